Source: an optimization exercise on an open RTL-to-GDS flow (aim: small area, a short achievable clock period and few clock cycles). Production flows keep margins and buffers that such runs may drop. Where RTL was checked, it was by simulation tests only, not by an equivalence proof against the original. Runs are listed by start time; runs that overlapped did not see each other's results, and the first one shown may already differ from the original design. Some runs may be left out. An edit can pass the tests and still lose a function that they never use. Only the layout flow was run in runs 4, 5, 7, 9, 10, 12, 13, 17, 18, 22, 24, 25, 28, 37 and 41; the RTL was not checked for function there. Power and IR drop assume default switching activity.

==> flow/design.v <==
module ULA (
	input  [15:0] A,
	input  [15:0] B,
	input  [7:0]  OP,
	output reg [15:0] RESU,
	output reg O,
	output reg C,
	output reg S,
	output reg Z
);
	reg [16:0] AUX;
	reg signed [17:0] EXATO;  
	always @(*) begin
		RESU = 16'd0;
		C = 1'b0;
		O = 1'b0;
		AUX = 17'd0;
		EXATO = 18'sd0;
		if (OP[7:6] == 2'b01) begin             
			RESU = B;
		end else if (OP[7:6] == 2'b11) begin    
			if (OP[5])
				RESU = B | (A & 16'h00FF);
			else
				RESU = B | (A & 16'hFF00);
		end else if (OP[4:3] == 2'b00) begin    
			case (OP[4:0])
				5'b00000: begin
					AUX = {1'b0, A} + {1'b0, B};
					C = AUX[16];
					EXATO = $signed({{2{A[15]}}, A}) + $signed({{2{B[15]}}, B});
				end
				5'b00001: begin
					AUX = {1'b0, A} + {1'b0, B} + 17'd1;
					C = AUX[16];
					EXATO = $signed({{2{A[15]}}, A}) + $signed({{2{B[15]}}, B}) + 18'sd1;
				end
				5'b00011: begin
					AUX = {1'b0, A} + 17'd1;
					C = AUX[16];
					EXATO = $signed({{2{A[15]}}, A}) + 18'sd1;
				end
				5'b00100: begin
					AUX = {1'b0, A} - {1'b0, B} - 17'd1;
					C = ({1'b0, A} < ({1'b0, B} + 17'd1));
					EXATO = $signed({{2{A[15]}}, A}) - $signed({{2{B[15]}}, B}) - 18'sd1;
				end
				5'b00101: begin
					AUX = {1'b0, A} - {1'b0, B};
					C = (A < B);
					EXATO = $signed({{2{A[15]}}, A}) - $signed({{2{B[15]}}, B});
				end
				5'b00110: begin
					AUX = {1'b0, A} + 17'h0FFFF;
					C = AUX[16];
					EXATO = $signed({{2{A[15]}}, A}) - 18'sd1;
				end
				default: AUX = 17'd0;
			endcase
			RESU = AUX[15:0];
			O = (EXATO > 18'sd32767) || (EXATO < -18'sd32768);
		end else begin                           
			case (OP[4:0])
				5'b01000: begin C = A[15]; RESU = {A[14:0], 1'b0}; end
				5'b01001: begin C = A[0];  RESU = {A[15], A[15:1]}; end
				5'b10011: RESU = B;
				5'b11111: RESU = 16'd1;
				5'b10000: RESU = 16'd0;
				5'b10001: RESU = A & B;
				5'b10010: RESU = (~A) & B;
				5'b10100: RESU = A & (~B);
				5'b10101: RESU = A;
				5'b10110: RESU = A ^ B;
				5'b10111: RESU = A | B;
				5'b11000: RESU = (~A) & (~B);
				5'b11001: RESU = ~(A ^ B);
				5'b11010: RESU = ~A;
				5'b11011: RESU = (~A) | B;
				5'b11100: RESU = ~B;
				5'b11101: RESU = A | (~B);
				5'b11110: RESU = (~A) | (~B);
				default:  RESU = 16'd0;
			endcase
		end
		S = RESU[15];
		Z = (RESU == 16'd0);
	end
endmodule
module Registrador_Flags(
	input clock,
	input reset,
	input habilita,
	input [4:0] controleOperacao,
	input Z, C, S, O,
	output reg [3:0] ZCSO       
);
	always @(posedge clock) begin
		if (reset)
			ZCSO <= 4'b0000;
		else if (habilita) begin
			case (controleOperacao)
				5'b10000: ZCSO[0] <= Z;
				5'b01000, 5'b01001: begin
					ZCSO[0] <= Z; ZCSO[1] <= C; ZCSO[2] <= S;
				end
				5'b00000, 5'b00001, 5'b00011,
				5'b00100, 5'b00101, 5'b00110: begin
					ZCSO <= {O, S, C, Z};
				end
				5'b10001, 5'b10010,
				5'b10100, 5'b10101, 5'b10110, 5'b10111,
				5'b11000, 5'b11001, 5'b11010, 5'b11011,
				5'b11100, 5'b11101, 5'b11110: begin
					ZCSO[0] <= Z; ZCSO[2] <= S;
				end
				default: ;
			endcase
		end
	end
endmodule
module TesteFlagsTemporario(
	input [3:0] RFlag_ZCSO,
	input [3:0] condicao,
	input Ver_Fal,
	output reg saida
);
	always @(*) begin
		case (condicao)
			4'b0100: saida = ~(Ver_Fal ^ RFlag_ZCSO[2]);
			4'b0101: saida = ~(Ver_Fal ^ RFlag_ZCSO[0]);
			4'b0110: saida = ~(Ver_Fal ^ RFlag_ZCSO[1]);
			4'b0111: saida = (~(Ver_Fal ^ RFlag_ZCSO[2])) | (~(Ver_Fal ^ RFlag_ZCSO[0]));
			4'b0000: saida = Ver_Fal;
			4'b0011: saida = ~(Ver_Fal ^ RFlag_ZCSO[3]);
			default: saida = 1'b0;
		endcase
	end
endmodule
module Extensor(
	input [15:0] instrucao,
	output reg [15:0] constanteExtendida
);
	always @(*) begin
		case (instrucao[15:14])
			2'b01: constanteExtendida = {{5{instrucao[10]}}, instrucao[10:0]};      
			2'b11: constanteExtendida = instrucao[10] ? {instrucao[7:0], 8'h00}     
			                                          : {8'h00, instrucao[7:0]};    
			2'b00: constanteExtendida = (instrucao[13:12] == 2'b10)
			                          ? {{4{instrucao[11]}}, instrucao[11:0]}        
			                          : {{8{instrucao[7]}}, instrucao[7:0]};        
			default: constanteExtendida = 16'd0;
		endcase
	end
endmodule
module Banco_Registro (
	input clock,
	input Hab_Escrita,
	input [2:0] Sel_E,
	input [15:0] E,
	input [2:0] Sel_A,
	input [2:0] Sel_B,
	output [15:0] A,
	output [15:0] B
);
	reg [15:0] registro [0:7];
	always @(posedge clock)
		if (Hab_Escrita)
			registro[Sel_E] <= E;
	assign A = registro[Sel_A];
	assign B = registro[Sel_B];
endmodule
module Controle(
	input clock,
	input reset,
	input [15:0] instrucao,        
	input salto,                   
	output reg [1:0] estado,
	output reg halted,
	output controlePC,             
	output carregaIR,              
	output habJump,                
	output [2:0] Sel_A,
	output [7:0] ULA_OP,
	output Controle_Mux_PC,        
	output Controle_Mux1,          
	output [1:0] Controle_Mux2,    
	output BR_Hab_Escrita,
	output MD_Hab_Escrita,
	output atualizaFlag,
	output controlePCcopia,
	output acessoMem               
);
	localparam BUSCA = 2'b00, DECODIFICA = 2'b01, EXECUTA = 2'b10, ESCREVE = 2'b11;
	wire [1:0] formato = instrucao[15:14];
	wire [4:0] op = instrucao[10:6];
	wire eh_store = (formato == 2'b10) && (op == 5'b01011);
	wire eh_load  = (formato == 2'b10) && (op == 5'b01010);
	wire eh_jreg  = (formato == 2'b00) && (instrucao[13:12] == 2'b11);
	wire eh_jal   = eh_jreg && !instrucao[11];
	wire eh_jcond = (formato == 2'b00) && !instrucao[13];
	wire eh_halt  = (instrucao == 16'h2FFF);
	always @(posedge clock) begin
		if (reset) begin
			estado <= BUSCA;
			halted <= 1'b0;
		end else if (!halted) begin
			estado <= estado + 2'b01;
			if (estado == EXECUTA && eh_halt)
				halted <= 1'b1;
		end
	end
	wire ativo = !halted;
	assign controlePC      = ativo && (estado == BUSCA);
	assign carregaIR       = ativo && (estado == BUSCA);
	assign controlePCcopia = ativo && (estado == DECODIFICA);
	assign habJump         = ativo && (estado == EXECUTA) && (formato == 2'b00)
	                         && (eh_jcond ? salto : 1'b1);
	assign MD_Hab_Escrita  = ativo && (estado == EXECUTA) && eh_store;
	assign acessoMem       = ativo && (estado == EXECUTA) && (eh_store || eh_load);
	assign atualizaFlag    = ativo && (estado == EXECUTA) && (formato == 2'b10);
	assign BR_Hab_Escrita  = ativo && (estado == ESCREVE)
	                         && ((formato == 2'b01) || (formato == 2'b11)
	                             || ((formato == 2'b10) && !eh_store) || eh_jal);
	assign Sel_A = (formato == 2'b11) ? instrucao[13:11] : instrucao[5:3];
	assign Controle_Mux_PC = (formato == 2'b00) && !eh_jreg;
	assign Controle_Mux1 = !((formato == 2'b10) || eh_jreg);
	assign Controle_Mux2 = eh_load ? 2'b01 : (eh_jal ? 2'b10 : 2'b00);
	assign ULA_OP = (formato == 2'b00) ? {2'b00, instrucao[10], (eh_jreg ? 5'b10011 : 5'b00000)}
	                                   : {formato, instrucao[10], op};
endmodule
module IntegracaoModulos(
	input clock,
	input reset,
	output [15:0] imem_addr,
	input  [15:0] imem_data,
	output [15:0] dmem_addr,
	output [15:0] dmem_wdata,
	output dmem_we,
	input  [15:0] dmem_rdata,
	output halted
);
	reg [15:0] PC, IR, RA, RB, Saida_ULA_r, MDR, CopiaPC;
	wire [1:0] estado;
	wire controlePC, carregaIR, habJump, Controle_Mux_PC, Controle_Mux1;
	wire BR_Hab_Escrita, MD_Hab_Escrita, atualizaFlag, controlePCcopia, salto, acessoMem;
	wire [1:0] Controle_Mux2;
	wire [2:0] Sel_A;
	wire [7:0] ULA_OP;
	wire [15:0] A, B, constanteExtendida, Saida_ULA, entrada_A, entrada_B;
	reg  [15:0] saida_Mux;
	wire Z, C, S, O;
	wire [3:0] ZCSO;
	Controle Controle(
		.clock(clock), .reset(reset), .instrucao(IR), .salto(salto),
		.estado(estado), .halted(halted), .controlePC(controlePC),
		.carregaIR(carregaIR), .habJump(habJump), .Sel_A(Sel_A), .ULA_OP(ULA_OP),
		.Controle_Mux_PC(Controle_Mux_PC), .Controle_Mux1(Controle_Mux1),
		.Controle_Mux2(Controle_Mux2), .BR_Hab_Escrita(BR_Hab_Escrita),
		.MD_Hab_Escrita(MD_Hab_Escrita), .atualizaFlag(atualizaFlag),
		.controlePCcopia(controlePCcopia), .acessoMem(acessoMem)
	);
	always @(posedge clock) begin
		if (reset)
			PC <= 16'd0;
		else if (controlePC)
			PC <= PC + 16'd1;
		else if (habJump)
			PC <= Saida_ULA;
		if (carregaIR)
			IR <= imem_data;
	end
	assign imem_addr = PC;
	Banco_Registro Banco_Registro(
		.clock(clock), .Hab_Escrita(BR_Hab_Escrita), .Sel_E(IR[13:11]), .E(saida_Mux),
		.Sel_A(Sel_A), .Sel_B(IR[2:0]), .A(A), .B(B)
	);
	Extensor Extensor(.instrucao(IR), .constanteExtendida(constanteExtendida));
	always @(posedge clock) begin
		if (estado == 2'b01) begin
			RA <= A;
			RB <= B;
		end
		if (controlePCcopia)
			CopiaPC <= PC;
	end
	assign entrada_A = Controle_Mux_PC ? PC : RA;
	assign entrada_B = Controle_Mux1 ? constanteExtendida : RB;
	ULA ULA(.A(entrada_A), .B(entrada_B), .OP(ULA_OP), .RESU(Saida_ULA),
	        .O(O), .C(C), .S(S), .Z(Z));
	Registrador_Flags Registrador_Flags(
		.clock(clock), .reset(reset), .habilita(atualizaFlag), .controleOperacao(IR[10:6]),
		.Z(Z), .C(C), .S(S), .O(O), .ZCSO(ZCSO)
	);
	TesteFlagsTemporario TesteFlagsTemporario(
		.RFlag_ZCSO(ZCSO), .condicao(IR[11:8]), .Ver_Fal(IR[12]), .saida(salto)
	);
	always @(posedge clock)
		if (estado == 2'b10) begin
			Saida_ULA_r <= Saida_ULA;
			MDR <= dmem_rdata;
		end
	assign dmem_addr  = acessoMem ? RA : 16'd0;
	assign dmem_wdata = RB;
	assign dmem_we    = MD_Hab_Escrita;
	always @(*) begin
		case (Controle_Mux2)
			2'b01:   saida_Mux = MDR;
			2'b10:   saida_Mux = CopiaPC;
			default: saida_Mux = Saida_ULA_r;
		endcase
	end
endmodule
==> flow/run.sh <==
#!/bin/bash
# synth_recipe.tcl (not shown) runs the flow's synth.tcl, then flattens the netlist and writes it again
# the make line also repeats each setting of config.mk as NAME=value (left out here)
make -C /OpenROAD-flow-scripts/flow DESIGN_CONFIG=/design/flow/config.mk WORK_HOME=/design/flow/orfs CLKGATE_MAP_FILE= SYNTH_SCRIPT=/design/flow/synth_recipe.tcl finish
==> flow/config.mk <==
export PLATFORM = sky130hd
export DESIGN_NAME = IntegracaoModulos
export DESIGN_NICKNAME = IntegracaoModulos
export VERILOG_FILES = /design/flow/design.v
export SDC_FILE = /design/flow/constraint.sdc
export NUM_CORES = 4
export LEC_CHECK = 0
export CAP_MARGIN = 20
export CORE_MARGIN = 2
export CORE_UTILIZATION = 40
export SLEW_MARGIN = 20
==> flow/constraint.sdc <==
create_clock -name core_clock -period 9.0 [get_ports {clock}]
set_input_delay 1.8000 -clock core_clock [delete_from_list [all_inputs] [get_ports {clock}]]
set_output_delay 1.8000 -clock core_clock [all_outputs]
set_load 0.01 [all_outputs]
==> metrics.md, run 1 <==
| Metric | Value |
|---|---|
| Status | `no timing/DRC/antenna violations` |
| Worst Hold Path Cells | `2` |
| Kind of critical path | `reg -> reg` |
| Setup TNS | `0 ns` |
| Final setup violating endpoints | `0` |
| Final Skew | `0.0221 ns` |
| Port bufs | `83` |
| Layout cells sized above 1 | `12.7%` |
| Vias per cell | `6.62` |
| Sink Count | `247` |
| Share of the synthesized area in the top cell type | `36.7%` |
| Buffer depth of the longest clock path | `3` |
| Maximum net fanout on the critical path | `30` |
| Fill cell count | `4,348` |
| Hold buffer count at cts | `0` |
| Worst setup margin | `1.86 ns` |
| Top post-synthesis cells by area | `edfxtp_1 (37%), mux4_2 (7.9%), ha_1 (5.1%)` |
| First-pass GRT wire length | `113,000 um` |
| Reg2reg start | `IR[14]` |
| Vias in the first global route | `15,800` |
| Post-CTS Setup Inserts | `0` |
| WL/cell | `30.9 um` |
| DRT Wirelength | `78,200 um` |
| Die X | `218 um` |
| Biggest area consumer among synthesized cells | `edfxtp_1` |
| Slew margin rel. | `25.4%` |
| Via count | `16,800` |
| Post-DP HPWL | `58,100 um` |
| Most frequent cells after synthesis | `edfxtp_1 (224), nor2_1 (179), nand2_1 (162), a21oi_1 (91), o21ai_0 (81)` |
| Yosys cell types | `95` |
| Hold Path End | `Registrador_Flags.ZCSO[0]` |
| Inserted Diodes | `0` |
| Final period util | `79.3%` |
| Net Sw Power | `1650 uW` |
| Post-synth EDFFs | `224` |
| Avg Inst Size Synth | `9.83 sq um` |
| RR Endpoint | `Registrador_Flags.ZCSO[0]` |
| Crit. End Element | `flop` |
| Worst Min Path Start | `Registrador_Flags.ZCSO[0]` |
| Final instance area | `20,800 sq um` |
| Placer congestion estimate | `1.02` |
| R2r setup slk | `1.86 ns` |
| Worst Tran Pin Value | `1.11 ns` |
| Req. time, crit path | `9.46 ns` |
| Mapped Cells | `1,862` |
| Multi-input gate area | `10,500 sq um` |
| Synthesized flop and latch total | `247` |
| Worst Path Arrival | `7.59 ns` |
| Largest net degree at the start of global routing | `36` |
| Core box area | `45,300 sq um` |
| Final Hold Fails | `0` |
| Syn nets | `1,972` |
| Residual DRC | `0` |
| Clock root buffer | `clkbuf_16` |
| Count leader, synth | `edfxtp_1` |
| Cell Area, Placed | `19,900 sq um` |
| Nets | `2,025` |
| TritonCTS Buffers | `25` |
| Reg2Reg Depth | `16` |
| Cell internal pwr | `2470 uW` |
| PostCTS Resize Cnt | `0` |
| Total grt overflow | `0` |
| VDD IR max | `0.176 mV` |
| Startpoint types | `flop` |
| Leakage | `0.00709 uW` |
| Slew Viols, Final | `0` |
| Worst hold margin | `0.523 ns` |
| Yosys warning total | `7` |
| FFs w/ async S/R, synth | `0%` |
| Worst-skew pair later-pin latency | `0.56 ns` |
| Die Y-Extent | `218 um` |
| Iteration-0 DRC Markers | `2,213` |
| Die Area | `47,500 sq um` |
| Post-synth top flop | `edfxtp_1` |
| Sequential cell area | `7190 sq um` |
| Net Sw Frac | `40.0%` |
| Power Dens Cells | `199 nW/um^2` |
| Seq pwr share | `33.8%` |
| Max cap viols | `0` |
| Rows | `78` |
| Antenna violations before repair | `1` |
| CTS H-tree depth | `1` |
| TritonCTS clock tree | `built` |
| FMAX | `0.140 GHz` |
| Sequential area share after synthesis | `39.3%` |
| RSZ-0062 raised after global routing | `false` |
| Comb pwr share | `41.1%` |
| Tightest Hold Check Type | `reg -> reg` |
| Ports | `84` |
| Minimum clock period | `7.14 ns` |
| Post-route antenna net violation count | `0` |
| TritonRoute pass-1 iters | `6` |
| Tot GR Track Use | `32.6%` |
| Pre-CTS setup slack | `2.16 ns` |
| Syn-to-layout area delta | `13.4%` |
| Clk pwr share | `25.1%` |
| Post-synthesis cell area | `18,300 sq um` |
| Clock slew at reported path FFs | `0.06 ns` |
| Initial Utilization | `40.4%` |
[worst max-delay path by stage]
| stage | depth (start not counted) | endpoint | slack (ns) | from |
|---|---|---|---|---|
| finish | 16 | Registrador_Flags.ZCSO[0] | 1.86 | IR[14] |
| global route | 15 | Registrador_Flags.ZCSO[0] | 1.61 | IR[14] |
| CTS | 16 | Registrador_Flags.ZCSO[0] | 2.10 | IR[2] |
| detailed placement | 16 | Registrador_Flags.ZCSO[0] | 2.16 | IR[2] |
| global placement | 16 | Registrador_Flags.ZCSO[0] | 2.34 | IR[14] |
| floorplan | 20 | Registrador_Flags.ZCSO[0] | 4.12 | IR[14] |
[state kept, by name, indices dropped and copies added, names as in the netlist, 16 cells and up]
signal                   cells
Banco_Registro.registro    128
CopiaPC                     16
IR                          16
MDR                         16
PC                          16
RA                          16
RB                          16
Saida_ULA_r                 16
[layer usage]
metal	routed length, um	global-route usage, %	vias up
li1	-	-	7277
met1	33000	45.6	8343
met2	34600	50.1	972
met3	6990	5.45	194
met4	3570	13.4	0
met5	0	0	-
[cells in the final DEF (no fill, tap or decap), types with 32 or more instances in the layout]
cell / synthesis / final
ha_1: 74 / 74
and2_1: 36 / 36
xnor2_1: 59 / 59
mux4_2: 64 / 64
clkdlybuf4s50_1: 0 / 83
nand2_1: 162 / 162
nor3_1: 59 / 53
o21ai_0: 81 / 81
edfxtp_1: 224 / 224
nand3_1: 62 / 62
inv_1: 62 / 62
a211oi_1: 32 / 32
a21oi_1: 91 / 91
o22ai_1: 39 / 39
nor2_1: 179 / 178
buf_4: 3 / 57
[cells by family (layout without fill, tap and decap cells)]
family                   after synthesis  after routing  synth area share (%)
multiplexers                         119            119                  11.4
AND/OR/NAND/NOR                      683            683                  18.4
flip-flops                           247            247                  39.3
buffers and inverters                185            257                  4.07
XOR/XNOR                              70             70                  3.35
AO/OA/AOI/OAI                        482            482                  18.2
adder cells (fa/ha/maj)               76             76                  5.28
[critical path: stages, from the launching register on]
cell and delay [ns]:
edfxtp_1 1.05, nand3b_1 0.36, or2_2 0.18, and3_1 0.61, inv_1 0.23, ha_1 0.62
o21bai_1 0.19, a2111o_1 0.39, a32oi_1 0.42, o2111ai_1 0.43, o31ai_1 0.37, a21oi_1 0.13
a2111oi_1 0.79, o21ai_1 0.29, nand4bb_1 0.25, or4_1 0.49, o32ai_1 0.22
[per-stage QoR]
step | std cells | total power [uW] | utilization [%]
floorplan | 1862 | 2490 | -
global placement | 2488 | 3050 | 44.0
detailed placement | 2488 | 3050 | 44.0
CTS | 2534 | 4080 | 45.8
global route | 2534 | 4290 | 45.8
finish | 2534 | 4120 | 45.8
[final cells by class]
class	instances	area share, %
multi-input combinational	1430	50.5
sequential	247	34.6
timing repair buffer	140	6.06
tap	600	3.62
inverter	71	1.28
clock inverter	16	0.687
clock buffer	30	3.26
[power groups by stage]
stage,Combinational (uW),Sequential [uW],Clock (uW)
after floorplan,1120,1380,0
after global placement,1630,1410,0
after detailed placement,1630,1420,0
after CTS,1640,1390,1050
after global routing,1800,1400,1090
final,1690,1390,1040
Testbench counts, summed over its fixed seeds: cycles 105,356.
==> inputs of run 2 (changes only) <==
==> flow/design.v (replaced) <==
module ULA (
	input  [15:0] A,
	input  [15:0] B,
	input  [4:0]  OP,
	output reg [15:0] RESU,
	output O,
	output C,
	output S,
	output Z
);
	wire [15:0] Y = OP[1] ? {16{OP[2]}} : (B ^ {16{OP[2]}});
	wire [16:0] SOMA = {1'b0, A} + {1'b0, Y} + {16'd0, OP[0]};
	wire arit_ok = (OP[2:0] != 3'b010) && (OP[2:0] != 3'b111);
	wire C_arit = SOMA[16] ^ (OP[2] & ~OP[1]);
	assign O = (A[15] == Y[15]) && (SOMA[15] != A[15]);
	wire um = (OP[3:0] == 4'b1111);
	wire [15:0] LOGICA;
	genvar i;
	generate
		for (i = 0; i < 16; i = i + 1) begin : g_logica
			assign LOGICA[i] = OP[{~B[i], ~A[i]}] && (i == 0 || !um);
		end
	endgenerate
	always @(*) begin
		if (OP[4])
			RESU = LOGICA;
		else if (!OP[3])
			RESU = arit_ok ? SOMA[15:0] : 16'd0;
		else if (OP[2:0] == 3'b000)
			RESU = {A[14:0], 1'b0};
		else if (OP[2:0] == 3'b001)
			RESU = {A[15], A[15:1]};
		else
			RESU = 16'd0;
	end
	assign C = OP[3] ? (OP[0] ? A[0] : A[15]) : C_arit;
	assign S = RESU[15];
	assign Z = (RESU == 16'd0);
endmodule
module Registrador_Flags(
	input clock,
	input reset,
	input habilita,
	input [4:0] controleOperacao,
	input Z, C, S, O,
	output reg [3:0] ZCSO       
);
	always @(posedge clock) begin
		if (reset)
			ZCSO <= 4'b0000;
		else if (habilita) begin
			case (controleOperacao)
				5'b10000: ZCSO[0] <= Z;
				5'b01000, 5'b01001: begin
					ZCSO[0] <= Z; ZCSO[1] <= C; ZCSO[2] <= S;
				end
				5'b00000, 5'b00001, 5'b00011,
				5'b00100, 5'b00101, 5'b00110: begin
					ZCSO <= {O, S, C, Z};
				end
				5'b10001, 5'b10010,
				5'b10100, 5'b10101, 5'b10110, 5'b10111,
				5'b11000, 5'b11001, 5'b11010, 5'b11011,
				5'b11100, 5'b11101, 5'b11110: begin
					ZCSO[0] <= Z; ZCSO[2] <= S;
				end
				default: ;
			endcase
		end
	end
endmodule
module TesteFlagsTemporario(
	input [3:0] RFlag_ZCSO,
	input [3:0] condicao,
	input Ver_Fal,
	output reg saida
);
	always @(*) begin
		case (condicao)
			4'b0100: saida = ~(Ver_Fal ^ RFlag_ZCSO[2]);
			4'b0101: saida = ~(Ver_Fal ^ RFlag_ZCSO[0]);
			4'b0110: saida = ~(Ver_Fal ^ RFlag_ZCSO[1]);
			4'b0111: saida = (~(Ver_Fal ^ RFlag_ZCSO[2])) | (~(Ver_Fal ^ RFlag_ZCSO[0]));
			4'b0000: saida = Ver_Fal;
			4'b0011: saida = ~(Ver_Fal ^ RFlag_ZCSO[3]);
			default: saida = 1'b0;
		endcase
	end
endmodule
module Extensor(
	input [15:0] instrucao,
	input [15:0] PC,
	input [15:0] B,
	output [15:0] alvo
);
	wire [15:0] desloc = instrucao[13] ? {{4{instrucao[11]}}, instrucao[11:0]}    
	                                   : {{8{instrucao[7]}}, instrucao[7:0]};     
	assign alvo = (instrucao[13:12] == 2'b11) ? B : PC + desloc;
endmodule
module Banco_Registro (
	input clock,
	input Hab_Lo,
	input Hab_Hi,
	input [2:0] Sel_E,
	input [15:0] E,
	input [2:0] Sel_A,
	input [2:0] Sel_B,
	output [15:0] A,
	output [15:0] B
);
	reg [15:0] registro [0:7];
	always @(posedge clock) begin
		if (Hab_Lo)
			registro[Sel_E][7:0] <= E[7:0];
		if (Hab_Hi)
			registro[Sel_E][15:8] <= E[15:8];
	end
	assign A = registro[Sel_A];
	assign B = registro[Sel_B];
endmodule
module IntegracaoModulos(
	input clock,
	input reset,
	output [15:0] imem_addr,
	input  [15:0] imem_data,
	output [15:0] dmem_addr,
	output [15:0] dmem_wdata,
	output dmem_we,
	input  [15:0] dmem_rdata,
	output halted
);
	reg [15:0] PC;         
	reg [15:0] IR;         
	reg        valido;     
	reg        halted_r;
	wire [1:0] formato = IR[15:14];
	wire [4:0] op = IR[10:6];
	wire [15:0] A, B, RESU, alvo;
	wire Z, C, S, O, salto;
	wire [3:0] ZCSO;
	wire eh_alu   = (formato == 2'b10);
	wire eh_store = eh_alu && (op == 5'b01011);
	wire eh_load  = eh_alu && (op == 5'b01010);
	wire eh_jreg  = (formato == 2'b00) && (IR[13:12] == 2'b11);
	wire eh_jal   = eh_jreg && !IR[11];
	wire eh_halt  = (IR == 16'h2FFF);
	wire desvia   = valido && (formato == 2'b00) && (IR[13] ? 1'b1 : salto);
	always @(posedge clock) begin
		if (reset) begin
			PC <= 16'd0;
			valido <= 1'b0;
			halted_r <= 1'b0;
		end else begin
			PC <= desvia ? alvo : PC + 16'd1;
			valido <= !desvia;
			if (valido && eh_halt)
				halted_r <= 1'b1;
		end
		IR <= imem_data;
	end
	assign imem_addr = PC;
	assign halted = halted_r || (valido && eh_halt);
	Extensor Extensor(.instrucao(IR), .PC(PC), .B(B), .alvo(alvo));
	wire [2:0] Sel_E = eh_jal ? 3'd6 : IR[13:11];
	reg  [15:0] E;
	always @(*) begin
		case (formato)
			2'b01:   E = {{5{IR[10]}}, IR[10:0]};
			2'b11:   E = {IR[7:0], IR[7:0]};
			2'b10:   E = eh_load ? dmem_rdata : RESU;
			default: E = PC;
		endcase
	end
	wire escreve = valido && ((formato == 2'b01) || (eh_alu && !eh_store) || eh_jal);
	wire hab_lo = escreve || (valido && formato == 2'b11 && !IR[10]);
	wire hab_hi = escreve || (valido && formato == 2'b11 && IR[10]);
	Banco_Registro Banco_Registro(
		.clock(clock), .Hab_Lo(hab_lo), .Hab_Hi(hab_hi), .Sel_E(Sel_E), .E(E),
		.Sel_A(IR[5:3]), .Sel_B(IR[2:0]), .A(A), .B(B)
	);
	ULA ULA(.A(A), .B(B), .OP(op), .RESU(RESU), .O(O), .C(C), .S(S), .Z(Z));
	Registrador_Flags Registrador_Flags(
		.clock(clock), .reset(reset), .habilita(valido && eh_alu), .controleOperacao(op),
		.Z(Z), .C(C), .S(S), .O(O), .ZCSO(ZCSO)
	);
	TesteFlagsTemporario TesteFlagsTemporario(
		.RFlag_ZCSO(ZCSO), .condicao(IR[11:8]), .Ver_Fal(IR[12]), .saida(salto)
	);
	assign dmem_addr  = A;
	assign dmem_wdata = B;
	assign dmem_we    = valido && eh_store;
endmodule
==> run 2 against run 1 <==
Critical path depth is 1 lower. Combinational power down 69%. Sequential share of layout area up 1.6 points. Worst hold slack lost 0.0059 ns. Die area fell by 39%. Design area decreased by 39%. Utilization is 1.2 points higher. Clock skew down 0.0058 ns. Clock-buffer cell count down 11. Clock power shrank about 30%. Register-to-register slack improved by 1.7 ns. Cell count shrank 45%. Critical path type unchanged. Critical endpoint is now Banco_Registro.registro[2][15].
==> metrics.md, run 2 <==
| Metric | Value |
|---|---|
| Top post-synthesis cells by area | `edfxtp_1 (35%), mux4_2 (12%), dfxtp_1 (6.9%)` |
| First-pass GRT wire length | `52,300 um (-54%)` |
| Leakage | `0.00458 uW (-35%)` |
| Most frequent cells in the layout | `edfxtp_1 (128), nor2_1 (99), clkdlybuf4s50_1 (83)` |
| Most frequent cells after synthesis | `edfxtp_1 (128), nor2_1 (99), nand2_1 (61), mux4_2 (60), a21oi_1 (55)` |
| Post-synth EDFFs | `128 (-43%)` |
| Largest net degree at the start of global routing | `45 (+25%)` |
| Worst Path Arrival | `5.54 ns (-2.05 ns)` |
| Die Area | `28,900 sq um (-39%)` |
| Tot GR Track Use | `24.6% (-8.0 points)` |
| RSZ-0062 raised after global routing | `false` |
| VDD IR max | `0.128 mV (-27%)` |
| R2r setup slk | `3.59 ns (+1.72 ns)` |
| Hold buffer count at cts | `0 (unchanged)` |
| Via count | `8,598 (-49%)` |
| Die X | `170 um (-22%)` |
| Nets | `1,096 (-46%)` |
| Critical Path Sink | `Banco_Registro.registro[2][15]` |
| Clock slew at reported path FFs | `0.07 ns (about the same)` |
| Layout cells sized above 1 | `14.7% (+2.0 points)` |
| Avg Inst Size Synth | `11.4 sq um (+16%)` |
| Reg2reg start | `IR[0]` |
| Minimum clock period | `5.41 ns (-1.72 ns)` |
| FFs w/ async S/R, synth | `0% (unchanged)` |
| TritonCTS Buffers | `17 (-32%)` |
| Commonest non-fill, non-tap cell in the layout | `edfxtp_1` |
| Biggest regs | `Banco_Registro.registro: 128 flops, IR: 16 flops, PC: 16 flops` |
| Biggest area consumer among synthesized cells | `edfxtp_1` |
| Share of the synthesized area in the top cell type | `34.9% (-1.9 points)` |
| Worst-skew pair later-pin latency | `0.44 ns (-0.12 ns)` |
| Final Hold Fails | `0 (unchanged)` |
| Setup TNS | `0 ns (unchanged)` |
| Maximum net fanout on the critical path | `24 (-20%)` |
| Mapped Cells | `964 (-48%)` |
| Final setup violating endpoints | `0 (unchanged)` |
| Critical path origin | `IR[0]` |
| Status | `no timing/DRC/antenna violations` |
| Kind of critical path | `reg -> reg` |
| Inserted Diodes | `0 (unchanged)` |
| Slew margin rel. | `27.7% (+2.3 points)` |
| Req. time, crit path | `9.13 ns (-0.33 ns)` |
| Vias in the first global route | `8,326 (-47%)` |
| TritonCTS clock tree | `built` |
| DRT Wirelength | `35,100 um (-55%)` |
| Power Dens Cells | `167 nW/um^2 (-16%)` |
| Reg2Reg Depth | `15 (-1)` |
| Residual DRC | `0 (unchanged)` |
| Pre-CTS setup slack | `3.50 ns (+1.34 ns)` |
| Synthesized flop and latch total | `166 (-33%)` |
| Final period util | `60.1% (-19 points)` |
| Worst setup margin | `3.59 ns (+1.72 ns)` |
| Post-route antenna net violation count | `0 (unchanged)` |
| Rows | `60 (-23%)` |
| Core box area | `27,000 sq um (-40%)` |
| Crit. End Element | `flop` |
| Port bufs | `83 (unchanged)` |
| Worst Min Path Start | `Registrador_Flags.ZCSO[3]` |
| Placer congestion estimate | `0.932 (-9.1%)` |
| TritonRoute pass-1 iters | `6 (unchanged)` |
| Count leader, synth | `edfxtp_1` |
| Vias per cell | `6.22 (-6.1%)` |
| FMAX | `0.185 GHz (+32%)` |
| Post-synthesis cell area | `11,000 sq um (-40%)` |
| Die Y-Extent | `170 um (-22%)` |
| Slew Viols, Final | `0 (unchanged)` |
| Yosys warning total | `5 (-2)` |
| Yosys cell types | `74 (-22%)` |
| Number of flip-flops in the largest register | `128 (unchanged)` |
| Startpoint types | `flop` |
| Post-CTS Setup Inserts | `0 (unchanged)` |
| Worst Tran Pin Value | `1.08 ns (-0.0325 ns)` |
| Syn nets | `1,032 (-48%)` |
| Antenna violations before repair | `0 (-1)` |
| Ports | `84 (unchanged)` |
| Iteration-0 DRC Markers | `916 (-59%)` |
| Post-DP HPWL | `25,000 um (-57%)` |
| PostCTS Resize Cnt | `0 (unchanged)` |
| Syn-to-layout area delta | `15.3%` |
| Buffer depth of the longest clock path | `2 (-1)` |
| Post-synth top flop | `edfxtp_1` |
| Tightest Hold Check Type | `reg -> reg` |
| Sink Count | `166 (-33%)` |
| Initial Utilization | `40.8% (+0.37 points)` |
| Total grt overflow | `0 (unchanged)` |
| Biggest register | `Banco_Registro.registro` |
| Clock root buffer | `clkbuf_16` |
| Sequential area share after synthesis | `41.8% (+2.5 points)` |
| Final Skew | `0.0163 ns (-0.00577 ns)` |
| Max cap viols | `0 (unchanged)` |
| RR Endpoint | `Banco_Registro.registro[2][15]` |
| WL/cell | `25.4 um (-18%)` |
| CTS H-tree depth | `4 (+3)` |
## run 2: cell types whose count changed after synthesis, moves of 36 or more
cell      delta
clkbuf_1    -45
ha_1        -43
nor3_1      -43
o21ai_0     -46
nand2_1    -101
nor2_1      -80
a21oi_1     -36
edfxtp_1    -96
nand3_1     -38
## run 2: cells by family (layout without fill, tap and decap cells)
group	count (synthesis)	count (layout)	synth area share (%)
fa+ha+maj	34	34	4.06
compound gates	217	217	13.0
flops	166	166	41.8
mux	127	127	21.5
xor+xnor	51	51	4.05
simple gates	259	259	10.9
buf+inv	110	187	4.76
## run 2: area by class of cell
type                    count  area, sq um
well taps                 341          427
flip-flops and latches    166         4610
clock inverters            13          134
inverters                  48          180
repair buffers            107         1010
clock buffers              19          433
multi-input cells         688         5920
fillers                  2429        14300
## run 2: per-layer routing
| metal | part of all wire, % | wire length (um) | GRT usage [%] |
|---|---|---|---|
| met3 | 9.4 | 3310 | 6.35 |
| met4 | 3.7 | 1300 | 10.2 |
| met1 | 42 | 14600 | 33.1 |
| met5 | 0 | 0 | 0 |
| met2 | 45 | 15900 | 37.8 |
## run 2: worst max-delay path, cell delays in order, from the launching register on
cell and delay (ns):
dfxtp_2 0.56, buf_4 0.49, mux4_2 0.58, mux2i_2 0.46
nor2_1 0.14, xnor2_1 0.16, ha_1 0.42, nand4_1 0.17
a211oi_1 0.25, a21oi_1 0.09, a21oi_1 0.24, o21ai_0 0.22
a2111oi_0 0.41, nand3b_1 0.25, a211oi_1 0.08, o22ai_1 0.58
## run 2: worst min path at each step
stage	slack, ns	cells past startpoint	to
final	0.52	2	Registrador_Flags.ZCSO[3]
after global routing	0.55	2	Registrador_Flags.ZCSO[3]
after CTS	0.52	2	Registrador_Flags.ZCSO[3]
after detailed placement	0.51	2	Registrador_Flags.ZCSO[3]
after global placement	0.50	2	Registrador_Flags.ZCSO[3]
after floorplan	0.47	2	Registrador_Flags.ZCSO[3]
## run 2: where the power goes
group | internal [uW] | total [uW] | switching (uW)
Sequential | 858 | 879 | 20.7
Combinational | 220 | 523 | 304
Clock | 390 | 724 | 333
Total | 1470 | 2130 | 658
## run 2: stage by stage
step | hold slack, ns | cells | instance area [sq um] | total power (uW) | util [%]
after floorplan | 0.472 | 964 | 11000 | 1240 | -
after detailed placement | 0.509 | 1350 | 12100 | 1410 | 44.9
after CTS | 0.519 | 1382 | 12700 | 2130 | 47.0
after global routing | 0.551 | 1382 | 12700 | 2210 | 47.0
after global placement | 0.503 | 1350 | 12100 | 1400 | 44.9
final | 0.517 | 1382 | 12700 | 2130 | 47.0
Testbench counts for the RTL of run 2, summed over its fixed seeds: cycles 28,186.
==> inputs of run 3 (changes only) <==
--- a/flow/config.mk
+++ b/flow/config.mk
@@ -8,4 +8,5 @@
 export CAP_MARGIN = 20
 export CORE_MARGIN = 2
 export CORE_UTILIZATION = 40
+export SETUP_SLACK_MARGIN = 5
 export SLEW_MARGIN = 20
==> run 3 against run 2 <==
Clock power barely moved. Sequential share of layout area fell by 5.1 points. Clock-buffer cell count did not move. Setup slack improved by 1.1 ns. Sequential power rose by 0.5%. Cell count rose by 10%. Global-route usage rose by 2.7 points. Synthesized area did not move. Via count rose by 11%. First-iteration DRC count rose by 60%. Largest power group unchanged.
==> metrics.md, run 3 <==
| Metric | Value |
|---|---|
| Biggest register | `Banco_Registro.registro` |
| Vias per cell | `6.28 (+0.89%)` |
| Syn-to-layout area delta | `34.6%` |
| Biggest regs | `Banco_Registro.registro: 128 flops, IR: 16 flops, PC: 16 flops` |
| Clock root buffer | `clkbuf_16` |
| Largest net degree at the start of global routing | `45 (unchanged)` |
| Post-route antenna net violation count | `0 (unchanged)` |
| Worst-skew pair later-pin latency | `0.44 ns (about the same)` |
| Final instance area | `14,800 sq um (+17%)` |
| Sink Count | `166 (unchanged)` |
| Max cap viols | `0 (unchanged)` |
| Top post-synthesis cells by area | `edfxtp_1 (35%), mux4_2 (12%), dfxtp_1 (6.9%)` |
| Worst Hold Path Cells | `2 (unchanged)` |
| Antenna violations before repair | `0 (unchanged)` |
| Final setup violating endpoints | `0 (unchanged)` |
| Maximum net fanout on the critical path | `8 (-67%)` |
| Yosys warning total | `5 (unchanged)` |
| Ports | `84 (unchanged)` |
| Initial Utilization | `40.8% (unchanged)` |
| Worst Min Path Start | `Registrador_Flags.ZCSO[3]` |
| Reg2reg start | `IR[0]` |
| FFs w/ async S/R, synth | `0% (unchanged)` |
| Core box area | `27,000 sq um (unchanged)` |
| Power Dens Cells | `158 nW/um^2 (-5.7%)` |
| Post-synth top flop | `edfxtp_1` |
| Vias in the first global route | `8,941 (+7.4%)` |
| Die Area | `28,900 sq um (unchanged)` |
| Share of the synthesized area in the top cell type | `34.9% (unchanged)` |
| Startpoint types | `flop` |
| Hold Path End | `Registrador_Flags.ZCSO[3]` |
| Tightest Hold Check Type | `reg -> reg` |
| Sequential area share after synthesis | `41.8% (unchanged)` |
| TritonRoute pass-1 iters | `6 (unchanged)` |
| Reg2Reg Depth | `16 (+1)` |
| Yosys cell types | `74 (unchanged)` |
| Crit. End Element | `flop` |
| Slew margin rel. | `24.4% (-3.3 points)` |
| Worst Tran Pin Value | `1.13 ns (+0.0460 ns)` |
| Avg Inst Size Synth | `11.4 sq um (unchanged)` |
| Layout cells sized above 1 | `37.0% (+22 points)` |
| Nets | `1,240 (+13%)` |
| Most frequent cells after synthesis | `edfxtp_1 (128), nor2_1 (99), nand2_1 (61), mux4_2 (60), a21oi_1 (55)` |
| Rows | `60 (unchanged)` |
| RR Endpoint | `Banco_Registro.registro[4][14]` |
| Clock slew at reported path FFs | `0.07 ns (about the same)` |
| Minimum clock period | `4.35 ns (-1.06 ns)` |
| Syn nets | `1,032 (unchanged)` |
| Slew Viols, Final | `0 (unchanged)` |
| DRT Wirelength | `39,700 um (+13%)` |
| Status | `no timing/DRC/antenna violations` |
| Iteration-0 DRC Markers | `1,470 (+60%)` |
| Total grt overflow | `0 (unchanged)` |
| Biggest area consumer among synthesized cells | `edfxtp_1` |
| RSZ-0062 raised after global routing | `true` |
| Residual DRC | `0 (unchanged)` |
| Die Y-Extent | `170 um (unchanged)` |
| Commonest non-fill, non-tap cell in the layout | `edfxtp_1` |
| Number of flip-flops in the largest register | `128 (unchanged)` |
| Post-DP HPWL | `25,000 um (+0.26%)` |
| Req. time, crit path | `9.15 ns (+0.02 ns)` |
| Post-synth EDFFs | `128 (unchanged)` |
| Worst Path Arrival | `4.50 ns (-1.04 ns)` |
| Final period util | `48.3% (-12 points)` |
| Final core occ | `54.9% (+7.9 points)` |
| R2r setup slk | `4.65 ns (+1.06 ns)` |
| TritonCTS Buffers | `17 (unchanged)` |
| Port bufs | `83 (unchanged)` |
| Mapped Cells | `964 (unchanged)` |
| VDD IR max | `0.137 mV (+7.0%)` |
| First-pass GRT wire length | `57,400 um (+9.9%)` |
| Leakage | `0.00552 uW (+20%)` |
| Setup TNS | `0 ns (unchanged)` |
| Final Skew | `0.0164 ns (+0.0000445 ns)` |
| Inserted Diodes | `0 (unchanged)` |
| Die X | `170 um (unchanged)` |
| Synthesized flop and latch total | `166 (unchanged)` |
| Tot GR Track Use | `27.2% (+2.7 points)` |
| Cell Area, Placed | `12,200 sq um (+0.15%)` |
| Placer congestion estimate | `0.942 (+1.1%)` |
| CTS H-tree depth | `4 (unchanged)` |
| Kind of critical path | `reg -> reg` |
| Post-synthesis cell area | `11,000 sq um (unchanged)` |
| FMAX | `0.230 GHz (+24%)` |
| TritonCTS clock tree | `built` |
| Final Hold Fails | `0 (unchanged)` |
| Via count | `9,578 (+11%)` |
| Count leader, synth | `edfxtp_1` |
| Buffer depth of the longest clock path | `2 (unchanged)` |
| Hold buffer count at cts | `0 (unchanged)` |
| Most frequent cells in the layout | `edfxtp_1 (128), buf_4 (102), nor2_1 (90)` |
| WL/cell | `26.0 um (+2.4%)` |
| Total power | `2340 uW (+10%)` |
## run 3: cell counts after synthesis
Identical to the previous run, type by type.
## run 3: per-layer routing
metal	part of all wire (%)	wire length (um)	vias up	GRT usage [%]
met5	0	0	-	0
met4	3.7	1470	0	10.4
met3	11	4400	85	6.19
met2	46	18400	653	43.3
met1	39	15400	4707	36.5
li1	-	-	4133	-
## run 3: worst max-delay path by stage
stage / from / to / slack [ns] / cells past startpoint
2_1_floorplan: IR[0] / Banco_Registro.registro[0][14] / 4.57 / 18
3_3_place_gp: IR[0] / Banco_Registro.registro[3][14] / 3.68 / 15
3_5_place_dp: IR[0] / Banco_Registro.registro[1][13] / 3.61 / 14
4_1_cts: IR[0] / Banco_Registro.registro[4][14] / 4.67 / 16
5_1_grt: IR[0] / Banco_Registro.registro[0][14] / 4.55 / 17
6_report: IR[0] / Banco_Registro.registro[4][14] / 4.65 / 16
## run 3: cell type report
class	instances	area [sq um]
clock inverters	13	134
fillers	2218	12200
well taps	341	427
flip-flops and latches	166	4630
inverters	48	191
clock buffers	19	443
repair buffers	251	2490
multi-input cells	688	6520
## run 3: kinds of logic (layout without fill, tap and decap cells)
| group | count (synthesis) | after routing | share of synthesized area (%) |
|---|---|---|---|
| xor gates and xnor gates | 51 | 51 | 4.05 |
| muxes | 127 | 127 | 21.5 |
| adders and majority gates | 34 | 34 | 4.06 |
| DFF | 166 | 166 | 41.8 |
| AOI/OAI and AO/OA | 217 | 217 | 13.0 |
| buffers and inverters | 110 | 331 | 4.76 |
| and+or+nand+nor | 259 | 259 | 10.9 |
## run 3: metrics by stage
step / hold WS (ns) / cells / worst slack [ns]
after floorplan: 0.472 / 964 / 4.57
after global placement: 0.492 / 1346 / 3.68
after detailed placement: 0.498 / 1346 / 3.61
after CTS: 0.509 / 1479 / 4.67
after global routing: 0.555 / 1526 / 4.55
final: 0.508 / 1526 / 4.65
## run 3: report_power, final
| part | leakage (uW) | internal, uW | switching [uW] |
|---|---|---|---|
| Combinational | 0.00376 | 353 | 378 |
| Sequential | 0.00148 | 857 | 25.6 |
| Clock | 0.000277 | 376 | 350 |
## run 3: repair_timing
action	in CTS	in global routing
resized for setup	227	118
setup endpoints to repair	168	156
endpoints found under the hold margin	0	0
gates cloned	4	1
buffers inserted	97	46
pin swaps	27	27
## run 3: worst max-delay path: stages, from the launching register on
cell and delay, ns:
dfxtp_4 0.44, buf_12 0.13, mux4_2 0.52, mux2i_4 0.19, nor2_2 0.07, xnor2_2 0.16, fa_2 0.41, fa_2 0.36
nand2b_4 0.16, a21oi_4 0.15, o22a_4 0.19, a21oi_4 0.07, o21ai_4 0.17, xnor2_2 0.14, o221ai_2 0.15, a21o_1 0.20
mux4_2 0.55
==> inputs of run 4 (changes only) <==
--- a/flow/design.v
+++ b/flow/design.v
@@ -131,6 +131,7 @@
 );
 	reg [15:0] PC;         
 	reg [15:0] IR;         
+	reg [15:0] RA, RB;     
 	reg        valido;     
 	reg        halted_r;
 	wire [1:0] formato = IR[15:14];
@@ -145,6 +146,26 @@
 	wire eh_jal   = eh_jreg && !IR[11];
 	wire eh_halt  = (IR == 16'h2FFF);
 	wire desvia   = valido && (formato == 2'b00) && (IR[13] ? 1'b1 : salto);
+	wire [2:0] Sel_E = eh_jal ? 3'd6 : IR[13:11];
+	reg  [15:0] E;
+	always @(*) begin
+		case (formato)
+			2'b01:   E = {{5{IR[10]}}, IR[10:0]};
+			2'b11:   E = {IR[7:0], IR[7:0]};
+			2'b10:   E = eh_load ? dmem_rdata : RESU;
+			default: E = PC;
+		endcase
+	end
+	wire escreve = valido && ((formato == 2'b01) || (eh_alu && !eh_store) || eh_jal);
+	wire hab_lo = escreve || (valido && formato == 2'b11 && !IR[10]);
+	wire hab_hi = escreve || (valido && formato == 2'b11 && IR[10]);
+	wire [2:0] Sel_A = imem_data[5:3];
+	wire [2:0] Sel_B = imem_data[2:0];
+	Banco_Registro Banco_Registro(
+		.clock(clock), .Hab_Lo(hab_lo), .Hab_Hi(hab_hi), .Sel_E(Sel_E), .E(E),
+		.Sel_A(Sel_A), .Sel_B(Sel_B), .A(A), .B(B)
+	);
+	wire fA = (Sel_A == Sel_E), fB = (Sel_B == Sel_E);
 	always @(posedge clock) begin
 		if (reset) begin
 			PC <= 16'd0;
@@ -157,28 +178,15 @@
 				halted_r <= 1'b1;
 		end
 		IR <= imem_data;
+		RA[7:0]  <= (fA && hab_lo) ? E[7:0]  : A[7:0];
+		RA[15:8] <= (fA && hab_hi) ? E[15:8] : A[15:8];
+		RB[7:0]  <= (fB && hab_lo) ? E[7:0]  : B[7:0];
+		RB[15:8] <= (fB && hab_hi) ? E[15:8] : B[15:8];
 	end
 	assign imem_addr = PC;
 	assign halted = halted_r || (valido && eh_halt);
-	Extensor Extensor(.instrucao(IR), .PC(PC), .B(B), .alvo(alvo));
-	wire [2:0] Sel_E = eh_jal ? 3'd6 : IR[13:11];
-	reg  [15:0] E;
-	always @(*) begin
-		case (formato)
-			2'b01:   E = {{5{IR[10]}}, IR[10:0]};
-			2'b11:   E = {IR[7:0], IR[7:0]};
-			2'b10:   E = eh_load ? dmem_rdata : RESU;
-			default: E = PC;
-		endcase
-	end
-	wire escreve = valido && ((formato == 2'b01) || (eh_alu && !eh_store) || eh_jal);
-	wire hab_lo = escreve || (valido && formato == 2'b11 && !IR[10]);
-	wire hab_hi = escreve || (valido && formato == 2'b11 && IR[10]);
-	Banco_Registro Banco_Registro(
-		.clock(clock), .Hab_Lo(hab_lo), .Hab_Hi(hab_hi), .Sel_E(Sel_E), .E(E),
-		.Sel_A(IR[5:3]), .Sel_B(IR[2:0]), .A(A), .B(B)
-	);
-	ULA ULA(.A(A), .B(B), .OP(op), .RESU(RESU), .O(O), .C(C), .S(S), .Z(Z));
+	Extensor Extensor(.instrucao(IR), .PC(PC), .B(RB), .alvo(alvo));
+	ULA ULA(.A(RA), .B(RB), .OP(op), .RESU(RESU), .O(O), .C(C), .S(S), .Z(Z));
 	Registrador_Flags Registrador_Flags(
 		.clock(clock), .reset(reset), .habilita(valido && eh_alu), .controleOperacao(op),
 		.Z(Z), .C(C), .S(S), .O(O), .ZCSO(ZCSO)
@@ -186,7 +194,7 @@
 	TesteFlagsTemporario TesteFlagsTemporario(
 		.RFlag_ZCSO(ZCSO), .condicao(IR[11:8]), .Ver_Fal(IR[12]), .saida(salto)
 	);
-	assign dmem_addr  = A;
-	assign dmem_wdata = B;
+	assign dmem_addr  = RA;
+	assign dmem_wdata = RB;
 	assign dmem_we    = valido && eh_store;
 endmodule
==> run 4 against run 3 <==
Routed wire length down 6.6%. Global-route usage fell by 1.2 points. Fmax decreased by 3.9%. First-iteration DRC count fell by 27%. Total power increased by 1.6%. Design area shrank 2.8%. Clock-buffer cell count shrank 1. Sequential cell count did not move. Worst hold slack gained 0.012 ns. Critical path type unchanged.
==> metrics.md, run 4 <==
| Metric | Value |
|---|---|
| Post-DP HPWL | `23,200 um (-7.2%)` |
| Core box area | `26,200 sq um (-3.0%)` |
| Total grt overflow | `0 (unchanged)` |
| Avg Inst Size Synth | `11.6 sq um (+1.2%)` |
| Worst setup margin | `4.47 ns (-0.176 ns)` |
| Antenna violations before repair | `0 (unchanged)` |
| Post-synth top flop | `edfxtp_1` |
| FFs w/ async S/R, synth | `0% (unchanged)` |
| Minimum clock period | `4.53 ns (+0.176 ns)` |
| Synthesized flop and latch total | `166 (unchanged)` |
| Buffer depth of the longest clock path | `2 (unchanged)` |
| Die Y-Extent | `168 um (-1.4%)` |
| Count leader, synth | `edfxtp_1` |
| Yosys warning total | `5 (unchanged)` |
| Inserted Diodes | `0 (unchanged)` |
| Power Dens Cells | `165 nW/um^2 (+4.5%)` |
| Initial Utilization | `40.9% (+0.11 points)` |
| TritonCTS Buffers | `17 (unchanged)` |
| Clock root buffer | `clkbuf_16` |
| Mapped Cells | `926 (-3.9%)` |
| WL/cell | `25.1 um (-3.5%)` |
| Top post-synthesis cells by area | `edfxtp_1 (36%), mux4_2 (16%), dfxtp_1 (7.1%)` |
| Vias per cell | `6.20 (-1.3%)` |
| Sequential area share after synthesis | `43.0% (+1.2 points)` |
| Rows | `59 (-1.7%)` |
| Nets | `1,196 (-3.5%)` |
| Final instance area | `14,400 sq um (-2.8%)` |
| Final Hold Fails | `0 (unchanged)` |
| Status | `no timing/DRC/antenna violations` |
| Tot GR Track Use | `26.0% (-1.2 points)` |
| Final Skew | `0.0121 ns (-0.00429 ns)` |
| Die X | `168 um (-1.4%)` |
| Commonest non-fill, non-tap cell in the layout | `edfxtp_1` |
| Total power | `2380 uW (+1.6%)` |
| RSZ-0062 raised after global routing | `true` |
| Tightest Hold Check Type | `reg -> reg` |
| Startpoint types | `flop` |
| Cell Area, Placed | `12,000 sq um (-1.5%)` |
| Worst-skew pair later-pin latency | `0.44 ns (about the same)` |
| Pre-CTS setup slack | `3.40 ns (-0.202 ns)` |
| VDD IR max | `0.132 mV (-3.5%)` |
| Slew margin rel. | `21.8% (-2.6 points)` |
| Hold buffer count at cts | `0 (unchanged)` |
| CTS H-tree depth | `4 (unchanged)` |
| Biggest regs | `Banco_Registro.registro: 128 flops, IR: 16 flops, PC: 16 flops` |
| Maximum net fanout on the critical path | `8 (unchanged)` |
| Worst Path Arrival | `4.67 ns (+0.17 ns)` |
| FMAX | `0.221 GHz (-3.9%)` |
| Final period util | `50.3% (+2.0 points)` |
| Die Area | `28,100 sq um (-2.7%)` |
| Ports | `84 (unchanged)` |
| Post-synth EDFFs | `128 (unchanged)` |
| Layout cells sized above 1 | `34.2% (-2.9 points)` |
| Kind of critical path | `reg -> reg` |
| Via count | `9,144 (-4.5%)` |
| Biggest register | `Banco_Registro.registro` |
| Leakage | `0.00544 uW (-1.5%)` |
| Sink Count | `166 (unchanged)` |
| Setup TNS | `0 ns (unchanged)` |
| TritonRoute pass-1 iters | `6 (unchanged)` |
| Number of flip-flops in the largest register | `128 (unchanged)` |
| Slew Viols, Final | `0 (unchanged)` |
| First-pass GRT wire length | `54,300 um (-5.5%)` |
| Largest net degree at the start of global routing | `53 (+18%)` |
| Syn nets | `994 (-3.7%)` |
| Port bufs | `83 (unchanged)` |
| Worst Tran Pin Value | `1.17 ns (+0.0428 ns)` |
| Residual DRC | `0 (unchanged)` |
| DRT Wirelength | `37,100 um (-6.6%)` |
| Iteration-0 DRC Markers | `1,073 (-27%)` |
| Biggest area consumer among synthesized cells | `edfxtp_1` |
| Post-route antenna net violation count | `0 (unchanged)` |
| Post-synthesis cell area | `10,700 sq um (-2.8%)` |
| Reg2Reg Depth | `15 (-1)` |
| Max cap viols | `0 (unchanged)` |
| Final setup violating endpoints | `0 (unchanged)` |
| Crit. End Element | `flop` |
| Most frequent cells after synthesis | `edfxtp_1 (128), nor2_1 (83), mux4_2 (77), nand2_1 (60), a21oi_1 (50)` |
| TritonCTS clock tree | `built` |
| Yosys cell types | `65 (-12%)` |
| Vias in the first global route | `8,689 (-2.8%)` |
| Share of the synthesized area in the top cell type | `35.9% (+0.99 points)` |
| Req. time, crit path | `9.14 ns (about the same)` |
| Worst Hold Path Cells | `2 (unchanged)` |
| Clock slew at reported path FFs | `0.07 ns (about the same)` |
| Placer congestion estimate | `0.935 (-0.75%)` |
| Syn-to-layout area delta | `34.6% (about the same)` |
| Most frequent cells in the layout | `edfxtp_1 (128), buf_4 (108), nor2_1 (80)` |
run 4: changes by cell type in the layout (fill, tap and decap cells not counted), sizes merged, moves of 6 or more:
cell / previous run / this run
xor2: 14 / 30
mux2i: 34 / 50
clkdlybuf4s50: 51 / 57
nor2: 101 / 83
xnor2: 37 / 24
a22oi: 2 / 8
inv: 55 / 48
clkbuf: 30 / 22
a211oi: 30 / 24
and3: 10 / 4
o21ai: 41 / 32
run 4: cell families after synthesis:
family / count (synthesis) / share of synthesized area [%]
fa+ha+maj: 34 / 4.18
flops: 166 / 43.0
xor+xnor: 54 / 4.41
mux: 142 / 22.5
simple gates: 237 / 10.2
compound gates: 190 / 11.9
buf+inv: 103 / 3.89
run 4: final cells by class:
class	count	area (sq um)
well taps	335	419
clock inverters	14	210
inverters	43	168
flip-flops and latches	166	4620
fillers	2152	11800
clock buffers	18	429
multi-input cells	657	6220
repair buffers	243	2360
run 4: per-stage QoR:
| stage | hold WS (ns) | instances | utilization, % |
|---|---|---|---|
| after detailed placement | 0.497 | 1303 | 45.7 |
| after global placement | 0.490 | 1303 | 45.7 |
| after global routing | 0.554 | 1476 | 55.0 |
| after CTS | 0.507 | 1447 | 53.6 |
| final | 0.520 | 1476 | 55.0 |
| after floorplan | 0.463 | 926 | - |
run 4: worst paths after layout:
path	end	start	slack (ns)
worst max-delay path	Banco_Registro.registro[1][15]	IR[0]	4.47
worst min-delay path	Registrador_Flags.ZCSO[3]	Registrador_Flags.ZCSO[3]	0.52
worst max register to register	Banco_Registro.registro[1][15]	IR[0]	4.47
worst min register to register	Registrador_Flags.ZCSO[3]	Registrador_Flags.ZCSO[3]	0.52
run 4: worst max-delay path, cell delays in order (launching register included):
cell     delay (ns)
dfxtp_4        0.41
buf_6          0.13
buf_16         0.12
mux4_2         0.53
mux2i_4        0.23
nor2_1         0.11
xor2_1         0.17
ha_2           0.20
or3_1          0.39
o221a_4        0.27
o31a_1         0.26
o41a_1         0.35
mux2i_1        0.20
o21ai_2        0.10
a21o_1         0.18
mux4_2         0.58
run 4: report_power, final:
part	total [uW]	internal [uW]	switching, uW
Sequential	881	857	24.3
Combinational	689	337	352
Clock	808	474	334
run 4: per-layer routing:
layer / vias up / part of all wire [%] / global-route usage [%]
met5: - / 0 / 0
li1: 3974 / - / -
met3: 97 / 7.7 / 4.16
met4: 0 / 3.7 / 9.68
met2: 469 / 48 / 42.0
met1: 4604 / 41 / 35.5
run 4: timing repair:
action | 4_1_cts | 5_1_grt
pin swaps | 22 | 15
gates resized for setup | 204 | 48
buffers inserted | 106 | 29
cloned | 6 | 0
setup endpoints to repair | 166 | 137
==> inputs of run 5 (changes only) <==
--- a/flow/design.v
+++ b/flow/design.v
@@ -89,13 +89,10 @@
 endmodule
 module Extensor(
 	input [15:0] instrucao,
-	input [15:0] PC,
-	input [15:0] B,
-	output [15:0] alvo
-);
-	wire [15:0] desloc = instrucao[13] ? {{4{instrucao[11]}}, instrucao[11:0]}    
-	                                   : {{8{instrucao[7]}}, instrucao[7:0]};     
-	assign alvo = (instrucao[13:12] == 2'b11) ? B : PC + desloc;
+	output [15:0] desloc
+);
+	assign desloc = instrucao[13] ? {{4{instrucao[11]}}, instrucao[11:0]}    
+	                              : {{8{instrucao[7]}}, instrucao[7:0]};     
 endmodule
 module Banco_Registro (
 	input clock,
@@ -108,15 +105,17 @@
 	output [15:0] A,
 	output [15:0] B
 );
-	reg [15:0] registro [0:7];
-	always @(posedge clock) begin
-		if (Hab_Lo)
-			registro[Sel_E][7:0] <= E[7:0];
-		if (Hab_Hi)
-			registro[Sel_E][15:8] <= E[15:8];
-	end
-	assign A = registro[Sel_A];
-	assign B = registro[Sel_B];
+	reg [127:0] registro;    
+	integer i;
+	always @(posedge clock)
+		for (i = 0; i < 8; i = i + 1) begin
+			if (Hab_Lo && Sel_E == i)
+				registro[16*i +: 8] <= E[7:0];
+			if (Hab_Hi && Sel_E == i)
+				registro[16*i+8 +: 8] <= E[15:8];
+		end
+	assign A = registro[16*Sel_A +: 16];
+	assign B = registro[16*Sel_B +: 16];
 endmodule
 module IntegracaoModulos(
 	input clock,
@@ -130,71 +129,83 @@
 	output halted
 );
 	reg [15:0] PC;         
-	reg [15:0] IR;         
+	reg [15:0] IR_D, IR_E;
+	reg        vD, vE;     
 	reg [15:0] RA, RB;     
-	reg        valido;     
+	reg [15:0] ALT;        
 	reg        halted_r;
-	wire [1:0] formato = IR[15:14];
-	wire [4:0] op = IR[10:6];
-	wire [15:0] A, B, RESU, alvo;
+	wire [1:0] fmt = IR_E[15:14];
+	wire [4:0] op  = IR_E[10:6];
+	wire [15:0] RESU;
 	wire Z, C, S, O, salto;
 	wire [3:0] ZCSO;
-	wire eh_alu   = (formato == 2'b10);
-	wire eh_store = eh_alu && (op == 5'b01011);
-	wire eh_load  = eh_alu && (op == 5'b01010);
-	wire eh_jreg  = (formato == 2'b00) && (IR[13:12] == 2'b11);
-	wire eh_jal   = eh_jreg && !IR[11];
-	wire eh_halt  = (IR == 16'h2FFF);
-	wire desvia   = valido && (formato == 2'b00) && (IR[13] ? 1'b1 : salto);
-	wire [2:0] Sel_E = eh_jal ? 3'd6 : IR[13:11];
+	wire e_alu   = (fmt == 2'b10);
+	wire e_store = e_alu && (op == 5'b01011);
+	wire e_load  = e_alu && (op == 5'b01010);
+	wire e_cond  = (IR_E[15:13] == 3'b000);
+	wire e_jreg  = (IR_E[15:12] == 4'b0011);
+	wire e_jal   = e_jreg && !IR_E[11];
+	wire e_halt  = (IR_E == 16'h2FFF);
+	wire redirE  = vE && ((e_cond && (salto != IR_E[7])) || e_jreg);
+	wire [15:0] tgtE = e_jreg ? RB : ALT;
+	wire [2:0] Sel_E = e_jal ? 3'd6 : IR_E[13:11];
 	reg  [15:0] E;
 	always @(*) begin
-		case (formato)
-			2'b01:   E = {{5{IR[10]}}, IR[10:0]};
-			2'b11:   E = {IR[7:0], IR[7:0]};
-			2'b10:   E = eh_load ? dmem_rdata : RESU;
-			default: E = PC;
+		case (fmt)
+			2'b01:   E = {{5{IR_E[10]}}, IR_E[10:0]};
+			2'b11:   E = {IR_E[7:0], IR_E[7:0]};
+			2'b10:   E = e_load ? dmem_rdata : RESU;
+			default: E = ALT;
 		endcase
 	end
-	wire escreve = valido && ((formato == 2'b01) || (eh_alu && !eh_store) || eh_jal);
-	wire hab_lo = escreve || (valido && formato == 2'b11 && !IR[10]);
-	wire hab_hi = escreve || (valido && formato == 2'b11 && IR[10]);
-	wire [2:0] Sel_A = imem_data[5:3];
-	wire [2:0] Sel_B = imem_data[2:0];
+	wire escreve = vE && ((fmt == 2'b01) || (e_alu && !e_store) || e_jal);
+	wire hab_lo = escreve || (vE && fmt == 2'b11 && !IR_E[10]);
+	wire hab_hi = escreve || (vE && fmt == 2'b11 && IR_E[10]);
+	ULA ULA(.A(RA), .B(RB), .OP(op), .RESU(RESU), .O(O), .C(C), .S(S), .Z(Z));
+	Registrador_Flags Registrador_Flags(
+		.clock(clock), .reset(reset), .habilita(vE && e_alu), .controleOperacao(op),
+		.Z(Z), .C(C), .S(S), .O(O), .ZCSO(ZCSO)
+	);
+	TesteFlagsTemporario TesteFlagsTemporario(
+		.RFlag_ZCSO(ZCSO), .condicao(IR_E[11:8]), .Ver_Fal(IR_E[12]), .saida(salto)
+	);
+	assign dmem_addr  = RA;
+	assign dmem_wdata = RB;
+	assign dmem_we    = vE && e_store;
+	assign halted     = halted_r || (vE && e_halt);
+	wire [2:0] Sel_A = IR_D[5:3];
+	wire [2:0] Sel_B = IR_D[2:0];
+	wire [15:0] A, B, desloc;
 	Banco_Registro Banco_Registro(
 		.clock(clock), .Hab_Lo(hab_lo), .Hab_Hi(hab_hi), .Sel_E(Sel_E), .E(E),
 		.Sel_A(Sel_A), .Sel_B(Sel_B), .A(A), .B(B)
 	);
 	wire fA = (Sel_A == Sel_E), fB = (Sel_B == Sel_E);
+	Extensor Extensor(.instrucao(IR_D), .desloc(desloc));
+	wire [15:0] tgtD = PC + desloc;
+	wire d_jump  = (IR_D[15:12] == 4'b0010);
+	wire d_cond  = (IR_D[15:13] == 3'b000);
+	wire redirD  = vD && (d_jump || (d_cond && IR_D[7]));
 	always @(posedge clock) begin
 		if (reset) begin
 			PC <= 16'd0;
-			valido <= 1'b0;
+			vD <= 1'b0;
+			vE <= 1'b0;
 			halted_r <= 1'b0;
 		end else begin
-			PC <= desvia ? alvo : PC + 16'd1;
-			valido <= !desvia;
-			if (valido && eh_halt)
+			PC <= redirE ? tgtE : (redirD ? tgtD : PC + 16'd1);
+			vD <= !(redirE || redirD);
+			vE <= vD && !redirE;
+			if (vE && e_halt)
 				halted_r <= 1'b1;
 		end
-		IR <= imem_data;
+		IR_D <= imem_data;
+		IR_E <= IR_D;
+		ALT  <= (d_cond && !IR_D[7]) ? tgtD : PC;
 		RA[7:0]  <= (fA && hab_lo) ? E[7:0]  : A[7:0];
 		RA[15:8] <= (fA && hab_hi) ? E[15:8] : A[15:8];
 		RB[7:0]  <= (fB && hab_lo) ? E[7:0]  : B[7:0];
 		RB[15:8] <= (fB && hab_hi) ? E[15:8] : B[15:8];
 	end
 	assign imem_addr = PC;
-	assign halted = halted_r || (valido && eh_halt);
-	Extensor Extensor(.instrucao(IR), .PC(PC), .B(RB), .alvo(alvo));
-	ULA ULA(.A(RA), .B(RB), .OP(op), .RESU(RESU), .O(O), .C(C), .S(S), .Z(Z));
-	Registrador_Flags Registrador_Flags(
-		.clock(clock), .reset(reset), .habilita(valido && eh_alu), .controleOperacao(op),
-		.Z(Z), .C(C), .S(S), .O(O), .ZCSO(ZCSO)
-	);
-	TesteFlagsTemporario TesteFlagsTemporario(
-		.RFlag_ZCSO(ZCSO), .condicao(IR[11:8]), .Ver_Fal(IR[12]), .saida(salto)
-	);
-	assign dmem_addr  = RA;
-	assign dmem_wdata = RB;
-	assign dmem_we    = valido && eh_store;
-endmodule
+endmodule
==> run 5 against run 4 <==
Still clean. Critical path depth fell by 10. First-iteration DRC count shrank 14%. Total power increased by 17%. Global-route usage is 3.6 points lower. Die area increased by 22%. Worst hold slack worse by 0.17 ns. Clock skew increased by 0.0074 ns. Sequential share of layout area rose by 6.5 points. Synthesized cell count up 25%. Routed wire length increased by 3.4%. Combinational power down 23%. Critical endpoint is now halted. Largest cell class unchanged. Highest routed layer unchanged.
==> metrics.md, run 5 <==
| Metric | Value |
|---|---|
| VDD IR max | `0.144 mV (+9.2%)` |
| Sequential area share after synthesis | `45.0% (+2.0 points)` |
| Yosys cell types | `75 (+15%)` |
| Worst setup margin | `4.88 ns (+0.406 ns)` |
| Clock slew at reported path FFs | `0.06 ns (about the same)` |
| Nets | `1,291 (+7.9%)` |
| Count leader, synth | `edfxtp_1` |
| Critical path origin | `IR_E[8]` |
| Most frequent cells after synthesis | `edfxtp_1 (128), dfxtp_1 (103), nor2_1 (85), mux4_2 (82), a21oi_1 (81)` |
| Placer congestion estimate | `0.880 (-5.9%)` |
| TritonRoute pass-1 iters | `6 (unchanged)` |
| Most frequent cells in the layout | `edfxtp_1 (128), dfxtp_1 (95), nor2_1 (83)` |
| Commonest non-fill, non-tap cell in the layout | `edfxtp_1` |
| Layout cells sized above 1 | `16.9% (-17 points)` |
| DRT Wirelength | `38,300 um (+3.4%)` |
| Share of the synthesized area in the top cell type | `29.3% (-6.6 points)` |
| Buffer depth of the longest clock path | `3 (+1)` |
| Antenna violations before repair | `0 (unchanged)` |
| Ports | `84 (unchanged)` |
| Iteration-0 DRC Markers | `925 (-14%)` |
| FFs w/ async S/R, synth | `0% (unchanged)` |
| TritonCTS clock tree | `built` |
| Fill cell count | `2,925 (+36%)` |
| Synthesized flop and latch total | `231 (+39%)` |
| Pre-CTS setup slack | `4.71 ns (+1.31 ns)` |
| Crit. End Element | `output pin` |
| Vias per cell | `5.82 (-6.1%)` |
| Final period util | `45.8% (-4.5 points)` |
| Top delay family on crit path | `buffers and inverters` |
| Die Area | `34,300 sq um (+22%)` |
| Post-synthesis simple-gate area fraction | `12.2% (+2.0 points)` |
| Rows | `66 (+12%)` |
| Worst Tran Pin Value | `1.15 ns (-0.0224 ns)` |
| Number of flip-flops in the largest register | `128 (unchanged)` |
| Startpoint types | `flop` |
| Sink Count | `231 (+39%)` |
| Slew margin rel. | `22.6% (+0.81 points)` |
| Multiplexer share of the synthesized area | `18.2% (-4.3 points)` |
| CP Depth | `5 (-10)` |
| Top post-synthesis cells by area | `edfxtp_1 (29%), dfxtp_1 (16%), mux4_2 (14%)` |
| Clock root buffer | `clkbuf_16` |
| Maximum net fanout on the critical path | `36 (+28)` |
| Status | `no timing/DRC/antenna violations` |
| Post-synthesis compound-gate area fraction | `14.5% (+2.6 points)` |
| Worst Hold Path Cells | `0 (-2)` |
| FMAX | `0.243 GHz (+9.9%)` |
| Final setup violating endpoints | `0 (unchanged)` |
| Total grt overflow | `0 (unchanged)` |
| Post-Synth Adder-Cell Area | `3.41% (-0.77 points)` |
| Critical Path Sink | `halted` |
| Post-synthesis xor/xnor area fraction | `3.47% (-0.94 points)` |
| Vias in the first global route | `9,530 (+9.7%)` |
| Die X | `185 um (+10%)` |
| Post-synth top flop | `edfxtp_1` |
| RSZ-0062 raised after global routing | `true` |
| Cell Area, Placed | `14,400 sq um (+20%)` |
| Die Y-Extent | `185 um (+10%)` |
| Worst Path Buf+Inv | `2 (unchanged)` |
| WL/cell | `22.7 um (-9.5%)` |
| Post-route antenna net violation count | `0 (unchanged)` |
| Yosys warning total | `5 (unchanged)` |
| Biggest area consumer among synthesized cells | `edfxtp_1` |
| Residual DRC | `0 (unchanged)` |
| TritonCTS Buffers | `26 (+9)` |
| Final core occ | `47.3% (-7.7 points)` |
| Max cap viols | `0 (unchanged)` |
| Tightest Hold Check Type | `reg -> reg` |
| Post-DP HPWL | `26,800 um (+15%)` |
| Largest net degree at the start of global routing | `52 (-1.9%)` |
| Setup TNS | `0 ns (unchanged)` |
| Post-synthesis cell area | `13,100 sq um (+23%)` |
| Final Hold Fails | `0 (unchanged)` |
| R2r setup slk | `5.22 ns (+0.75 ns)` |
| Power Dens Cells | `182 nW/um^2 (+10%)` |
| Reg2Reg Depth | `12 (-3)` |
| Critical-path top delay cell | `clkdlybuf4s50_1` |
| Worst hold margin | `0.351 ns (-0.169 ns)` |
| Via count | `9,812 (+7.3%)` |
| Syn-to-layout area delta | `17.0%` |
| Syn nets | `1,227 (+23%)` |
| Worst-skew pair later-pin latency | `0.54 ns (+0.10 ns)` |
| RR Endpoint | `Banco_Registro.registro[25]` |
| Port bufs | `83 (unchanged)` |
| Largest family of logic cells by synthesized area | `multiplexers` |
| Initial Utilization | `40.5% (-0.44 points)` |
| Hold buffer count at cts | `0 (unchanged)` |
| Core box area | `32,500 sq um (+24%)` |
| Leakage | `0.00537 uW (-1.2%)` |
| Minimum clock period | `4.12 ns (-0.406 ns)` |
| Biggest register | `Banco_Registro.registro` |
| First-pass GRT wire length | `57,900 um (+6.6%)` |
| Critical path, cell by cell | `buf_6 > nand4_1 > nor3_1 > a21o_1 > clkdlybuf4s50_1` |
| CP peak stage delay | `0.55 ns (-0.03 ns)` |
| Tot GR Track Use | `22.4% (-3.6 points)` |
| CTS H-tree depth | `1 (-3)` |
| Final instance area | `15,400 sq um (+6.5%)` |
| Worst Path Arrival | `2.32 ns (-2.35 ns)` |
| Post-synth EDFFs | `128 (unchanged)` |
| Kind of critical path | `reg -> out` |
| Mapped Cells | `1,159 (+25%)` |
| Reg2reg start | `IR_E[8]` |
| Avg Inst Size Synth | `11.3 sq um (-2.1%)` |
| Final Skew | `0.0195 ns (+0.00742 ns)` |
| Req. time, crit path | `7.20 ns (-1.94 ns)` |
| Slew Viols, Final | `0 (unchanged)` |
-- run 5: layout make-up --
cell class	count	area, sq um	area share [%]
clock buffers	36	761	4.95
clock inverters	12	68.8	0.448
well taps	442	553	3.60
multi-input cells	818	6850	44.6
inverters	37	141	0.920
diodes	1	2.50	0.0163
flip-flops and latches	231	5920	38.5
repair buffers	109	1070	6.94
-- run 5: per-stage QoR --
stage | power [uW] | std cells
2_1_floorplan | 1590 | 1159
3_3_place_gp | 1770 | 1633
3_5_place_dp | 1770 | 1633
4_1_cts | 2790 | 1683
5_1_grt | 2890 | 1685
6_report | 2790 | 1686
-- run 5: cell families (layout without fill, tap and decap cells) --
family                     Yosys count  count (layout)
AOI/OAI and AO/OA                  278             278
xor gates and xnor gates            52              52
adders and majority gates           34              34
buffers and inverters              110             194
DFF                                231             231
muxes                              134             134
other                                0               1
and+or+nand+nor                    320             320
-- run 5: repair_timing --
item / 4_1_cts / 5_1_grt
endpoints found under the hold margin: 0 / 0
pin swaps: 1 / 1
endpoints found under the setup margin: 91 / 52
resized for setup: 14 / 13
buffers inserted: 2 / 2
-- run 5: power by group --
group	internal (uW)	total, uW	switching, uW
Sequential	1170	1230	68.2
Combinational	243	530	287
Clock	591	1020	433
Total	2000	2790	788
-- run 5: worst min path at each step --
stage,startpoint,slack (ns),end
2_1_floorplan,IR_D[11],0.33,IR_E[11]
3_3_place_gp,IR_D[9],0.35,IR_E[9]
3_5_place_dp,IR_D[14],0.34,IR_E[14]
4_1_cts,IR_D[11],0.35,IR_E[11]
5_1_grt,IR_D[11],0.36,IR_E[11]
6_report,IR_D[11],0.35,IR_E[11]
-- run 5: metal layers --
metal / wire length (um) / global-route usage (%) / up-vias
li1: - / - / 4550
met1: 15800 / 28.9 / 4818
met2: 18300 / 37.2 / 354
met3: 2590 / 4.46 / 90
met4: 1590 / 8.76 / 0
met5: 0 / 0 / -
==> inputs of run 6 (changes only) <==
--- a/flow/design.v
+++ b/flow/design.v
@@ -89,10 +89,13 @@
 endmodule
 module Extensor(
 	input [15:0] instrucao,
-	output [15:0] desloc
-);
-	assign desloc = instrucao[13] ? {{4{instrucao[11]}}, instrucao[11:0]}    
-	                              : {{8{instrucao[7]}}, instrucao[7:0]};     
+	input [15:0] PC,
+	input [15:0] B,
+	output [15:0] alvo
+);
+	wire [15:0] desloc = instrucao[13] ? {{4{instrucao[11]}}, instrucao[11:0]}    
+	                                   : {{8{instrucao[7]}}, instrucao[7:0]};     
+	assign alvo = (instrucao[13:12] == 2'b11) ? B : PC + desloc;
 endmodule
 module Banco_Registro (
 	input clock,
@@ -129,83 +132,71 @@
 	output halted
 );
 	reg [15:0] PC;         
-	reg [15:0] IR_D, IR_E;
-	reg        vD, vE;     
+	reg [15:0] IR;         
 	reg [15:0] RA, RB;     
-	reg [15:0] ALT;        
+	reg        valido;     
 	reg        halted_r;
-	wire [1:0] fmt = IR_E[15:14];
-	wire [4:0] op  = IR_E[10:6];
-	wire [15:0] RESU;
+	wire [1:0] formato = IR[15:14];
+	wire [4:0] op = IR[10:6];
+	wire [15:0] A, B, RESU, alvo;
 	wire Z, C, S, O, salto;
 	wire [3:0] ZCSO;
-	wire e_alu   = (fmt == 2'b10);
-	wire e_store = e_alu && (op == 5'b01011);
-	wire e_load  = e_alu && (op == 5'b01010);
-	wire e_cond  = (IR_E[15:13] == 3'b000);
-	wire e_jreg  = (IR_E[15:12] == 4'b0011);
-	wire e_jal   = e_jreg && !IR_E[11];
-	wire e_halt  = (IR_E == 16'h2FFF);
-	wire redirE  = vE && ((e_cond && (salto != IR_E[7])) || e_jreg);
-	wire [15:0] tgtE = e_jreg ? RB : ALT;
-	wire [2:0] Sel_E = e_jal ? 3'd6 : IR_E[13:11];
+	wire eh_alu   = (formato == 2'b10);
+	wire eh_store = eh_alu && (op == 5'b01011);
+	wire eh_load  = eh_alu && (op == 5'b01010);
+	wire eh_jreg  = (formato == 2'b00) && (IR[13:12] == 2'b11);
+	wire eh_jal   = eh_jreg && !IR[11];
+	wire eh_halt  = (IR == 16'h2FFF);
+	wire desvia   = valido && (formato == 2'b00) && (IR[13] ? 1'b1 : salto);
+	wire [2:0] Sel_E = eh_jal ? 3'd6 : IR[13:11];
 	reg  [15:0] E;
 	always @(*) begin
-		case (fmt)
-			2'b01:   E = {{5{IR_E[10]}}, IR_E[10:0]};
-			2'b11:   E = {IR_E[7:0], IR_E[7:0]};
-			2'b10:   E = e_load ? dmem_rdata : RESU;
-			default: E = ALT;
+		case (formato)
+			2'b01:   E = {{5{IR[10]}}, IR[10:0]};
+			2'b11:   E = {IR[7:0], IR[7:0]};
+			2'b10:   E = eh_load ? dmem_rdata : RESU;
+			default: E = PC;
 		endcase
 	end
-	wire escreve = vE && ((fmt == 2'b01) || (e_alu && !e_store) || e_jal);
-	wire hab_lo = escreve || (vE && fmt == 2'b11 && !IR_E[10]);
-	wire hab_hi = escreve || (vE && fmt == 2'b11 && IR_E[10]);
-	ULA ULA(.A(RA), .B(RB), .OP(op), .RESU(RESU), .O(O), .C(C), .S(S), .Z(Z));
-	Registrador_Flags Registrador_Flags(
-		.clock(clock), .reset(reset), .habilita(vE && e_alu), .controleOperacao(op),
-		.Z(Z), .C(C), .S(S), .O(O), .ZCSO(ZCSO)
-	);
-	TesteFlagsTemporario TesteFlagsTemporario(
-		.RFlag_ZCSO(ZCSO), .condicao(IR_E[11:8]), .Ver_Fal(IR_E[12]), .saida(salto)
-	);
-	assign dmem_addr  = RA;
-	assign dmem_wdata = RB;
-	assign dmem_we    = vE && e_store;
-	assign halted     = halted_r || (vE && e_halt);
-	wire [2:0] Sel_A = IR_D[5:3];
-	wire [2:0] Sel_B = IR_D[2:0];
-	wire [15:0] A, B, desloc;
+	wire escreve = valido && ((formato == 2'b01) || (eh_alu && !eh_store) || eh_jal);
+	wire hab_lo = escreve || (valido && formato == 2'b11 && !IR[10]);
+	wire hab_hi = escreve || (valido && formato == 2'b11 && IR[10]);
+	wire [2:0] Sel_A = imem_data[5:3];
+	wire [2:0] Sel_B = imem_data[2:0];
 	Banco_Registro Banco_Registro(
 		.clock(clock), .Hab_Lo(hab_lo), .Hab_Hi(hab_hi), .Sel_E(Sel_E), .E(E),
 		.Sel_A(Sel_A), .Sel_B(Sel_B), .A(A), .B(B)
 	);
 	wire fA = (Sel_A == Sel_E), fB = (Sel_B == Sel_E);
-	Extensor Extensor(.instrucao(IR_D), .desloc(desloc));
-	wire [15:0] tgtD = PC + desloc;
-	wire d_jump  = (IR_D[15:12] == 4'b0010);
-	wire d_cond  = (IR_D[15:13] == 3'b000);
-	wire redirD  = vD && (d_jump || (d_cond && IR_D[7]));
 	always @(posedge clock) begin
 		if (reset) begin
 			PC <= 16'd0;
-			vD <= 1'b0;
-			vE <= 1'b0;
+			valido <= 1'b0;
 			halted_r <= 1'b0;
 		end else begin
-			PC <= redirE ? tgtE : (redirD ? tgtD : PC + 16'd1);
-			vD <= !(redirE || redirD);
-			vE <= vD && !redirE;
-			if (vE && e_halt)
+			PC <= desvia ? alvo : PC + 16'd1;
+			valido <= !desvia;
+			if (valido && eh_halt)
 				halted_r <= 1'b1;
 		end
-		IR_D <= imem_data;
-		IR_E <= IR_D;
-		ALT  <= (d_cond && !IR_D[7]) ? tgtD : PC;
+		IR <= imem_data;
 		RA[7:0]  <= (fA && hab_lo) ? E[7:0]  : A[7:0];
 		RA[15:8] <= (fA && hab_hi) ? E[15:8] : A[15:8];
 		RB[7:0]  <= (fB && hab_lo) ? E[7:0]  : B[7:0];
 		RB[15:8] <= (fB && hab_hi) ? E[15:8] : B[15:8];
 	end
 	assign imem_addr = PC;
-endmodule
+	assign halted = halted_r || (valido && eh_halt);
+	Extensor Extensor(.instrucao(IR), .PC(PC), .B(RB), .alvo(alvo));
+	ULA ULA(.A(RA), .B(RB), .OP(op), .RESU(RESU), .O(O), .C(C), .S(S), .Z(Z));
+	Registrador_Flags Registrador_Flags(
+		.clock(clock), .reset(reset), .habilita(valido && eh_alu), .controleOperacao(op),
+		.Z(Z), .C(C), .S(S), .O(O), .ZCSO(ZCSO)
+	);
+	TesteFlagsTemporario TesteFlagsTemporario(
+		.RFlag_ZCSO(ZCSO), .condicao(IR[11:8]), .Ver_Fal(IR[12]), .saida(salto)
+	);
+	assign dmem_addr  = RA;
+	assign dmem_wdata = RB;
+	assign dmem_we    = valido && eh_store;
+endmodule
==> run 6 against run 5 <==
Sequential power shrank 11%. Die area fell by 8.8%. Via count decreased by 7.6%. Sequential cell count fell by 33. Clock-buffer cell count is 19 lower. Routed wire length fell by 5.4%. Still clean on timing, DRC and antenna. Highest routed layer unchanged. Combinational power is 3% higher. Clock power shrank 18%. Sequential share of layout area is 1.3 points lower. Setup slack gained 0.24 ns.
==> metrics.md, run 6 <==
| Metric | Value |
|---|---|
| Commonest non-fill, non-tap cell in the layout | `edfxtp_1` |
| Clock root buffer | `clkbuf_16` |
| Req. time, crit path | `7.20 ns (about the same)` |
| First-pass GRT wire length | `54,400 um (-5.9%)` |
| Post-synthesis simple-gate area fraction | `11.8% (-0.39 points)` |
| Port bufs | `83 (unchanged)` |
| Initial Utilization | `40.4% (-0.052 points)` |
| Buffer depth of the longest clock path | `2 (-1)` |
| Final period util | `43.1% (-2.6 points)` |
| Fill cell count | `2,639 (-9.8%)` |
| Final instance area | `14,100 sq um (-8.0%)` |
| TritonCTS Buffers | `17 (-35%)` |
| Crit. End Element | `output pin` |
| Power Dens Cells | `175 nW/um^2 (-3.7%)` |
| Clock slew at reported path FFs | `0.09 ns (+0.03 ns)` |
| Final Hold Fails | `0 (unchanged)` |
| Maximum net fanout on the critical path | `18 (-50%)` |
| Tightest Hold Check Type | `reg -> reg` |
| Ports | `84 (unchanged)` |
| DRT Wirelength | `36,200 um (-5.4%)` |
| Startpoint types | `flop` |
| CTS H-tree depth | `4 (+3)` |
| Post-DP HPWL | `23,900 um (-11%)` |
| TritonCTS clock tree | `built` |
| Placer congestion estimate | `0.887 (+0.80%)` |
| FFs w/ async S/R, synth | `0% (unchanged)` |
| Layout cells sized above 1 | `17.1% (+0.21 points)` |
| Vias in the first global route | `8,831 (-7.3%)` |
| Iteration-0 DRC Markers | `860 (-7.0%)` |
| RSZ-0062 raised after global routing | `false` |
| Residual DRC | `0 (unchanged)` |
| TritonRoute pass-1 iters | `6 (unchanged)` |
| Setup TNS | `0 ns (unchanged)` |
| Rows | `63 (-4.5%)` |
| Die Y-Extent | `177 um (-4.5%)` |
| Final Skew | `0.0153 ns (-0.00421 ns)` |
| Via count | `9,062 (-7.6%)` |
| Core box area | `29,600 sq um (-8.9%)` |
| Sequential area share after synthesis | `43.9% (-1.1 points)` |
| Largest family of logic cells by synthesized area | `multiplexers` |
| Die X | `177 um (-4.5%)` |
| Nets | `1,167 (-9.6%)` |
| Post-synth top flop | `edfxtp_1` |
| Final setup violating endpoints | `0 (unchanged)` |
| Syn nets | `1,106 (-9.9%)` |
| Post-Synth Adder-Cell Area | `3.86% (+0.44 points)` |
| Syn-to-layout area delta | `18.3%` |
| Tot GR Track Use | `23.6% (+1.2 points)` |
| Avg Inst Size Synth | `11.5 sq um (+1.7%)` |
| Worst Path Arrival | `2.08 ns (-0.24 ns)` |
| Post-route antenna net violation count | `0 (unchanged)` |
| Number of flip-flops in the largest register | `128 (unchanged)` |
| Max cap viols | `0 (unchanged)` |
| Synthesized flop and latch total | `198 (-14%)` |
| Most frequent cells after synthesis | `edfxtp_1 (128), mux4_2 (79), a21oi_1 (76), dfxtp_1 (70), nand2_1 (60)` |
| Cell Area, Placed | `13,100 sq um (-9.0%)` |
| Sink Count | `198 (-14%)` |
| Worst Path Buf+Inv | `2 (unchanged)` |
| Kind of critical path | `reg -> out` |
| Vias per cell | `6.04 (+3.7%)` |
| Slew Viols, Final | `0 (unchanged)` |
| Yosys cell types | `76 (+1.3%)` |
| Count leader, synth | `edfxtp_1` |
| Status | `no timing/DRC/antenna violations` |
| Worst Tran Pin Value | `1.07 ns (-0.0798 ns)` |
| Antenna violations before repair | `0 (unchanged)` |
| Minimum clock period | `3.88 ns (-0.237 ns)` |
| Mapped Cells | `1,037 (-11%)` |
| Worst-skew pair later-pin latency | `0.45 ns (-0.09 ns)` |
| WL/cell | `24.1 um (+6.2%)` |
| Die Area | `31,300 sq um (-8.8%)` |
| Biggest register | `Banco_Registro.registro` |
| Leakage | `0.00496 uW (-7.6%)` |
| Critical path, cell by cell | `buf_12 > nand2b_1 > nor4_1 > clkdlybuf4s50_1` |
| Post-synth EDFFs | `128 (unchanged)` |
| Multiplexer share of the synthesized area | `17.6% (-0.59 points)` |
| Share of the synthesized area in the top cell type | `32.2% (+2.9 points)` |
| Slew margin rel. | `28.6% (+6.0 points)` |
| Total grt overflow | `0 (unchanged)` |
| Most frequent cells in the layout | `edfxtp_1 (128), clkdlybuf4s50_1 (80), mux4_2 (79)` |
| Post-synthesis cell area | `11,900 sq um (-9.0%)` |
| Biggest area consumer among synthesized cells | `edfxtp_1` |
| Top post-synthesis cells by area | `edfxtp_1 (32%), mux4_2 (15%), dfxtp_1 (12%)` |
| CP peak stage delay | `0.59 ns (+0.04 ns)` |
| Yosys warning total | `5 (unchanged)` |
| Inserted Diodes | `0 (-1)` |
| Critical-path top delay cell | `clkdlybuf4s50_1` |
| FMAX | `0.258 GHz (+6.1%)` |
| VDD IR max | `0.144 mV (-0.13%)` |
| Top delay family on crit path | `buffers and inverters` |
| Post-synthesis xor/xnor area fraction | `4.03% (+0.56 points)` |
| Post-synthesis compound-gate area fraction | `15.0% (+0.51 points)` |
| Largest net degree at the start of global routing | `39 (-25%)` |
## run 6: cell types whose count changed after synthesis, moves of 6 or more
cell      delta
a21o_1       +8
clkbuf_1     -7
dfxtp_1     -33
mux2_2       -9
mux2i_1     -17
nand2_1     -20
nand3_1      +9
nor2_1      -26
o21a_1       -7
o21ai_0      -9
o21bai_1     +6
## run 6: power by group
group          total (uW)  switching (uW)  internal [uW]
clock                 836             441            395
combinational         547             289            258
sequential           1090            73.2           1010
## run 6: area by class of cell
type / count / area (sq um) / area share (%)
Clock inverter: 15 / 220 / 1.56
Sequential cell: 198 / 5260 / 37.2
Inverter: 35 / 131 / 0.930
Timing Repair Buffer: 114 / 1280 / 9.06
Multi-Input combinational cell: 732 / 6330 / 44.8
Clock buffer: 17 / 425 / 3.01
Tap cell: 390 / 488 / 3.45
## run 6: worst register-to-register path: cells and delay by family (launching register included)
family,cells,cell delay [ns]
xor gates and xnor gates,1,0.15
adders and majority gates,2,0.68
AOI/OAI and AO/OA,6,1.59
DFF,1,0.50
and+or+nand+nor,2,0.48
buffers and inverters,2,0.20
## run 6: per-stage QoR
step / setup WS, ns / hold slack (ns) / instances / power, uW / utilization, %
after global routing: 5.00 / 0.530 / 1501 / 2570 / 47.8
after CTS: 4.95 / 0.501 / 1500 / 2470 / 47.6
final: 5.12 / 0.500 / 1501 / 2470 / 47.8
after global placement: 4.75 / 0.482 / 1460 / 1620 / 44.4
after floorplan: 5.03 / 0.467 / 1037 / 1440 / -
after detailed placement: 4.68 / 0.486 / 1460 / 1630 / 44.4
## run 6: logic make-up after synthesis
family / Yosys count
flops: 198
simple gates: 272
fa+ha+maj: 35
buf+inv: 107
mux: 107
xor+xnor: 55
compound gates: 263
## run 6: timing repair
item / CTS / global route
resized for setup: 24 / 13
pin swaps: 2 / 1
buffers inserted: 2 / 0
endpoints found under the setup margin: 37 / 44
hold buffers: 0 / 0
cloned: 6 / 0
## run 6: final timing paths
| kind | end | slack [ns] | startpoint | cells after the start |
|---|---|---|---|---|
| max reg2reg | Banco_Registro.registro[76] | 5.14 | RB[0] | 13 |
| max | dmem_we | 5.12 | IR[8] | 4 |
| min | Registrador_Flags.ZCSO[3] | 0.50 | Registrador_Flags.ZCSO[3] | 2 |
| min reg2reg | Registrador_Flags.ZCSO[3] | 0.50 | Registrador_Flags.ZCSO[3] | 2 |
## run 6: per-layer routing
metal	share of wire [%]	global-route usage, %
met3	7.8	5.11
met2	48	39.2
met1	39	29.6
met5	0	0
met4	4.3	10.6
Testbench counts for the RTL of run 6, summed over its fixed seeds: cycles 28,186.
==> inputs of run 7 (changes only) <==
==> flow/design.v: back to that of run 5 <==
==> flow/flow/run.sh (new file) <==
#!/bin/bash
set -euo pipefail
bash standard.sh SETUP_SLACK_MARGIN=${MARGIN:-6} finish > standard.log 2>&1
==> flow/standard.sh (new file) <==
#!/bin/bash
# synth_recipe.tcl (not shown) runs the flow's synth.tcl, then flattens the netlist and writes it again
# the make line also repeats each setting of config.mk as NAME=value (left out here)
make -C /OpenROAD-flow-scripts/flow DESIGN_CONFIG=/design/flow/config.mk WORK_HOME=/design/flow/orfs CLKGATE_MAP_FILE= SYNTH_SCRIPT=/design/flow/synth_recipe.tcl "${@:-finish}"
--- a/flow/config.mk
+++ b/flow/config.mk
@@ -8,5 +8,4 @@
 export CAP_MARGIN = 20
 export CORE_MARGIN = 2
 export CORE_UTILIZATION = 40
-export SETUP_SLACK_MARGIN = 5
 export SLEW_MARGIN = 20
removed: flow/run.sh
==> run 7 against run 6 <==
Non-clock buffer count is 85 higher. Die area is 9.7% higher. Largest cell class unchanged. Utilization is 5.3 points higher. Critical endpoint is now halted. Still clean on timing, DRC and antenna.
==> metrics.md, run 7 <==
| Metric | Value |
|---|---|
| Sequential area share after synthesis | `45.0% (+1.1 points)` |
| Minimum clock period | `3.47 ns (-0.415 ns)` |
| Post-synthesis cell area | `13,100 sq um (+9.9%)` |
| Buffer depth of the longest clock path | `3 (+1)` |
| Final core occ | `53.1% (+5.3 points)` |
| Number of flip-flops in the largest register | `128 (unchanged)` |
| Via count | `10,600 (+17%)` |
| Iteration-0 DRC Markers | `981 (+14%)` |
| Critical-path top delay cell | `dfxtp_4` |
| Residual DRC | `0 (unchanged)` |
| Clock slew at reported path FFs | `0.06 ns (-0.03 ns)` |
| Max cap viols | `0 (unchanged)` |
| VDD IR max | `0.118 mV (-18%)` |
| Ports | `84 (unchanged)` |
| Reg2reg start | `IR_E[7]` |
| Tot GR Track Use | `24.1% (+0.49 points)` |
| Vias in the first global route | `10,100 (+14%)` |
| Worst Hold Path Cells | `0 (-2)` |
| Req. time, crit path | `7.20 ns (about the same)` |
| Post-synth top flop | `edfxtp_1` |
| Rows | `66 (+4.8%)` |
| Reg2Reg Depth | `15 (+2)` |
| Top delay family on crit path | `simple AND/OR/NAND/NOR gates` |
| CTS H-tree depth | `1 (-3)` |
| Core box area | `32,500 sq um (+9.8%)` |
| Yosys warning total | `5 (unchanged)` |
| Setup TNS | `0 ns (unchanged)` |
| Critical path, cell by cell | `buf_12 > nand4_1 > nor3_2 > a21o_1 > buf_6` |
| FFs w/ async S/R, synth | `0% (unchanged)` |
| CP peak stage delay | `0.36 ns (-0.23 ns)` |
| Synthesized flop and latch total | `231 (+17%)` |
| Tightest Hold Check Type | `reg -> reg` |
| First-pass GRT wire length | `61,800 um (+13%)` |
| Commonest non-fill, non-tap cell in the layout | `edfxtp_1` |
| Maximum net fanout on the critical path | `8 (-10)` |
| Post-route antenna net violation count | `0 (unchanged)` |
| TritonCTS Buffers | `26 (+9)` |
| FMAX | `0.288 GHz (+12%)` |
| Syn nets | `1,227 (+11%)` |
| Worst-skew pair later-pin latency | `0.55 ns (+0.10 ns)` |
| Antenna violations before repair | `0 (unchanged)` |
| Syn-to-layout area delta | `31.2%` |
| Hold Path End | `IR_E[14]` |
| Count leader, synth | `edfxtp_1` |
| Slew Viols, Final | `0 (unchanged)` |
| Most frequent cells after synthesis | `edfxtp_1 (128), dfxtp_1 (103), nor2_1 (85), mux4_2 (82), a21oi_1 (81)` |
| Top post-synthesis cells by area | `edfxtp_1 (29%), dfxtp_1 (16%), mux4_2 (14%)` |
| Initial Utilization | `40.5% (+0.052 points)` |
| RR Endpoint | `Banco_Registro.registro[47]` |
| Largest net degree at the start of global routing | `37 (-5.1%)` |
| Sink Count | `231 (+17%)` |
| Port bufs | `83 (unchanged)` |
| DRT Wirelength | `42,000 um (+16%)` |
| Worst hold margin | `0.365 ns (-0.135 ns)` |
| TritonCTS clock tree | `built` |
| Worst Tran Pin Value | `1.02 ns (-0.0497 ns)` |
| Clock root buffer | `clkbuf_16` |
| TritonRoute pass-1 iters | `5 (-1)` |
| Crit. End Element | `output pin` |
| Share of the synthesized area in the top cell type | `29.3% (-2.9 points)` |
| Power Dens Cells | `174 nW/um^2 (-0.52%)` |
| Placer congestion estimate | `0.899 (+1.4%)` |
| Die Area | `34,300 sq um (+9.7%)` |
| Inserted Diodes | `0 (unchanged)` |
| Status | `no timing/DRC/antenna violations` |
| Final period util | `38.5% (-4.6 points)` |
| Final setup violating endpoints | `0 (unchanged)` |
| Worst setup margin | `5.53 ns (+0.415 ns)` |
| Die X | `185 um (+4.7%)` |
| Post-DP HPWL | `26,700 um (+12%)` |
| Die Y-Extent | `185 um (+4.7%)` |
| Yosys cell types | `75 (-1.3%)` |
| R2r setup slk | `5.62 ns (+0.48 ns)` |
| Post-synth EDFFs | `128 (unchanged)` |
| Slew margin rel. | `32.0% (+3.3 points)` |
| Worst Path Buf+Inv | `2 (unchanged)` |
| Worst Path Arrival | `1.67 ns (-0.41 ns)` |
| RSZ-0062 raised after global routing | `true` |
| Kind of critical path | `reg -> out` |
| Nets | `1,382 (+18%)` |
| Mapped Cells | `1,159 (+12%)` |
| Vias per cell | `5.95 (-1.4%)` |
| Worst Min Path Start | `IR_D[14]` |
| Pre-CTS setup slack | `4.90 ns (+0.213 ns)` |
| Final Hold Fails | `0 (unchanged)` |
| Hold buffer count at cts | `0 (unchanged)` |
| WL/cell | `23.7 um (-2.0%)` |
| Biggest area consumer among synthesized cells | `edfxtp_1` |
| Layout cells sized above 1 | `37.8% (+21 points)` |
| Avg Inst Size Synth | `11.3 sq um (-1.6%)` |
| Biggest register | `Banco_Registro.registro` |
| Startpoint types | `flop` |
| Total grt overflow | `0 (unchanged)` |
| Final Skew | `0.0156 ns (+0.000344 ns)` |
| Most frequent cells in the layout | `edfxtp_1 (128), buf_4 (85), mux4_2 (82)` |
| Leakage | `0.00620 uW (+25%)` |
-- run 7: final cells by class --
| class | instances | area, sq um |
|---|---|---|
| timing repair buffer | 199 | 1990 |
| clock buffer | 32 | 724 |
| tap | 442 | 553 |
| sequential | 231 | 6110 |
| clock inverter | 16 | 126 |
| inverter | 37 | 169 |
| fill | 2689 | 15200 |
| multi-input combinational | 819 | 7550 |
-- run 7: report_power, final --
group / internal [uW] / switching [uW] / leakage (uW)
sequential: 1170 / 59.3 / 0.00205
combinational: 341 / 371 / 0.00374
clock: 604 / 453 / 0.000415
total: 2110 / 884 / 0.00620
-- run 7: worst register-to-register path: cells and delay by family (launching register included) --
kind	cells	cell delay, ns
and+or+nand+nor	3	0.62
DFF	1	0.35
buffers and inverters	4	0.54
adders and majority gates	1	0.35
muxes	1	0.38
AOI/OAI and AO/OA	5	0.94
xor gates and xnor gates	1	0.08
-- run 7: cells by family after synthesis --
group	synth area share, %
fa+ha+maj	3.41
flops	45.0
compound gates	14.5
simple gates	12.2
buf+inv	3.30
mux	18.2
xor+xnor	3.47
-- run 7: per-stage QoR --
stage          total power [uW]  std cells  area (sq um)
3_5_place_dp               1780       1632         14500
3_3_place_gp               1780       1632         14500
6_report                   2990       1776         17200
5_1_grt                    3100       1776         17200
2_1_floorplan              1600       1159         13200
4_1_cts                    2940       1752         16700
-- run 7: how the worst max path moves through the flow --
stage          startpoint                           end  slack, ns  depth (start not counted)
2_1_floorplan     IR_E[7]  Banco_Registro.registro[104]       5.72                         15
3_3_place_gp      IR_E[8]   Banco_Registro.registro[41]       4.94                         12
3_5_place_dp      IR_E[8]   Banco_Registro.registro[41]       4.90                         12
4_1_cts          IR_E[15]                       dmem_we       5.52                          6
5_1_grt           IR_E[9]                        halted       5.48                          5
6_report          IR_E[9]                        halted       5.53                          5
-- run 7: per-layer routing --
metal	global-route usage (%)	wire, um	part of all wire, %	vias up
li1	-	-	-	4730
met1	31.9	16900	40	5271
met2	39.2	19800	47	451
met3	3.56	2910	6.9	123
met4	11.0	2440	5.8	0
met5	0	0	0	-
-- run 7: timing repair --
item                                    4_1_cts  5_1_grt
resized for setup                           350      102
buffers inserted                             65       22
gates cloned                                  7        2
pin swaps                                    36       25
endpoints found under the setup margin      333      256
==> inputs of run 8 (changes only) <==
==> flow/design.v: back to that of run 6 <==
==> run 8 against run 7 <==
Still clean. Sequential share of layout area is 1.5 points lower. Global-route usage up 0.99 points. Die area fell by 8.8%. Worst hold slack gained 0.15 ns. Critical endpoint unchanged. Highest routed layer unchanged.
==> metrics.md, run 8 <==
| Metric | Value |
|---|---|
| R2r setup slk | `5.55 ns (-0.07 ns)` |
| RR Endpoint | `Banco_Registro.registro[104]` |
| Synthesized flop and latch total | `198 (-14%)` |
| Net Sw Frac | `32.5% (+3.0 points)` |
| Tightest Hold Check Type | `reg -> reg` |
| Die Area | `31,300 sq um (-8.8%)` |
| Nets | `1,245 (-9.9%)` |
| Post-synth EDFFs | `128 (unchanged)` |
| Reg2Reg Depth | `15 (unchanged)` |
| Worst Tran Pin Value | `0.991 ns (-0.0257 ns)` |
| TritonCTS Buffers | `17 (-35%)` |
| Post-synthesis cell area | `11,900 sq um (-9.0%)` |
| Count leader, synth | `edfxtp_1` |
| Kind of critical path | `reg -> out` |
| Antenna violations before repair | `0 (unchanged)` |
| Syn-to-layout area delta | `33.8%` |
| Yosys cell types | `76 (+1.3%)` |
| Req. time, crit path | `7.20 ns (about the same)` |
| Net Sw Power | `844 uW (-4.5%)` |
| Buffer depth of the longest clock path | `2 (-1)` |
| Clock slew at reported path FFs | `0.09 ns (+0.03 ns)` |
| Inserted Diodes | `0 (unchanged)` |
| Initial Utilization | `40.4% (-0.052 points)` |
| Slew Viols, Final | `0 (unchanged)` |
| Number of flip-flops in the largest register | `128 (unchanged)` |
| Biggest register | `Banco_Registro.registro` |
| CTS H-tree depth | `4 (+3)` |
| Seq pwr share | `41.9% (+1.0 points)` |
| RSZ-0062 raised after global routing | `true` |
| Critical Path Sink | `halted` |
| Clock root buffer | `clkbuf_16` |
| Multi-input gate area | `7150 sq um (-5.4%)` |
| Reg2reg start | `IR[7]` |
| Post-route antenna net violation count | `0 (unchanged)` |
| Worst-skew pair later-pin latency | `0.44 ns (-0.11 ns)` |
| Leakage | `0.00578 uW (-6.8%)` |
| Final core occ | `54.1% (+1.0 points)` |
| Comb pwr share | `28.4% (+4.6 points)` |
| Commonest non-fill, non-tap cell in the layout | `edfxtp_1` |
| Crit. End Element | `output pin` |
| Final Skew | `0.0186 ns (+0.00296 ns)` |
| Die X | `177 um (-4.5%)` |
| Residual DRC | `0 (unchanged)` |
| Total power | `2600 uW (-13%)` |
| TritonRoute pass-1 iters | `5 (unchanged)` |
| Most frequent cells in the layout | `edfxtp_1 (128), mux4_2 (79), buf_4 (60)` |
| Layout cells sized above 1 | `36.8% (-1.0 points)` |
| Max cap viols | `0 (unchanged)` |
| Rows | `63 (-4.5%)` |
| Iteration-0 DRC Markers | `798 (-19%)` |
| FFs w/ async S/R, synth | `0% (unchanged)` |
| Final Hold Fails | `0 (unchanged)` |
| Via count | `9,578 (-9.4%)` |
| TritonCTS clock tree | `built` |
| Sequential area share after synthesis | `43.9% (-1.1 points)` |
| Post-synth top flop | `edfxtp_1` |
| Clk pwr share | `29.7% (-5.6 points)` |
| Tot GR Track Use | `25.1% (+0.99 points)` |
| Die Y-Extent | `177 um (-4.5%)` |
| Final setup violating endpoints | `0 (unchanged)` |
| Maximum net fanout on the critical path | `2 (-6)` |
| Mapped Cells | `1,037 (-11%)` |
| WL/cell | `25.3 um (+6.7%)` |
| Ports | `84 (unchanged)` |
| Hold buffer count at cts | `0 (unchanged)` |
| Share of the synthesized area in the top cell type | `32.2% (+2.9 points)` |
| Critical path origin | `IR[10]` |
| Biggest area consumer among synthesized cells | `edfxtp_1` |
| Setup TNS | `0 ns (unchanged)` |
| Minimum clock period | `3.50 ns (+0.0270 ns)` |
| First-pass GRT wire length | `58,300 um (-5.6%)` |
| Cell internal pwr | `1750 uW (-17%)` |
| Status | `no timing/DRC/antenna violations` |
| Most frequent cells after synthesis | `edfxtp_1 (128), mux4_2 (79), a21oi_1 (76), dfxtp_1 (70), nand2_1 (60)` |
| VDD IR max | `0.131 mV (+11%)` |
| Post-DP HPWL | `24,300 um (-9.3%)` |
| Vias in the first global route | `9,487 (-6.2%)` |
| Slew margin rel. | `33.7% (+1.7 points)` |
| FMAX | `0.286 GHz (-0.77%)` |
| Core box area | `29,600 sq um (-8.9%)` |
| Final period util | `38.8% (+0.30 points)` |
| Fill cell count | `2,464 (-8.4%)` |
| Sequential cell area | `5440 sq um (-11%)` |
| Avg Inst Size Synth | `11.5 sq um (+1.7%)` |
| Startpoint types | `flop` |
| Sink Count | `198 (-14%)` |
| Vias per cell | `6.07 (+1.9%)` |
| Worst Path Arrival | `1.70 ns (+0.03 ns)` |
| Power Dens Cells | `163 nW/um^2 (-6.5%)` |
| Yosys warning total | `5 (unchanged)` |
| Syn nets | `1,106 (-9.9%)` |
| Top post-synthesis cells by area | `edfxtp_1 (32%), mux4_2 (15%), dfxtp_1 (12%)` |
| DRT Wirelength | `39,900 um (-5.1%)` |
| Total grt overflow | `0 (unchanged)` |
| Largest net degree at the start of global routing | `39 (+5.4%)` |
| Port bufs | `83 (unchanged)` |
| Placer congestion estimate | `0.931 (+3.5%)` |
==> run 8: worst min-delay path by stage <==
stage / from / to / cells past startpoint
floorplan: Registrador_Flags.ZCSO[3] / Registrador_Flags.ZCSO[3] / 2
global placement: Registrador_Flags.ZCSO[3] / Registrador_Flags.ZCSO[3] / 2
detailed placement: Registrador_Flags.ZCSO[3] / Registrador_Flags.ZCSO[3] / 2
CTS: Registrador_Flags.ZCSO[3] / Registrador_Flags.ZCSO[3] / 2
global route: PC[0] / PC[0] / 1
finish: PC[0] / PC[0] / 1
==> run 8: routing by layer <==
metal	vias up	track usage, %	part of all wire (%)
li1	4304	-	-
met4	0	10.5	4.7
met5	-	0	0
met2	411	43.1	50
met3	114	4.77	7.5
met1	4749	31.0	38
==> run 8: layout make-up <==
cell class | count | share of cell area, %
multi-input combinational | 733 | 44.7
sequential | 198 | 34.0
timing repair buffer | 191 | 13.5
tap | 390 | 3.05
clock buffer | 18 | 2.69
clock inverter | 14 | 1.04
inverter | 35 | 0.979
==> run 8: what timing repair did <==
item / CTS / global route
pin swaps: 51 / 31
cloned: 9 / 5
buffers inserted: 53 / 23
endpoints found under the hold margin: 0 / 0
gates resized for setup: 310 / 76
endpoints found under the setup margin: 335 / 238
==> run 8: worst max-delay path, stage by stage, from the launching register on <==
cell and delay, ns:
dfxtp_4 0.37, buf_12 0.11, nand4_1 0.13, nor4_4 0.33
a21o_1 0.18, buf_2 0.14
==> run 8: logic make-up after synthesis <==
kind of cell	after synthesis	synth area share, %
adder cells (fa/ha/maj)	35	3.86
AO/OA/AOI/OAI	263	15.0
flip-flops	198	43.9
multiplexers	107	17.6
XOR/XNOR	55	4.03
AND/OR/NAND/NOR	272	11.8
buffers and inverters	107	3.82
==> run 8: power groups by stage <==
stage / Clock (uW) / Combinational, uW / Sequential [uW]
global placement: 0 / 527 / 1110
detailed placement: 0 / 532 / 1110
finish: 773 / 737 / 1090
floorplan: 0 / 383 / 1070
global route: 822 / 786 / 1090
CTS: 780 / 667 / 1080
==> run 8: per-stage QoR <==
step | setup slack (ns) | area [sq um] | cells | hold slack, ns
after global routing | 5.45 | 16000 | 1579 | 0.537
final | 5.50 | 16000 | 1579 | 0.517
after floorplan | 5.65 | 12200 | 1037 | 0.467
after detailed placement | 4.86 | 13200 | 1456 | 0.492
after CTS | 5.53 | 15300 | 1550 | 0.503
after global placement | 4.87 | 13200 | 1456 | 0.489
Testbench counts for the RTL of run 8, summed over its fixed seeds: cycles 28,186.
==> inputs of run 9 (changes only) <==
--- a/flow/design.v
+++ b/flow/design.v
@@ -135,7 +135,8 @@
 	reg [15:0] IR;         
 	reg [15:0] RA, RB;     
 	reg        valido;     
-	reg        halted_r;
+	reg        halted_r;   
+	reg        escrita;    
 	wire [1:0] formato = IR[15:14];
 	wire [4:0] op = IR[10:6];
 	wire [15:0] A, B, RESU, alvo;
@@ -146,7 +147,6 @@
 	wire eh_load  = eh_alu && (op == 5'b01010);
 	wire eh_jreg  = (formato == 2'b00) && (IR[13:12] == 2'b11);
 	wire eh_jal   = eh_jreg && !IR[11];
-	wire eh_halt  = (IR == 16'h2FFF);
 	wire desvia   = valido && (formato == 2'b00) && (IR[13] ? 1'b1 : salto);
 	wire [2:0] Sel_E = eh_jal ? 3'd6 : IR[13:11];
 	reg  [15:0] E;
@@ -173,11 +173,13 @@
 			PC <= 16'd0;
 			valido <= 1'b0;
 			halted_r <= 1'b0;
+			escrita <= 1'b0;
 		end else begin
 			PC <= desvia ? alvo : PC + 16'd1;
 			valido <= !desvia;
-			if (valido && eh_halt)
+			if (!desvia && imem_data == 16'h2FFF)
 				halted_r <= 1'b1;
+			escrita <= !desvia && (imem_data[15:14] == 2'b10) && (imem_data[10:6] == 5'b01011);
 		end
 		IR <= imem_data;
 		RA[7:0]  <= (fA && hab_lo) ? E[7:0]  : A[7:0];
@@ -186,7 +188,7 @@
 		RB[15:8] <= (fB && hab_hi) ? E[15:8] : B[15:8];
 	end
 	assign imem_addr = PC;
-	assign halted = halted_r || (valido && eh_halt);
+	assign halted = halted_r;
 	Extensor Extensor(.instrucao(IR), .PC(PC), .B(RB), .alvo(alvo));
 	ULA ULA(.A(RA), .B(RB), .OP(op), .RESU(RESU), .O(O), .C(C), .S(S), .Z(Z));
 	Registrador_Flags Registrador_Flags(
@@ -198,5 +200,5 @@
 	);
 	assign dmem_addr  = RA;
 	assign dmem_wdata = RB;
-	assign dmem_we    = valido && eh_store;
-endmodule
+	assign dmem_we    = escrita;
+endmodule
==> flow/run.sh (new file) <==
#!/bin/bash
# synth_recipe.tcl (not shown) runs the flow's synth.tcl, then flattens the netlist and writes it again
# the make line also repeats each setting of config.mk as NAME=value (left out here)
make -C /OpenROAD-flow-scripts/flow DESIGN_CONFIG=/design/flow/config.mk WORK_HOME=/design/flow/orfs CLKGATE_MAP_FILE= SYNTH_SCRIPT=/design/flow/synth_recipe.tcl finish
--- a/flow/config.mk
+++ b/flow/config.mk
@@ -7,5 +7,6 @@
 export LEC_CHECK = 0
 export CAP_MARGIN = 20
 export CORE_MARGIN = 2
-export CORE_UTILIZATION = 40
+export CORE_UTILIZATION = 65
+export SETUP_SLACK_MARGIN = 5
 export SLEW_MARGIN = 20
removed: flow/flow/run.sh
removed: flow/standard.sh
==> run 9 against run 8 <==
Clock skew decreased by 0.0089 ns. Sequential cell count up 1. Routed wire length down 16%. Setup slack worse by 0.39 ns. Non-clock buffer count down 83. Synthesized cell count is 1.5% higher. Clock power fell by 2%. Fmax fell by 10%. Total power fell by 7.9%. Sequential share of layout area grew 4.6 points. Combinational power is 27% lower. Critical endpoint is now Banco_Registro.registro[46].
==> metrics.md, run 9 <==
| Metric | Value |
|---|---|
| Clock slew at reported path FFs | `0.07 ns (-0.02 ns)` |
| Worst-skew pair later-pin latency | `0.44 ns (about the same)` |
| Post-synth top flop | `edfxtp_1` |
| Post-route antenna net violation count | `0 (unchanged)` |
| Power Dens Cells | `175 nW/um^2 (+7.9%)` |
| Clock root buffer | `clkbuf_16` |
| Ports | `84 (unchanged)` |
| Most frequent cells after synthesis | `edfxtp_1 (128), a21oi_1 (86), mux4_2 (80), nor2_1 (78), dfxtp_1 (71)` |
| Max cap viols | `0 (unchanged)` |
| Avg Inst Size Synth | `11.3 sq um (-1.7%)` |
| Vias per cell | `6.95 (+15%)` |
| Final period util | `43.2% (+4.4 points)` |
| Core box area | `18,000 sq um (-39%)` |
| Commonest non-fill, non-tap cell in the layout | `edfxtp_1` |
| Startpoint types | `flop` |
| Share of the synthesized area in the top cell type | `32.2% (+0.051 points)` |
| Rows | `49 (-22%)` |
| Syn nets | `1,122 (+1.4%)` |
| Initial Utilization | `66.4% (+26 points)` |
| DRT Wirelength | `33,300 um (-16%)` |
| Worst Path Arrival | `4.15 ns (+2.45 ns)` |
| Hold buffer count at cts | `0 (unchanged)` |
| Post-synth EDFFs | `128 (unchanged)` |
| Worst Tran Pin Value | `0.938 ns (-0.0529 ns)` |
| Biggest area consumer among synthesized cells | `edfxtp_1` |
| RSZ-0062 raised after global routing | `true` |
| Sink Count | `199 (+0.51%)` |
| Worst setup margin | `5.11 ns (-0.395 ns)` |
| FMAX | `0.257 GHz (-10%)` |
| Most frequent cells in the layout | `edfxtp_1 (128), a21oi_1 (84), clkdlybuf4s50_1 (81)` |
| Iteration-0 DRC Markers | `1,158 (+45%)` |
| Placer congestion estimate | `0.977 (+4.9%)` |
| Finished Layout Cells | `1,349 (-15%)` |
| Mapped Cells | `1,053 (+1.5%)` |
| Sequential area share after synthesis | `44.2% (+0.24 points)` |
| CTS H-tree depth | `4 (unchanged)` |
| Status | `no timing/DRC/antenna violations` |
| Minimum clock period | `3.89 ns (+0.395 ns)` |
| Antenna violations before repair | `0 (unchanged)` |
| Count leader, synth | `edfxtp_1` |
| Biggest register | `Banco_Registro.registro` |
| Die Y-Extent | `139 um (-21%)` |
| Yosys warning total | `5 (unchanged)` |
| Final setup violating endpoints | `0 (unchanged)` |
| Worst hold margin | `0.496 ns (-0.0204 ns)` |
| Slew Viols, Final | `0 (unchanged)` |
| Final Skew | `0.00966 ns (-0.00893 ns)` |
| TritonCTS Buffers | `17 (unchanged)` |
| Number of flip-flops in the largest register | `128 (unchanged)` |
| Leakage | `0.00478 uW (-17%)` |
| WL/cell | `24.7 um (-2.2%)` |
| Via count | `9,381 (-2.1%)` |
| First-pass GRT wire length | `51,200 um (-12%)` |
| Post-synthesis cell area | `11,900 sq um (-0.16%)` |
| Tightest Hold Check Type | `reg -> reg` |
| Crit. End Element | `flop` |
| Die X | `139 um (-21%)` |
| Placed insts | `1,312 (-9.9%)` |
| Final Hold Fails | `0 (unchanged)` |
| TritonRoute pass-1 iters | `5 (unchanged)` |
| Largest net degree at the start of global routing | `53 (+36%)` |
| Kind of critical path | `reg -> reg` |
| Slew margin rel. | `37.1% (+3.4 points)` |
| FFs w/ async S/R, synth | `0% (unchanged)` |
| Syn-to-layout area delta | `14.4%` |
| Yosys cell types | `70 (-7.9%)` |
| Inserted Diodes | `0 (unchanged)` |
| Top post-synthesis cells by area | `edfxtp_1 (32%), mux4_2 (15%), dfxtp_1 (12%)` |
| Die Area | `19,400 sq um (-38%)` |
| Layout cells sized above 1 | `15.8% (-21 points)` |
| TritonCTS clock tree | `built` |
| VDD IR max | `0.159 mV (+21%)` |
| Synthesized flop and latch total | `199 (+0.51%)` |
| Pre-CTS setup slack | `4.44 ns (-0.420 ns)` |
| Tot GR Track Use | `34.7% (+9.6 points)` |
| Vias in the first global route | `8,839 (-6.8%)` |
| Residual DRC | `0 (unchanged)` |
| Post-DP HPWL | `23,000 um (-5.4%)` |
| Port bufs | `83 (unchanged)` |
| Total grt overflow | `0 (unchanged)` |
| Buffer depth of the longest clock path | `2 (unchanged)` |
| Setup TNS | `0 ns (unchanged)` |
| Req. time, crit path | `9.26 ns (+2.06 ns)` |
| Maximum net fanout on the critical path | `42 (+40)` |
| Nets | `1,177 (-5.5%)` |
run 9: through the flow:
step	util (%)	power, uW	instance area, sq um
4_1_cts	75.4	2370	13500
2_1_floorplan	-	1440	11900
6_report	76.0	2390	13600
5_1_grt	76.0	2480	13600
3_3_place_gp	71.8	1620	12900
3_5_place_dp	71.8	1620	12900
run 9: final cells by class:
class / count / area, sq um
Tap cell: 229 / 287
Inverter: 33 / 128
Timing Repair Buffer: 108 / 1050
Sequential cell: 199 / 5270
Multi-Input combinational cell: 748 / 6320
Clock inverter: 14 / 163
Fill cell: 1208 / 4320
Timing Repair inverter: 1 / 5.00
Clock buffer: 17 / 425
run 9: cell families after synthesis:
group                      count (synthesis)  synth area share [%]
buffers and inverters                    106                  3.74
and+or+nand+nor                          299                  12.5
DFF                                      199                  44.2
adders and majority gates                 35                  3.86
muxes                                    103                  17.1
xor gates and xnor gates                  60                  4.41
AOI/OAI and AO/OA                        251                  14.2
run 9: worst max-delay path, cell delays in order, from the launching register on:
cell	delay [ns]
dfxtp_1	0.32
clkbuf_8	0.32
inv_1	0.18
fa_1	0.45
inv_1	0.10
fa_1	0.26
a211oi_2	0.12
o211ai_1	0.35
nand4_1	0.27
a211oi_2	0.30
nor3_1	0.10
o311ai_1	0.45
a31oi_2	0.23
inv_1	0.23
run 9: worst paths after layout:
kind / start / endpoint / slack [ns] / cells after the start
worst max-delay path: IR[6] / Banco_Registro.registro[46] / 5.11 / 13
worst min-delay path: Registrador_Flags.ZCSO[1] / Registrador_Flags.ZCSO[1] / 0.50 / 2
worst max register to register: IR[6] / Banco_Registro.registro[46] / 5.11 / 13
worst min register to register: Registrador_Flags.ZCSO[1] / Registrador_Flags.ZCSO[1] / 0.50 / 2
run 9: power breakdown:
part | switching [uW] | internal, uW
combinational | 295 | 246
clock | 367 | 393
sequential | 72.4 | 1020
total | 734 | 1660
run 9: what timing repair did:
action,in CTS,in global routing
setup endpoints to repair,169,118
buffers inserted,2,1
resized for setup,10,18
pin swaps,0,1
hold endpoints to repair,0,0
gates cloned,1,1
run 9: per-layer routing:
metal | GRT usage [%] | part of all wire (%) | vias to the layer above
met4 | 14.0 | 3.9 | 0
met2 | 55.1 | 48 | 558
met3 | 6.88 | 11 | 98
met5 | 0 | 0 | -
li1 | - | - | 4172
met1 | 47.6 | 38 | 4553
==> inputs of run 10 (changes only) <==
--- a/flow/config.mk
+++ b/flow/config.mk
@@ -7,6 +7,6 @@
 export LEC_CHECK = 0
 export CAP_MARGIN = 20
 export CORE_MARGIN = 2
-export CORE_UTILIZATION = 65
+export CORE_UTILIZATION = 40
 export SETUP_SLACK_MARGIN = 5
 export SLEW_MARGIN = 20
==> run 10 against run 9 <==
Fmax is 1.9% higher. Clock power down 1%. Synthesized area unchanged. Largest cell class unchanged.
==> metrics.md, run 10 <==
| Metric | Value |
|---|---|
| Slew margin rel. | `26.2% (-11 points)` |
| Fill cell count | `2,680 (+120%)` |
| Worst Tran Pin Value | `1.10 ns (+0.165 ns)` |
| Top post-synthesis cells by area | `edfxtp_1 (32%), mux4_2 (15%), dfxtp_1 (12%)` |
| Cell Area, Placed | `13,100 sq um (+1.9%)` |
| Post-synthesis cell area | `11,900 sq um (unchanged)` |
| Die Area | `31,200 sq um (+60%)` |
| Vias per cell | `6.09 (-12%)` |
| DRT Wirelength | `35,400 um (+6.2%)` |
| Top delay family on crit path | `compound AO/OA/AOI/OAI gates` |
| Multiplexer share of the synthesized area | `17.1% (unchanged)` |
| Clock slew at reported path FFs | `0.08 ns (about the same)` |
| Sink Count | `199 (unchanged)` |
| Count leader, synth | `edfxtp_1` |
| Req. time, crit path | `9.38 ns (+0.12 ns)` |
| VDD IR max | `0.129 mV (-18%)` |
| Post-synthesis xor/xnor area fraction | `4.41% (unchanged)` |
| Post-synth EDFFs | `128 (unchanged)` |
| Yosys warning total | `5 (unchanged)` |
| Clk pwr share | `31.4% (-0.4 points)` |
| Post-synth top flop | `edfxtp_1` |
| Setup TNS | `0 ns (unchanged)` |
| TritonCTS clock tree | `built` |
| TritonCTS Buffers | `17 (unchanged)` |
| Final instance area | `13,900 sq um (+1.6%)` |
| Cell internal pwr | `1640 uW (-0.90%)` |
| Share of the synthesized area in the top cell type | `32.2% (unchanged)` |
| Rows | `63 (+29%)` |
| Largest family of logic cells by synthesized area | `multiplexers` |
| Final period util | `42.4% (-0.81 points)` |
| Slew Viols, Final | `0 (unchanged)` |
| Post-synthesis compound-gate area fraction | `14.2% (unchanged)` |
| Most frequent cells after synthesis | `edfxtp_1 (128), a21oi_1 (86), mux4_2 (80), nor2_1 (78), dfxtp_1 (71)` |
| Comb pwr share | `23.2% (+0.6 points)` |
| CP peak stage delay | `0.61 ns (+0.16 ns)` |
| Buffer depth of the longest clock path | `2 (unchanged)` |
| Tot GR Track Use | `22.9% (-12 points)` |
| Hold buffer count at cts | `0 (unchanged)` |
| Syn-to-layout area delta | `16.2%` |
| Yosys cell types | `70 (unchanged)` |
| Final Hold Fails | `0 (unchanged)` |
| Total grt overflow | `0 (unchanged)` |
| CTS H-tree depth | `4 (unchanged)` |
| Antenna violations before repair | `0 (unchanged)` |
| RSZ-0062 raised after global routing | `true` |
| Critical-path top delay cell | `or4_1` |
| Layout cells sized above 1 | `16.0% (+0.21 points)` |
| Biggest area consumer among synthesized cells | `edfxtp_1` |
| Iteration-0 DRC Markers | `823 (-29%)` |
| Final setup violating endpoints | `0 (unchanged)` |
| Seq pwr share | `45.5% (about the same)` |
| Most used cell, CP | `fa_1` |
| Startpoint types | `flop` |
| Crit. End Element | `flop` |
| Residual DRC | `0 (unchanged)` |
| Critical path, cell by cell | `buf_12 > nor2b_1 > xnor2_1 > fa_1 > inv_1 > fa_1 > a211oi_2 > o211ai_1 > a41oi_2 > xor2_1 > o221ai_1 > or4_1 > nor4_4 > a32o_1` |
| Max cap viols | `0 (unchanged)` |
| Tightest Hold Check Type | `reg -> reg` |
| Synthesized flop and latch total | `199 (unchanged)` |
| Mapped Cells | `1,053 (unchanged)` |
| Kind of critical path | `reg -> reg` |
| Die X | `177 um (+27%)` |
| Post-route antenna net violation count | `0 (unchanged)` |
| Maximum net fanout on the critical path | `52 (+24%)` |
| Inserted Diodes | `0 (unchanged)` |
| Port bufs | `83 (unchanged)` |
| Worst Path Buf+Inv | `2 (-2)` |
| Net Sw Power | `747 uW (+1.8%)` |
| FFs w/ async S/R, synth | `0% (unchanged)` |
| Vias in the first global route | `8,925 (+0.97%)` |
| Commonest non-fill, non-tap cell in the layout | `edfxtp_1` |
| First-pass GRT wire length | `53,800 um (+5.1%)` |
| Die Y-Extent | `177 um (+27%)` |
| Core box area | `29,500 sq um (+64%)` |
| Largest net degree at the start of global routing | `53 (unchanged)` |
| Worst Path Arrival | `4.20 ns (+0.05 ns)` |
| Post-Synth Adder-Cell Area | `3.86% (unchanged)` |
| Sequential area share after synthesis | `44.2% (unchanged)` |
| FMAX | `0.262 GHz (+1.9%)` |
| Leakage | `0.00479 uW (+0.23%)` |
| Status | `no timing/DRC/antenna violations` |
| Minimum clock period | `3.82 ns (-0.0728 ns)` |
| Final Skew | `0.0132 ns (+0.00358 ns)` |
| Placer congestion estimate | `0.914 (-6.4%)` |
| Clock root buffer | `clkbuf_16` |
| Power Dens Cells | `173 nW/um^2 (-1.6%)` |
| Final core occ | `47.0% (-29 points)` |
| Via count | `9,220 (-1.7%)` |
| Post-DP HPWL | `24,400 um (+6.4%)` |
| Avg Inst Size Synth | `11.3 sq um (unchanged)` |
| Nets | `1,180 (+0.25%)` |
| Biggest register | `Banco_Registro.registro` |
| Post-synthesis simple-gate area fraction | `12.5% (unchanged)` |
| Most frequent cells in the layout | `edfxtp_1 (128), a21oi_1 (83), mux4_2 (80)` |
| Net Sw Frac | `31.3% (+0.58 points)` |
| Worst-skew pair later-pin latency | `0.44 ns (about the same)` |
| Number of flip-flops in the largest register | `128 (unchanged)` |
| Syn nets | `1,122 (unchanged)` |
| Initial Utilization | `40.5% (-26 points)` |
| WL/cell | `23.4 um (-5.4%)` |
| TritonRoute pass-1 iters | `5 (unchanged)` |
| Ports | `84 (unchanged)` |
==> run 10: tightest hold or removal path, cell delays in order, from the launching register on <==
cell	delay (ns)
dfxtp_1	0.35
a21oi_1	0.05
nor2_1	0.08
==> run 10: final cells by class <==
class	instances	area [sq um]	share of cell area, %
Tap cell	390	488	3.52
Sequential cell	199	5270	38.0
Clock inverter	13	139	1.00
Clock buffer	19	443	3.20
Inverter	33	128	0.921
Timing Repair Buffer	112	1050	7.59
Multi-Input combinational cell	748	6340	45.8
==> run 10: per-layer routing <==
layer / GRT usage [%] / wire (um)
met1: 30.6 / 15200
met2: 37.3 / 16800
met3: 3.50 / 1900
met4: 9.95 / 1430
met5: 0 / 0
==> run 10: path summary, 6_finish.rpt <==
kind         startpoint                   endpoint  slack (ns)  depth (start not counted)
max               IR[7]  Registrador_Flags.ZCSO[0]        5.18                         14
min            halted_r                   halted_r        0.50                          2
max reg2reg       IR[7]  Registrador_Flags.ZCSO[0]        5.18                         14
min reg2reg    halted_r                   halted_r        0.50                          2
==> run 10: stage by stage <==
step	total power [uW]	std cells	hold slack (ns)	setup WS, ns
floorplan	1440	1053	0.449	5.01
global placement	1630	1478	0.472	4.79
detailed placement	1640	1478	0.472	4.70
CTS	2380	1513	0.496	5.00
global route	2480	1514	0.531	4.98
finish	2390	1514	0.501	5.18
==> run 10: cell families after synthesis <==
group / after synthesis
and+or+nand+nor: 299
AOI/OAI and AO/OA: 251
DFF: 199
buffers and inverters: 106
muxes: 103
xor gates and xnor gates: 60
adders and majority gates: 35
==> run 10: power by group through the flow <==
stage | logic, uW | registers [uW] | clock network (uW)
after global placement | 527 | 1110 | 0
final | 554 | 1090 | 750
after detailed placement | 531 | 1110 | 0
after CTS | 539 | 1090 | 758
after floorplan | 362 | 1080 | 0
after global routing | 602 | 1090 | 793
==> run 10: what timing repair did <==
action / CTS / global route
setup endpoints to repair: 57 / 71
resized for setup: 6 / 21
pin swaps: 1 / 4
buffers inserted: 3 / 0
==> inputs of run 11 (changes only) <==
--- a/flow/design.v
+++ b/flow/design.v
@@ -89,13 +89,15 @@
 endmodule
 module Extensor(
 	input [15:0] instrucao,
+	input desvia,              
 	input [15:0] PC,
 	input [15:0] B,
-	output [15:0] alvo
-);
-	wire [15:0] desloc = instrucao[13] ? {{4{instrucao[11]}}, instrucao[11:0]}    
+	output [15:0] proximo
+);
+	wire [15:0] desloc = !desvia ? 16'd1
+	                   : instrucao[13] ? {{4{instrucao[11]}}, instrucao[11:0]}    
 	                                   : {{8{instrucao[7]}}, instrucao[7:0]};     
-	assign alvo = (instrucao[13:12] == 2'b11) ? B : PC + desloc;
+	assign proximo = (desvia && instrucao[13:12] == 2'b11) ? B : PC + desloc;
 endmodule
 module Banco_Registro (
 	input clock,
@@ -139,7 +141,7 @@
 	reg        escrita;    
 	wire [1:0] formato = IR[15:14];
 	wire [4:0] op = IR[10:6];
-	wire [15:0] A, B, RESU, alvo;
+	wire [15:0] A, B, RESU, proximo;
 	wire Z, C, S, O, salto;
 	wire [3:0] ZCSO;
 	wire eh_alu   = (formato == 2'b10);
@@ -175,7 +177,7 @@
 			halted_r <= 1'b0;
 			escrita <= 1'b0;
 		end else begin
-			PC <= desvia ? alvo : PC + 16'd1;
+			PC <= proximo;
 			valido <= !desvia;
 			if (!desvia && imem_data == 16'h2FFF)
 				halted_r <= 1'b1;
@@ -189,7 +191,7 @@
 	end
 	assign imem_addr = PC;
 	assign halted = halted_r;
-	Extensor Extensor(.instrucao(IR), .PC(PC), .B(RB), .alvo(alvo));
+	Extensor Extensor(.instrucao(IR), .desvia(desvia), .PC(PC), .B(RB), .proximo(proximo));
 	ULA ULA(.A(RA), .B(RB), .OP(op), .RESU(RESU), .O(O), .C(C), .S(S), .Z(Z));
 	Registrador_Flags Registrador_Flags(
 		.clock(clock), .reset(reset), .habilita(valido && eh_alu), .controleOperacao(op),
==> run 11 against run 10 <==
Combinational power fell by 6.1%. Fmax hardly changed. Sequential power about the same. Worst hold slack gained 0.0026 ns. Synthesized cell count fell by 3.5%. Critical path type unchanged. Highest routed layer unchanged.
==> metrics.md, run 11 <==
| Metric | Value |
|---|---|
| Iteration-0 DRC Markers | `913 (+11%)` |
| Net Sw Frac | `31.3% (+0.084 points)` |
| Synthesized flop and latch total | `199 (unchanged)` |
| Core box area | `28,700 sq um (-2.6%)` |
| Final core occ | `47.3% (+0.26 points)` |
| VDD IR max | `0.141 mV (+8.8%)` |
| Vias in the first global route | `8,619 (-3.4%)` |
| Worst-skew pair later-pin latency | `0.46 ns (+0.02 ns)` |
| Top delay family on crit path | `compound AO/OA/AOI/OAI gates` |
| Rows | `62 (-1.6%)` |
| Sink Count | `199 (unchanged)` |
| Crit. End Element | `flop` |
| Inserted Diodes | `0 (unchanged)` |
| Reg2reg start | `IR[8]` |
| Clock slew at reported path FFs | `0.08 ns (about the same)` |
| Fill cell count | `2,597 (-3.1%)` |
| Post-DP HPWL | `23,700 um (-2.9%)` |
| Final instance area | `13,600 sq um (-2.1%)` |
| Final period util | `42.4% (about the same)` |
| Count leader, synth | `edfxtp_1` |
| Setup TNS | `0 ns (unchanged)` |
| Final Skew | `0.0218 ns (+0.00855 ns)` |
| TritonCTS clock tree | `built` |
| Biggest area consumer among synthesized cells | `edfxtp_1` |
| Buffer depth of the longest clock path | `2 (unchanged)` |
| Die Area | `30,500 sq um (-2.3%)` |
| Critical-path top delay cell | `a221o_1` |
| Status | `no timing/DRC/antenna violations` |
| Biggest register | `Banco_Registro.registro` |
| Share of the synthesized area in the top cell type | `33.0% (+0.77 points)` |
| Worst hold margin | `0.504 ns (+0.00256 ns)` |
| Syn-to-layout area delta | `16.5%` |
| Largest net degree at the start of global routing | `44 (-17%)` |
| Die X | `175 um (-1.2%)` |
| Seq pwr share | `45.3% (-0.2 points)` |
| Top post-synthesis cells by area | `edfxtp_1 (33%), mux4_2 (15%), dfxtp_1 (12%)` |
| Comb pwr share | `21.7% (-1.5 points)` |
| Max cap viols | `0 (unchanged)` |
| FFs w/ async S/R, synth | `0% (unchanged)` |
| Antenna violations before repair | `0 (unchanged)` |
| TritonCTS Buffers | `17 (unchanged)` |
| Yosys warning total | `5 (unchanged)` |
| Layout cells sized above 1 | `16.8% (+0.76 points)` |
| Tot GR Track Use | `22.6% (-0.38 points)` |
| Slew Viols, Final | `0 (unchanged)` |
| Critical path, cell by cell | `buf_12 > clkinvlp_4 > buf_4 > xnor2_1 > ha_1 > and2_4 > a221o_1 > o21a_1 > or3_1 > a31o_1 > a211oi_2 > nor3_1 > a21oi_2 > inv_1` |
| Critical path origin | `IR[8]` |
| Post-synth top flop | `edfxtp_1` |
| Placer congestion estimate | `0.919 (+0.58%)` |
| Post-synth EDFFs | `128 (unchanged)` |
| Residual DRC | `0 (unchanged)` |
| Worst Tran Pin Value | `1.11 ns (+0.00351 ns)` |
| First-pass GRT wire length | `51,800 um (-3.8%)` |
| Cell Area, Placed | `12,800 sq um (-2.5%)` |
| Initial Utilization | `40.6% (+0.12 points)` |
| Worst Min Path Start | `Registrador_Flags.ZCSO[0]` |
| RSZ-0062 raised after global routing | `true` |
| Nets | `1,145 (-3.0%)` |
| Hold buffer count at cts | `0 (unchanged)` |
| Total grt overflow | `0 (unchanged)` |
| Commonest non-fill, non-tap cell in the layout | `edfxtp_1` |
| Post-route antenna net violation count | `0 (unchanged)` |
| Syn nets | `1,083 (-3.5%)` |
| Die Y-Extent | `175 um (-1.2%)` |
| CP peak stage delay | `0.38 ns (-0.23 ns)` |
| Maximum net fanout on the critical path | `35 (-33%)` |
| FMAX | `0.262 GHz (about the same)` |
| Minimum clock period | `3.82 ns (+0.00247 ns)` |
| Port bufs | `83 (unchanged)` |
| Cell internal pwr | `1650 uW (+0.19%)` |
| Req. time, crit path | `9.16 ns (-0.22 ns)` |
| Kind of critical path | `reg -> reg` |
| TritonRoute pass-1 iters | `6 (+1)` |
| CTS H-tree depth | `4 (unchanged)` |
| Clock root buffer | `clkbuf_16` |
| Avg Inst Size Synth | `11.5 sq um (+1.2%)` |
| Vias per cell | `5.95 (-2.3%)` |
| Number of flip-flops in the largest register | `128 (unchanged)` |
| Ports | `84 (unchanged)` |
| Power Dens Cells | `177 nW/um^2 (+2.5%)` |
| Tightest Hold Check Type | `reg -> reg` |
| Mapped Cells | `1,016 (-3.5%)` |
| Slew margin rel. | `25.7% (-0.52 points)` |
| Most frequent cells in the layout | `edfxtp_1 (128), mux4_2 (80), clkdlybuf4s50_1 (79)` |
| Leakage | `0.00472 uW (-1.4%)` |
| Clk pwr share | `33.0% (+1.6 points)` |
| Worst Path Arrival | `3.98 ns (-0.22 ns)` |
| DRT Wirelength | `33,500 um (-5.4%)` |
| Worst Path Buf+Inv | `4 (+2)` |
| Post-synthesis cell area | `11,600 sq um (-2.3%)` |
| Yosys cell types | `74 (+5.7%)` |
| Final Hold Fails | `0 (unchanged)` |
| Via count | `8,777 (-4.8%)` |
| Sequential area share after synthesis | `45.2% (+1.1 points)` |
| Most frequent cells after synthesis | `edfxtp_1 (128), mux4_2 (80), a21oi_1 (77), nand2_1 (77), dfxtp_1 (71)` |
| Startpoint types | `flop` |
| Final setup violating endpoints | `0 (unchanged)` |
| WL/cell | `22.7 um (-2.9%)` |
| Net Sw Power | `752 uW (+0.58%)` |
## run 11: cell count changes in the layout (fill, tap and decap cells not counted), moves of 7 or more
cell | before | now
xor2_1 | 24 | 4
o21ai_0 | 19 | 38
nor2_1 | 78 | 61
a211oi_1 | 47 | 35
nand2_1 | 65 | 77
a31oi_1 | 4 | 14
nand3_1 | 20 | 11
o21ai_1 | 0 | 9
nor3_1 | 13 | 21
a21oi_1 | 83 | 76
## run 11: cell families after synthesis
logic type	share of synthesized area [%]
AOI/OAI and AO/OA	14.4
xor gates and xnor gates	3.16
adders and majority gates	3.74
buffers and inverters	3.86
DFF	45.2
muxes	17.6
and+or+nand+nor	12.1
## run 11: metrics by stage
stage,total power [uW],worst slack [ns],instances
6_report,2400,5.18,1475
5_1_grt,2500,4.89,1475
4_1_cts,2400,4.99,1472
3_5_place_dp,1610,4.44,1436
3_3_place_gp,1610,4.59,1436
2_1_floorplan,1430,5.29,1016
## run 11: worst min-delay path: cells and delay by family (launching register included)
kind	cells	cell delay, ns
AO/OA/AOI/OAI	1	0.05
flip-flops	1	0.34
AND/OR/NAND/NOR	1	0.07
## run 11: area by class of cell
| type | count | area, sq um | area share (%) |
|---|---|---|---|
| multi-input combinational | 712 | 5990 | 44.1 |
| sequential | 199 | 5270 | 38.8 |
| clock buffer | 17 | 425 | 3.14 |
| clock inverter | 15 | 191 | 1.41 |
| inverter | 37 | 144 | 1.06 |
| timing repair buffer | 110 | 1060 | 7.84 |
| tap | 384 | 480 | 3.54 |
| timing repair inverter | 1 | 5.00 | 0.0369 |
## run 11: routing by layer
layer	wire [um]	track usage, %	vias to the layer above
li1	-	-	4012
met1	15000	31.7	4384
met2	15700	36.1	335
met3	2070	3.68	46
met4	698	6.94	0
met5	0	0	-
## run 11: power by group through the flow
stage,registers [uW],clock network [uW],logic [uW]
final,1090,791,520
after global routing,1090,843,567
after CTS,1090,800,510
after detailed placement,1110,0,503
after global placement,1110,0,499
after floorplan,1080,0,345
## run 11: repair_timing
item                                    4_1_cts  5_1_grt
gates resized for setup                       8       22
pin swaps                                     1        3
cloned                                        1        0
endpoints found under the setup margin       92       57
buffers inserted                              3        2
## run 11: worst paths after layout
check / to / slack (ns) / depth (start not counted)
max: Banco_Registro.registro[57] / 5.18 / 14
min: Registrador_Flags.ZCSO[0] / 0.50 / 2
max reg2reg: Banco_Registro.registro[57] / 5.18 / 14
min reg2reg: Registrador_Flags.ZCSO[0] / 0.50 / 2
Testbench counts for the RTL of run 11, summed over its fixed seeds: cycles 28,186.
==> inputs of run 12 (changes only) <==
--- a/flow/design.v
+++ b/flow/design.v
@@ -9,33 +9,69 @@
 	output Z
 );
 	wire [15:0] Y = OP[1] ? {16{OP[2]}} : (B ^ {16{OP[2]}});
-	wire [16:0] SOMA = {1'b0, A} + {1'b0, Y} + {16'd0, OP[0]};
+	wire cin = OP[0];
+	wire [15:0] P = A ^ Y;
+	wire [15:0] G = A & Y;
+	wire [15:0] gg0, pp0, gg1, pp1, gg2, pp2, gg3, pp3, gg4;
+	assign gg0 = {G[15:1], G[0] | (P[0] & cin)};
+	assign pp0 = P;
+	genvar i;
+	generate
+		for (i = 0; i < 16; i = i + 1) begin : g_pref
+			if (i >= 1) begin : l1
+				assign gg1[i] = gg0[i] | (pp0[i] & gg0[i-1]);
+				assign pp1[i] = pp0[i] & pp0[i-1];
+			end else begin : l1b
+				assign gg1[i] = gg0[i];
+				assign pp1[i] = pp0[i];
+			end
+			if (i >= 2) begin : l2
+				assign gg2[i] = gg1[i] | (pp1[i] & gg1[i-2]);
+				assign pp2[i] = pp1[i] & pp1[i-2];
+			end else begin : l2b
+				assign gg2[i] = gg1[i];
+				assign pp2[i] = pp1[i];
+			end
+			if (i >= 4) begin : l3
+				assign gg3[i] = gg2[i] | (pp2[i] & gg2[i-4]);
+				assign pp3[i] = pp2[i] & pp2[i-4];
+			end else begin : l3b
+				assign gg3[i] = gg2[i];
+				assign pp3[i] = pp2[i];
+			end
+			if (i >= 8) begin : l4
+				assign gg4[i] = gg3[i] | (pp3[i] & gg3[i-8]);
+			end else begin : l4b
+				assign gg4[i] = gg3[i];
+			end
+		end
+	endgenerate
+	wire [16:0] carry = {gg4, cin};           
+	wire [15:0] SOMA = P ^ carry[15:0];
 	wire arit_ok = (OP[2:0] != 3'b010) && (OP[2:0] != 3'b111);
-	wire C_arit = SOMA[16] ^ (OP[2] & ~OP[1]);
-	assign O = (A[15] == Y[15]) && (SOMA[15] != A[15]);
+	wire C_arit = carry[16] ^ (OP[2] & ~OP[1]);
+	assign O = carry[16] ^ carry[15];
+	wire Z_arit = &(P ^ ~{A[14:0] | Y[14:0], cin});
 	wire um = (OP[3:0] == 4'b1111);
 	wire [15:0] LOGICA;
-	genvar i;
 	generate
 		for (i = 0; i < 16; i = i + 1) begin : g_logica
 			assign LOGICA[i] = OP[{~B[i], ~A[i]}] && (i == 0 || !um);
 		end
 	endgenerate
+	wire [15:0] DESLOC = (OP[2:0] == 3'b000) ? {A[14:0], 1'b0}
+	                   : (OP[2:0] == 3'b001) ? {A[15], A[15:1]} : 16'd0;
 	always @(*) begin
 		if (OP[4])
 			RESU = LOGICA;
 		else if (!OP[3])
-			RESU = arit_ok ? SOMA[15:0] : 16'd0;
-		else if (OP[2:0] == 3'b000)
-			RESU = {A[14:0], 1'b0};
-		else if (OP[2:0] == 3'b001)
-			RESU = {A[15], A[15:1]};
+			RESU = arit_ok ? SOMA : 16'd0;
 		else
-			RESU = 16'd0;
+			RESU = DESLOC;
 	end
 	assign C = OP[3] ? (OP[0] ? A[0] : A[15]) : C_arit;
 	assign S = RESU[15];
-	assign Z = (RESU == 16'd0);
+	assign Z = OP[4] ? (LOGICA == 16'd0) : !OP[3] ? (!arit_ok || Z_arit) : (DESLOC == 16'd0);
 endmodule
 module Registrador_Flags(
 	input clock,
==> run 12 against run 11 <==
Synthesized area increased by 5.7%. Sequential power about the same. Global-route usage increased by 1.7 points. Clock skew decreased by 0.0048 ns. Still clean. Total power increased by 4.3%. Design area increased by 5.2%. Setup slack got worse by 0.10 ns. Cell count increased by 6.3%. Combinational power increased by 15%. Worst hold slack got worse by 0.023 ns.
==> metrics.md, run 12 <==
| Metric | Value |
|---|---|
| Status | `no timing/DRC/antenna violations` |
| Seq pwr share | `43.9% (-1.4 points)` |
| Yosys cell types | `78 (+5.4%)` |
| VDD IR max | `0.142 mV (+0.86%)` |
| Tightest Hold Check Type | `reg -> reg` |
| Syn nets | `1,185 (+9.4%)` |
| DRT Wirelength | `39,600 um (+18%)` |
| CTS H-tree depth | `4 (unchanged)` |
| RSZ-0062 raised after global routing | `true` |
| Setup TNS | `0 ns (unchanged)` |
| Post-synthesis cell area | `12,300 sq um (+5.7%)` |
| Post-DP HPWL | `28,300 um (+19%)` |
| Minimum clock period | `3.92 ns (+0.100 ns)` |
| Max cap viols | `0 (unchanged)` |
| Worst-skew pair later-pin latency | `0.45 ns (about the same)` |
| Crit. End Element | `flop` |
| Vias in the first global route | `9,455 (+9.7%)` |
| TritonRoute pass-1 iters | `7 (+1)` |
| Die Y-Extent | `179 um (+2.8%)` |
| Multiplexer share of the synthesized area | `18.8% (+1.2 points)` |
| Fill cell count | `2,765 (+6.5%)` |
| Req. time, crit path | `9.35 ns (+0.19 ns)` |
| Syn-to-layout area delta | `16.0%` |
| Residual DRC | `0 (unchanged)` |
| Final instance area | `14,300 sq um (+5.2%)` |
| Iteration-0 DRC Markers | `892 (-2.3%)` |
| Clock slew at reported path FFs | `0.08 ns (about the same)` |
| Total grt overflow | `0 (unchanged)` |
| Post-synth top flop | `edfxtp_1` |
| Post-synthesis simple-gate area fraction | `11.2% (-0.84 points)` |
| Critical Path Sink | `PC[14]` |
| Top post-synthesis cells by area | `edfxtp_1 (31%), mux4_2 (15%), dfxtp_1 (12%)` |
| Rows | `64 (+3.2%)` |
| Power Dens Cells | `175 nW/um^2 (-0.86%)` |
| Vias per cell | `6.13 (+3.1%)` |
| Antenna violations before repair | `0 (unchanged)` |
| Tot GR Track Use | `24.3% (+1.7 points)` |
| Ports | `84 (unchanged)` |
| Post-Synth Adder-Cell Area | `5.06% (+1.3 points)` |
| Comb pwr share | `23.9% (+2.2 points)` |
| Largest family of logic cells by synthesized area | `multiplexers` |
| Pre-CTS setup slack | `4.51 ns (+0.0634 ns)` |
| Sequential cell area | `5270 sq um (about the same)` |
| Clk pwr share | `32.2% (-0.8 points)` |
| Count leader, synth | `edfxtp_1` |
| Synthesized flop and latch total | `199 (unchanged)` |
| Initial Utilization | `40.5% (-0.11 points)` |
| Sink Count | `199 (unchanged)` |
| Mapped Cells | `1,103 (+8.6%)` |
| Placer congestion estimate | `0.987 (+7.4%)` |
| Core box area | `30,400 sq um (+6.0%)` |
| Final period util | `43.6% (+1.1 points)` |
| Critical path origin | `IR[10]` |
| Worst Hold Path Cells | `2 (unchanged)` |
| Hold buffer count at cts | `0 (unchanged)` |
| Most frequent cells in the layout | `edfxtp_1 (128), nand2_1 (106), mux4_2 (80), clkdlybuf4s50_1 (80), dfxtp_1 (69)` |
| Post-synth EDFFs | `128 (unchanged)` |
| Cell internal pwr | `1730 uW (+5.3%)` |
| Final setup violating endpoints | `0 (unchanged)` |
| Biggest area consumer among synthesized cells | `edfxtp_1` |
| Most frequent cells after synthesis | `edfxtp_1 (128), nand2_1 (106), mux4_2 (80), dfxtp_1 (71), a21oi_1 (63)` |
| Clock root buffer | `clkbuf_16` |
| Yosys warning total | `5 (unchanged)` |
| Biggest register | `Banco_Registro.registro` |
| Startpoint types | `flop` |
| Slew margin rel. | `29.1% (+3.4 points)` |
| R2r setup slk | `5.08 ns (-0.10 ns)` |
| WL/cell | `25.2 um (+11%)` |
| FMAX | `0.255 GHz (-2.6%)` |
| Maximum net fanout on the critical path | `43 (+23%)` |
| Via count | `9,616 (+9.6%)` |
| Avg Inst Size Synth | `11.2 sq um (-2.6%)` |
| Die X | `179 um (+2.8%)` |
| Net Sw Power | `768 uW (+2.1%)` |
| Slew Viols, Final | `0 (unchanged)` |
| Port bufs | `83 (unchanged)` |
| Reg2Reg Depth | `16 (+2)` |
| FFs w/ async S/R, synth | `0% (unchanged)` |
| Commonest non-fill, non-tap cell in the layout | `edfxtp_1` |
| Buffer depth of the longest clock path | `2 (unchanged)` |
| Reg2reg start | `IR[10]` |
| Final Hold Fails | `0 (unchanged)` |
| Worst Path Arrival | `4.27 ns (+0.29 ns)` |
| TritonCTS Buffers | `17 (unchanged)` |
| TritonCTS clock tree | `built` |
| Multi-input gate area | `6620 sq um (+11%)` |
| Final Skew | `0.0170 ns (-0.00481 ns)` |
| Nets | `1,241 (+8.4%)` |
| Worst setup margin | `5.08 ns (-0.100 ns)` |
| Cell Area, Placed | `13,500 sq um (+5.3%)` |
| Post-route antenna net violation count | `0 (unchanged)` |
| Share of the synthesized area in the top cell type | `31.2% (-1.8 points)` |
| Leakage | `0.00530 uW (+12%)` |
| First-pass GRT wire length | `59,000 um (+14%)` |
| Post-synthesis xor/xnor area fraction | `4.05% (+0.90 points)` |
| Net Sw Frac | `30.7% (-0.66 points)` |
| Inserted Diodes | `0 (unchanged)` |
| Worst Tran Pin Value | `1.06 ns (-0.0461 ns)` |
| Largest net degree at the start of global routing | `45 (+2.3%)` |
| Kind of critical path | `reg -> reg` |
| Die Area | `32,200 sq um (+5.6%)` |
| Layout cells sized above 1 | `16.6% (-0.14 points)` |
| RR Endpoint | `PC[14]` |
| Post-synthesis compound-gate area fraction | `13.9% (-0.50 points)` |
| Sequential area share after synthesis | `42.8% (-2.4 points)` |
| Number of flip-flops in the largest register | `128 (unchanged)` |
run 12: layout make-up:
type	instances	share of cell area, %
multi-input combinational	773	46.4
tap	396	3.47
inverter	56	1.56
sequential	199	36.9
clock buffer	20	3.13
timing repair buffer	112	7.46
clock inverter	12	1.14
run 12: repair_timing:
action / 4_1_cts / 5_1_grt
pin swaps: 1 / 1
endpoints found under the setup margin: 67 / 83
setup buffers: 5 / 4
gates cloned: 0 / 0
resized for setup: 7 / 17
run 12: layer usage:
layer	routed length (um)	part of all wire (%)	GRT usage, %
met5	0	0	0
met4	1630	4.1	10.9
met3	2920	7.4	4.11
met2	18600	47	38.9
met1	16500	42	32.3
run 12: per-stage QoR:
| step | total power [uW] | cells | utilization, % | hold slack (ns) |
|---|---|---|---|---|
| detailed placement | 1690 | 1527 | 44.4 | 0.464 |
| global placement | 1690 | 1527 | 44.3 | 0.454 |
| floorplan | 1470 | 1103 | - | 0.473 |
| global route | 2590 | 1568 | 46.9 | 0.534 |
| finish | 2500 | 1568 | 46.9 | 0.481 |
| CTS | 2500 | 1564 | 46.6 | 0.481 |
run 12: how the worst min path moves through the flow:
stage,slack (ns),from,endpoint
CTS,0.48,halted_r,halted_r
global placement,0.45,halted_r,halted_r
detailed placement,0.46,halted_r,halted_r
global route,0.53,halted_r,halted_r
floorplan,0.47,Registrador_Flags.ZCSO[2],Registrador_Flags.ZCSO[2]
finish,0.48,halted_r,halted_r
run 12: power groups by stage:
stage               logic, uW  clock network (uW)  registers [uW]
finish                    598                 805            1100
CTS                       585                 816            1100
global route              645                 847            1100
detailed placement        578                   0            1120
floorplan                 387                   0            1080
global placement          575                   0            1120
run 12: critical path, cell delays in order, from the launching register on:
cell and delay (ns):
dfxtp_1 0.32, buf_6 0.32, clkinvlp_4 0.34, a31oi_1 0.29, o21ai_2 0.16, a21oi_4 0.36, nand2b_1 0.11, ha_1 0.22
inv_1 0.08, fa_1 0.22, nor2b_1 0.08, o2111ai_1 0.30, a31oi_2 0.18, a221o_1 0.37, a31oi_1 0.23, xnor2_1 0.10
a21o_1 0.15
run 12: kinds of logic after synthesis:
| logic type | Yosys count |
|---|---|
| DFF | 199 |
| AOI/OAI and AO/OA | 257 |
| adders and majority gates | 48 |
| muxes | 129 |
| xor gates and xnor gates | 57 |
| buffers and inverters | 131 |
| and+or+nand+nor | 282 |
==> inputs of run 13 (changes only) <==
--- a/flow/design.v
+++ b/flow/design.v
@@ -9,51 +9,14 @@
 	output Z
 );
 	wire [15:0] Y = OP[1] ? {16{OP[2]}} : (B ^ {16{OP[2]}});
-	wire cin = OP[0];
-	wire [15:0] P = A ^ Y;
-	wire [15:0] G = A & Y;
-	wire [15:0] gg0, pp0, gg1, pp1, gg2, pp2, gg3, pp3, gg4;
-	assign gg0 = {G[15:1], G[0] | (P[0] & cin)};
-	assign pp0 = P;
-	genvar i;
-	generate
-		for (i = 0; i < 16; i = i + 1) begin : g_pref
-			if (i >= 1) begin : l1
-				assign gg1[i] = gg0[i] | (pp0[i] & gg0[i-1]);
-				assign pp1[i] = pp0[i] & pp0[i-1];
-			end else begin : l1b
-				assign gg1[i] = gg0[i];
-				assign pp1[i] = pp0[i];
-			end
-			if (i >= 2) begin : l2
-				assign gg2[i] = gg1[i] | (pp1[i] & gg1[i-2]);
-				assign pp2[i] = pp1[i] & pp1[i-2];
-			end else begin : l2b
-				assign gg2[i] = gg1[i];
-				assign pp2[i] = pp1[i];
-			end
-			if (i >= 4) begin : l3
-				assign gg3[i] = gg2[i] | (pp2[i] & gg2[i-4]);
-				assign pp3[i] = pp2[i] & pp2[i-4];
-			end else begin : l3b
-				assign gg3[i] = gg2[i];
-				assign pp3[i] = pp2[i];
-			end
-			if (i >= 8) begin : l4
-				assign gg4[i] = gg3[i] | (pp3[i] & gg3[i-8]);
-			end else begin : l4b
-				assign gg4[i] = gg3[i];
-			end
-		end
-	endgenerate
-	wire [16:0] carry = {gg4, cin};           
-	wire [15:0] SOMA = P ^ carry[15:0];
+	wire [16:0] SOMA = {1'b0, A} + {1'b0, Y} + {16'd0, OP[0]};
 	wire arit_ok = (OP[2:0] != 3'b010) && (OP[2:0] != 3'b111);
-	wire C_arit = carry[16] ^ (OP[2] & ~OP[1]);
-	assign O = carry[16] ^ carry[15];
-	wire Z_arit = &(P ^ ~{A[14:0] | Y[14:0], cin});
+	wire C_arit = SOMA[16] ^ (OP[2] & ~OP[1]);
+	assign O = (A[15] == Y[15]) && (SOMA[15] != A[15]);
+	wire Z_arit = &((A ^ Y) ^ ~{A[14:0] | Y[14:0], OP[0]});
 	wire um = (OP[3:0] == 4'b1111);
 	wire [15:0] LOGICA;
+	genvar i;
 	generate
 		for (i = 0; i < 16; i = i + 1) begin : g_logica
 			assign LOGICA[i] = OP[{~B[i], ~A[i]}] && (i == 0 || !um);
@@ -65,7 +28,7 @@
 		if (OP[4])
 			RESU = LOGICA;
 		else if (!OP[3])
-			RESU = arit_ok ? SOMA : 16'd0;
+			RESU = arit_ok ? SOMA[15:0] : 16'd0;
 		else
 			RESU = DESLOC;
 	end
==> run 13 against run 12 <==
Critical path type unchanged. Setup slack gained 0.0074 ns. Die area rose by 1.1%. Largest power group unchanged. Non-clock buffer count rose by 3. Cell count grew 0.96%. First-iteration DRC count up 34%. Sequential share of layout area fell by 0.23 points. Via count is 0.31% higher. Sequential cell count unchanged.
==> metrics.md, run 13 <==
| Metric | Value |
|---|---|
| Die Area | `32,600 sq um (+1.1%)` |
| WL/cell | `24.8 um (-1.9%)` |
| Post-synth EDFFs | `128 (unchanged)` |
| Final period util | `43.5% (-0.082 points)` |
| Residual DRC | `0 (unchanged)` |
| TritonCTS clock tree | `built` |
| RR Endpoint | `Banco_Registro.registro[68]` |
| Setup TNS | `0 ns (unchanged)` |
| Ports | `84 (unchanged)` |
| Comb pwr share | `24.3% (+0.4 points)` |
| Largest net degree at the start of global routing | `50 (+11%)` |
| Pre-CTS setup slack | `4.52 ns (+0.0111 ns)` |
| Die Y-Extent | `180 um (+0.55%)` |
| Leakage | `0.00527 uW (-0.47%)` |
| Worst Tran Pin Value | `1.06 ns (-0.00131 ns)` |
| Biggest register | `Banco_Registro.registro` |
| Startpoint types | `flop` |
| Reg2Reg Depth | `12 (-4)` |
| Die X | `180 um (+0.55%)` |
| Biggest area consumer among synthesized cells | `edfxtp_1` |
| Top post-synthesis cells by area | `edfxtp_1 (31%), mux4_2 (14%), dfxtp_1 (11%)` |
| TritonCTS Buffers | `17 (unchanged)` |
| Vias in the first global route | `9,387 (-0.72%)` |
| Tightest Hold Check Type | `reg -> reg` |
| Yosys warning total | `5 (unchanged)` |
| Final Hold Fails | `0 (unchanged)` |
| Final setup violating endpoints | `0 (unchanged)` |
| VDD IR max | `0.121 mV (-15%)` |
| Cell Area, Placed | `13,500 sq um (-0.10%)` |
| Slew margin rel. | `29.1% (+0.088 points)` |
| Worst Path Arrival | `4.03 ns (-0.24 ns)` |
| RSZ-0062 raised after global routing | `false` |
| Req. time, crit path | `9.12 ns (-0.23 ns)` |
| Via count | `9,646 (+0.31%)` |
| Clock root buffer | `clkbuf_16` |
| Port bufs | `83 (unchanged)` |
| Inserted Diodes | `0 (unchanged)` |
| Slew Viols, Final | `0 (unchanged)` |
| CTS H-tree depth | `4 (unchanged)` |
| Kind of critical path | `reg -> reg` |
| Most frequent cells after synthesis | `edfxtp_1 (128), a21oi_1 (95), nand2_1 (81), mux4_2 (78), nor2_1 (72)` |
| Tot GR Track Use | `23.8% (-0.47 points)` |
| Cell internal pwr | `1680 uW (-3.1%)` |
| Total grt overflow | `0 (unchanged)` |
| Final Skew | `0.0303 ns (+0.0133 ns)` |
| Worst Hold Path Cells | `2 (unchanged)` |
| Status | `no timing/DRC/antenna violations` |
| Net Sw Frac | `33.2% (+2.5 points)` |
| Placer congestion estimate | `0.961 (-2.7%)` |
| Commonest non-fill, non-tap cell in the layout | `edfxtp_1` |
| Sequential area share after synthesis | `42.3% (-0.48 points)` |
| Max cap viols | `0 (unchanged)` |
| Power Dens Cells | `175 nW/um^2 (-0.15%)` |
| TritonRoute pass-1 iters | `6 (-1)` |
| Clock slew at reported path FFs | `0.08 ns (about the same)` |
| Critical path origin | `IR[7]` |
| Worst-skew pair later-pin latency | `0.46 ns (about the same)` |
| Post-synthesis cell area | `12,500 sq um (+1.1%)` |
| Maximum net fanout on the critical path | `39 (-9.3%)` |
| Final instance area | `14,400 sq um (+0.76%)` |
| Seq pwr share | `43.6% (-0.3 points)` |
| Crit. End Element | `flop` |
| Nets | `1,257 (+1.3%)` |
| Post-synth top flop | `edfxtp_1` |
| FFs w/ async S/R, synth | `0% (unchanged)` |
| Post-DP HPWL | `27,500 um (-2.7%)` |
| Yosys cell types | `85 (+9.0%)` |
| Share of the synthesized area in the top cell type | `30.9% (-0.35 points)` |
| Vias per cell | `6.09 (-0.64%)` |
| Count leader, synth | `edfxtp_1` |
| Net Sw Power | `836 uW (+8.9%)` |
| Initial Utilization | `40.7% (+0.24 points)` |
| Critical Path Sink | `Banco_Registro.registro[68]` |
| Minimum clock period | `3.91 ns (-0.00741 ns)` |
| Reg2reg start | `IR[7]` |
| First-pass GRT wire length | `58,700 um (-0.55%)` |
| Syn-to-layout area delta | `15.6%` |
| Mapped Cells | `1,112 (+0.82%)` |
| Core box area | `30,600 sq um (+0.53%)` |
| Worst setup margin | `5.09 ns (+0.00741 ns)` |
| Layout cells sized above 1 | `17.2% (+0.55 points)` |
| DRT Wirelength | `39,200 um (-0.99%)` |
| Syn nets | `1,195 (+0.84%)` |
| Sink Count | `199 (unchanged)` |
| Buffer depth of the longest clock path | `2 (unchanged)` |
| Hold buffer count at cts | `0 (unchanged)` |
| Post-route antenna net violation count | `0 (unchanged)` |
| Iteration-0 DRC Markers | `1,194 (+34%)` |
| Most frequent cells in the layout | `edfxtp_1 (128), a21oi_1 (92), nand2_1 (81)` |
| R2r setup slk | `5.09 ns (about the same)` |
| Antenna violations before repair | `0 (unchanged)` |
| Avg Inst Size Synth | `11.2 sq um (+0.31%)` |
| Clk pwr share | `32.1% (about the same)` |
| Synthesized flop and latch total | `199 (unchanged)` |
| Number of flip-flops in the largest register | `128 (unchanged)` |
| Rows | `64 (unchanged)` |
| FMAX | `0.256 GHz (+0.19%)` |
run 13: worst min-delay path by stage:
stage	from	endpoint	slack [ns]
floorplan	Registrador_Flags.ZCSO[3]	Registrador_Flags.ZCSO[3]	0.45
global placement	Registrador_Flags.ZCSO[3]	Registrador_Flags.ZCSO[3]	0.48
detailed placement	Registrador_Flags.ZCSO[3]	Registrador_Flags.ZCSO[3]	0.49
CTS	Registrador_Flags.ZCSO[3]	Registrador_Flags.ZCSO[3]	0.50
global route	Registrador_Flags.ZCSO[3]	Registrador_Flags.ZCSO[3]	0.52
finish	Registrador_Flags.ZCSO[3]	Registrador_Flags.ZCSO[3]	0.51
run 13: cell type report:
class | instances | area, sq um
multi-input cells | 784 | 6630
clock buffers | 17 | 425
clock inverters | 15 | 208
well taps | 396 | 495
flip-flops and latches | 199 | 5280
inverters | 57 | 229
repair buffers | 115 | 1130
fillers | 2812 | 16200
run 13: repair_timing:
item / 4_1_cts / 5_1_grt
gates resized for setup: 8 / 27
setup buffers: 7 / 6
endpoints found under the setup margin: 50 / 76
pin swaps: 0 / 6
gates cloned: 0 / 2
run 13: cells by family after synthesis:
family	count (synthesis)	synth area share [%]
simple gates	302	12.1
flops	199	42.3
mux	103	16.4
xor+xnor	65	4.57
fa+ha+maj	49	5.11
compound gates	265	14.2
buf+inv	129	5.39
run 13: power groups by stage:
stage | logic (uW) | registers (uW) | clock network [uW]
floorplan | 413 | 1090 | 0
global placement | 582 | 1110 | 0
detailed placement | 586 | 1110 | 0
CTS | 594 | 1090 | 817
global route | 659 | 1100 | 852
finish | 613 | 1100 | 807
run 13: layer usage:
metal | track usage, % | vias to the layer above | wire length (um)
li1 | - | 4301 | -
met1 | 32.8 | 4744 | 16600
met2 | 36.6 | 525 | 17600
met3 | 5.17 | 76 | 3450
met4 | 9.35 | 0 | 1480
met5 | 0 | - | 0
run 13: metrics by stage:
step                utilization (%)  instances  hold slack, ns  power (uW)
finish                         47.0       1583           0.509        2520
global route                   47.0       1583           0.517        2610
CTS                            46.4       1575           0.503        2510
detailed placement             44.1       1536           0.493        1700
global placement               44.1       1536           0.478        1700
floorplan                         -       1112           0.448        1500
run 13: worst max-delay path, stage by stage (launching register included):
cell,delay [ns]
dfxtp_1,0.34
buf_8,0.24
nor2b_1,0.11
xnor2_1,0.25
fa_1,0.26
inv_1,0.07
fa_1,0.46
a21o_2,0.22
a21oi_1,0.17
xor2_1,0.22
o221ai_1,0.21
a222oi_1,0.70
inv_1,0.33
==> inputs of run 14 (changes only) <==
--- a/flow/design.v
+++ b/flow/design.v
@@ -13,7 +13,6 @@
 	wire arit_ok = (OP[2:0] != 3'b010) && (OP[2:0] != 3'b111);
 	wire C_arit = SOMA[16] ^ (OP[2] & ~OP[1]);
 	assign O = (A[15] == Y[15]) && (SOMA[15] != A[15]);
-	wire Z_arit = &((A ^ Y) ^ ~{A[14:0] | Y[14:0], OP[0]});
 	wire um = (OP[3:0] == 4'b1111);
 	wire [15:0] LOGICA;
 	genvar i;
@@ -22,19 +21,21 @@
 			assign LOGICA[i] = OP[{~B[i], ~A[i]}] && (i == 0 || !um);
 		end
 	endgenerate
-	wire [15:0] DESLOC = (OP[2:0] == 3'b000) ? {A[14:0], 1'b0}
-	                   : (OP[2:0] == 3'b001) ? {A[15], A[15:1]} : 16'd0;
 	always @(*) begin
 		if (OP[4])
 			RESU = LOGICA;
 		else if (!OP[3])
 			RESU = arit_ok ? SOMA[15:0] : 16'd0;
+		else if (OP[2:0] == 3'b000)
+			RESU = {A[14:0], 1'b0};
+		else if (OP[2:0] == 3'b001)
+			RESU = {A[15], A[15:1]};
 		else
-			RESU = DESLOC;
+			RESU = 16'd0;
 	end
 	assign C = OP[3] ? (OP[0] ? A[0] : A[15]) : C_arit;
 	assign S = RESU[15];
-	assign Z = OP[4] ? (LOGICA == 16'd0) : !OP[3] ? (!arit_ok || Z_arit) : (DESLOC == 16'd0);
+	assign Z = (RESU == 16'd0);
 endmodule
 module Registrador_Flags(
 	input clock,
==> flow/flow/run.sh (new file) <==
#!/bin/bash
# The standard layout, with two changes to how it is made:
#  - ports are buffered with buf_2 cells (by default buffer_ports picks a
#    delay buffer, clkdlybuf4s50_1, which is larger and slower);
#  - clock tree synthesis adds no dummy loads.
set -euo pipefail
bash standard.sh \
	"BUFFER_PORTS_ARGS=-buffer_cell sky130_fd_sc_hd__buf_2" \
	"CTS_ARGS=-sink_clustering_enable -repair_clock_nets -dont_use_dummy_load" \
	finish > standard.log 2>&1
==> flow/standard.sh (new file) <==
#!/bin/bash
# synth_recipe.tcl (not shown) runs the flow's synth.tcl, then flattens the netlist and writes it again
# the make line also repeats each setting of config.mk as NAME=value (left out here)
make -C /OpenROAD-flow-scripts/flow DESIGN_CONFIG=/design/flow/config.mk WORK_HOME=/design/flow/orfs CLKGATE_MAP_FILE= SYNTH_SCRIPT=/design/flow/synth_recipe.tcl "${@:-finish}"
removed: flow/run.sh
==> run 14 against run 13 <==
Utilization decreased by 1.6 points. Global-route usage decreased by 1.5 points. Design area decreased by 9.3%. Combinational power decreased by 19%. Synthesized area decreased by 6.5%. Clock-buffer cell count unchanged. Sequential cell count unchanged. Sequential power about the same. Critical path depth increased by 1. Worst hold slack got worse by 0.011 ns. First-iteration DRC count decreased by 21%. Largest cell class unchanged.
==> metrics.md, run 14 <==
| Metric | Value |
|---|---|
| Status | `no timing/DRC/antenna violations` |
| Mapped Cells | `1,016 (-8.6%)` |
| Worst setup margin | `5.19 ns (+0.102 ns)` |
| Buffer depth of the longest clock path | `2 (unchanged)` |
| Finished Layout Cells | `1,466 (-7.4%)` |
| Final core occ | `45.5% (-1.6 points)` |
| Largest net degree at the start of global routing | `44 (-12%)` |
| Final setup violating endpoints | `0 (unchanged)` |
| Post-synthesis cell area | `11,600 sq um (-6.5%)` |
| Vias per cell | `6.05 (-0.64%)` |
| Die Area | `30,500 sq um (-6.3%)` |
| Final period util | `42.3% (-1.1 points)` |
| Die Y-Extent | `175 um (-3.2%)` |
| Startpoint types | `flop` |
| Via count | `8,876 (-8.0%)` |
| Yosys warning total | `5 (unchanged)` |
| Slew Viols, Final | `0 (unchanged)` |
| Req. time, crit path | `9.15 ns (+0.03 ns)` |
| Crit. End Element | `flop` |
| VDD IR max | `0.132 mV (+9.1%)` |
| Setup TNS | `0 ns (unchanged)` |
| Minimum clock period | `3.81 ns (-0.102 ns)` |
| First-pass GRT wire length | `51,100 um (-13%)` |
| TritonCTS clock tree | `built` |
| Max cap viols | `0 (unchanged)` |
| Avg Inst Size Synth | `11.5 sq um (+2.4%)` |
| FMAX | `0.262 GHz (+2.7%)` |
| Pre-CTS setup slack | `4.05 ns (-0.465 ns)` |
| Synthesized flop and latch total | `199 (unchanged)` |
| Residual DRC | `0 (unchanged)` |
| DRT Wirelength | `33,900 um (-13%)` |
| Kind of critical path | `reg -> reg` |
| Post-synth EDFFs | `128 (unchanged)` |
| Fill cell count | `2,645 (-5.9%)` |
| Layout cells sized above 1 | `23.6% (+6.4 points)` |
| Post-synth top flop | `edfxtp_1` |
| Syn-to-layout area delta | `12.0%` |
| Port bufs | `83 (unchanged)` |
| CTS H-tree depth | `4 (unchanged)` |
| Biggest area consumer among synthesized cells | `edfxtp_1` |
| Final Skew | `0.0302 ns (-0.0000717 ns)` |
| Clock slew at reported path FFs | `0.06 ns (-0.02 ns)` |
| Inserted Diodes | `0 (unchanged)` |
| RSZ-0062 raised after global routing | `true` |
| Vias in the first global route | `8,443 (-10%)` |
| Total grt overflow | `0 (unchanged)` |
| Placed insts | `1,436 (-6.5%)` |
| Count leader, synth | `edfxtp_1` |
| Tot GR Track Use | `22.3% (-1.5 points)` |
| Most frequent cells after synthesis | `edfxtp_1 (128), mux4_2 (80), a21oi_1 (77), nand2_1 (77), dfxtp_1 (71)` |
| Worst Tran Pin Value | `1.06 ns (+0.00219 ns)` |
| Syn nets | `1,083 (-9.4%)` |
| Number of flip-flops in the largest register | `128 (unchanged)` |
| TritonRoute pass-1 iters | `5 (-1)` |
| Slew margin rel. | `28.7% (-0.42 points)` |
| Yosys cell types | `74 (-13%)` |
| Nets | `1,151 (-8.4%)` |
| Iteration-0 DRC Markers | `944 (-21%)` |
| Maximum net fanout on the critical path | `43 (+10%)` |
| Worst hold margin | `0.499 ns (-0.0106 ns)` |
| WL/cell | `23.1 um (-6.5%)` |
| Clock root buffer | `clkbuf_16` |
| Power Dens Cells | `169 nW/um^2 (-3.3%)` |
| Rows | `62 (-3.1%)` |
| Initial Utilization | `40.6% (-0.13 points)` |
| Placer congestion estimate | `0.902 (-6.1%)` |
| Biggest register | `Banco_Registro.registro` |
| Final Hold Fails | `0 (unchanged)` |
| TritonCTS Buffers | `17 (unchanged)` |
| Sequential area share after synthesis | `45.2% (+2.9 points)` |
| Post-DP HPWL | `23,900 um (-13%)` |
| Ports | `84 (unchanged)` |
| Sink Count | `199 (unchanged)` |
| Share of the synthesized area in the top cell type | `33.0% (+2.1 points)` |
| Die X | `175 um (-3.2%)` |
| Antenna violations before repair | `0 (unchanged)` |
| Commonest non-fill, non-tap cell in the layout | `edfxtp_1` |
| Tightest Hold Check Type | `reg -> reg` |
| Worst Path Arrival | `3.96 ns (-0.07 ns)` |
| Top post-synthesis cells by area | `edfxtp_1 (33%), mux4_2 (15%), dfxtp_1 (12%)` |
| FFs w/ async S/R, synth | `0% (unchanged)` |
| Core box area | `28,700 sq um (-6.2%)` |
| Worst-skew pair later-pin latency | `0.45 ns (about the same)` |
| Post-route antenna net violation count | `0 (unchanged)` |
| Leakage | `0.00470 uW (-11%)` |
| Most frequent cells in the layout | `edfxtp_1 (128), buf_2 (83), mux4_2 (80)` |
-- run 14: changes by cell type after synthesis, moves of 15 or more --
cell     change
xor2_1      -22
a21oi_1     -18
inv_1       -21
ha_1        -16
nor2b_1     +15
-- run 14: worst paths after layout --
| check | start | endpoint | slack, ns | depth (start not counted) |
|---|---|---|---|---|
| setup / recovery | IR[6] | Banco_Registro.registro[72] | 5.19 | 13 |
| hold / removal | Registrador_Flags.ZCSO[0] | Registrador_Flags.ZCSO[0] | 0.50 | 2 |
| setup reg to reg | IR[6] | Banco_Registro.registro[72] | 5.19 | 13 |
| hold reg to reg | Registrador_Flags.ZCSO[0] | Registrador_Flags.ZCSO[0] | 0.50 | 2 |
-- run 14: power breakdown --
group	leakage, uW	internal (uW)	total [uW]	switching, uW
clock	0.000209	329	624	295
combinational	0.00273	217	497	280
sequential	0.00176	1020	1090	64.4
total	0.00470	1570	2210	639
-- run 14: repair_timing --
action,CTS,global route
pin swaps,0,6
gates cloned,1,2
hold buffers,0,0
resized for setup,10,20
setup buffers,2,8
setup endpoints to repair,88,56
-- run 14: final cells by class --
class	count	area, sq um	area share, %
Clock buffer	17	425	3.26
Inverter	37	144	1.10
Multi-Input combinational cell	713	6010	46.1
Sequential cell	199	5270	40.4
Tap cell	384	480	3.68
Timing Repair Buffer	115	709	5.44
Timing Repair inverter	1	5.00	0.0384
-- run 14: per-stage QoR --
stage / area, sq um / power (uW)
global route: 13000 / 2300
finish: 13000 / 2210
detailed placement: 12400 / 1580
CTS: 12900 / 2210
floorplan: 11600 / 1430
global placement: 12400 / 1580
-- run 14: layer usage --
| metal | vias up | routed length (um) | share of wire [%] | track usage [%] |
|---|---|---|---|---|
| li1 | 4017 | - | - | - |
| met4 | 0 | 1140 | 3.4 | 7.92 |
| met5 | - | 0 | 0 | 0 |
| met2 | 383 | 15700 | 46 | 35.4 |
| met1 | 4405 | 14500 | 43 | 30.7 |
| met3 | 71 | 2520 | 7.4 | 4.05 |
-- run 14: logic make-up after synthesis --
| group | synth area share (%) |
|---|---|
| multiplexers | 17.6 |
| XOR/XNOR | 3.16 |
| buffers and inverters | 3.86 |
| adder cells (fa/ha/maj) | 3.74 |
| AO/OA/AOI/OAI | 14.4 |
| flip-flops | 45.2 |
| AND/OR/NAND/NOR | 12.1 |
-- run 14: critical path: stages (launching register included) --
cell      delay [ns]
dfxtp_2         0.33
buf_8           0.29
inv_1           0.22
fa_1            0.49
fa_1            0.48
nor2b_4         0.14
o31a_1          0.21
o21ai_0         0.15
xnor2_1         0.19
a222oi_1        0.26
buf_4           0.18
o31ai_1         0.07
a21oi_2         0.31
inv_1           0.18
Testbench counts for the RTL of run 14, summed over its fixed seeds: cycles 28,186.
==> inputs of run 15 (changes only) <==
==> flow/run.sh (new file) <==
#!/bin/bash
# synth_recipe.tcl (not shown) runs the flow's synth.tcl, then flattens the netlist and writes it again
# the make line also repeats each setting of config.mk as NAME=value (left out here)
make -C /OpenROAD-flow-scripts/flow DESIGN_CONFIG=/design/flow/config.mk WORK_HOME=/design/flow/orfs CLKGATE_MAP_FILE= SYNTH_SCRIPT=/design/flow/synth_recipe.tcl finish
--- a/flow/config.mk
+++ b/flow/config.mk
@@ -8,5 +8,5 @@
 export CAP_MARGIN = 20
 export CORE_MARGIN = 2
 export CORE_UTILIZATION = 40
-export SETUP_SLACK_MARGIN = 5
+export SETUP_SLACK_MARGIN = 4.5
 export SLEW_MARGIN = 20
removed: flow/flow/run.sh
removed: flow/standard.sh
==> run 15 against run 14 <==
Sequential share of layout area is 1.3 points lower. Combinational power is 3% higher. Synthesized cell count stayed put. Fmax is 10% lower. Clock-buffer cell count stayed put. Die area stayed put. Worst hold slack better by 0.0044 ns. Total power is 8.2% higher. Clock power is 26% higher. Utilization is 1.5 points higher.
==> metrics.md, run 15 <==
| Metric | Value |
|---|---|
| RSZ-0062 raised after global routing | `false` |
| CP peak stage delay | `0.54 ns (+0.05 ns)` |
| Top post-synthesis cells by area | `edfxtp_1 (33%), mux4_2 (15%), dfxtp_1 (12%)` |
| Crit. End Element | `flop` |
| Inserted Diodes | `0 (unchanged)` |
| Commonest non-fill, non-tap cell in the layout | `edfxtp_1` |
| Worst Tran Pin Value | `1.09 ns (+0.0332 ns)` |
| Biggest area consumer among synthesized cells | `edfxtp_1` |
| TritonCTS clock tree | `built` |
| Fill cell count | `2,609 (-1.4%)` |
| FFs w/ async S/R, synth | `0% (unchanged)` |
| Post-synth EDFFs | `128 (unchanged)` |
| Clock slew at reported path FFs | `0.08 ns (+0.02 ns)` |
| Mapped Cells | `1,016 (unchanged)` |
| Number of flip-flops in the largest register | `128 (unchanged)` |
| Ports | `84 (unchanged)` |
| FMAX | `0.235 GHz (-10%)` |
| Maximum net fanout on the critical path | `43 (unchanged)` |
| Vias per cell | `5.96 (-1.5%)` |
| Hold buffer count at cts | `0 (unchanged)` |
| Tot GR Track Use | `22.5% (+0.26 points)` |
| Final setup violating endpoints | `0 (unchanged)` |
| Max cap viols | `0 (unchanged)` |
| Post-route antenna net violation count | `0 (unchanged)` |
| Critical path origin | `IR[7]` |
| Critical-path top delay cell | `a222oi_1` |
| Total grt overflow | `0 (unchanged)` |
| Sequential cell area | `5270 sq um (about the same)` |
| Status | `no timing/DRC/antenna violations` |
| TritonCTS Buffers | `17 (unchanged)` |
| Worst setup margin | `4.75 ns (-0.439 ns)` |
| Die Y-Extent | `175 um (unchanged)` |
| Biggest register | `Banco_Registro.registro` |
| Sequential area share after synthesis | `45.2% (unchanged)` |
| Iteration-0 DRC Markers | `937 (-0.74%)` |
| Req. time, crit path | `9.14 ns (about the same)` |
| VDD IR max | `0.140 mV (+5.8%)` |
| Avg Inst Size Synth | `11.5 sq um (unchanged)` |
| Via count | `8,770 (-1.2%)` |
| Startpoint types | `flop` |
| Final period util | `47.2% (+4.9 points)` |
| Initial Utilization | `40.6% (unchanged)` |
| Die X | `175 um (unchanged)` |
| Post-DP HPWL | `23,700 um (-0.67%)` |
| Tightest Hold Check Type | `reg -> reg` |
| Die Area | `30,500 sq um (unchanged)` |
| Final core occ | `46.9% (+1.5 points)` |
| Most frequent cells after synthesis | `edfxtp_1 (128), mux4_2 (80), a21oi_1 (77), nand2_1 (77), dfxtp_1 (71)` |
| Yosys warning total | `5 (unchanged)` |
| First-pass GRT wire length | `51,700 um (+1.2%)` |
| Top delay family on crit path | `compound AO/OA/AOI/OAI gates` |
| Count leader, synth | `edfxtp_1` |
| Vias in the first global route | `8,628 (+2.2%)` |
| Share of the synthesized area in the top cell type | `33.0% (unchanged)` |
| Slew margin rel. | `26.5% (-2.2 points)` |
| WL/cell | `22.8 um (-1.5%)` |
| Total power | `2390 uW (+8.2%)` |
| Sink Count | `199 (unchanged)` |
| Worst Path Arrival | `4.39 ns (+0.43 ns)` |
| Reg2reg start | `IR[7]` |
| Largest net degree at the start of global routing | `44 (unchanged)` |
| Layout cells sized above 1 | `15.5% (-8.0 points)` |
| Critical path, cell by cell | `buf_4 > nor2b_1 > xnor2_1 > fa_1 > fa_1 > nor2b_4 > o31a_1 > o21ai_0 > xnor2_1 > a222oi_1 > o31ai_1 > a21oi_1 > inv_1` |
| Worst Min Path Start | `Registrador_Flags.ZCSO[0]` |
| Worst-skew pair later-pin latency | `0.46 ns (about the same)` |
| CTS H-tree depth | `4 (unchanged)` |
| Synthesized flop and latch total | `199 (unchanged)` |
| Syn nets | `1,083 (unchanged)` |
| Syn-to-layout area delta | `15.6%` |
| Setup TNS | `0 ns (unchanged)` |
| Minimum clock period | `4.25 ns (+0.439 ns)` |
| Port bufs | `83 (unchanged)` |
| Leakage | `0.00468 uW (-0.48%)` |
| Yosys cell types | `74 (unchanged)` |
| Antenna violations before repair | `0 (unchanged)` |
| TritonRoute pass-1 iters | `5 (unchanged)` |
| Slew Viols, Final | `0 (unchanged)` |
| Post-synth top flop | `edfxtp_1` |
| Pre-CTS setup slack | `4.44 ns (+0.391 ns)` |
| Placer congestion estimate | `0.919 (+1.9%)` |
| Worst Path Buf+Inv | `2 (-2)` |
| Final Skew | `0.0219 ns (-0.00830 ns)` |
| Nets | `1,141 (-0.87%)` |
| Buffer depth of the longest clock path | `2 (unchanged)` |
| Most frequent cells in the layout | `edfxtp_1 (128), mux4_2 (80), clkdlybuf4s50_1 (79)` |
| Multi-input gate area | `5960 sq um (-0.85%)` |
| Rows | `62 (unchanged)` |
| Core box area | `28,700 sq um (unchanged)` |
| Post-synthesis cell area | `11,600 sq um (unchanged)` |
| Power Dens Cells | `177 nW/um^2 (+4.8%)` |
| DRT Wirelength | `33,500 um (-1.2%)` |
| Final Hold Fails | `0 (unchanged)` |
| Residual DRC | `0 (unchanged)` |
| Clock root buffer | `clkbuf_16` |
| Kind of critical path | `reg -> reg` |
==> run 15: area by class of cell <==
cell class | instances | area share [%]
Timing Repair inverter | 1 | 0.0372
Sequential cell | 199 | 39.1
Inverter | 37 | 1.09
Multi-Input combinational cell | 712 | 44.3
Clock inverter | 15 | 1.42
Clock buffer | 17 | 3.16
Tap cell | 384 | 3.57
Timing Repair Buffer | 106 | 7.36
==> run 15: repair_timing <==
| item | CTS | global route |
|---|---|---|
| setup buffers | 0 | 1 |
| setup endpoints to repair | 2 | 14 |
| gates cloned | 1 | 0 |
| gates resized for setup | 1 | 3 |
==> run 15: logic make-up after synthesis <==
| group | synth area share (%) |
|---|---|
| XOR/XNOR | 3.16 |
| buffers and inverters | 3.86 |
| multiplexers | 17.6 |
| adder cells (fa/ha/maj) | 3.74 |
| AND/OR/NAND/NOR | 12.1 |
| AO/OA/AOI/OAI | 14.4 |
| flip-flops | 45.2 |
==> run 15: layer usage <==
metal  routed length (um)  track usage, %  up-vias
met1                14800            31.6     4375
met4                  723            7.43        0
met2                15700            35.8      349
li1                     -               -     3999
met3                 2290            3.68       47
met5                    0               0        -
==> run 15: stage by stage <==
step / hold slack (ns) / instances / cell area, sq um
floorplan: 0.455 / 1016 / 11600
global placement: 0.477 / 1436 / 12800
detailed placement: 0.486 / 1436 / 12800
CTS: 0.504 / 1469 / 13400
global route: 0.527 / 1471 / 13500
finish: 0.503 / 1471 / 13500
==> run 15: worst min-delay path, delay by kind of cell, from the launching register on <==
| kind | cells | cell delay [ns] |
|---|---|---|
| AND/OR/NAND/NOR | 1 | 0.07 |
| flip-flops | 1 | 0.34 |
| AO/OA/AOI/OAI | 1 | 0.05 |
==> run 15: worst paths after layout <==
check | end | cells past startpoint | slack, ns
worst min register to register | Registrador_Flags.ZCSO[0] | 2 | 0.50
worst max register to register | Banco_Registro.registro[72] | 13 | 4.75
worst max-delay path | Banco_Registro.registro[72] | 13 | 4.75
worst min-delay path | Registrador_Flags.ZCSO[0] | 2 | 0.50
==> run 15: power by group <==
group	leakage, uW	switching (uW)	total, uW	internal [uW]
sequential	0.00176	66.9	1090	1020
clock	0.000299	407	789	382
combinational	0.00262	275	511	237
total	0.00468	749	2390	1640
==> inputs of run 16 (changes only) <==
==> flow/flow/run.sh (new file) <==
#!/bin/bash
# The standard layout, with two changes to how it is made:
#  - ports are buffered with buf_2 cells (by default buffer_ports picks a
#    delay buffer, clkdlybuf4s50_1, which is larger and slower);
#  - clock tree synthesis adds no dummy loads.
set -euo pipefail
bash standard.sh \
	"BUFFER_PORTS_ARGS=-buffer_cell sky130_fd_sc_hd__buf_2" \
	"CTS_ARGS=-sink_clustering_enable -repair_clock_nets -dont_use_dummy_load -buf_list {sky130_fd_sc_hd__clkbuf_4 sky130_fd_sc_hd__clkbuf_8}" \
	finish > standard.log 2>&1
==> flow/standard.sh (new file) <==
#!/bin/bash
# synth_recipe.tcl (not shown) runs the flow's synth.tcl, then flattens the netlist and writes it again
# the make line also repeats each setting of config.mk as NAME=value (left out here)
make -C /OpenROAD-flow-scripts/flow DESIGN_CONFIG=/design/flow/config.mk WORK_HOME=/design/flow/orfs CLKGATE_MAP_FILE= SYNTH_SCRIPT=/design/flow/synth_recipe.tcl "${@:-finish}"
--- a/flow/config.mk
+++ b/flow/config.mk
@@ -8,5 +8,5 @@
 export CAP_MARGIN = 20
 export CORE_MARGIN = 2
 export CORE_UTILIZATION = 40
-export SETUP_SLACK_MARGIN = 4.5
+export SETUP_SLACK_MARGIN = 5
 export SLEW_MARGIN = 20
removed: flow/run.sh
==> run 16 against run 15 <==
Largest power group unchanged. Design area fell by 4.8%. Highest routed layer unchanged. Largest cell class unchanged. Clock power fell by 45%. Global-route usage is 0.27 points lower. Via count is 0.24% higher. Utilization shrank 2.3 points. Register-to-register slack gained 0.42 ns. Non-clock buffer count is 7 higher.
==> metrics.md, run 16 <==
| Metric | Value |
|---|---|
| Status | `no timing/DRC/antenna violations` |
| Via count | `8,791 (+0.24%)` |
| First-pass GRT wire length | `51,100 um (-1.2%)` |
| Multi-input gate area | `6000 sq um (+0.65%)` |
| TritonCTS Buffers | `17 (unchanged)` |
| Mapped Cells | `1,016 (unchanged)` |
| Post-synthesis cell area | `11,600 sq um (unchanged)` |
| Sink Count | `199 (unchanged)` |
| Final Hold Fails | `0 (unchanged)` |
| Leakage | `0.00460 uW (-1.8%)` |
| Iteration-0 DRC Markers | `794 (-15%)` |
| Residual DRC | `0 (unchanged)` |
| CTS H-tree depth | `4 (unchanged)` |
| FMAX | `0.261 GHz (+11%)` |
| Die Y-Extent | `175 um (unchanged)` |
| Power Dens Cells | `157 nW/um^2 (-11%)` |
| Yosys cell types | `74 (unchanged)` |
| Cell Area, Placed | `12,400 sq um (-3.1%)` |
| Biggest register | `Banco_Registro.registro` |
| Port bufs | `83 (unchanged)` |
| Nets | `1,148 (+0.61%)` |
| Critical path, cell by cell | `clkbuf_8 > nor2b_1 > xnor2_1 > fa_1 > fa_1 > nor2b_4 > o31a_1 > o21ai_0 > xnor2_1 > a222oi_1 > buf_4 > o31ai_1 > a21oi_2 > inv_1` |
| Top delay family on crit path | `compound AO/OA/AOI/OAI gates` |
| Clock root buffer | `clkbuf_8` |
| Biggest area consumer among synthesized cells | `edfxtp_1` |
| Count leader, synth | `edfxtp_1` |
| CP peak stage delay | `0.48 ns (-0.06 ns)` |
| Die X | `175 um (unchanged)` |
| RSZ-0062 raised after global routing | `true` |
| Worst Path Buf+Inv | `3 (+1)` |
| Tightest Hold Check Type | `reg -> reg` |
| Final Skew | `0.0460 ns (+0.0241 ns)` |
| Post-synth EDFFs | `128 (unchanged)` |
| Tot GR Track Use | `22.2% (-0.27 points)` |
| Final instance area | `12,800 sq um (-4.8%)` |
| Avg Inst Size Synth | `11.5 sq um (unchanged)` |
| WL/cell | `22.9 um (+0.57%)` |
| Post-synth top flop | `edfxtp_1` |
| Pre-CTS setup slack | `4.05 ns (-0.391 ns)` |
| Worst setup margin | `5.17 ns (+0.425 ns)` |
| Post-route antenna net violation count | `0 (unchanged)` |
| VDD IR max | `0.0890 mV (-36%)` |
| Post-DP HPWL | `23,900 um (+0.68%)` |
| Inserted Diodes | `0 (unchanged)` |
| Fill cell count | `2,671 (+2.4%)` |
| Total power | `2020 uW (-16%)` |
| Antenna violations before repair | `0 (unchanged)` |
| Crit. End Element | `flop` |
| Placer congestion estimate | `0.902 (-1.8%)` |
| DRT Wirelength | `33,500 um (about the same)` |
| Slew Viols, Final | `0 (unchanged)` |
| Worst Tran Pin Value | `1.06 ns (-0.0380 ns)` |
| Kind of critical path | `reg -> reg` |
| Req. time, crit path | `9.18 ns (+0.04 ns)` |
| Ports | `84 (unchanged)` |
| TritonCTS clock tree | `built` |
| Slew margin rel. | `29.0% (+2.6 points)` |
| Largest net degree at the start of global routing | `44 (unchanged)` |
| TritonRoute pass-1 iters | `5 (unchanged)` |
| Startpoint types | `flop` |
| Worst-skew pair later-pin latency | `0.49 ns (+0.03 ns)` |
| Synthesized flop and latch total | `199 (unchanged)` |
| Final setup violating endpoints | `0 (unchanged)` |
| Minimum clock period | `3.83 ns (-0.425 ns)` |
| Rows | `62 (unchanged)` |
| Yosys warning total | `5 (unchanged)` |
| Vias in the first global route | `8,411 (-2.5%)` |
| Sequential area share after synthesis | `45.2% (unchanged)` |
| Critical-path top delay cell | `fa_1` |
| Total grt overflow | `0 (unchanged)` |
| Share of the synthesized area in the top cell type | `33.0% (unchanged)` |
| Final period util | `42.5% (-4.7 points)` |
| Max cap viols | `0 (unchanged)` |
| Syn nets | `1,083 (unchanged)` |
| Buffer depth of the longest clock path | `2 (unchanged)` |
| Setup TNS | `0 ns (unchanged)` |
| Most frequent cells after synthesis | `edfxtp_1 (128), mux4_2 (80), a21oi_1 (77), nand2_1 (77), dfxtp_1 (71)` |
| Vias per cell | `6.01 (+0.79%)` |
| Layout cells sized above 1 | `23.2% (+7.6 points)` |
| Most frequent cells in the layout | `edfxtp_1 (128), buf_2 (83), mux4_2 (80)` |
| Sequential cell area | `5270 sq um (about the same)` |
| Maximum net fanout on the critical path | `43 (unchanged)` |
| Clock slew at reported path FFs | `0.09 ns (about the same)` |
| Syn-to-layout area delta | `10.1%` |
| Die Area | `30,500 sq um (unchanged)` |
| Commonest non-fill, non-tap cell in the layout | `edfxtp_1` |
| Worst Path Arrival | `4.00 ns (-0.39 ns)` |
| Number of flip-flops in the largest register | `128 (unchanged)` |
| Top post-synthesis cells by area | `edfxtp_1 (33%), mux4_2 (15%), dfxtp_1 (12%)` |
| Initial Utilization | `40.6% (unchanged)` |
| Core box area | `28,700 sq um (unchanged)` |
| FFs w/ async S/R, synth | `0% (unchanged)` |
run 16: cell types whose count changed in the layout (fill, tap and decap cells not counted), moves of 3 or more:
cell,change
clkbuf_8,+18
clkdlybuf4s50_1,-79
inv_8,-3
o21ai_1,+4
buf_2,+79
buf_4,+5
clkinv_8,-6
clkbuf_16,-17
o21ai_0,-4
inv_6,-5
buf_12,+3
run 16: layer usage:
layer	track usage, %	vias to the layer above	share of wire (%)
li1	-	4018	-
met1	30.9	4369	43
met2	35.2	341	47
met3	4.22	63	6.9
met4	7.50	0	2.9
met5	0	-	0
run 16: report_power, final:
group | switching, uW | internal (uW) | total (uW)
Combinational | 278 | 216 | 494
Sequential | 64.2 | 1020 | 1090
Clock | 269 | 167 | 437
run 16: kinds of logic (layout without fill, tap and decap cells):
group / count (synthesis) / count (layout) / share of synthesized area, %
AO/OA/AOI/OAI: 253 / 253 / 14.4
XOR/XNOR: 42 / 42 / 3.16
adder cells (fa/ha/maj): 33 / 33 / 3.74
buffers and inverters: 105 / 168 / 3.86
flip-flops: 199 / 199 / 45.2
multiplexers: 104 / 104 / 17.6
AND/OR/NAND/NOR: 280 / 280 / 12.1
run 16: cell type report:
type	count	share of cell area [%]
flip-flops and latches	199	41.1
well taps	384	3.75
multi-input cells	712	46.8
inverters	37	1.12
repair buffers	113	5.34
clock buffers	17	1.83
repair inverters	1	0.0586
run 16: stage by stage:
step / std cells / hold slack (ns) / utilization, %
after CTS: 1457 / 0.500 / 44.3
after floorplan: 1016 / 0.455 / -
after global routing: 1463 / 0.535 / 44.7
after detailed placement: 1436 / 0.483 / 43.2
final: 1463 / 0.501 / 44.7
after global placement: 1436 / 0.479 / 43.2
run 16: path summary, 6_finish.rpt:
path | start | end | slack, ns | depth (start not counted)
worst max-delay path | IR[7] | Banco_Registro.registro[72] | 5.17 | 14
worst min-delay path | Registrador_Flags.ZCSO[0] | Registrador_Flags.ZCSO[0] | 0.50 | 2
worst max register to register | IR[7] | Banco_Registro.registro[72] | 5.17 | 14
worst min register to register | Registrador_Flags.ZCSO[0] | Registrador_Flags.ZCSO[0] | 0.50 | 2
run 16: what timing repair did:
action                     in CTS  in global routing
resized for setup               9                 22
setup buffers                   3                  6
pin swaps                       0                  5
hold buffers                    0                  0
setup endpoints to repair      89                 56
cloned                          1                  0
run 16: worst register-to-register path: stages (launching register included):
cell and delay (ns):
dfxtp_1 0.33, clkbuf_8 0.31, nor2b_1 0.11, xnor2_1 0.15, fa_1 0.43, fa_1 0.48
nor2b_4 0.14, o31a_1 0.21, o21ai_0 0.15, xnor2_1 0.18, a222oi_1 0.28, buf_4 0.19
o31ai_1 0.08, a21oi_2 0.31, inv_1 0.19
==> inputs of run 17 (changes only) <==
--- a/flow/design.v
+++ b/flow/design.v
@@ -2,7 +2,11 @@
 	input  [15:0] A,
 	input  [15:0] B,
 	input  [4:0]  OP,
-	output reg [15:0] RESU,
+	input  [6:0]  SEL,         
+	input  [15:0] LIDO,        
+	input  [15:0] LITERAL,
+	input  [15:0] LINK,
+	output [15:0] RESU,        
 	output O,
 	output C,
 	output S,
@@ -10,7 +14,6 @@
 );
 	wire [15:0] Y = OP[1] ? {16{OP[2]}} : (B ^ {16{OP[2]}});
 	wire [16:0] SOMA = {1'b0, A} + {1'b0, Y} + {16'd0, OP[0]};
-	wire arit_ok = (OP[2:0] != 3'b010) && (OP[2:0] != 3'b111);
 	wire C_arit = SOMA[16] ^ (OP[2] & ~OP[1]);
 	assign O = (A[15] == Y[15]) && (SOMA[15] != A[15]);
 	wire um = (OP[3:0] == 4'b1111);
@@ -21,21 +24,14 @@
 			assign LOGICA[i] = OP[{~B[i], ~A[i]}] && (i == 0 || !um);
 		end
 	endgenerate
-	always @(*) begin
-		if (OP[4])
-			RESU = LOGICA;
-		else if (!OP[3])
-			RESU = arit_ok ? SOMA[15:0] : 16'd0;
-		else if (OP[2:0] == 3'b000)
-			RESU = {A[14:0], 1'b0};
-		else if (OP[2:0] == 3'b001)
-			RESU = {A[15], A[15:1]};
-		else
-			RESU = 16'd0;
-	end
+	wire [15:0] LS = ({16{SEL[1]}} & LOGICA)
+	               | ({16{SEL[2]}} & {A[14:0], 1'b0})
+	               | ({16{SEL[3]}} & {A[15], A[15:1]});
+	assign RESU = ({16{SEL[0]}} & SOMA[15:0]) | LS
+	            | ({16{SEL[4]}} & LIDO) | ({16{SEL[5]}} & LITERAL) | ({16{SEL[6]}} & LINK);
 	assign C = OP[3] ? (OP[0] ? A[0] : A[15]) : C_arit;
-	assign S = RESU[15];
-	assign Z = (RESU == 16'd0);
+	assign S = SEL[0] ? SOMA[15] : LS[15];
+	assign Z = SEL[0] ? (SOMA[15:0] == 16'd0) : (LS == 16'd0);
 endmodule
 module Registrador_Flags(
 	input clock,
@@ -139,6 +135,7 @@
 	reg        valido;     
 	reg        halted_r;   
 	reg        escrita;    
+	reg  [6:0] sel;        
 	wire [1:0] formato = IR[15:14];
 	wire [4:0] op = IR[10:6];
 	wire [15:0] A, B, RESU, proximo;
@@ -146,20 +143,12 @@
 	wire [3:0] ZCSO;
 	wire eh_alu   = (formato == 2'b10);
 	wire eh_store = eh_alu && (op == 5'b01011);
-	wire eh_load  = eh_alu && (op == 5'b01010);
 	wire eh_jreg  = (formato == 2'b00) && (IR[13:12] == 2'b11);
 	wire eh_jal   = eh_jreg && !IR[11];
 	wire desvia   = valido && (formato == 2'b00) && (IR[13] ? 1'b1 : salto);
 	wire [2:0] Sel_E = eh_jal ? 3'd6 : IR[13:11];
-	reg  [15:0] E;
-	always @(*) begin
-		case (formato)
-			2'b01:   E = {{5{IR[10]}}, IR[10:0]};
-			2'b11:   E = {IR[7:0], IR[7:0]};
-			2'b10:   E = eh_load ? dmem_rdata : RESU;
-			default: E = PC;
-		endcase
-	end
+	wire [15:0] E = RESU;
+	wire [15:0] literal = IR[15] ? {IR[7:0], IR[7:0]} : {{5{IR[10]}}, IR[10:0]};
 	wire escreve = valido && ((formato == 2'b01) || (eh_alu && !eh_store) || eh_jal);
 	wire hab_lo = escreve || (valido && formato == 2'b11 && !IR[10]);
 	wire hab_hi = escreve || (valido && formato == 2'b11 && IR[10]);
@@ -170,6 +159,18 @@
 		.Sel_A(Sel_A), .Sel_B(Sel_B), .A(A), .B(B)
 	);
 	wire fA = (Sel_A == Sel_E), fB = (Sel_B == Sel_E);
+	wire [1:0] fmt_F = imem_data[15:14];
+	wire [4:0] op_F  = imem_data[10:6];
+	wire [6:0] sel_F = {
+		(fmt_F == 2'b00) && (imem_data[13:11] == 3'b110),                   
+		fmt_F[0],                                                             
+		(fmt_F == 2'b10) && (op_F == 5'b01010),                               
+		(fmt_F == 2'b10) && (op_F == 5'b01001),                               
+		(fmt_F == 2'b10) && (op_F == 5'b01000),                               
+		(fmt_F == 2'b10) && op_F[4],                                          
+		(fmt_F == 2'b10) && (op_F[4:3] == 2'b00) && (op_F[2:0] != 3'b010)
+		                 && (op_F[2:0] != 3'b111)                             
+	};
 	always @(posedge clock) begin
 		if (reset) begin
 			PC <= 16'd0;
@@ -184,6 +185,7 @@
 			escrita <= !desvia && (imem_data[15:14] == 2'b10) && (imem_data[10:6] == 5'b01011);
 		end
 		IR <= imem_data;
+		sel <= sel_F;
 		RA[7:0]  <= (fA && hab_lo) ? E[7:0]  : A[7:0];
 		RA[15:8] <= (fA && hab_hi) ? E[15:8] : A[15:8];
 		RB[7:0]  <= (fB && hab_lo) ? E[7:0]  : B[7:0];
@@ -192,7 +194,8 @@
 	assign imem_addr = PC;
 	assign halted = halted_r;
 	Extensor Extensor(.instrucao(IR), .desvia(desvia), .PC(PC), .B(RB), .proximo(proximo));
-	ULA ULA(.A(RA), .B(RB), .OP(op), .RESU(RESU), .O(O), .C(C), .S(S), .Z(Z));
+	ULA ULA(.A(RA), .B(RB), .OP(op), .SEL(sel), .LIDO(dmem_rdata), .LITERAL(literal),
+	        .LINK(PC), .RESU(RESU), .O(O), .C(C), .S(S), .Z(Z));
 	Registrador_Flags Registrador_Flags(
 		.clock(clock), .reset(reset), .habilita(valido && eh_alu), .controleOperacao(op),
 		.Z(Z), .C(C), .S(S), .O(O), .ZCSO(ZCSO)
--- a/flow/flow/run.sh
+++ b/flow/flow/run.sh
@@ -6,5 +6,5 @@
 set -euo pipefail
 bash standard.sh \
 	"BUFFER_PORTS_ARGS=-buffer_cell sky130_fd_sc_hd__buf_2" \
-	"CTS_ARGS=-sink_clustering_enable -repair_clock_nets -dont_use_dummy_load -buf_list {sky130_fd_sc_hd__clkbuf_4 sky130_fd_sc_hd__clkbuf_8}" \
+	"CTS_ARGS=-sink_clustering_enable -repair_clock_nets -dont_use_dummy_load" \
 	finish > standard.log 2>&1
==> run 17 against run 16 <==
Fmax up 1.7%. Die area up 1.7%. Register-to-register slack better by 0.07 ns. Utilization up 1.1 points. Critical path depth up 3. Critical endpoint is now PC[14]. Largest cell class unchanged.
==> metrics.md, run 17 <==
| Metric | Value |
|---|---|
| Worst Path Arrival | `4.20 ns (+0.20 ns)` |
| Syn-to-layout area delta | `11.7%` |
| Tightest Hold Check Type | `reg -> reg` |
| Total power | `2400 uW (+19%)` |
| Vias per cell | `6.10 (+1.6%)` |
| Worst Hold Path Cells | `2 (unchanged)` |
| Final Skew | `0.0591 ns (+0.0131 ns)` |
| Post-route antenna net violation count | `0 (unchanged)` |
| Crit. End Element | `flop` |
| FFs w/ async S/R, synth | `0% (unchanged)` |
| Kind of critical path | `reg -> reg` |
| Worst setup margin | `5.24 ns (+0.0651 ns)` |
| Syn nets | `1,075 (-0.74%)` |
| Sequential area share after synthesis | `45.5% (+0.26 points)` |
| Die X | `176 um (+0.82%)` |
| Yosys warning total | `4 (-1)` |
| Post-synthesis cell area | `11,800 sq um (+1.7%)` |
| Reg2reg start | `IR[8]` |
| Most frequent cells in the layout | `edfxtp_1 (128), buf_2 (83), dfxtp_1 (74)` |
| Inserted Diodes | `0 (unchanged)` |
| Pre-CTS setup slack | `4.70 ns (+0.643 ns)` |
| DRT Wirelength | `34,100 um (+1.6%)` |
| Largest net degree at the start of global routing | `47 (+6.8%)` |
| Mapped Cells | `1,008 (-0.79%)` |
| FMAX | `0.266 GHz (+1.7%)` |
| Via count | `8,827 (+0.41%)` |
| Ports | `84 (unchanged)` |
| Placed insts | `1,418 (-1.3%)` |
| First-pass GRT wire length | `52,000 um (+1.8%)` |
| Layout cells sized above 1 | `21.8% (-1.4 points)` |
| Sink Count | `205 (+3.0%)` |
| Final setup violating endpoints | `0 (unchanged)` |
| Die Y-Extent | `176 um (+0.82%)` |
| Worst-skew pair later-pin latency | `0.53 ns (+0.04 ns)` |
| Core box area | `28,900 sq um (+0.81%)` |
| Die Area | `31,000 sq um (+1.7%)` |
| Placer congestion estimate | `0.947 (+5.0%)` |
| Slew margin rel. | `28.8% (-0.28 points)` |
| WL/cell | `23.6 um (+2.8%)` |
| Clock root buffer | `clkbuf_16` |
| Count leader, synth | `edfxtp_1` |
| Port bufs | `83 (unchanged)` |
| TritonCTS clock tree | `built` |
| Leakage | `0.00478 uW (+4.0%)` |
| Finished Layout Cells | `1,446 (-1.2%)` |
| Residual DRC | `0 (unchanged)` |
| Commonest non-fill, non-tap cell in the layout | `edfxtp_1` |
| Top post-synthesis cells by area | `edfxtp_1 (32%), mux4_2 (14%), dfxtp_1 (13%)` |
| Final period util | `41.8% (-0.72 points)` |
| Maximum net fanout on the critical path | `32 (-26%)` |
| Power Dens Cells | `182 nW/um^2 (+15%)` |
| CTS H-tree depth | `1 (-3)` |
| Worst Min Path Start | `halted_r` |
| Synthesized flop and latch total | `205 (+3.0%)` |
| Hold Path End | `halted_r` |
| Metal3 WL | `2500 um (+7.3%)` |
| Uppermost layer routed | `met4` |
| WL met2 | `16,400 um (+4.6%)` |
| RSZ-0062 raised after global routing | `true` |
| Setup TNS | `0 ns (unchanged)` |
| Biggest register | `Banco_Registro.registro` |
| TritonCTS Buffers | `23 (+6)` |
| Tot GR Track Use | `21.9% (-0.32 points)` |
| Reg2Reg Depth | `17 (+3)` |
| Initial Utilization | `40.9% (+0.35 points)` |
| Biggest area consumer among synthesized cells | `edfxtp_1` |
| Post-synth EDFFs | `128 (unchanged)` |
| Share of the synthesized area in the top cell type | `32.5% (-0.55 points)` |
| Total grt overflow | `0 (unchanged)` |
| Yosys cell types | `73 (-1.4%)` |
| Post-synth top flop | `edfxtp_1` |
| Max cap viols | `0 (unchanged)` |
| RR Endpoint | `PC[14]` |
| Startpoint types | `flop` |
| Req. time, crit path | `9.44 ns (+0.26 ns)` |
| Status | `no timing/DRC/antenna violations` |
| Worst Tran Pin Value | `1.06 ns (+0.00814 ns)` |
| Buffer depth of the longest clock path | `3 (+1)` |
| Most frequent cells after synthesis | `edfxtp_1 (128), dfxtp_1 (77), nand2_1 (73), mux4_2 (72), a21oi_1 (58)` |
| R2r setup slk | `5.24 ns (+0.07 ns)` |
| Vias in the first global route | `8,886 (+5.6%)` |
| Hold buffer count at cts | `0 (unchanged)` |
| VDD IR max | `0.0964 mV (+8.4%)` |
| Final Hold Fails | `0 (unchanged)` |
| Worst hold margin | `0.470 ns (-0.0309 ns)` |
| Clock slew at reported path FFs | `0.06 ns (-0.03 ns)` |
| Antenna violations before repair | `0 (unchanged)` |
| Iteration-0 DRC Markers | `912 (+15%)` |
| Rows | `62 (unchanged)` |
| Avg Inst Size Synth | `11.7 sq um (+2.5%)` |
| Post-DP HPWL | `23,700 um (-0.59%)` |
| Number of flip-flops in the largest register | `128 (unchanged)` |
| Post-Route M1 WL | `14,400 um (-1.4%)` |
| TritonRoute pass-1 iters | `9 (+4)` |
| Minimum clock period | `3.76 ns (-0.0651 ns)` |
| Slew Viols, Final | `0 (unchanged)` |
| Nets | `1,131 (-1.5%)` |
run 17: cell count changes in the layout (fill, tap and decap cells not counted), moves of 14 or more:
cell	delta
nor2_1	-30
clkbuf_16	+23
a21oi_1	-18
clkbuf_8	-18
mux2i_1	-16
nand3_1	+14
run 17: repair_timing:
item                                    in CTS  in global routing
resized for setup                            2                 16
setup buffers                                3                  1
pin swaps                                    0                  2
endpoints found under the setup margin      39                 52
gates cloned                                 1                  0
run 17: layout make-up:
cell class / count / area, sq um
well taps: 384 / 480
multi-input cells: 697 / 6070
inverters: 35 / 135
clock buffers: 23 / 576
flip-flops and latches: 205 / 5390
repair inverters: 1 / 5.00
fillers: 2627 / 15700
repair buffers: 101 / 571
run 17: per-stage QoR:
step | cell area (sq um) | util [%]
after floorplan | 11800 | -
after global placement | 12500 | 43.3
after detailed placement | 12500 | 43.3
after CTS | 13100 | 45.4
after global routing | 13200 | 45.7
final | 13200 | 45.7
run 17: layer usage:
metal / GRT usage [%] / vias up
li1: - / 4036
met1: 29.5 / 4394
met2: 36.6 / 333
met3: 3.66 / 64
met4: 6.61 / 0
met5: 0 / -
run 17: worst max-delay path by stage:
stage,to,depth (start not counted),from
floorplan,PC[14],15,IR[15]
global placement,PC[14],16,IR[8]
detailed placement,PC[14],16,IR[8]
CTS,PC[14],17,IR[8]
global route,PC[14],17,IR[8]
finish,PC[14],17,IR[8]
run 17: where the power goes:
group | internal (uW) | switching, uW | total, uW | leakage, uW
logic | 210 | 288 | 498 | 0.00268
clock network | 446 | 338 | 784 | 0.000283
registers | 1050 | 69.1 | 1120 | 0.00181
total | 1710 | 695 | 2400 | 0.00478
run 17: cells by family (layout without fill, tap and decap cells):
group                      count (synthesis)  count (layout)  synth area share [%]
and+or+nand+nor                          286             286                  12.8
adders and majority gates                 33              33                  3.68
buffers and inverters                    106             160                  4.03
muxes                                     88              88                  16.2
xor gates and xnor gates                  45              45                  3.33
DFF                                      205             205                  45.5
AOI/OAI and AO/OA                        245             245                  14.5
run 17: worst max-delay path, stage by stage, from the launching register on:
cell and delay (ns):
dfxtp_1 0.35, buf_12 0.19, clkinvlp_4 0.11, buf_4 0.14, nand3_1 0.06, a41oi_1 0.16
or2_4 0.32, nand2b_1 0.10, ha_1 0.18, inv_1 0.07, fa_1 0.40, and2b_1 0.25
o211ai_1 0.11, nand2_1 0.11, a311o_1 0.26, a211oi_2 0.11, or4b_2 0.61, a31oi_1 0.14
==> inputs of run 18 (changes only) <==
--- a/flow/flow/run.sh
+++ b/flow/flow/run.sh
@@ -6,5 +6,5 @@
 set -euo pipefail
 bash standard.sh \
 	"BUFFER_PORTS_ARGS=-buffer_cell sky130_fd_sc_hd__buf_2" \
-	"CTS_ARGS=-sink_clustering_enable -repair_clock_nets -dont_use_dummy_load" \
+	"CTS_ARGS=-sink_clustering_enable -repair_clock_nets -dont_use_dummy_load -buf_list sky130_fd_sc_hd__clkbuf_8" \
 	finish > standard.log 2>&1
==> run 18 against run 17 <==
First-iteration DRC count fell by 11%. Combinational power barely moved. Global-route usage rose by 0.10 points. Register-to-register slack got worse by 0.12 ns. Sequential share of layout area rose by 0.30 points. Synthesized cell count did not move. Critical path type unchanged.
==> metrics.md, run 18 <==
| Metric | Value |
|---|---|
| DRT Wirelength | `34,300 um (+0.64%)` |
| Worst-skew pair later-pin latency | `0.53 ns (about the same)` |
| FFs w/ async S/R, synth | `0% (unchanged)` |
| FMAX | `0.258 GHz (-3.1%)` |
| Total grt overflow | `0 (unchanged)` |
| Largest net degree at the start of global routing | `47 (unchanged)` |
| Inserted Diodes | `0 (unchanged)` |
| Biggest register | `Banco_Registro.registro` |
| Ports | `84 (unchanged)` |
| Worst setup margin | `5.12 ns (-0.121 ns)` |
| Port bufs | `83 (unchanged)` |
| Total power | `2300 uW (-4.0%)` |
| Post-DP HPWL | `23,700 um (unchanged)` |
| Tightest Hold Check Type | `reg -> reg` |
| Fill cell count | `2,656 (+1.1%)` |
| Syn-to-layout area delta | `10.8%` |
| Iteration-0 DRC Markers | `812 (-11%)` |
| Final Skew | `0.0591 ns (+0.0000622 ns)` |
| Syn nets | `1,075 (unchanged)` |
| Share of the synthesized area in the top cell type | `32.5% (unchanged)` |
| Die Y-Extent | `176 um (unchanged)` |
| Rows | `62 (unchanged)` |
| Vias per cell | `6.12 (+0.24%)` |
| Commonest non-fill, non-tap cell in the layout | `edfxtp_1` |
| Core box area | `28,900 sq um (unchanged)` |
| Avg Inst Size Synth | `11.7 sq um (unchanged)` |
| Sequential cell area | `5390 sq um (about the same)` |
| Status | `no timing/DRC/antenna violations` |
| Die X | `176 um (unchanged)` |
| TritonCTS clock tree | `built` |
| Reg2reg start | `sel[5]` |
| Top post-synthesis cells by area | `edfxtp_1 (32%), mux4_2 (14%), dfxtp_1 (13%)` |
| Tot GR Track Use | `22.0% (+0.10 points)` |
| Maximum net fanout on the critical path | `15 (-53%)` |
| Post-synthesis cell area | `11,800 sq um (unchanged)` |
| Initial Utilization | `40.9% (unchanged)` |
| Biggest area consumer among synthesized cells | `edfxtp_1` |
| Slew margin rel. | `28.7% (-0.11 points)` |
| Sequential area share after synthesis | `45.5% (unchanged)` |
| Seq pwr share | `48.6% (+2.0 points)` |
| Final period util | `43.1% (+1.3 points)` |
| Comb pwr share | `21.6% (+0.9 points)` |
| Power Dens Cells | `176 nW/um^2 (-3.3%)` |
| Max cap viols | `0 (unchanged)` |
| Clock root buffer | `clkbuf_8` |
| Worst hold margin | `0.468 ns (-0.00191 ns)` |
| Number of flip-flops in the largest register | `128 (unchanged)` |
| Most frequent cells after synthesis | `edfxtp_1 (128), dfxtp_1 (77), nand2_1 (73), mux4_2 (72), a21oi_1 (58)` |
| RR Endpoint | `PC[14]` |
| First-pass GRT wire length | `52,100 um (about the same)` |
| Multi-input gate area | `6070 sq um (about the same)` |
| VDD IR max | `0.0960 mV (-0.40%)` |
| Final Hold Fails | `0 (unchanged)` |
| Critical Path Sink | `PC[14]` |
| Worst Tran Pin Value | `1.07 ns (+0.00164 ns)` |
| Pre-CTS setup slack | `4.70 ns (unchanged)` |
| Req. time, crit path | `9.44 ns (about the same)` |
| Sink Count | `205 (unchanged)` |
| Residual DRC | `0 (unchanged)` |
| R2r setup slk | `5.12 ns (-0.12 ns)` |
| TritonCTS Buffers | `36 (+57%)` |
| Reg2Reg Depth | `15 (-2)` |
| Startpoint types | `flop` |
| Slew Viols, Final | `0 (unchanged)` |
| Nets | `1,143 (+1.1%)` |
| CTS H-tree depth | `2 (+1)` |
| Synthesized flop and latch total | `205 (unchanged)` |
| Most frequent cells in the layout | `edfxtp_1 (128), buf_2 (83), dfxtp_1 (76)` |
| Yosys cell types | `73 (unchanged)` |
| Via count | `8,922 (+1.1%)` |
| Kind of critical path | `reg -> reg` |
| Cell internal pwr | `1610 uW (-5.4%)` |
| Layout cells sized above 1 | `22.3% (+0.59 points)` |
| Leakage | `0.00475 uW (-0.71%)` |
| Crit. End Element | `flop` |
| Die Area | `31,000 sq um (unchanged)` |
| Vias in the first global route | `8,920 (+0.38%)` |
| Worst Path Arrival | `4.32 ns (+0.12 ns)` |
| Final setup violating endpoints | `0 (unchanged)` |
| RSZ-0062 raised after global routing | `true` |
| Clock slew at reported path FFs | `0.05 ns (about the same)` |
| Post-synth top flop | `edfxtp_1` |
| Setup TNS | `0 ns (unchanged)` |
| Placer congestion estimate | `0.947 (unchanged)` |
| Count leader, synth | `edfxtp_1` |
| Buffer depth of the longest clock path | `3 (unchanged)` |
| Minimum clock period | `3.88 ns (+0.121 ns)` |
| Critical path origin | `sel[5]` |
| Net Sw Power | `691 uW (-0.51%)` |
| Clk pwr share | `29.8% (-2.8 points)` |
| TritonRoute pass-1 iters | `6 (-3)` |
| Mapped Cells | `1,008 (unchanged)` |
| Yosys warning total | `4 (unchanged)` |
| Post-synth EDFFs | `128 (unchanged)` |
| Post-route antenna net violation count | `0 (unchanged)` |
| Antenna violations before repair | `0 (unchanged)` |
| WL/cell | `23.5 um (-0.19%)` |
| Net Sw Frac | `30.0% (+1.1 points)` |
run 18: power by group through the flow:
stage	combinational [uW]	clock (uW)	sequential [uW]
6_report	499	686	1120
4_1_cts	488	706	1120
2_1_floorplan	352	0	1110
3_5_place_dp	484	0	1140
3_3_place_gp	482	0	1140
5_1_grt	544	738	1120
run 18: timing repair:
action | 4_1_cts | 5_1_grt
cloned | 1 | 0
buffers inserted | 3 | 0
endpoints found under the setup margin | 39 | 46
gates resized for setup | 2 | 12
hold buffers | 0 | 0
run 18: through the flow:
step	std cells	utilization [%]	cell area, sq um
after floorplan	1008	-	11800
after global placement	1418	43.3	12500
after detailed placement	1418	43.3	12500
after CTS	1458	45.2	13100
after global routing	1458	45.4	13100
final	1458	45.4	13100
run 18: kinds of logic (layout without fill, tap and decap cells):
group | count (synthesis) | after routing | synth area share [%]
mux | 88 | 88 | 16.2
fa+ha+maj | 33 | 33 | 3.68
flops | 205 | 205 | 45.5
simple gates | 286 | 286 | 12.8
compound gates | 245 | 245 | 14.5
xor+xnor | 45 | 45 | 3.33
buf+inv | 106 | 172 | 4.03
run 18: layout make-up:
cell class | instances | share of cell area, %
clock buffers | 36 | 3.77
inverters | 35 | 1.03
multi-input cells | 697 | 46.2
flip-flops and latches | 205 | 41.1
well taps | 384 | 3.66
repair buffers | 100 | 4.22
repair inverters | 1 | 0.0381
run 18: worst max-delay path: stages (launching register included):
cell	delay, ns
dfxtp_1	0.72
nor3b_2	0.16
nand3_1	0.12
o21ai_0	0.13
or2_4	0.33
nand2b_1	0.10
ha_1	0.18
inv_1	0.07
fa_1	0.40
and2b_1	0.25
o211ai_1	0.12
nand2_1	0.11
a311o_1	0.25
a211oi_1	0.12
or4b_2	0.61
a31oi_1	0.14
run 18: layer usage:
| layer | wire [um] | up-vias | GRT usage (%) |
|---|---|---|---|
| li1 | - | 4055 | - |
| met1 | 14500 | 4434 | 29.5 |
| met2 | 16400 | 369 | 36.2 |
| met3 | 2510 | 64 | 4.03 |
| met4 | 832 | 0 | 7.37 |
| met5 | 0 | - | 0 |
run 18: how the worst min path moves through the flow:
stage / startpoint / end / slack, ns / depth (start not counted)
6_report: halted_r / halted_r / 0.47 / 2
4_1_cts: halted_r / halted_r / 0.47 / 2
5_1_grt: halted_r / halted_r / 0.50 / 2
3_3_place_gp: halted_r / halted_r / 0.45 / 2
2_1_floorplan: Registrador_Flags.ZCSO[3] / Registrador_Flags.ZCSO[3] / 0.46 / 2
3_5_place_dp: halted_r / halted_r / 0.46 / 2
==> inputs of run 19 (changes only) <==
==> flow/design.v: back to that of run 11 <==
==> run 19 against run 18 <==
Still clean on timing, DRC and antenna. Sequential share of layout area is essentially flat. Register-to-register slack better by 0.06 ns. Global-route usage grew 0.22 points. Largest power group unchanged.
==> metrics.md, run 19 <==
| Metric | Value |
|---|---|
| Nets | `1,148 (+0.44%)` |
| CTS H-tree depth | `4 (+2)` |
| TritonCTS Buffers | `17 (-53%)` |
| Share of the synthesized area in the top cell type | `33.0% (+0.55 points)` |
| CP peak stage delay | `0.48 ns (-0.24 ns)` |
| TritonCTS clock tree | `built` |
| Post-synth EDFFs | `128 (unchanged)` |
| Top delay family on crit path | `compound AO/OA/AOI/OAI gates` |
| Number of flip-flops in the largest register | `128 (unchanged)` |
| Worst setup margin | `5.17 ns (+0.0558 ns)` |
| VDD IR max | `0.0890 mV (-7.3%)` |
| Die X | `175 um (-0.82%)` |
| Biggest area consumer among synthesized cells | `edfxtp_1` |
| Kind of critical path | `reg -> reg` |
| Worst Path Arrival | `4.00 ns (-0.32 ns)` |
| Critical path, cell by cell | `clkbuf_8 > nor2b_1 > xnor2_1 > fa_1 > fa_1 > nor2b_4 > o31a_1 > o21ai_0 > xnor2_1 > a222oi_1 > buf_4 > o31ai_1 > a21oi_2 > inv_1` |
| Count leader, synth | `edfxtp_1` |
| Post-DP HPWL | `23,900 um (+0.59%)` |
| Rows | `62 (unchanged)` |
| Setup TNS | `0 ns (unchanged)` |
| Leakage | `0.00460 uW (-3.1%)` |
| Maximum net fanout on the critical path | `43 (+28)` |
| Post-route antenna net violation count | `0 (unchanged)` |
| Status | `no timing/DRC/antenna violations` |
| Layout cells sized above 1 | `23.2% (+0.82 points)` |
| Vias in the first global route | `8,411 (-5.7%)` |
| Post-synthesis cell area | `11,600 sq um (-1.7%)` |
| Pre-CTS setup slack | `4.05 ns (-0.643 ns)` |
| Avg Inst Size Synth | `11.5 sq um (-2.4%)` |
| Ports | `84 (unchanged)` |
| Syn-to-layout area delta | `10.1%` |
| Post-synth top flop | `edfxtp_1` |
| Tightest Hold Check Type | `reg -> reg` |
| Most frequent cells in the layout | `edfxtp_1 (128), buf_2 (83), mux4_2 (80)` |
| Total grt overflow | `0 (unchanged)` |
| Syn nets | `1,083 (+0.74%)` |
| Residual DRC | `0 (unchanged)` |
| Critical-path top delay cell | `fa_1` |
| Finished Layout Cells | `1,463 (+0.34%)` |
| Port bufs | `83 (unchanged)` |
| DRT Wirelength | `33,500 um (-2.2%)` |
| Most frequent cells after synthesis | `edfxtp_1 (128), mux4_2 (80), a21oi_1 (77), nand2_1 (77), dfxtp_1 (71)` |
| First-pass GRT wire length | `51,100 um (-1.8%)` |
| Slew Viols, Final | `0 (unchanged)` |
| Worst Tran Pin Value | `1.06 ns (-0.00978 ns)` |
| Final Skew | `0.0460 ns (-0.0132 ns)` |
| FFs w/ async S/R, synth | `0% (unchanged)` |
| WL/cell | `22.9 um (-2.6%)` |
| Antenna violations before repair | `0 (unchanged)` |
| Vias per cell | `6.01 (-1.8%)` |
| Mapped Cells | `1,016 (+0.79%)` |
| Final setup violating endpoints | `0 (unchanged)` |
| Largest net degree at the start of global routing | `44 (-6.4%)` |
| Iteration-0 DRC Markers | `794 (-2.2%)` |
| Power Dens Cells | `157 nW/um^2 (-10%)` |
| Max cap viols | `0 (unchanged)` |
| Final period util | `42.5% (-0.62 points)` |
| Initial Utilization | `40.6% (-0.35 points)` |
| Worst-skew pair later-pin latency | `0.49 ns (-0.04 ns)` |
| TritonRoute pass-1 iters | `5 (-1)` |
| Placed insts | `1,436 (+1.3%)` |
| Final instance area | `12,800 sq um (-2.3%)` |
| Tot GR Track Use | `22.2% (+0.22 points)` |
| Core box area | `28,700 sq um (-0.80%)` |
| Die Area | `30,500 sq um (-1.6%)` |
| Final Hold Fails | `0 (unchanged)` |
| Slew margin rel. | `29.0% (+0.39 points)` |
| FMAX | `0.261 GHz (+1.5%)` |
| Hold buffer count at cts | `0 (unchanged)` |
| Sequential area share after synthesis | `45.2% (-0.26 points)` |
| Total power | `2020 uW (-12%)` |
| Sink Count | `199 (-2.9%)` |
| Clock slew at reported path FFs | `0.09 ns (+0.04 ns)` |
| Commonest non-fill, non-tap cell in the layout | `edfxtp_1` |
| Startpoint types | `flop` |
| RSZ-0062 raised after global routing | `true` |
| Clock root buffer | `clkbuf_8` |
| Synthesized flop and latch total | `199 (-2.9%)` |
| Inserted Diodes | `0 (unchanged)` |
| Top post-synthesis cells by area | `edfxtp_1 (33%), mux4_2 (15%), dfxtp_1 (12%)` |
| Via count | `8,791 (-1.5%)` |
| Die Y-Extent | `175 um (-0.82%)` |
| Buffer depth of the longest clock path | `2 (-1)` |
| Yosys cell types | `74 (+1.4%)` |
| Req. time, crit path | `9.18 ns (-0.26 ns)` |
| Worst Path Buf+Inv | `3 (+2)` |
| Cell Area, Placed | `12,400 sq um (-1.0%)` |
| Placer congestion estimate | `0.902 (-4.7%)` |
| Minimum clock period | `3.83 ns (-0.0558 ns)` |
| Crit. End Element | `flop` |
| Yosys warning total | `5 (+1)` |
| Biggest register | `Banco_Registro.registro` |
==> run 19: what timing repair did <==
action | CTS | global route
resized for setup | 9 | 22
pin swaps | 0 | 5
buffers inserted | 3 | 6
gates cloned | 1 | 0
endpoints found under the setup margin | 89 | 56
==> run 19: worst paths after layout <==
check | start | end | slack, ns | cells after the start
worst max register to register | IR[7] | Banco_Registro.registro[72] | 5.17 | 14
worst max-delay path | IR[7] | Banco_Registro.registro[72] | 5.17 | 14
worst min register to register | Registrador_Flags.ZCSO[0] | Registrador_Flags.ZCSO[0] | 0.50 | 2
worst min-delay path | Registrador_Flags.ZCSO[0] | Registrador_Flags.ZCSO[0] | 0.50 | 2
==> run 19: cell type report <==
| cell class | instances | area (sq um) |
|---|---|---|
| Timing Repair Buffer | 113 | 684 |
| Inverter | 37 | 144 |
| Sequential cell | 199 | 5270 |
| Timing Repair inverter | 1 | 7.51 |
| Tap cell | 384 | 480 |
| Clock buffer | 17 | 234 |
| Multi-Input combinational cell | 712 | 6000 |
| Fill cell | 2671 | 15900 |
==> run 19: cell families (layout without fill, tap and decap cells) <==
family                     Yosys count  in the layout  synth area share (%)
DFF                                199            199                  45.2
xor gates and xnor gates            42             42                  3.16
AOI/OAI and AO/OA                  253            253                  14.4
and+or+nand+nor                    280            280                  12.1
buffers and inverters              105            168                  3.86
adders and majority gates           33             33                  3.74
muxes                              104            104                  17.6
==> run 19: per-layer routing <==
| metal | share of wire, % | up-vias | track usage [%] |
|---|---|---|---|
| met2 | 47 | 341 | 35.2 |
| met5 | 0 | - | 0 |
| li1 | - | 4018 | - |
| met1 | 43 | 4369 | 30.9 |
| met3 | 6.9 | 63 | 4.22 |
| met4 | 2.9 | 0 | 7.50 |
==> run 19: stage by stage <==
stage | utilization [%] | hold slack, ns
6_report | 44.7 | 0.501
5_1_grt | 44.7 | 0.535
4_1_cts | 44.3 | 0.500
3_5_place_dp | 43.2 | 0.483
3_3_place_gp | 43.2 | 0.479
2_1_floorplan | - | 0.455
==> run 19: worst min-delay path, cell delays in order (launching register included) <==
cell and delay (ns):
dfxtp_1 0.34, nand2b_1 0.07, o21ai_1 0.05
==> run 19: power by group <==
group	total (uW)	switching [uW]	leakage [uW]	internal (uW)
Combinational	494	278	0.00272	216
Sequential	1090	64.2	0.00176	1020
Clock	437	269	0.000122	167
Total	2020	612	0.00460	1410
Testbench counts for the RTL of run 19, summed over its fixed seeds: cycles 28,186.
==> inputs of run 20 (changes only) <==
--- a/flow/config.mk
+++ b/flow/config.mk
@@ -5,6 +5,7 @@
 export SDC_FILE = /design/flow/constraint.sdc
 export NUM_CORES = 4
 export LEC_CHECK = 0
+export ABC_AREA = 1
 export CAP_MARGIN = 20
 export CORE_MARGIN = 2
 export CORE_UTILIZATION = 40
==> run 20 against run 19 <==
Design area up 4.1%. Still clean. Combinational power up 9.1%. Utilization fell by 0.92 points. Sequential cell count is the same. Register-to-register slack better by 0.05 ns. Total power up 2.3%. Fmax up 1.4%. Setup slack better by 0.054 ns. Die area up 6.2%.
==> metrics.md, run 20 <==
| Metric | Value |
|---|---|
| Status | `no timing/DRC/antenna violations` |
| RSZ-0062 raised after global routing | `true` |
| Final period util | `41.9% (-0.60 points)` |
| Top delay family on crit path | `compound AO/OA/AOI/OAI gates` |
| TritonCTS Buffers | `17 (unchanged)` |
| Cell Area, Placed | `13,000 sq um (+4.9%)` |
| CP Depth | `21 (+7)` |
| Reg2Reg Depth | `21 (+7)` |
| Die Y-Extent | `180 um (+3.1%)` |
| Syn-to-layout area delta | `7.70%` |
| Final Skew | `0.0485 ns (+0.00257 ns)` |
| DRT Wirelength | `44,000 um (+31%)` |
| RR Endpoint | `PC[12]` |
| Nets | `1,799 (+57%)` |
| TritonCTS clock tree | `built` |
| Worst Hold Path Cells | `2 (unchanged)` |
| Share of the synthesized area in the top cell type | `31.0% (-2.0 points)` |
| Yosys cell types | `47 (-36%)` |
| Post-synth EDFFs | `128 (unchanged)` |
| Commonest non-fill, non-tap cell in the layout | `nand2_1` |
| Fill cell count | `3,157 (+18%)` |
| Buffer depth of the longest clock path | `2 (unchanged)` |
| Reg2reg start | `IR[8]` |
| Most used cell, CP | `o21ai_1` |
| Top post-synthesis cells by area | `edfxtp_1 (31%), nand2_1 (12%), dfxtp_1 (11%)` |
| Mapped Cells | `1,693 (+67%)` |
| Post-route antenna net violation count | `0 (unchanged)` |
| Largest net degree at the start of global routing | `68 (+55%)` |
| Vias in the first global route | `11,500 (+36%)` |
| CTS H-tree depth | `4 (unchanged)` |
| VDD IR max | `0.0973 mV (+9.3%)` |
| Most frequent cells after synthesis | `nand2_1 (382), o21ai_0 (263), inv_1 (190), a21oi_1 (156), nor2_1 (149)` |
| Die X | `180 um (+3.1%)` |
| Slew Viols, Final | `0 (unchanged)` |
| Final instance area | `13,300 sq um (+4.1%)` |
| Residual DRC | `0 (unchanged)` |
| Total power | `2060 uW (+2.3%)` |
| Sequential area share after synthesis | `42.5% (-2.7 points)` |
| Tightest Hold Check Type | `reg -> reg` |
| Final Hold Fails | `0 (unchanged)` |
| Die Area | `32,400 sq um (+6.2%)` |
| Post-synthesis cell area | `12,400 sq um (+6.4%)` |
| Biggest area consumer among synthesized cells | `edfxtp_1` |
| Core box area | `30,500 sq um (+6.3%)` |
| Iteration-0 DRC Markers | `1,150 (+45%)` |
| FFs w/ async S/R, synth | `0% (unchanged)` |
| Biggest register | `Banco_Registro.registro` |
| Ports | `84 (unchanged)` |
| R2r setup slk | `5.23 ns (+0.05 ns)` |
| Power Dens Cells | `155 nW/um^2 (-1.7%)` |
| Layout cells sized above 1 | `9.42% (-14 points)` |
| Placer congestion estimate | `0.988 (+9.5%)` |
| Tot GR Track Use | `26.9% (+4.7 points)` |
| Crit. End Element | `flop` |
| Yosys warning total | `5 (unchanged)` |
| Total grt overflow | `0 (unchanged)` |
| Count leader, synth | `nand2_1` |
| Final setup violating endpoints | `0 (unchanged)` |
| Post-DP HPWL | `31,800 um (+33%)` |
| Clock root buffer | `clkbuf_8` |
| Port bufs | `83 (unchanged)` |
| Syn nets | `1,760 (+63%)` |
| Most frequent cells in the layout | `nand2_1 (382), o21ai_0 (263), inv_1 (187)` |
| TritonRoute pass-1 iters | `5 (unchanged)` |
| Antenna violations before repair | `0 (unchanged)` |
| Sink Count | `199 (unchanged)` |
| Slew margin rel. | `37.1% (+8.1 points)` |
| Leakage | `0.00607 uW (+32%)` |
| Setup TNS | `0 ns (unchanged)` |
| Synthesized flop and latch total | `199 (unchanged)` |
| Critical path, cell by cell | `buf_4 > inv_6 > nand2_2 > nor2_1 > o21ai_0 > a31oi_1 > nor2_1 > nand2_1 > nand2_2 > or2_2 > ha_1 > inv_1 > fa_1 > o21ai_1 > a21oi_1 > o21ai_1 > a21boi_1 > o21ai_1 > xor2_1 > o21ai_0 > inv_1` |
| Kind of critical path | `reg -> reg` |
| Inserted Diodes | `0 (unchanged)` |
| Worst Path Buf+Inv | `4 (+1)` |
| FMAX | `0.265 GHz (+1.4%)` |
| Worst-skew pair later-pin latency | `0.49 ns (about the same)` |
| Critical-path top delay cell | `or2_2` |
| Maximum net fanout on the critical path | `28 (-35%)` |
| Vias per cell | `5.59 (-7.0%)` |
| Worst Tran Pin Value | `0.940 ns (-0.117 ns)` |
| Via count | `11,900 (+35%)` |
| Minimum clock period | `3.77 ns (-0.0541 ns)` |
| Hold Path End | `Registrador_Flags.ZCSO[0]` |
| Startpoint types | `flop` |
| WL/cell | `20.7 um (-9.8%)` |
| Number of flip-flops in the largest register | `128 (unchanged)` |
| Worst Path Arrival | `4.18 ns (+0.18 ns)` |
| Max cap viols | `0 (unchanged)` |
| Initial Utilization | `40.6% (about the same)` |
| Post-synth top flop | `edfxtp_1` |
| Hold buffer count at cts | `0 (unchanged)` |
| Avg Inst Size Synth | `7.32 sq um (-36%)` |
| Clock slew at reported path FFs | `0.12 ns (+0.03 ns)` |
| CP peak stage delay | `0.33 ns (-0.15 ns)` |
| Worst Min Path Start | `Registrador_Flags.ZCSO[0]` |
| Req. time, crit path | `9.41 ns (+0.23 ns)` |
| First-pass GRT wire length | `67,200 um (+31%)` |
| Rows | `64 (+3.2%)` |
==> run 20: power by group <==
| group | switching, uW | total (uW) | internal (uW) |
|---|---|---|---|
| sequential | 66.0 | 1090 | 1020 |
| clock | 272 | 440 | 167 |
| combinational | 368 | 539 | 170 |
==> run 20: timing repair <==
action / 4_1_cts / 5_1_grt
gates resized for setup: 4 / 14
setup buffers: 2 / 4
setup endpoints to repair: 126 / 96
pin swaps: 0 / 1
==> run 20: logic make-up after synthesis <==
kind of cell | after synthesis | share of synthesized area (%)
AO/OA/AOI/OAI | 506 | 21.8
XOR/XNOR | 19 | 1.34
adder cells (fa/ha/maj) | 33 | 3.51
buffers and inverters | 283 | 9.10
flip-flops | 199 | 42.5
AND/OR/NAND/NOR | 653 | 21.8
==> run 20: stage by stage <==
step / setup slack (ns) / hold slack (ns) / cells / util (%)
after global placement: 4.63 / 0.494 / 2103 / 42.7
after global routing: 4.90 / 0.547 / 2126 / 43.7
after CTS: 5.09 / 0.508 / 2122 / 43.5
after floorplan: 5.61 / 0.464 / 1693 / -
final: 5.23 / 0.509 / 2126 / 43.7
after detailed placement: 4.48 / 0.494 / 2103 / 42.7
==> run 20: worst max path at each step <==
stage          slack (ns)   from                      endpoint
2_1_floorplan        5.61  IR[7]  Banco_Registro.registro[108]
3_3_place_gp         4.63  IR[7]   Banco_Registro.registro[41]
3_5_place_dp         4.48  IR[8]   Banco_Registro.registro[25]
4_1_cts              5.09  IR[8]   Banco_Registro.registro[42]
5_1_grt              4.90  IR[8]                        PC[12]
6_report             5.23  IR[8]                        PC[12]
==> run 20: area by class of cell <==
class | instances | area, sq um | area share [%]
inverters | 202 | 769 | 5.77
well taps | 396 | 495 | 3.71
flip-flops and latches | 199 | 5270 | 39.5
multi-input cells | 1211 | 6020 | 45.1
clock buffers | 17 | 234 | 1.75
repair buffers | 101 | 557 | 4.17
==> run 20: per-layer routing <==
layer / wire length, um / track usage (%) / vias up
met5: 0 / 0 / -
met4: 2120 / 13.5 / 0
met3: 2900 / 3.95 / 111
met2: 20600 / 44.6 / 497
met1: 18300 / 34.4 / 5532
li1: - / - / 5737
==> run 20: worst reg2reg max path, delay by kind of cell, from the launching register on <==
kind	cells	cell delay [ns]
compound gates	8	1.28
xor+xnor	1	0.15
fa+ha+maj	2	0.40
buf+inv	4	0.58
flops	1	0.31
simple gates	6	0.97
==> inputs of run 21 (changes only) <==
==> flow/flow/run.sh (replaced) <==
#!/bin/bash
# The standard layout, with changes to how it is made:
#  - ports are buffered with buf_2 cells (by default buffer_ports picks a
#    delay buffer, clkdlybuf4s50_1, which is larger and slower);
#  - clock tree synthesis adds no dummy loads and uses clkbuf_8 buffers;
set -euo pipefail
bash standard.sh \
	"SETUP_SLACK_MARGIN=6" \
	"BUFFER_PORTS_ARGS=-buffer_cell sky130_fd_sc_hd__buf_2" \
	"CTS_ARGS=-sink_clustering_enable -repair_clock_nets -dont_use_dummy_load -buf_list sky130_fd_sc_hd__clkbuf_8" \
	finish > standard.log 2>&1
--- a/flow/config.mk
+++ b/flow/config.mk
@@ -5,9 +5,7 @@
 export SDC_FILE = /design/flow/constraint.sdc
 export NUM_CORES = 4
 export LEC_CHECK = 0
-export ABC_AREA = 1
 export CAP_MARGIN = 20
 export CORE_MARGIN = 2
 export CORE_UTILIZATION = 40
-export SETUP_SLACK_MARGIN = 5
 export SLEW_MARGIN = 20
==> run 21 against run 20 <==
Non-clock buffer count grew 71. Global-route usage shrank 3.5 points. Critical path depth down 7. First-iteration DRC count is 28% lower. Total power increased by 6.3%. Clock-buffer cell count did not move.
==> metrics.md, run 21 <==
| Metric | Value |
|---|---|
| Tightest Hold Check Type | `reg -> reg` |
| Initial Utilization | `40.6% (about the same)` |
| Vias in the first global route | `9,107 (-21%)` |
| WL/cell | `23.6 um (+14%)` |
| Final setup violating endpoints | `0 (unchanged)` |
| Placer congestion estimate | `0.923 (-6.5%)` |
| Worst hold margin | `0.495 ns (-0.0137 ns)` |
| Residual DRC | `0 (unchanged)` |
| Nets | `1,207 (-33%)` |
| FFs w/ async S/R, synth | `0% (unchanged)` |
| Post-route antenna net violation count | `0 (unchanged)` |
| Biggest area consumer among synthesized cells | `edfxtp_1` |
| TritonCTS clock tree | `built` |
| Cell Area, Placed | `12,500 sq um (-3.7%)` |
| CP peak stage delay | `0.38 ns (+0.05 ns)` |
| Final Hold Fails | `0 (unchanged)` |
| Multi-input gate area | `6910 sq um (+15%)` |
| Post-DP HPWL | `23,800 um (-25%)` |
| Sequential cell area | `5320 sq um (+0.93%)` |
| Hold buffer count at cts | `0 (unchanged)` |
| CTS H-tree depth | `4 (unchanged)` |
| Die X | `175 um (-3.0%)` |
| Biggest register | `Banco_Registro.registro` |
| Critical-path top delay cell | `a221o_1` |
| Share of the synthesized area in the top cell type | `33.0% (+2.0 points)` |
| Slew Viols, Final | `0 (unchanged)` |
| Minimum clock period | `3.39 ns (-0.386 ns)` |
| Startpoint types | `flop` |
| Via count | `9,251 (-22%)` |
| Maximum net fanout on the critical path | `8 (-71%)` |
| Worst Hold Path Cells | `2 (unchanged)` |
| Rows | `62 (-3.1%)` |
| Largest net degree at the start of global routing | `37 (-46%)` |
| Core box area | `28,700 sq um (-5.9%)` |
| Avg Inst Size Synth | `11.5 sq um (+57%)` |
| Kind of critical path | `reg -> reg` |
| Reg2Reg Depth | `14 (-33%)` |
| Slew margin rel. | `44.2% (+7.0 points)` |
| Layout cells sized above 1 | `42.2% (+33 points)` |
| Ports | `84 (unchanged)` |
| Number of flip-flops in the largest register | `128 (unchanged)` |
| Most frequent cells after synthesis | `edfxtp_1 (128), mux4_2 (80), a21oi_1 (77), nand2_1 (77), dfxtp_1 (71)` |
| Sink Count | `199 (unchanged)` |
| VDD IR max | `0.0941 mV (-3.3%)` |
| Final period util | `37.6% (-4.3 points)` |
| Die Y-Extent | `175 um (-3.0%)` |
| FMAX | `0.295 GHz (+11%)` |
| Vias per cell | `6.08 (+8.8%)` |
| Clock slew at reported path FFs | `0.12 ns (about the same)` |
| Count leader, synth | `edfxtp_1` |
| RSZ-0062 raised after global routing | `true` |
| Post-synth EDFFs | `128 (unchanged)` |
| Yosys warning total | `5 (unchanged)` |
| Top post-synthesis cells by area | `edfxtp_1 (33%), mux4_2 (15%), dfxtp_1 (12%)` |
| Final instance area | `14,500 sq um (+8.5%)` |
| Worst Path Buf+Inv | `3 (-1)` |
| Power Dens Cells | `152 nW/um^2 (-2.0%)` |
| Worst-skew pair later-pin latency | `0.49 ns (about the same)` |
| Total grt overflow | `0 (unchanged)` |
| Crit. End Element | `flop` |
| Top delay family on crit path | `compound AO/OA/AOI/OAI gates` |
| Max cap viols | `0 (unchanged)` |
| TritonCTS Buffers | `17 (unchanged)` |
| Setup TNS | `0 ns (unchanged)` |
| Clock root buffer | `clkbuf_8` |
| CP Depth | `14 (-33%)` |
| Antenna violations before repair | `0 (unchanged)` |
| Inserted Diodes | `0 (unchanged)` |
| Req. time, crit path | `9.20 ns (-0.21 ns)` |
| Synthesized flop and latch total | `199 (unchanged)` |
| Fill cell count | `2,505 (-21%)` |
| Die Area | `30,500 sq um (-5.9%)` |
| Leakage | `0.00516 uW (-15%)` |
| Post-synth top flop | `edfxtp_1` |
| Buffer depth of the longest clock path | `2 (unchanged)` |
| Tot GR Track Use | `23.5% (-3.5 points)` |
| Commonest non-fill, non-tap cell in the layout | `edfxtp_1` |
| DRT Wirelength | `35,900 um (-18%)` |
| Final Skew | `0.0497 ns (+0.00118 ns)` |
| Worst Tran Pin Value | `0.837 ns (-0.102 ns)` |
| Sequential area share after synthesis | `45.2% (+2.7 points)` |
| Syn-to-layout area delta | `24.4%` |
| Iteration-0 DRC Markers | `830 (-28%)` |
| First-pass GRT wire length | `53,700 um (-20%)` |
| Critical path, cell by cell | `buf_12 > buf_6 > nor2b_4 > xnor2_2 > ha_1 > and2_4 > a221o_1 > o21a_1 > or3_1 > a31o_1 > a211oi_2 > nor3_2 > a21oi_2 > inv_2` |
| Syn nets | `1,083 (-38%)` |
| Mapped Cells | `1,016 (-40%)` |
| Post-synthesis cell area | `11,600 sq um (-6.0%)` |
| Worst Path Arrival | `3.58 ns (-0.60 ns)` |
| Yosys cell types | `74 (+57%)` |
| Port bufs | `83 (unchanged)` |
| Most frequent cells in the layout | `edfxtp_1 (128), mux4_2 (80), buf_2 (79)` |
| Status | `no timing/DRC/antenna violations` |
| TritonRoute pass-1 iters | `6 (+1)` |
[run 21: changes by cell type after synthesis, sizes merged, moves of 35 or more]
cell,delta
nand2,-313
inv,-165
a211oi,+36
nand3,-53
a21oi,-78
nor2b,+52
mux4,+80
o21ai,-234
nor2,-91
xnor2,+35
[run 21: routing by layer]
layer / share of wire, % / track usage [%] / routed length (um)
met1: 39 / 30.1 / 14100
met2: 47 / 37.7 / 17000
met3: 8.8 / 5.57 / 3150
met4: 4.5 / 11.0 / 1610
met5: 0 / 0 / 0
[run 21: cell type report]
class | instances | area share [%]
clock buffer | 17 | 1.62
multi-input combinational | 713 | 47.7
tap | 384 | 3.32
sequential | 199 | 36.7
timing repair buffer | 172 | 9.57
inverter | 37 | 1.12
[run 21: cells by family (layout without fill, tap and decap cells)]
logic type / after synthesis / count (layout) / share of synthesized area, %
flip-flops: 199 / 199 / 45.2
multiplexers: 104 / 104 / 17.6
AO/OA/AOI/OAI: 253 / 253 / 14.4
adder cells (fa/ha/maj): 33 / 33 / 3.74
buffers and inverters: 105 / 226 / 3.86
AND/OR/NAND/NOR: 280 / 281 / 12.1
XOR/XNOR: 42 / 42 / 3.16
[run 21: repair_timing]
action                     CTS  global route
resized for setup          133           110
buffers inserted            46            22
setup endpoints to repair  261           248
pin swaps                   58            61
cloned                       7             0
[run 21: path summary, 6_finish.rpt]
| check | from | endpoint | slack (ns) |
|---|---|---|---|
| setup / recovery | IR[7] | Banco_Registro.registro[89] | 5.61 |
| hold / removal | RB[3] | PC[3] | 0.50 |
| setup reg to reg | IR[7] | Banco_Registro.registro[89] | 5.61 |
| hold reg to reg | RB[3] | PC[3] | 0.50 |
[run 21: through the flow]
stage               worst slack [ns]  power, uW  instances  util [%]
finish                          5.61       2190       1522      50.5
global route                    5.47       2290       1522      50.5
CTS                             5.64       2100       1500      48.1
detailed placement              4.55       1590       1430      43.7
global placement                4.68       1590       1430      43.7
floorplan                       5.89       1450       1016         -
[run 21: report_power, final]
group	total, uW	internal, uW	switching (uW)
logic	671	316	355
registers	1090	1020	69.0
clock network	431	167	264
[run 21: worst reg2reg max path, cell delays in order (launching register included)]
cell	delay [ns]
dfxtp_4	0.36
buf_12	0.15
buf_6	0.12
nor2b_4	0.12
xnor2_2	0.12
ha_1	0.27
and2_4	0.18
a221o_1	0.39
o21a_1	0.23
or3_1	0.35
a31o_1	0.21
a211oi_2	0.18
nor3_2	0.08
a21oi_2	0.24
inv_2	0.13
==> inputs of run 22 (changes only) <==
--- a/flow/design.v
+++ b/flow/design.v
@@ -9,7 +9,8 @@
 	output Z
 );
 	wire [15:0] Y = OP[1] ? {16{OP[2]}} : (B ^ {16{OP[2]}});
-	wire [16:0] SOMA = {1'b0, A} + {1'b0, Y} + {16'd0, OP[0]};
+	wire [17:0] SOMA_X = {1'b0, A, 1'b1} + {1'b0, Y, OP[0]};
+	wire [16:0] SOMA = SOMA_X[17:1];
 	wire arit_ok = (OP[2:0] != 3'b010) && (OP[2:0] != 3'b111);
 	wire C_arit = SOMA[16] ^ (OP[2] & ~OP[1]);
 	assign O = (A[15] == Y[15]) && (SOMA[15] != A[15]);
--- a/flow/flow/run.sh
+++ b/flow/flow/run.sh
@@ -5,7 +5,7 @@
 #  - clock tree synthesis adds no dummy loads and uses clkbuf_8 buffers;
 set -euo pipefail
 bash standard.sh \
-	"SETUP_SLACK_MARGIN=6" \
+	"SETUP_SLACK_MARGIN=5.5" \
 	"BUFFER_PORTS_ARGS=-buffer_cell sky130_fd_sc_hd__buf_2" \
 	"CTS_ARGS=-sink_clustering_enable -repair_clock_nets -dont_use_dummy_load -buf_list sky130_fd_sc_hd__clkbuf_8" \
 	finish > standard.log 2>&1
==> run 22 against run 21 <==
Still clean. Critical path depth up 4. Utilization down 3.1 points. Clock power up 3%. Cell count down 2.4%. Register-to-register slack worse by 0.23 ns. Sequential power about the same. Via count down 2.6%. Die area up 0.59%. Largest cell class unchanged. Largest power group unchanged.
==> metrics.md, run 22 <==
| Metric | Value |
|---|---|
| Cell internal pwr | `1440 uW (-4.5%)` |
| Most frequent cells after synthesis | `edfxtp_1 (128), a21oi_1 (95), mux4_2 (82), nand2_1 (72), dfxtp_1 (71)` |
| Startpoint types | `flop` |
| Slew margin rel. | `30.9% (-13 points)` |
| Rows | `62 (unchanged)` |
| FMAX | `0.277 GHz (-6.4%)` |
| Post-DP HPWL | `24,300 um (+1.8%)` |
| Via count | `9,014 (-2.6%)` |
| TritonCTS clock tree | `built` |
| Clock slew at reported path FFs | `0.09 ns (-0.03 ns)` |
| Minimum clock period | `3.62 ns (+0.230 ns)` |
| Final instance area | `13,600 sq um (-5.9%)` |
| CTS H-tree depth | `4 (unchanged)` |
| Fill cell count | `2,607 (+4.1%)` |
| Ports | `84 (unchanged)` |
| R2r setup slk | `5.38 ns (-0.23 ns)` |
| Largest net degree at the start of global routing | `51 (+38%)` |
| Crit. End Element | `flop` |
| Most frequent cells in the layout | `edfxtp_1 (128), a21oi_1 (83), mux4_2 (83), buf_2 (83), nand2_1 (69)` |
| Total grt overflow | `0 (unchanged)` |
| Yosys cell types | `87 (+18%)` |
| Avg Inst Size Synth | `11.6 sq um (+1.4%)` |
| Clk pwr share | `21.2% (+1.6 points)` |
| Final Hold Fails | `0 (unchanged)` |
| RSZ-0062 raised after global routing | `true` |
| VDD IR max | `0.0849 mV (-9.7%)` |
| Syn nets | `1,076 (-0.65%)` |
| Net Sw Frac | `31.4% (+0.067 points)` |
| Initial Utilization | `40.7% (+0.13 points)` |
| Die Y-Extent | `175 um (+0.29%)` |
| Tightest Hold Check Type | `reg -> reg` |
| Buffer depth of the longest clock path | `2 (unchanged)` |
| Power Dens Cells | `154 nW/um^2 (+1.5%)` |
| Post-synth top flop | `edfxtp_1` |
| Kind of critical path | `reg -> reg` |
| Tot GR Track Use | `22.6% (-0.83 points)` |
| Sequential area share after synthesis | `44.9% (-0.27 points)` |
| Post-route antenna net violation count | `0 (unchanged)` |
| Top delay family on crit path | `compound AO/OA/AOI/OAI gates` |
| Nets | `1,172 (-2.9%)` |
| Setup TNS | `0 ns (unchanged)` |
| Mapped Cells | `1,008 (-0.79%)` |
| Hold Path End | `Registrador_Flags.ZCSO[3]` |
| Inserted Diodes | `0 (unchanged)` |
| Cell Area, Placed | `12,500 sq um (-0.31%)` |
| Die Area | `30,700 sq um (+0.59%)` |
| Worst Min Path Start | `Registrador_Flags.ZCSO[3]` |
| Leakage | `0.00486 uW (-5.8%)` |
| Worst Path Arrival | `4.02 ns (+0.44 ns)` |
| Top post-synthesis cells by area | `edfxtp_1 (33%), mux4_2 (16%), dfxtp_1 (12%)` |
| Iteration-0 DRC Markers | `777 (-6.4%)` |
| Worst Hold Path Cells | `2 (unchanged)` |
| Die X | `175 um (+0.29%)` |
| First-pass GRT wire length | `52,300 um (-2.6%)` |
| Residual DRC | `0 (unchanged)` |
| Biggest register | `Banco_Registro.registro` |
| Maximum net fanout on the critical path | `8 (unchanged)` |
| Most used cell, CP | `a21oi_2` |
| Final setup violating endpoints | `0 (unchanged)` |
| WL/cell | `23.8 um (+0.97%)` |
| Critical-path top delay cell | `dfxtp_2` |
| TritonRoute pass-1 iters | `5 (-1)` |
| Core box area | `28,800 sq um (+0.27%)` |
| Post-synthesis cell area | `11,700 sq um (+0.60%)` |
| Port bufs | `83 (unchanged)` |
| Count leader, synth | `edfxtp_1` |
| Synthesized flop and latch total | `199 (unchanged)` |
| Status | `no timing/DRC/antenna violations` |
| Req. time, crit path | `9.41 ns (+0.21 ns)` |
| Final Skew | `0.0445 ns (-0.00524 ns)` |
| FFs w/ async S/R, synth | `0% (unchanged)` |
| Commonest non-fill, non-tap cell in the layout | `edfxtp_1` |
| Net Sw Power | `658 uW (-4.2%)` |
| Post-synth EDFFs | `128 (unchanged)` |
| RR Endpoint | `PC[14]` |
| TritonCTS Buffers | `17 (unchanged)` |
| Seq pwr share | `51.6% (+1.8 points)` |
| Vias per cell | `6.07 (-0.20%)` |
| Reg2Reg Depth | `18 (+4)` |
| DRT Wirelength | `35,400 um (-1.4%)` |
| Comb pwr share | `27.2% (-3.4 points)` |
| Max cap viols | `0 (unchanged)` |
| Reg2reg start | `IR[8]` |
| Final period util | `40.2% (+2.6 points)` |
| Antenna violations before repair | `0 (unchanged)` |
| Worst-skew pair later-pin latency | `0.48 ns (about the same)` |
| Multi-input gate area | `6490 sq um (-5.9%)` |
| Sequential cell area | `5280 sq um (-0.75%)` |
| Worst Path Buf+Inv | `2 (-1)` |
| Number of flip-flops in the largest register | `128 (unchanged)` |
| Placer congestion estimate | `0.878 (-5.0%)` |
| Share of the synthesized area in the top cell type | `32.8% (-0.20 points)` |
| Vias in the first global route | `8,705 (-4.4%)` |
| Critical path origin | `IR[8]` |
| Layout cells sized above 1 | `31.6% (-11 points)` |
| CP peak stage delay | `0.33 ns (-0.05 ns)` |
| Sink Count | `199 (unchanged)` |
| Critical path, cell by cell | `buf_12 > nand2b_4 > o221a_1 > a21oi_2 > a31oi_2 > nor2b_4 > nand2_1 > ha_2 > inv_2 > fa_2 > nor2b_2 > o31a_1 > o211ai_1 > a21oi_2 > o31ai_4 > o21ai_2 > nor4b_2 > a211o_1` |
| Worst Tran Pin Value | `1.03 ns (+0.195 ns)` |
| Syn-to-layout area delta | `16.4%` |
| Yosys warning total | `5 (unchanged)` |
| Slew Viols, Final | `0 (unchanged)` |
| Clock root buffer | `clkbuf_8` |
| Biggest area consumer among synthesized cells | `edfxtp_1` |
==> run 22: metal layers <==
| layer | GRT usage, % | wire length (um) | vias to the layer above |
|---|---|---|---|
| li1 | - | - | 4055 |
| met3 | 3.98 | 2590 | 73 |
| met4 | 9.31 | 1290 | 0 |
| met1 | 30.6 | 14900 | 4494 |
| met5 | 0 | 0 | - |
| met2 | 36.0 | 16600 | 392 |
==> run 22: power by group through the flow <==
stage          registers [uW]  clock network, uW  logic (uW)
2_1_floorplan            1080                  0         348
3_3_place_gp             1100                  0         479
3_5_place_dp             1100                  0         483
4_1_cts                  1080                457         520
5_1_grt                  1080                486         615
6_report                 1080                445         569
==> run 22: kinds of logic after synthesis <==
logic type	count (synthesis)	share of synthesized area, %
compound gates	250	14.5
xor+xnor	43	3.21
fa+ha+maj	34	3.76
buf+inv	101	3.67
flops	199	44.9
mux	101	17.4
simple gates	280	12.5
==> run 22: timing repair <==
action | 4_1_cts | 5_1_grt
hold buffers | 0 | 0
pin swaps | 21 | 31
gates resized for setup | 50 | 59
buffers inserted | 15 | 23
setup endpoints to repair | 108 | 100
gates cloned | 2 | 2
==> run 22: worst min-delay path, stage by stage, from the launching register on <==
cell and delay [ns]:
dfxtp_1 0.35, o21ai_0 0.08, a21oi_1 0.06
==> run 22: worst max path at each step <==
stage                                        to  slack [ns]  cells past startpoint
floorplan                                 RA[5]        5.51                      8
global placement    Banco_Registro.registro[26]        4.75                     13
detailed placement  Banco_Registro.registro[42]        4.73                     13
CTS                                       RA[2]        5.50                      7
global route                             PC[14]        5.25                     18
finish                                   PC[14]        5.38                     18
==> run 22: layout make-up <==
class	count	share of cell area, %
multi-input combinational	709	47.6
sequential	199	38.7
timing repair buffer	146	7.51
tap	384	3.52
clock buffer	17	1.72
inverter	31	0.927
==> run 22: stage by stage <==
stage          hold slack, ns  util [%]  total power (uW)  setup WS (ns)  instances
3_5_place_dp            0.513      43.4              1580           4.73       1427
6_report                0.532      47.4              2100           5.38       1486
2_1_floorplan           0.462         -              1420           5.51       1008
4_1_cts                 0.523      45.6              2050           5.50       1461
5_1_grt                 0.561      47.4              2190           5.25       1486
3_3_place_gp            0.514      43.4              1580           4.75       1427
==> inputs of run 23 (changes only) <==
--- a/flow/design.v
+++ b/flow/design.v
@@ -9,8 +9,7 @@
 	output Z
 );
 	wire [15:0] Y = OP[1] ? {16{OP[2]}} : (B ^ {16{OP[2]}});
-	wire [17:0] SOMA_X = {1'b0, A, 1'b1} + {1'b0, Y, OP[0]};
-	wire [16:0] SOMA = SOMA_X[17:1];
+	wire [16:0] SOMA = {1'b0, A} + {1'b0, Y} + {16'd0, OP[0]};
 	wire arit_ok = (OP[2:0] != 3'b010) && (OP[2:0] != 3'b111);
 	wire C_arit = SOMA[16] ^ (OP[2] & ~OP[1]);
 	assign O = (A[15] == Y[15]) && (SOMA[15] != A[15]);
==> run 23 against run 22 <==
Sequential power barely moved. Utilization rose by 0.51 points. Routed wire length rose by 1.0%. Clock skew rose by 0.0063 ns. Via count rose by 0.39%. Sequential share of layout area fell by 0.24 points. Largest cell class unchanged. Total power rose by 1.1%. Sequential cell count did not move. Critical endpoint is now Banco_Registro.registro[73]. Global-route usage rose by 0.53 points.
==> metrics.md, run 23 <==
| Metric | Value |
|---|---|
| FFs w/ async S/R, synth | `0% (unchanged)` |
| Syn nets | `1,083 (+0.65%)` |
| VDD IR max | `0.0883 mV (+4.0%)` |
| TritonRoute pass-1 iters | `5 (unchanged)` |
| Yosys warning total | `5 (unchanged)` |
| Worst setup margin | `5.52 ns (+0.136 ns)` |
| Worst Path Arrival | `3.65 ns (-0.37 ns)` |
| FMAX | `0.287 GHz (+3.9%)` |
| Pre-CTS setup slack | `4.46 ns (-0.263 ns)` |
| Residual DRC | `0 (unchanged)` |
| Final period util | `38.7% (-1.5 points)` |
| Syn-to-layout area delta | `18.0%` |
| Yosys cell types | `74 (-15%)` |
| Sink Count | `199 (unchanged)` |
| Die Y-Extent | `175 um (-0.29%)` |
| Power Dens Cells | `154 nW/um^2 (+0.27%)` |
| Nets | `1,177 (+0.43%)` |
| Crit. End Element | `flop` |
| Clock slew at reported path FFs | `0.09 ns (about the same)` |
| RSZ-0062 raised after global routing | `true` |
| Total grt overflow | `0 (unchanged)` |
| Final core occ | `47.9% (+0.51 points)` |
| Final Skew | `0.0508 ns (+0.00629 ns)` |
| Placer congestion estimate | `0.905 (+3.2%)` |
| Critical-path top delay cell | `a221o_1` |
| Most used cell, CP | `buf_12` |
| Multi-input gate area | `6550 sq um (+0.87%)` |
| Most frequent cells in the layout | `edfxtp_1 (128), buf_2 (82), mux4_2 (80)` |
| Minimum clock period | `3.48 ns (-0.136 ns)` |
| CP peak stage delay | `0.39 ns (+0.06 ns)` |
| Biggest area consumer among synthesized cells | `edfxtp_1` |
| Post-route antenna net violation count | `0 (unchanged)` |
| Post-synth top flop | `edfxtp_1` |
| Req. time, crit path | `9.17 ns (-0.24 ns)` |
| First-pass GRT wire length | `52,900 um (+1.3%)` |
| DRT Wirelength | `35,700 um (+1.0%)` |
| Total power | `2120 uW (+1.1%)` |
| Mapped Cells | `1,016 (+0.79%)` |
| Most frequent cells after synthesis | `edfxtp_1 (128), mux4_2 (80), a21oi_1 (77), nand2_1 (77), dfxtp_1 (71)` |
| Commonest non-fill, non-tap cell in the layout | `edfxtp_1` |
| Antenna violations before repair | `0 (unchanged)` |
| Slew Viols, Final | `0 (unchanged)` |
| Share of the synthesized area in the top cell type | `33.0% (+0.20 points)` |
| Clock root buffer | `clkbuf_8` |
| TritonCTS Buffers | `17 (unchanged)` |
| Die X | `175 um (-0.29%)` |
| Core box area | `28,700 sq um (-0.27%)` |
| Avg Inst Size Synth | `11.5 sq um (-1.4%)` |
| Setup TNS | `0 ns (unchanged)` |
| Largest net degree at the start of global routing | `37 (-27%)` |
| Max cap viols | `0 (unchanged)` |
| Synthesized flop and latch total | `199 (unchanged)` |
| Rows | `62 (unchanged)` |
| Sequential area share after synthesis | `45.2% (+0.27 points)` |
| Number of flip-flops in the largest register | `128 (unchanged)` |
| Final setup violating endpoints | `0 (unchanged)` |
| Post-synthesis cell area | `11,600 sq um (-0.60%)` |
| Post-DP HPWL | `24,000 um (-0.97%)` |
| Final Hold Fails | `0 (unchanged)` |
| Status | `no timing/DRC/antenna violations` |
| Buffer depth of the longest clock path | `2 (unchanged)` |
| Maximum net fanout on the critical path | `8 (unchanged)` |
| Tot GR Track Use | `23.2% (+0.53 points)` |
| Sequential cell area | `5290 sq um (+0.19%)` |
| Ports | `84 (unchanged)` |
| Critical path, cell by cell | `buf_12 > clkinvlp_4 > buf_12 > xnor2_4 > ha_4 > and2_4 > a221o_1 > o21a_1 > or3_1 > a31o_1 > a211oi_2 > nor3_2 > a21oi_2 > inv_2` |
| Iteration-0 DRC Markers | `909 (+17%)` |
| R2r setup slk | `5.52 ns (+0.14 ns)` |
| TritonCTS clock tree | `built` |
| Startpoint types | `flop` |
| Slew margin rel. | `30.3% (-0.62 points)` |
| Fill cell count | `2,606 (-0.038%)` |
| Kind of critical path | `reg -> reg` |
| Inserted Diodes | `0 (unchanged)` |
| Via count | `9,049 (+0.39%)` |
| Tightest Hold Check Type | `reg -> reg` |
| Vias in the first global route | `8,581 (-1.4%)` |
| Initial Utilization | `40.6% (-0.13 points)` |
| Layout cells sized above 1 | `32.4% (+0.82 points)` |
| Top post-synthesis cells by area | `edfxtp_1 (33%), mux4_2 (15%), dfxtp_1 (12%)` |
| Die Area | `30,500 sq um (-0.59%)` |
| Leakage | `0.00491 uW (+1.1%)` |
| WL/cell | `24.0 um (+0.63%)` |
| Biggest register | `Banco_Registro.registro` |
| Port bufs | `83 (unchanged)` |
| Vias per cell | `6.07 (about the same)` |
| Worst-skew pair later-pin latency | `0.49 ns (about the same)` |
| CTS H-tree depth | `4 (unchanged)` |
| Post-synth EDFFs | `128 (unchanged)` |
| Count leader, synth | `edfxtp_1` |
| Worst Tran Pin Value | `1.04 ns (+0.00930 ns)` |
[run 23: cell types whose count changed after synthesis, moves of 4 or more]
cell | before | now
o21ai_1 | 11 | 6
a31oi_1 | 5 | 14
or3_1 | 3 | 9
nor3_1 | 19 | 25
nand2_1 | 72 | 77
mux2i_1 | 16 | 22
o21ai_0 | 19 | 41
xor2_1 | 8 | 4
a21oi_1 | 95 | 77
clkbuf_1 | 44 | 38
buf_1 | 4 | 8
nor2b_1 | 55 | 51
inv_1 | 30 | 35
[run 23: power by group]
group          leakage [uW]  switching, uW  total (uW)  internal [uW]
Combinational       0.00303            317         592            275
Sequential          0.00176           68.3        1090           1020
Clock              0.000122            270         438            168
Total               0.00491            656        2120           1460
[run 23: critical path, delay by kind of cell (launching register included)]
kind	cells	cell delay [ns]
AO/OA/AOI/OAI	5	1.31
adder cells (fa/ha/maj)	1	0.23
buffers and inverters	4	0.57
flip-flops	1	0.36
XOR/XNOR	1	0.18
AND/OR/NAND/NOR	3	0.53
[run 23: per-layer routing]
| layer | share of wire [%] | up-vias | routed length [um] | GRT usage, % |
|---|---|---|---|---|
| li1 | - | 4061 | - | - |
| met2 | 47 | 427 | 16900 | 37.0 |
| met5 | 0 | - | 0 | 0 |
| met1 | 42 | 4497 | 14900 | 32.2 |
| met3 | 8.1 | 64 | 2910 | 4.29 |
| met4 | 2.9 | 0 | 1030 | 7.15 |
[run 23: path summary, 6_finish.rpt]
check / from / endpoint / cells past startpoint
max: IR[8] / Banco_Registro.registro[73] / 14
min reg2reg: Registrador_Flags.ZCSO[0] / Registrador_Flags.ZCSO[0] / 2
min: Registrador_Flags.ZCSO[0] / Registrador_Flags.ZCSO[0] / 2
max reg2reg: IR[8] / Banco_Registro.registro[73] / 14
[run 23: repair_timing]
item | in CTS | in global routing
hold buffers | 0 | 0
pin swaps | 12 | 59
cloned | 3 | 1
endpoints found under the setup margin | 156 | 109
gates resized for setup | 50 | 93
setup buffers | 17 | 24
[run 23: final cells by class]
class                      instances  share of cell area [%]
tap                              384                    3.50
sequential                       199                    38.5
clock buffer                      17                    1.70
multi-input combinational        712                    47.7
timing repair buffer             143                    7.58
inverter                          37                    1.10
[run 23: cell families (layout without fill, tap and decap cells)]
logic type | after synthesis | in the layout | share of synthesized area, %
AND/OR/NAND/NOR | 280 | 280 | 12.1
AO/OA/AOI/OAI | 253 | 253 | 14.4
flip-flops | 199 | 199 | 45.2
buffers and inverters | 105 | 197 | 3.86
multiplexers | 104 | 104 | 17.6
XOR/XNOR | 42 | 42 | 3.16
adder cells (fa/ha/maj) | 33 | 33 | 3.74
[run 23: through the flow]
step,hold WS [ns],std cells,instance area [sq um]
finish,0.497,1492,13700
global placement,0.475,1430,12400
detailed placement,0.473,1430,12400
floorplan,0.455,1016,11700
global route,0.539,1492,13700
CTS,0.496,1467,13000
Testbench counts for the RTL of run 23, summed over its fixed seeds: cycles 28,186.
==> inputs of run 24 (changes only) <==
--- a/flow/design.v
+++ b/flow/design.v
@@ -2,16 +2,23 @@
 	input  [15:0] A,
 	input  [15:0] B,
 	input  [4:0]  OP,
-	output reg [15:0] RESU,
+	input  [6:0]  SEL,
+	input         YK,          
+	input         YI,          
+	input         CI,          
+	input  [15:0] LIDO,        
+	input  [15:0] LITERAL,
+	input  [15:0] LINK,
+	output [15:0] RESU,        
 	output O,
 	output C,
 	output S,
 	output Z
 );
-	wire [15:0] Y = OP[1] ? {16{OP[2]}} : (B ^ {16{OP[2]}});
-	wire [16:0] SOMA = {1'b0, A} + {1'b0, Y} + {16'd0, OP[0]};
-	wire arit_ok = (OP[2:0] != 3'b010) && (OP[2:0] != 3'b111);
-	wire C_arit = SOMA[16] ^ (OP[2] & ~OP[1]);
+	wire [15:0] Y = (B & {16{~YK}}) ^ {16{YI}};
+	wire [17:0] SOMA_X = {1'b0, A, 1'b1} + {1'b0, Y, CI};
+	wire [16:0] SOMA = SOMA_X[17:1];
+	wire C_arit = SOMA[16] ^ (YI & ~YK);
 	assign O = (A[15] == Y[15]) && (SOMA[15] != A[15]);
 	wire um = (OP[3:0] == 4'b1111);
 	wire [15:0] LOGICA;
@@ -21,21 +28,14 @@
 			assign LOGICA[i] = OP[{~B[i], ~A[i]}] && (i == 0 || !um);
 		end
 	endgenerate
-	always @(*) begin
-		if (OP[4])
-			RESU = LOGICA;
-		else if (!OP[3])
-			RESU = arit_ok ? SOMA[15:0] : 16'd0;
-		else if (OP[2:0] == 3'b000)
-			RESU = {A[14:0], 1'b0};
-		else if (OP[2:0] == 3'b001)
-			RESU = {A[15], A[15:1]};
-		else
-			RESU = 16'd0;
-	end
-	assign C = OP[3] ? (OP[0] ? A[0] : A[15]) : C_arit;
-	assign S = RESU[15];
-	assign Z = (RESU == 16'd0);
+	wire [15:0] LS = ({16{SEL[1]}} & LOGICA)
+	               | ({16{SEL[2]}} & {A[14:0], 1'b0})
+	               | ({16{SEL[3]}} & {A[15], A[15:1]});
+	assign RESU = ({16{SEL[0]}} & SOMA[15:0]) | LS
+	            | ({16{SEL[4]}} & LIDO) | ({16{SEL[5]}} & LITERAL) | ({16{SEL[6]}} & LINK);
+	assign C = SEL[0] ? C_arit : (SEL[2] ? A[15] : A[0]);
+	assign S = SEL[0] ? SOMA[15] : LS[15];
+	assign Z = SEL[0] ? (SOMA[15:0] == 16'd0) : (LS == 16'd0);
 endmodule
 module Registrador_Flags(
 	input clock,
@@ -139,6 +139,8 @@
 	reg        valido;     
 	reg        halted_r;   
 	reg        escrita;    
+	reg  [6:0] sel;        
+	reg  [2:0] yctl;       
 	wire [1:0] formato = IR[15:14];
 	wire [4:0] op = IR[10:6];
 	wire [15:0] A, B, RESU, proximo;
@@ -146,20 +148,12 @@
 	wire [3:0] ZCSO;
 	wire eh_alu   = (formato == 2'b10);
 	wire eh_store = eh_alu && (op == 5'b01011);
-	wire eh_load  = eh_alu && (op == 5'b01010);
 	wire eh_jreg  = (formato == 2'b00) && (IR[13:12] == 2'b11);
 	wire eh_jal   = eh_jreg && !IR[11];
 	wire desvia   = valido && (formato == 2'b00) && (IR[13] ? 1'b1 : salto);
 	wire [2:0] Sel_E = eh_jal ? 3'd6 : IR[13:11];
-	reg  [15:0] E;
-	always @(*) begin
-		case (formato)
-			2'b01:   E = {{5{IR[10]}}, IR[10:0]};
-			2'b11:   E = {IR[7:0], IR[7:0]};
-			2'b10:   E = eh_load ? dmem_rdata : RESU;
-			default: E = PC;
-		endcase
-	end
+	wire [15:0] E = RESU;
+	wire [15:0] literal = IR[15] ? {IR[7:0], IR[7:0]} : {{5{IR[10]}}, IR[10:0]};
 	wire escreve = valido && ((formato == 2'b01) || (eh_alu && !eh_store) || eh_jal);
 	wire hab_lo = escreve || (valido && formato == 2'b11 && !IR[10]);
 	wire hab_hi = escreve || (valido && formato == 2'b11 && IR[10]);
@@ -170,6 +164,18 @@
 		.Sel_A(Sel_A), .Sel_B(Sel_B), .A(A), .B(B)
 	);
 	wire fA = (Sel_A == Sel_E), fB = (Sel_B == Sel_E);
+	wire [1:0] fmt_F = imem_data[15:14];
+	wire [4:0] op_F  = imem_data[10:6];
+	wire [6:0] sel_F = {
+		(fmt_F == 2'b00) && (imem_data[13:11] == 3'b110),                   
+		fmt_F[0],                                                             
+		(fmt_F == 2'b10) && (op_F == 5'b01010),                               
+		(fmt_F == 2'b10) && (op_F == 5'b01001),                               
+		(fmt_F == 2'b10) && (op_F == 5'b01000),                               
+		(fmt_F == 2'b10) && op_F[4],                                          
+		(fmt_F == 2'b10) && (op_F[4:3] == 2'b00) && (op_F[2:0] != 3'b010)
+		                 && (op_F[2:0] != 3'b111)                             
+	};
 	always @(posedge clock) begin
 		if (reset) begin
 			PC <= 16'd0;
@@ -184,6 +190,8 @@
 			escrita <= !desvia && (imem_data[15:14] == 2'b10) && (imem_data[10:6] == 5'b01011);
 		end
 		IR <= imem_data;
+		sel <= sel_F;
+		yctl <= (fmt_F == 2'b10 && op_F[4:3] == 2'b00) ? op_F[2:0] : 3'b000;
 		RA[7:0]  <= (fA && hab_lo) ? E[7:0]  : A[7:0];
 		RA[15:8] <= (fA && hab_hi) ? E[15:8] : A[15:8];
 		RB[7:0]  <= (fB && hab_lo) ? E[7:0]  : B[7:0];
@@ -192,7 +200,8 @@
 	assign imem_addr = PC;
 	assign halted = halted_r;
 	Extensor Extensor(.instrucao(IR), .desvia(desvia), .PC(PC), .B(RB), .proximo(proximo));
-	ULA ULA(.A(RA), .B(RB), .OP(op), .RESU(RESU), .O(O), .C(C), .S(S), .Z(Z));
+	ULA ULA(.A(RA), .B(RB), .OP(op), .SEL(sel), .YK(yctl[1]), .YI(yctl[2]), .CI(yctl[0]), .LIDO(dmem_rdata), .LITERAL(literal),
+	        .LINK(PC), .RESU(RESU), .O(O), .C(C), .S(S), .Z(Z));
 	Registrador_Flags Registrador_Flags(
 		.clock(clock), .reset(reset), .habilita(valido && eh_alu), .controleOperacao(op),
 		.Z(Z), .C(C), .S(S), .O(O), .ZCSO(ZCSO)
==> run 24 against run 23 <==
Critical path depth is 3 higher. First-iteration DRC count is 13% higher. Worst hold slack worse by 0.044 ns. Non-clock buffer count is 18 lower. Design area is 1.3% higher. Setup slack better by 0.033 ns. Sequential cell count is 9 higher. Via count is 1.1% lower. Clock skew is 0.029 ns higher. Die area is 2.3% higher. Highest routed layer unchanged.
==> metrics.md, run 24 <==
| Metric | Value |
|---|---|
| Status | `no timing/DRC/antenna violations` |
| Power Dens Cells | `166 nW/um^2 (+7.5%)` |
| Clock slew at reported path FFs | `0.06 ns (-0.03 ns)` |
| Yosys warning total | `4 (-1)` |
| Share of the synthesized area in the top cell type | `32.2% (-0.76 points)` |
| Biggest area consumer among synthesized cells | `edfxtp_1` |
| Kind of critical path | `reg -> reg` |
| Clock root buffer | `clkbuf_8` |
| Nets | `1,145 (-2.7%)` |
| Crit. End Element | `flop` |
| Via count | `8,946 (-1.1%)` |
| Maximum net fanout on the critical path | `6 (-2)` |
| FMAX | `0.290 GHz (+0.96%)` |
| Vias per cell | `6.10 (+0.62%)` |
| Post-synthesis compound-gate area fraction | `11.4% (-3.0 points)` |
| Fill cell count | `2,690 (+3.2%)` |
| Synthesized flop and latch total | `208 (+4.5%)` |
| Multi-input gate area | `6520 sq um (-0.53%)` |
| Yosys cell types | `76 (+2.7%)` |
| CP peak stage delay | `0.41 ns (+0.02 ns)` |
| Post-synthesis xor/xnor area fraction | `3.23% (+0.075 points)` |
| Largest family of logic cells by synthesized area | `multiplexers` |
| First-pass GRT wire length | `53,100 um (+0.31%)` |
| VDD IR max | `0.0910 mV (+3.0%)` |
| Core box area | `29,500 sq um (+2.7%)` |
| TritonRoute pass-1 iters | `9 (+4)` |
| Final Skew | `0.0802 ns (+0.0294 ns)` |
| Post-synth EDFFs | `128 (unchanged)` |
| Leakage | `0.00506 uW (+3.0%)` |
| Setup TNS | `0 ns (unchanged)` |
| Die Area | `31,200 sq um (+2.3%)` |
| Buffer depth of the longest clock path | `3 (+1)` |
| Syn nets | `1,048 (-3.2%)` |
| Final setup violating endpoints | `0 (unchanged)` |
| Tot GR Track Use | `22.7% (-0.43 points)` |
| Post-synth top flop | `edfxtp_1` |
| Post-route antenna net violation count | `0 (unchanged)` |
| Multiplexer share of the synthesized area | `21.2% (+3.7 points)` |
| RSZ-0062 raised after global routing | `true` |
| CTS H-tree depth | `2 (-2)` |
| Antenna violations before repair | `0 (unchanged)` |
| Tightest Hold Check Type | `reg -> reg` |
| Layout cells sized above 1 | `31.4% (-0.99 points)` |
| FFs w/ async S/R, synth | `0% (unchanged)` |
| Top post-synthesis cells by area | `edfxtp_1 (32%), mux4_2 (15%), dfxtp_1 (13%)` |
| Req. time, crit path | `9.41 ns (+0.24 ns)` |
| Initial Utilization | `40.4% (-0.15 points)` |
| Worst Tran Pin Value | `1.03 ns (-0.0155 ns)` |
| Sink Count | `208 (+4.5%)` |
| Minimum clock period | `3.45 ns (-0.0332 ns)` |
| Worst hold margin | `0.453 ns (-0.0435 ns)` |
| Finished Layout Cells | `1,466 (-1.7%)` |
| Critical path, cell by cell | `buf_12 > mux2i_4 > xnor2_2 > a221oi_2 > nor2_2 > o21a_4 > nand2b_1 > ha_2 > inv_2 > fa_2 > nor2b_4 > o31ai_4 > a211o_1 > nand3_2 > a41oi_2 > xor2_1 > o31ai_1` |
| WL/cell | `24.3 um (+1.3%)` |
| Count leader, synth | `edfxtp_1` |
| Syn-to-layout area delta | `16.8%` |
| Mapped Cells | `981 (-3.4%)` |
| Inserted Diodes | `0 (unchanged)` |
| Biggest register | `Banco_Registro.registro` |
| Final Hold Fails | `0 (unchanged)` |
| Placer congestion estimate | `0.908 (+0.25%)` |
| Hold buffer count at cts | `0 (unchanged)` |
| TritonCTS Buffers | `35 (+18)` |
| Ports | `84 (unchanged)` |
| Sequential area share after synthesis | `45.7% (+0.48 points)` |
| Startpoint types | `flop` |
| Critical-path top delay cell | `fa_2` |
| Post-synthesis simple-gate area fraction | `11.5% (-0.62 points)` |
| Post-Synth Adder-Cell Area | `3.59% (-0.15 points)` |
| Worst Path Arrival | `3.86 ns (+0.21 ns)` |
| Max cap viols | `0 (unchanged)` |
| Total grt overflow | `0 (unchanged)` |
| Most frequent cells after synthesis | `edfxtp_1 (128), dfxtp_1 (80), mux4_2 (80), mux2i_1 (66), nand2_1 (56)` |
| Placed insts | `1,399 (-2.2%)` |
| Die X | `177 um (+1.1%)` |
| Port bufs | `83 (unchanged)` |
| Slew Viols, Final | `0 (unchanged)` |
| Sequential cell area | `5470 sq um (+3.4%)` |
| Post-synthesis cell area | `11,900 sq um (+2.3%)` |
| Commonest non-fill, non-tap cell in the layout | `edfxtp_1` |
| Slew margin rel. | `31.3% (+1.0 points)` |
| Residual DRC | `0 (unchanged)` |
| Worst-skew pair later-pin latency | `0.54 ns (+0.05 ns)` |
| Iteration-0 DRC Markers | `1,026 (+13%)` |
| Die Y-Extent | `177 um (+1.1%)` |
| Most frequent cells in the layout | `edfxtp_1 (128), buf_2 (82), mux4_2 (80)` |
| DRT Wirelength | `35,600 um (-0.43%)` |
| Number of flip-flops in the largest register | `128 (unchanged)` |
| Avg Inst Size Synth | `12.1 sq um (+6.0%)` |
| Final period util | `38.3% (-0.37 points)` |
| Rows | `63 (+1.6%)` |
| Post-DP HPWL | `24,300 um (+1.2%)` |
| Largest net degree at the start of global routing | `36 (-2.7%)` |
| TritonCTS clock tree | `built` |
| Vias in the first global route | `8,751 (+2.0%)` |
==> run 24: cell types whose count changed after synthesis, sizes merged, moves of 19 or more <==
| cell | before | now |
|---|---|---|
| mux2i | 22 | 66 |
| a21oi | 80 | 43 |
| nor2b | 52 | 23 |
| nor2 | 64 | 39 |
| o21ai | 48 | 23 |
| a211oi | 39 | 15 |
| nand2 | 77 | 56 |
| a222oi | 2 | 21 |
==> run 24: final cells by class <==
class	instances	share of cell area, %
flip-flops and latches	208	39.3
well taps	390	3.50
multi-input cells	671	46.8
repair buffers	125	5.92
inverters	37	1.06
clock buffers	35	3.46
==> run 24: worst max-delay path: cells and delay by family, from the launching register on <==
| family | cells | cell delay [ns] |
|---|---|---|
| AO/OA/AOI/OAI | 6 | 1.27 |
| multiplexers | 1 | 0.18 |
| adder cells (fa/ha/maj) | 2 | 0.59 |
| buffers and inverters | 2 | 0.17 |
| XOR/XNOR | 2 | 0.32 |
| AND/OR/NAND/NOR | 4 | 0.42 |
| flip-flops | 1 | 0.35 |
==> run 24: logic make-up after synthesis <==
| group | count (synthesis) |
|---|---|
| fa+ha+maj | 33 |
| flops | 208 |
| xor+xnor | 44 |
| compound gates | 189 |
| mux | 152 |
| buf+inv | 103 |
| simple gates | 252 |
==> run 24: stage by stage <==
step                utilization, %  setup WS (ns)  instance area, sq um  total power [uW]
floorplan                        -           5.50                 11900              1450
global placement              43.1           4.81                 12700              1610
detailed placement            43.1           4.67                 12700              1610
CTS                           45.8           5.43                 13500              2300
global route                  47.2           5.38                 13900              2400
finish                        47.2           5.55                 13900              2310
==> run 24: path summary, 6_finish.rpt <==
kind,startpoint,slack (ns),endpoint,cells after the start
worst max-delay path,IR[9],5.55,PC[14],17
worst min-delay path,halted_r,0.45,halted_r,2
worst max register to register,IR[9],5.55,PC[14],17
worst min register to register,halted_r,0.45,halted_r,2
==> run 24: metal layers <==
layer,GRT usage (%),vias up,wire length (um)
li1,-,4009,-
met1,30.4,4457,14700
met2,36.8,393,16700
met3,4.32,87,2870
met4,8.44,0,1320
met5,0,-,0
==> run 24: what timing repair did <==
action                                  CTS  global route
endpoints found under the setup margin  106            66
pin swaps                                 9            36
gates resized for setup                  47            57
setup buffers                            12            17
cloned                                    3             0
==> run 24: where the power goes <==
group | internal, uW | switching [uW] | leakage [uW]
registers | 1060 | 70.1 | 0.00184
logic | 221 | 282 | 0.00297
clock network | 343 | 331 | 0.000252
==> inputs of run 25 (changes only) <==
--- a/flow/flow/run.sh
+++ b/flow/flow/run.sh
@@ -5,7 +5,7 @@
 #  - clock tree synthesis adds no dummy loads and uses clkbuf_8 buffers;
 set -euo pipefail
 bash standard.sh \
-	"SETUP_SLACK_MARGIN=5.5" \
+	"SETUP_SLACK_MARGIN=6" \
 	"BUFFER_PORTS_ARGS=-buffer_cell sky130_fd_sc_hd__buf_2" \
 	"CTS_ARGS=-sink_clustering_enable -repair_clock_nets -dont_use_dummy_load -buf_list sky130_fd_sc_hd__clkbuf_8" \
 	finish > standard.log 2>&1
==> run 25 against run 24 <==
Die area did not move. Sequential power barely moved. Setup slack improved by 0.095 ns. Routed wire length rose by 3.5%. Still clean. Critical path type unchanged. Total power rose by 4.9%.
==> metrics.md, run 25 <==
| Metric | Value |
|---|---|
| Status | `no timing/DRC/antenna violations` |
| Yosys warning total | `4 (unchanged)` |
| Iteration-0 DRC Markers | `845 (-18%)` |
| R2r setup slk | `5.65 ns (+0.09 ns)` |
| Worst Path Arrival | `3.78 ns (-0.08 ns)` |
| Nets | `1,172 (+2.4%)` |
| Ports | `84 (unchanged)` |
| WL/cell | `24.6 um (+1.5%)` |
| Rows | `63 (unchanged)` |
| Post-Synth Adder-Cell Area | `3.59% (unchanged)` |
| Number of flip-flops in the largest register | `128 (unchanged)` |
| CTS H-tree depth | `2 (unchanged)` |
| Die Y-Extent | `177 um (unchanged)` |
| DRT Wirelength | `36,800 um (+3.5%)` |
| Biggest register | `Banco_Registro.registro` |
| Max cap viols | `0 (unchanged)` |
| Req. time, crit path | `9.43 ns (+0.02 ns)` |
| Most frequent cells in the layout | `edfxtp_1 (128), mux4_2 (80), buf_2 (80)` |
| Most frequent cells after synthesis | `edfxtp_1 (128), dfxtp_1 (80), mux4_2 (80), mux2i_1 (66), nand2_1 (56)` |
| Worst setup margin | `5.65 ns (+0.0948 ns)` |
| Fill cell count | `2,633 (-2.1%)` |
| Syn nets | `1,048 (unchanged)` |
| Post-DP HPWL | `24,900 um (+2.4%)` |
| Largest family of logic cells by synthesized area | `multiplexers` |
| CP peak stage delay | `0.39 ns (-0.02 ns)` |
| Placer congestion estimate | `0.925 (+1.9%)` |
| Worst-skew pair later-pin latency | `0.54 ns (about the same)` |
| Net Sw Frac | `30.4% (+0.82 points)` |
| Vias per cell | `6.12 (+0.29%)` |
| Net Sw Power | `736 uW (+7.8%)` |
| Post-synthesis cell area | `11,900 sq um (unchanged)` |
| Sink Count | `208 (unchanged)` |
| Post-synth top flop | `edfxtp_1` |
| Critical-path top delay cell | `or3_4` |
| TritonRoute pass-1 iters | `7 (-2)` |
| First-pass GRT wire length | `54,700 um (+3.1%)` |
| Port bufs | `83 (unchanged)` |
| Antenna violations before repair | `2 (+2)` |
| Total grt overflow | `0 (unchanged)` |
| Clk pwr share | `28.7% (-0.5 points)` |
| Power Dens Cells | `167 nW/um^2 (+0.88%)` |
| Largest net degree at the start of global routing | `36 (unchanged)` |
| Maximum net fanout on the critical path | `5 (-1)` |
| Die X | `177 um (unchanged)` |
| TritonCTS Buffers | `36 (+2.9%)` |
| Worst Tran Pin Value | `1.15 ns (+0.125 ns)` |
| Die Area | `31,200 sq um (unchanged)` |
| Kind of critical path | `reg -> reg` |
| FFs w/ async S/R, synth | `0% (unchanged)` |
| Biggest area consumer among synthesized cells | `edfxtp_1` |
| Critical path, cell by cell | `mux2i_2 > xnor2_1 > a221oi_2 > nor2_2 > o21a_4 > buf_12 > and2_4 > ha_4 > or3_4 > o21ai_4 > a211oi_4 > o21ai_1 > a21boi_1 > or3_1 > a311oi_2` |
| Pre-CTS setup slack | `5.15 ns (+0.476 ns)` |
| Final period util | `37.2% (-1.1 points)` |
| Residual DRC | `0 (unchanged)` |
| Slew Viols, Final | `0 (unchanged)` |
| VDD IR max | `0.0808 mV (-11%)` |
| Synthesized flop and latch total | `208 (unchanged)` |
| Top post-synthesis cells by area | `edfxtp_1 (32%), mux4_2 (15%), dfxtp_1 (13%)` |
| Post-synthesis compound-gate area fraction | `11.4% (unchanged)` |
| Commonest non-fill, non-tap cell in the layout | `edfxtp_1` |
| Core box area | `29,500 sq um (unchanged)` |
| Seq pwr share | `46.8% (-2.2 points)` |
| Multiplexer share of the synthesized area | `21.2% (unchanged)` |
| Post-synthesis simple-gate area fraction | `11.5% (unchanged)` |
| Comb pwr share | `24.5% (+2.7 points)` |
| Post-synthesis xor/xnor area fraction | `3.23% (unchanged)` |
| Crit. End Element | `flop` |
| Final Hold Fails | `0 (unchanged)` |
| Minimum clock period | `3.35 ns (-0.0948 ns)` |
| Vias in the first global route | `9,049 (+3.4%)` |
| Top delay family on crit path | `compound AO/OA/AOI/OAI gates` |
| Startpoint types | `flop` |
| Avg Inst Size Synth | `12.1 sq um (unchanged)` |
| Syn-to-layout area delta | `21.5%` |
| Worst hold margin | `0.464 ns (+0.0109 ns)` |
| Clock slew at reported path FFs | `0.06 ns (about the same)` |
| Worst Path Buf+Inv | `1 (-1)` |
| FMAX | `0.298 GHz (+2.8%)` |
| Final Skew | `0.0766 ns (-0.00362 ns)` |
| RSZ-0062 raised after global routing | `true` |
| Final setup violating endpoints | `0 (unchanged)` |
| Count leader, synth | `edfxtp_1` |
| Sequential area share after synthesis | `45.7% (unchanged)` |
| Via count | `9,149 (+2.3%)` |
| Post-route antenna net violation count | `0 (unchanged)` |
| Cell internal pwr | `1690 uW (+3.7%)` |
| Clock root buffer | `clkbuf_8` |
| Slew margin rel. | `23.2% (-8.2 points)` |
| Tightest Hold Check Type | `reg -> reg` |
| Buffer depth of the longest clock path | `3 (unchanged)` |
| Yosys cell types | `76 (unchanged)` |
| Leakage | `0.00526 uW (+4.0%)` |
| Initial Utilization | `40.4% (unchanged)` |
| Layout cells sized above 1 | `40.3% (+8.8 points)` |
| Mapped Cells | `981 (unchanged)` |
| TritonCTS clock tree | `built` |
| Post-synth EDFFs | `128 (unchanged)` |
| Share of the synthesized area in the top cell type | `32.2% (unchanged)` |
| Tot GR Track Use | `23.4% (+0.70 points)` |
| Setup TNS | `0 ns (unchanged)` |
[run 25: routing by layer]
layer / up-vias / part of all wire [%] / global-route usage [%]
li1: 4063 / - / -
met1: 4551 / 40 / 31.1
met2: 448 / 48 / 38.4
met3: 87 / 8.2 / 4.30
met4: 0 / 3.7 / 8.61
met5: - / 0 / 0
[run 25: repair_timing]
item / in CTS / in global routing
setup buffers: 34 / 22
endpoints found under the setup margin: 253 / 154
hold buffers: 0 / 0
hold endpoints to repair: 0 / 0
cloned: 0 / 2
pin swaps: 15 / 33
resized for setup: 93 / 87
[run 25: power by group through the flow]
stage / combinational, uW / sequential [uW] / clock [uW]
3_5_place_dp: 471 / 1150 / 0
6_report: 593 / 1130 / 696
5_1_grt: 636 / 1140 / 750
3_3_place_gp: 468 / 1150 / 0
4_1_cts: 527 / 1130 / 709
2_1_floorplan: 350 / 1120 / 0
[run 25: worst paths after layout]
| path | depth (start not counted) | start | endpoint |
|---|---|---|---|
| max | 15 | IR[9] | PC[15] |
| min | 2 | halted_r | halted_r |
| max reg2reg | 15 | IR[9] | PC[15] |
| min reg2reg | 2 | halted_r | halted_r |
[run 25: final cells by class]
cell class,instances,area [sq um],area share [%]
well taps,390,488,3.37
inverters,37,161,1.11
multi-input cells,671,6760,46.6
diodes,2,5.00,0.0346
repair buffers,151,1050,7.27
flip-flops and latches,208,5520,38.1
clock buffers,36,495,3.42
[run 25: logic make-up after synthesis]
logic type / after synthesis
compound gates: 189
xor+xnor: 44
fa+ha+maj: 33
buf+inv: 103
flops: 208
mux: 152
simple gates: 252
[run 25: per-stage QoR]
stage	total power (uW)	std cells	area, sq um	util (%)
6_report	2420	1495	14500	49.1
3_3_place_gp	1620	1399	12800	43.5
5_1_grt	2520	1493	14500	49.1
3_5_place_dp	1620	1399	12800	43.5
2_1_floorplan	1470	981	12200	-
4_1_cts	2370	1469	13900	47.1
[run 25: worst register-to-register path, delay by kind of cell, from the launching register on]
| family | cells | cell delay [ns] |
|---|---|---|
| and+or+nand+nor | 4 | 0.98 |
| muxes | 1 | 0.23 |
| DFF | 1 | 0.38 |
| buffers and inverters | 1 | 0.13 |
| adders and majority gates | 1 | 0.17 |
| AOI/OAI and AO/OA | 7 | 1.23 |
| xor gates and xnor gates | 1 | 0.10 |
==> inputs of run 26 (changes only) <==
==> flow/design.v: back to that of run 11 <==
--- a/flow/flow/run.sh
+++ b/flow/flow/run.sh
@@ -5,7 +5,7 @@
 #  - clock tree synthesis adds no dummy loads and uses clkbuf_8 buffers;
 set -euo pipefail
 bash standard.sh \
-	"SETUP_SLACK_MARGIN=6" \
+	"SETUP_SLACK_MARGIN=5.5" "TNS_END_PERCENT=0" \
 	"BUFFER_PORTS_ARGS=-buffer_cell sky130_fd_sc_hd__buf_2" \
 	"CTS_ARGS=-sink_clustering_enable -repair_clock_nets -dont_use_dummy_load -buf_list sky130_fd_sc_hd__clkbuf_8" \
 	finish > standard.log 2>&1
==> run 26 against run 25 <==
Global-route usage fell by 0.35 points. Setup slack got worse by 0.22 ns. Total power fell by 15%. Combinational power fell by 9.4%. Synthesized cell count rose by 3.6%. Sequential cell count fell by 9. Die area fell by 2.2%. Fmax fell by 6.3%. Non-clock buffer count fell by 27. Design area fell by 8.5%. Clock power fell by 38%. Cell count fell by 1.5%. Largest cell class unchanged.
==> metrics.md, run 26 <==
| Metric | Value |
|---|---|
| First-pass GRT wire length | `52,500 um (-4.1%)` |
| Status | `no timing/DRC/antenna violations` |
| Max cap viols | `0 (unchanged)` |
| Rows | `62 (-1.6%)` |
| Synthesized flop and latch total | `199 (-4.3%)` |
| Clock root buffer | `clkbuf_8` |
| Worst Tran Pin Value | `1.25 ns (+0.104 ns)` |
| Total power | `2060 uW (-15%)` |
| Tightest Hold Check Type | `reg -> reg` |
| Clock slew at reported path FFs | `0.09 ns (+0.03 ns)` |
| Worst-skew pair later-pin latency | `0.49 ns (-0.05 ns)` |
| Post-synthesis compound-gate area fraction | `14.4% (+3.0 points)` |
| Minimum clock period | `3.57 ns (+0.224 ns)` |
| Number of flip-flops in the largest register | `128 (unchanged)` |
| Post-synth EDFFs | `128 (unchanged)` |
| Leakage | `0.00474 uW (-9.8%)` |
| Slew margin rel. | `16.4% (-6.8 points)` |
| Reg2reg start | `IR[8]` |
| Inserted Diodes | `0 (-2)` |
| TritonRoute pass-1 iters | `6 (-1)` |
| Buffer depth of the longest clock path | `2 (-1)` |
| Final period util | `39.7% (+2.5 points)` |
| Critical path origin | `IR[8]` |
| Most frequent cells in the layout | `edfxtp_1 (128), buf_2 (82), mux4_2 (80)` |
| Most frequent cells after synthesis | `edfxtp_1 (128), mux4_2 (80), a21oi_1 (77), nand2_1 (77), dfxtp_1 (71)` |
| Post-Synth Adder-Cell Area | `3.74% (+0.15 points)` |
| Post-synth top flop | `edfxtp_1` |
| Final Skew | `0.0455 ns (-0.0311 ns)` |
| Syn-to-layout area delta | `13.8%` |
| Biggest register | `Banco_Registro.registro` |
| Biggest area consumer among synthesized cells | `edfxtp_1` |
| WL/cell | `23.9 um (-3.1%)` |
| Tot GR Track Use | `23.1% (-0.35 points)` |
| Count leader, synth | `edfxtp_1` |
| Finished Layout Cells | `1,473 (-1.5%)` |
| DRT Wirelength | `35,200 um (-4.5%)` |
| Fill cell count | `2,685 (+2.0%)` |
| Residual DRC | `0 (unchanged)` |
| Ports | `84 (unchanged)` |
| Multiplexer share of the synthesized area | `17.6% (-3.7 points)` |
| CTS H-tree depth | `4 (+2)` |
| Post-route antenna net violation count | `0 (unchanged)` |
| Core box area | `28,700 sq um (-2.6%)` |
| Pre-CTS setup slack | `4.51 ns (-0.637 ns)` |
| Slew Viols, Final | `0 (unchanged)` |
| Post-synthesis xor/xnor area fraction | `3.16% (-0.075 points)` |
| Multi-input gate area | `6200 sq um (-8.2%)` |
| Avg Inst Size Synth | `11.5 sq um (-5.7%)` |
| Worst Path Arrival | `3.75 ns (-0.03 ns)` |
| Total grt overflow | `0 (unchanged)` |
| Worst setup margin | `5.43 ns (-0.224 ns)` |
| Post-synthesis simple-gate area fraction | `12.1% (+0.62 points)` |
| FFs w/ async S/R, synth | `0% (unchanged)` |
| Die X | `175 um (-1.1%)` |
| Largest net degree at the start of global routing | `40 (+11%)` |
| Via count | `8,902 (-2.7%)` |
| Post-DP HPWL | `24,000 um (-3.7%)` |
| VDD IR max | `0.0889 mV (+10%)` |
| Req. time, crit path | `9.18 ns (-0.25 ns)` |
| Layout cells sized above 1 | `27.6% (-13 points)` |
| Antenna violations before repair | `0 (-2)` |
| Largest family of logic cells by synthesized area | `multiplexers` |
| Syn nets | `1,083 (+3.3%)` |
| Sequential area share after synthesis | `45.2% (-0.48 points)` |
| Yosys warning total | `5 (+1)` |
| Vias per cell | `6.04 (-1.2%)` |
| Nets | `1,158 (-1.2%)` |
| Placed insts | `1,429 (+2.1%)` |
| Die Area | `30,500 sq um (-2.2%)` |
| Share of the synthesized area in the top cell type | `33.0% (+0.76 points)` |
| TritonCTS Buffers | `17 (-53%)` |
| Hold buffer count at cts | `0 (unchanged)` |
| Top post-synthesis cells by area | `edfxtp_1 (33%), mux4_2 (15%), dfxtp_1 (12%)` |
| Crit. End Element | `flop` |
| Kind of critical path | `reg -> reg` |
| Maximum net fanout on the critical path | `19 (+14)` |
| Final setup violating endpoints | `0 (unchanged)` |
| TritonCTS clock tree | `built` |
| Commonest non-fill, non-tap cell in the layout | `edfxtp_1` |
| Post-synthesis cell area | `11,600 sq um (-2.3%)` |
| Mapped Cells | `1,016 (+3.6%)` |
| Sequential cell area | `5280 sq um (-4.3%)` |
| Iteration-0 DRC Markers | `856 (+1.3%)` |
| Sink Count | `199 (-4.3%)` |
| Port bufs | `83 (unchanged)` |
| Power Dens Cells | `155 nW/um^2 (-7.2%)` |
| Die Y-Extent | `175 um (-1.1%)` |
| Yosys cell types | `74 (-2.6%)` |
| RSZ-0062 raised after global routing | `true` |
| Vias in the first global route | `8,713 (-3.7%)` |
| Worst Min Path Start | `Registrador_Flags.ZCSO[0]` |
| Setup TNS | `0 ns (unchanged)` |
| Initial Utilization | `40.6% (+0.15 points)` |
| Final Hold Fails | `0 (unchanged)` |
| Startpoint types | `flop` |
| Placer congestion estimate | `0.924 (about the same)` |
| FMAX | `0.280 GHz (-6.3%)` |
-- run 26: cell types whose count changed in the layout (fill, tap and decap cells not counted), moves of 11 or more --
cell / previous run / this run
dfxtp_2: 29 / 3
nor2_1: 30 / 61
buf_4: 59 / 29
a22oi_1: 13 / 2
nand2_1: 55 / 76
a211oi_1: 6 / 34
clkbuf_8: 36 / 17
a222oi_1: 21 / 2
a21oi_1: 32 / 75
nor2b_1: 14 / 48
mux2i_1: 65 / 21
dfxtp_1: 40 / 64
o21ai_0: 9 / 34
-- run 26: final timing paths --
kind,slack [ns],cells past startpoint,end
worst max-delay path,5.43,14,Banco_Registro.registro[9]
worst min-delay path,0.49,2,Registrador_Flags.ZCSO[0]
worst max register to register,5.43,14,Banco_Registro.registro[9]
worst min register to register,0.49,2,Registrador_Flags.ZCSO[0]
-- run 26: routing by layer --
metal  share of wire, %  routed length [um]  track usage, %  up-vias
met5                  0                   0               0        -
met4                4.0                1400            9.10        0
met3                7.1                2480            4.77       91
met2                 47               16700            36.8      391
met1                 42               14600            31.1     4393
li1                   -                   -               -     4027
-- run 26: metrics by stage --
step | util [%] | hold slack (ns) | area, sq um
after floorplan | - | 0.455 | 11700
after global placement | 43.2 | 0.473 | 12400
after detailed placement | 43.2 | 0.481 | 12400
after CTS | 44.9 | 0.495 | 12900
after global routing | 46.2 | 0.507 | 13300
final | 46.2 | 0.495 | 13300
-- run 26: what timing repair did --
| action | 4_1_cts | 5_1_grt |
|---|---|---|
| pin swaps | 4 | 20 |
| gates cloned | 3 | 2 |
| gates resized for setup | 39 | 46 |
| endpoints found under the setup margin | 152 | 149 |
| buffers inserted | 6 | 16 |
-- run 26: power breakdown --
| group | switching (uW) | total, uW | internal (uW) |
|---|---|---|---|
| logic | 297 | 537 | 240 |
| clock network | 265 | 432 | 167 |
| registers | 66.7 | 1090 | 1020 |
| total | 629 | 2060 | 1430 |
-- run 26: final cells by class --
type	count	area share, %
inverters	37	1.11
repair buffers	124	6.84
flip-flops and latches	199	39.9
multi-input cells	712	46.8
well taps	384	3.63
clock buffers	17	1.77
-- run 26: kinds of logic (layout without fill, tap and decap cells) --
logic type / after synthesis / count (layout)
flops: 199 / 199
mux: 104 / 104
buf+inv: 105 / 178
compound gates: 253 / 253
xor+xnor: 42 / 42
fa+ha+maj: 33 / 33
simple gates: 280 / 280
-- run 26: worst max-delay path, cell delays in order (launching register included) --
cell and delay [ns]:
dfxtp_4 0.38, buf_12 0.12, clkinvlp_4 0.13, buf_12 0.19
xnor2_2 0.15, ha_1 0.32, and2_4 0.16, a221o_1 0.37
o21a_1 0.21, or3_1 0.35, a31o_1 0.24, a211oi_2 0.19
nor3_1 0.11, a21oi_2 0.22, inv_2 0.11
Testbench counts for the RTL of run 26, summed over its fixed seeds: cycles 28,186.
==> inputs of run 27 (changes only) <==
--- a/flow/flow/run.sh
+++ b/flow/flow/run.sh
@@ -5,7 +5,7 @@
 #  - clock tree synthesis adds no dummy loads and uses clkbuf_8 buffers;
 set -euo pipefail
 bash standard.sh \
-	"SETUP_SLACK_MARGIN=5.5" "TNS_END_PERCENT=0" \
+	"SETUP_SLACK_MARGIN=6" "TNS_END_PERCENT=0" \
 	"BUFFER_PORTS_ARGS=-buffer_cell sky130_fd_sc_hd__buf_2" \
 	"CTS_ARGS=-sink_clustering_enable -repair_clock_nets -dont_use_dummy_load -buf_list sky130_fd_sc_hd__clkbuf_8" \
 	finish > standard.log 2>&1
==> run 27 against run 26 <==
Synthesized area unchanged. Global-route usage decreased by 0.51 points. Routed wire length decreased by 0.44%. Sequential cell count unchanged. Sequential power about the same. Synthesized cell count unchanged. Clock-buffer cell count unchanged. Critical path type unchanged. Critical endpoint is now RB[10].
==> metrics.md, run 27 <==
| Metric | Value |
|---|---|
| Status | `no timing/DRC/antenna violations` |
| Biggest register | `Banco_Registro.registro` |
| First-pass GRT wire length | `51,900 um (-1.1%)` |
| Die Area | `30,500 sq um (unchanged)` |
| Power Dens Cells | `154 nW/um^2 (-0.73%)` |
| Worst Min Path Start | `Registrador_Flags.ZCSO[0]` |
| Synthesized flop and latch total | `199 (unchanged)` |
| WL/cell | `23.6 um (-1.2%)` |
| FFs w/ async S/R, synth | `0% (unchanged)` |
| Final Hold Fails | `0 (unchanged)` |
| Most frequent cells after synthesis | `edfxtp_1 (128), mux4_2 (80), a21oi_1 (77), nand2_1 (77), dfxtp_1 (71)` |
| TritonCTS Buffers | `17 (unchanged)` |
| Final Skew | `0.0421 ns (-0.00338 ns)` |
| Minimum clock period | `3.51 ns (-0.0625 ns)` |
| Kind of critical path | `reg -> reg` |
| Final period util | `39.0% (-0.69 points)` |
| Sink Count | `199 (unchanged)` |
| Layout cells sized above 1 | `28.5% (+0.81 points)` |
| TritonRoute pass-1 iters | `7 (+1)` |
| Share of the synthesized area in the top cell type | `33.0% (unchanged)` |
| Req. time, crit path | `9.31 ns (+0.13 ns)` |
| Post-synth EDFFs | `128 (unchanged)` |
| Post-synthesis cell area | `11,600 sq um (unchanged)` |
| Nets | `1,169 (+0.95%)` |
| Clock slew at reported path FFs | `0.10 ns (about the same)` |
| DRT Wirelength | `35,000 um (-0.44%)` |
| Syn-to-layout area delta | `14.7%` |
| VDD IR max | `0.0964 mV (+8.5%)` |
| Largest net degree at the start of global routing | `44 (+10%)` |
| Top post-synthesis cells by area | `edfxtp_1 (33%), mux4_2 (15%), dfxtp_1 (12%)` |
| Worst-skew pair later-pin latency | `0.47 ns (-0.02 ns)` |
| Placer congestion estimate | `0.927 (+0.37%)` |
| Setup TNS | `0 ns (unchanged)` |
| Vias in the first global route | `8,614 (-1.1%)` |
| Iteration-0 DRC Markers | `823 (-3.9%)` |
| Maximum net fanout on the critical path | `10 (-9)` |
| Worst hold margin | `0.496 ns (+0.000921 ns)` |
| Clock root buffer | `clkbuf_8` |
| Via count | `8,977 (+0.84%)` |
| Final setup violating endpoints | `0 (unchanged)` |
| Worst Tran Pin Value | `1.02 ns (-0.234 ns)` |
| Avg Inst Size Synth | `11.5 sq um (unchanged)` |
| RSZ-0062 raised after global routing | `true` |
| Die Y-Extent | `175 um (unchanged)` |
| Vias per cell | `6.05 (about the same)` |
| Initial Utilization | `40.6% (unchanged)` |
| Startpoint types | `flop` |
| Leakage | `0.00481 uW (+1.5%)` |
| Syn nets | `1,083 (unchanged)` |
| Inserted Diodes | `0 (unchanged)` |
| Core box area | `28,700 sq um (unchanged)` |
| Ports | `84 (unchanged)` |
| Yosys cell types | `74 (unchanged)` |
| Yosys warning total | `5 (unchanged)` |
| Post-DP HPWL | `24,000 um (+0.22%)` |
| Residual DRC | `0 (unchanged)` |
| Number of flip-flops in the largest register | `128 (unchanged)` |
| CTS H-tree depth | `4 (unchanged)` |
| Most frequent cells in the layout | `edfxtp_1 (128), buf_2 (83), mux4_2 (80)` |
| Biggest area consumer among synthesized cells | `edfxtp_1` |
| Tightest Hold Check Type | `reg -> reg` |
| Port bufs | `83 (unchanged)` |
| Slew Viols, Final | `0 (unchanged)` |
| TritonCTS clock tree | `built` |
| Sequential area share after synthesis | `45.2% (unchanged)` |
| Crit. End Element | `flop` |
| Die X | `175 um (unchanged)` |
| Count leader, synth | `edfxtp_1` |
| Mapped Cells | `1,016 (unchanged)` |
| FMAX | `0.285 GHz (+1.8%)` |
| Rows | `62 (unchanged)` |
| Post-synth top flop | `edfxtp_1` |
| Antenna violations before repair | `1 (+1)` |
| Fill cell count | `2,647 (-1.4%)` |
| Post-route antenna net violation count | `0 (unchanged)` |
| Buffer depth of the longest clock path | `2 (unchanged)` |
| Total grt overflow | `0 (unchanged)` |
| Commonest non-fill, non-tap cell in the layout | `edfxtp_1` |
| Max cap viols | `0 (unchanged)` |
| Reg2reg start | `IR[8]` |
| Critical path origin | `IR[8]` |
| Slew margin rel. | `31.7% (+15 points)` |
| Worst Path Arrival | `3.82 ns (+0.07 ns)` |
| Tot GR Track Use | `22.6% (-0.51 points)` |
## run 27: logic make-up after synthesis
logic type | Yosys count | share of synthesized area, %
AOI/OAI and AO/OA | 253 | 14.4
xor gates and xnor gates | 42 | 3.16
adders and majority gates | 33 | 3.74
buffers and inverters | 105 | 3.86
DFF | 199 | 45.2
muxes | 104 | 17.6
and+or+nand+nor | 280 | 12.1
## run 27: cell type report
cell class                      count  area (sq um)  area share, %
Tap cell                          384           480           3.60
Multi-Input combinational cell    713          6230           46.7
Timing Repair Buffer              134           976           7.30
Clock buffer                       17           234           1.75
Inverter                           37           156           1.17
Sequential cell                   199          5280           39.5
## run 27: path summary, 6_finish.rpt
| path | end | slack, ns | depth (start not counted) |
|---|---|---|---|
| setup / recovery | RB[10] | 5.49 | 15 |
| hold / removal | Registrador_Flags.ZCSO[0] | 0.50 | 2 |
| setup reg to reg | RB[10] | 5.49 | 15 |
| hold reg to reg | Registrador_Flags.ZCSO[0] | 0.50 | 2 |
## run 27: stage by stage
step	instance area (sq um)	power, uW	utilization [%]	cells	setup WS (ns)
finish	13400	2060	46.6	1484	5.49
global route	13400	2150	46.6	1484	5.32
CTS	13100	2040	45.5	1472	5.55
detailed placement	12400	1580	43.3	1433	4.66
global placement	12400	1580	43.3	1433	4.75
floorplan	11800	1440	-	1016	5.89
## run 27: critical path, cell delays in order (launching register included)
cell and delay, ns:
dfxtp_2 0.36, buf_12 0.15, buf_4 0.16, xnor2_2 0.15
fa_2 0.26, fa_2 0.24, nor2b_4 0.05, o31a_1 0.34
o21a_1 0.23, buf_4 0.14, or3_1 0.39, a31oi_4 0.24
a21oi_2 0.12, a211o_2 0.38, nand2_1 0.09, o21ai_1 0.06
## run 27: timing repair
item,CTS,global route
pin swaps,12,16
setup endpoints to repair,208,208
buffers inserted,19,8
gates resized for setup,44,31
endpoints found under the hold margin,0,0
hold buffers,0,0
gates cloned,3,4
## run 27: per-layer routing
layer | vias up | routed length, um | global-route usage [%]
li1 | 4051 | - | -
met1 | 4436 | 14600 | 30.8
met2 | 411 | 16700 | 36.8
met3 | 77 | 2630 | 3.33
met4 | 2 | 1030 | 8.02
met5 | - | 7 | 0
## run 27: power breakdown
part           internal, uW  switching, uW
sequential             1020           66.1
clock                   167            264
combinational           240            300
total                  1430            630
==> inputs of run 28 (changes only) <==
==> flow/design.v: back to that of run 24 <==
==> run 28 against run 27 <==
Sequential power rose by 4%. Routed wire length rose by 0.42%. Synthesized area increased by 2.3%. Total power increased by 13%. Register-to-register slack improved by 0.07 ns. Setup slack gained 0.069 ns. Non-clock buffer count decreased by 23. Critical path type unchanged. Cell count decreased by 2.2%. Sequential share of layout area rose by 0.79 points. Largest cell class unchanged. Still clean on timing, DRC and antenna. Global-route usage decreased by 0.15 points.
==> metrics.md, run 28 <==
| Metric | Value |
|---|---|
| Fill cell count | `2,717 (+2.6%)` |
| First-pass GRT wire length | `51,900 um (about the same)` |
| Clk pwr share | `30.0% (+9.1 points)` |
| Most frequent cells in the layout | `edfxtp_1 (128), buf_2 (83), mux4_2 (80)` |
| Layout cells sized above 1 | `27.9% (-0.58 points)` |
| Die Y-Extent | `177 um (+1.1%)` |
| Final instance area | `13,500 sq um (+1.4%)` |
| Inserted Diodes | `0 (unchanged)` |
| Residual DRC | `0 (unchanged)` |
| Slew margin rel. | `30.8% (-0.95 points)` |
| Worst-skew pair later-pin latency | `0.54 ns (+0.07 ns)` |
| Power Dens Cells | `171 nW/um^2 (+11%)` |
| Yosys warning total | `4 (-1)` |
| Max cap viols | `0 (unchanged)` |
| Total grt overflow | `0 (unchanged)` |
| Cell internal pwr | `1630 uW (+14%)` |
| Sequential area share after synthesis | `45.7% (+0.48 points)` |
| Final Skew | `0.0741 ns (+0.0320 ns)` |
| Syn nets | `1,048 (-3.2%)` |
| RSZ-0062 raised after global routing | `true` |
| Worst Tran Pin Value | `1.03 ns (+0.0143 ns)` |
| Clock root buffer | `clkbuf_8` |
| Seq pwr share | `48.7% (-4.1 points)` |
| Core box area | `29,500 sq um (+2.7%)` |
| Yosys cell types | `76 (+2.7%)` |
| Sink Count | `208 (+4.5%)` |
| Avg Inst Size Synth | `12.1 sq um (+6.0%)` |
| Biggest area consumer among synthesized cells | `edfxtp_1` |
| CTS H-tree depth | `2 (-2)` |
| Net Sw Power | `693 uW (+10%)` |
| Sequential cell area | `5460 sq um (+3.4%)` |
| Placer congestion estimate | `0.914 (-1.4%)` |
| Antenna violations before repair | `0 (-1)` |
| Kind of critical path | `reg -> reg` |
| Comb pwr share | `21.2% (-5.0 points)` |
| DRT Wirelength | `35,200 um (+0.42%)` |
| Maximum net fanout on the critical path | `18 (+8)` |
| Crit. End Element | `flop` |
| TritonRoute pass-1 iters | `13 (+6)` |
| Clock slew at reported path FFs | `0.07 ns (-0.03 ns)` |
| Count leader, synth | `edfxtp_1` |
| Most frequent cells after synthesis | `edfxtp_1 (128), dfxtp_1 (80), mux4_2 (80), mux2i_1 (66), nand2_1 (56)` |
| Post-DP HPWL | `24,300 um (+1.0%)` |
| TritonCTS clock tree | `built` |
| Multi-input gate area | `6280 sq um (+0.74%)` |
| WL/cell | `24.2 um (+2.6%)` |
| Slew Viols, Final | `0 (unchanged)` |
| Port bufs | `83 (unchanged)` |
| Mapped Cells | `981 (-3.4%)` |
| FMAX | `0.290 GHz (+2.0%)` |
| Final setup violating endpoints | `0 (unchanged)` |
| Nets | `1,131 (-3.3%)` |
| Die Area | `31,200 sq um (+2.3%)` |
| Largest net degree at the start of global routing | `36 (-18%)` |
| Net Sw Frac | `29.9% (-0.72 points)` |
| Post-synthesis cell area | `11,900 sq um (+2.3%)` |
| VDD IR max | `0.0723 mV (-25%)` |
| Final Hold Fails | `0 (unchanged)` |
| Biggest register | `Banco_Registro.registro` |
| Startpoint types | `flop` |
| Status | `no timing/DRC/antenna violations` |
| Ports | `84 (unchanged)` |
| Iteration-0 DRC Markers | `930 (+13%)` |
| Number of flip-flops in the largest register | `128 (unchanged)` |
| Post-route antenna net violation count | `0 (unchanged)` |
| Top post-synthesis cells by area | `edfxtp_1 (32%), mux4_2 (15%), dfxtp_1 (13%)` |
| Vias in the first global route | `8,487 (-1.5%)` |
| Minimum clock period | `3.44 ns (-0.0689 ns)` |
| Tightest Hold Check Type | `reg -> reg` |
| TritonCTS Buffers | `36 (+19)` |
| Synthesized flop and latch total | `208 (+4.5%)` |
| Post-synth top flop | `edfxtp_1` |
| Final period util | `38.3% (-0.77 points)` |
| Post-synth EDFFs | `128 (unchanged)` |
| Tot GR Track Use | `22.4% (-0.15 points)` |
| Rows | `63 (+1.6%)` |
| Buffer depth of the longest clock path | `3 (+1)` |
| Vias per cell | `6.04 (about the same)` |
| Cell Area, Placed | `12,700 sq um (+2.2%)` |
| Syn-to-layout area delta | `13.7%` |
| Via count | `8,777 (-2.2%)` |
| Initial Utilization | `40.4% (-0.15 points)` |
| Worst Path Arrival | `3.70 ns (-0.12 ns)` |
| Commonest non-fill, non-tap cell in the layout | `edfxtp_1` |
| Die X | `177 um (+1.1%)` |
| Setup TNS | `0 ns (unchanged)` |
| FFs w/ async S/R, synth | `0% (unchanged)` |
| Leakage | `0.00496 uW (+3.0%)` |
| Hold buffer count at cts | `0 (unchanged)` |
| Req. time, crit path | `9.26 ns (-0.05 ns)` |
| Share of the synthesized area in the top cell type | `32.2% (-0.76 points)` |
[run 28: cell types whose count changed after synthesis, sizes merged, moves of 9 or more]
cell,change
mux2i,+44
a21oi,-37
nor2b,-29
nor2,-25
o21ai,-25
a211oi,-24
nand2,-21
a222oi,+19
a22oi,+10
nand3,+10
buf,-9
dfxtp,+9
[run 28: worst max-delay path: stages, from the launching register on]
cell     delay, ns
dfxtp_4       0.49
nor2b_1       0.09
xnor2_1       0.13
ha_1          0.43
a21oi_1       0.20
o21ai_0       0.17
a211o_1       0.36
o211a_1       0.26
or4_4         0.54
a31oi_4       0.29
inv_1         0.18
[run 28: metrics by stage]
step           hold WS (ns)  utilization, %  cells  setup slack [ns]  power [uW]
2_1_floorplan         0.459               -    981              5.75        1460
3_3_place_gp          0.435            43.1   1398              4.79        1610
3_5_place_dp          0.438            43.1   1398              4.65        1620
4_1_cts               0.451            45.8   1451              5.50        2320
5_1_grt               0.464            46.0   1452              5.43        2410
6_report              0.450            46.0   1452              5.56        2320
[run 28: cells by family after synthesis]
| logic type | share of synthesized area (%) |
|---|---|
| simple gates | 11.5 |
| compound gates | 11.4 |
| fa+ha+maj | 3.59 |
| xor+xnor | 3.23 |
| flops | 45.7 |
| mux | 21.2 |
| buf+inv | 3.45 |
[run 28: layout make-up]
| class | count | share of cell area [%] |
|---|---|---|
| multi-input combinational | 670 | 46.4 |
| sequential | 208 | 40.3 |
| timing repair buffer | 111 | 4.99 |
| clock buffer | 36 | 3.66 |
| tap | 390 | 3.60 |
| inverter | 37 | 1.09 |
[run 28: per-layer routing]
metal,routed length [um],track usage (%)
met2,16700,36.5
met1,14600,29.4
met3,2800,5.22
met5,0,0
met4,1100,7.89
[run 28: power groups by stage]
| stage | Clock (uW) | Combinational [uW] | Sequential, uW |
|---|---|---|---|
| after CTS | 708 | 484 | 1130 |
| final | 697 | 492 | 1130 |
| after global routing | 748 | 530 | 1130 |
| after detailed placement | 0 | 467 | 1150 |
| after global placement | 0 | 464 | 1150 |
| after floorplan | 0 | 337 | 1120 |
[run 28: final timing paths]
check	start	slack, ns	to	depth (start not counted)
worst max-delay path	yctl[1]	5.56	Banco_Registro.registro[111]	10
worst min-delay path	halted_r	0.45	halted_r	2
worst max register to register	yctl[1]	5.56	Banco_Registro.registro[111]	10
worst min register to register	halted_r	0.45	halted_r	2
[run 28: timing repair]
item / in CTS / in global routing
pin swaps: 13 / 8
resized for setup: 39 / 12
endpoints found under the setup margin: 286 / 272
buffers inserted: 16 / 1
cloned: 1 / 0
==> inputs of run 29 (changes only) <==
==> flow/design.v: back to that of run 11 <==
--- a/flow/flow/run.sh
+++ b/flow/flow/run.sh
@@ -5,7 +5,7 @@
 #  - clock tree synthesis adds no dummy loads and uses clkbuf_8 buffers;
 set -euo pipefail
 bash standard.sh \
-	"SETUP_SLACK_MARGIN=6" "TNS_END_PERCENT=0" \
+	"SETUP_SLACK_MARGIN=7" "TNS_END_PERCENT=0" \
 	"BUFFER_PORTS_ARGS=-buffer_cell sky130_fd_sc_hd__buf_2" \
 	"CTS_ARGS=-sink_clustering_enable -repair_clock_nets -dont_use_dummy_load -buf_list sky130_fd_sc_hd__clkbuf_8" \
 	finish > standard.log 2>&1
==> run 29 against run 28 <==
Still clean. Synthesized cell count rose by 3.6%. Non-clock buffer count rose by 23. Sequential cell count fell by 9. Sequential power fell by 4%. Critical endpoint is now RB[10]. Largest cell class unchanged. Largest power group unchanged. Highest routed layer is now met5.
==> metrics.md, run 29 <==
| Metric | Value |
|---|---|
| Status | `no timing/DRC/antenna violations` |
| FMAX | `0.285 GHz (-2.0%)` |
| Antenna violations before repair | `1 (+1)` |
| Syn nets | `1,083 (+3.3%)` |
| Post-route antenna net violation count | `0 (unchanged)` |
| Mapped Cells | `1,016 (+3.6%)` |
| Slew margin rel. | `31.7% (+0.95 points)` |
| Minimum clock period | `3.51 ns (+0.0689 ns)` |
| Post-synth top flop | `edfxtp_1` |
| Avg Inst Size Synth | `11.5 sq um (-5.7%)` |
| Post-Synth Adder-Cell Area | `3.74% (+0.15 points)` |
| Clock slew at reported path FFs | `0.10 ns (+0.03 ns)` |
| Share of the synthesized area in the top cell type | `33.0% (+0.76 points)` |
| Inserted Diodes | `0 (unchanged)` |
| Iteration-0 DRC Markers | `823 (-12%)` |
| Post-synthesis compound-gate area fraction | `14.4% (+3.0 points)` |
| Port bufs | `83 (unchanged)` |
| Vias in the first global route | `8,614 (+1.5%)` |
| Largest net degree at the start of global routing | `44 (+22%)` |
| Setup TNS | `0 ns (unchanged)` |
| Count leader, synth | `edfxtp_1` |
| TritonCTS Buffers | `17 (-53%)` |
| Crit. End Element | `flop` |
| Worst Path Arrival | `3.82 ns (+0.12 ns)` |
| Nets | `1,169 (+3.4%)` |
| TritonRoute pass-1 iters | `7 (-6)` |
| Via count | `8,977 (+2.3%)` |
| Biggest register | `Banco_Registro.registro` |
| Ports | `84 (unchanged)` |
| Max cap viols | `0 (unchanged)` |
| Top post-synthesis cells by area | `edfxtp_1 (33%), mux4_2 (15%), dfxtp_1 (12%)` |
| Final setup violating endpoints | `0 (unchanged)` |
| Final period util | `39.0% (+0.77 points)` |
| Vias per cell | `6.05 (about the same)` |
| First-pass GRT wire length | `51,900 um (about the same)` |
| Initial Utilization | `40.6% (+0.15 points)` |
| Sink Count | `199 (-4.3%)` |
| Post-synthesis xor/xnor area fraction | `3.16% (-0.075 points)` |
| Die Area | `30,500 sq um (-2.2%)` |
| Finished Layout Cells | `1,484 (+2.2%)` |
| Post-DP HPWL | `24,000 um (-0.99%)` |
| Biggest area consumer among synthesized cells | `edfxtp_1` |
| Comb pwr share | `26.2% (+5.0 points)` |
| Maximum net fanout on the critical path | `10 (-8)` |
| Kind of critical path | `reg -> reg` |
| Yosys cell types | `74 (-2.6%)` |
| Syn-to-layout area delta | `14.7%` |
| TritonCTS clock tree | `built` |
| Commonest non-fill, non-tap cell in the layout | `edfxtp_1` |
| Hold buffer count at cts | `0 (unchanged)` |
| Layout cells sized above 1 | `28.5% (+0.58 points)` |
| Sequential cell area | `5280 sq um (-3.3%)` |
| Clock root buffer | `clkbuf_8` |
| Die X | `175 um (-1.1%)` |
| Multi-input gate area | `6230 sq um (-0.74%)` |
| FFs w/ async S/R, synth | `0% (unchanged)` |
| Tightest Hold Check Type | `reg -> reg` |
| Sequential area share after synthesis | `45.2% (-0.48 points)` |
| Largest family of logic cells by synthesized area | `multiplexers` |
| Startpoint types | `flop` |
| Post-synthesis simple-gate area fraction | `12.1% (+0.62 points)` |
| Rows | `62 (-1.6%)` |
| Residual DRC | `0 (unchanged)` |
| Total grt overflow | `0 (unchanged)` |
| Cell Area, Placed | `12,400 sq um (-2.2%)` |
| Synthesized flop and latch total | `199 (-4.3%)` |
| Total power | `2060 uW (-11%)` |
| Multiplexer share of the synthesized area | `17.6% (-3.7 points)` |
| Power Dens Cells | `154 nW/um^2 (-10%)` |
| Req. time, crit path | `9.31 ns (+0.05 ns)` |
| Post-synthesis cell area | `11,600 sq um (-2.3%)` |
| Worst-skew pair later-pin latency | `0.47 ns (-0.07 ns)` |
| Most frequent cells in the layout | `edfxtp_1 (128), buf_2 (83), mux4_2 (80)` |
| Final Hold Fails | `0 (unchanged)` |
| Cell internal pwr | `1430 uW (-12%)` |
| Leakage | `0.00481 uW (-2.9%)` |
| Placer congestion estimate | `0.927 (+1.4%)` |
| Clk pwr share | `20.9% (-9.1 points)` |
| Core box area | `28,700 sq um (-2.6%)` |
| VDD IR max | `0.0964 mV (+33%)` |
| Die Y-Extent | `175 um (-1.1%)` |
| Worst Tran Pin Value | `1.02 ns (-0.0143 ns)` |
| Net Sw Power | `630 uW (-9.1%)` |
| Most frequent cells after synthesis | `edfxtp_1 (128), mux4_2 (80), a21oi_1 (77), nand2_1 (77), dfxtp_1 (71)` |
| Placed insts | `1,433 (+2.5%)` |
| WL/cell | `23.6 um (-2.6%)` |
| Final instance area | `13,400 sq um (-1.4%)` |
| Number of flip-flops in the largest register | `128 (unchanged)` |
| Net Sw Frac | `30.6% (+0.72 points)` |
| Post-synth EDFFs | `128 (unchanged)` |
| Tot GR Track Use | `22.6% (+0.15 points)` |
| Seq pwr share | `52.8% (+4.1 points)` |
| DRT Wirelength | `35,000 um (-0.42%)` |
| Buffer depth of the longest clock path | `2 (-1)` |
| Slew Viols, Final | `0 (unchanged)` |
| Yosys warning total | `5 (+1)` |
| RSZ-0062 raised after global routing | `true` |
| Final Skew | `0.0421 ns (-0.0320 ns)` |
| Fill cell count | `2,647 (-2.6%)` |
| CTS H-tree depth | `4 (+2)` |
-- run 29: area by class of cell --
| cell class | count | area share, % |
|---|---|---|
| Inverter | 37 | 1.17 |
| Multi-Input combinational cell | 713 | 46.7 |
| Clock buffer | 17 | 1.75 |
| Sequential cell | 199 | 39.5 |
| Tap cell | 384 | 3.60 |
| Timing Repair Buffer | 134 | 7.30 |
-- run 29: worst paths after layout --
kind                            cells after the start                       from  slack [ns]                   endpoint
worst max register to register                     15                      IR[8]        5.49                     RB[10]
worst min-delay path                                2  Registrador_Flags.ZCSO[0]        0.50  Registrador_Flags.ZCSO[0]
worst min register to register                      2  Registrador_Flags.ZCSO[0]        0.50  Registrador_Flags.ZCSO[0]
worst max-delay path                               15                      IR[8]        5.49                     RB[10]
-- run 29: critical path, stage by stage (launching register included) --
cell and delay, ns:
dfxtp_2 0.36, buf_12 0.15, buf_4 0.16, xnor2_2 0.15, fa_2 0.26, fa_2 0.24, nor2b_4 0.05, o31a_1 0.34
o21a_1 0.23, buf_4 0.14, or3_1 0.39, a31oi_4 0.24, a21oi_2 0.12, a211o_2 0.38, nand2_1 0.09, o21ai_1 0.06
-- run 29: power by group through the flow --
stage / sequential (uW) / combinational [uW] / clock, uW
2_1_floorplan: 1080 / 355 / 0
3_3_place_gp: 1110 / 475 / 0
3_5_place_dp: 1100 / 480 / 0
4_1_cts: 1090 / 509 / 448
5_1_grt: 1090 / 585 / 474
6_report: 1090 / 540 / 431
-- run 29: kinds of logic after synthesis --
family | Yosys count
AOI/OAI and AO/OA | 253
xor gates and xnor gates | 42
adders and majority gates | 33
buffers and inverters | 105
DFF | 199
muxes | 104
and+or+nand+nor | 280
-- run 29: layer usage --
layer / global-route usage (%) / wire length [um] / vias up
met1: 30.8 / 14600 / 4436
met3: 3.33 / 2630 / 77
met4: 8.02 / 1030 / 2
li1: - / - / 4051
met5: 0 / 7 / -
met2: 36.8 / 16700 / 411
-- run 29: metrics by stage --
stage          setup WS [ns]  utilization, %  hold slack [ns]
2_1_floorplan           5.89               -            0.455
3_3_place_gp            4.75            43.3            0.477
3_5_place_dp            4.66            43.3            0.476
4_1_cts                 5.55            45.5            0.490
5_1_grt                 5.32            46.6            0.547
6_report                5.49            46.6            0.496
-- run 29: timing repair --
item / 4_1_cts / 5_1_grt
setup endpoints to repair: 367 / 367
gates resized for setup: 44 / 31
pin swaps: 12 / 16
gates cloned: 3 / 4
setup buffers: 19 / 8
Testbench counts for the RTL of run 29, summed over its fixed seeds: cycles 28,186.
==> inputs of run 30 (changes only) <==
--- a/flow/design.v
+++ b/flow/design.v
@@ -2,16 +2,23 @@
 	input  [15:0] A,
 	input  [15:0] B,
 	input  [4:0]  OP,
-	output reg [15:0] RESU,
+	input  [6:0]  SEL,
+	input         YK,          
+	input         YI,          
+	input         CI,          
+	input  [15:0] LIDO,        
+	input  [15:0] LITERAL,
+	input  [15:0] LINK,
+	output [15:0] RESU,        
 	output O,
 	output C,
 	output S,
 	output Z
 );
-	wire [15:0] Y = OP[1] ? {16{OP[2]}} : (B ^ {16{OP[2]}});
-	wire [16:0] SOMA = {1'b0, A} + {1'b0, Y} + {16'd0, OP[0]};
-	wire arit_ok = (OP[2:0] != 3'b010) && (OP[2:0] != 3'b111);
-	wire C_arit = SOMA[16] ^ (OP[2] & ~OP[1]);
+	wire [15:0] Y = (B & {16{~YK}}) ^ {16{YI}};
+	wire [17:0] SOMA_X = {1'b0, A, 1'b1} + {1'b0, Y, CI};
+	wire [16:0] SOMA = SOMA_X[17:1];
+	wire C_arit = SOMA[16] ^ (YI & ~YK);
 	assign O = (A[15] == Y[15]) && (SOMA[15] != A[15]);
 	wire um = (OP[3:0] == 4'b1111);
 	wire [15:0] LOGICA;
@@ -21,21 +28,14 @@
 			assign LOGICA[i] = OP[{~B[i], ~A[i]}] && (i == 0 || !um);
 		end
 	endgenerate
-	always @(*) begin
-		if (OP[4])
-			RESU = LOGICA;
-		else if (!OP[3])
-			RESU = arit_ok ? SOMA[15:0] : 16'd0;
-		else if (OP[2:0] == 3'b000)
-			RESU = {A[14:0], 1'b0};
-		else if (OP[2:0] == 3'b001)
-			RESU = {A[15], A[15:1]};
-		else
-			RESU = 16'd0;
-	end
-	assign C = OP[3] ? (OP[0] ? A[0] : A[15]) : C_arit;
-	assign S = RESU[15];
-	assign Z = (RESU == 16'd0);
+	wire [15:0] LS = ({16{SEL[1]}} & LOGICA)
+	               | ({16{SEL[2]}} & {A[14:0], 1'b0})
+	               | ({16{SEL[3]}} & {A[15], A[15:1]});
+	assign RESU = ({16{SEL[0]}} & SOMA[15:0]) | LS
+	            | ({16{SEL[4]}} & LIDO) | ({16{SEL[5]}} & LITERAL) | ({16{SEL[6]}} & LINK);
+	assign C = SEL[0] ? C_arit : (SEL[2] ? A[15] : A[0]);
+	assign S = SEL[0] ? SOMA[15] : LS[15];
+	assign Z = SEL[0] ? (SOMA[15:0] == 16'd0) : (LS == 16'd0);
 endmodule
 module Registrador_Flags(
 	input clock,
@@ -94,10 +94,10 @@
 	input [15:0] B,
 	output [15:0] proximo
 );
-	wire [15:0] desloc = !desvia ? 16'd1
-	                   : instrucao[13] ? {{4{instrucao[11]}}, instrucao[11:0]}    
+	wire [15:0] desloc = instrucao[13] ? {{4{instrucao[11]}}, instrucao[11:0]}    
 	                                   : {{8{instrucao[7]}}, instrucao[7:0]};     
-	assign proximo = (desvia && instrucao[13:12] == 2'b11) ? B : PC + desloc;
+	wire [15:0] alvo = (instrucao[13:12] == 2'b11) ? B : PC + desloc;
+	assign proximo = desvia ? alvo : PC + 16'd1;
 endmodule
 module Banco_Registro (
 	input clock,
@@ -139,6 +139,8 @@
 	reg        valido;     
 	reg        halted_r;   
 	reg        escrita;    
+	reg  [6:0] sel;        
+	reg  [2:0] yctl;       
 	wire [1:0] formato = IR[15:14];
 	wire [4:0] op = IR[10:6];
 	wire [15:0] A, B, RESU, proximo;
@@ -146,20 +148,12 @@
 	wire [3:0] ZCSO;
 	wire eh_alu   = (formato == 2'b10);
 	wire eh_store = eh_alu && (op == 5'b01011);
-	wire eh_load  = eh_alu && (op == 5'b01010);
 	wire eh_jreg  = (formato == 2'b00) && (IR[13:12] == 2'b11);
 	wire eh_jal   = eh_jreg && !IR[11];
 	wire desvia   = valido && (formato == 2'b00) && (IR[13] ? 1'b1 : salto);
 	wire [2:0] Sel_E = eh_jal ? 3'd6 : IR[13:11];
-	reg  [15:0] E;
-	always @(*) begin
-		case (formato)
-			2'b01:   E = {{5{IR[10]}}, IR[10:0]};
-			2'b11:   E = {IR[7:0], IR[7:0]};
-			2'b10:   E = eh_load ? dmem_rdata : RESU;
-			default: E = PC;
-		endcase
-	end
+	wire [15:0] E = RESU;
+	wire [15:0] literal = IR[15] ? {IR[7:0], IR[7:0]} : {{5{IR[10]}}, IR[10:0]};
 	wire escreve = valido && ((formato == 2'b01) || (eh_alu && !eh_store) || eh_jal);
 	wire hab_lo = escreve || (valido && formato == 2'b11 && !IR[10]);
 	wire hab_hi = escreve || (valido && formato == 2'b11 && IR[10]);
@@ -170,6 +164,18 @@
 		.Sel_A(Sel_A), .Sel_B(Sel_B), .A(A), .B(B)
 	);
 	wire fA = (Sel_A == Sel_E), fB = (Sel_B == Sel_E);
+	wire [1:0] fmt_F = imem_data[15:14];
+	wire [4:0] op_F  = imem_data[10:6];
+	wire [6:0] sel_F = {
+		(fmt_F == 2'b00) && (imem_data[13:11] == 3'b110),                   
+		fmt_F[0],                                                             
+		(fmt_F == 2'b10) && (op_F == 5'b01010),                               
+		(fmt_F == 2'b10) && (op_F == 5'b01001),                               
+		(fmt_F == 2'b10) && (op_F == 5'b01000),                               
+		(fmt_F == 2'b10) && op_F[4],                                          
+		(fmt_F == 2'b10) && (op_F[4:3] == 2'b00) && (op_F[2:0] != 3'b010)
+		                 && (op_F[2:0] != 3'b111)                             
+	};
 	always @(posedge clock) begin
 		if (reset) begin
 			PC <= 16'd0;
@@ -184,6 +190,8 @@
 			escrita <= !desvia && (imem_data[15:14] == 2'b10) && (imem_data[10:6] == 5'b01011);
 		end
 		IR <= imem_data;
+		sel <= sel_F;
+		yctl <= (fmt_F == 2'b10 && op_F[4:3] == 2'b00) ? op_F[2:0] : 3'b000;
 		RA[7:0]  <= (fA && hab_lo) ? E[7:0]  : A[7:0];
 		RA[15:8] <= (fA && hab_hi) ? E[15:8] : A[15:8];
 		RB[7:0]  <= (fB && hab_lo) ? E[7:0]  : B[7:0];
@@ -192,7 +200,8 @@
 	assign imem_addr = PC;
 	assign halted = halted_r;
 	Extensor Extensor(.instrucao(IR), .desvia(desvia), .PC(PC), .B(RB), .proximo(proximo));
-	ULA ULA(.A(RA), .B(RB), .OP(op), .RESU(RESU), .O(O), .C(C), .S(S), .Z(Z));
+	ULA ULA(.A(RA), .B(RB), .OP(op), .SEL(sel), .YK(yctl[1]), .YI(yctl[2]), .CI(yctl[0]), .LIDO(dmem_rdata), .LITERAL(literal),
+	        .LINK(PC), .RESU(RESU), .O(O), .C(C), .S(S), .Z(Z));
 	Registrador_Flags Registrador_Flags(
 		.clock(clock), .reset(reset), .habilita(valido && eh_alu), .controleOperacao(op),
 		.Z(Z), .C(C), .S(S), .O(O), .ZCSO(ZCSO)
--- a/flow/flow/run.sh
+++ b/flow/flow/run.sh
@@ -5,7 +5,7 @@
 #  - clock tree synthesis adds no dummy loads and uses clkbuf_8 buffers;
 set -euo pipefail
 bash standard.sh \
-	"SETUP_SLACK_MARGIN=7" "TNS_END_PERCENT=0" \
+	"SETUP_SLACK_MARGIN=6" "TNS_END_PERCENT=0" \
 	"BUFFER_PORTS_ARGS=-buffer_cell sky130_fd_sc_hd__buf_2" \
 	"CTS_ARGS=-sink_clustering_enable -repair_clock_nets -dont_use_dummy_load -buf_list sky130_fd_sc_hd__clkbuf_8" \
 	finish > standard.log 2>&1
==> run 30 against run 29 <==
Critical endpoint is now imem_addr[1]. Clock skew is 0.021 ns higher. Sequential share of layout area is 0.76 points higher. Largest cell class unchanged. Design area is 1.5% higher. Cell count is 1.8% higher.
==> metrics.md, run 30 <==
| Metric | Value |
|---|---|
| Biggest register | `Banco_Registro.registro` |
| Post-DP HPWL | `24,500 um (+2.2%)` |
| Commonest non-fill, non-tap cell in the layout | `edfxtp_1` |
| CTS H-tree depth | `2 (-2)` |
| WL/cell | `23.1 um (-2.3%)` |
| Post-Synth Adder-Cell Area | `3.64% (-0.099 points)` |
| Count leader, synth | `edfxtp_1` |
| Crit. End Element | `output pin` |
| Top post-synthesis cells by area | `edfxtp_1 (32%), mux4_2 (15%), dfxtp_1 (13%)` |
| Total grt overflow | `0 (unchanged)` |
| Critical-path top delay cell | `dfxtp_1` |
| Sequential area share after synthesis | `45.0% (-0.21 points)` |
| Startpoint types | `flop` |
| Residual DRC | `0 (unchanged)` |
| Core box area | `29,700 sq um (+3.5%)` |
| Setup TNS | `0 ns (unchanged)` |
| Worst setup margin | `5.89 ns (+0.406 ns)` |
| Most frequent cells after synthesis | `edfxtp_1 (128), dfxtp_1 (80), mux4_2 (80), a21oi_1 (79), nand2_1 (67)` |
| Post-synthesis xor/xnor area fraction | `4.56% (+1.4 points)` |
| Tot GR Track Use | `21.9% (-0.65 points)` |
| Number of flip-flops in the largest register | `128 (unchanged)` |
| FMAX | `0.322 GHz (+13%)` |
| Post-synthesis simple-gate area fraction | `12.6% (+0.51 points)` |
| Max cap viols | `0 (unchanged)` |
| VDD IR max | `0.0978 mV (+1.4%)` |
| Tightest Hold Check Type | `reg -> reg` |
| Post-synthesis cell area | `12,100 sq um (+3.9%)` |
| Syn nets | `1,123 (+3.7%)` |
| Power Dens Cells | `173 nW/um^2 (+12%)` |
| Post-synth top flop | `edfxtp_1` |
| Final period util | `34.5% (-4.5 points)` |
| Post-synthesis compound-gate area fraction | `15.0% (+0.61 points)` |
| Die Y-Extent | `178 um (+1.9%)` |
| Buffer depth of the longest clock path | `3 (+1)` |
| CP peak stage delay | `0.58 ns (+0.19 ns)` |
| Worst hold margin | `0.478 ns (-0.0175 ns)` |
| Antenna violations before repair | `0 (-1)` |
| Via count | `9,235 (+2.9%)` |
| Yosys warning total | `4 (-1)` |
| TritonRoute pass-1 iters | `5 (-2)` |
| Vias in the first global route | `8,993 (+4.4%)` |
| Rows | `63 (+1.6%)` |
| DRT Wirelength | `34,800 um (-0.56%)` |
| Die X | `178 um (+1.9%)` |
| Sink Count | `208 (+4.5%)` |
| Port bufs | `83 (unchanged)` |
| Largest net degree at the start of global routing | `36 (-18%)` |
| First-pass GRT wire length | `52,600 um (+1.4%)` |
| FFs w/ async S/R, synth | `0% (unchanged)` |
| Worst-skew pair later-pin latency | `0.53 ns (+0.06 ns)` |
| TritonCTS clock tree | `built` |
| Kind of critical path | `reg -> out` |
| Final setup violating endpoints | `0 (unchanged)` |
| Largest family of logic cells by synthesized area | `multiplexers` |
| Worst Tran Pin Value | `1.09 ns (+0.0744 ns)` |
| Minimum clock period | `3.11 ns (-0.406 ns)` |
| RSZ-0062 raised after global routing | `true` |
| Clock slew at reported path FFs | `0.06 ns (-0.04 ns)` |
| Synthesized flop and latch total | `208 (+4.5%)` |
| Critical path, cell by cell | `buf_2` |
| Top delay family on crit path | `flip-flops` |
| Slew margin rel. | `27.0% (-4.7 points)` |
| Nets | `1,190 (+1.8%)` |
| Most frequent cells in the layout | `edfxtp_1 (128), buf_2 (83), mux4_2 (80)` |
| Ports | `84 (unchanged)` |
| Die Area | `31,700 sq um (+3.8%)` |
| Worst Path Arrival | `1.31 ns (-2.51 ns)` |
| TritonCTS Buffers | `36 (+19)` |
| Yosys cell types | `73 (-1.4%)` |
| Leakage | `0.00493 uW (+2.5%)` |
| Iteration-0 DRC Markers | `731 (-11%)` |
| Placer congestion estimate | `0.937 (+1.1%)` |
| Final Skew | `0.0627 ns (+0.0206 ns)` |
| Avg Inst Size Synth | `11.5 sq um (about the same)` |
| Pre-CTS setup slack | `5.08 ns (+0.423 ns)` |
| Biggest area consumer among synthesized cells | `edfxtp_1` |
| Share of the synthesized area in the top cell type | `31.8% (-1.2 points)` |
| Vias per cell | `6.12 (+1.1%)` |
| Mapped Cells | `1,055 (+3.8%)` |
| Layout cells sized above 1 | `24.9% (-3.5 points)` |
| Status | `no timing/DRC/antenna violations` |
| Inserted Diodes | `0 (unchanged)` |
| Final Hold Fails | `0 (unchanged)` |
| Req. time, crit path | `7.20 ns (-2.11 ns)` |
| Multiplexer share of the synthesized area | `15.6% (-2.0 points)` |
| Post-route antenna net violation count | `0 (unchanged)` |
| Clock root buffer | `clkbuf_8` |
| Slew Viols, Final | `0 (unchanged)` |
| Post-synth EDFFs | `128 (unchanged)` |
| Maximum net fanout on the critical path | `10 (unchanged)` |
| Syn-to-layout area delta | `12.1%` |
| Initial Utilization | `40.7% (+0.14 points)` |
| Worst Path Buf+Inv | `1 (-2)` |
-- run 30: cell count changes in the layout (fill, tap and decap cells not counted), moves of 11 or more --
cell | before | now
a211oi_1 | 34 | 49
a22o_1 | 2 | 15
buf_4 | 41 | 17
clkbuf_8 | 17 | 36
mux2i_1 | 21 | 4
nand3_1 | 11 | 22
nor2_1 | 59 | 38
o21ai_0 | 34 | 17
xor2_1 | 4 | 17
-- run 30: final timing paths --
path,startpoint,depth (start not counted),slack (ns),to
hold / removal,halted_r,2,0.48,halted_r
setup / recovery,PC[1],1,5.89,imem_addr[1]
hold reg to reg,halted_r,2,0.48,halted_r
setup reg to reg,IR[13],7,5.98,Banco_Registro.registro[56]
-- run 30: repair_timing --
action / CTS / global route
buffers inserted: 0 / 5
cloned: 0 / 0
hold endpoints to repair: 0 / 0
hold buffers: 0 / 0
resized for setup: 9 / 41
endpoints found under the setup margin: 238 / 253
pin swaps: 0 / 5
-- run 30: metrics by stage --
step                      instances  area, sq um  utilization, %  power, uW
after floorplan                1055        12300               -       1500
after global placement         1469        12900            43.3       1650
after detailed placement       1469        12900            43.3       1650
after CTS                      1505        13400            45.1       2350
after global routing           1510        13600            45.6       2450
final                          1510        13600            45.6       2340
-- run 30: worst register-to-register path: cells and delay by family (launching register included) --
family,cells,cell delay (ns)
AOI/OAI and AO/OA,3,0.75
buffers and inverters,1,0.11
DFF,1,0.67
and+or+nand+nor,3,1.13
-- run 30: area by class of cell --
type	count	area [sq um]
fillers	2692	16200
repair buffers	103	581
flip-flops and latches	208	5460
clock buffers	36	495
well taps	390	488
inverters	37	144
multi-input cells	736	6390
-- run 30: kinds of logic (layout without fill, tap and decap cells) --
group,Yosys count,count (layout)
simple gates,287,287
compound gates,264,264
flops,208,208
buf+inv,111,176
mux,88,88
xor+xnor,63,63
fa+ha+maj,34,34
-- run 30: routing by layer --
layer | wire length (um) | global-route usage [%] | up-vias
met5 | 0 | 0 | -
met4 | 1340 | 8.44 | 0
met3 | 2750 | 3.47 | 96
met2 | 16800 | 37.4 | 393
met1 | 13900 | 28.0 | 4544
li1 | - | - | 4202
-- run 30: report_power, final --
group / leakage, uW / switching, uW / internal, uW / total [uW]
registers: 0.00184 / 68.4 / 1060 / 1130
clock network: 0.000259 / 335 / 352 / 688
logic: 0.00284 / 300 / 221 / 522
total: 0.00493 / 704 / 1640 / 2340
Testbench counts for the RTL of run 30, summed over its fixed seeds: cycles 28,186.
==> inputs of run 31 (changes only) <==
--- a/flow/flow/run.sh
+++ b/flow/flow/run.sh
@@ -5,7 +5,7 @@
 #  - clock tree synthesis adds no dummy loads and uses clkbuf_8 buffers;
 set -euo pipefail
 bash standard.sh \
-	"SETUP_SLACK_MARGIN=6" "TNS_END_PERCENT=0" \
+	"SETUP_SLACK_MARGIN=7" "TNS_END_PERCENT=0" \
 	"BUFFER_PORTS_ARGS=-buffer_cell sky130_fd_sc_hd__buf_2" \
 	"CTS_ARGS=-sink_clustering_enable -repair_clock_nets -dont_use_dummy_load -buf_list sky130_fd_sc_hd__clkbuf_8" \
 	finish > standard.log 2>&1
==> run 31 against run 30 <==
Total power up 3.2%. Die area unchanged. Synthesized area unchanged. Synthesized cell count unchanged. Critical path depth up 5. Register-to-register slack about the same. Cell count up 1.3%. Clock skew down 0.0066 ns. Largest cell class unchanged. Highest routed layer unchanged.
==> metrics.md, run 31 <==
| Metric | Value |
|---|---|
| Total grt overflow | `0 (unchanged)` |
| Die Y-Extent | `178 um (unchanged)` |
| Setup TNS | `0 ns (unchanged)` |
| Commonest non-fill, non-tap cell in the layout | `edfxtp_1` |
| Yosys warning total | `4 (unchanged)` |
| Buffer depth of the longest clock path | `3 (unchanged)` |
| FFs w/ async S/R, synth | `0% (unchanged)` |
| Most frequent cells in the layout | `edfxtp_1 (128), buf_2 (81), mux4_2 (80)` |
| Power Dens Cells | `173 nW/um^2 (+0.13%)` |
| R2r setup slk | `5.98 ns (about the same)` |
| Most frequent cells after synthesis | `edfxtp_1 (128), dfxtp_1 (80), mux4_2 (80), a21oi_1 (79), nand2_1 (67)` |
| Placer congestion estimate | `0.942 (+0.57%)` |
| Minimum clock period | `3.04 ns (-0.0667 ns)` |
| Pre-CTS setup slack | `5.06 ns (-0.0214 ns)` |
| Status | `no timing/DRC/antenna violations` |
| Die Area | `31,700 sq um (unchanged)` |
| Max cap viols | `0 (unchanged)` |
| Syn-to-layout area delta | `15.5%` |
| WL met2 | `17,000 um (+1.0%)` |
| Avg Inst Size Synth | `11.5 sq um (unchanged)` |
| Post-Route M1 WL | `14,400 um (+3.3%)` |
| Clock slew at reported path FFs | `0.05 ns (about the same)` |
| Layout cells sized above 1 | `30.5% (+5.6 points)` |
| FMAX | `0.329 GHz (+2.2%)` |
| Syn nets | `1,123 (unchanged)` |
| TritonCTS Buffers | `36 (unchanged)` |
| Yosys cell types | `73 (unchanged)` |
| Uppermost layer routed | `met4` |
| Leakage | `0.00510 uW (+3.4%)` |
| Maximum net fanout on the critical path | `35 (+25)` |
| Antenna violations before repair | `0 (unchanged)` |
| RSZ-0062 raised after global routing | `true` |
| Ports | `84 (unchanged)` |
| Clock root buffer | `clkbuf_8` |
| Number of flip-flops in the largest register | `128 (unchanged)` |
| Post-synth EDFFs | `128 (unchanged)` |
| Final period util | `33.8% (-0.74 points)` |
| Mapped Cells | `1,055 (unchanged)` |
| Worst Tran Pin Value | `1.10 ns (+0.00725 ns)` |
| Sequential area share after synthesis | `45.0% (unchanged)` |
| Post-route antenna net violation count | `0 (unchanged)` |
| Port bufs | `83 (unchanged)` |
| Via count | `9,344 (+1.2%)` |
| Req. time, crit path | `9.36 ns (+2.16 ns)` |
| Core box area | `29,700 sq um (unchanged)` |
| Inserted Diodes | `0 (unchanged)` |
| Worst setup margin | `5.96 ns (+0.0667 ns)` |
| Kind of critical path | `in -> reg` |
| Hold buffer count at cts | `0 (unchanged)` |
| DRT Wirelength | `35,500 um (+1.9%)` |
| Worst-skew pair later-pin latency | `0.52 ns (about the same)` |
| Tot GR Track Use | `22.4% (+0.53 points)` |
| Crit. End Element | `flop` |
| Vias in the first global route | `9,242 (+2.8%)` |
| Slew Viols, Final | `0 (unchanged)` |
| WL/cell | `23.2 um (+0.53%)` |
| VDD IR max | `0.0696 mV (-29%)` |
| Share of the synthesized area in the top cell type | `31.8% (unchanged)` |
| Slew margin rel. | `26.5% (-0.48 points)` |
| TritonCTS clock tree | `built` |
| TritonRoute pass-1 iters | `6 (+1)` |
| First-pass GRT wire length | `53,500 um (+1.5%)` |
| Post-synthesis cell area | `12,100 sq um (unchanged)` |
| Final Hold Fails | `0 (unchanged)` |
| Final core occ | `47.0% (+1.4 points)` |
| Die X | `178 um (unchanged)` |
| Vias per cell | `6.11 (-0.14%)` |
| Sink Count | `208 (unchanged)` |
| Rows | `63 (unchanged)` |
| Initial Utilization | `40.7% (unchanged)` |
| Residual DRC | `0 (unchanged)` |
| Final Skew | `0.0561 ns (-0.00661 ns)` |
| Count leader, synth | `edfxtp_1` |
| Worst Path Arrival | `3.40 ns (+2.09 ns)` |
| Tightest Hold Check Type | `reg -> reg` |
| Iteration-0 DRC Markers | `744 (+1.8%)` |
| Post-synth top flop | `edfxtp_1` |
| Biggest register | `Banco_Registro.registro` |
| Nets | `1,210 (+1.7%)` |
| Startpoint types | `primary input` |
| Post-DP HPWL | `24,200 um (-1.3%)` |
| Largest net degree at the start of global routing | `36 (unchanged)` |
| Biggest area consumer among synthesized cells | `edfxtp_1` |
| CTS H-tree depth | `2 (unchanged)` |
| Synthesized flop and latch total | `208 (unchanged)` |
| Final setup violating endpoints | `0 (unchanged)` |
| Top post-synthesis cells by area | `edfxtp_1 (32%), mux4_2 (15%), dfxtp_1 (13%)` |
| Metal3 WL | `2710 um (-1.2%)` |
==> run 31: cell counts after synthesis <==
Identical to the previous run, type by type.
==> run 31: per-layer routing <==
layer / GRT usage, % / vias to the layer above
li1: - / 4244
met1: 28.7 / 4596
met2: 37.3 / 406
met3: 3.92 / 98
met4: 9.84 / 0
met5: 0 / -
==> run 31: what timing repair did <==
action / 4_1_cts / 5_1_grt
resized for setup: 95 / 22
cloned: 0 / 0
setup endpoints to repair: 372 / 371
pin swaps: 22 / 25
buffers inserted: 18 / 9
==> run 31: report_power, final <==
part	internal (uW)	total (uW)	switching, uW
Combinational	263	591	328
Sequential	1070	1130	66.9
Clock	353	691	339
Total	1680	2420	734
==> run 31: stage by stage <==
stage	instances	total power, uW	hold WS, ns	instance area (sq um)
after floorplan	1055	1500	0.470	12300
after global placement	1467	1650	0.462	12900
after detailed placement	1467	1650	0.471	12900
after CTS	1521	2400	0.486	13800
after global routing	1530	2530	0.511	14000
final	1530	2420	0.471	14000
==> run 31: area by class of cell <==
class                   instances  area (sq um)
flip-flops and latches        208          5490
inverters                      37           146
repair buffers                123           747
well taps                     390           488
clock buffers                  36           495
multi-input cells             736          6610
fillers                      2656         15700
==> run 31: path summary, 6_finish.rpt <==
| check | from | end | cells past startpoint |
|---|---|---|---|
| worst max-delay path | imem_data[0] | RB[3] | 6 |
| worst min-delay path | halted_r | halted_r | 2 |
| worst max register to register | RB[0] | Registrador_Flags.ZCSO[0] | 13 |
| worst min register to register | halted_r | halted_r | 2 |
==> run 31: critical path, cell delays in order <==
cell      delay, ns
buf_2          0.09
buf_8          0.35
mux4_2         0.54
nor2b_1        0.15
a211oi_1       0.36
a21oi_1        0.08
==> run 31: cells by family after synthesis <==
family / share of synthesized area (%)
xor gates and xnor gates: 4.56
and+or+nand+nor: 12.6
buffers and inverters: 3.61
AOI/OAI and AO/OA: 15.0
adders and majority gates: 3.64
muxes: 15.6
DFF: 45.0
==> inputs of run 32 (changes only) <==
==> flow/flow/run.sh (replaced) <==
#!/bin/bash
# The standard layout, with changes to how it is made:
#  - ports are buffered with buf_2 cells (by default buffer_ports picks a
#    delay buffer, clkdlybuf4s50_1, which is larger and slower);
#  - clock tree synthesis adds no dummy loads and uses clkbuf_8 buffers;
set -euo pipefail
bash standard.sh \
	"SETUP_SLACK_MARGIN=6" "TNS_END_PERCENT=0" \
	"BUFFER_PORTS_ARGS=-buffer_cell sky130_fd_sc_hd__buf_2" \
	"CTS_ARGS=-sink_clustering_enable -repair_clock_nets -dont_use_dummy_load -buf_list sky130_fd_sc_hd__clkbuf_16" \
	finish > standard.log 2>&1
==> run 32 against run 31 <==
Still clean on timing, DRC and antenna. Global-route usage is 0.60 points lower. Die area unchanged. First-iteration DRC count up 18%. Critical endpoint is now dmem_addr[0].
==> metrics.md, run 32 <==
| Metric | Value |
|---|---|
| Inserted Diodes | `0 (unchanged)` |
| Critical path origin | `RA[0]` |
| Ports | `84 (unchanged)` |
| Final setup violating endpoints | `0 (unchanged)` |
| Placer congestion estimate | `0.937 (-0.56%)` |
| Number of flip-flops in the largest register | `128 (unchanged)` |
| Critical-path top delay cell | `dfxtp_1` |
| Share of the synthesized area in the top cell type | `31.8% (unchanged)` |
| TritonCTS Buffers | `23 (-36%)` |
| Total grt overflow | `0 (unchanged)` |
| Core box area | `29,700 sq um (unchanged)` |
| Sequential area share after synthesis | `45.0% (unchanged)` |
| Yosys cell types | `73 (unchanged)` |
| Mapped Cells | `1,055 (unchanged)` |
| Pre-CTS setup slack | `5.08 ns (+0.0214 ns)` |
| Syn-to-layout area delta | `12.9%` |
| Post-synth EDFFs | `128 (unchanged)` |
| Commonest non-fill, non-tap cell in the layout | `edfxtp_1` |
| Final instance area | `13,700 sq um (-2.3%)` |
| Cell internal pwr | `1730 uW (+3.0%)` |
| Rows | `63 (unchanged)` |
| Final period util | `34.4% (+0.66 points)` |
| Net Sw Power | `705 uW (-3.9%)` |
| Fill cell count | `2,685 (+1.1%)` |
| Slew margin rel. | `29.1% (+2.6 points)` |
| FMAX | `0.323 GHz (-1.9%)` |
| Leakage | `0.00497 uW (-2.6%)` |
| Post-synthesis cell area | `12,100 sq um (unchanged)` |
| Yosys warning total | `4 (unchanged)` |
| Initial Utilization | `40.7% (unchanged)` |
| Syn nets | `1,123 (unchanged)` |
| Tot GR Track Use | `21.8% (-0.60 points)` |
| Worst Path Arrival | `1.30 ns (-2.10 ns)` |
| Req. time, crit path | `7.20 ns (-2.16 ns)` |
| Worst Tran Pin Value | `1.06 ns (-0.0390 ns)` |
| Clock root buffer | `clkbuf_16` |
| Die Y-Extent | `178 um (unchanged)` |
| Tightest Hold Check Type | `reg -> reg` |
| Reg2reg start | `yctl[2]` |
| TritonCTS clock tree | `built` |
| Post-synth top flop | `edfxtp_1` |
| Post-DP HPWL | `24,500 um (+1.3%)` |
| GR Util met2 | `37.3% (+0.048 points)` |
| RR Endpoint | `Registrador_Flags.ZCSO[0]` |
| Busiest grt layer | `met2` |
| Slew Viols, Final | `0 (unchanged)` |
| Setup TNS | `0 ns (unchanged)` |
| Count leader, synth | `edfxtp_1` |
| FFs w/ async S/R, synth | `0% (unchanged)` |
| Post-route antenna net violation count | `0 (unchanged)` |
| Vias in the first global route | `8,948 (-3.2%)` |
| Met1 Use GR | `28.2% (-0.55 points)` |
| Sequential cell area | `5460 sq um (-0.55%)` |
| Die X | `178 um (unchanged)` |
| Buffer depth of the longest clock path | `3 (unchanged)` |
| Cell Area, Placed | `12,900 sq um (about the same)` |
| Port bufs | `83 (unchanged)` |
| Critical Path Sink | `dmem_addr[0]` |
| Top post-synthesis cells by area | `edfxtp_1 (32%), mux4_2 (15%), dfxtp_1 (13%)` |
| Die Area | `31,700 sq um (unchanged)` |
| CP Depth | `1 (-5)` |
| Total power | `2440 uW (+0.89%)` |
| Worst-skew pair later-pin latency | `0.51 ns (about the same)` |
| Via count | `9,099 (-2.6%)` |
| Kind of critical path | `reg -> out` |
| DRT Wirelength | `34,700 um (-2.0%)` |
| Vias per cell | `6.07 (-0.54%)` |
| Final Skew | `0.0170 ns (-0.0391 ns)` |
| Nets | `1,178 (-2.6%)` |
| Worst Path Buf+Inv | `1 (-1)` |
| Crit. End Element | `output pin` |
| R2r setup slk | `5.99 ns (about the same)` |
| Layout cells sized above 1 | `23.8% (-6.7 points)` |
| Most frequent cells in the layout | `edfxtp_1 (128), buf_2 (83), mux4_2 (80)` |
| Biggest register | `Banco_Registro.registro` |
| Critical path, cell by cell | `buf_2` |
| Maximum net fanout on the critical path | `6 (-83%)` |
| CTS H-tree depth | `1 (-1)` |
| Largest net degree at the start of global routing | `36 (unchanged)` |
| Startpoint types | `flop` |
| Max cap viols | `0 (unchanged)` |
| Iteration-0 DRC Markers | `877 (+18%)` |
| VDD IR max | `0.122 mV (+76%)` |
| Most frequent cells after synthesis | `edfxtp_1 (128), dfxtp_1 (80), mux4_2 (80), a21oi_1 (79), nand2_1 (67)` |
| Residual DRC | `0 (unchanged)` |
| RSZ-0062 raised after global routing | `true` |
| Minimum clock period | `3.10 ns (+0.0590 ns)` |
| Seq pwr share | `46.5% (-0.4 points)` |
| Top delay family on crit path | `flip-flops` |
| Final Hold Fails | `0 (unchanged)` |
| Hold buffer count at cts | `0 (unchanged)` |
| Biggest area consumer among synthesized cells | `edfxtp_1` |
| Reg2Reg Depth | `10 (-3)` |
| Clk pwr share | `32.1% (+3.5 points)` |
| Antenna violations before repair | `0 (unchanged)` |
| Power Dens Cells | `179 nW/um^2 (+3.2%)` |
| Comb pwr share | `21.4% (-3.1 points)` |
| Avg Inst Size Synth | `11.5 sq um (unchanged)` |
| CP peak stage delay | `0.58 ns (+0.04 ns)` |
| Multi-input gate area | `6390 sq um (-3.3%)` |
| WL/cell | `23.2 um (about the same)` |
| Sink Count | `208 (unchanged)` |
| Synthesized flop and latch total | `208 (unchanged)` |
| Met3 GRT Util | `3.19% (-0.73 points)` |
| Worst setup margin | `5.90 ns (-0.0590 ns)` |
| Worst Hold Path Cells | `2 (unchanged)` |
| Clock slew at reported path FFs | `0.06 ns (about the same)` |
| First-pass GRT wire length | `52,700 um (-1.3%)` |
| Net Sw Frac | `28.9% (-1.4 points)` |
| Status | `no timing/DRC/antenna violations` |
| Final core occ | `46.0% (-1.1 points)` |
| TritonRoute pass-1 iters | `6 (unchanged)` |
## run 32: through the flow
stage,hold WS (ns),cells
2_1_floorplan,0.470,1055
3_3_place_gp,0.468,1469
3_5_place_dp,0.468,1469
5_1_grt,0.535,1498
4_1_cts,0.485,1492
6_report,0.480,1498
## run 32: how the worst min path moves through the flow
| stage | from | to |
|---|---|---|
| final | halted_r | halted_r |
| after global routing | Registrador_Flags.ZCSO[2] | Registrador_Flags.ZCSO[2] |
| after CTS | halted_r | halted_r |
| after detailed placement | halted_r | halted_r |
| after global placement | halted_r | halted_r |
| after floorplan | Registrador_Flags.ZCSO[2] | Registrador_Flags.ZCSO[2] |
## run 32: power by group through the flow
| stage | logic (uW) | clock network [uW] | registers [uW] |
|---|---|---|---|
| floorplan | 374 | 0 | 1120 |
| global placement | 497 | 0 | 1150 |
| detailed placement | 501 | 0 | 1150 |
| CTS | 507 | 802 | 1130 |
| global route | 573 | 835 | 1140 |
| finish | 523 | 783 | 1130 |
## run 32: area by class of cell
type / instances / share of cell area [%]
multi-input combinational: 736 / 46.8
sequential: 208 / 40.0
timing repair buffer: 104 / 4.40
clock buffer: 23 / 4.21
tap: 390 / 3.57
inverter: 37 / 1.04
## run 32: per-layer routing
| metal | vias up | wire length [um] |
|---|---|---|
| li1 | 4186 | - |
| met1 | 4479 | 14100 |
| met2 | 370 | 17100 |
| met3 | 64 | 2590 |
| met4 | 0 | 1000 |
| met5 | - | 0 |
## run 32: cell families after synthesis
kind of cell	count (synthesis)	synth area share, %
muxes	88	15.6
adders and majority gates	34	3.64
and+or+nand+nor	287	12.6
xor gates and xnor gates	63	4.56
buffers and inverters	111	3.61
DFF	208	45.0
AOI/OAI and AO/OA	264	15.0
## run 32: worst reg2reg max path, stage by stage (launching register included)
cell and delay (ns):
dfxtp_1 0.32, inv_4 0.22, xnor2_1 0.15, fa_1 0.45, a211oi_2 0.32, o21bai_1 0.12
a21oi_1 0.18, xnor2_1 0.10, or4b_1 0.47, or4_1 0.43, o31ai_2 0.17
## run 32: timing repair
item / CTS / global route
hold endpoints to repair: 0 / 0
pin swaps: 0 / 8
setup endpoints to repair: 235 / 275
buffers inserted: 0 / 6
resized for setup: 20 / 25
==> inputs of run 33 (changes only) <==
--- a/flow/flow/run.sh
+++ b/flow/flow/run.sh
@@ -7,5 +7,5 @@
 bash standard.sh \
 	"SETUP_SLACK_MARGIN=6" "TNS_END_PERCENT=0" \
 	"BUFFER_PORTS_ARGS=-buffer_cell sky130_fd_sc_hd__buf_2" \
-	"CTS_ARGS=-sink_clustering_enable -repair_clock_nets -dont_use_dummy_load -buf_list sky130_fd_sc_hd__clkbuf_16" \
+	"CTS_ARGS=-sink_clustering_enable -repair_clock_nets -dont_use_dummy_load -buf_list sky130_fd_sc_hd__clkbuf_16 -sink_clustering_size 25" \
 	finish > standard.log 2>&1
==> run 33 against run 32 <==
Still clean. Utilization unchanged. Worst hold slack did not move. Sequential share of layout area unchanged. Sequential power hardly changed. Cell count unchanged. Fmax did not move. Design area stayed put. Highest routed layer unchanged.
==> metrics.md, run 33 <==
| Metric | Value |
|---|---|
| Slew Viols, Final | `0 (unchanged)` |
| Layout cells sized above 1 | `23.8% (unchanged)` |
| Ports | `84 (unchanged)` |
| Post-Route M1 WL | `14,100 um (unchanged)` |
| Kind of critical path | `reg -> out` |
| Final period util | `34.4% (unchanged)` |
| Setup TNS | `0 ns (unchanged)` |
| Worst Hold Path Cells | `2 (unchanged)` |
| Post-synth EDFFs | `128 (unchanged)` |
| RSZ-0062 raised after global routing | `true` |
| Vias in the first global route | `8,948 (unchanged)` |
| Post-synthesis cell area | `12,100 sq um (unchanged)` |
| Worst Path Buf+Inv | `1 (unchanged)` |
| Mapped Cells | `1,055 (unchanged)` |
| FMAX | `0.323 GHz (unchanged)` |
| Worst Path Arrival | `1.30 ns (about the same)` |
| Initial Utilization | `40.7% (unchanged)` |
| Post-synth top flop | `edfxtp_1` |
| Biggest area consumer among synthesized cells | `edfxtp_1` |
| Critical path, cell by cell | `buf_2` |
| Fill cell count | `2,685 (unchanged)` |
| Iteration-0 DRC Markers | `877 (unchanged)` |
| FFs w/ async S/R, synth | `0% (unchanged)` |
| Tot GR Track Use | `21.8% (unchanged)` |
| Worst Tran Pin Value | `1.06 ns (unchanged)` |
| Total grt overflow | `0 (unchanged)` |
| Yosys warning total | `4 (unchanged)` |
| Post-route antenna net violation count | `0 (unchanged)` |
| Syn-to-layout area delta | `12.9% (unchanged)` |
| Core box area | `29,700 sq um (unchanged)` |
| Via count | `9,099 (unchanged)` |
| Residual DRC | `0 (unchanged)` |
| Vias per cell | `6.07 (unchanged)` |
| Metal3 WL | `2590 um (unchanged)` |
| Maximum net fanout on the critical path | `6 (unchanged)` |
| Req. time, crit path | `7.20 ns (about the same)` |
| Rows | `63 (unchanged)` |
| Final setup violating endpoints | `0 (unchanged)` |
| Hold Path End | `halted_r` |
| Die Area | `31,700 sq um (unchanged)` |
| Top delay family on crit path | `flip-flops` |
| Final Hold Fails | `0 (unchanged)` |
| Die Y-Extent | `178 um (unchanged)` |
| Tightest Hold Check Type | `reg -> reg` |
| Biggest register | `Banco_Registro.registro` |
| Sink Count | `208 (unchanged)` |
| Commonest non-fill, non-tap cell in the layout | `edfxtp_1` |
| RR Endpoint | `Registrador_Flags.ZCSO[0]` |
| WL met2 | `17,100 um (unchanged)` |
| Status | `no timing/DRC/antenna violations` |
| Crit. End Element | `output pin` |
| Final Skew | `0.0170 ns (unchanged)` |
| Syn nets | `1,123 (unchanged)` |
| Minimum clock period | `3.10 ns (unchanged)` |
| First-pass GRT wire length | `52,700 um (unchanged)` |
| Critical-path top delay cell | `dfxtp_1` |
| R2r setup slk | `5.99 ns (about the same)` |
| Antenna violations before repair | `0 (unchanged)` |
| Placer congestion estimate | `0.937 (unchanged)` |
| Power Dens Cells | `179 nW/um^2 (unchanged)` |
| Inserted Diodes | `0 (unchanged)` |
| Uppermost layer routed | `met4` |
| Yosys cell types | `73 (unchanged)` |
| Count leader, synth | `edfxtp_1` |
| Hold buffer count at cts | `0 (unchanged)` |
| Largest net degree at the start of global routing | `36 (unchanged)` |
| Most frequent cells after synthesis | `edfxtp_1 (128), dfxtp_1 (80), mux4_2 (80), a21oi_1 (79), nand2_1 (67)` |
| WL/cell | `23.2 um (unchanged)` |
| Worst Min Path Start | `halted_r` |
| Most frequent cells in the layout | `edfxtp_1 (128), buf_2 (83), mux4_2 (80)` |
| Number of flip-flops in the largest register | `128 (unchanged)` |
| Avg Inst Size Synth | `11.5 sq um (unchanged)` |
| Sequential area share after synthesis | `45.0% (unchanged)` |
| Worst hold margin | `0.480 ns (unchanged)` |
| Reg2reg start | `yctl[2]` |
| VDD IR max | `0.122 mV (unchanged)` |
| TritonRoute pass-1 iters | `6 (unchanged)` |
| Die X | `178 um (unchanged)` |
| Reg2Reg Depth | `10 (unchanged)` |
| DRT Wirelength | `34,700 um (unchanged)` |
| Top post-synthesis cells by area | `edfxtp_1 (32%), mux4_2 (15%), dfxtp_1 (13%)` |
| Startpoint types | `flop` |
| Worst-skew pair later-pin latency | `0.51 ns (about the same)` |
| Slew margin rel. | `29.1% (unchanged)` |
| Post-DP HPWL | `24,500 um (unchanged)` |
| Max cap viols | `0 (unchanged)` |
| TritonCTS clock tree | `built` |
| TritonCTS Buffers | `23 (unchanged)` |
| Buffer depth of the longest clock path | `3 (unchanged)` |
| Leakage | `0.00497 uW (unchanged)` |
| Port bufs | `83 (unchanged)` |
| Share of the synthesized area in the top cell type | `31.8% (unchanged)` |
| Synthesized flop and latch total | `208 (unchanged)` |
| Nets | `1,178 (unchanged)` |
| Clock root buffer | `clkbuf_16` |
| Clock slew at reported path FFs | `0.06 ns (about the same)` |
| CTS H-tree depth | `1 (unchanged)` |
| CP peak stage delay | `0.58 ns (about the same)` |
==> run 33: cell counts after synthesis <==
Identical to the previous run, type by type.
==> run 33: area by class of cell <==
cell class                      instances  area (sq um)  share of cell area, %
Inverter                               37           141                   1.04
Tap cell                              390           488                   3.57
Sequential cell                       208          5460                   40.0
Clock buffer                           23           576                   4.21
Multi-Input combinational cell        736          6390                   46.8
Timing Repair Buffer                  104           601                   4.40
==> run 33: worst max-delay path by stage <==
stage	start	end	slack, ns	cells past startpoint
3_3_place_gp	imem_data[0]	RB[2]	5.10	7
6_report	RA[0]	dmem_addr[0]	5.90	1
2_1_floorplan	reset	Registrador_Flags.ZCSO[0]	5.96	6
5_1_grt	yctl[1]	Registrador_Flags.ZCSO[0]	5.84	11
4_1_cts	IR[12]	Banco_Registro.registro[65]	5.82	5
3_5_place_dp	imem_data[0]	RB[2]	5.08	7
==> run 33: per-stage QoR <==
step	cells	setup WS [ns]	total power [uW]	util (%)	instance area [sq um]
2_1_floorplan	1055	5.96	1500	-	12300
3_3_place_gp	1469	5.10	1650	43.3	12900
3_5_place_dp	1469	5.08	1650	43.3	12900
4_1_cts	1492	5.82	2440	45.5	13500
5_1_grt	1498	5.84	2540	46.0	13700
6_report	1498	5.90	2440	46.0	13700
==> run 33: logic make-up after synthesis <==
kind of cell             count (synthesis)  synth area share (%)
AND/OR/NAND/NOR                        287                  12.6
buffers and inverters                  111                  3.61
adder cells (fa/ha/maj)                 34                  3.64
AO/OA/AOI/OAI                          264                  15.0
flip-flops                             208                  45.0
multiplexers                            88                  15.6
XOR/XNOR                                63                  4.56
==> run 33: power by group <==
part / total, uW / internal, uW / switching, uW / leakage [uW]
Sequential: 1130 / 1060 / 68.4 / 0.00184
Clock: 783 / 446 / 337 / 0.000283
Combinational: 523 / 223 / 300 / 0.00285
Total: 2440 / 1730 / 705 / 0.00497
==> run 33: layer usage <==
layer	up-vias	global-route usage (%)
met2	370	37.3
met5	-	0
li1	4186	-
met4	0	7.82
met3	64	3.19
met1	4479	28.2
==> run 33: what timing repair did <==
| item | 4_1_cts | 5_1_grt |
|---|---|---|
| buffers inserted | 0 | 6 |
| endpoints found under the setup margin | 235 | 275 |
| pin swaps | 0 | 8 |
| hold endpoints to repair | 0 | 0 |
| resized for setup | 20 | 25 |
==> inputs of run 34 (changes only) <==
--- a/flow/flow/run.sh
+++ b/flow/flow/run.sh
@@ -7,5 +7,5 @@
 bash standard.sh \
 	"SETUP_SLACK_MARGIN=6" "TNS_END_PERCENT=0" \
 	"BUFFER_PORTS_ARGS=-buffer_cell sky130_fd_sc_hd__buf_2" \
-	"CTS_ARGS=-sink_clustering_enable -repair_clock_nets -dont_use_dummy_load -buf_list sky130_fd_sc_hd__clkbuf_16 -sink_clustering_size 25" \
+	"CTS_ARGS=-sink_clustering_enable -repair_clock_nets -dont_use_dummy_load -buf_list sky130_fd_sc_hd__clkbuf_8" \
 	finish > standard.log 2>&1
--- a/flow/config.mk
+++ b/flow/config.mk
@@ -7,5 +7,5 @@
 export LEC_CHECK = 0
 export CAP_MARGIN = 20
 export CORE_MARGIN = 2
-export CORE_UTILIZATION = 40
+export CORE_UTILIZATION = 55
 export SLEW_MARGIN = 20
==> run 34 against run 33 <==
Still clean. Worst hold slack gained 0.00067 ns. Cell count shrank 7.0%. Sequential cell count unchanged. Combinational power is essentially flat. Critical path depth is the same. Design area down 2.4%. Total power fell by 3.5%. Synthesized area stayed put. Non-clock buffer count fell by 8. Sequential share of layout area grew 1.0 points. Routed wire length decreased by 0.14%. Largest cell class unchanged.
==> metrics.md, run 34 <==
| Metric | Value |
|---|---|
| Nets | `1,183 (+0.42%)` |
| Tot GR Track Use | `29.8% (+7.9 points)` |
| Slew Viols, Final | `0 (unchanged)` |
| Most frequent cells in the layout | `edfxtp_1 (128), buf_2 (81), mux4_2 (80)` |
| Mapped Cells | `1,055 (unchanged)` |
| Startpoint types | `flop` |
| Leakage | `0.00489 uW (-1.7%)` |
| Biggest area consumer among synthesized cells | `edfxtp_1` |
| Die Area | `23,200 sq um (-27%)` |
| Number of flip-flops in the largest register | `128 (unchanged)` |
| Die X | `152 um (-14%)` |
| Sequential cell area | `5470 sq um (about the same)` |
| Total grt overflow | `0 (unchanged)` |
| Power Dens Cells | `177 nW/um^2 (-1.1%)` |
| Die Y-Extent | `152 um (-14%)` |
| Vias in the first global route | `8,851 (-1.1%)` |
| Placer congestion estimate | `0.918 (-2.0%)` |
| Post-synth top flop | `edfxtp_1` |
| Final setup violating endpoints | `0 (unchanged)` |
| Ports | `84 (unchanged)` |
| Final Hold Fails | `0 (unchanged)` |
| Syn-to-layout area delta | `10.1%` |
| Worst-skew pair later-pin latency | `0.53 ns (+0.02 ns)` |
| FFs w/ async S/R, synth | `0% (unchanged)` |
| Synthesized flop and latch total | `208 (unchanged)` |
| Post-synthesis cell area | `12,100 sq um (unchanged)` |
| Antenna violations before repair | `0 (unchanged)` |
| Initial Utilization | `55.8% (+15 points)` |
| WL/cell | `24.9 um (+7.4%)` |
| Sequential area share after synthesis | `45.0% (unchanged)` |
| Final Skew | `0.0744 ns (+0.0574 ns)` |
| Count leader, synth | `edfxtp_1` |
| Vias per cell | `6.57 (+8.1%)` |
| Status | `no timing/DRC/antenna violations` |
| Via count | `9,150 (+0.56%)` |
| Setup TNS | `0 ns (unchanged)` |
| TritonCTS Buffers | `36 (+57%)` |
| First-pass GRT wire length | `53,000 um (+0.45%)` |
| Biggest register | `Banco_Registro.registro` |
| Inserted Diodes | `0 (unchanged)` |
| Worst setup margin | `5.87 ns (-0.0364 ns)` |
| Kind of critical path | `reg -> out` |
| Core box area | `21,700 sq um (-27%)` |
| RSZ-0062 raised after global routing | `true` |
| Minimum clock period | `3.13 ns (+0.0364 ns)` |
| Tightest Hold Check Type | `reg -> reg` |
| Crit. End Element | `output pin` |
| Multi-input gate area | `6340 sq um (-0.76%)` |
| Post-route antenna net violation count | `0 (unchanged)` |
| Yosys warning total | `4 (unchanged)` |
| Post-synth EDFFs | `128 (unchanged)` |
| Worst Path Arrival | `1.33 ns (+0.03 ns)` |
| DRT Wirelength | `34,700 um (-0.14%)` |
| FMAX | `0.319 GHz (-1.2%)` |
| Buffer depth of the longest clock path | `3 (unchanged)` |
| Residual DRC | `0 (unchanged)` |
| Post-DP HPWL | `24,900 um (+1.5%)` |
| Rows | `54 (-14%)` |
| Sink Count | `208 (unchanged)` |
| Critical path, cell by cell | `buf_2` |
| Avg Inst Size Synth | `11.5 sq um (unchanged)` |
| Iteration-0 DRC Markers | `939 (+7.1%)` |
| Final core occ | `61.4% (+15 points)` |
| CTS H-tree depth | `2 (+1)` |
| Hold buffer count at cts | `0 (unchanged)` |
| Clock root buffer | `clkbuf_8` |
| Largest net degree at the start of global routing | `36 (unchanged)` |
| Worst hold margin | `0.481 ns (+0.000674 ns)` |
| Clock slew at reported path FFs | `0.06 ns (about the same)` |
| Req. time, crit path | `7.20 ns (about the same)` |
| Syn nets | `1,123 (unchanged)` |
| Top post-synthesis cells by area | `edfxtp_1 (32%), mux4_2 (15%), dfxtp_1 (13%)` |
| Final period util | `34.8% (+0.40 points)` |
| Placed insts | `1,354 (-7.8%)` |
| Layout cells sized above 1 | `23.6% (-0.20 points)` |
| Worst Tran Pin Value | `1.06 ns (-0.00730 ns)` |
| Yosys cell types | `73 (unchanged)` |
| Commonest non-fill, non-tap cell in the layout | `edfxtp_1` |
| Most frequent cells after synthesis | `edfxtp_1 (128), dfxtp_1 (80), mux4_2 (80), a21oi_1 (79), nand2_1 (67)` |
| Pre-CTS setup slack | `5.14 ns (+0.0576 ns)` |
| Port bufs | `83 (unchanged)` |
| Share of the synthesized area in the top cell type | `31.8% (unchanged)` |
| CP peak stage delay | `0.60 ns (+0.02 ns)` |
| Worst Path Buf+Inv | `1 (unchanged)` |
| Top delay family on crit path | `flip-flops` |
| Finished Layout Cells | `1,393 (-7.0%)` |
| Slew margin rel. | `29.0% (-0.099 points)` |
| TritonCTS clock tree | `built` |
| Critical-path top delay cell | `dfxtp_1` |
| TritonRoute pass-1 iters | `6 (unchanged)` |
| VDD IR max | `0.121 mV (-1.5%)` |
| Fill cell count | `1,762 (-34%)` |
| Max cap viols | `0 (unchanged)` |
| Maximum net fanout on the critical path | `4 (-2)` |
run 34: stage by stage:
step                total power (uW)  area, sq um
finish                          2350        13300
global route                    2450        13300
CTS                             2350        13300
detailed placement              1660        12700
global placement                1660        12700
floorplan                       1500        12300
run 34: report_power, final:
part / internal [uW] / switching (uW)
logic: 218 / 304
registers: 1070 / 77.7
clock network: 352 / 334
total: 1640 / 716
run 34: area by class of cell:
cell class | count | area share, %
flip-flops and latches | 208 | 41.0
clock buffers | 36 | 3.72
well taps | 280 | 2.63
repair buffers | 96 | 3.94
multi-input cells | 736 | 47.6
inverters | 37 | 1.08
run 34: cell families after synthesis:
| kind of cell | after synthesis | synth area share [%] |
|---|---|---|
| multiplexers | 88 | 15.6 |
| AND/OR/NAND/NOR | 287 | 12.6 |
| adder cells (fa/ha/maj) | 34 | 3.64 |
| XOR/XNOR | 63 | 4.56 |
| AO/OA/AOI/OAI | 264 | 15.0 |
| flip-flops | 208 | 45.0 |
| buffers and inverters | 111 | 3.61 |
run 34: worst paths after layout:
kind	from	end	slack [ns]	cells past startpoint
max	RB[10]	dmem_wdata[10]	5.87	1
min	halted_r	halted_r	0.48	2
max reg2reg	yctl[1]	Registrador_Flags.ZCSO[0]	5.89	11
min reg2reg	halted_r	halted_r	0.48	2
run 34: timing repair:
action                                  4_1_cts  5_1_grt
gates resized for setup                      21       18
endpoints found under the setup margin      187      211
pin swaps                                     1        1
setup buffers                                 0        3
gates cloned                                  0        0
run 34: metal layers:
| metal | routed length, um | vias to the layer above | track usage [%] |
|---|---|---|---|
| li1 | - | 4197 | - |
| met1 | 14400 | 4496 | 41.9 |
| met2 | 16200 | 370 | 47.4 |
| met3 | 2740 | 87 | 4.29 |
| met4 | 1410 | 0 | 11.5 |
| met5 | 0 | - | 0 |
==> inputs of run 35 (changes only) <==
--- a/flow/flow/run.sh
+++ b/flow/flow/run.sh
@@ -6,6 +6,6 @@
 set -euo pipefail
 bash standard.sh \
 	"SETUP_SLACK_MARGIN=6" "TNS_END_PERCENT=0" \
-	"BUFFER_PORTS_ARGS=-buffer_cell sky130_fd_sc_hd__buf_2" \
+	"BUFFER_PORTS_ARGS=-buffer_cell sky130_fd_sc_hd__buf_1" \
 	"CTS_ARGS=-sink_clustering_enable -repair_clock_nets -dont_use_dummy_load -buf_list sky130_fd_sc_hd__clkbuf_8" \
 	finish > standard.log 2>&1
--- a/flow/config.mk
+++ b/flow/config.mk
@@ -7,5 +7,5 @@
 export LEC_CHECK = 0
 export CAP_MARGIN = 20
 export CORE_MARGIN = 2
-export CORE_UTILIZATION = 55
+export CORE_UTILIZATION = 40
 export SLEW_MARGIN = 20
==> run 35 against run 34 <==
Still clean. Critical path depth did not move. Die area rose by 36%. Setup slack better by 0.039 ns. Fmax rose by 1.2%. Global-route usage is 7.8 points lower. Sequential share of layout area fell by 0.64 points. Total power fell by 0.10%. Clock power rose by 1%. Cell count is 8.7% higher. Critical path type unchanged. Critical endpoint is now dmem_addr[15]. Largest power group unchanged.
==> metrics.md, run 35 <==
| Metric | Value |
|---|---|
| Hold Path End | `Registrador_Flags.ZCSO[2]` |
| Post-synthesis cell area | `12,100 sq um (unchanged)` |
| Post-synth EDFFs | `128 (unchanged)` |
| Most frequent cells after synthesis | `edfxtp_1 (128), dfxtp_1 (80), mux4_2 (80), a21oi_1 (79), nand2_1 (67)` |
| Biggest register | `Banco_Registro.registro` |
| Synthesized flop and latch total | `208 (unchanged)` |
| Startpoint types | `flop` |
| Die Y-Extent | `178 um (+17%)` |
| Inserted Diodes | `0 (unchanged)` |
| CP peak stage delay | `0.53 ns (-0.07 ns)` |
| Worst Tran Pin Value | `1.08 ns (+0.0278 ns)` |
| Final Skew | `0.0505 ns (-0.0240 ns)` |
| RR Endpoint | `PC[2]` |
| Syn-to-layout area delta | `11.6%` |
| Mapped Cells | `1,055 (unchanged)` |
| Top post-synthesis cells by area | `edfxtp_1 (32%), mux4_2 (15%), dfxtp_1 (13%)` |
| TritonCTS Buffers | `36 (unchanged)` |
| Status | `no timing/DRC/antenna violations` |
| Kind of critical path | `reg -> out` |
| Biggest area consumer among synthesized cells | `edfxtp_1` |
| Critical-path top delay cell | `dfxtp_1` |
| First-pass GRT wire length | `53,100 um (+0.16%)` |
| Die Area | `31,700 sq um (+36%)` |
| Post-synth top flop | `edfxtp_1` |
| DRT Wirelength | `34,700 um (about the same)` |
| Sequential area share after synthesis | `45.0% (unchanged)` |
| Fill cell count | `2,736 (+55%)` |
| Placer congestion estimate | `0.956 (+4.2%)` |
| FFs w/ async S/R, synth | `0% (unchanged)` |
| Crit. End Element | `output pin` |
| FMAX | `0.323 GHz (+1.2%)` |
| Final setup violating endpoints | `0 (unchanged)` |
| Initial Utilization | `40.7% (-15 points)` |
| Nets | `1,194 (+0.93%)` |
| Core box area | `29,700 sq um (+37%)` |
| Power Dens Cells | `174 nW/um^2 (-1.5%)` |
| Slew Viols, Final | `0 (unchanged)` |
| Worst-skew pair later-pin latency | `0.53 ns (about the same)` |
| Port bufs | `83 (unchanged)` |
| Number of flip-flops in the largest register | `128 (unchanged)` |
| R2r setup slk | `6.01 ns (+0.12 ns)` |
| Layout cells sized above 1 | `17.6% (-6.0 points)` |
| Maximum net fanout on the critical path | `7 (+3)` |
| Reg2reg start | `IR[8]` |
| Post-route antenna net violation count | `0 (unchanged)` |
| Antenna violations before repair | `0 (unchanged)` |
| VDD IR max | `0.0747 mV (-38%)` |
| Leakage | `0.00472 uW (-3.4%)` |
| Largest net degree at the start of global routing | `36 (unchanged)` |
| TritonCTS clock tree | `built` |
| Residual DRC | `0 (unchanged)` |
| Tightest Hold Check Type | `reg -> reg` |
| Via count | `9,156 (+0.066%)` |
| Count leader, synth | `edfxtp_1` |
| Die X | `178 um (+17%)` |
| Worst setup margin | `5.90 ns (+0.0387 ns)` |
| Most frequent cells in the layout | `edfxtp_1 (128), mux4_2 (80), buf_1 (77)` |
| Critical path, cell by cell | `buf_1` |
| Iteration-0 DRC Markers | `668 (-29%)` |
| Hold buffer count at cts | `0 (unchanged)` |
| TritonRoute pass-1 iters | `5 (-1)` |
| Vias per cell | `6.05 (-7.9%)` |
| Ports | `84 (unchanged)` |
| Req. time, crit path | `7.20 ns (about the same)` |
| Commonest non-fill, non-tap cell in the layout | `edfxtp_1` |
| Worst Path Arrival | `1.30 ns (-0.03 ns)` |
| Avg Inst Size Synth | `11.5 sq um (unchanged)` |
| Total grt overflow | `0 (unchanged)` |
| Buffer depth of the longest clock path | `3 (unchanged)` |
| Worst Min Path Start | `Registrador_Flags.ZCSO[2]` |
| WL/cell | `22.9 um (-7.9%)` |
| Yosys cell types | `73 (unchanged)` |
| Sink Count | `208 (unchanged)` |
| Top delay family on crit path | `flip-flops` |
| Slew margin rel. | `27.8% (-1.3 points)` |
| Final period util | `34.4% (-0.43 points)` |
| RSZ-0062 raised after global routing | `true` |
| Yosys warning total | `4 (unchanged)` |
| Pre-CTS setup slack | `5.17 ns (+0.0301 ns)` |
| Worst Hold Path Cells | `2 (unchanged)` |
| Post-DP HPWL | `24,700 um (-0.79%)` |
| Tot GR Track Use | `22.0% (-7.8 points)` |
| Syn nets | `1,123 (unchanged)` |
| Setup TNS | `0 ns (unchanged)` |
| Share of the synthesized area in the top cell type | `31.8% (unchanged)` |
| Vias in the first global route | `9,121 (+3.1%)` |
| Final Hold Fails | `0 (unchanged)` |
| Rows | `63 (+17%)` |
| Reg2Reg Depth | `8 (-3)` |
| CTS H-tree depth | `2 (unchanged)` |
| Clock slew at reported path FFs | `0.06 ns (about the same)` |
| Minimum clock period | `3.10 ns (-0.0387 ns)` |
| Worst Path Buf+Inv | `1 (unchanged)` |
| Max cap viols | `0 (unchanged)` |
| Clock root buffer | `clkbuf_8` |
run 35: cell counts after synthesis:
Identical to the previous run, type by type.
run 35: kinds of logic (layout without fill, tap and decap cells):
kind of cell,after synthesis,in the layout,share of synthesized area (%)
fa+ha+maj,34,34,3.64
xor+xnor,63,63,4.56
mux,88,88,15.6
compound gates,264,264,15.0
buf+inv,111,180,3.61
flops,208,208,45.0
simple gates,287,287,12.6
run 35: worst max path at each step:
| stage | depth (start not counted) | slack, ns | start | endpoint |
|---|---|---|---|---|
| floorplan | 6 | 5.96 | reset | Registrador_Flags.ZCSO[0] |
| global placement | 10 | 5.25 | yctl[1] | Banco_Registro.registro[45] |
| detailed placement | 10 | 5.17 | yctl[1] | Banco_Registro.registro[45] |
| CTS | 5 | 5.74 | IR[12] | Banco_Registro.registro[14] |
| global route | 10 | 5.83 | RB[12] | Registrador_Flags.ZCSO[0] |
| finish | 1 | 5.90 | RA[15] | dmem_addr[15] |
run 35: metal layers:
metal / wire, um / GRT usage [%]
met1: 14500 / 28.3
met2: 16600 / 36.4
met3: 2370 / 4.03
met4: 1280 / 9.12
met5: 0 / 0
run 35: per-stage QoR:
| step | total power [uW] | hold WS, ns | instances | area, sq um | utilization (%) |
|---|---|---|---|---|---|
| 6_report | 2350 | 0.507 | 1514 | 13500 | 45.4 |
| 3_3_place_gp | 1640 | 0.498 | 1474 | 12800 | 43.0 |
| 3_5_place_dp | 1640 | 0.497 | 1474 | 12800 | 43.0 |
| 4_1_cts | 2350 | 0.507 | 1510 | 13300 | 44.8 |
| 2_1_floorplan | 1500 | 0.470 | 1055 | 12300 | - |
| 5_1_grt | 2460 | 0.542 | 1514 | 13500 | 45.4 |
run 35: layout make-up:
type	count	area, sq um	share of cell area, %
inverters	37	144	1.07
repair buffers	107	510	3.78
flip-flops and latches	208	5460	40.4
well taps	390	488	3.61
clock buffers	36	495	3.67
multi-input cells	736	6410	47.5
run 35: power by group:
group | switching (uW) | internal [uW] | total (uW)
Combinational | 307 | 219 | 527
Sequential | 62.9 | 1060 | 1130
Clock | 343 | 353 | 696
Total | 713 | 1640 | 2350
run 35: what timing repair did:
item / 4_1_cts / 5_1_grt
setup buffers: 0 / 4
pin swaps: 0 / 4
resized for setup: 8 / 40
hold endpoints to repair: 0 / 0
setup endpoints to repair: 224 / 249
==> inputs of run 36 (changes only) <==
--- a/flow/config.mk
+++ b/flow/config.mk
@@ -5,6 +5,7 @@
 export SDC_FILE = /design/flow/constraint.sdc
 export NUM_CORES = 4
 export LEC_CHECK = 0
+export ABC_AREA = 1
 export CAP_MARGIN = 20
 export CORE_MARGIN = 2
 export CORE_UTILIZATION = 40
==> run 36 against run 35 <==
Register-to-register slack got worse by 0.04 ns. Utilization fell by 0.57 points. Critical endpoint is now dmem_addr[11]. Die area rose by 5.8%. Sequential share of layout area fell by 1.9 points. Sequential power barely moved. Largest cell class unchanged. Sequential cell count did not move.
==> metrics.md, run 36 <==
| Metric | Value |
|---|---|
| Post-Synth Adder-Cell Area | `3.44% (-0.20 points)` |
| Most frequent cells after synthesis | `nand2_1 (368), o21ai_0 (282), inv_1 (201), nor2_1 (156), a21oi_1 (135)` |
| Core box area | `31,600 sq um (+6.2%)` |
| Worst-skew pair later-pin latency | `0.53 ns (about the same)` |
| Vias per cell | `5.69 (-5.9%)` |
| Largest net degree at the start of global routing | `105 (+190%)` |
| TritonCTS clock tree | `built` |
| Worst Path Arrival | `1.34 ns (+0.04 ns)` |
| Sink Count | `208 (unchanged)` |
| FFs w/ async S/R, synth | `0% (unchanged)` |
| Largest family of logic cells by synthesized area | `simple AND/OR/NAND/NOR gates` |
| Status | `no timing/DRC/antenna violations` |
| Antenna violations before repair | `0 (unchanged)` |
| Yosys warning total | `4 (unchanged)` |
| Clk pwr share | `30.2% (+0.6 points)` |
| Final setup violating endpoints | `0 (unchanged)` |
| Ports | `84 (unchanged)` |
| Via count | `12,500 (+37%)` |
| Sequential area share after synthesis | `42.5% (-2.5 points)` |
| Clock slew at reported path FFs | `0.05 ns (about the same)` |
| Biggest register | `Banco_Registro.registro` |
| Multiplexer share of the synthesized area | `0% (-16 points)` |
| Residual DRC | `0 (unchanged)` |
| Post-synth top flop | `edfxtp_1` |
| Buffer depth of the longest clock path | `3 (unchanged)` |
| Worst Tran Pin Value | `0.801 ns (-0.283 ns)` |
| Top post-synthesis cells by area | `edfxtp_1 (30%), dfxtp_1 (13%), o21ai_0 (11%)` |
| Share of the synthesized area in the top cell type | `30.0% (-1.8 points)` |
| CTS H-tree depth | `2 (unchanged)` |
| Worst hold margin | `0.523 ns (+0.0153 ns)` |
| Tightest Hold Check Type | `reg -> reg` |
| Startpoint types | `flop` |
| Synthesized flop and latch total | `208 (unchanged)` |
| Net Sw Frac | `33.6% (+3.2 points)` |
| WL/cell | `20.4 um (-11%)` |
| RSZ-0062 raised after global routing | `true` |
| Maximum net fanout on the critical path | `8 (+1)` |
| Mapped Cells | `1,740 (+65%)` |
| Uppermost layer routed | `met4` |
| Most frequent cells in the layout | `nand2_1 (367), o21ai_0 (277), inv_1 (199)` |
| Initial Utilization | `40.6% (-0.12 points)` |
| Count leader, synth | `nand2_1` |
| Layout cells sized above 1 | `7.32% (-10 points)` |
| Number of flip-flops in the largest register | `128 (unchanged)` |
| Kind of critical path | `reg -> out` |
| First-pass GRT wire length | `66,800 um (+26%)` |
| Comb pwr share | `22.8% (+0.4 points)` |
| Inserted Diodes | `0 (unchanged)` |
| Nets | `1,873 (+57%)` |
| Top delay family on crit path | `flip-flops` |
| Critical-path top delay cell | `dfxtp_1` |
| Vias in the first global route | `11,500 (+26%)` |
| Leakage | `0.00585 uW (+24%)` |
| Req. time, crit path | `7.20 ns (about the same)` |
| Hold buffer count at cts | `0 (unchanged)` |
| Clock root buffer | `clkbuf_8` |
| Post-synthesis xor/xnor area fraction | `1.71% (-2.9 points)` |
| Rows | `65 (+3.2%)` |
| Max cap viols | `0 (unchanged)` |
| Port bufs | `83 (unchanged)` |
| Post-DP HPWL | `31,900 um (+29%)` |
| Syn nets | `1,808 (+61%)` |
| Cell internal pwr | `1600 uW (-2.0%)` |
| Yosys cell types | `46 (-37%)` |
| VDD IR max | `0.0826 mV (+11%)` |
| Biggest area consumer among synthesized cells | `edfxtp_1` |
| Iteration-0 DRC Markers | `1,159 (+74%)` |
| CP peak stage delay | `0.61 ns (+0.08 ns)` |
| Critical path, cell by cell | `buf_1` |
| Placer congestion estimate | `0.972 (+1.7%)` |
| Die Y-Extent | `183 um (+2.8%)` |
| Worst Path Buf+Inv | `1 (unchanged)` |
| Final Hold Fails | `0 (unchanged)` |
| Avg Inst Size Synth | `7.36 sq um (-36%)` |
| Power Dens Cells | `170 nW/um^2 (-2.0%)` |
| Crit. End Element | `output pin` |
| WL met2 | `20,200 um (+22%)` |
| Die Area | `33,500 sq um (+5.8%)` |
| Post-synth EDFFs | `128 (unchanged)` |
| Final Skew | `0.0390 ns (-0.0114 ns)` |
| Setup TNS | `0 ns (unchanged)` |
| TritonRoute pass-1 iters | `6 (+1)` |
| TritonCTS Buffers | `38 (+5.6%)` |
| Die X | `183 um (+2.8%)` |
| Post-route antenna net violation count | `0 (unchanged)` |
| Slew margin rel. | `46.6% (+19 points)` |
| Post-synthesis compound-gate area fraction | `20.9% (+5.9 points)` |
| DRT Wirelength | `45,000 um (+30%)` |
| Syn-to-layout area delta | `10.5%` |
| Post-synthesis cell area | `12,800 sq um (+5.9%)` |
| Tot GR Track Use | `26.1% (+4.1 points)` |
| Slew Viols, Final | `0 (unchanged)` |
| FMAX | `0.318 GHz (-1.5%)` |
| Net Sw Power | `811 uW (+14%)` |
| Seq pwr share | `47.0% (-1.0 points)` |
| Minimum clock period | `3.14 ns (+0.0470 ns)` |
| Commonest non-fill, non-tap cell in the layout | `nand2_1` |
| Metal3 WL | `3400 um (+43%)` |
| Final period util | `34.9% (+0.52 points)` |
| Post-synthesis simple-gate area fraction | `22.7% (+10 points)` |
| Post-Route M1 WL | `19,400 um (+34%)` |
| Total grt overflow | `0 (unchanged)` |
[run 36: repair_timing]
action,in CTS,in global routing
setup buffers,3,4
endpoints found under the setup margin,235,285
pin swaps,3,3
resized for setup,17,41
cloned,0,1
[run 36: final cells by class]
type                    instances  area, sq um
clock buffers                  38          523
fillers                      3196        17400
inverters                     206          782
multi-input cells            1250         6420
flip-flops and latches        208         5450
well taps                     402          503
repair buffers                101          484
[run 36: power groups by stage]
stage	registers [uW]	clock network [uW]	logic, uW
4_1_cts	1130	743	525
2_1_floorplan	1120	0	354
6_report	1130	730	550
5_1_grt	1140	777	615
3_3_place_gp	1150	0	509
3_5_place_dp	1150	0	516
[run 36: metal layers]
layer / global-route usage, % / vias to the layer above
met3: 3.67 / 98
li1: - / 5992
met2: 41.5 / 544
met4: 12.0 / 0
met1: 35.2 / 5913
met5: 0 / -
[run 36: cells by family after synthesis]
| logic type | Yosys count |
|---|---|
| adder cells (fa/ha/maj) | 34 |
| XOR/XNOR | 25 |
| AND/OR/NAND/NOR | 690 |
| buffers and inverters | 283 |
| flip-flops | 208 |
| AO/OA/AOI/OAI | 500 |
[run 36: worst paths after layout]
check                           startpoint            end  slack, ns  cells past startpoint
worst min register to register    halted_r       halted_r       0.52                      2
worst max register to register       IR[8]          RB[2]       5.97                     10
worst max-delay path                RA[11]  dmem_addr[11]       5.86                      1
worst min-delay path              halted_r       halted_r       0.52                      2
[run 36: metrics by stage]
step                      total power, uW  cell area, sq um  utilization, %  std cells  setup slack [ns]
final                                2410             14200            44.9       2205              5.86
after global routing                 2530             14200            44.9       2205              5.82
after CTS                            2400             14000            44.3       2200              5.85
after detailed placement             1670             13400            42.4       2159              5.13
after global placement               1660             13400            42.4       2159              5.17
after floorplan                      1480             12800               -       1740              6.10
==> inputs of run 37 (changes only) <==
--- a/flow/design.v
+++ b/flow/design.v
@@ -141,6 +141,7 @@
 	reg        escrita;    
 	reg  [6:0] sel;        
 	reg  [2:0] yctl;       
+	reg        reset_r;    
 	wire [1:0] formato = IR[15:14];
 	wire [4:0] op = IR[10:6];
 	wire [15:0] A, B, RESU, proximo;
@@ -190,6 +191,7 @@
 			escrita <= !desvia && (imem_data[15:14] == 2'b10) && (imem_data[10:6] == 5'b01011);
 		end
 		IR <= imem_data;
+		reset_r <= reset;
 		sel <= sel_F;
 		yctl <= (fmt_F == 2'b10 && op_F[4:3] == 2'b00) ? op_F[2:0] : 3'b000;
 		RA[7:0]  <= (fA && hab_lo) ? E[7:0]  : A[7:0];
@@ -203,7 +205,7 @@
 	ULA ULA(.A(RA), .B(RB), .OP(op), .SEL(sel), .YK(yctl[1]), .YI(yctl[2]), .CI(yctl[0]), .LIDO(dmem_rdata), .LITERAL(literal),
 	        .LINK(PC), .RESU(RESU), .O(O), .C(C), .S(S), .Z(Z));
 	Registrador_Flags Registrador_Flags(
-		.clock(clock), .reset(reset), .habilita(valido && eh_alu), .controleOperacao(op),
+		.clock(clock), .reset(reset_r), .habilita(valido && eh_alu), .controleOperacao(op),
 		.Z(Z), .C(C), .S(S), .O(O), .ZCSO(ZCSO)
 	);
 	TesteFlagsTemporario TesteFlagsTemporario(
--- a/flow/config.mk
+++ b/flow/config.mk
@@ -5,7 +5,6 @@
 export SDC_FILE = /design/flow/constraint.sdc
 export NUM_CORES = 4
 export LEC_CHECK = 0
-export ABC_AREA = 1
 export CAP_MARGIN = 20
 export CORE_MARGIN = 2
 export CORE_UTILIZATION = 40
==> run 37 against run 36 <==
Still clean on timing, DRC and antenna. Critical path depth rose by 10. Worst hold slack got worse by 0.029 ns. Global-route usage fell by 4.6 points. Register-to-register slack got worse by 0.09 ns. Clock skew rose by 0.0014 ns.
==> metrics.md, run 37 <==
| Metric | Value |
|---|---|
| Critical path, cell by cell | `nand2b_4 > xnor2_4 > ha_1 > a211oi_2 > o21ai_1 > nand4_1 > a31o_2 > a21oi_1 > or3_2 > a311oi_4 > inv_2` |
| Die Area | `31,700 sq um (-5.4%)` |
| Net Sw Power | `704 uW (-13%)` |
| Die Y-Extent | `178 um (-2.7%)` |
| Max cap viols | `0 (unchanged)` |
| TritonCTS Buffers | `37 (-2.6%)` |
| Sequential cell area | `5480 sq um (+0.53%)` |
| VDD IR max | `0.0700 mV (-15%)` |
| Leakage | `0.00470 uW (-20%)` |
| Port bufs | `83 (unchanged)` |
| Worst Tran Pin Value | `1.13 ns (+0.326 ns)` |
| Minimum clock period | `3.12 ns (-0.0217 ns)` |
| Net Sw Frac | `30.0% (-3.6 points)` |
| RSZ-0062 raised after global routing | `true` |
| TritonCTS clock tree | `built` |
| Startpoint types | `flop` |
| Total power | `2350 uW (-2.8%)` |
| Post-synth top flop | `edfxtp_1` |
| Ports | `84 (unchanged)` |
| Worst Path Arrival | `3.35 ns (+2.01 ns)` |
| Critical-path top delay cell | `or3_2` |
| Biggest register | `Banco_Registro.registro` |
| Post-route antenna net violation count | `0 (unchanged)` |
| Mapped Cells | `1,045 (-40%)` |
| CP peak stage delay | `0.46 ns (-0.15 ns)` |
| Top post-synthesis cells by area | `edfxtp_1 (32%), mux4_2 (15%), dfxtp_1 (13%)` |
| WL/cell | `22.7 um (+11%)` |
| Biggest area consumer among synthesized cells | `edfxtp_1` |
| TritonRoute pass-1 iters | `6 (unchanged)` |
| Vias in the first global route | `8,879 (-23%)` |
| Clock slew at reported path FFs | `0.06 ns (about the same)` |
| Setup TNS | `0 ns (unchanged)` |
| CTS H-tree depth | `2 (unchanged)` |
| Die X | `178 um (-2.7%)` |
| Placer congestion estimate | `0.922 (-5.1%)` |
| Status | `no timing/DRC/antenna violations` |
| Yosys cell types | `80 (+74%)` |
| Core box area | `29,700 sq um (-5.8%)` |
| Initial Utilization | `40.7% (+0.13 points)` |
| Via count | `9,136 (-27%)` |
| Clk pwr share | `30.2% (about the same)` |
| Count leader, synth | `edfxtp_1` |
| Synthesized flop and latch total | `209 (+0.48%)` |
| Number of flip-flops in the largest register | `128 (unchanged)` |
| Cell internal pwr | `1640 uW (+2.4%)` |
| Fill cell count | `2,704 (-15%)` |
| Commonest non-fill, non-tap cell in the layout | `edfxtp_1` |
| Tot GR Track Use | `21.5% (-4.6 points)` |
| Antenna violations before repair | `0 (unchanged)` |
| Avg Inst Size Synth | `11.6 sq um (+57%)` |
| Kind of critical path | `reg -> reg` |
| Slew margin rel. | `24.9% (-22 points)` |
| Clock root buffer | `clkbuf_8` |
| Final Skew | `0.0405 ns (+0.00145 ns)` |
| Nets | `1,187 (-37%)` |
| Final Hold Fails | `0 (unchanged)` |
| Seq pwr share | `48.4% (+1.4 points)` |
| Yosys warning total | `4 (unchanged)` |
| Syn nets | `1,113 (-38%)` |
| Post-synth EDFFs | `128 (unchanged)` |
| Vias per cell | `6.06 (+6.5%)` |
| Most frequent cells in the layout | `edfxtp_1 (128), mux4_2 (80), buf_1 (77)` |
| Iteration-0 DRC Markers | `749 (-35%)` |
| Residual DRC | `0 (unchanged)` |
| Rows | `63 (-3.1%)` |
| Slew Viols, Final | `0 (unchanged)` |
| Syn-to-layout area delta | `11.7%` |
| Sink Count | `209 (+0.48%)` |
| Final period util | `34.7% (-0.24 points)` |
| FMAX | `0.320 GHz (+0.69%)` |
| Buffer depth of the longest clock path | `3 (unchanged)` |
| Maximum net fanout on the critical path | `17 (+9)` |
| Sequential area share after synthesis | `45.2% (+2.7 points)` |
| Comb pwr share | `21.4% (-1.4 points)` |
| Most frequent cells after synthesis | `edfxtp_1 (128), dfxtp_1 (81), mux4_2 (80), a21oi_1 (75), nand2_1 (65)` |
| Post-synthesis cell area | `12,100 sq um (-5.5%)` |
| DRT Wirelength | `34,200 um (-24%)` |
| Req. time, crit path | `9.23 ns (+2.03 ns)` |
| Total grt overflow | `0 (unchanged)` |
| Post-DP HPWL | `24,200 um (-24%)` |
| Multi-input gate area | `6400 sq um (-0.25%)` |
| Largest net degree at the start of global routing | `38 (-64%)` |
| Worst-skew pair later-pin latency | `0.53 ns (about the same)` |
| First-pass GRT wire length | `51,500 um (-23%)` |
| Tightest Hold Check Type | `reg -> reg` |
| Inserted Diodes | `0 (unchanged)` |
| FFs w/ async S/R, synth | `0% (unchanged)` |
| Final setup violating endpoints | `0 (unchanged)` |
| Share of the synthesized area in the top cell type | `31.8% (+1.8 points)` |
| Power Dens Cells | `173 nW/um^2 (+1.8%)` |
| Layout cells sized above 1 | `19.1% (+12 points)` |
| Worst hold margin | `0.494 ns (-0.0291 ns)` |
| Crit. End Element | `flop` |
-- run 37: changes by cell type in the layout (fill, tap and decap cells not counted), moves of 16 or more --
cell / previous run / this run
nand2b_1: 0 / 29
nor2_2: 20 / 4
nor2b_1: 0 / 44
a31oi_1: 28 / 9
a222oi_1: 0 / 20
nor2_1: 140 / 39
nand3_1: 106 / 22
a211oi_1: 11 / 49
a21oi_1: 132 / 74
inv_1: 199 / 35
nand2_1: 367 / 65
xnor2_1: 12 / 41
o21ai_0: 277 / 13
mux4_2: 0 / 80
-- run 37: power groups by stage --
stage          clock network, uW  registers [uW]  logic [uW]
2_1_floorplan                  0            1130         356
3_3_place_gp                   0            1150         465
3_5_place_dp                   0            1150         470
4_1_cts                      728            1130         482
5_1_grt                      767            1140         551
6_report                     708            1130         503
-- run 37: worst max-delay path, delay by kind of cell, from the launching register on --
| kind | cells | cell delay (ns) |
|---|---|---|
| AOI/OAI and AO/OA | 5 | 1.08 |
| and+or+nand+nor | 3 | 0.79 |
| DFF | 1 | 0.39 |
| adders and majority gates | 1 | 0.32 |
| xor gates and xnor gates | 1 | 0.15 |
| buffers and inverters | 1 | 0.13 |
-- run 37: per-stage QoR --
stage	setup slack, ns	cell area [sq um]	utilization [%]	instances
after floorplan	5.96	12200	-	1045
final	5.88	13500	45.5	1507
after CTS	5.86	13400	45.1	1505
after detailed placement	5.16	12800	43.0	1467
after global placement	5.19	12800	43.0	1467
after global routing	5.78	13500	45.5	1507
-- run 37: layout make-up --
type,instances,share of cell area [%]
multi-input cells,726,47.3
flip-flops and latches,209,40.5
clock buffers,37,3.77
repair buffers,105,3.64
well taps,390,3.61
inverters,40,1.11
-- run 37: cell families after synthesis --
logic type	share of synthesized area, %
simple gates	12.8
mux	15.3
xor+xnor	4.12
compound gates	15.2
fa+ha+maj	3.64
flops	45.2
buf+inv	3.76
-- run 37: path summary, 6_finish.rpt --
path,cells after the start,slack [ns],from,end
max,11,5.88,yctl[1],Banco_Registro.registro[78]
min,2,0.49,halted_r,halted_r
max reg2reg,11,5.88,yctl[1],Banco_Registro.registro[78]
min reg2reg,2,0.49,halted_r,halted_r
-- run 37: layer usage --
metal	GRT usage (%)	vias to the layer above	wire length [um]
li1	-	4188	-
met1	28.5	4492	14600
met2	34.9	369	16000
met3	3.73	87	2440
met4	8.78	0	1220
met5	0	-	0
-- run 37: repair_timing --
item,in CTS,in global routing
hold buffers,0,0
pin swaps,2,11
gates resized for setup,27,25
setup buffers,1,2
setup endpoints to repair,254,230
==> inputs of run 38 (changes only) <==
--- a/flow/design.v
+++ b/flow/design.v
@@ -141,7 +141,6 @@
 	reg        escrita;    
 	reg  [6:0] sel;        
 	reg  [2:0] yctl;       
-	reg        reset_r;    
 	wire [1:0] formato = IR[15:14];
 	wire [4:0] op = IR[10:6];
 	wire [15:0] A, B, RESU, proximo;
@@ -191,7 +190,6 @@
 			escrita <= !desvia && (imem_data[15:14] == 2'b10) && (imem_data[10:6] == 5'b01011);
 		end
 		IR <= imem_data;
-		reset_r <= reset;
 		sel <= sel_F;
 		yctl <= (fmt_F == 2'b10 && op_F[4:3] == 2'b00) ? op_F[2:0] : 3'b000;
 		RA[7:0]  <= (fA && hab_lo) ? E[7:0]  : A[7:0];
@@ -205,7 +203,7 @@
 	ULA ULA(.A(RA), .B(RB), .OP(op), .SEL(sel), .YK(yctl[1]), .YI(yctl[2]), .CI(yctl[0]), .LIDO(dmem_rdata), .LITERAL(literal),
 	        .LINK(PC), .RESU(RESU), .O(O), .C(C), .S(S), .Z(Z));
 	Registrador_Flags Registrador_Flags(
-		.clock(clock), .reset(reset_r), .habilita(valido && eh_alu), .controleOperacao(op),
+		.clock(clock), .reset(reset), .habilita(valido && eh_alu), .controleOperacao(op),
 		.Z(Z), .C(C), .S(S), .O(O), .ZCSO(ZCSO)
 	);
 	TesteFlagsTemporario TesteFlagsTemporario(
--- a/flow/flow/run.sh
+++ b/flow/flow/run.sh
@@ -5,7 +5,7 @@
 #  - clock tree synthesis adds no dummy loads and uses clkbuf_8 buffers;
 set -euo pipefail
 bash standard.sh \
-	"SETUP_SLACK_MARGIN=6" "TNS_END_PERCENT=0" \
+	"SETUP_SLACK_MARGIN=5.75" "TNS_END_PERCENT=0" \
 	"BUFFER_PORTS_ARGS=-buffer_cell sky130_fd_sc_hd__buf_1" \
 	"CTS_ARGS=-sink_clustering_enable -repair_clock_nets -dont_use_dummy_load -buf_list sky130_fd_sc_hd__clkbuf_8" \
 	finish > standard.log 2>&1
==> run 38 against run 37 <==
Still clean on timing, DRC and antenna. Design area is 1.4% lower. Die area hardly changed. Sequential power about the same. Sequential cell count down 1. Combinational power rose by 3%. Critical endpoint is now Banco_Registro.registro[28]. Largest cell class unchanged.
==> metrics.md, run 38 <==
| Metric | Value |
|---|---|
| Mapped Cells | `1,055 (+0.96%)` |
| First-pass GRT wire length | `51,700 um (+0.50%)` |
| Clock slew at reported path FFs | `0.05 ns (about the same)` |
| Post-synthesis simple-gate area fraction | `12.6% (-0.24 points)` |
| Yosys cell types | `73 (-8.8%)` |
| Largest family of logic cells by synthesized area | `multiplexers` |
| Die Y-Extent | `178 um (about the same)` |
| Multiplexer share of the synthesized area | `15.6% (+0.26 points)` |
| CTS H-tree depth | `2 (unchanged)` |
| Worst Tran Pin Value | `1.08 ns (-0.0499 ns)` |
| Commonest non-fill, non-tap cell in the layout | `edfxtp_1` |
| Startpoint types | `flop` |
| Vias in the first global route | `8,774 (-1.2%)` |
| Syn-to-layout area delta | `10.2%` |
| RSZ-0062 raised after global routing | `true` |
| Minimum clock period | `3.18 ns (+0.0602 ns)` |
| Yosys warning total | `4 (unchanged)` |
| Post-synth EDFFs | `128 (unchanged)` |
| Most frequent cells in the layout | `edfxtp_1 (128), mux4_2 (80), dfxtp_1 (79)` |
| Count leader, synth | `edfxtp_1` |
| Critical-path top delay cell | `dfxtp_4` |
| Worst Path Arrival | `3.39 ns (+0.04 ns)` |
| Kind of critical path | `reg -> reg` |
| Buffer depth of the longest clock path | `3 (unchanged)` |
| Tightest Hold Check Type | `reg -> reg` |
| Post-CTS Setup Inserts | `0 (-1)` |
| Core box area | `29,700 sq um (unchanged)` |
| FFs w/ async S/R, synth | `0% (unchanged)` |
| Port bufs | `83 (unchanged)` |
| Final Skew | `0.0709 ns (+0.0304 ns)` |
| Ports | `84 (unchanged)` |
| Top post-synthesis cells by area | `edfxtp_1 (32%), mux4_2 (15%), dfxtp_1 (13%)` |
| Clock root buffer | `clkbuf_8` |
| Post-synthesis xor/xnor area fraction | `4.56% (+0.44 points)` |
| Total power | `2330 uW (-0.48%)` |
| Worst setup margin | `5.82 ns (-0.0602 ns)` |
| Maximum net fanout on the critical path | `17 (unchanged)` |
| Slew margin rel. | `27.6% (+2.7 points)` |
| WL/cell | `22.6 um (-0.72%)` |
| Post-route antenna net violation count | `0 (unchanged)` |
| Post-DP HPWL | `24,600 um (+1.5%)` |
| Fill cell count | `2,724 (+0.74%)` |
| Syn nets | `1,123 (+0.90%)` |
| Final setup violating endpoints | `0 (unchanged)` |
| Post-synthesis cell area | `12,100 sq um (about the same)` |
| Iteration-0 DRC Markers | `635 (-15%)` |
| Number of flip-flops in the largest register | `128 (unchanged)` |
| Most frequent cells after synthesis | `edfxtp_1 (128), dfxtp_1 (80), mux4_2 (80), a21oi_1 (79), nand2_1 (67)` |
| TritonCTS clock tree | `built` |
| CP peak stage delay | `0.48 ns (+0.02 ns)` |
| Status | `no timing/DRC/antenna violations` |
| Die Area | `31,700 sq um (about the same)` |
| Hold buffer count at cts | `0 (unchanged)` |
| Max cap viols | `0 (unchanged)` |
| Rows | `63 (unchanged)` |
| Pre-CTS setup slack | `4.98 ns (-0.181 ns)` |
| Post-synth top flop | `edfxtp_1` |
| Residual DRC | `0 (unchanged)` |
| PostCTS Resize Cnt | `4 (-85%)` |
| Post-Synth Adder-Cell Area | `3.64% (about the same)` |
| Via count | `9,012 (-1.4%)` |
| Post-synthesis compound-gate area fraction | `15.0% (-0.15 points)` |
| Initial Utilization | `40.7% (about the same)` |
| Layout cells sized above 1 | `15.1% (-4.0 points)` |
| Inserted Diodes | `0 (unchanged)` |
| Vias per cell | `5.97 (-1.5%)` |
| Share of the synthesized area in the top cell type | `31.8% (about the same)` |
| Synthesized flop and latch total | `208 (-0.48%)` |
| Worst-skew pair later-pin latency | `0.53 ns (about the same)` |
| FMAX | `0.314 GHz (-1.9%)` |
| Tot GR Track Use | `21.6% (+0.13 points)` |
| Slew Viols, Final | `0 (unchanged)` |
| Final period util | `35.3% (+0.67 points)` |
| Final Hold Fails | `0 (unchanged)` |
| Die X | `178 um (about the same)` |
| Critical path, cell by cell | `nor2b_1 > xnor2_1 > ha_1 > a211oi_2 > o21ai_2 > a21oi_4 > o21ai_0 > or2_2 > a311oi_2 > inv_1` |
| Req. time, crit path | `9.21 ns (-0.02 ns)` |
| Sink Count | `208 (-0.48%)` |
| Total grt overflow | `0 (unchanged)` |
| DRT Wirelength | `34,000 um (-0.59%)` |
| TritonRoute pass-1 iters | `5 (-1)` |
| TritonCTS Buffers | `37 (unchanged)` |
| Largest net degree at the start of global routing | `36 (-5.3%)` |
| Placer congestion estimate | `0.957 (+3.8%)` |
| Biggest area consumer among synthesized cells | `edfxtp_1` |
| Setup TNS | `0 ns (unchanged)` |
| Antenna violations before repair | `0 (unchanged)` |
| Leakage | `0.00466 uW (-0.77%)` |
| Avg Inst Size Synth | `11.5 sq um (-0.98%)` |
| Power Dens Cells | `175 nW/um^2 (+0.92%)` |
| Sequential area share after synthesis | `45.0% (-0.15 points)` |
| Crit. End Element | `flop` |
| Biggest register | `Banco_Registro.registro` |
| Nets | `1,189 (+0.17%)` |
| VDD IR max | `0.0704 mV (+0.49%)` |
==> run 38: worst paths after layout <==
| check | slack, ns | depth (start not counted) | to | startpoint |
|---|---|---|---|---|
| hold / removal | 0.48 | 2 | halted_r | halted_r |
| hold reg to reg | 0.48 | 2 | halted_r | halted_r |
| setup reg to reg | 5.82 | 10 | Banco_Registro.registro[28] | yctl[1] |
| setup / recovery | 5.82 | 10 | Banco_Registro.registro[28] | yctl[1] |
==> run 38: layout make-up <==
cell class                 count  area, sq um  area share [%]
sequential                   208         5450            40.9
clock buffer                  37          509            3.82
timing repair buffer         101          462            3.46
multi-input combinational    736         6280            47.1
inverter                      37          141            1.06
tap                          390          488            3.66
==> run 38: cells by family (layout without fill, tap and decap cells) <==
kind of cell               Yosys count  in the layout
and+or+nand+nor                    287            287
AOI/OAI and AO/OA                  264            264
DFF                                208            208
buffers and inverters              111            175
muxes                               88             88
xor gates and xnor gates            63             63
adders and majority gates           34             34
==> run 38: per-stage QoR <==
| stage | util, % | hold slack, ns | cell area, sq um | instances |
|---|---|---|---|---|
| after floorplan | - | 0.470 | 12100 | 1055 |
| after global placement | 42.9 | 0.460 | 12800 | 1472 |
| after detailed placement | 43.0 | 0.461 | 12800 | 1472 |
| after CTS | 44.7 | 0.475 | 13300 | 1509 |
| after global routing | 44.9 | 0.497 | 13300 | 1509 |
| final | 44.9 | 0.481 | 13300 | 1509 |
==> run 38: report_power, final <==
group | internal (uW) | switching [uW]
Sequential | 1060 | 60.5
Clock | 361 | 333
Combinational | 210 | 306
==> run 38: critical path: cells and delay by family (launching register included) <==
kind	cells	cell delay, ns
compound gates	5	1.22
fa+ha+maj	1	0.30
flops	1	0.48
simple gates	2	0.41
buf+inv	1	0.23
xor+xnor	1	0.22
==> run 38: per-layer routing <==
| layer | track usage [%] | wire length, um | up-vias |
|---|---|---|---|
| met2 | 35.3 | 15900 | 311 |
| li1 | - | - | 4205 |
| met3 | 3.60 | 2210 | 59 |
| met5 | 0 | 0 | - |
| met4 | 6.86 | 1010 | 0 |
| met1 | 29.4 | 15000 | 4437 |
Testbench counts for the RTL of run 38, summed over its fixed seeds: cycles 28,186.
==> inputs of run 39 (changes only) <==
--- a/flow/flow/run.sh
+++ b/flow/flow/run.sh
@@ -5,7 +5,7 @@
 #  - clock tree synthesis adds no dummy loads and uses clkbuf_8 buffers;
 set -euo pipefail
 bash standard.sh \
-	"SETUP_SLACK_MARGIN=5.75" "TNS_END_PERCENT=0" \
+	"SETUP_SLACK_MARGIN=6.5" "TNS_END_PERCENT=0" \
 	"BUFFER_PORTS_ARGS=-buffer_cell sky130_fd_sc_hd__buf_1" \
 	"CTS_ARGS=-sink_clustering_enable -repair_clock_nets -dont_use_dummy_load -buf_list sky130_fd_sc_hd__clkbuf_8" \
 	finish > standard.log 2>&1
==> run 39 against run 38 <==
Global-route usage up 0.73 points. Combinational power grew 13%. First-iteration DRC count is 8.8% higher. Setup slack gained 0.26 ns. Clock power increased by 0.6%. Synthesized cell count did not move. Total power rose by 3.1%. Synthesized area did not move. Cell count up 1.8%. Fmax rose by 9.0%. Routed wire length up 3.8%. Register-to-register slack improved by 0.30 ns. Critical path type is now in -> reg. Highest routed layer unchanged.
==> metrics.md, run 39 <==
| Metric | Value |
|---|---|
| Status | `no timing/DRC/antenna violations` |
| Final Hold Fails | `0 (unchanged)` |
| Worst Tran Pin Value | `0.958 ns (-0.120 ns)` |
| Die X | `178 um (unchanged)` |
| Power Dens Cells | `171 nW/um^2 (-2.4%)` |
| Via count | `9,247 (+2.6%)` |
| Minimum clock period | `2.92 ns (-0.263 ns)` |
| CP peak stage delay | `0.55 ns (+0.07 ns)` |
| Post-synth top flop | `edfxtp_1` |
| Maximum net fanout on the critical path | `35 (+18)` |
| Req. time, crit path | `9.38 ns (+0.17 ns)` |
| Most frequent cells in the layout | `edfxtp_1 (128), mux4_2 (80), a21oi_1 (71)` |
| Ports | `84 (unchanged)` |
| Iteration-0 DRC Markers | `691 (+8.8%)` |
| Reg2Reg Depth | `11 (+1)` |
| Worst Path Arrival | `3.30 ns (-0.09 ns)` |
| Tightest Hold Check Type | `reg -> reg` |
| Die Y-Extent | `178 um (unchanged)` |
| Rows | `63 (unchanged)` |
| Vias in the first global route | `9,262 (+5.6%)` |
| Fill cell count | `2,672 (-1.9%)` |
| Total grt overflow | `0 (unchanged)` |
| Residual DRC | `0 (unchanged)` |
| Clock root buffer | `clkbuf_8` |
| Kind of critical path | `in -> reg` |
| Biggest area consumer among synthesized cells | `edfxtp_1` |
| Largest net degree at the start of global routing | `36 (unchanged)` |
| Final period util | `32.4% (-2.9 points)` |
| Crit. End Element | `flop` |
| Mapped Cells | `1,055 (unchanged)` |
| Slew Viols, Final | `0 (unchanged)` |
| Placer congestion estimate | `0.920 (-3.9%)` |
| Port bufs | `83 (unchanged)` |
| Max cap viols | `0 (unchanged)` |
| Final setup violating endpoints | `0 (unchanged)` |
| Number of flip-flops in the largest register | `128 (unchanged)` |
| Most frequent cells after synthesis | `edfxtp_1 (128), dfxtp_1 (80), mux4_2 (80), a21oi_1 (79), nand2_1 (67)` |
| CP Depth | `6 (-4)` |
| Slew margin rel. | `36.2% (+8.6 points)` |
| Post-DP HPWL | `24,600 um (+0.23%)` |
| Syn nets | `1,123 (unchanged)` |
| Layout cells sized above 1 | `28.0% (+13 points)` |
| Critical path, cell by cell | `clkbuf_2 > buf_12 > mux4_2 > nor2b_1 > a211oi_1 > a21oi_1` |
| Biggest register | `Banco_Registro.registro` |
| Cell Area, Placed | `12,800 sq um (about the same)` |
| DRT Wirelength | `35,300 um (+3.8%)` |
| Worst Path Buf+Inv | `2 (+1)` |
| Worst Hold Path Cells | `2 (unchanged)` |
| Core box area | `29,700 sq um (unchanged)` |
| Commonest non-fill, non-tap cell in the layout | `edfxtp_1` |
| Inserted Diodes | `0 (unchanged)` |
| Yosys warning total | `4 (unchanged)` |
| TritonCTS clock tree | `built` |
| RSZ-0062 raised after global routing | `true` |
| Startpoint types | `primary input` |
| Critical-path top delay cell | `mux4_2` |
| Avg Inst Size Synth | `11.5 sq um (unchanged)` |
| Post-synth EDFFs | `128 (unchanged)` |
| FFs w/ async S/R, synth | `0% (unchanged)` |
| Post-route antenna net violation count | `0 (unchanged)` |
| Buffer depth of the longest clock path | `3 (unchanged)` |
| Count leader, synth | `edfxtp_1` |
| Synthesized flop and latch total | `208 (unchanged)` |
| Vias per cell | `6.02 (+0.80%)` |
| FMAX | `0.343 GHz (+9.0%)` |
| WL/cell | `23.0 um (+1.9%)` |
| Setup TNS | `0 ns (unchanged)` |
| First-pass GRT wire length | `53,900 um (+4.3%)` |
| Hold buffer count at cts | `0 (unchanged)` |
| Final Skew | `0.0588 ns (-0.0121 ns)` |
| Leakage | `0.00502 uW (+7.8%)` |
| TritonRoute pass-1 iters | `6 (+1)` |
| Syn-to-layout area delta | `16.4%` |
| VDD IR max | `0.0772 mV (+9.8%)` |
| Share of the synthesized area in the top cell type | `31.8% (unchanged)` |
| Sink Count | `208 (unchanged)` |
| Final instance area | `14,100 sq um (+5.6%)` |
| Antenna violations before repair | `0 (unchanged)` |
| TritonCTS Buffers | `36 (-2.7%)` |
| Top delay family on crit path | `multiplexers` |
| Tot GR Track Use | `22.4% (+0.73 points)` |
| Top post-synthesis cells by area | `edfxtp_1 (32%), mux4_2 (15%), dfxtp_1 (13%)` |
| Clock slew at reported path FFs | `0.06 ns (about the same)` |
| Initial Utilization | `40.7% (unchanged)` |
| Worst-skew pair later-pin latency | `0.53 ns (about the same)` |
| CTS H-tree depth | `2 (unchanged)` |
| Sequential area share after synthesis | `45.0% (unchanged)` |
| Yosys cell types | `73 (unchanged)` |
| Die Area | `31,700 sq um (unchanged)` |
| Nets | `1,216 (+2.3%)` |
| Post-synthesis cell area | `12,100 sq um (unchanged)` |
==> run 39: layer usage <==
layer | routed length, um | vias up | global-route usage (%)
met4 | 1330 | 0 | 9.08
li1 | - | 4252 | -
met5 | 0 | - | 0
met2 | 17000 | 340 | 37.3
met1 | 14800 | 4580 | 28.7
met3 | 2160 | 75 | 3.98
==> run 39: cell families (layout without fill, tap and decap cells) <==
| group | count (synthesis) | after routing | synth area share (%) |
|---|---|---|---|
| AND/OR/NAND/NOR | 287 | 287 | 12.6 |
| AO/OA/AOI/OAI | 264 | 264 | 15.0 |
| flip-flops | 208 | 208 | 45.0 |
| buffers and inverters | 111 | 202 | 3.61 |
| XOR/XNOR | 63 | 63 | 4.56 |
| multiplexers | 88 | 88 | 15.6 |
| adder cells (fa/ha/maj) | 34 | 34 | 3.64 |
==> run 39: power breakdown <==
group	total, uW	leakage (uW)	internal [uW]	switching [uW]
combinational	583	0.00291	257	326
clock	698	0.000259	353	345
sequential	1130	0.00185	1070	58.8
total	2410	0.00502	1680	730
==> run 39: cell type report <==
class                           count  area (sq um)  share of cell area [%]
Clock buffer                       36           495                    3.52
Inverter                           37           144                    1.02
Multi-Input combinational cell    736          6520                    46.3
Sequential cell                   208          5600                    39.8
Tap cell                          390           488                    3.47
Timing Repair Buffer              129           836                    5.94
==> run 39: worst paths after layout <==
kind	from	endpoint	slack [ns]
setup / recovery	imem_data[3]	RA[2]	6.08
hold / removal	halted_r	halted_r	0.48
setup reg to reg	yctl[1]	Registrador_Flags.ZCSO[0]	6.12
hold reg to reg	halted_r	halted_r	0.48
==> run 39: worst reg2reg max path: stages (launching register included) <==
cell,delay (ns)
dfxtp_4,0.40
buf_4,0.16
nor2b_1,0.13
xnor2_1,0.08
ha_2,0.43
a21oi_2,0.10
o211ai_1,0.29
o21ai_0,0.15
a21oi_2,0.21
xor2_2,0.16
or4_4,0.54
o31ai_2,0.17
==> run 39: stage by stage <==
step	hold WS (ns)	util [%]	cells	setup WS, ns	total power (uW)
floorplan	0.470	-	1055	5.97	1500
global placement	0.470	43.0	1471	5.18	1640
detailed placement	0.478	43.0	1471	5.17	1640
CTS	0.492	47.1	1535	6.11	2410
global route	0.534	47.4	1536	5.99	2520
finish	0.480	47.4	1536	6.08	2410
==> run 39: timing repair <==
action / 4_1_cts / 5_1_grt
pin swaps: 15 / 5
gates resized for setup: 186 / 14
setup endpoints to repair: 349 / 338
buffers inserted: 27 / 0
gates cloned: 1 / 1
endpoints found under the hold margin: 0 / 0
==> inputs of run 40 (changes only) <==
--- a/flow/flow/run.sh
+++ b/flow/flow/run.sh
@@ -5,7 +5,7 @@
 #  - clock tree synthesis adds no dummy loads and uses clkbuf_8 buffers;
 set -euo pipefail
 bash standard.sh \
-	"SETUP_SLACK_MARGIN=6.5" "TNS_END_PERCENT=0" \
+	"SETUP_SLACK_MARGIN=6" "TNS_END_PERCENT=10" \
 	"BUFFER_PORTS_ARGS=-buffer_cell sky130_fd_sc_hd__buf_1" \
 	"CTS_ARGS=-sink_clustering_enable -repair_clock_nets -dont_use_dummy_load -buf_list sky130_fd_sc_hd__clkbuf_8" \
 	finish > standard.log 2>&1
==> run 40 against run 39 <==
Synthesized cell count is the same. Routed wire length shrank 1.5%. First-iteration DRC count shrank 6.7%. Sequential power is essentially flat. Fmax shrank 5.7%. Clock skew shrank 0.025 ns. Setup slack lost 0.18 ns. Sequential share of layout area grew 0.52 points. Largest power group unchanged. Combinational power shrank about 10%. Global-route usage shrank 0.30 points. Register-to-register slack lost 0.16 ns. Design area shrank 3.8%.
==> metrics.md, run 40 <==
| Metric | Value |
|---|---|
| Status | `no timing/DRC/antenna violations` |
| Worst Path Arrival | `1.30 ns (-2.00 ns)` |
| Kind of critical path | `reg -> out` |
| Hold buffer count at cts | `0 (unchanged)` |
| Final period util | `34.4% (+2.0 points)` |
| Yosys cell types | `73 (unchanged)` |
| Count leader, synth | `edfxtp_1` |
| Syn nets | `1,123 (unchanged)` |
| Sequential area share after synthesis | `45.0% (unchanged)` |
| Via count | `9,192 (-0.59%)` |
| Largest net degree at the start of global routing | `36 (unchanged)` |
| R2r setup slk | `5.96 ns (-0.16 ns)` |
| Post-route antenna net violation count | `0 (unchanged)` |
| Biggest register | `Banco_Registro.registro` |
| Final Hold Fails | `0 (unchanged)` |
| RSZ-0062 raised after global routing | `true` |
| Biggest area consumer among synthesized cells | `edfxtp_1` |
| Initial Utilization | `40.7% (unchanged)` |
| Setup TNS | `0 ns (unchanged)` |
| Worst Min Path Start | `Registrador_Flags.ZCSO[2]` |
| Die Y-Extent | `178 um (unchanged)` |
| Multi-input gate area | `6420 sq um (-1.5%)` |
| Final Skew | `0.0337 ns (-0.0251 ns)` |
| Post-synth top flop | `edfxtp_1` |
| Leakage | `0.00473 uW (-5.8%)` |
| Commonest non-fill, non-tap cell in the layout | `edfxtp_1` |
| TritonRoute pass-1 iters | `5 (-1)` |
| Tightest Hold Check Type | `reg -> reg` |
| Worst Hold Path Cells | `2 (unchanged)` |
| Antenna violations before repair | `0 (unchanged)` |
| Clock slew at reported path FFs | `0.06 ns (about the same)` |
| Post-DP HPWL | `24,500 um (-0.62%)` |
| FMAX | `0.323 GHz (-5.7%)` |
| Slew margin rel. | `33.2% (-3.0 points)` |
| Worst-skew pair later-pin latency | `0.52 ns (about the same)` |
| CTS H-tree depth | `2 (unchanged)` |
| Rows | `63 (unchanged)` |
| Req. time, crit path | `7.20 ns (-2.18 ns)` |
| Slew Viols, Final | `0 (unchanged)` |
| Most frequent cells after synthesis | `edfxtp_1 (128), dfxtp_1 (80), mux4_2 (80), a21oi_1 (79), nand2_1 (67)` |
| Final instance area | `13,500 sq um (-3.8%)` |
| Critical path, cell by cell | `buf_1` |
| Share of the synthesized area in the top cell type | `31.8% (unchanged)` |
| Total grt overflow | `0 (unchanged)` |
| Final setup violating endpoints | `0 (unchanged)` |
| DRT Wirelength | `34,800 um (-1.5%)` |
| Reg2reg start | `yctl[1]` |
| Avg Inst Size Synth | `11.5 sq um (unchanged)` |
| Worst Tran Pin Value | `0.999 ns (+0.0412 ns)` |
| Inserted Diodes | `0 (unchanged)` |
| Die Area | `31,700 sq um (unchanged)` |
| Minimum clock period | `3.10 ns (+0.177 ns)` |
| Placer congestion estimate | `0.934 (+1.5%)` |
| Buffer depth of the longest clock path | `3 (unchanged)` |
| Vias per cell | `6.06 (+0.72%)` |
| Maximum net fanout on the critical path | `6 (-83%)` |
| Fill cell count | `2,696 (+0.90%)` |
| Reg2Reg Depth | `11 (unchanged)` |
| WL/cell | `22.9 um (-0.24%)` |
| Yosys warning total | `4 (unchanged)` |
| Ports | `84 (unchanged)` |
| Max cap viols | `0 (unchanged)` |
| Top post-synthesis cells by area | `edfxtp_1 (32%), mux4_2 (15%), dfxtp_1 (13%)` |
| Syn-to-layout area delta | `12.0%` |
| Worst setup margin | `5.90 ns (-0.177 ns)` |
| Core box area | `29,700 sq um (unchanged)` |
| Crit. End Element | `output pin` |
| Startpoint types | `flop` |
| Most frequent cells in the layout | `edfxtp_1 (128), mux4_2 (80), buf_1 (77)` |
| Cell Area, Placed | `12,800 sq um (+0.12%)` |
| Number of flip-flops in the largest register | `128 (unchanged)` |
| TritonCTS clock tree | `built` |
| TritonCTS Buffers | `37 (+2.8%)` |
| Pre-CTS setup slack | `5.14 ns (-0.0318 ns)` |
| Sequential cell area | `5460 sq um (-2.5%)` |
| Nets | `1,196 (-1.6%)` |
| Vias in the first global route | `9,316 (+0.58%)` |
| Mapped Cells | `1,055 (unchanged)` |
| First-pass GRT wire length | `53,100 um (-1.5%)` |
| VDD IR max | `0.0775 mV (+0.42%)` |
| CP peak stage delay | `0.58 ns (+0.03 ns)` |
| FFs w/ async S/R, synth | `0% (unchanged)` |
| Sink Count | `208 (unchanged)` |
| Clock root buffer | `clkbuf_8` |
| Iteration-0 DRC Markers | `645 (-6.7%)` |
| Layout cells sized above 1 | `18.0% (-10 points)` |
| Synthesized flop and latch total | `208 (unchanged)` |
| Hold Path End | `Registrador_Flags.ZCSO[2]` |
| Tot GR Track Use | `22.1% (-0.30 points)` |
| Worst Path Buf+Inv | `1 (-1)` |
| Post-synth EDFFs | `128 (unchanged)` |
| Top delay family on crit path | `flip-flops` |
| Die X | `178 um (unchanged)` |
| Critical-path top delay cell | `dfxtp_1` |
| Power Dens Cells | `174 nW/um^2 (+1.7%)` |
| Residual DRC | `0 (unchanged)` |
| RR Endpoint | `Registrador_Flags.ZCSO[0]` |
| Port bufs | `83 (unchanged)` |
| Post-synthesis cell area | `12,100 sq um (unchanged)` |
==> run 40: cell counts after synthesis <==
Identical to the previous run, type by type.
==> run 40: layer usage <==
layer | share of wire, % | global-route usage, % | up-vias
li1 | - | - | 4219
met1 | 41 | 27.7 | 4519
met2 | 48 | 37.5 | 363
met3 | 7.4 | 4.03 | 91
met4 | 3.9 | 8.91 | 0
met5 | 0 | 0 | -
==> run 40: worst max-delay path by stage <==
| stage | from | to | slack (ns) | cells past startpoint |
|---|---|---|---|---|
| floorplan | reset | Registrador_Flags.ZCSO[0] | 5.96 | 6 |
| global placement | imem_data[3] | RA[2] | 5.11 | 7 |
| detailed placement | imem_data[3] | RA[2] | 5.14 | 7 |
| CTS | imem_data[0] | RB[14] | 5.74 | 7 |
| global route | yctl[1] | Registrador_Flags.ZCSO[0] | 5.79 | 11 |
| finish | RA[0] | dmem_addr[0] | 5.90 | 1 |
==> run 40: cell families (layout without fill, tap and decap cells) <==
kind of cell	count (synthesis)	in the layout	synth area share, %
AOI/OAI and AO/OA	264	264	15.0
xor gates and xnor gates	63	63	4.56
adders and majority gates	34	34	3.64
buffers and inverters	111	182	3.61
DFF	208	208	45.0
muxes	88	88	15.6
and+or+nand+nor	287	287	12.6
==> run 40: metrics by stage <==
stage	power [uW]	hold WS (ns)	cells	util, %
3_3_place_gp	1640	0.497	1473	43.1
5_1_grt	2460	0.535	1516	45.6
2_1_floorplan	1500	0.470	1055	-
6_report	2350	0.510	1516	45.6
4_1_cts	2360	0.506	1510	45.0
3_5_place_dp	1640	0.497	1473	43.1
==> run 40: cell type report <==
type                    count  area share (%)
flip-flops and latches    208            40.3
clock buffers              37            3.76
well taps                 390            3.60
multi-input cells         736            47.4
repair buffers            108            3.91
inverters                  37            1.06
==> run 40: timing repair <==
action / 4_1_cts / 5_1_grt
endpoints found under the setup margin: 199 / 207
pin swaps: 1 / 5
resized for setup: 16 / 37
setup buffers: 0 / 6
==> run 40: report_power, final <==
| group | switching, uW | leakage [uW] | total, uW | internal [uW] |
|---|---|---|---|---|
| clock | 339 | 0.000266 | 701 | 362 |
| combinational | 307 | 0.00263 | 524 | 217 |
| sequential | 65.3 | 0.00184 | 1130 | 1060 |
| total | 711 | 0.00473 | 2350 | 1640 |
==> inputs of run 41 (changes only) <==
--- a/flow/design.v
+++ b/flow/design.v
@@ -141,6 +141,7 @@
 	reg        escrita;    
 	reg  [6:0] sel;        
 	reg  [2:0] yctl;       
+	reg        reset_r;    
 	wire [1:0] formato = IR[15:14];
 	wire [4:0] op = IR[10:6];
 	wire [15:0] A, B, RESU, proximo;
@@ -190,6 +191,7 @@
 			escrita <= !desvia && (imem_data[15:14] == 2'b10) && (imem_data[10:6] == 5'b01011);
 		end
 		IR <= imem_data;
+		reset_r <= reset;
 		sel <= sel_F;
 		yctl <= (fmt_F == 2'b10 && op_F[4:3] == 2'b00) ? op_F[2:0] : 3'b000;
 		RA[7:0]  <= (fA && hab_lo) ? E[7:0]  : A[7:0];
@@ -203,7 +205,7 @@
 	ULA ULA(.A(RA), .B(RB), .OP(op), .SEL(sel), .YK(yctl[1]), .YI(yctl[2]), .CI(yctl[0]), .LIDO(dmem_rdata), .LITERAL(literal),
 	        .LINK(PC), .RESU(RESU), .O(O), .C(C), .S(S), .Z(Z));
 	Registrador_Flags Registrador_Flags(
-		.clock(clock), .reset(reset), .habilita(valido && eh_alu), .controleOperacao(op),
+		.clock(clock), .reset(reset_r), .habilita(valido && eh_alu), .controleOperacao(op),
 		.Z(Z), .C(C), .S(S), .O(O), .ZCSO(ZCSO)
 	);
 	TesteFlagsTemporario TesteFlagsTemporario(
==> run 41 against run 40 <==
Combinational power increased by 5.0%. Clock-buffer cell count decreased by 1. Global-route usage increased by 0.53 points. Synthesized area about the same. Synthesized cell count decreased by 0.95%. Worst hold slack got worse by 0.036 ns.
==> metrics.md, run 41 <==
| Metric | Value |
|---|---|
| Worst hold margin | `0.474 ns (-0.0355 ns)` |
| Final setup violating endpoints | `0 (unchanged)` |
| Final Hold Fails | `0 (unchanged)` |
| Crit. End Element | `flop` |
| Largest net degree at the start of global routing | `38 (+5.6%)` |
| RSZ-0062 raised after global routing | `true` |
| Net Sw Frac | `30.4% (+0.17 points)` |
| Pre-CTS setup slack | `5.09 ns (-0.0522 ns)` |
| WL/cell | `23.7 um (+3.4%)` |
| Layout cells sized above 1 | `22.8% (+4.8 points)` |
| Fill cell count | `2,645 (-1.9%)` |
| Iteration-0 DRC Markers | `1,005 (+56%)` |
| Via count | `9,418 (+2.5%)` |
| Tightest Hold Check Type | `reg -> reg` |
| DRT Wirelength | `36,200 um (+4.2%)` |
| Max cap viols | `0 (unchanged)` |
| Worst Tran Pin Value | `0.948 ns (-0.0506 ns)` |
| Minimum clock period | `3.20 ns (+0.101 ns)` |
| Ports | `84 (unchanged)` |
| Post-DP HPWL | `25,000 um (+2.2%)` |
| Cell internal pwr | `1660 uW (+1.3%)` |
| Inserted Diodes | `0 (unchanged)` |
| Final instance area | `13,900 sq um (+2.5%)` |
| Share of the synthesized area in the top cell type | `31.8% (about the same)` |
| Hold buffer count at cts | `0 (unchanged)` |
| Sequential area share after synthesis | `45.2% (+0.15 points)` |
| Setup TNS | `0 ns (unchanged)` |
| Number of flip-flops in the largest register | `128 (unchanged)` |
| Total power | `2390 uW (+1.5%)` |
| Req. time, crit path | `9.16 ns (+1.96 ns)` |
| Yosys cell types | `80 (+9.6%)` |
| Cell Area, Placed | `12,800 sq um (-0.17%)` |
| Die Area | `31,700 sq um (about the same)` |
| Kind of critical path | `reg -> reg` |
| Net Sw Power | `726 uW (+2.1%)` |
| Die X | `178 um (about the same)` |
| Leakage | `0.00484 uW (+2.4%)` |
| Avg Inst Size Synth | `11.6 sq um (+0.99%)` |
| Core box area | `29,700 sq um (unchanged)` |
| FFs w/ async S/R, synth | `0% (unchanged)` |
| Status | `no timing/DRC/antenna violations` |
| Post-synth EDFFs | `128 (unchanged)` |
| Port bufs | `83 (unchanged)` |
| Busiest grt layer | `met2` |
| Vias in the first global route | `8,733 (-6.3%)` |
| Clk pwr share | `29.1% (-0.7 points)` |
| Worst setup margin | `5.80 ns (-0.101 ns)` |
| Most frequent cells in the layout | `edfxtp_1 (128), mux4_2 (80), buf_1 (76)` |
| Clock root buffer | `clkbuf_8` |
| Rows | `63 (unchanged)` |
| Startpoint types | `flop` |
| Met3 GRT Util | `3.43% (-0.60 points)` |
| FMAX | `0.313 GHz (-3.2%)` |
| GR Util met2 | `36.9% (-0.60 points)` |
| CTS H-tree depth | `2 (unchanged)` |
| Power Dens Cells | `172 nW/um^2 (-0.93%)` |
| Initial Utilization | `40.7% (about the same)` |
| Biggest area consumer among synthesized cells | `edfxtp_1` |
| Syn nets | `1,113 (-0.89%)` |
| Final period util | `35.5% (+1.1 points)` |
| TritonCTS Buffers | `36 (-2.7%)` |
| Yosys warning total | `4 (unchanged)` |
| Clock slew at reported path FFs | `0.05 ns (about the same)` |
| Buffer depth of the longest clock path | `3 (unchanged)` |
| Count leader, synth | `edfxtp_1` |
| Met1 Use GR | `30.6% (+2.9 points)` |
| Tot GR Track Use | `22.6% (+0.53 points)` |
| Die Y-Extent | `178 um (about the same)` |
| Slew margin rel. | `36.4% (+3.3 points)` |
| Comb pwr share | `23.0% (+0.7 points)` |
| Commonest non-fill, non-tap cell in the layout | `edfxtp_1` |
| Vias per cell | `6.16 (+1.7%)` |
| Seq pwr share | `47.9% (about the same)` |
| Post-synth top flop | `edfxtp_1` |
| Placer congestion estimate | `0.932 (-0.17%)` |
| Top post-synthesis cells by area | `edfxtp_1 (32%), mux4_2 (15%), dfxtp_1 (13%)` |
| Mapped Cells | `1,045 (-0.95%)` |
| Slew Viols, Final | `0 (unchanged)` |
| Antenna violations before repair | `0 (unchanged)` |
| Synthesized flop and latch total | `209 (+0.48%)` |
| VDD IR max | `0.0879 mV (+13%)` |
| Total grt overflow | `0 (unchanged)` |
| Final Skew | `0.0321 ns (-0.00165 ns)` |
| Residual DRC | `0 (unchanged)` |
| Biggest register | `Banco_Registro.registro` |
| Syn-to-layout area delta | `14.7%` |
| TritonRoute pass-1 iters | `12 (+7)` |
| Worst Path Arrival | `3.35 ns (+2.05 ns)` |
| Post-synthesis cell area | `12,100 sq um (about the same)` |
| TritonCTS clock tree | `built` |
| Sink Count | `209 (+0.48%)` |
| Maximum net fanout on the critical path | `19 (+13)` |
| Nets | `1,208 (+1.0%)` |
| First-pass GRT wire length | `53,200 um (+0.25%)` |
| Most frequent cells after synthesis | `edfxtp_1 (128), dfxtp_1 (81), mux4_2 (80), a21oi_1 (75), nand2_1 (65)` |
| Post-route antenna net violation count | `0 (unchanged)` |
| Worst-skew pair later-pin latency | `0.52 ns (about the same)` |
-- run 41: area by class of cell --
type                       instances  area [sq um]  share of cell area [%]
clock buffer                      36           495                    3.57
inverter                          40           156                    1.13
multi-input combinational        726          6570                    47.3
sequential                       209          5480                    39.5
tap                              390           488                    3.52
timing repair buffer             127           694                    5.00
-- run 41: worst max-delay path, cell delays in order, from the launching register on --
cell	delay, ns
dfxtp_1	0.71
and2_2	0.57
a21oi_1	0.13
a21oi_1	0.13
o21ai_1	0.09
a21o_1	0.30
or2_2	0.41
nor3_4	0.50
-- run 41: stage by stage --
stage               utilization [%]  cells
finish                         46.7   1528
global route                   46.7   1528
CTS                            45.2   1505
detailed placement             43.0   1466
global placement               43.0   1466
floorplan                         -   1045
-- run 41: logic make-up after synthesis --
group	synth area share (%)
compound gates	15.2
fa+ha+maj	3.64
buf+inv	3.76
mux	15.3
xor+xnor	4.12
flops	45.2
simple gates	12.8
-- run 41: timing repair --
action                     in CTS  in global routing
resized for setup              40                 49
pin swaps                       6                 15
setup endpoints to repair     248                226
buffers inserted                3                 23
-- run 41: power groups by stage --
stage	logic [uW]	registers, uW	clock network, uW
2_1_floorplan	356	1130	0
3_3_place_gp	470	1160	0
3_5_place_dp	474	1160	0
4_1_cts	494	1140	713
5_1_grt	596	1150	751
6_report	550	1140	696
-- run 41: final timing paths --
| kind | start | end | slack [ns] | cells after the start |
|---|---|---|---|---|
| max | IR[12] | Banco_Registro.registro[24] | 5.80 | 7 |
| min reg2reg | halted_r | halted_r | 0.47 | 2 |
| min | halted_r | halted_r | 0.47 | 2 |
| max reg2reg | IR[12] | Banco_Registro.registro[24] | 5.80 | 7 |
-- run 41: layer usage --
layer,vias up,routed length [um]
li1,4235,-
met1,4653,14800
met2,429,16900
met3,101,2990
met4,0,1510
met5,-,0
==> inputs of run 42 (changes only) <==
--- a/flow/design.v
+++ b/flow/design.v
@@ -141,7 +141,6 @@
 	reg        escrita;    
 	reg  [6:0] sel;        
 	reg  [2:0] yctl;       
-	reg        reset_r;    
 	wire [1:0] formato = IR[15:14];
 	wire [4:0] op = IR[10:6];
 	wire [15:0] A, B, RESU, proximo;
@@ -191,7 +190,6 @@
 			escrita <= !desvia && (imem_data[15:14] == 2'b10) && (imem_data[10:6] == 5'b01011);
 		end
 		IR <= imem_data;
-		reset_r <= reset;
 		sel <= sel_F;
 		yctl <= (fmt_F == 2'b10 && op_F[4:3] == 2'b00) ? op_F[2:0] : 3'b000;
 		RA[7:0]  <= (fA && hab_lo) ? E[7:0]  : A[7:0];
@@ -205,7 +203,7 @@
 	ULA ULA(.A(RA), .B(RB), .OP(op), .SEL(sel), .YK(yctl[1]), .YI(yctl[2]), .CI(yctl[0]), .LIDO(dmem_rdata), .LITERAL(literal),
 	        .LINK(PC), .RESU(RESU), .O(O), .C(C), .S(S), .Z(Z));
 	Registrador_Flags Registrador_Flags(
-		.clock(clock), .reset(reset_r), .habilita(valido && eh_alu), .controleOperacao(op),
+		.clock(clock), .reset(reset), .habilita(valido && eh_alu), .controleOperacao(op),
 		.Z(Z), .C(C), .S(S), .O(O), .ZCSO(ZCSO)
 	);
 	TesteFlagsTemporario TesteFlagsTemporario(
==> flow/flow/run.sh (replaced) <==
#!/bin/bash
# The standard layout (standard.sh: standard synthesis, floorplan, power
# grid, placement, CTS, routing), with these changes to how it is made:
#  - ports are buffered with buf_1 cells (by default buffer_ports picks the
#    larger and slower delay buffer clkdlybuf4s50_1); every port still gets
#    its own buffer;
#  - clock tree synthesis adds no dummy loads and builds the tree from
#    clkbuf_8 buffers.
# The full output of the flow goes to standard.log; ORFS keeps each step's
# log under orfs/logs/.
set -euo pipefail
bash standard.sh \
	"SETUP_SLACK_MARGIN=6" "TNS_END_PERCENT=0" \
	"BUFFER_PORTS_ARGS=-buffer_cell sky130_fd_sc_hd__buf_1" \
	"CTS_ARGS=-sink_clustering_enable -repair_clock_nets -dont_use_dummy_load -buf_list sky130_fd_sc_hd__clkbuf_8" \
	finish > standard.log 2>&1
==> run 42 against run 41 <==
Still clean. Clock skew increased by 0.018 ns. Worst hold slack improved by 0.033 ns. First-iteration DRC count decreased by 34%. Non-clock buffer count decreased by 20. Routed wire length decreased by 4.2%. Largest cell class unchanged.
==> metrics.md, run 42 <==
| Metric | Value |
|---|---|
| Residual DRC | `0 (unchanged)` |
| Worst Tran Pin Value | `1.08 ns (+0.135 ns)` |
| Req. time, crit path | `7.20 ns (-1.96 ns)` |
| Biggest area consumer among synthesized cells | `edfxtp_1` |
| Hold buffer count at cts | `0 (unchanged)` |
| First-pass GRT wire length | `53,100 um (-0.34%)` |
| Tot GR Track Use | `22.0% (-0.62 points)` |
| Placer congestion estimate | `0.956 (+2.5%)` |
| Buffer depth of the longest clock path | `3 (unchanged)` |
| Initial Utilization | `40.7% (about the same)` |
| Most frequent cells after synthesis | `edfxtp_1 (128), dfxtp_1 (80), mux4_2 (80), a21oi_1 (79), nand2_1 (67)` |
| Multi-input gate area | `6410 sq um (-2.3%)` |
| Clock slew at reported path FFs | `0.06 ns (about the same)` |
| Sink Count | `208 (-0.48%)` |
| Comb pwr share | `22.4% (-0.6 points)` |
| Antenna violations before repair | `0 (unchanged)` |
| Vias in the first global route | `9,121 (+4.4%)` |
| Most frequent cells in the layout | `edfxtp_1 (128), mux4_2 (80), buf_1 (77)` |
| Core box area | `29,700 sq um (unchanged)` |
| Worst Path Arrival | `1.30 ns (-2.05 ns)` |
| Sequential cell area | `5460 sq um (-0.46%)` |
| Worst Path Buf+Inv | `1 (+1)` |
| Worst-skew pair later-pin latency | `0.53 ns (about the same)` |
| Seq pwr share | `48.0% (about the same)` |
| Final Hold Fails | `0 (unchanged)` |
| Kind of critical path | `reg -> out` |
| Final Skew | `0.0505 ns (+0.0184 ns)` |
| Inserted Diodes | `0 (unchanged)` |
| Biggest register | `Banco_Registro.registro` |
| FMAX | `0.323 GHz (+3.3%)` |
| Die Y-Extent | `178 um (about the same)` |
| Maximum net fanout on the critical path | `7 (-12)` |
| Startpoint types | `flop` |
| Final setup violating endpoints | `0 (unchanged)` |
| RSZ-0062 raised after global routing | `true` |
| TritonCTS Buffers | `36 (unchanged)` |
| Pre-CTS setup slack | `5.17 ns (+0.0807 ns)` |
| Yosys cell types | `73 (-8.8%)` |
| Sequential area share after synthesis | `45.0% (-0.15 points)` |
| Max cap viols | `0 (unchanged)` |
| Final period util | `34.4% (-1.1 points)` |
| Post-route antenna net violation count | `0 (unchanged)` |
| Clk pwr share | `29.6% (+0.5 points)` |
| Minimum clock period | `3.10 ns (-0.101 ns)` |
| Ports | `84 (unchanged)` |
| Worst setup margin | `5.90 ns (+0.101 ns)` |
| Total grt overflow | `0 (unchanged)` |
| TritonCTS clock tree | `built` |
| CTS H-tree depth | `2 (unchanged)` |
| Die X | `178 um (about the same)` |
| Critical path, cell by cell | `buf_1` |
| Synthesized flop and latch total | `208 (-0.48%)` |
| Fill cell count | `2,736 (+3.4%)` |
| Net Sw Frac | `30.4% (about the same)` |
| Share of the synthesized area in the top cell type | `31.8% (about the same)` |
| Nets | `1,194 (-1.2%)` |
| Critical-path top delay cell | `dfxtp_1` |
| Largest net degree at the start of global routing | `36 (-5.3%)` |
| CP peak stage delay | `0.53 ns (-0.18 ns)` |
| Mapped Cells | `1,055 (+0.96%)` |
| Commonest non-fill, non-tap cell in the layout | `edfxtp_1` |
| Count leader, synth | `edfxtp_1` |
| TritonRoute pass-1 iters | `5 (-7)` |
| Tightest Hold Check Type | `reg -> reg` |
| Clock root buffer | `clkbuf_8` |
| Post-synth EDFFs | `128 (unchanged)` |
| Layout cells sized above 1 | `17.6% (-5.2 points)` |
| DRT Wirelength | `34,700 um (-4.2%)` |
| Syn nets | `1,123 (+0.90%)` |
| Rows | `63 (unchanged)` |
| Port bufs | `83 (unchanged)` |
| Syn-to-layout area delta | `11.6%` |
| Status | `no timing/DRC/antenna violations` |
| Number of flip-flops in the largest register | `128 (unchanged)` |
| Die Area | `31,700 sq um (about the same)` |
| Setup TNS | `0 ns (unchanged)` |
| Avg Inst Size Synth | `11.5 sq um (-0.98%)` |
| WL/cell | `22.9 um (-3.3%)` |
| Post-DP HPWL | `24,700 um (-1.2%)` |
| Via count | `9,156 (-2.8%)` |
| Leakage | `0.00472 uW (-2.6%)` |
| Vias per cell | `6.05 (-1.9%)` |
| VDD IR max | `0.0747 mV (-15%)` |
| Post-synth top flop | `edfxtp_1` |
| Net Sw Power | `713 uW (-1.8%)` |
| FFs w/ async S/R, synth | `0% (unchanged)` |
| Power Dens Cells | `174 nW/um^2 (+1.0%)` |
| Slew margin rel. | `27.8% (-8.7 points)` |
| Slew Viols, Final | `0 (unchanged)` |
| Post-synthesis cell area | `12,100 sq um (about the same)` |
| Crit. End Element | `output pin` |
| Yosys warning total | `4 (unchanged)` |
| Cell internal pwr | `1640 uW (-1.7%)` |
| Iteration-0 DRC Markers | `668 (-34%)` |
| Top delay family on crit path | `flip-flops` |
| Top post-synthesis cells by area | `edfxtp_1 (32%), mux4_2 (15%), dfxtp_1 (13%)` |
## run 42: cell count changes after synthesis, sizes merged, moves of 8 or more
cell,change
a222oi,-11
a22o,+12
a31oi,+8
buf,-11
clkbuf,+15
nand2b,-19
nor2b,+10
## run 42: through the flow
step / util [%] / total power, uW / hold WS (ns) / std cells / area [sq um]
floorplan: - / 1500 / 0.470 / 1055 / 12300
global placement: 43.0 / 1640 / 0.498 / 1474 / 12800
detailed placement: 43.0 / 1640 / 0.497 / 1474 / 12800
CTS: 44.8 / 2350 / 0.507 / 1510 / 13300
global route: 45.4 / 2460 / 0.542 / 1514 / 13500
finish: 45.4 / 2350 / 0.507 / 1514 / 13500
## run 42: cell families after synthesis
logic type,Yosys count,synth area share (%)
AO/OA/AOI/OAI,264,15.0
flip-flops,208,45.0
adder cells (fa/ha/maj),34,3.64
XOR/XNOR,63,4.56
AND/OR/NAND/NOR,287,12.6
multiplexers,88,15.6
buffers and inverters,111,3.61
## run 42: area by class of cell
cell class	count	share of cell area, %
Sequential cell	208	40.4
Tap cell	390	3.61
Timing Repair Buffer	107	3.78
Inverter	37	1.07
Clock buffer	36	3.67
Multi-Input combinational cell	736	47.5
## run 42: final timing paths
check,start,endpoint,slack [ns],cells after the start
max,RA[15],dmem_addr[15],5.90,1
min,Registrador_Flags.ZCSO[2],Registrador_Flags.ZCSO[2],0.51,2
max reg2reg,IR[8],PC[2],6.01,8
min reg2reg,Registrador_Flags.ZCSO[2],Registrador_Flags.ZCSO[2],0.51,2
## run 42: timing repair
action,4_1_cts,5_1_grt
cloned,0,0
endpoints found under the setup margin,224,249
buffers inserted,0,4
pin swaps,0,4
gates resized for setup,8,40
## run 42: power groups by stage
stage / logic [uW] / registers, uW / clock network [uW]
detailed placement: 500 / 1140 / 0
finish: 527 / 1130 / 696
global placement: 497 / 1140 / 0
CTS: 505 / 1120 / 716
global route: 574 / 1130 / 756
floorplan: 374 / 1120 / 0
## run 42: layer usage
layer	global-route usage, %	vias up	wire length, um
met3	4.03	89	2370
met5	0	-	0
met4	9.12	0	1280
li1	-	4218	-
met1	28.3	4491	14500
met2	36.4	358	16600
Testbench counts for the RTL of run 42, summed over its fixed seeds: cycles 28,186.

static timing again, ports no longer ideal:
The results above use ideal ports. As a check the final layouts listed here were re-extracted and re-timed, cells and wires unchanged.
Step 1: set_driving_cell puts a clkbuf_16 on clock and a buf_2 on each other input, an assumption about the parent block.
Step 2 times the ports against the registers' clock, not the clock port: input delays grow and output delays shrink by t, the midpoint of the rising clock arrivals with the driver on.
Three values: no drivers, after step 1, after step 2; two values: the first two.
| run | t, ns | setup slack, ns | clock arrival spread, ns | worst register clock-pin slew, ns |
|---|---|---|---|---|
| run 1 | 0.601 | 1.865 / 1.865 / 1.865 | 0.023 / 0.022 | 0.08 / 0.08 |
| run 2 | 0.481 | 3.589 / 3.589 / 3.589 | 0.016 / 0.016 | 0.08 / 0.08 |
| run 3 | 0.486 | 4.649 / 4.649 / 4.649 | 0.016 / 0.016 | 0.08 / 0.08 |
| run 4 | 0.487 | 4.473 / 4.473 / 4.473 | 0.012 / 0.012 | 0.07 / 0.07 |
| run 5 | 0.581 | 4.879 / 4.827 / 5.215 | 0.019 / 0.020 | 0.06 / 0.06 |
| run 6 | 0.491 | 5.117 / 5.067 / 4.979 | 0.018 / 0.019 | 0.09 / 0.09 |
| run 7 | 0.593 | 5.532 / 5.477 / 5.350 | 0.018 / 0.018 | 0.07 / 0.07 |
| run 8 | 0.483 | 5.505 / 5.457 / 5.388 | 0.019 / 0.019 | 0.09 / 0.09 |
| run 9 | 0.479 | 5.110 / 5.110 / 4.899 | 0.010 / 0.009 | 0.08 / 0.08 |
| run 10 | 0.485 | 5.183 / 5.183 / 5.179 | 0.016 / 0.016 | 0.08 / 0.08 |
| run 11 | 0.498 | 5.180 / 5.180 / 5.086 | 0.021 / 0.022 | 0.09 / 0.09 |
| run 12 | 0.495 | 5.080 / 5.080 / 4.731 | 0.017 / 0.017 | 0.08 / 0.08 |
| run 13 | 0.491 | 5.087 / 5.087 / 4.823 | 0.030 / 0.030 | 0.10 / 0.10 |
| run 14 | 0.487 | 5.189 / 5.189 / 5.086 | 0.030 / 0.030 | 0.08 / 0.08 |
| run 15 | 0.498 | 4.750 / 4.750 / 4.750 | 0.022 / 0.022 | 0.09 / 0.09 |
| run 16 | 0.511 | 5.175 / 5.175 / 5.098 | 0.046 / 0.046 | 0.12 / 0.12 |
| run 17 | 0.544 | 5.240 / 5.240 / 5.026 | 0.059 / 0.059 | 0.06 / 0.06 |
| run 18 | 0.543 | 5.119 / 5.119 / 4.977 | 0.059 / 0.059 | 0.06 / 0.06 |
| run 19 | 0.511 | 5.175 / 5.175 / 5.098 | 0.046 / 0.046 | 0.12 / 0.12 |
| run 20 | 0.520 | 5.229 / 5.229 / 4.884 | 0.049 / 0.048 | 0.12 / 0.12 |
| run 21 | 0.516 | 5.615 / 5.615 / 5.425 | 0.050 / 0.050 | 0.12 / 0.12 |
| run 22 | 0.497 | 5.385 / 5.385 / 5.232 | 0.051 / 0.050 | 0.12 / 0.12 |
| run 23 | 0.511 | 5.521 / 5.521 / 5.189 | 0.054 / 0.054 | 0.12 / 0.12 |
| run 24 | 0.548 | 5.554 / 5.554 / 5.137 | 0.084 / 0.083 | 0.06 / 0.06 |
| run 25 | 0.542 | 5.649 / 5.649 / 5.471 | 0.076 / 0.076 | 0.06 / 0.06 |
| run 26 | 0.510 | 5.425 / 5.425 / 4.984 | 0.046 / 0.045 | 0.11 / 0.11 |
| run 27 | 0.502 | 5.488 / 5.488 / 5.110 | 0.042 / 0.042 | 0.11 / 0.11 |
| run 28 | 0.553 | 5.556 / 5.556 / 5.090 | 0.074 / 0.074 | 0.07 / 0.07 |
| run 29 | 0.502 | 5.488 / 5.488 / 5.110 | 0.042 / 0.042 | 0.11 / 0.11 |
| run 30 | 0.547 | 5.894 / 5.844 / 5.435 | 0.063 / 0.063 | 0.06 / 0.06 |
| run 31 | 0.547 | 5.961 / 5.944 / 5.435 | 0.056 / 0.056 | 0.06 / 0.06 |
| run 32 | 0.558 | 5.902 / 5.846 / 5.431 | 0.017 / 0.018 | 0.06 / 0.06 |
| run 33 | 0.558 | 5.902 / 5.846 / 5.431 | 0.017 / 0.018 | 0.06 / 0.06 |
| run 34 | 0.532 | 5.865 / 5.823 / 5.403 | 0.075 / 0.074 | 0.06 / 0.06 |
| run 35 | 0.550 | 5.904 / 5.857 / 5.449 | 0.051 / 0.050 | 0.06 / 0.06 |
| run 36 | 0.553 | 5.857 / 5.810 / 5.397 | 0.039 / 0.039 | 0.06 / 0.06 |
| run 37 | 0.559 | 5.879 / 5.867 / 5.440 | 0.041 / 0.041 | 0.06 / 0.06 |
| run 38 | 0.541 | 5.819 / 5.819 / 5.330 | 0.071 / 0.071 | 0.06 / 0.06 |
| run 39 | 0.551 | 6.081 / 6.085 / 5.552 | 0.059 / 0.059 | 0.06 / 0.06 |
| run 40 | 0.554 | 5.904 / 5.856 / 5.444 | 0.033 / 0.034 | 0.06 / 0.06 |
| run 41 | 0.555 | 5.803 / 5.785 / 5.371 | 0.033 / 0.032 | 0.06 / 0.06 |
| run 42 | 0.550 | 5.904 / 5.857 / 5.449 | 0.051 / 0.050 | 0.06 / 0.06 |
After both steps setup and hold are still met in every run listed. The setup slack of run 39, which loses most, moves by +0.004 ns with the drivers and by -0.529 ns with both steps.
